From an optimization exercise on the open Yosys and OpenROAD flow, aimed at small area; shortcuts taken in it are not production practice.
In this exercise RTL edits were held to simulation tests only and were not proved equivalent to the original.
Runs are listed by start time; runs that overlapped did not see each other's results, and the first one shown may already differ from the original design.
The series may have gaps, and a smaller design here may also do less where the tests do not look.

--- flow/run.sh ---
#!/bin/bash
# synth_recipe.tcl (not shown) runs the flow's synth.tcl, then flattens the netlist and writes it again
# the make line also repeats each setting of config.mk as NAME=value (left out here)
make -C /OpenROAD-flow-scripts/flow DESIGN_CONFIG=/design/flow/config.mk WORK_HOME=/design/flow/orfs CLKGATE_MAP_FILE= SYNTH_SCRIPT=/design/flow/synth_recipe.tcl finish
--- flow/config.mk ---
export PLATFORM = sky130hd
export DESIGN_NAME = synth_engine
export DESIGN_NICKNAME = synth_engine
export VERILOG_FILES = /design/flow/design.v
export SDC_FILE = /design/flow/constraint.sdc
export NUM_CORES = 4
export LEC_CHECK = 0
export CAP_MARGIN = 20
export CORE_MARGIN = 2
export CORE_UTILIZATION = 40
export SLEW_MARGIN = 20
--- flow/constraint.sdc ---
create_clock -name core_clock -period 10.0 [get_ports {clk}]
set_input_delay 2.0000 -clock core_clock [delete_from_list [all_inputs] [get_ports {clk}]]
set_output_delay 2.0000 -clock core_clock [all_outputs]
set_load 0.01 [all_outputs]
--- flow/design.v ---
`timescale 1ns / 1ps
module phase_gen_256(
    input nReset,
    input sysClk,
    input audioClkSync,
    output [10:0] reg_index,
    output reg_index_valid,
    input signed [23:0] s_axis_delta_tdata,
    input s_axis_delta_tvalid,
    output [10:0] m_bram_int_rdaddr,
    output [10:0] m_bram_int_wraddr,
    input signed [23:0] m_bram_int_rddata,
    output signed [23:0] m_bram_int_wrdata,
    output m_bram_int_we,
    output [15:0] m_axis_phase_tdata,
    output m_axis_phase_tvalid,
    output sync,
    output last
    );
parameter signed [23:0] M_TWO = 24'hC00000;
parameter signed [23:0] M_ONE = 24'hE00000;
parameter signed [23:0] ONE = 24'h200000;
reg [10:0] index;
reg index_valid;
reg [10:0] bram_int_rdIndex;
reg [10:0] bram_int_wrIndex;
reg signed [23:0] delta;
reg delta_valid;
reg signed [23:0] phase;
reg phase_valid;
reg signed [23:0] phasePlusDelta;
reg phasePlusDeltaValid;
always @(posedge sysClk)
begin
    if(~nReset)
    begin
        index_valid <= 1'b0;
        index <= 11'h7FF;
    end
    else
    begin
        if(audioClkSync)
        begin
            index_valid <= 1'b1;
            index <= 11'h000;
        end
        else if(index < 11'h7FF)
        begin
            index_valid <= 1'b1;
            index <= index + 11'h001;
        end
        else
        begin
            index_valid <= 1'b0;
        end
    end
end
always @(posedge sysClk)
begin
    if(~nReset)
    begin
        delta <= 24'h000000;
        delta_valid <= 1'b0;
        phasePlusDelta <= 24'b000000;
        phasePlusDeltaValid <= 1'b0;
        bram_int_rdIndex <= 11'h000;
    end
    else
    begin
        delta <= s_axis_delta_tdata;
        delta_valid <= s_axis_delta_tvalid;
        phasePlusDelta <= m_bram_int_rddata + delta;
        phasePlusDeltaValid <= delta_valid;
        if(s_axis_delta_tvalid)
        begin
            bram_int_rdIndex <= bram_int_rdIndex + 11'h001;
        end
        else
        begin
            bram_int_rdIndex <= 11'h000;
        end
    end
end
always @(posedge sysClk)
begin
    if(~nReset)
    begin
        phase <= 24'h000000;
        phase_valid <= 1'b0;
        bram_int_wrIndex <= 11'h7FF;
    end
    else
    begin
        if(phasePlusDeltaValid)
        begin
            if(phasePlusDelta < ONE)
            begin
                phase <= phasePlusDelta;
            end
            else
            begin
                phase <= M_TWO + phasePlusDelta;
            end
            phase_valid <= 1'b1;
            bram_int_wrIndex <= bram_int_wrIndex + 11'h001;
        end
        else
        begin
            phase_valid <= 1'b0;
            bram_int_wrIndex <= 11'h7FF;
        end
    end
end
assign reg_index = index;
assign reg_index_valid = index_valid;
assign m_bram_int_rdaddr = bram_int_rdIndex;
assign m_bram_int_wraddr = bram_int_wrIndex;
assign m_bram_int_wrdata = phase;
assign m_bram_int_we = phase_valid;
assign m_axis_phase_tdata = phase[23:8];
assign m_axis_phase_tvalid = phase_valid;
assign sync = index_valid & (index == 11'h000);
assign last = index_valid & (index == 11'h7FF);
endmodule
`timescale 1ns / 1ps
module DSP_reg_read
#(
    parameter EXT_MULT_DELAY = 4
)(
    input nReset,
    input aclk,
    output [10:0] m_bram_addr,
    input [31:0] m_bram_rddata,
    input [10:0] index,
    input index_valid,
    output [17:0] freq,
    output [17:0] freq_const,
    input [35:0] freqXconst,
    output [23:0] m_axis_delta_tdata,
    output m_axis_delta_tvalid,
    output [13:0] m_axis_gain_tdata,
    output m_axis_gain_tvalid
    );
reg bramDataValid;
reg [EXT_MULT_DELAY:0] freqXconstValid;
reg gainValid;
reg [13:0] gainBuffer;
reg [23:0] deltaBuffer;
always @(posedge aclk)
begin
    if(~nReset)
    begin
        bramDataValid <= 1'b0;
        freqXconstValid <= 0;
        gainValid <= 1'b0;
    end
    else
    begin
        bramDataValid <= index_valid;
        freqXconstValid <= {bramDataValid, freqXconstValid[EXT_MULT_DELAY:1]};
        gainValid <= bramDataValid;
    end 
end
always @(posedge aclk)
begin
    if(~nReset)
    begin
        gainBuffer <= 14'h0000;
        deltaBuffer <= 24'h000000;
    end
    else
    begin
        gainBuffer <= m_bram_rddata[31:18];
        deltaBuffer <= (freqXconst >> 14);
    end 
end
assign m_bram_addr = index;
assign freq = m_bram_rddata[17:0];
assign freq_const = 18'd143165;
assign m_axis_delta_tdata = deltaBuffer;
assign m_axis_delta_tvalid = freqXconstValid[0];
assign m_axis_gain_tdata = gainBuffer;
assign m_axis_gain_tvalid = gainValid;
endmodule
`timescale 1ns / 1ps
module mult_gen
#(
    parameter A_WIDTH = 18,
    parameter B_WIDTH = 18,
    parameter A_SIGNED = 0,
    parameter LATENCY = 4
)(
    input CLK,
    input [A_WIDTH-1:0] A,
    input [B_WIDTH-1:0] B,
    output [A_WIDTH+B_WIDTH-1:0] P
    );
reg [A_WIDTH-1:0] a_r;
reg [B_WIDTH-1:0] b_r;
reg [A_WIDTH+B_WIDTH-1:0] p_r [0:LATENCY-2];
wire [A_WIDTH+B_WIDTH-1:0] a_ext;
wire [A_WIDTH+B_WIDTH-1:0] prod;
integer i;
assign a_ext = A_SIGNED ? {{B_WIDTH{a_r[A_WIDTH-1]}}, a_r} : {{B_WIDTH{1'b0}}, a_r};
assign prod = a_ext * {{A_WIDTH{1'b0}}, b_r};
always @(posedge CLK)
begin
    a_r <= A;
    b_r <= B;
    p_r[0] <= prod;
    for(i=1; i<=LATENCY-2; i=i+1)
    begin
        p_r[i] <= p_r[i-1];
    end
end
assign P = p_r[LATENCY-2];
endmodule
`timescale 1ns / 1ps
module sin_cordic
#(
    parameter ITER = 16
)(
    input aclk,
    input nReset,
    input signed [15:0] s_axis_phase_tdata,
    input s_axis_phase_tvalid,
    output signed [15:0] m_axis_dout_tdata,
    output m_axis_dout_tvalid
    );
localparam signed [19:0] X_INIT = 20'd159188;  
localparam signed [15:0] HALF   = 16'sh1000;
localparam signed [15:0] M_HALF = 16'shF000;
localparam signed [15:0] ONE    = 16'sh2000;
function [19:0] atan_tab;
    input integer i;
    case(i)
     0: atan_tab = 20'd65536;
     1: atan_tab = 20'd38688;
     2: atan_tab = 20'd20442;
     3: atan_tab = 20'd10377;
     4: atan_tab = 20'd5208;
     5: atan_tab = 20'd2607;
     6: atan_tab = 20'd1304;
     7: atan_tab = 20'd652;
     8: atan_tab = 20'd326;
     9: atan_tab = 20'd163;
    10: atan_tab = 20'd81;
    11: atan_tab = 20'd41;
    12: atan_tab = 20'd20;
    13: atan_tab = 20'd10;
    14: atan_tab = 20'd5;
    15: atan_tab = 20'd3;
    default: atan_tab = 20'd0;
    endcase
endfunction
reg signed [19:0] x [0:ITER];
reg signed [19:0] y [0:ITER];
reg signed [19:0] z [0:ITER];
reg neg [0:ITER];
reg valid [0:ITER+1];
reg signed [15:0] dout;
integer i;
wire flip;
wire signed [15:0] coarse;
assign flip = (s_axis_phase_tdata > HALF) | (s_axis_phase_tdata < M_HALF);
assign coarse = (s_axis_phase_tdata > HALF) ? s_axis_phase_tdata - ONE :
                (s_axis_phase_tdata < M_HALF) ? s_axis_phase_tdata + ONE :
                s_axis_phase_tdata;
always @(posedge aclk)
begin
    x[0] <= X_INIT;
    y[0] <= 20'sd0;
    z[0] <= {{4{coarse[15]}}, coarse} << 5;
    neg[0] <= flip;
    for(i=0; i<ITER; i=i+1)
    begin
        if(z[i][19])
        begin
            x[i+1] <= x[i] + (y[i] >>> i);
            y[i+1] <= y[i] - (x[i] >>> i);
            z[i+1] <= z[i] + atan_tab(i);
        end
        else
        begin
            x[i+1] <= x[i] - (y[i] >>> i);
            y[i+1] <= y[i] + (x[i] >>> i);
            z[i+1] <= z[i] - atan_tab(i);
        end
        neg[i+1] <= neg[i];
    end
    dout <= neg[ITER] ? -y[ITER][19:4] : y[ITER][19:4];
end
always @(posedge aclk)
begin
    if(~nReset)
    begin
        for(i=0; i<=ITER+1; i=i+1)
        begin
            valid[i] <= 1'b0;
        end
    end
    else
    begin
        valid[0] <= s_axis_phase_tvalid;
        for(i=0; i<=ITER; i=i+1)
        begin
            valid[i+1] <= valid[i];
        end
    end
end
assign m_axis_dout_tdata = dout;
assign m_axis_dout_tvalid = valid[ITER+1];
endmodule
`timescale 1ns / 1ps
module delay
#(
    parameter WIDTH = 10,
    parameter DELAY = 16
)(
    input nReset,
    input aclk,
    input [WIDTH-1:0] s_axis_in_tdata,
    input s_axis_in_tvalid,
    output [WIDTH-1:0] m_axis_out_tdata,
    output m_axis_out_tvalid
    );
integer i;
reg [WIDTH-1:0] dataBuffer [0:DELAY-1];
reg validBuffer [0:DELAY-1];
always @(posedge aclk)
begin
    if(~nReset)
    begin
        for(i=0; i<=DELAY-1; i=i+1)
        begin
            dataBuffer[i] <= 64'd0;
            validBuffer[i] <= 1'b0;
        end
    end
    else
    begin
        for(i=0; i<=DELAY-2; i=i+1)
        begin
            dataBuffer[i] <= dataBuffer[i+1];
            validBuffer[i] <= validBuffer[i+1];
        end
        dataBuffer[DELAY-1] <= s_axis_in_tdata;
        validBuffer[DELAY-1] <= s_axis_in_tvalid;
    end
end
assign m_axis_out_tdata = dataBuffer[0];
assign m_axis_out_tvalid = validBuffer[0];
endmodule
`timescale 1ns / 1ps
module mult_sum
#(
    parameter CLEAR_DELAY = 30,
    parameter LAST_DELAY = 31
)(
    input nReset,
    input sysClk,
    input frameSync,
    input clear,
    input last,
    output sync,
    input signed [15:0] s_axis_sin_tdata,
    input s_axis_sin_tvalid,
    input [13:0] s_axis_gain_tdata,
    input s_axis_gain_tvalid,
    output signed [15:0] mult_A,
    output [13:0] mult_B,
    input signed [29:0] mult_P,
    output signed [15:0] outData,
    input [4:0] outGain
    );
wire signed [40:0] mult_P_ex;
assign mult_P_ex = mult_P[29] ? {11'h7FF, mult_P[29:0]} : {11'h000, mult_P[29:0]};
reg signed [40:0] sum;
reg signed [15:0] outDataBuffer;
reg outValid;
reg [CLEAR_DELAY-1:0] clear_delay;
reg [LAST_DELAY-1:0] last_delay;
reg [4:0] frameGain;
reg [4:0] outGainBuf;
wire signed [40:0] sum_gained;
assign sum_gained = sum >>> outGainBuf;
always @(posedge sysClk)
begin
    if(~nReset)
    begin
        frameGain <= 5'h00;
        outGainBuf <= 5'h00;
    end
    else
    begin
        if(frameSync)
        begin
            frameGain <= outGain;
        end
        if(last)
        begin
            outGainBuf <= frameGain;
        end
    end
end
always @(posedge sysClk)
begin
    if(~nReset)
    begin
        outDataBuffer <= 16'h0000;
        outValid <= 1'b0;
        sum <= 41'h00000000000;
        clear_delay <= 0;
        last_delay <= 0;
    end
    else
    begin
        if(last_delay[0])
        begin
            if(sum[40])
            begin
                outDataBuffer <= ~sum_gained > 41'h7FFF ? 16'h8000 : sum_gained[15:0];
            end
            else
            begin
                outDataBuffer <= sum_gained > 41'h7FFF ? 16'h7FFF : sum_gained[15:0];
            end
        end
        else
        begin
            outDataBuffer <= outDataBuffer;
        end
        outValid <= last_delay[0];
        if(clear_delay[0])
        begin
            sum <= mult_P_ex;
        end
        else
        begin
            sum <= sum + mult_P_ex;
        end
        clear_delay <= {clear,clear_delay[CLEAR_DELAY-1:1]};
        last_delay <= {last,last_delay[LAST_DELAY-1:1]};
    end
end
assign mult_A = s_axis_sin_tvalid ? s_axis_sin_tdata : 16'h0000;
assign mult_B = s_axis_sin_tvalid ? s_axis_gain_tdata : 14'h0000;
assign outData = outDataBuffer;
assign sync = outValid;
endmodule
`timescale 1ns / 1ps
module synth_engine(
    input clk,
    input rst_n,
    input audio_sync,
    input [4:0] out_gain,
    output [10:0] reg_addr,
    input [31:0] reg_rdata,
    output [10:0] ph_raddr,
    input [23:0] ph_rdata,
    output [10:0] ph_waddr,
    output [23:0] ph_wdata,
    output ph_we,
    output [15:0] out_data,
    output out_valid
    );
wire [10:0] reg_index;
wire reg_index_valid;
wire frame_first;
wire frame_last;
wire [17:0] freq;
wire [17:0] freq_const;
wire [35:0] freqXconst;
wire [23:0] delta_tdata;
wire delta_tvalid;
wire [13:0] gain_tdata;
wire gain_tvalid;
wire [15:0] phase_tdata;
wire phase_tvalid;
wire [15:0] sin_tdata;
wire sin_tvalid;
wire [13:0] gain_d_tdata;
wire gain_d_tvalid;
wire [15:0] mult_A;
wire [13:0] mult_B;
wire [29:0] mult_P;
phase_gen_256 phase_gen_256_0(
    .nReset(rst_n),
    .sysClk(clk),
    .audioClkSync(audio_sync),
    .reg_index(reg_index),
    .reg_index_valid(reg_index_valid),
    .s_axis_delta_tdata(delta_tdata),
    .s_axis_delta_tvalid(delta_tvalid),
    .m_bram_int_rdaddr(ph_raddr),
    .m_bram_int_wraddr(ph_waddr),
    .m_bram_int_rddata(ph_rdata),
    .m_bram_int_wrdata(ph_wdata),
    .m_bram_int_we(ph_we),
    .m_axis_phase_tdata(phase_tdata),
    .m_axis_phase_tvalid(phase_tvalid),
    .sync(frame_first),
    .last(frame_last)
    );
DSP_reg_read #(.EXT_MULT_DELAY(4)) DSP_reg_read_0(
    .nReset(rst_n),
    .aclk(clk),
    .m_bram_addr(reg_addr),
    .m_bram_rddata(reg_rdata),
    .index(reg_index),
    .index_valid(reg_index_valid),
    .freq(freq),
    .freq_const(freq_const),
    .freqXconst(freqXconst),
    .m_axis_delta_tdata(delta_tdata),
    .m_axis_delta_tvalid(delta_tvalid),
    .m_axis_gain_tdata(gain_tdata),
    .m_axis_gain_tvalid(gain_tvalid)
    );
mult_gen #(.A_WIDTH(18), .B_WIDTH(18), .A_SIGNED(0), .LATENCY(4)) mult_gen_1(
    .CLK(clk),
    .A(freq),
    .B(freq_const),
    .P(freqXconst)
    );
sin_cordic #(.ITER(16)) cordic_0(
    .aclk(clk),
    .nReset(rst_n),
    .s_axis_phase_tdata(phase_tdata),
    .s_axis_phase_tvalid(phase_tvalid),
    .m_axis_dout_tdata(sin_tdata),
    .m_axis_dout_tvalid(sin_tvalid)
    );
delay #(.WIDTH(14), .DELAY(25)) delay_0(
    .nReset(rst_n),
    .aclk(clk),
    .s_axis_in_tdata(gain_tdata),
    .s_axis_in_tvalid(gain_tvalid),
    .m_axis_out_tdata(gain_d_tdata),
    .m_axis_out_tvalid(gain_d_tvalid)
    );
mult_gen #(.A_WIDTH(16), .B_WIDTH(14), .A_SIGNED(1), .LATENCY(3)) mult_gen_0(
    .CLK(clk),
    .A(mult_A),
    .B(mult_B),
    .P(mult_P)
    );
mult_sum #(.CLEAR_DELAY(30), .LAST_DELAY(31)) mult_sum_0(
    .nReset(rst_n),
    .sysClk(clk),
    .frameSync(audio_sync),
    .clear(frame_first),
    .last(frame_last),
    .sync(out_valid),
    .s_axis_sin_tdata(sin_tdata),
    .s_axis_sin_tvalid(sin_tvalid),
    .s_axis_gain_tdata(gain_d_tdata),
    .s_axis_gain_tvalid(gain_d_tvalid),
    .mult_A(mult_A),
    .mult_B(mult_B),
    .mult_P(mult_P),
    .outData(out_data),
    .outGain(out_gain)
    );
endmodule
==> results of run 1 <==
[per-layer routing]
layer  GRT usage (%)  up-vias  share of wire, %
met1            22.1    32900                46
met5               0        -             0.021
met2            30.1     1051                48
met3            2.33      357               3.3
li1                -    35500                 -
met4            5.21        8               2.7
[metrics by stage]
step	cell area, um2	hold slack [ns]	worst slack, ns	std cells
3_3_place_gp	102000	0.310	2.98	13500
5_1_grt	108000	0.313	2.46	13800
2_1_floorplan	97400	0.310	3.73	10400
4_1_cts	108000	0.305	2.92	13800
3_5_place_dp	102000	0.312	2.97	13500
6_report	108000	0.305	3.01	13800
[path summary, 6_finish.rpt]
check                                to  slack, ns
setup / recovery  mult_gen_0.p_r[0][29]       3.01
hold / removal         cordic_0.z[5][1]       0.30
setup reg to reg  mult_gen_0.p_r[0][29]       3.01
hold reg to reg        cordic_0.z[5][1]       0.30
[area by class of cell]
class	count	share of cell area [%]
sequential	1678	31.0
clock buffer	244	4.68
antenna	2	0.00462
multi-input combinational	7661	55.3
tap	3202	3.70
timing repair buffer	166	1.49
inverter	775	2.69
clock inverter	92	1.17
[synthesized netlist by cell type (all sizes together) (60+ instances only)]
cell    count
dfxtp    1678
ha       1092
nor2      853
inv       773
and2      715
xnor2     661
a21oi     619
nand2     475
o21ai     435
fa        372
xor2      315
nor3      296
clkbuf    178
a21o      171
nor2b     153
mux2i     135
nand3     132
o21a      120
and3      108
nand2b    103
a31oi      99
or3        88
a211oi     75
buf        60
[sequential cells by signal, summed over array words and instances (netlist names), 17 cells and up]
signal and count:
mult_sum_0.last_delay 31, cordic_0.y 296, mult_sum_0.sum 41, cordic_0.x 257, phase_gen_256_0.delta 22, delay_0.dataBuffer 350, cordic_0.valid 18, cordic_0.z 272
DSP_reg_read_0.deltaBuffer 22, mult_gen_1.a_r 18, mult_gen_1.p_r 66, phase_gen_256_0.phasePlusDelta 24, mult_sum_0.clear_delay 30, cordic_0.neg 17, mult_gen_0.p_r 60, phase_gen_256_0.phase 24
[cells by family after synthesis]
| group | synth area share [%] |
|---|---|
| AOI/OAI and AO/OA | 12.4 |
| other | 0.00385 |
| DFF | 34.5 |
| buffers and inverters | 4.07 |
| muxes | 2.57 |
| adders and majority gates | 21.7 |
| and+or+nand+nor | 16.0 |
| xor gates and xnor gates | 8.78 |
==> run notes, run 1 <==
* Final WL at 216 mm
* Worst skew pair latency at 0.84 ns
* Die X at between 400 and 500 um
* Yosys cell types at 100
* Syn_area_per_cell at 9.41 um2
* Syn Nets at ~12,000
* Die Y at 497 um
* Initial antenna violation count at 9
* Final nets at 12,000
* Area of the core at 0.243 mm2
* Storage cell area at 0.0336 mm2
* Area leader, netlist: dfxtp_1
* Number of synthesized flops with an enable pin at 0
* Final HPWL DP at about 170 mm
* Die Area at 0.247 mm2
* CTS sink cnt at approximately 1,700
* WP data required at 10.74 ns
* Mapped cell area at 0.0974 mm2
* GP Congestion at 0.883
* Largest net degree at the start of global routing at 278
* First-pass GRT wire length at 357 mm
* Hold crit path type: reg -> reg
* Num ports at 139
* Synthesized instance count at 10,400
* Most frequent cells in the layout: dfxtp_1, ha_1, nor2_1
* H-tree depth at 4
* Fin. max-slew vios at 0
* Vias in the first global route at 70,300
* Cell mode on critical path: fa_1
* Clk buf depth at 3
* Top-area cell type share of the netlist area at between 30% and 40%
* GRT Util Overall at between 15 and 20%
* Post-synthesis sequential area ratio at 34.5%
* Area Overhead vs Synth at 11.2%
* Hold depth at 0
* Flops & latches, synth at around 1,700
* Reg2reg start: mult_gen_0.b_r[8]
* Worst-path fanout max at 16
* Starting DRT DRC Count at 3,523
* Min-delay src: cordic_0.z[4][1]
* CP arrival at 7.74 ns
* Status: finished clean
* Root Driver: clkbuf_16
* Worst slew margin at 32.1%
* Total grt overflow at 0
* Per-cell routed wire length at 15.6 um
* Top cells by area, synth: dfxtp_1, ha_1, fa_1
* ANT nets after route at 0
* Vias per cell at 5.05
* Skew final at roughly 0.047 ns
* Crit. End Element: flip-flop
* Reg2reg path depth at 21
* Critical path class: reg -> reg
* CP top delay family: adder cells
* Worst-path clk slew at around 0.070 ns
* Share of cells above drive strength 1 at 4.66%
* Port-buffer cells at 138
* Min cycle time layout at 6.99 ns
* CTS tree: built
* Post-CTS Setup Bufs at 0
* Ys async rst share at 0%
* Filler cell count at 23,200
* RSZ-0062 raised after global routing: no
* Stages on the worst setup path at 21
* Worst-margin pin slew at 1.01 ns
* Critical Path, Cell by Cell: nand2_1, fa_1, fa_1, inv_1, fa_1, fa_1, fa_1, inv_1, fa_1, inv_1, ha_1, a21o_1, a21oi_1, o21ai_0, o41ai_1, a31oi_1, a41o_1, o41ai_1, o21bai_1, a21oi_1, xnor2_1
* DRC Markers at 0
* Beginning of the critical path: mult_gen_0.b_r[8]
* Slowest CP cell: dfxtp_1
* Num CTS Buffers at 182
* F_max at 143 MHz
* Util after Layout at roughly 45%
* Post-CTS Hold Buffers at 0
* Area of the multi-input gates at 0.0598 mm2
* Setup tns final at 0 ns
* Tcrit/Tclk final at approximately 70%
* Synth warnings at 16
* WP buf/inv at 3
* Hold Vio Cnt, Final at 0
* Post-cts sizing count at 0
* Initial Util at between 40% and 50%
* Total vias in the final route at between 60,000 and 70,000
* Most common cell after layout, fill and taps aside: dfxtp_1
* Final Setup Violations at 0
* Maxcap violations at 0
* Crit start category: flip-flop
* Pre-antenna DRT Iters at 7
* Ys flop type: dfxtp_1
* Worst path max stage delay at 0.77 ns
* # rows at about 180
Power of run 1 is not shown: the default activity estimate is doubtful for this run.
==> run 2, diff against run 1 <==
==> flow/design.v (replaced) <==
`timescale 1ns / 1ps
module synth_engine(
    input clk,
    input rst_n,
    input audio_sync,
    input [4:0] out_gain,
    output [10:0] reg_addr,
    input [31:0] reg_rdata,
    output [10:0] ph_raddr,
    input [23:0] ph_rdata,
    output [10:0] ph_waddr,
    output [23:0] ph_wdata,
    output ph_we,
    output [15:0] out_data,
    output out_valid
    );
reg [10:0] cnt;
reg run;
reg v;                  
reg [4:0] gain_frame;   
reg [4:0] gain_out;     
wire cnt_last = &cnt;
always @(posedge clk) begin
    if (!rst_n) begin
        cnt <= 11'd0;
        run <= 1'b0;
        v <= 1'b0;
    end else begin
        v <= run;
        if (audio_sync) begin
            cnt <= 11'd0;
            run <= 1'b1;
        end else begin
            cnt <= cnt + {10'd0, run};
            if (cnt_last) run <= 1'b0;
        end
    end
end
always @(posedge clk) begin
    if (audio_sync) gain_frame <= out_gain;
    if (run & cnt_last) gain_out <= gain_frame;
end
assign reg_addr = cnt;
assign ph_raddr = cnt;
reg [21:0] pn1_q2;
reg v_q2;
reg signed [13:0] z_5_q3;
reg signed [9:0] z_9_q4;
reg pos_4_q3;
reg pos_4_q4;
reg pos_3_q3;
reg pos_3_q4;
reg pos_2_q3;
reg pos_2_q4;
reg pos_1_q3;
reg pos_1_q4;
reg pos_0_q3;
reg pos_0_q4;
reg pos_5_q4;
reg pos_6_q4;
reg pos_7_q4;
reg signed [19:0] x_8_q5;
reg signed [19:0] y_8_q5;
reg pos_8_q4;
reg pos_8_q5;
reg pos_9_q5;
reg pos_10_q5;
reg signed [19:0] x_11_q6;
reg signed [19:0] y_11_q6;
reg pos_11_q5;
reg pos_11_q6;
reg pos_12_q5;
reg pos_12_q6;
reg pos_13_q5;
reg pos_13_q6;
reg signed [19:0] x_14_q7;
reg signed [19:0] y_14_q7;
reg pos_14_q5;
reg pos_14_q6;
reg pos_14_q7;
reg pos_15_q5;
reg pos_15_q6;
reg pos_15_q7;
reg signed [15:0] sin_m_q8;
reg flip_q3;
reg flip_q4;
reg flip_q5;
reg flip_q6;
reg flip_q7;
reg flip_q8;
reg [13:0] g_q2;
reg [13:0] g_q3;
reg [13:0] g_q4;
reg [13:0] g_q5;
reg [13:0] g_q6;
reg [13:0] g_q7;
reg [13:0] g_q8;
reg v_q3;
reg v_q4;
reg v_q5;
reg v_q6;
reg v_q7;
reg v_q8;
reg first_q3;
reg first_q4;
reg first_q5;
reg first_q6;
reg first_q7;
reg first_q8;
reg last_q3;
reg last_q4;
reg last_q5;
reg last_q6;
reg last_q7;
reg last_q8;
always @(posedge clk) begin
    pn1_q2 <= pn1;
    z_5_q3 <= z_5;
    z_9_q4 <= z_9;
    pos_4_q3 <= pos_4;
    pos_4_q4 <= pos_4_q3;
    pos_3_q3 <= pos_3;
    pos_3_q4 <= pos_3_q3;
    pos_2_q3 <= pos_2;
    pos_2_q4 <= pos_2_q3;
    pos_1_q3 <= pos_1;
    pos_1_q4 <= pos_1_q3;
    pos_0_q3 <= pos_0;
    pos_0_q4 <= pos_0_q3;
    pos_5_q4 <= pos_5;
    pos_6_q4 <= pos_6;
    pos_7_q4 <= pos_7;
    x_8_q5 <= x_8;
    y_8_q5 <= y_8;
    pos_8_q4 <= pos_8;
    pos_8_q5 <= pos_8_q4;
    pos_9_q5 <= pos_9;
    pos_10_q5 <= pos_10;
    x_11_q6 <= x_11;
    y_11_q6 <= y_11;
    pos_11_q5 <= pos_11;
    pos_11_q6 <= pos_11_q5;
    pos_12_q5 <= pos_12;
    pos_12_q6 <= pos_12_q5;
    pos_13_q5 <= pos_13;
    pos_13_q6 <= pos_13_q5;
    x_14_q7 <= x_14;
    y_14_q7 <= y_14;
    pos_14_q5 <= pos_14;
    pos_14_q6 <= pos_14_q5;
    pos_14_q7 <= pos_14_q6;
    pos_15_q5 <= pos_15;
    pos_15_q6 <= pos_15_q5;
    pos_15_q7 <= pos_15_q6;
    sin_m_q8 <= sin_m;
    flip_q3 <= flip;
    flip_q4 <= flip_q3;
    flip_q5 <= flip_q4;
    flip_q6 <= flip_q5;
    flip_q7 <= flip_q6;
    flip_q8 <= flip_q7;
    g_q2 <= g;
    g_q3 <= g_q2;
    g_q4 <= g_q3;
    g_q5 <= g_q4;
    g_q6 <= g_q5;
    g_q7 <= g_q6;
    g_q8 <= g_q7;
    if (!rst_n) begin
        v_q2 <= 1'b0;
        v_q3 <= 1'b0;
        v_q4 <= 1'b0;
        v_q5 <= 1'b0;
        v_q6 <= 1'b0;
        v_q7 <= 1'b0;
        v_q8 <= 1'b0;
        first_q3 <= 1'b0;
        first_q4 <= 1'b0;
        first_q5 <= 1'b0;
        first_q6 <= 1'b0;
        first_q7 <= 1'b0;
        first_q8 <= 1'b0;
        last_q3 <= 1'b0;
        last_q4 <= 1'b0;
        last_q5 <= 1'b0;
        last_q6 <= 1'b0;
        last_q7 <= 1'b0;
        last_q8 <= 1'b0;
    end else begin
        v_q2 <= v;
        v_q3 <= v_q2;
        v_q4 <= v_q3;
        v_q5 <= v_q4;
        v_q6 <= v_q5;
        v_q7 <= v_q6;
        v_q8 <= v_q7;
        first_q3 <= first;
        first_q4 <= first_q3;
        first_q5 <= first_q4;
        first_q6 <= first_q5;
        first_q7 <= first_q6;
        first_q8 <= first_q7;
        last_q3 <= last;
        last_q4 <= last_q3;
        last_q5 <= last_q4;
        last_q6 <= last_q5;
        last_q7 <= last_q6;
        last_q8 <= last_q7;
    end
end
wire [13:0] g = reg_rdata[31:18];
wire [35:0] fx1 = {ph_rdata[21:0], 14'd0} + reg_rdata[17:0] * 18'd143165;
wire [21:0] pn1 = fx1[35:14];
reg [10:0] wcnt;
always @(posedge clk) begin
    if (!rst_n) wcnt <= 11'd0;
    else wcnt <= wcnt + {10'd0, v_q2};
end
assign ph_waddr = wcnt;
assign ph_wdata = {{2{pn1_q2[21]}}, pn1_q2};
assign ph_we = v_q2;
wire first = v_q2 & (wcnt == 11'd0);
wire last = v_q2 & (&wcnt);
wire [13:0] th = pn1_q2[21:8];
wire flip = (th[13] ^ th[12]) & (th[13] | (|th[11:0]));
wire signed [13:0] coarse = {th[13] ^ flip, th[12:0]};
wire signed [19:0] z_0 = {coarse[13], coarse, 5'd0};
wire pos_0 = ~z_0[19];
wire signed [17:0] z_1 = z_0[17:0] + (pos_0 ? -18'sd65536 : 18'sd65536);
wire pos_1 = ~z_1[17];
wire signed [16:0] z_2 = z_1[16:0] + (pos_1 ? -17'sd38688 : 17'sd38688);
wire pos_2 = ~z_2[16];
wire signed [15:0] z_3 = z_2[15:0] + (pos_2 ? -16'sd20442 : 16'sd20442);
wire pos_3 = ~z_3[15];
wire signed [14:0] z_4 = z_3[14:0] + (pos_3 ? -15'sd10377 : 15'sd10377);
wire pos_4 = ~z_4[14];
wire signed [13:0] z_5 = z_4[13:0] + (pos_4 ? -14'sd5208 : 14'sd5208);
wire pos_5 = ~z_5_q3[13];
wire signed [12:0] z_6 = z_5_q3[12:0] + (pos_5 ? -13'sd2607 : 13'sd2607);
wire pos_6 = ~z_6[12];
wire signed [11:0] z_7 = z_6[11:0] + (pos_6 ? -12'sd1304 : 12'sd1304);
wire pos_7 = ~z_7[11];
wire signed [10:0] z_8 = z_7[10:0] + (pos_7 ? -11'sd652 : 11'sd652);
wire pos_8 = ~z_8[10];
wire signed [9:0] z_9 = z_8[9:0] + (pos_8 ? -10'sd326 : 10'sd326);
wire pos_9 = ~z_9_q4[9];
wire signed [8:0] z_10 = z_9_q4[8:0] + (pos_9 ? -9'sd163 : 9'sd163);
wire pos_10 = ~z_10[8];
wire signed [7:0] z_11 = z_10[7:0] + (pos_10 ? -8'sd81 : 8'sd81);
wire pos_11 = ~z_11[7];
wire signed [6:0] z_12 = z_11[6:0] + (pos_11 ? -7'sd41 : 7'sd41);
wire pos_12 = ~z_12[6];
wire signed [5:0] z_13 = z_12[5:0] + (pos_12 ? -6'sd20 : 6'sd20);
wire pos_13 = ~z_13[5];
wire signed [4:0] z_14 = z_13[4:0] + (pos_13 ? -5'sd10 : 5'sd10);
wire pos_14 = ~z_14[4];
wire signed [3:0] z_15 = z_14[3:0] + (pos_14 ? -4'sd5 : 4'sd5);
wire pos_15 = ~z_15[3];
reg signed [19:0] x_5, y_5;
always @(*) begin
    case ({pos_4_q4, pos_3_q4, pos_2_q4, pos_1_q4, pos_0_q4})
    5'd0: begin x_5 = -20'sd28760; y_5 = -20'sd260389; end
    5'd1: begin x_5 = 20'sd260389; y_5 = -20'sd28758; end
    5'd2: begin x_5 = 20'sd191055; y_5 = -20'sd179240; end
    5'd3: begin x_5 = 20'sd179241; y_5 = 20'sd191058; end
    5'd4: begin x_5 = 20'sd97160; y_5 = -20'sd243290; end
    5'd5: begin x_5 = 20'sd243290; y_5 = 20'sd97161; end
    5'd6: begin x_5 = 20'sd252928; y_5 = -20'sd68246; end
    5'd7: begin x_5 = 20'sd68246; y_5 = 20'sd252929; end
    5'd8: begin x_5 = 20'sd36220; y_5 = -20'sd259457; end
    5'd9: begin x_5 = 20'sd259457; y_5 = 20'sd36222; end
    5'd10: begin x_5 = 20'sd229299; y_5 = -20'sd126697; end
    5'd11: begin x_5 = 20'sd126697; y_5 = 20'sd229300; end
    5'd12: begin x_5 = 20'sd154058; y_5 = -20'sd211888; end
    5'd13: begin x_5 = 20'sd211888; y_5 = 20'sd154057; end
    5'd14: begin x_5 = 20'sd261946; y_5 = -20'sd3887; end
    5'd15: begin x_5 = 20'sd3886; y_5 = 20'sd261945; end
    5'd16: begin x_5 = 20'sd3886; y_5 = -20'sd261945; end
    5'd17: begin x_5 = 20'sd261945; y_5 = 20'sd3886; end
    5'd18: begin x_5 = 20'sd211887; y_5 = -20'sd154058; end
    5'd19: begin x_5 = 20'sd154057; y_5 = 20'sd211888; end
    5'd20: begin x_5 = 20'sd126698; y_5 = -20'sd229300; end
    5'd21: begin x_5 = 20'sd229300; y_5 = 20'sd126697; end
    5'd22: begin x_5 = 20'sd259458; y_5 = -20'sd36222; end
    5'd23: begin x_5 = 20'sd36222; y_5 = 20'sd259457; end
    5'd24: begin x_5 = 20'sd68246; y_5 = -20'sd252929; end
    5'd25: begin x_5 = 20'sd252929; y_5 = 20'sd68246; end
    5'd26: begin x_5 = 20'sd243291; y_5 = -20'sd97161; end
    5'd27: begin x_5 = 20'sd97161; y_5 = 20'sd243290; end
    5'd28: begin x_5 = 20'sd179244; y_5 = -20'sd191058; end
    5'd29: begin x_5 = 20'sd191058; y_5 = 20'sd179241; end
    5'd30: begin x_5 = 20'sd260392; y_5 = 20'sd28759; end
    5'd31: begin x_5 = -20'sd28758; y_5 = 20'sd260389; end
    default: begin x_5 = 20'sd0; y_5 = 20'sd0; end
    endcase
end
wire signed [19:0] ys_5 = y_5 >>> 5;
wire signed [19:0] x_6 = x_5 + (ys_5 ^ {20{pos_5_q4}}) + {19'd0, pos_5_q4};
wire signed [19:0] xs_5 = x_5 >>> 5;
wire signed [19:0] y_6 = y_5 + (xs_5 ^ {20{~pos_5_q4}}) + {19'd0, ~pos_5_q4};
wire signed [19:0] ys_6 = y_6 >>> 6;
wire signed [19:0] x_7 = x_6 + (ys_6 ^ {20{pos_6_q4}}) + {19'd0, pos_6_q4};
wire signed [19:0] xs_6 = x_6 >>> 6;
wire signed [19:0] y_7 = y_6 + (xs_6 ^ {20{~pos_6_q4}}) + {19'd0, ~pos_6_q4};
wire signed [19:0] ys_7 = y_7 >>> 7;
wire signed [19:0] x_8 = x_7 + (ys_7 ^ {20{pos_7_q4}}) + {19'd0, pos_7_q4};
wire signed [19:0] xs_7 = x_7 >>> 7;
wire signed [19:0] y_8 = y_7 + (xs_7 ^ {20{~pos_7_q4}}) + {19'd0, ~pos_7_q4};
wire signed [19:0] ys_8 = y_8_q5 >>> 8;
wire signed [19:0] x_9 = x_8_q5 + (ys_8 ^ {20{pos_8_q5}}) + {19'd0, pos_8_q5};
wire signed [19:0] xs_8 = x_8_q5 >>> 8;
wire signed [19:0] y_9 = y_8_q5 + (xs_8 ^ {20{~pos_8_q5}}) + {19'd0, ~pos_8_q5};
wire signed [19:0] ys_9 = y_9 >>> 9;
wire signed [19:0] x_10 = x_9 + (ys_9 ^ {20{pos_9_q5}}) + {19'd0, pos_9_q5};
wire signed [19:0] xs_9 = x_9 >>> 9;
wire signed [19:0] y_10 = y_9 + (xs_9 ^ {20{~pos_9_q5}}) + {19'd0, ~pos_9_q5};
wire signed [19:0] ys_10 = y_10 >>> 10;
wire signed [19:0] x_11 = x_10 + (ys_10 ^ {20{pos_10_q5}}) + {19'd0, pos_10_q5};
wire signed [19:0] xs_10 = x_10 >>> 10;
wire signed [19:0] y_11 = y_10 + (xs_10 ^ {20{~pos_10_q5}}) + {19'd0, ~pos_10_q5};
wire signed [19:0] ys_11 = y_11_q6 >>> 11;
wire signed [19:0] x_12 = x_11_q6 + (ys_11 ^ {20{pos_11_q6}}) + {19'd0, pos_11_q6};
wire signed [19:0] xs_11 = x_11_q6 >>> 11;
wire signed [19:0] y_12 = y_11_q6 + (xs_11 ^ {20{~pos_11_q6}}) + {19'd0, ~pos_11_q6};
wire signed [19:0] ys_12 = y_12 >>> 12;
wire signed [19:0] x_13 = x_12 + (ys_12 ^ {20{pos_12_q6}}) + {19'd0, pos_12_q6};
wire signed [19:0] xs_12 = x_12 >>> 12;
wire signed [19:0] y_13 = y_12 + (xs_12 ^ {20{~pos_12_q6}}) + {19'd0, ~pos_12_q6};
wire signed [19:0] ys_13 = y_13 >>> 13;
wire signed [19:0] x_14 = x_13 + (ys_13 ^ {20{pos_13_q6}}) + {19'd0, pos_13_q6};
wire signed [19:0] xs_13 = x_13 >>> 13;
wire signed [19:0] y_14 = y_13 + (xs_13 ^ {20{~pos_13_q6}}) + {19'd0, ~pos_13_q6};
wire signed [19:0] x_15 = x_14_q7;
wire signed [19:0] xs_14 = x_14_q7 >>> 14;
wire signed [19:0] y_15 = y_14_q7 + (xs_14 ^ {20{~pos_14_q7}}) + {19'd0, ~pos_14_q7};
wire signed [19:0] xs_15 = x_15 >>> 15;
wire signed [19:0] y_16 = y_15 + (xs_15 ^ {20{~pos_15_q7}}) + {19'd0, ~pos_15_q7};
wire signed [15:0] sin_m = y_16[19:4];
wire signed [14:0] gs = {1'b0, g_q8};
wire signed [29:0] prod = sin_m_q8 * gs;
wire [40:0] prodx = {{11{prod[29]}}, prod} ^ {41{flip_q8}};
reg signed [40:0] sum;
reg out_v;
always @(posedge clk) begin
    if (v_q8) sum <= (first_q8 ? 41'sd0 : sum) + prodx + {40'd0, flip_q8};
    if (!rst_n) out_v <= 1'b0;
    else out_v <= last_q8;
end
wire signed [40:0] sh = sum >>> gain_out;
wire ovf = ~(&sh[40:15] | ~(|sh[40:15]));
assign out_data = ovf ? (sh[40] ? 16'h8000 : 16'h7FFF) : sh[15:0];
assign out_valid = out_v;
endmodule
==> run 2 against run 1 <==
  * First-iteration DRC count decreased by 36%
  * Register-to-register slack lost 2.3 ns
  * Maximum frequency decreased by 24%
  * Design area is 47% lower
  * Die area fell by 46%
  * Critical path depth increased by 10
  * Synthesized cell count fell by 42%
  * Global-route usage grew 0.47 points
  * Still clean on timing, DRC and antenna
  * Clock skew shrank 0.015 ns
  * Sequential share of layout area fell by 15 points
  * Count of clock-buffer cells in the layout decreased by 180
==> run notes, run 2 <==
* Final WL at 120 mm (-44%)
* Cell mode on critical path: fa_1
* Pre-antenna DRT Iters at 7 (unchanged)
* Port-buffer cells at 136 (-1.4%)
* Finished Layout Cells at 7,856 (-43%)
* Most common cell after layout, fill and taps aside: ha_1
* Filler cell count at 12,800 (-45%)
* Worst path max stage delay at 0.73 ns (-0.04 ns)
* Placed cells at 7,753 (-42%)
* CP top delay family: adder cells
* Crit start category: flip-flop
* WP buf/inv at 3 (unchanged)
* Hold depth at 0 (unchanged)
* CTS tree: built
* Post-synthesis sequential area ratio at 17.2% (-17 points)
* Vias in the first global route at 40,400 (-43%)
* Flops & latches, synth at 426 (-75%)
* Most frequent cells in the layout: ha_1, inv_1, xnor2_1
* Total vias in the final route at 40,600 (-42%)
* F_max at 108 MHz (-24%)
* Hold WS at 0.318 ns (+0.0130 ns)
* Starting DRT DRC Count at 2,260 (-36%)
* Cell with the most instances after synthesis: ha_1
* GP Congestion at 0.863 (-2.2%)
* Hold crit path type: reg -> reg
* Largest regs: sum: 41 flops, pn1_q2: 22 flops
* Critical path class: reg -> reg
* Final HPWL DP at 97.7 mm (-42%)
* Syn Nets at 7,173 (-40%)
* Share of cells above drive strength 1 at 4.25% (-0.41 points)
* DRC Markers at 0 (unchanged)
* Per-cell routed wire length at 15.3 um (-2.1%)
* Initial Util at 40.4% (+0.29 points)
* Stages on the worst setup path at 31 (+48%)
* Reg2reg path depth at 31 (+48%)
* Yosys cell types at 96 (-4.0%)
* Area leader, netlist: ha_1
* Largest net degree at the start of global routing at 86 (-69%)
* CTS sink cnt at 426 (-75%)
* First-pass GRT wire length at 201 mm (-44%)
* Maxcap violations at 0 (unchanged)
* Clk buf depth at 3 (unchanged)
* Setup tns final at 0 ns (unchanged)
* WP data required at 10.39 ns (-0.35 ns)
* Storage cell area at 0.00905 mm2 (-73%)
* Die X at 366 um (-26%)
* Ys flop type: dfxtp_1
* Top-area cell type share of the netlist area at 17.4% (-17 points)
* Root Driver: clkbuf_16
* Synth cell count leaders: ha_1, inv_1, xnor2_1
* GRT Util Overall at 17.8% (+0.47 points)
* Tcrit/Tclk final at 92.5% (+23 points)
* Vias per cell at 5.17 (+2.4%)
* Number of synthesized flops with an enable pin at 51 (+51)
* # rows at 132 (-27%)
* Largest register by flop count: sum
* ANT nets after route at 0 (unchanged)
* Slowest CP cell: dfxtp_1
* Initial antenna violation count at 0 (-9)
* Mapped cell area at 0.0525 mm2 (-46%)
* H-tree depth at 2 (-2)
* Top cells by area, synth: ha_1, fa_1, dfxtp_1
* Status: finished clean
* Hold Vio Cnt, Final at 0 (unchanged)
* Fin. max-slew vios at 0 (unchanged)
* Area of the core at 0.130 mm2 (-46%)
* Worst slew margin at 30.0% (-2.1 points)
* Num ports at 139 (unchanged)
* Worst skew pair latency at 0.66 ns (-0.18 ns)
* Synth warnings at 1 (-15)
* Total grt overflow at 0 (unchanged)
* Final nets at 7,247 (-40%)
* Min cycle time layout at 9.25 ns (+2.26 ns)
* Number of flip-flops in the largest register at 41 (-88%)
* Syn_area_per_cell at 8.75 um2 (-6.9%)
* Area Overhead vs Synth at 9.75%
* Synthesized instance count at 5,996 (-42%)
* Worst-path fanout max at 18 (+2)
* Worst-path clk slew at 0.06 ns (about the same)
* Worst-margin pin slew at 1.05 ns (+0.0408 ns)
* Die Area at 0.134 mm2 (-46%)
* Die Y at 366 um (-26%)
* Area of the multi-input gates at 0.0403 mm2 (-33%)
* Skew final at 0.0314 ns (-0.0152 ns)
* Crit. End Element: flip-flop
* RSZ-0062 raised after global routing: no
* Num CTS Buffers at 51 (-72%)
* Ys async rst share at 0% (unchanged)
* CP arrival at 9.64 ns (+1.90 ns)
* Final Setup Violations at 0 (unchanged)
run 2: cell types whose count changed in the layout (fill, tap and decap cells not counted), sizes merged, moves of 197 or more:
cell   delta
a21oi   -219
and2    -555
dfxtp  -1303
ha      -363
nor2    -482
nor3    -197
run 2: cells by family (layout without fill, tap and decap cells):
group | after synthesis | in the layout | share of synthesized area, %
AO/OA/AOI/OAI | 1304 | 1304 | 16.0
flip-flops | 426 | 426 | 17.2
other | 0 | 1 | 0
AND/OR/NAND/NOR | 1493 | 1493 | 13.8
multiplexers | 106 | 106 | 2.62
buffers and inverters | 839 | 956 | 6.13
adder cells (fa/ha/maj) | 1116 | 1116 | 32.1
XOR/XNOR | 712 | 712 | 12.2
run 2: layer usage:
layer	vias to the layer above	GRT usage, %	part of all wire, %
met2	575	30.6	48
met1	19300	24.0	48
met4	0	3.72	1.7
li1	20600	-	-
met3	120	1.78	2.9
met5	-	0	0
run 2: timing repair:
item                                    in CTS  in global routing
buffers inserted                             0                  6
endpoints found under the setup margin       0                  8
hold buffers                                 0                  0
gates resized for setup                      0                 10
run 2: area by class of cell:
cell class,count,share of cell area [%]
flip-flops and latches,426,15.7
repair buffers,188,3.04
diodes,1,0.00434
well taps,1742,3.78
clock inverters,32,0.712
clock buffers,64,2.46
inverters,672,4.38
multi-input cells,4731,69.9
run 2: final timing paths:
kind	from	end	slack, ns
worst max-delay path	g_q8[0]	sum[40]	0.75
worst min-delay path	g_q7[10]	g_q8[10]	0.32
worst max register to register	g_q8[0]	sum[40]	0.75
worst min register to register	g_q7[10]	g_q8[10]	0.32
run 2: worst reg2reg max path, delay by kind of cell (launching register included):
kind	cells	cell delay, ns
buffers and inverters	3	0.33
flip-flops	1	0.73
AO/OA/AOI/OAI	15	3.22
XOR/XNOR	2	0.48
AND/OR/NAND/NOR	3	0.63
adder cells (fa/ha/maj)	8	3.61
run 2: per-stage QoR:
stage / setup slack (ns) / util [%] / cell area (um2)
after floorplan: 1.06 / - / 52500
after global placement: 0.405 / 42.9 / 55700
after detailed placement: 0.320 / 42.9 / 55700
after CTS: 0.190 / 44.3 / 57500
after global routing: 0.0459 / 44.4 / 57600
final: 0.748 / 44.4 / 57600
Power of run 2 is not shown: default switching activity piles up to over one toggle a cycle in this logic, so the estimate is an artifact.
==> run 3, diff against run 2 <==
--- a/flow/design.v
+++ b/flow/design.v
@@ -46,6 +46,7 @@
 reg v_q2;
 reg signed [13:0] z_5_q3;
 reg signed [9:0] z_9_q4;
+reg pos_5_q4;
 reg pos_4_q3;
 reg pos_4_q4;
 reg pos_3_q3;
@@ -56,7 +57,6 @@
 reg pos_1_q4;
 reg pos_0_q3;
 reg pos_0_q4;
-reg pos_5_q4;
 reg pos_6_q4;
 reg pos_7_q4;
 reg signed [19:0] x_8_q5;
@@ -117,6 +117,7 @@
     pn1_q2 <= pn1;
     z_5_q3 <= z_5;
     z_9_q4 <= z_9;
+    pos_5_q4 <= pos_5;
     pos_4_q3 <= pos_4;
     pos_4_q4 <= pos_4_q3;
     pos_3_q3 <= pos_3;
@@ -127,7 +128,6 @@
     pos_1_q4 <= pos_1_q3;
     pos_0_q3 <= pos_0;
     pos_0_q4 <= pos_0_q3;
-    pos_5_q4 <= pos_5;
     pos_6_q4 <= pos_6;
     pos_7_q4 <= pos_7;
     x_8_q5 <= x_8;
@@ -209,7 +209,10 @@
     end
 end
 wire [13:0] g = reg_rdata[31:18];
-wire [35:0] fx1 = {ph_rdata[21:0], 14'd0} + reg_rdata[17:0] * 18'd143165;
+wire [17:0] f = reg_rdata[17:0];
+wire [19:0] u = {2'b00, f} + {1'b0, f, 1'b0};
+wire [25:0] u65 = {6'd0, u} + {u, 6'd0};
+wire [35:0] fx1 = {ph_rdata[21:0], 14'd0} + {1'b0, f, 17'd0} + {4'd0, u, 12'd0} - {10'd0, u65};
 wire [21:0] pn1 = fx1[35:14];
 reg [10:0] wcnt;
 always @(posedge clk) begin
@@ -256,48 +259,76 @@
 wire pos_14 = ~z_14[4];
 wire signed [3:0] z_15 = z_14[3:0] + (pos_14 ? -4'sd5 : 4'sd5);
 wire pos_15 = ~z_15[3];
-reg signed [19:0] x_5, y_5;
+reg signed [19:0] x_6, y_6;
 always @(*) begin
-    case ({pos_4_q4, pos_3_q4, pos_2_q4, pos_1_q4, pos_0_q4})
-    5'd0: begin x_5 = -20'sd28760; y_5 = -20'sd260389; end
-    5'd1: begin x_5 = 20'sd260389; y_5 = -20'sd28758; end
-    5'd2: begin x_5 = 20'sd191055; y_5 = -20'sd179240; end
-    5'd3: begin x_5 = 20'sd179241; y_5 = 20'sd191058; end
-    5'd4: begin x_5 = 20'sd97160; y_5 = -20'sd243290; end
-    5'd5: begin x_5 = 20'sd243290; y_5 = 20'sd97161; end
-    5'd6: begin x_5 = 20'sd252928; y_5 = -20'sd68246; end
-    5'd7: begin x_5 = 20'sd68246; y_5 = 20'sd252929; end
-    5'd8: begin x_5 = 20'sd36220; y_5 = -20'sd259457; end
-    5'd9: begin x_5 = 20'sd259457; y_5 = 20'sd36222; end
-    5'd10: begin x_5 = 20'sd229299; y_5 = -20'sd126697; end
-    5'd11: begin x_5 = 20'sd126697; y_5 = 20'sd229300; end
-    5'd12: begin x_5 = 20'sd154058; y_5 = -20'sd211888; end
-    5'd13: begin x_5 = 20'sd211888; y_5 = 20'sd154057; end
-    5'd14: begin x_5 = 20'sd261946; y_5 = -20'sd3887; end
-    5'd15: begin x_5 = 20'sd3886; y_5 = 20'sd261945; end
-    5'd16: begin x_5 = 20'sd3886; y_5 = -20'sd261945; end
-    5'd17: begin x_5 = 20'sd261945; y_5 = 20'sd3886; end
-    5'd18: begin x_5 = 20'sd211887; y_5 = -20'sd154058; end
-    5'd19: begin x_5 = 20'sd154057; y_5 = 20'sd211888; end
-    5'd20: begin x_5 = 20'sd126698; y_5 = -20'sd229300; end
-    5'd21: begin x_5 = 20'sd229300; y_5 = 20'sd126697; end
-    5'd22: begin x_5 = 20'sd259458; y_5 = -20'sd36222; end
-    5'd23: begin x_5 = 20'sd36222; y_5 = 20'sd259457; end
-    5'd24: begin x_5 = 20'sd68246; y_5 = -20'sd252929; end
-    5'd25: begin x_5 = 20'sd252929; y_5 = 20'sd68246; end
-    5'd26: begin x_5 = 20'sd243291; y_5 = -20'sd97161; end
-    5'd27: begin x_5 = 20'sd97161; y_5 = 20'sd243290; end
-    5'd28: begin x_5 = 20'sd179244; y_5 = -20'sd191058; end
-    5'd29: begin x_5 = 20'sd191058; y_5 = 20'sd179241; end
-    5'd30: begin x_5 = 20'sd260392; y_5 = 20'sd28759; end
-    5'd31: begin x_5 = -20'sd28758; y_5 = 20'sd260389; end
-    default: begin x_5 = 20'sd0; y_5 = 20'sd0; end
+    case ({pos_5_q4, pos_4_q4, pos_3_q4, pos_2_q4, pos_1_q4, pos_0_q4})
+    6'd0: begin x_6 = -20'sd36898; y_6 = -20'sd259490; end
+    6'd1: begin x_6 = 20'sd259490; y_6 = -20'sd36895; end
+    6'd2: begin x_6 = 20'sd185453; y_6 = -20'sd185210; end
+    6'd3: begin x_6 = 20'sd185211; y_6 = 20'sd185457; end
+    6'd4: begin x_6 = 20'sd89557; y_6 = -20'sd246326; end
+    6'd5: begin x_6 = 20'sd246326; y_6 = 20'sd89559; end
+    6'd6: begin x_6 = 20'sd250795; y_6 = -20'sd76150; end
+    6'd7: begin x_6 = 20'sd76150; y_6 = 20'sd250797; end
+    6'd8: begin x_6 = 20'sd28111; y_6 = -20'sd260588; end
+    6'd9: begin x_6 = 20'sd260588; y_6 = 20'sd28114; end
+    6'd10: begin x_6 = 20'sd225339; y_6 = -20'sd133862; end
+    6'd11: begin x_6 = 20'sd133862; y_6 = 20'sd225341; end
+    6'd12: begin x_6 = 20'sd147436; y_6 = -20'sd216702; end
+    6'd13: begin x_6 = 20'sd216702; y_6 = 20'sd147436; end
+    6'd14: begin x_6 = 20'sd261824; y_6 = -20'sd12072; end
+    6'd15: begin x_6 = 20'sd12071; y_6 = 20'sd261824; end
+    6'd16: begin x_6 = -20'sd4300; y_6 = -20'sd262066; end
+    6'd17: begin x_6 = 20'sd262066; y_6 = -20'sd4299; end
+    6'd18: begin x_6 = 20'sd207072; y_6 = -20'sd160679; end
+    6'd19: begin x_6 = 20'sd160678; y_6 = 20'sd207074; end
+    6'd20: begin x_6 = 20'sd119532; y_6 = -20'sd233259; end
+    6'd21: begin x_6 = 20'sd233259; y_6 = 20'sd119532; end
+    6'd22: begin x_6 = 20'sd258326; y_6 = -20'sd44330; end
+    6'd23: begin x_6 = 20'sd44330; y_6 = 20'sd258326; end
+    6'd24: begin x_6 = 20'sd60341; y_6 = -20'sd255061; end
+    6'd25: begin x_6 = 20'sd255061; y_6 = 20'sd60342; end
+    6'd26: begin x_6 = 20'sd240254; y_6 = -20'sd104763; end
+    6'd27: begin x_6 = 20'sd104763; y_6 = 20'sd240254; end
+    6'd28: begin x_6 = 20'sd173273; y_6 = -20'sd196659; end
+    6'd29: begin x_6 = 20'sd196659; y_6 = 20'sd173271; end
+    6'd30: begin x_6 = 20'sd261290; y_6 = 20'sd20622; end
+    6'd31: begin x_6 = -20'sd20621; y_6 = 20'sd261288; end
+    6'd32: begin x_6 = -20'sd20622; y_6 = -20'sd261288; end
+    6'd33: begin x_6 = 20'sd261288; y_6 = -20'sd20621; end
+    6'd34: begin x_6 = 20'sd196657; y_6 = -20'sd173270; end
+    6'd35: begin x_6 = 20'sd173271; y_6 = 20'sd196659; end
+    6'd36: begin x_6 = 20'sd104763; y_6 = -20'sd240254; end
+    6'd37: begin x_6 = 20'sd240254; y_6 = 20'sd104763; end
+    6'd38: begin x_6 = 20'sd255061; y_6 = -20'sd60342; end
+    6'd39: begin x_6 = 20'sd60342; y_6 = 20'sd255061; end
+    6'd40: begin x_6 = 20'sd44329; y_6 = -20'sd258326; end
+    6'd41: begin x_6 = 20'sd258326; y_6 = 20'sd44330; end
+    6'd42: begin x_6 = 20'sd233259; y_6 = -20'sd119532; end
+    6'd43: begin x_6 = 20'sd119532; y_6 = 20'sd233259; end
+    6'd44: begin x_6 = 20'sd160680; y_6 = -20'sd207074; end
+    6'd45: begin x_6 = 20'sd207074; y_6 = 20'sd160678; end
+    6'd46: begin x_6 = 20'sd262068; y_6 = 20'sd4298; end
+    6'd47: begin x_6 = -20'sd4299; y_6 = 20'sd262066; end
+    6'd48: begin x_6 = 20'sd12072; y_6 = -20'sd261824; end
+    6'd49: begin x_6 = 20'sd261824; y_6 = 20'sd12071; end
+    6'd50: begin x_6 = 20'sd216702; y_6 = -20'sd147437; end
+    6'd51: begin x_6 = 20'sd147436; y_6 = 20'sd216702; end
+    6'd52: begin x_6 = 20'sd133864; y_6 = -20'sd225341; end
+    6'd53: begin x_6 = 20'sd225341; y_6 = 20'sd133862; end
+    6'd54: begin x_6 = 20'sd260590; y_6 = -20'sd28114; end
+    6'd55: begin x_6 = 20'sd28114; y_6 = 20'sd260588; end
+    6'd56: begin x_6 = 20'sd76151; y_6 = -20'sd250797; end
+    6'd57: begin x_6 = 20'sd250797; y_6 = 20'sd76150; end
+    6'd58: begin x_6 = 20'sd246328; y_6 = -20'sd89559; end
+    6'd59: begin x_6 = 20'sd89559; y_6 = 20'sd246326; end
+    6'd60: begin x_6 = 20'sd185215; y_6 = -20'sd185457; end
+    6'd61: begin x_6 = 20'sd185457; y_6 = 20'sd185211; end
+    6'd62: begin x_6 = 20'sd259494; y_6 = 20'sd36896; end
+    6'd63: begin x_6 = -20'sd36895; y_6 = 20'sd259490; end
+    default: begin x_6 = 20'sd0; y_6 = 20'sd0; end
     endcase
 end
-wire signed [19:0] ys_5 = y_5 >>> 5;
-wire signed [19:0] x_6 = x_5 + (ys_5 ^ {20{pos_5_q4}}) + {19'd0, pos_5_q4};
-wire signed [19:0] xs_5 = x_5 >>> 5;
-wire signed [19:0] y_6 = y_5 + (xs_5 ^ {20{~pos_5_q4}}) + {19'd0, ~pos_5_q4};
 wire signed [19:0] ys_6 = y_6 >>> 6;
 wire signed [19:0] x_7 = x_6 + (ys_6 ^ {20{pos_6_q4}}) + {19'd0, pos_6_q4};
 wire signed [19:0] xs_6 = x_6 >>> 6;
@@ -342,7 +373,7 @@
 reg signed [40:0] sum;
 reg out_v;
 always @(posedge clk) begin
-    if (v_q8) sum <= (first_q8 ? 41'sd0 : sum) + prodx + {40'd0, flip_q8};
+    sum <= (first_q8 ? 41'sd0 : sum) + prodx + {40'd0, flip_q8};
     if (!rst_n) out_v <= 1'b0;
     else out_v <= last_q8;
 end
==> run 3 against run 2 <==
  * Critical path depth up 8
  * Final cell count down 6.2%
  * Wire length down 1.2%
  * Hold slack better by 0.0021 ns
  * Setup slack worse by 0.42 ns
  * Critical path type is now in -> reg
  * Global-route usage up 1.5 points
  * Highest routed layer unchanged
  * Non-clock buffer count up 101
  * Design area down 7.0%
  * Clock skew up 0.0086 ns
  * Synthesized area down 9.1%
  * Die area down 9.0%
  * Synthesized cell count down 6.2%
==> run notes, run 3 <==
* H-tree depth at 2 (unchanged)
* GRT Util Overall at 19.3% (+1.5 points)
* Placed cells at 7,258 (-6.4%)
* Mapped cell area at 0.0477 mm2 (-9.1%)
* DRC Markers at 0 (unchanged)
* Total vias in the final route at 39,000 (-3.9%)
* Cell with the most instances after synthesis: ha_1
* Largest net degree at the start of global routing at 100 (+16%)
* Top cells by area, synth: dfxtp_1, ha_1, fa_1
* Number of synthesized flops with an enable pin at 10 (-80%)
* Worst-path clk slew at 0.07 ns (about the same)
* Die Area at 0.122 mm2 (-9.0%)
* Final Setup Violations at 0 (unchanged)
* Area of the core at 0.118 mm2 (-8.9%)
* Synth cell count leaders: ha_1, inv_1, xnor2_1
* Pre-antenna DRT Iters at 6 (-1)
* Clk buf depth at 3 (unchanged)
* Ys flop type: dfxtp_1
* Worst-margin pin slew at 1.01 ns (-0.0325 ns)
* Initial Util at 40.3% (-0.091 points)
* Slowest CP cell: fa_1
* Worst skew pair latency at 0.68 ns (+0.02 ns)
* Final HPWL DP at 95.3 mm (-2.5%)
* Setup tns final at 0 ns (unchanged)
* Num ports at 139 (unchanged)
* Worst path max stage delay at 0.50 ns (-0.23 ns)
* Crit. End Element: flip-flop
* CP top delay family: compound AO/OA/AOI/OAI gates
* Worst slew margin at 31.9% (+1.9 points)
* Tcrit/Tclk final at 96.8% (+4.2 points)
* Syn_area_per_cell at 8.48 um2 (-3.1%)
* CP arrival at 10.29 ns (+0.65 ns)
* Skew final at 0.0400 ns (+0.00857 ns)
* Critical path class: in -> reg
* Final WL at 119 mm (-1.2%)
* Per-cell routed wire length at 16.1 um (+5.3%)
* WP data required at 10.62 ns (+0.23 ns)
* Place WS at -0.590 ns (-0.910 ns)
* Finished Layout Cells at 7,370 (-6.2%)
* Area leader, netlist: dfxtp_1
* Total grt overflow at 0 (unchanged)
* Die X at 349 um (-4.6%)
* Syn Nets at 6,570 (-8.4%)
* Starting DRT DRC Count at 2,474 (+9.5%)
* Initial antenna violation count at 2 (+2)
* Share of cells above drive strength 1 at 7.20% (+2.9 points)
* # rows at 126 (-4.5%)
* Top-area cell type share of the netlist area at 17.2% (-0.21 points)
* Final setup margin at 0.323 ns (-0.425 ns)
* Post-synthesis sequential area ratio at 17.8% (+0.57 points)
* WP buf/inv at 8 (+5)
* Fin. max-slew vios at 0 (unchanged)
* Number of flip-flops in the largest register at 41 (unchanged)
* Final nets at 6,733 (-7.1%)
* First-pass GRT wire length at 195 mm (-3.2%)
* Yosys cell types at 111 (+16%)
* Largest register by flop count: sum
* Final instance area at 0.0536 mm2 (-7.0%)
* Hold Vio Cnt, Final at 0 (unchanged)
* Vias in the first global route at 38,600 (-4.4%)
* Largest regs: sum: 41 flops, pn1_q2: 22 flops
* CTS tree: built
* Hold crit path type: reg -> reg
* Num CTS Buffers at 54 (+5.9%)
* Synth warnings at 1 (unchanged)
* Area Overhead vs Synth at 12.4%
* Port-buffer cells at 136 (unchanged)
* Instance area at placement at 0.0513 mm2 (-7.9%)
* Most frequent cells in the layout: ha_1, inv_1, xnor2_1
* F_max at 103 MHz (-4.4%)
* Ys async rst share at 0% (unchanged)
* Min cycle time layout at 9.68 ns (+0.425 ns)
* Flops & latches, synth at 419 (-1.6%)
* ANT nets after route at 0 (unchanged)
* CTS sink cnt at 419 (-1.6%)
* Crit start category: input port
* Vias per cell at 5.30 (+2.4%)
* Root Driver: clkbuf_16
* Synthesized instance count at 5,625 (-6.2%)
* GP Congestion at 0.883 (+2.3%)
* Most common cell after layout, fill and taps aside: ha_1
* Status: finished clean
* Post-CTS Hold Buffers at 0 (unchanged)
* Maxcap violations at 0 (unchanged)
* Die Y at 349 um (-4.6%)
* Worst-path fanout max at 4 (-14)
==> run 3: final cells by class <==
class	instances	area, um2
fillers	11600	64600
multi-input cells	4473	36600
flip-flops and latches	419	8510
repair buffers	289	2510
inverters	551	2070
well taps	1536	1920
clock buffers	70	1510
clock inverters	31	422
diodes	1	2.50
==> run 3: worst paths after layout <==
path | slack [ns] | cells after the start | end | from
setup / recovery | 0.32 | 39 | pn1_q2[21] | reg_rdata[2]
hold / removal | 0.32 | 0 | g_q6[2] | g_q5[2]
setup reg to reg | 0.62 | 33 | sum[40] | g_q8[1]
hold reg to reg | 0.32 | 0 | g_q6[2] | g_q5[2]
==> run 3: cells by family (layout without fill, tap and decap cells) <==
logic type | Yosys count | count (layout) | synth area share (%)
AND/OR/NAND/NOR | 1476 | 1476 | 14.9
AO/OA/AOI/OAI | 1296 | 1296 | 17.7
adder cells (fa/ha/maj) | 884 | 884 | 27.5
buffers and inverters | 733 | 941 | 5.93
XOR/XNOR | 703 | 703 | 13.1
flip-flops | 419 | 419 | 17.8
multiplexers | 114 | 114 | 3.19
other | 0 | 1 | 0
==> run 3: metrics by stage <==
stage	hold WS [ns]	utilization, %
floorplan	0.310	-
global placement	0.311	43.4
detailed placement	0.312	43.4
CTS	0.321	45.0
global route	0.329	45.3
finish	0.320	45.3
==> run 3: per-layer routing <==
layer	global-route usage [%]	up-vias	part of all wire, %
li1	-	19600	-
met1	25.1	18500	45
met2	33.5	776	48
met3	2.63	184	4.6
met4	5.03	0	2.5
met5	0	-	0
==> run 3: worst register-to-register path, delay by kind of cell (launching register included) <==
family	cells	cell delay, ns
flip-flops	1	0.53
adder cells (fa/ha/maj)	8	3.64
AND/OR/NAND/NOR	4	0.60
XOR/XNOR	3	0.61
buffers and inverters	2	0.10
AO/OA/AOI/OAI	16	3.83
==> run 3: repair_timing <==
| action | CTS | global route |
|---|---|---|
| resized for setup | 0 | 68 |
| setup endpoints to repair | 0 | 26 |
| buffers inserted | 0 | 10 |
Power of run 3 is left out for the same reason.
==> run 4, diff against run 3 <==
--- a/flow/design.v
+++ b/flow/design.v
@@ -334,31 +334,38 @@
 wire signed [19:0] xs_6 = x_6 >>> 6;
 wire signed [19:0] y_7 = y_6 + (xs_6 ^ {20{~pos_6_q4}}) + {19'd0, ~pos_6_q4};
 wire signed [19:0] ys_7 = y_7 >>> 7;
-wire signed [19:0] x_8 = x_7 + (ys_7 ^ {20{pos_7_q4}}) + {19'd0, pos_7_q4};
+wire [18:0] xh_8 = x_7[19:1] + (ys_7[19:1] ^ {19{pos_7_q4}}) + {18'd0, pos_7_q4};
+wire signed [19:0] x_8 = {xh_8, 1'd0};
 wire signed [19:0] xs_7 = x_7 >>> 7;
 wire signed [19:0] y_8 = y_7 + (xs_7 ^ {20{~pos_7_q4}}) + {19'd0, ~pos_7_q4};
 wire signed [19:0] ys_8 = y_8_q5 >>> 8;
-wire signed [19:0] x_9 = x_8_q5 + (ys_8 ^ {20{pos_8_q5}}) + {19'd0, pos_8_q5};
+wire [18:0] xh_9 = x_8_q5[19:1] + (ys_8[19:1] ^ {19{pos_8_q5}}) + {18'd0, pos_8_q5};
+wire signed [19:0] x_9 = {xh_9, 1'd0};
 wire signed [19:0] xs_8 = x_8_q5 >>> 8;
 wire signed [19:0] y_9 = y_8_q5 + (xs_8 ^ {20{~pos_8_q5}}) + {19'd0, ~pos_8_q5};
 wire signed [19:0] ys_9 = y_9 >>> 9;
-wire signed [19:0] x_10 = x_9 + (ys_9 ^ {20{pos_9_q5}}) + {19'd0, pos_9_q5};
+wire [16:0] xh_10 = x_9[19:3] + (ys_9[19:3] ^ {17{pos_9_q5}}) + {16'd0, pos_9_q5};
+wire signed [19:0] x_10 = {xh_10, 3'd0};
 wire signed [19:0] xs_9 = x_9 >>> 9;
 wire signed [19:0] y_10 = y_9 + (xs_9 ^ {20{~pos_9_q5}}) + {19'd0, ~pos_9_q5};
 wire signed [19:0] ys_10 = y_10 >>> 10;
-wire signed [19:0] x_11 = x_10 + (ys_10 ^ {20{pos_10_q5}}) + {19'd0, pos_10_q5};
+wire [15:0] xh_11 = x_10[19:4] + (ys_10[19:4] ^ {16{pos_10_q5}}) + {15'd0, pos_10_q5};
+wire signed [19:0] x_11 = {xh_11, 4'd0};
 wire signed [19:0] xs_10 = x_10 >>> 10;
 wire signed [19:0] y_11 = y_10 + (xs_10 ^ {20{~pos_10_q5}}) + {19'd0, ~pos_10_q5};
 wire signed [19:0] ys_11 = y_11_q6 >>> 11;
-wire signed [19:0] x_12 = x_11_q6 + (ys_11 ^ {20{pos_11_q6}}) + {19'd0, pos_11_q6};
+wire [15:0] xh_12 = x_11_q6[19:4] + (ys_11[19:4] ^ {16{pos_11_q6}}) + {15'd0, pos_11_q6};
+wire signed [19:0] x_12 = {xh_12, 4'd0};
 wire signed [19:0] xs_11 = x_11_q6 >>> 11;
 wire signed [19:0] y_12 = y_11_q6 + (xs_11 ^ {20{~pos_11_q6}}) + {19'd0, ~pos_11_q6};
 wire signed [19:0] ys_12 = y_12 >>> 12;
-wire signed [19:0] x_13 = x_12 + (ys_12 ^ {20{pos_12_q6}}) + {19'd0, pos_12_q6};
+wire [15:0] xh_13 = x_12[19:4] + (ys_12[19:4] ^ {16{pos_12_q6}}) + {15'd0, pos_12_q6};
+wire signed [19:0] x_13 = {xh_13, 4'd0};
 wire signed [19:0] xs_12 = x_12 >>> 12;
 wire signed [19:0] y_13 = y_12 + (xs_12 ^ {20{~pos_12_q6}}) + {19'd0, ~pos_12_q6};
 wire signed [19:0] ys_13 = y_13 >>> 13;
-wire signed [19:0] x_14 = x_13 + (ys_13 ^ {20{pos_13_q6}}) + {19'd0, pos_13_q6};
+wire [15:0] xh_14 = x_13[19:4] + (ys_13[19:4] ^ {16{pos_13_q6}}) + {15'd0, pos_13_q6};
+wire signed [19:0] x_14 = {xh_14, 4'd0};
 wire signed [19:0] xs_13 = x_13 >>> 13;
 wire signed [19:0] y_14 = y_13 + (xs_13 ^ {20{~pos_13_q6}}) + {19'd0, ~pos_13_q6};
 wire signed [19:0] x_15 = x_14_q7;
@@ -373,10 +380,11 @@
 reg signed [40:0] sum;
 reg out_v;
 always @(posedge clk) begin
-    sum <= (first_q8 ? 41'sd0 : sum) + prodx + {40'd0, flip_q8};
+    sum <= sum_next;
     if (!rst_n) out_v <= 1'b0;
     else out_v <= last_q8;
 end
+wire [40:0] sum_next = (first_q8 ? 41'sd0 : sum) + prodx + {40'd0, flip_q8};
 wire signed [40:0] sh = sum >>> gain_out;
 wire ovf = ~(&sh[40:15] | ~(|sh[40:15]));
 assign out_data = ovf ? (sh[40] ? 16'h8000 : 16'h7FFF) : sh[15:0];
==> run 4 against run 3 <==
  * Wire length is 3.1% lower
  * Non-clock buffer count shrank 58
  * Still clean
  * Clock skew down 0.015 ns
  * Critical path depth is the same
  * Maximum frequency up 4.1%
  * Largest cell class unchanged
  * Register-to-register slack improved by 0.08 ns
  * Via count fell by 2.0%
  * Die area fell by 1.8%
  * First-iteration DRC count decreased by 7.2%
  * Critical path type is now reg -> reg
==> run notes, run 4 <==
* Status: finished clean
* Util after Layout at 44.7% (-0.66 points)
* Slowest CP cell: or4_1
* Ys flop type: dfxtp_1
* Mapped cell area at 0.0468 mm2 (-1.9%)
* Top-area cell type share of the netlist area at 17.3% (+0.11 points)
* Tcrit/Tclk final at 93.0% (-3.8 points)
* Total grt overflow at 0 (unchanged)
* Area leader, netlist: dfxtp_1
* Crit start category: flip-flop
* Syn_area_per_cell at 8.48 um2 (about the same)
* Share of cells above drive strength 1 at 5.37% (-1.8 points)
* Crit. End Element: flip-flop
* Largest regs: sum: 41 flops, pn1_q2: 22 flops
* Vias in the first global route at 37,100 (-3.8%)
* Filler cell count at 11,400 (-1.8%)
* Critical path class: reg -> reg
* Largest register by flop count: sum
* Initial Util at 40.3% (-0.055 points)
* Storage cell area at 0.00840 mm2 (-1.3%)
* Per-cell routed wire length at 16.0 um (-0.63%)
* Root Driver: clkbuf_16
* Port-buffer cells at 136 (unchanged)
* Starting DRT DRC Count at 2,295 (-7.2%)
* Maxcap violations at 0 (unchanged)
* Pre-antenna DRT Iters at 6 (unchanged)
* Worst-path clk slew at 0.06 ns (about the same)
* Die Area at 0.120 mm2 (-1.8%)
* Initial antenna violation count at 2 (unchanged)
* Cell with the most instances after synthesis: ha_1
* Final WL at 115 mm (-3.1%)
* Skew final at 0.0249 ns (-0.0151 ns)
* Final HPWL DP at 92.5 mm (-2.9%)
* Hold WS at 0.313 ns (-0.00677 ns)
* Die Y at 346 um (-0.92%)
* Post-synthesis sequential area ratio at 17.9% (+0.12 points)
* Num CTS Buffers at 51 (-5.6%)
* Clk buf depth at 3 (unchanged)
* ANT nets after route at 0 (unchanged)
* # rows at 125 (-0.79%)
* Final Setup Violations at 0 (unchanged)
* Cell mode on critical path: ha_1
* Ys async rst share at 0% (unchanged)
* Die X at 346 um (-0.92%)
* Worst slew margin at 37.7% (+5.8 points)
* GP Congestion at 0.913 (+3.4%)
* Area of the core at 0.116 mm2 (-1.7%)
* Post-CTS Hold Buffers at 0 (unchanged)
* Num ports at 139 (unchanged)
* GRT Util Overall at 19.0% (-0.33 points)
* Worst-path fanout max at 14 (+10)
* Vias per cell at 5.32 (+0.50%)
* Flops & latches, synth at 414 (-1.2%)
* Largest net degree at the start of global routing at 79 (-21%)
* R2r setup slk at 0.70 ns (+0.08 ns)
* CP arrival at 9.79 ns (-0.50 ns)
* Hold crit path type: reg -> reg
* CTS sink cnt at 414 (-1.2%)
* Synthesized instance count at 5,518 (-1.9%)
* Synth cell count leaders: ha_1, inv_1, xnor2_1
* Most common cell after layout, fill and taps aside: ha_1
* Hold Vio Cnt, Final at 0 (unchanged)
* Number of flip-flops in the largest register at 41 (unchanged)
* DRC Markers at 0 (unchanged)
* Most frequent cells in the layout: ha_1, inv_1, xnor2_1
* F_max at 108 MHz (+4.1%)
* Top cells by area, synth: dfxtp_1, ha_1, fa_1
* Worst-margin pin slew at 0.922 ns (-0.0915 ns)
* Fin. max-slew vios at 0 (unchanged)
* Worst path max stage delay at 0.55 ns (+0.05 ns)
* Min cycle time layout at 9.30 ns (-0.378 ns)
* Worst skew pair latency at 0.62 ns (-0.06 ns)
* Final nets at 6,544 (-2.8%)
* Instance area at placement at 0.0500 mm2 (-2.6%)
* WP data required at 10.50 ns (-0.12 ns)
* First-pass GRT wire length at 190 mm (-2.3%)
* Final instance area at 0.0519 mm2 (-3.1%)
* Total vias in the final route at 38,300 (-2.0%)
* Syn Nets at 6,442 (-1.9%)
* Area of the multi-input gates at 0.0357 mm2 (-2.5%)
* H-tree depth at 2 (unchanged)
* Area Overhead vs Synth at 10.9%
* Number of synthesized flops with an enable pin at 10 (unchanged)
* CTS tree: built
* Synth warnings at 1 (unchanged)
* Yosys cell types at 92 (-17%)
-- run 4: cells by family after synthesis --
family / after synthesis / synth area share, %
mux: 105 / 3.31
flops: 414 / 17.9
compound gates: 1293 / 17.8
xor+xnor: 644 / 12.2
buf+inv: 713 / 5.86
fa+ha+maj: 860 / 27.3
simple gates: 1489 / 15.5
-- run 4: worst paths after layout --
path,start,to,cells after the start
worst max-delay path,pn1_q2[15],z_5_q3[13],39
worst min-delay path,g_q4[1],g_q5[1],0
worst max register to register,pn1_q2[15],z_5_q3[13],39
worst min register to register,g_q4[1],g_q5[1],0
-- run 4: stage by stage --
step	cells	setup TNS [ns]	worst slack (ns)
2_1_floorplan	5518	0	0.349
3_3_place_gp	7080	0	0.165
3_5_place_dp	7080	0	0.130
4_1_cts	7173	0	0.135
5_1_grt	7184	-0.0528	-0.0528
6_report	7185	0	0.701
-- run 4: what timing repair did --
item / CTS / global route
endpoints found under the setup margin: 0 / 11
setup buffers: 0 / 11
hold endpoints to repair: 0 / 0
gates resized for setup: 0 / 16
-- run 4: per-layer routing --
layer / share of wire, % / track usage (%)
met3: 4.5 / 2.11
met2: 46 / 31.6
met4: 1.9 / 4.26
met5: 0 / 0
met1: 47 / 26.3
-- run 4: worst max-delay path: cells and delay by family, from the launching register on --
| family | cells | cell delay [ns] |
|---|---|---|
| AO/OA/AOI/OAI | 14 | 3.40 |
| AND/OR/NAND/NOR | 11 | 2.27 |
| adder cells (fa/ha/maj) | 5 | 1.38 |
| XOR/XNOR | 4 | 0.86 |
| buffers and inverters | 4 | 0.70 |
| flip-flops | 1 | 0.38 |
| multiplexers | 1 | 0.18 |
-- run 4: final cells by class --
cell class                      instances  area share (%)
Antenna cell                            1         0.00482
Clock buffer                           64            2.73
Clock inverter                         29           0.682
Inverter                              531            3.85
Multi-Input combinational cell       4391            68.9
Sequential cell                       414            16.2
Tap cell                             1524            3.67
Timing Repair Buffer                  231            4.02
Power of run 4 is left out for the same reason.
==> run 5, diff against run 4 <==
--- a/flow/design.v
+++ b/flow/design.v
@@ -71,10 +71,11 @@
 reg pos_11_q6;
 reg pos_12_q5;
 reg pos_12_q6;
+reg signed [19:0] x_13_q7;
+reg signed [19:0] y_13_q7;
 reg pos_13_q5;
 reg pos_13_q6;
-reg signed [19:0] x_14_q7;
-reg signed [19:0] y_14_q7;
+reg pos_13_q7;
 reg pos_14_q5;
 reg pos_14_q6;
 reg pos_14_q7;
@@ -142,10 +143,11 @@
     pos_11_q6 <= pos_11_q5;
     pos_12_q5 <= pos_12;
     pos_12_q6 <= pos_12_q5;
+    x_13_q7 <= x_13;
+    y_13_q7 <= y_13;
     pos_13_q5 <= pos_13;
     pos_13_q6 <= pos_13_q5;
-    x_14_q7 <= x_14;
-    y_14_q7 <= y_14;
+    pos_13_q7 <= pos_13_q6;
     pos_14_q5 <= pos_14;
     pos_14_q6 <= pos_14_q5;
     pos_14_q7 <= pos_14_q6;
@@ -363,16 +365,14 @@
 wire signed [19:0] x_13 = {xh_13, 4'd0};
 wire signed [19:0] xs_12 = x_12 >>> 12;
 wire signed [19:0] y_13 = y_12 + (xs_12 ^ {20{~pos_12_q6}}) + {19'd0, ~pos_12_q6};
-wire signed [19:0] ys_13 = y_13 >>> 13;
-wire [15:0] xh_14 = x_13[19:4] + (ys_13[19:4] ^ {16{pos_13_q6}}) + {15'd0, pos_13_q6};
+wire signed [19:0] ys_13 = y_13_q7 >>> 13;
+wire [15:0] xh_14 = x_13_q7[19:4] + (ys_13[19:4] ^ {16{pos_13_q7}}) + {15'd0, pos_13_q7};
 wire signed [19:0] x_14 = {xh_14, 4'd0};
-wire signed [19:0] xs_13 = x_13 >>> 13;
-wire signed [19:0] y_14 = y_13 + (xs_13 ^ {20{~pos_13_q6}}) + {19'd0, ~pos_13_q6};
-wire signed [19:0] x_15 = x_14_q7;
-wire signed [19:0] xs_14 = x_14_q7 >>> 14;
-wire signed [19:0] y_15 = y_14_q7 + (xs_14 ^ {20{~pos_14_q7}}) + {19'd0, ~pos_14_q7};
+wire signed [19:0] xs_13 = x_13_q7 >>> 13;
+wire signed [19:0] x_15 = x_14;
+wire signed [19:0] xs_14 = x_14 >>> 14;
 wire signed [19:0] xs_15 = x_15 >>> 15;
-wire signed [19:0] y_16 = y_15 + (xs_15 ^ {20{~pos_15_q7}}) + {19'd0, ~pos_15_q7};
+wire signed [19:0] y_16 = y_13_q7 + (xs_13 ^ {20{~pos_13_q7}}) + (xs_14 ^ {20{~pos_14_q7}}) + (xs_15 ^ {20{~pos_15_q7}}) + {19'd0, ~pos_13_q7} + {19'd0, ~pos_14_q7} + {19'd0, ~pos_15_q7};
 wire signed [15:0] sin_m = y_16[19:4];
 wire signed [14:0] gs = {1'b0, g_q8};
 wire signed [29:0] prod = sin_m_q8 * gs;
@@ -385,8 +385,28 @@
     else out_v <= last_q8;
 end
 wire [40:0] sum_next = (first_q8 ? 41'sd0 : sum) + prodx + {40'd0, flip_q8};
-wire signed [40:0] sh = sum >>> gain_out;
-wire ovf = ~(&sh[40:15] | ~(|sh[40:15]));
-assign out_data = ovf ? (sh[40] ? 16'h8000 : 16'h7FFF) : sh[15:0];
+wire [30:0] osh1; wire [22:0] osh2; wire [18:0] osh3; wire [16:0] osh4; wire [15:0] osh5;
+genvar ok;
+generate
+for (ok = 0; ok < 31; ok = ok + 1) begin : osl1
+    assign osh1[ok] = gain_out[4] ? sum[(ok + 16 > 40) ? 40 : ok + 16] : sum[ok];
+end
+for (ok = 0; ok < 23; ok = ok + 1) begin : osl2
+    assign osh2[ok] = gain_out[3] ? osh1[ok + 8] : osh1[ok];
+end
+for (ok = 0; ok < 19; ok = ok + 1) begin : osl3
+    assign osh3[ok] = gain_out[2] ? osh2[ok + 4] : osh2[ok];
+end
+for (ok = 0; ok < 17; ok = ok + 1) begin : osl4
+    assign osh4[ok] = gain_out[1] ? osh3[ok + 2] : osh3[ok];
+end
+for (ok = 0; ok < 16; ok = ok + 1) begin : osl5
+    assign osh5[ok] = gain_out[0] ? osh4[ok + 1] : osh4[ok];
+end
+endgenerate
+wire [24:0] odiff = sum[39:15] ^ {25{sum[40]}};
+wire [24:0] omask = {25{1'b1}} << gain_out;
+wire ovf = |(odiff & omask);
+assign out_data = ovf ? {sum[40], {15{~sum[40]}}} : osh5;
 assign out_valid = out_v;
 endmodule
==> flow/config.mk (replaced) <==
export PLATFORM = sky130hd
export DESIGN_NAME = synth_engine
export DESIGN_NICKNAME = synth_engine
export VERILOG_FILES = /design/flow/design.v
export SDC_FILE = /design/flow/constraint.sdc
export NUM_CORES = 4
export LEC_CHECK = 0
export CAP_MARGIN = 0
export CORE_MARGIN = 2
export CORE_UTILIZATION = 65
export SLEW_MARGIN = 0
==> run 5 against run 4 <==
  * Largest cell class unchanged
  * Final cell count decreased by 12%
  * Die area decreased by 40%
  * Setup slack got worse by 0.074 ns
  * Still clean
  * Utilization increased by 27 points
==> run notes, run 5 <==
* Crit start category: flip-flop
* Initial Util at 65.8% (+25 points)
* Most common cell after layout, fill and taps aside: ha_1
* Min-delay src: g_q7[10]
* Cell mode on critical path: a21oi_1
* Synthesized instance count at 5,286 (-4.2%)
* CTS sink cnt at 425 (+2.7%)
* Most frequent cells in the layout: ha_1, inv_1, xnor2_1
* GRT Util Overall at 30.1% (+11 points)
* Mapped cell area at 0.0453 mm2 (-3.3%)
* Pre-antenna DRT Iters at 6 (unchanged)
* Skew final at 0.0314 ns (+0.00657 ns)
* Post-synthesis sequential area ratio at 19.0% (+1.1 points)
* Area Overhead vs Synth at 9.01%
* DRC Markers at 0 (unchanged)
* Ant. Diodes at 0 (-1)
* Total grt overflow at 0 (unchanged)
* H-tree depth at 2 (unchanged)
* Number of flip-flops in the largest register at 41 (unchanged)
* Reg2reg path depth at 46 (+18%)
* Final instance area at 0.0494 mm2 (-4.9%)
* Yosys cell types at 96 (+4.3%)
* F_max at 107 MHz (-0.80%)
* Util after Layout at 71.7% (+27 points)
* Final setup margin at 0.627 ns (-0.0745 ns)
* Critical path class: reg -> reg
* WP buf/inv at 6 (+2)
* Crit. End Element: flip-flop
* Synth cell count leaders: ha_1, inv_1, xnor2_1
* Top cells by area, synth: dfxtp_1, ha_1, fa_1
* Area of the core at 0.0688 mm2 (-41%)
* First-pass GRT wire length at 177 mm (-6.9%)
* Worst skew pair latency at 0.60 ns (-0.02 ns)
* Syn_area_per_cell at 8.57 um2 (+0.96%)
* Synth warnings at 1 (unchanged)
* Ys async rst share at 0% (unchanged)
* Die X at 268 um (-23%)
* Clk buf depth at 3 (unchanged)
* Largest net degree at the start of global routing at 98 (+24%)
* Hold EP: g_q8[10]
* Hold depth at 0 (unchanged)
* Flops & latches, synth at 425 (+2.7%)
* # rows at 96 (-23%)
* Total vias in the final route at 37,000 (-3.1%)
* Final nets at 6,293 (-3.8%)
* Root Driver: clkbuf_16
* CTS tree: built
* Vias in the first global route at 35,500 (-4.3%)
* Num ports at 139 (unchanged)
* Final WL at 108 mm (-5.9%)
* CP top delay family: compound AO/OA/AOI/OAI gates
* Syn Nets at 6,199 (-3.8%)
* Initial antenna violation count at 1 (-1)
* Cell with the most instances after synthesis: ha_1
* Die Area at 0.0718 mm2 (-40%)
* Min cycle time layout at 9.37 ns (+0.0745 ns)
* ANT nets after route at 0 (unchanged)
* Worst-path fanout max at 6 (-8)
* WP data required at 10.52 ns (+0.02 ns)
* Worst path max stage delay at 0.49 ns (-0.06 ns)
* Final Setup Violations at 0 (unchanged)
* R2r setup slk at 0.63 ns (-0.07 ns)
* GP Congestion at 1.01 (+10%)
* Instance area at placement at 0.0477 mm2 (-4.7%)
* Slowest CP cell: dfxtp_1
* Filler cell count at 5,672 (-50%)
* Worst-path clk slew at 0.06 ns (about the same)
* Top-area cell type share of the netlist area at 18.3% (+1.1 points)
* Hold Vio Cnt, Final at 0 (unchanged)
* Ys flop type: dfxtp_1
* Vias per cell at 5.84 (+9.6%)
* Die Y at 268 um (-23%)
* Fin. max-slew vios at 0 (unchanged)
* Largest register by flop count: sum
* Hold crit path type: reg -> reg
* Port-buffer cells at 136 (unchanged)
* Tcrit/Tclk final at 93.7% (+0.74 points)
* Worst slew margin at 17.5% (-20 points)
* CP arrival at 9.90 ns (+0.11 ns)
* Starting DRT DRC Count at 2,669 (+16%)
* Final HPWL DP at 85.9 mm (-7.1%)
* Reg2reg start: z_9_q4[9]
* Place WS at -0.113 ns (-0.243 ns)
* Per-cell routed wire length at 17.0 um (+6.5%)
* Share of cells above drive strength 1 at 4.95% (-0.42 points)
* Reg2Reg Capture Point: pos_15_q5
* Status: finished clean
* Maxcap violations at 0 (unchanged)
* RSZ-0062 raised after global routing: yes
* Number of synthesized flops with an enable pin at 10 (unchanged)
* Num CTS Buffers at 47 (-7.8%)
* Area leader, netlist: dfxtp_1
* Largest regs: sum: 41 flops, pn1_q2: 22 flops
* Worst-margin pin slew at 1.23 ns (+0.304 ns)
run 5: cell types whose count changed in the layout (fill, tap and decap cells not counted), moves of 21 or more:
cell	before	now
mux4_2	38	4
ha_1	588	558
inv_1	524	485
o21ai_0	257	232
xor2_1	185	155
a21o_1	161	113
xnor2_1	447	468
nand2_1	408	353
run 5: cell families (layout without fill, tap and decap cells):
group                    Yosys count  count (layout)  share of synthesized area [%]
AO/OA/AOI/OAI                   1213            1213                           17.1
XOR/XNOR                         631             631                           12.3
adder cells (fa/ha/maj)          850             850                           28.3
buffers and inverters            657             789                           5.58
flip-flops                       425             425                           19.0
multiplexers                     103             103                           2.48
AND/OR/NAND/NOR                 1407            1407                           15.2
run 5: how the worst max path moves through the flow:
stage                 start         end  slack [ns]  cells after the start
2_1_floorplan    z_5_q3[13]   z_9_q4[9]        0.53                     49
3_3_place_gp   reg_rdata[1]  pn1_q2[21]        0.08                     38
3_5_place_dp   reg_rdata[1]  pn1_q2[21]       -0.11                     38
4_1_cts           z_9_q4[9]   pos_15_q5        0.17                     46
5_1_grt           z_9_q4[9]   pos_15_q5       -0.12                     46
6_report          z_9_q4[9]   pos_15_q5        0.63                     46
run 5: repair_timing:
item,in CTS,in global routing
endpoints found under the setup margin,0,7
hold buffers,0,0
buffers inserted,0,5
resized for setup,0,13
run 5: through the flow:
stage / instances / setup TNS, ns / hold slack [ns]
2_1_floorplan: 5286 / 0 / 0.310
3_3_place_gp: 6257 / 0 / 0.310
3_5_place_dp: 6257 / -0.113 / 0.312
4_1_cts: 6344 / 0 / 0.322
5_1_grt: 6349 / -0.165 / 0.327
6_report: 6349 / 0 / 0.321
run 5: routing by layer:
layer / wire (um) / global-route usage, % / part of all wire (%)
met5: 0 / 0 / 0
met4: 2710 / 7.91 / 2.5
met3: 5900 / 3.73 / 5.5
met2: 50300 / 50.3 / 47
met1: 49100 / 41.2 / 45
run 5: layout make-up:
cell class	instances	area (um2)	area share [%]
clock inverter	32	358	0.725
inverter	492	1850	3.75
timing repair buffer	210	1920	3.88
clock buffer	55	1240	2.50
multi-input combinational	4204	34200	69.3
tap	931	1160	2.36
sequential	425	8610	17.5
run 5: worst register-to-register path: cells and delay by family, from the launching register on:
kind	cells	cell delay, ns
adders and majority gates	6	1.93
AOI/OAI and AO/OA	19	3.24
xor gates and xnor gates	13	2.56
and+or+nand+nor	2	0.23
buffers and inverters	6	0.86
DFF	1	0.49
Power of run 5 is left out for the same reason.
==> run 6, diff against run 5 <==
--- a/flow/design.v
+++ b/flow/design.v
@@ -374,9 +374,721 @@
 wire signed [19:0] xs_15 = x_15 >>> 15;
 wire signed [19:0] y_16 = y_13_q7 + (xs_13 ^ {20{~pos_13_q7}}) + (xs_14 ^ {20{~pos_14_q7}}) + (xs_15 ^ {20{~pos_15_q7}}) + {19'd0, ~pos_13_q7} + {19'd0, ~pos_14_q7} + {19'd0, ~pos_15_q7};
 wire signed [15:0] sin_m = y_16[19:4];
-wire signed [14:0] gs = {1'b0, g_q8};
-wire signed [29:0] prod = sin_m_q8 * gs;
-wire [40:0] prodx = {{11{prod[29]}}, prod} ^ {41{flip_q8}};
+wire [40:0] macc_acc = first_q8 ? 41'd0 : sum;
+wire [15:0] msx = sin_m_q8 ^ {16{flip_q8}};
+wire mpp_0_0 = g_q8[0] & msx[0];
+wire mpp_0_1 = g_q8[0] & msx[1];
+wire mpp_0_2 = g_q8[0] & msx[2];
+wire mpp_0_3 = g_q8[0] & msx[3];
+wire mpp_0_4 = g_q8[0] & msx[4];
+wire mpp_0_5 = g_q8[0] & msx[5];
+wire mpp_0_6 = g_q8[0] & msx[6];
+wire mpp_0_7 = g_q8[0] & msx[7];
+wire mpp_0_8 = g_q8[0] & msx[8];
+wire mpp_0_9 = g_q8[0] & msx[9];
+wire mpp_0_10 = g_q8[0] & msx[10];
+wire mpp_0_11 = g_q8[0] & msx[11];
+wire mpp_0_12 = g_q8[0] & msx[12];
+wire mpp_0_13 = g_q8[0] & msx[13];
+wire mpp_0_14 = g_q8[0] & msx[14];
+wire mpp_0_15 = ~(g_q8[0] & msx[15]);
+wire mpp_1_0 = g_q8[1] & msx[0];
+wire mpp_1_1 = g_q8[1] & msx[1];
+wire mpp_1_2 = g_q8[1] & msx[2];
+wire mpp_1_3 = g_q8[1] & msx[3];
+wire mpp_1_4 = g_q8[1] & msx[4];
+wire mpp_1_5 = g_q8[1] & msx[5];
+wire mpp_1_6 = g_q8[1] & msx[6];
+wire mpp_1_7 = g_q8[1] & msx[7];
+wire mpp_1_8 = g_q8[1] & msx[8];
+wire mpp_1_9 = g_q8[1] & msx[9];
+wire mpp_1_10 = g_q8[1] & msx[10];
+wire mpp_1_11 = g_q8[1] & msx[11];
+wire mpp_1_12 = g_q8[1] & msx[12];
+wire mpp_1_13 = g_q8[1] & msx[13];
+wire mpp_1_14 = g_q8[1] & msx[14];
+wire mpp_1_15 = ~(g_q8[1] & msx[15]);
+wire mpp_2_0 = g_q8[2] & msx[0];
+wire mpp_2_1 = g_q8[2] & msx[1];
+wire mpp_2_2 = g_q8[2] & msx[2];
+wire mpp_2_3 = g_q8[2] & msx[3];
+wire mpp_2_4 = g_q8[2] & msx[4];
+wire mpp_2_5 = g_q8[2] & msx[5];
+wire mpp_2_6 = g_q8[2] & msx[6];
+wire mpp_2_7 = g_q8[2] & msx[7];
+wire mpp_2_8 = g_q8[2] & msx[8];
+wire mpp_2_9 = g_q8[2] & msx[9];
+wire mpp_2_10 = g_q8[2] & msx[10];
+wire mpp_2_11 = g_q8[2] & msx[11];
+wire mpp_2_12 = g_q8[2] & msx[12];
+wire mpp_2_13 = g_q8[2] & msx[13];
+wire mpp_2_14 = g_q8[2] & msx[14];
+wire mpp_2_15 = ~(g_q8[2] & msx[15]);
+wire mpp_3_0 = g_q8[3] & msx[0];
+wire mpp_3_1 = g_q8[3] & msx[1];
+wire mpp_3_2 = g_q8[3] & msx[2];
+wire mpp_3_3 = g_q8[3] & msx[3];
+wire mpp_3_4 = g_q8[3] & msx[4];
+wire mpp_3_5 = g_q8[3] & msx[5];
+wire mpp_3_6 = g_q8[3] & msx[6];
+wire mpp_3_7 = g_q8[3] & msx[7];
+wire mpp_3_8 = g_q8[3] & msx[8];
+wire mpp_3_9 = g_q8[3] & msx[9];
+wire mpp_3_10 = g_q8[3] & msx[10];
+wire mpp_3_11 = g_q8[3] & msx[11];
+wire mpp_3_12 = g_q8[3] & msx[12];
+wire mpp_3_13 = g_q8[3] & msx[13];
+wire mpp_3_14 = g_q8[3] & msx[14];
+wire mpp_3_15 = ~(g_q8[3] & msx[15]);
+wire mpp_4_0 = g_q8[4] & msx[0];
+wire mpp_4_1 = g_q8[4] & msx[1];
+wire mpp_4_2 = g_q8[4] & msx[2];
+wire mpp_4_3 = g_q8[4] & msx[3];
+wire mpp_4_4 = g_q8[4] & msx[4];
+wire mpp_4_5 = g_q8[4] & msx[5];
+wire mpp_4_6 = g_q8[4] & msx[6];
+wire mpp_4_7 = g_q8[4] & msx[7];
+wire mpp_4_8 = g_q8[4] & msx[8];
+wire mpp_4_9 = g_q8[4] & msx[9];
+wire mpp_4_10 = g_q8[4] & msx[10];
+wire mpp_4_11 = g_q8[4] & msx[11];
+wire mpp_4_12 = g_q8[4] & msx[12];
+wire mpp_4_13 = g_q8[4] & msx[13];
+wire mpp_4_14 = g_q8[4] & msx[14];
+wire mpp_4_15 = ~(g_q8[4] & msx[15]);
+wire mpp_5_0 = g_q8[5] & msx[0];
+wire mpp_5_1 = g_q8[5] & msx[1];
+wire mpp_5_2 = g_q8[5] & msx[2];
+wire mpp_5_3 = g_q8[5] & msx[3];
+wire mpp_5_4 = g_q8[5] & msx[4];
+wire mpp_5_5 = g_q8[5] & msx[5];
+wire mpp_5_6 = g_q8[5] & msx[6];
+wire mpp_5_7 = g_q8[5] & msx[7];
+wire mpp_5_8 = g_q8[5] & msx[8];
+wire mpp_5_9 = g_q8[5] & msx[9];
+wire mpp_5_10 = g_q8[5] & msx[10];
+wire mpp_5_11 = g_q8[5] & msx[11];
+wire mpp_5_12 = g_q8[5] & msx[12];
+wire mpp_5_13 = g_q8[5] & msx[13];
+wire mpp_5_14 = g_q8[5] & msx[14];
+wire mpp_5_15 = ~(g_q8[5] & msx[15]);
+wire mpp_6_0 = g_q8[6] & msx[0];
+wire mpp_6_1 = g_q8[6] & msx[1];
+wire mpp_6_2 = g_q8[6] & msx[2];
+wire mpp_6_3 = g_q8[6] & msx[3];
+wire mpp_6_4 = g_q8[6] & msx[4];
+wire mpp_6_5 = g_q8[6] & msx[5];
+wire mpp_6_6 = g_q8[6] & msx[6];
+wire mpp_6_7 = g_q8[6] & msx[7];
+wire mpp_6_8 = g_q8[6] & msx[8];
+wire mpp_6_9 = g_q8[6] & msx[9];
+wire mpp_6_10 = g_q8[6] & msx[10];
+wire mpp_6_11 = g_q8[6] & msx[11];
+wire mpp_6_12 = g_q8[6] & msx[12];
+wire mpp_6_13 = g_q8[6] & msx[13];
+wire mpp_6_14 = g_q8[6] & msx[14];
+wire mpp_6_15 = ~(g_q8[6] & msx[15]);
+wire mpp_7_0 = g_q8[7] & msx[0];
+wire mpp_7_1 = g_q8[7] & msx[1];
+wire mpp_7_2 = g_q8[7] & msx[2];
+wire mpp_7_3 = g_q8[7] & msx[3];
+wire mpp_7_4 = g_q8[7] & msx[4];
+wire mpp_7_5 = g_q8[7] & msx[5];
+wire mpp_7_6 = g_q8[7] & msx[6];
+wire mpp_7_7 = g_q8[7] & msx[7];
+wire mpp_7_8 = g_q8[7] & msx[8];
+wire mpp_7_9 = g_q8[7] & msx[9];
+wire mpp_7_10 = g_q8[7] & msx[10];
+wire mpp_7_11 = g_q8[7] & msx[11];
+wire mpp_7_12 = g_q8[7] & msx[12];
+wire mpp_7_13 = g_q8[7] & msx[13];
+wire mpp_7_14 = g_q8[7] & msx[14];
+wire mpp_7_15 = ~(g_q8[7] & msx[15]);
+wire mpp_8_0 = g_q8[8] & msx[0];
+wire mpp_8_1 = g_q8[8] & msx[1];
+wire mpp_8_2 = g_q8[8] & msx[2];
+wire mpp_8_3 = g_q8[8] & msx[3];
+wire mpp_8_4 = g_q8[8] & msx[4];
+wire mpp_8_5 = g_q8[8] & msx[5];
+wire mpp_8_6 = g_q8[8] & msx[6];
+wire mpp_8_7 = g_q8[8] & msx[7];
+wire mpp_8_8 = g_q8[8] & msx[8];
+wire mpp_8_9 = g_q8[8] & msx[9];
+wire mpp_8_10 = g_q8[8] & msx[10];
+wire mpp_8_11 = g_q8[8] & msx[11];
+wire mpp_8_12 = g_q8[8] & msx[12];
+wire mpp_8_13 = g_q8[8] & msx[13];
+wire mpp_8_14 = g_q8[8] & msx[14];
+wire mpp_8_15 = ~(g_q8[8] & msx[15]);
+wire mpp_9_0 = g_q8[9] & msx[0];
+wire mpp_9_1 = g_q8[9] & msx[1];
+wire mpp_9_2 = g_q8[9] & msx[2];
+wire mpp_9_3 = g_q8[9] & msx[3];
+wire mpp_9_4 = g_q8[9] & msx[4];
+wire mpp_9_5 = g_q8[9] & msx[5];
+wire mpp_9_6 = g_q8[9] & msx[6];
+wire mpp_9_7 = g_q8[9] & msx[7];
+wire mpp_9_8 = g_q8[9] & msx[8];
+wire mpp_9_9 = g_q8[9] & msx[9];
+wire mpp_9_10 = g_q8[9] & msx[10];
+wire mpp_9_11 = g_q8[9] & msx[11];
+wire mpp_9_12 = g_q8[9] & msx[12];
+wire mpp_9_13 = g_q8[9] & msx[13];
+wire mpp_9_14 = g_q8[9] & msx[14];
+wire mpp_9_15 = ~(g_q8[9] & msx[15]);
+wire mpp_10_0 = g_q8[10] & msx[0];
+wire mpp_10_1 = g_q8[10] & msx[1];
+wire mpp_10_2 = g_q8[10] & msx[2];
+wire mpp_10_3 = g_q8[10] & msx[3];
+wire mpp_10_4 = g_q8[10] & msx[4];
+wire mpp_10_5 = g_q8[10] & msx[5];
+wire mpp_10_6 = g_q8[10] & msx[6];
+wire mpp_10_7 = g_q8[10] & msx[7];
+wire mpp_10_8 = g_q8[10] & msx[8];
+wire mpp_10_9 = g_q8[10] & msx[9];
+wire mpp_10_10 = g_q8[10] & msx[10];
+wire mpp_10_11 = g_q8[10] & msx[11];
+wire mpp_10_12 = g_q8[10] & msx[12];
+wire mpp_10_13 = g_q8[10] & msx[13];
+wire mpp_10_14 = g_q8[10] & msx[14];
+wire mpp_10_15 = ~(g_q8[10] & msx[15]);
+wire mpp_11_0 = g_q8[11] & msx[0];
+wire mpp_11_1 = g_q8[11] & msx[1];
+wire mpp_11_2 = g_q8[11] & msx[2];
+wire mpp_11_3 = g_q8[11] & msx[3];
+wire mpp_11_4 = g_q8[11] & msx[4];
+wire mpp_11_5 = g_q8[11] & msx[5];
+wire mpp_11_6 = g_q8[11] & msx[6];
+wire mpp_11_7 = g_q8[11] & msx[7];
+wire mpp_11_8 = g_q8[11] & msx[8];
+wire mpp_11_9 = g_q8[11] & msx[9];
+wire mpp_11_10 = g_q8[11] & msx[10];
+wire mpp_11_11 = g_q8[11] & msx[11];
+wire mpp_11_12 = g_q8[11] & msx[12];
+wire mpp_11_13 = g_q8[11] & msx[13];
+wire mpp_11_14 = g_q8[11] & msx[14];
+wire mpp_11_15 = ~(g_q8[11] & msx[15]);
+wire mpp_12_0 = g_q8[12] & msx[0];
+wire mpp_12_1 = g_q8[12] & msx[1];
+wire mpp_12_2 = g_q8[12] & msx[2];
+wire mpp_12_3 = g_q8[12] & msx[3];
+wire mpp_12_4 = g_q8[12] & msx[4];
+wire mpp_12_5 = g_q8[12] & msx[5];
+wire mpp_12_6 = g_q8[12] & msx[6];
+wire mpp_12_7 = g_q8[12] & msx[7];
+wire mpp_12_8 = g_q8[12] & msx[8];
+wire mpp_12_9 = g_q8[12] & msx[9];
+wire mpp_12_10 = g_q8[12] & msx[10];
+wire mpp_12_11 = g_q8[12] & msx[11];
+wire mpp_12_12 = g_q8[12] & msx[12];
+wire mpp_12_13 = g_q8[12] & msx[13];
+wire mpp_12_14 = g_q8[12] & msx[14];
+wire mpp_12_15 = ~(g_q8[12] & msx[15]);
+wire mpp_13_0 = g_q8[13] & msx[0];
+wire mpp_13_1 = g_q8[13] & msx[1];
+wire mpp_13_2 = g_q8[13] & msx[2];
+wire mpp_13_3 = g_q8[13] & msx[3];
+wire mpp_13_4 = g_q8[13] & msx[4];
+wire mpp_13_5 = g_q8[13] & msx[5];
+wire mpp_13_6 = g_q8[13] & msx[6];
+wire mpp_13_7 = g_q8[13] & msx[7];
+wire mpp_13_8 = g_q8[13] & msx[8];
+wire mpp_13_9 = g_q8[13] & msx[9];
+wire mpp_13_10 = g_q8[13] & msx[10];
+wire mpp_13_11 = g_q8[13] & msx[11];
+wire mpp_13_12 = g_q8[13] & msx[12];
+wire mpp_13_13 = g_q8[13] & msx[13];
+wire mpp_13_14 = g_q8[13] & msx[14];
+wire mpp_13_15 = ~(g_q8[13] & msx[15]);
+wire mgf_0 = g_q8[0] & flip_q8;
+wire mgf_1 = g_q8[1] & flip_q8;
+wire mgf_2 = g_q8[2] & flip_q8;
+wire mgf_3 = g_q8[3] & flip_q8;
+wire mgf_4 = g_q8[4] & flip_q8;
+wire mgf_5 = g_q8[5] & flip_q8;
+wire mgf_6 = g_q8[6] & flip_q8;
+wire mgf_7 = g_q8[7] & flip_q8;
+wire mgf_8 = g_q8[8] & flip_q8;
+wire mgf_9 = g_q8[9] & flip_q8;
+wire mgf_10 = g_q8[10] & flip_q8;
+wire mgf_11 = g_q8[11] & flip_q8;
+wire mgf_12 = g_q8[12] & flip_q8;
+wire mgf_13 = g_q8[13] & flip_q8;
+wire ma_1 = mpp_0_11 ^ mpp_1_10;
+wire ma_2 = mpp_0_11 & mpp_1_10;
+wire ma_3 = mpp_0_12 ^ mpp_1_11 ^ mpp_2_10;
+wire ma_4 = (mpp_0_12 & mpp_1_11) | (mpp_0_12 & mpp_2_10) | (mpp_1_11 & mpp_2_10);
+wire ma_5 = mpp_3_9 ^ mpp_4_8;
+wire ma_6 = mpp_3_9 & mpp_4_8;
+wire ma_7 = mpp_0_13 ^ mpp_1_12 ^ mpp_2_11;
+wire ma_8 = (mpp_0_13 & mpp_1_12) | (mpp_0_13 & mpp_2_11) | (mpp_1_12 & mpp_2_11);
+wire ma_9 = mpp_3_10 ^ mpp_4_9 ^ mpp_5_8;
+wire ma_10 = (mpp_3_10 & mpp_4_9) | (mpp_3_10 & mpp_5_8) | (mpp_4_9 & mpp_5_8);
+wire ma_11 = mpp_6_7 ^ mpp_7_6;
+wire ma_12 = mpp_6_7 & mpp_7_6;
+wire ma_13 = mpp_0_14 ^ mpp_1_13 ^ mpp_2_12;
+wire ma_14 = (mpp_0_14 & mpp_1_13) | (mpp_0_14 & mpp_2_12) | (mpp_1_13 & mpp_2_12);
+wire ma_15 = mpp_3_11 ^ mpp_4_10 ^ mpp_5_9;
+wire ma_16 = (mpp_3_11 & mpp_4_10) | (mpp_3_11 & mpp_5_9) | (mpp_4_10 & mpp_5_9);
+wire ma_17 = mpp_6_8 ^ mpp_7_7;
+wire ma_18 = mpp_6_8 & mpp_7_7;
+wire ma_19 = mpp_0_15 ^ mpp_1_14 ^ mpp_2_13;
+wire ma_20 = (mpp_0_15 & mpp_1_14) | (mpp_0_15 & mpp_2_13) | (mpp_1_14 & mpp_2_13);
+wire ma_21 = mpp_3_12 ^ mpp_4_11 ^ mpp_5_10;
+wire ma_22 = (mpp_3_12 & mpp_4_11) | (mpp_3_12 & mpp_5_10) | (mpp_4_11 & mpp_5_10);
+wire ma_23 = mpp_6_9 ^ mpp_7_8 ^ mpp_8_7;
+wire ma_24 = (mpp_6_9 & mpp_7_8) | (mpp_6_9 & mpp_8_7) | (mpp_7_8 & mpp_8_7);
+wire ma_25 = mpp_1_15 ^ mpp_2_14 ^ mpp_3_13;
+wire ma_26 = (mpp_1_15 & mpp_2_14) | (mpp_1_15 & mpp_3_13) | (mpp_2_14 & mpp_3_13);
+wire ma_27 = mpp_4_12 ^ mpp_5_11 ^ mpp_6_10;
+wire ma_28 = (mpp_4_12 & mpp_5_11) | (mpp_4_12 & mpp_6_10) | (mpp_5_11 & mpp_6_10);
+wire ma_29 = mpp_2_15 ^ mpp_3_14 ^ mpp_4_13;
+wire ma_30 = (mpp_2_15 & mpp_3_14) | (mpp_2_15 & mpp_4_13) | (mpp_3_14 & mpp_4_13);
+wire ma_31 = mpp_0_7 ^ mpp_1_6;
+wire ma_32 = mpp_0_7 & mpp_1_6;
+wire ma_33 = mpp_0_8 ^ mpp_1_7 ^ mpp_2_6;
+wire ma_34 = (mpp_0_8 & mpp_1_7) | (mpp_0_8 & mpp_2_6) | (mpp_1_7 & mpp_2_6);
+wire ma_35 = mpp_3_5 ^ mpp_4_4;
+wire ma_36 = mpp_3_5 & mpp_4_4;
+wire ma_37 = mpp_0_9 ^ mpp_1_8 ^ mpp_2_7;
+wire ma_38 = (mpp_0_9 & mpp_1_8) | (mpp_0_9 & mpp_2_7) | (mpp_1_8 & mpp_2_7);
+wire ma_39 = mpp_3_6 ^ mpp_4_5 ^ mpp_5_4;
+wire ma_40 = (mpp_3_6 & mpp_4_5) | (mpp_3_6 & mpp_5_4) | (mpp_4_5 & mpp_5_4);
+wire ma_41 = mpp_6_3 ^ mpp_7_2;
+wire ma_42 = mpp_6_3 & mpp_7_2;
+wire ma_43 = mpp_0_10 ^ mpp_1_9 ^ mpp_2_8;
+wire ma_44 = (mpp_0_10 & mpp_1_9) | (mpp_0_10 & mpp_2_8) | (mpp_1_9 & mpp_2_8);
+wire ma_45 = mpp_3_7 ^ mpp_4_6 ^ mpp_5_5;
+wire ma_46 = (mpp_3_7 & mpp_4_6) | (mpp_3_7 & mpp_5_5) | (mpp_4_6 & mpp_5_5);
+wire ma_47 = mpp_6_4 ^ mpp_7_3 ^ mpp_8_2;
+wire ma_48 = (mpp_6_4 & mpp_7_3) | (mpp_6_4 & mpp_8_2) | (mpp_7_3 & mpp_8_2);
+wire ma_49 = mpp_9_1 ^ mpp_10_0;
+wire ma_50 = mpp_9_1 & mpp_10_0;
+wire ma_51 = ma_1 ^ mpp_2_9 ^ mpp_3_8;
+wire ma_52 = (ma_1 & mpp_2_9) | (ma_1 & mpp_3_8) | (mpp_2_9 & mpp_3_8);
+wire ma_53 = mpp_4_7 ^ mpp_5_6 ^ mpp_6_5;
+wire ma_54 = (mpp_4_7 & mpp_5_6) | (mpp_4_7 & mpp_6_5) | (mpp_5_6 & mpp_6_5);
+wire ma_55 = mpp_7_4 ^ mpp_8_3 ^ mpp_9_2;
+wire ma_56 = (mpp_7_4 & mpp_8_3) | (mpp_7_4 & mpp_9_2) | (mpp_8_3 & mpp_9_2);
+wire ma_57 = mpp_10_1 ^ mpp_11_0 ^ mgf_11;
+wire ma_58 = (mpp_10_1 & mpp_11_0) | (mpp_10_1 & mgf_11) | (mpp_11_0 & mgf_11);
+wire ma_59 = ma_3 ^ ma_5 ^ mpp_5_7;
+wire ma_60 = (ma_3 & ma_5) | (ma_3 & mpp_5_7) | (ma_5 & mpp_5_7);
+wire ma_61 = mpp_6_6 ^ mpp_7_5 ^ mpp_8_4;
+wire ma_62 = (mpp_6_6 & mpp_7_5) | (mpp_6_6 & mpp_8_4) | (mpp_7_5 & mpp_8_4);
+wire ma_63 = mpp_9_3 ^ mpp_10_2 ^ mpp_11_1;
+wire ma_64 = (mpp_9_3 & mpp_10_2) | (mpp_9_3 & mpp_11_1) | (mpp_10_2 & mpp_11_1);
+wire ma_65 = mpp_12_0 ^ mgf_12 ^ macc_acc[12];
+wire ma_66 = (mpp_12_0 & mgf_12) | (mpp_12_0 & macc_acc[12]) | (mgf_12 & macc_acc[12]);
+wire ma_67 = ma_7 ^ ma_9 ^ ma_11;
+wire ma_68 = (ma_7 & ma_9) | (ma_7 & ma_11) | (ma_9 & ma_11);
+wire ma_69 = mpp_8_5 ^ mpp_9_4 ^ mpp_10_3;
+wire ma_70 = (mpp_8_5 & mpp_9_4) | (mpp_8_5 & mpp_10_3) | (mpp_9_4 & mpp_10_3);
+wire ma_71 = mpp_11_2 ^ mpp_12_1 ^ mpp_13_0;
+wire ma_72 = (mpp_11_2 & mpp_12_1) | (mpp_11_2 & mpp_13_0) | (mpp_12_1 & mpp_13_0);
+wire ma_73 = mgf_13 ^ macc_acc[13] ^ ma_4;
+wire ma_74 = (mgf_13 & macc_acc[13]) | (mgf_13 & ma_4) | (macc_acc[13] & ma_4);
+wire ma_75 = ma_13 ^ ma_15 ^ ma_17;
+wire ma_76 = (ma_13 & ma_15) | (ma_13 & ma_17) | (ma_15 & ma_17);
+wire ma_77 = mpp_8_6 ^ mpp_9_5 ^ mpp_10_4;
+wire ma_78 = (mpp_8_6 & mpp_9_5) | (mpp_8_6 & mpp_10_4) | (mpp_9_5 & mpp_10_4);
+wire ma_79 = mpp_11_3 ^ mpp_12_2 ^ mpp_13_1;
+wire ma_80 = (mpp_11_3 & mpp_12_2) | (mpp_11_3 & mpp_13_1) | (mpp_12_2 & mpp_13_1);
+wire ma_81 = macc_acc[14] ^ ma_8 ^ ma_10;
+wire ma_82 = (macc_acc[14] & ma_8) | (macc_acc[14] & ma_10) | (ma_8 & ma_10);
+wire ma_83 = ma_19 ^ ma_21 ^ ma_23;
+wire ma_84 = (ma_19 & ma_21) | (ma_19 & ma_23) | (ma_21 & ma_23);
+wire ma_85 = mpp_9_6 ^ mpp_10_5 ^ mpp_11_4;
+wire ma_86 = (mpp_9_6 & mpp_10_5) | (mpp_9_6 & mpp_11_4) | (mpp_10_5 & mpp_11_4);
+wire ma_87 = mpp_12_3 ^ mpp_13_2 ^ 1'b1;
+wire ma_88 = (mpp_12_3 & mpp_13_2) | (mpp_12_3 & 1'b1) | (mpp_13_2 & 1'b1);
+wire ma_89 = macc_acc[15] ^ ma_14 ^ ma_16;
+wire ma_90 = (macc_acc[15] & ma_14) | (macc_acc[15] & ma_16) | (ma_14 & ma_16);
+wire ma_91 = ma_25 ^ ma_27 ^ mpp_7_9;
+wire ma_92 = (ma_25 & ma_27) | (ma_25 & mpp_7_9) | (ma_27 & mpp_7_9);
+wire ma_93 = mpp_8_8 ^ mpp_9_7 ^ mpp_10_6;
+wire ma_94 = (mpp_8_8 & mpp_9_7) | (mpp_8_8 & mpp_10_6) | (mpp_9_7 & mpp_10_6);
+wire ma_95 = mpp_11_5 ^ mpp_12_4 ^ mpp_13_3;
+wire ma_96 = (mpp_11_5 & mpp_12_4) | (mpp_11_5 & mpp_13_3) | (mpp_12_4 & mpp_13_3);
+wire ma_97 = macc_acc[16] ^ ma_20 ^ ma_22;
+wire ma_98 = (macc_acc[16] & ma_20) | (macc_acc[16] & ma_22) | (ma_20 & ma_22);
+wire ma_99 = ma_29 ^ mpp_5_12 ^ mpp_6_11;
+wire ma_100 = (ma_29 & mpp_5_12) | (ma_29 & mpp_6_11) | (mpp_5_12 & mpp_6_11);
+wire ma_101 = mpp_7_10 ^ mpp_8_9 ^ mpp_9_8;
+wire ma_102 = (mpp_7_10 & mpp_8_9) | (mpp_7_10 & mpp_9_8) | (mpp_8_9 & mpp_9_8);
+wire ma_103 = mpp_10_7 ^ mpp_11_6 ^ mpp_12_5;
+wire ma_104 = (mpp_10_7 & mpp_11_6) | (mpp_10_7 & mpp_12_5) | (mpp_11_6 & mpp_12_5);
+wire ma_105 = mpp_13_4 ^ macc_acc[17] ^ ma_26;
+wire ma_106 = (mpp_13_4 & macc_acc[17]) | (mpp_13_4 & ma_26) | (macc_acc[17] & ma_26);
+wire ma_107 = mpp_3_15 ^ mpp_4_14 ^ mpp_5_13;
+wire ma_108 = (mpp_3_15 & mpp_4_14) | (mpp_3_15 & mpp_5_13) | (mpp_4_14 & mpp_5_13);
+wire ma_109 = mpp_6_12 ^ mpp_7_11 ^ mpp_8_10;
+wire ma_110 = (mpp_6_12 & mpp_7_11) | (mpp_6_12 & mpp_8_10) | (mpp_7_11 & mpp_8_10);
+wire ma_111 = mpp_9_9 ^ mpp_10_8 ^ mpp_11_7;
+wire ma_112 = (mpp_9_9 & mpp_10_8) | (mpp_9_9 & mpp_11_7) | (mpp_10_8 & mpp_11_7);
+wire ma_113 = mpp_12_6 ^ mpp_13_5 ^ macc_acc[18];
+wire ma_114 = (mpp_12_6 & mpp_13_5) | (mpp_12_6 & macc_acc[18]) | (mpp_13_5 & macc_acc[18]);
+wire ma_115 = mpp_4_15 ^ mpp_5_14 ^ mpp_6_13;
+wire ma_116 = (mpp_4_15 & mpp_5_14) | (mpp_4_15 & mpp_6_13) | (mpp_5_14 & mpp_6_13);
+wire ma_117 = mpp_7_12 ^ mpp_8_11 ^ mpp_9_10;
+wire ma_118 = (mpp_7_12 & mpp_8_11) | (mpp_7_12 & mpp_9_10) | (mpp_8_11 & mpp_9_10);
+wire ma_119 = mpp_10_9 ^ mpp_11_8 ^ mpp_12_7;
+wire ma_120 = (mpp_10_9 & mpp_11_8) | (mpp_10_9 & mpp_12_7) | (mpp_11_8 & mpp_12_7);
+wire ma_121 = mpp_5_15 ^ mpp_6_14 ^ mpp_7_13;
+wire ma_122 = (mpp_5_15 & mpp_6_14) | (mpp_5_15 & mpp_7_13) | (mpp_6_14 & mpp_7_13);
+wire ma_123 = mpp_8_12 ^ mpp_9_11 ^ mpp_10_10;
+wire ma_124 = (mpp_8_12 & mpp_9_11) | (mpp_8_12 & mpp_10_10) | (mpp_9_11 & mpp_10_10);
+wire ma_125 = mpp_6_15 ^ mpp_7_14 ^ mpp_8_13;
+wire ma_126 = (mpp_6_15 & mpp_7_14) | (mpp_6_15 & mpp_8_13) | (mpp_7_14 & mpp_8_13);
+wire ma_127 = mpp_0_4 ^ mpp_1_3;
+wire ma_128 = mpp_0_4 & mpp_1_3;
+wire ma_129 = mpp_0_5 ^ mpp_1_4 ^ mpp_2_3;
+wire ma_130 = (mpp_0_5 & mpp_1_4) | (mpp_0_5 & mpp_2_3) | (mpp_1_4 & mpp_2_3);
+wire ma_131 = mpp_3_2 ^ mpp_4_1;
+wire ma_132 = mpp_3_2 & mpp_4_1;
+wire ma_133 = mpp_0_6 ^ mpp_1_5 ^ mpp_2_4;
+wire ma_134 = (mpp_0_6 & mpp_1_5) | (mpp_0_6 & mpp_2_4) | (mpp_1_5 & mpp_2_4);
+wire ma_135 = mpp_3_3 ^ mpp_4_2 ^ mpp_5_1;
+wire ma_136 = (mpp_3_3 & mpp_4_2) | (mpp_3_3 & mpp_5_1) | (mpp_4_2 & mpp_5_1);
+wire ma_137 = mpp_6_0 ^ mgf_6;
+wire ma_138 = mpp_6_0 & mgf_6;
+wire ma_139 = ma_31 ^ mpp_2_5 ^ mpp_3_4;
+wire ma_140 = (ma_31 & mpp_2_5) | (ma_31 & mpp_3_4) | (mpp_2_5 & mpp_3_4);
+wire ma_141 = mpp_4_3 ^ mpp_5_2 ^ mpp_6_1;
+wire ma_142 = (mpp_4_3 & mpp_5_2) | (mpp_4_3 & mpp_6_1) | (mpp_5_2 & mpp_6_1);
+wire ma_143 = mpp_7_0 ^ mgf_7 ^ macc_acc[7];
+wire ma_144 = (mpp_7_0 & mgf_7) | (mpp_7_0 & macc_acc[7]) | (mgf_7 & macc_acc[7]);
+wire ma_145 = ma_33 ^ ma_35 ^ mpp_5_3;
+wire ma_146 = (ma_33 & ma_35) | (ma_33 & mpp_5_3) | (ma_35 & mpp_5_3);
+wire ma_147 = mpp_6_2 ^ mpp_7_1 ^ mpp_8_0;
+wire ma_148 = (mpp_6_2 & mpp_7_1) | (mpp_6_2 & mpp_8_0) | (mpp_7_1 & mpp_8_0);
+wire ma_149 = mgf_8 ^ macc_acc[8] ^ ma_32;
+wire ma_150 = (mgf_8 & macc_acc[8]) | (mgf_8 & ma_32) | (macc_acc[8] & ma_32);
+wire ma_151 = ma_37 ^ ma_39 ^ ma_41;
+wire ma_152 = (ma_37 & ma_39) | (ma_37 & ma_41) | (ma_39 & ma_41);
+wire ma_153 = mpp_8_1 ^ mpp_9_0 ^ mgf_9;
+wire ma_154 = (mpp_8_1 & mpp_9_0) | (mpp_8_1 & mgf_9) | (mpp_9_0 & mgf_9);
+wire ma_155 = macc_acc[9] ^ ma_34 ^ ma_36;
+wire ma_156 = (macc_acc[9] & ma_34) | (macc_acc[9] & ma_36) | (ma_34 & ma_36);
+wire ma_157 = ma_43 ^ ma_45 ^ ma_47;
+wire ma_158 = (ma_43 & ma_45) | (ma_43 & ma_47) | (ma_45 & ma_47);
+wire ma_159 = ma_49 ^ mgf_10 ^ macc_acc[10];
+wire ma_160 = (ma_49 & mgf_10) | (ma_49 & macc_acc[10]) | (mgf_10 & macc_acc[10]);
+wire ma_161 = ma_38 ^ ma_40 ^ ma_42;
+wire ma_162 = (ma_38 & ma_40) | (ma_38 & ma_42) | (ma_40 & ma_42);
+wire ma_163 = ma_51 ^ ma_53 ^ ma_55;
+wire ma_164 = (ma_51 & ma_53) | (ma_51 & ma_55) | (ma_53 & ma_55);
+wire ma_165 = ma_57 ^ macc_acc[11] ^ ma_44;
+wire ma_166 = (ma_57 & macc_acc[11]) | (ma_57 & ma_44) | (macc_acc[11] & ma_44);
+wire ma_167 = ma_46 ^ ma_48 ^ ma_50;
+wire ma_168 = (ma_46 & ma_48) | (ma_46 & ma_50) | (ma_48 & ma_50);
+wire ma_169 = ma_59 ^ ma_61 ^ ma_63;
+wire ma_170 = (ma_59 & ma_61) | (ma_59 & ma_63) | (ma_61 & ma_63);
+wire ma_171 = ma_65 ^ ma_2 ^ ma_52;
+wire ma_172 = (ma_65 & ma_2) | (ma_65 & ma_52) | (ma_2 & ma_52);
+wire ma_173 = ma_54 ^ ma_56 ^ ma_58;
+wire ma_174 = (ma_54 & ma_56) | (ma_54 & ma_58) | (ma_56 & ma_58);
+wire ma_175 = ma_67 ^ ma_69 ^ ma_71;
+wire ma_176 = (ma_67 & ma_69) | (ma_67 & ma_71) | (ma_69 & ma_71);
+wire ma_177 = ma_73 ^ ma_6 ^ ma_60;
+wire ma_178 = (ma_73 & ma_6) | (ma_73 & ma_60) | (ma_6 & ma_60);
+wire ma_179 = ma_62 ^ ma_64 ^ ma_66;
+wire ma_180 = (ma_62 & ma_64) | (ma_62 & ma_66) | (ma_64 & ma_66);
+wire ma_181 = ma_75 ^ ma_77 ^ ma_79;
+wire ma_182 = (ma_75 & ma_77) | (ma_75 & ma_79) | (ma_77 & ma_79);
+wire ma_183 = ma_81 ^ ma_12 ^ ma_68;
+wire ma_184 = (ma_81 & ma_12) | (ma_81 & ma_68) | (ma_12 & ma_68);
+wire ma_185 = ma_70 ^ ma_72 ^ ma_74;
+wire ma_186 = (ma_70 & ma_72) | (ma_70 & ma_74) | (ma_72 & ma_74);
+wire ma_187 = ma_83 ^ ma_85 ^ ma_87;
+wire ma_188 = (ma_83 & ma_85) | (ma_83 & ma_87) | (ma_85 & ma_87);
+wire ma_189 = ma_89 ^ ma_18 ^ ma_76;
+wire ma_190 = (ma_89 & ma_18) | (ma_89 & ma_76) | (ma_18 & ma_76);
+wire ma_191 = ma_78 ^ ma_80 ^ ma_82;
+wire ma_192 = (ma_78 & ma_80) | (ma_78 & ma_82) | (ma_80 & ma_82);
+wire ma_193 = ma_91 ^ ma_93 ^ ma_95;
+wire ma_194 = (ma_91 & ma_93) | (ma_91 & ma_95) | (ma_93 & ma_95);
+wire ma_195 = ma_97 ^ ma_24 ^ ma_84;
+wire ma_196 = (ma_97 & ma_24) | (ma_97 & ma_84) | (ma_24 & ma_84);
+wire ma_197 = ma_86 ^ ma_88 ^ ma_90;
+wire ma_198 = (ma_86 & ma_88) | (ma_86 & ma_90) | (ma_88 & ma_90);
+wire ma_199 = ma_99 ^ ma_101 ^ ma_103;
+wire ma_200 = (ma_99 & ma_101) | (ma_99 & ma_103) | (ma_101 & ma_103);
+wire ma_201 = ma_105 ^ ma_28 ^ ma_92;
+wire ma_202 = (ma_105 & ma_28) | (ma_105 & ma_92) | (ma_28 & ma_92);
+wire ma_203 = ma_94 ^ ma_96 ^ ma_98;
+wire ma_204 = (ma_94 & ma_96) | (ma_94 & ma_98) | (ma_96 & ma_98);
+wire ma_205 = ma_107 ^ ma_109 ^ ma_111;
+wire ma_206 = (ma_107 & ma_109) | (ma_107 & ma_111) | (ma_109 & ma_111);
+wire ma_207 = ma_113 ^ ma_30 ^ ma_100;
+wire ma_208 = (ma_113 & ma_30) | (ma_113 & ma_100) | (ma_30 & ma_100);
+wire ma_209 = ma_102 ^ ma_104 ^ ma_106;
+wire ma_210 = (ma_102 & ma_104) | (ma_102 & ma_106) | (ma_104 & ma_106);
+wire ma_211 = ma_115 ^ ma_117 ^ ma_119;
+wire ma_212 = (ma_115 & ma_117) | (ma_115 & ma_119) | (ma_117 & ma_119);
+wire ma_213 = mpp_13_6 ^ macc_acc[19] ^ ma_108;
+wire ma_214 = (mpp_13_6 & macc_acc[19]) | (mpp_13_6 & ma_108) | (macc_acc[19] & ma_108);
+wire ma_215 = ma_110 ^ ma_112 ^ ma_114;
+wire ma_216 = (ma_110 & ma_112) | (ma_110 & ma_114) | (ma_112 & ma_114);
+wire ma_217 = ma_121 ^ ma_123 ^ mpp_11_9;
+wire ma_218 = (ma_121 & ma_123) | (ma_121 & mpp_11_9) | (ma_123 & mpp_11_9);
+wire ma_219 = mpp_12_8 ^ mpp_13_7 ^ macc_acc[20];
+wire ma_220 = (mpp_12_8 & mpp_13_7) | (mpp_12_8 & macc_acc[20]) | (mpp_13_7 & macc_acc[20]);
+wire ma_221 = ma_116 ^ ma_118 ^ ma_120;
+wire ma_222 = (ma_116 & ma_118) | (ma_116 & ma_120) | (ma_118 & ma_120);
+wire ma_223 = ma_125 ^ mpp_9_12 ^ mpp_10_11;
+wire ma_224 = (ma_125 & mpp_9_12) | (ma_125 & mpp_10_11) | (mpp_9_12 & mpp_10_11);
+wire ma_225 = mpp_11_10 ^ mpp_12_9 ^ mpp_13_8;
+wire ma_226 = (mpp_11_10 & mpp_12_9) | (mpp_11_10 & mpp_13_8) | (mpp_12_9 & mpp_13_8);
+wire ma_227 = macc_acc[21] ^ ma_122 ^ ma_124;
+wire ma_228 = (macc_acc[21] & ma_122) | (macc_acc[21] & ma_124) | (ma_122 & ma_124);
+wire ma_229 = mpp_7_15 ^ mpp_8_14 ^ mpp_9_13;
+wire ma_230 = (mpp_7_15 & mpp_8_14) | (mpp_7_15 & mpp_9_13) | (mpp_8_14 & mpp_9_13);
+wire ma_231 = mpp_10_12 ^ mpp_11_11 ^ mpp_12_10;
+wire ma_232 = (mpp_10_12 & mpp_11_11) | (mpp_10_12 & mpp_12_10) | (mpp_11_11 & mpp_12_10);
+wire ma_233 = mpp_13_9 ^ macc_acc[22] ^ ma_126;
+wire ma_234 = (mpp_13_9 & macc_acc[22]) | (mpp_13_9 & ma_126) | (macc_acc[22] & ma_126);
+wire ma_235 = mpp_8_15 ^ mpp_9_14 ^ mpp_10_13;
+wire ma_236 = (mpp_8_15 & mpp_9_14) | (mpp_8_15 & mpp_10_13) | (mpp_9_14 & mpp_10_13);
+wire ma_237 = mpp_11_12 ^ mpp_12_11 ^ mpp_13_10;
+wire ma_238 = (mpp_11_12 & mpp_12_11) | (mpp_11_12 & mpp_13_10) | (mpp_12_11 & mpp_13_10);
+wire ma_239 = mpp_9_15 ^ mpp_10_14 ^ mpp_11_13;
+wire ma_240 = (mpp_9_15 & mpp_10_14) | (mpp_9_15 & mpp_11_13) | (mpp_10_14 & mpp_11_13);
+wire ma_241 = mpp_0_2 ^ mpp_1_1;
+wire ma_242 = mpp_0_2 & mpp_1_1;
+wire ma_243 = mpp_0_3 ^ mpp_1_2 ^ mpp_2_1;
+wire ma_244 = (mpp_0_3 & mpp_1_2) | (mpp_0_3 & mpp_2_1) | (mpp_1_2 & mpp_2_1);
+wire ma_245 = mpp_3_0 ^ mgf_3;
+wire ma_246 = mpp_3_0 & mgf_3;
+wire ma_247 = ma_127 ^ mpp_2_2 ^ mpp_3_1;
+wire ma_248 = (ma_127 & mpp_2_2) | (ma_127 & mpp_3_1) | (mpp_2_2 & mpp_3_1);
+wire ma_249 = mpp_4_0 ^ mgf_4 ^ macc_acc[4];
+wire ma_250 = (mpp_4_0 & mgf_4) | (mpp_4_0 & macc_acc[4]) | (mgf_4 & macc_acc[4]);
+wire ma_251 = ma_129 ^ ma_131 ^ mpp_5_0;
+wire ma_252 = (ma_129 & ma_131) | (ma_129 & mpp_5_0) | (ma_131 & mpp_5_0);
+wire ma_253 = mgf_5 ^ macc_acc[5] ^ ma_128;
+wire ma_254 = (mgf_5 & macc_acc[5]) | (mgf_5 & ma_128) | (macc_acc[5] & ma_128);
+wire ma_255 = ma_133 ^ ma_135 ^ ma_137;
+wire ma_256 = (ma_133 & ma_135) | (ma_133 & ma_137) | (ma_135 & ma_137);
+wire ma_257 = macc_acc[6] ^ ma_130 ^ ma_132;
+wire ma_258 = (macc_acc[6] & ma_130) | (macc_acc[6] & ma_132) | (ma_130 & ma_132);
+wire ma_259 = ma_139 ^ ma_141 ^ ma_143;
+wire ma_260 = (ma_139 & ma_141) | (ma_139 & ma_143) | (ma_141 & ma_143);
+wire ma_261 = ma_134 ^ ma_136 ^ ma_138;
+wire ma_262 = (ma_134 & ma_136) | (ma_134 & ma_138) | (ma_136 & ma_138);
+wire ma_263 = ma_145 ^ ma_147 ^ ma_149;
+wire ma_264 = (ma_145 & ma_147) | (ma_145 & ma_149) | (ma_147 & ma_149);
+wire ma_265 = ma_140 ^ ma_142 ^ ma_144;
+wire ma_266 = (ma_140 & ma_142) | (ma_140 & ma_144) | (ma_142 & ma_144);
+wire ma_267 = ma_151 ^ ma_153 ^ ma_155;
+wire ma_268 = (ma_151 & ma_153) | (ma_151 & ma_155) | (ma_153 & ma_155);
+wire ma_269 = ma_146 ^ ma_148 ^ ma_150;
+wire ma_270 = (ma_146 & ma_148) | (ma_146 & ma_150) | (ma_148 & ma_150);
+wire ma_271 = ma_157 ^ ma_159 ^ ma_161;
+wire ma_272 = (ma_157 & ma_159) | (ma_157 & ma_161) | (ma_159 & ma_161);
+wire ma_273 = ma_152 ^ ma_154 ^ ma_156;
+wire ma_274 = (ma_152 & ma_154) | (ma_152 & ma_156) | (ma_154 & ma_156);
+wire ma_275 = ma_163 ^ ma_165 ^ ma_167;
+wire ma_276 = (ma_163 & ma_165) | (ma_163 & ma_167) | (ma_165 & ma_167);
+wire ma_277 = ma_158 ^ ma_160 ^ ma_162;
+wire ma_278 = (ma_158 & ma_160) | (ma_158 & ma_162) | (ma_160 & ma_162);
+wire ma_279 = ma_169 ^ ma_171 ^ ma_173;
+wire ma_280 = (ma_169 & ma_171) | (ma_169 & ma_173) | (ma_171 & ma_173);
+wire ma_281 = ma_164 ^ ma_166 ^ ma_168;
+wire ma_282 = (ma_164 & ma_166) | (ma_164 & ma_168) | (ma_166 & ma_168);
+wire ma_283 = ma_175 ^ ma_177 ^ ma_179;
+wire ma_284 = (ma_175 & ma_177) | (ma_175 & ma_179) | (ma_177 & ma_179);
+wire ma_285 = ma_170 ^ ma_172 ^ ma_174;
+wire ma_286 = (ma_170 & ma_172) | (ma_170 & ma_174) | (ma_172 & ma_174);
+wire ma_287 = ma_181 ^ ma_183 ^ ma_185;
+wire ma_288 = (ma_181 & ma_183) | (ma_181 & ma_185) | (ma_183 & ma_185);
+wire ma_289 = ma_176 ^ ma_178 ^ ma_180;
+wire ma_290 = (ma_176 & ma_178) | (ma_176 & ma_180) | (ma_178 & ma_180);
+wire ma_291 = ma_187 ^ ma_189 ^ ma_191;
+wire ma_292 = (ma_187 & ma_189) | (ma_187 & ma_191) | (ma_189 & ma_191);
+wire ma_293 = ma_182 ^ ma_184 ^ ma_186;
+wire ma_294 = (ma_182 & ma_184) | (ma_182 & ma_186) | (ma_184 & ma_186);
+wire ma_295 = ma_193 ^ ma_195 ^ ma_197;
+wire ma_296 = (ma_193 & ma_195) | (ma_193 & ma_197) | (ma_195 & ma_197);
+wire ma_297 = ma_188 ^ ma_190 ^ ma_192;
+wire ma_298 = (ma_188 & ma_190) | (ma_188 & ma_192) | (ma_190 & ma_192);
+wire ma_299 = ma_199 ^ ma_201 ^ ma_203;
+wire ma_300 = (ma_199 & ma_201) | (ma_199 & ma_203) | (ma_201 & ma_203);
+wire ma_301 = ma_194 ^ ma_196 ^ ma_198;
+wire ma_302 = (ma_194 & ma_196) | (ma_194 & ma_198) | (ma_196 & ma_198);
+wire ma_303 = ma_205 ^ ma_207 ^ ma_209;
+wire ma_304 = (ma_205 & ma_207) | (ma_205 & ma_209) | (ma_207 & ma_209);
+wire ma_305 = ma_200 ^ ma_202 ^ ma_204;
+wire ma_306 = (ma_200 & ma_202) | (ma_200 & ma_204) | (ma_202 & ma_204);
+wire ma_307 = ma_211 ^ ma_213 ^ ma_215;
+wire ma_308 = (ma_211 & ma_213) | (ma_211 & ma_215) | (ma_213 & ma_215);
+wire ma_309 = ma_206 ^ ma_208 ^ ma_210;
+wire ma_310 = (ma_206 & ma_208) | (ma_206 & ma_210) | (ma_208 & ma_210);
+wire ma_311 = ma_217 ^ ma_219 ^ ma_221;
+wire ma_312 = (ma_217 & ma_219) | (ma_217 & ma_221) | (ma_219 & ma_221);
+wire ma_313 = ma_212 ^ ma_214 ^ ma_216;
+wire ma_314 = (ma_212 & ma_214) | (ma_212 & ma_216) | (ma_214 & ma_216);
+wire ma_315 = ma_223 ^ ma_225 ^ ma_227;
+wire ma_316 = (ma_223 & ma_225) | (ma_223 & ma_227) | (ma_225 & ma_227);
+wire ma_317 = ma_218 ^ ma_220 ^ ma_222;
+wire ma_318 = (ma_218 & ma_220) | (ma_218 & ma_222) | (ma_220 & ma_222);
+wire ma_319 = ma_229 ^ ma_231 ^ ma_233;
+wire ma_320 = (ma_229 & ma_231) | (ma_229 & ma_233) | (ma_231 & ma_233);
+wire ma_321 = ma_224 ^ ma_226 ^ ma_228;
+wire ma_322 = (ma_224 & ma_226) | (ma_224 & ma_228) | (ma_226 & ma_228);
+wire ma_323 = ma_235 ^ ma_237 ^ macc_acc[23];
+wire ma_324 = (ma_235 & ma_237) | (ma_235 & macc_acc[23]) | (ma_237 & macc_acc[23]);
+wire ma_325 = ma_230 ^ ma_232 ^ ma_234;
+wire ma_326 = (ma_230 & ma_232) | (ma_230 & ma_234) | (ma_232 & ma_234);
+wire ma_327 = ma_239 ^ mpp_12_12 ^ mpp_13_11;
+wire ma_328 = (ma_239 & mpp_12_12) | (ma_239 & mpp_13_11) | (mpp_12_12 & mpp_13_11);
+wire ma_329 = macc_acc[24] ^ ma_236 ^ ma_238;
+wire ma_330 = (macc_acc[24] & ma_236) | (macc_acc[24] & ma_238) | (ma_236 & ma_238);
+wire ma_331 = mpp_10_15 ^ mpp_11_14 ^ mpp_12_13;
+wire ma_332 = (mpp_10_15 & mpp_11_14) | (mpp_10_15 & mpp_12_13) | (mpp_11_14 & mpp_12_13);
+wire ma_333 = mpp_13_12 ^ macc_acc[25] ^ ma_240;
+wire ma_334 = (mpp_13_12 & macc_acc[25]) | (mpp_13_12 & ma_240) | (macc_acc[25] & ma_240);
+wire ma_335 = mpp_11_15 ^ mpp_12_14 ^ mpp_13_13;
+wire ma_336 = (mpp_11_15 & mpp_12_14) | (mpp_11_15 & mpp_13_13) | (mpp_12_14 & mpp_13_13);
+wire ma_337 = mpp_0_1 ^ mpp_1_0;
+wire ma_338 = mpp_0_1 & mpp_1_0;
+wire ma_339 = ma_241 ^ mpp_2_0 ^ mgf_2;
+wire ma_340 = (ma_241 & mpp_2_0) | (ma_241 & mgf_2) | (mpp_2_0 & mgf_2);
+wire ma_341 = ma_243 ^ ma_245 ^ macc_acc[3];
+wire ma_342 = (ma_243 & ma_245) | (ma_243 & macc_acc[3]) | (ma_245 & macc_acc[3]);
+wire ma_343 = ma_247 ^ ma_249 ^ ma_244;
+wire ma_344 = (ma_247 & ma_249) | (ma_247 & ma_244) | (ma_249 & ma_244);
+wire ma_345 = ma_251 ^ ma_253 ^ ma_248;
+wire ma_346 = (ma_251 & ma_253) | (ma_251 & ma_248) | (ma_253 & ma_248);
+wire ma_347 = ma_255 ^ ma_257 ^ ma_252;
+wire ma_348 = (ma_255 & ma_257) | (ma_255 & ma_252) | (ma_257 & ma_252);
+wire ma_349 = ma_259 ^ ma_261 ^ ma_256;
+wire ma_350 = (ma_259 & ma_261) | (ma_259 & ma_256) | (ma_261 & ma_256);
+wire ma_351 = ma_263 ^ ma_265 ^ ma_260;
+wire ma_352 = (ma_263 & ma_265) | (ma_263 & ma_260) | (ma_265 & ma_260);
+wire ma_353 = ma_267 ^ ma_269 ^ ma_264;
+wire ma_354 = (ma_267 & ma_269) | (ma_267 & ma_264) | (ma_269 & ma_264);
+wire ma_355 = ma_271 ^ ma_273 ^ ma_268;
+wire ma_356 = (ma_271 & ma_273) | (ma_271 & ma_268) | (ma_273 & ma_268);
+wire ma_357 = ma_275 ^ ma_277 ^ ma_272;
+wire ma_358 = (ma_275 & ma_277) | (ma_275 & ma_272) | (ma_277 & ma_272);
+wire ma_359 = ma_279 ^ ma_281 ^ ma_276;
+wire ma_360 = (ma_279 & ma_281) | (ma_279 & ma_276) | (ma_281 & ma_276);
+wire ma_361 = ma_283 ^ ma_285 ^ ma_280;
+wire ma_362 = (ma_283 & ma_285) | (ma_283 & ma_280) | (ma_285 & ma_280);
+wire ma_363 = ma_287 ^ ma_289 ^ ma_284;
+wire ma_364 = (ma_287 & ma_289) | (ma_287 & ma_284) | (ma_289 & ma_284);
+wire ma_365 = ma_291 ^ ma_293 ^ ma_288;
+wire ma_366 = (ma_291 & ma_293) | (ma_291 & ma_288) | (ma_293 & ma_288);
+wire ma_367 = ma_295 ^ ma_297 ^ ma_292;
+wire ma_368 = (ma_295 & ma_297) | (ma_295 & ma_292) | (ma_297 & ma_292);
+wire ma_369 = ma_299 ^ ma_301 ^ ma_296;
+wire ma_370 = (ma_299 & ma_301) | (ma_299 & ma_296) | (ma_301 & ma_296);
+wire ma_371 = ma_303 ^ ma_305 ^ ma_300;
+wire ma_372 = (ma_303 & ma_305) | (ma_303 & ma_300) | (ma_305 & ma_300);
+wire ma_373 = ma_307 ^ ma_309 ^ ma_304;
+wire ma_374 = (ma_307 & ma_309) | (ma_307 & ma_304) | (ma_309 & ma_304);
+wire ma_375 = ma_311 ^ ma_313 ^ ma_308;
+wire ma_376 = (ma_311 & ma_313) | (ma_311 & ma_308) | (ma_313 & ma_308);
+wire ma_377 = ma_315 ^ ma_317 ^ ma_312;
+wire ma_378 = (ma_315 & ma_317) | (ma_315 & ma_312) | (ma_317 & ma_312);
+wire ma_379 = ma_319 ^ ma_321 ^ ma_316;
+wire ma_380 = (ma_319 & ma_321) | (ma_319 & ma_316) | (ma_321 & ma_316);
+wire ma_381 = ma_323 ^ ma_325 ^ ma_320;
+wire ma_382 = (ma_323 & ma_325) | (ma_323 & ma_320) | (ma_325 & ma_320);
+wire ma_383 = ma_327 ^ ma_329 ^ ma_324;
+wire ma_384 = (ma_327 & ma_329) | (ma_327 & ma_324) | (ma_329 & ma_324);
+wire ma_385 = ma_331 ^ ma_333 ^ ma_328;
+wire ma_386 = (ma_331 & ma_333) | (ma_331 & ma_328) | (ma_333 & ma_328);
+wire ma_387 = ma_335 ^ macc_acc[26] ^ ma_332;
+wire ma_388 = (ma_335 & macc_acc[26]) | (ma_335 & ma_332) | (macc_acc[26] & ma_332);
+wire ma_389 = mpp_12_15 ^ mpp_13_14 ^ macc_acc[27];
+wire ma_390 = (mpp_12_15 & mpp_13_14) | (mpp_12_15 & macc_acc[27]) | (mpp_13_14 & macc_acc[27]);
+wire ma_391 = mpp_0_0 ^ mgf_0;
+wire ma_392 = mpp_0_0 & mgf_0;
+wire ma_393 = ma_337 ^ mgf_1 ^ macc_acc[1];
+wire ma_394 = (ma_337 & mgf_1) | (ma_337 & macc_acc[1]) | (mgf_1 & macc_acc[1]);
+wire ma_395 = ma_339 ^ macc_acc[2] ^ ma_338;
+wire ma_396 = (ma_339 & macc_acc[2]) | (ma_339 & ma_338) | (macc_acc[2] & ma_338);
+wire ma_397 = ma_341 ^ ma_242 ^ ma_340;
+wire ma_398 = (ma_341 & ma_242) | (ma_341 & ma_340) | (ma_242 & ma_340);
+wire ma_399 = ma_343 ^ ma_246 ^ ma_342;
+wire ma_400 = (ma_343 & ma_246) | (ma_343 & ma_342) | (ma_246 & ma_342);
+wire ma_401 = ma_345 ^ ma_250 ^ ma_344;
+wire ma_402 = (ma_345 & ma_250) | (ma_345 & ma_344) | (ma_250 & ma_344);
+wire ma_403 = ma_347 ^ ma_254 ^ ma_346;
+wire ma_404 = (ma_347 & ma_254) | (ma_347 & ma_346) | (ma_254 & ma_346);
+wire ma_405 = ma_349 ^ ma_258 ^ ma_348;
+wire ma_406 = (ma_349 & ma_258) | (ma_349 & ma_348) | (ma_258 & ma_348);
+wire ma_407 = ma_351 ^ ma_262 ^ ma_350;
+wire ma_408 = (ma_351 & ma_262) | (ma_351 & ma_350) | (ma_262 & ma_350);
+wire ma_409 = ma_353 ^ ma_266 ^ ma_352;
+wire ma_410 = (ma_353 & ma_266) | (ma_353 & ma_352) | (ma_266 & ma_352);
+wire ma_411 = ma_355 ^ ma_270 ^ ma_354;
+wire ma_412 = (ma_355 & ma_270) | (ma_355 & ma_354) | (ma_270 & ma_354);
+wire ma_413 = ma_357 ^ ma_274 ^ ma_356;
+wire ma_414 = (ma_357 & ma_274) | (ma_357 & ma_356) | (ma_274 & ma_356);
+wire ma_415 = ma_359 ^ ma_278 ^ ma_358;
+wire ma_416 = (ma_359 & ma_278) | (ma_359 & ma_358) | (ma_278 & ma_358);
+wire ma_417 = ma_361 ^ ma_282 ^ ma_360;
+wire ma_418 = (ma_361 & ma_282) | (ma_361 & ma_360) | (ma_282 & ma_360);
+wire ma_419 = ma_363 ^ ma_286 ^ ma_362;
+wire ma_420 = (ma_363 & ma_286) | (ma_363 & ma_362) | (ma_286 & ma_362);
+wire ma_421 = ma_365 ^ ma_290 ^ ma_364;
+wire ma_422 = (ma_365 & ma_290) | (ma_365 & ma_364) | (ma_290 & ma_364);
+wire ma_423 = ma_367 ^ ma_294 ^ ma_366;
+wire ma_424 = (ma_367 & ma_294) | (ma_367 & ma_366) | (ma_294 & ma_366);
+wire ma_425 = ma_369 ^ ma_298 ^ ma_368;
+wire ma_426 = (ma_369 & ma_298) | (ma_369 & ma_368) | (ma_298 & ma_368);
+wire ma_427 = ma_371 ^ ma_302 ^ ma_370;
+wire ma_428 = (ma_371 & ma_302) | (ma_371 & ma_370) | (ma_302 & ma_370);
+wire ma_429 = ma_373 ^ ma_306 ^ ma_372;
+wire ma_430 = (ma_373 & ma_306) | (ma_373 & ma_372) | (ma_306 & ma_372);
+wire ma_431 = ma_375 ^ ma_310 ^ ma_374;
+wire ma_432 = (ma_375 & ma_310) | (ma_375 & ma_374) | (ma_310 & ma_374);
+wire ma_433 = ma_377 ^ ma_314 ^ ma_376;
+wire ma_434 = (ma_377 & ma_314) | (ma_377 & ma_376) | (ma_314 & ma_376);
+wire ma_435 = ma_379 ^ ma_318 ^ ma_378;
+wire ma_436 = (ma_379 & ma_318) | (ma_379 & ma_378) | (ma_318 & ma_378);
+wire ma_437 = ma_381 ^ ma_322 ^ ma_380;
+wire ma_438 = (ma_381 & ma_322) | (ma_381 & ma_380) | (ma_322 & ma_380);
+wire ma_439 = ma_383 ^ ma_326 ^ ma_382;
+wire ma_440 = (ma_383 & ma_326) | (ma_383 & ma_382) | (ma_326 & ma_382);
+wire ma_441 = ma_385 ^ ma_330 ^ ma_384;
+wire ma_442 = (ma_385 & ma_330) | (ma_385 & ma_384) | (ma_330 & ma_384);
+wire ma_443 = ma_387 ^ ma_334 ^ ma_386;
+wire ma_444 = (ma_387 & ma_334) | (ma_387 & ma_386) | (ma_334 & ma_386);
+wire ma_445 = ma_389 ^ ma_336 ^ ma_388;
+wire ma_446 = (ma_389 & ma_336) | (ma_389 & ma_388) | (ma_336 & ma_388);
+wire ma_447 = mpp_13_15 ^ macc_acc[28] ^ ma_390;
+wire ma_448 = (mpp_13_15 & macc_acc[28]) | (mpp_13_15 & ma_390) | (macc_acc[28] & ma_390);
+wire ma_449 = 1'b1 ^ macc_acc[29];
+wire ma_450 = 1'b1 & macc_acc[29];
+wire ma_451 = 1'b1 ^ macc_acc[30];
+wire ma_452 = 1'b1 & macc_acc[30];
+wire ma_453 = 1'b1 ^ macc_acc[31];
+wire ma_454 = 1'b1 & macc_acc[31];
+wire ma_455 = 1'b1 ^ macc_acc[32];
+wire ma_456 = 1'b1 & macc_acc[32];
+wire ma_457 = 1'b1 ^ macc_acc[33];
+wire ma_458 = 1'b1 & macc_acc[33];
+wire ma_459 = 1'b1 ^ macc_acc[34];
+wire ma_460 = 1'b1 & macc_acc[34];
+wire ma_461 = 1'b1 ^ macc_acc[35];
+wire ma_462 = 1'b1 & macc_acc[35];
+wire ma_463 = 1'b1 ^ macc_acc[36];
+wire ma_464 = 1'b1 & macc_acc[36];
+wire ma_465 = 1'b1 ^ macc_acc[37];
+wire ma_466 = 1'b1 & macc_acc[37];
+wire ma_467 = 1'b1 ^ macc_acc[38];
+wire ma_468 = 1'b1 & macc_acc[38];
+wire ma_469 = 1'b1 ^ macc_acc[39];
+wire ma_470 = 1'b1 & macc_acc[39];
+wire ma_471 = 1'b1 ^ macc_acc[40];
+wire ma_472 = 1'b1 & macc_acc[40];
+wire [40:0] macc_r0 = {ma_471, ma_469, ma_467, ma_465, ma_463, ma_461, ma_459, ma_457, ma_455, ma_453, ma_451, ma_449, ma_447, ma_445, ma_443, ma_441, ma_439, ma_437, ma_435, ma_433, ma_431, ma_429, ma_427, ma_425, ma_423, ma_421, ma_419, ma_417, ma_415, ma_413, ma_411, ma_409, ma_407, ma_405, ma_403, ma_401, ma_399, ma_397, ma_395, ma_393, ma_391};
+wire [40:0] macc_r1 = {ma_470, ma_468, ma_466, ma_464, ma_462, ma_460, ma_458, ma_456, ma_454, ma_452, ma_450, ma_448, ma_446, ma_444, ma_442, ma_440, ma_438, ma_436, ma_434, ma_432, ma_430, ma_428, ma_426, ma_424, ma_422, ma_420, ma_418, ma_416, ma_414, ma_412, ma_410, ma_408, ma_406, ma_404, ma_402, ma_400, ma_398, ma_396, ma_394, ma_392, macc_acc[0]};
+wire [40:0] macc = macc_r0 + macc_r1;
 reg signed [40:0] sum;
 reg out_v;
 always @(posedge clk) begin
@@ -384,7 +1096,7 @@
     if (!rst_n) out_v <= 1'b0;
     else out_v <= last_q8;
 end
-wire [40:0] sum_next = (first_q8 ? 41'sd0 : sum) + prodx + {40'd0, flip_q8};
+wire [40:0] sum_next = macc;
 wire [30:0] osh1; wire [22:0] osh2; wire [18:0] osh3; wire [16:0] osh4; wire [15:0] osh5;
 genvar ok;
 generate
--- a/flow/config.mk
+++ b/flow/config.mk
@@ -8,4 +8,6 @@
 export CAP_MARGIN = 0
 export CORE_MARGIN = 2
 export CORE_UTILIZATION = 65
+export CTS_CLUSTER_DIAMETER = 80
+export CTS_CLUSTER_SIZE = 30
 export SLEW_MARGIN = 0
==> run 6 against run 5 <==
  * Sequential share of layout area increased by 0.59 points
  * Maximum frequency decreased by 0.25%
  * Global-route usage increased by 0.19 points
  * Still clean
  * Largest cell class unchanged
  * Hold slack got worse by 0.020 ns
  * Critical endpoint is now pn1_q2[21]
  * Design area decreased by 3.2%
  * Highest routed layer unchanged
  * Via count decreased by 2.5%
  * Critical path type is now in -> reg
  * First-iteration DRC count decreased by 7.4%
  * Critical path depth decreased by 7
==> run notes, run 6 <==
* RSZ-0062 raised after global routing: no
* Die Y at 265 um (-1.3%)
* CP arrival at 9.95 ns (+0.05 ns)
* Grt met2 use at 53.8% (+3.5 points)
* Tcrit/Tclk final at 94.0% (+0.23 points)
* Root Driver: clkbuf_16
* Port-buffer cells at 136 (unchanged)
* Min cycle time layout at 9.40 ns (+0.0234 ns)
* Number of flip-flops in the largest register at 41 (unchanged)
* Worst skew pair latency at 0.63 ns (+0.03 ns)
* Largest register by flop count: sum
* Initial Util at 65.7% (-0.093 points)
* Largest regs: sum: 41 flops, pn1_q2: 22 flops
* Cell mode on critical path: a21oi_1
* Gr busiest metal: met2
* Simple-gate share of the synthesized area at 15.1% (-0.12 points)
* CTS sink cnt at 425 (unchanged)
* Ys flop type: dfxtp_1
* Post-CTS Hold Buffers at 0 (unchanged)
* Worst slew margin at 26.4% (+8.9 points)
* Util after Layout at 71.2% (-0.57 points)
* Flops & latches, synth at 425 (unchanged)
* Starting DRT DRC Count at 2,471 (-7.4%)
* Area of the multi-input gates at 0.0330 mm2 (-3.5%)
* Num CTS Buffers at 30 (-36%)
* Ant. Diodes at 0 (unchanged)
* Synth warnings at 1 (unchanged)
* Num ports at 139 (unchanged)
* Die Area at 0.0700 mm2 (-2.5%)
* Critical path class: in -> reg
* Ys async rst share at 0% (unchanged)
* Most frequent cells in the layout: ha_1, inv_1, dfxtp_1
* Status: finished clean
* Total vias in the final route at 36,100 (-2.5%)
* Final HPWL DP at 83.1 mm (-3.3%)
* First-pass GRT wire length at 175 mm (-1.3%)
* Storage cell area at 0.00862 mm2 (about the same)
* Yosys cell types at 95 (-1.0%)
* Worst path max stage delay at 0.51 ns (+0.02 ns)
* Total grt overflow at 0 (unchanged)
* Synth cell count leaders: ha_1, inv_1, dfxtp_1
* Final WL at 107 mm (-0.79%)
* Clk buf depth at 3 (unchanged)
* Most common cell after layout, fill and taps aside: ha_1
* F_max at 106 MHz (-0.25%)
* Die X at 265 um (-1.3%)
* Maxcap violations at 0 (unchanged)
* Hold crit path type: reg -> reg
* Fin. max-slew vios at 0 (unchanged)
* Worst-margin pin slew at 1.10 ns (-0.126 ns)
* WP data required at 10.55 ns (+0.03 ns)
* Top cells by area, synth: dfxtp_1, ha_1, fa_1
* Crit. End Element: flip-flop
* Post-Synth Adder-Cell Area at 27.3% (-1.0 points)
* Area leader, netlist: dfxtp_1
* Mapped cell area at 0.0441 mm2 (-2.6%)
* CTS tree: built
* Initial antenna violation count at 2 (+1)
* GRT Util Overall at 30.3% (+0.19 points)
* Hold Vio Cnt, Final at 0 (unchanged)
* Met1 Track Usage GR at 38.6% (-2.6 points)
* H-tree depth at 1 (-1)
* Largest net degree at the start of global routing at 96 (-2.0%)
* Slowest CP cell: fa_1
* # rows at 95 (-1.0%)
* Top-area cell type share of the netlist area at 18.8% (+0.48 points)
* Syn Nets at 5,995 (-3.3%)
* Syn_area_per_cell at 8.58 um2 (+0.19%)
* Final Setup Violations at 0 (unchanged)
* Worst-path clk slew at 0.11 ns (+0.05 ns)
* Area of the core at 0.0672 mm2 (-2.4%)
* Pre-antenna DRT Iters at 7 (+1)
* Area Overhead vs Synth at 8.31%
* Vias per cell at 5.91 (+1.3%)
* Post-synthesis mux area share at 2.58% (+0.099 points)
* Share of cells above drive strength 1 at 4.73% (-0.21 points)
* Number of synthesized flops with an enable pin at 10 (unchanged)
* Crit start category: input port
* Skew final at 0.0267 ns (-0.00471 ns)
* Final nets at 6,069 (-3.6%)
* Cell with the most instances after synthesis: ha_1
* Synthesized instance count at 5,141 (-2.7%)
* Vias in the first global route at 35,200 (-0.95%)
* ANT nets after route at 0 (unchanged)
* Largest family of logic cells by synthesized area: adder cells
* Filler cell count at 5,462 (-3.7%)
* Worst-path fanout max at 4 (-2)
* GP Congestion at 0.983 (-2.3%)
* Compound-Gate Fraction of Synth Area at 17.8% (+0.71 points)
* Per-cell routed wire length at 17.5 um (+3.1%)
* Post-Synth XOR/XNOR Area at 11.9% (-0.46 points)
* DRC Markers at 0 (unchanged)
* Met3 Usage GRT at 3.29% (-0.44 points)
* Post-synthesis sequential area ratio at 19.5% (+0.50 points)
run 6: worst max-delay path: cells and delay by family:
| family | cells | cell delay, ns |
|---|---|---|
| xor+xnor | 3 | 0.52 |
| buf+inv | 6 | 1.01 |
| simple gates | 4 | 0.42 |
| fa+ha+maj | 6 | 2.12 |
| compound gates | 20 | 3.85 |
run 6: timing repair:
| action | 4_1_cts | 5_1_grt |
|---|---|---|
| endpoints found under the hold margin | 0 | 0 |
| buffers inserted | 0 | 5 |
| gates resized for setup | 0 | 26 |
| setup endpoints to repair | 0 | 9 |
run 6: cell type report:
type | count | share of cell area, %
Multi-Input combinational cell | 4049 | 69.1
Inverter | 491 | 3.88
Tap cell | 873 | 2.29
Sequential cell | 425 | 18.0
Timing Repair Buffer | 218 | 4.14
Clock inverter | 23 | 0.880
Clock buffer | 33 | 1.66
run 6: path summary, 6_finish.rpt:
path                startpoint          to  slack (ns)  cells after the start
setup / recovery  reg_rdata[1]  pn1_q2[21]        0.60                     39
hold / removal         g_q5[4]     g_q6[4]        0.30                      0
setup reg to reg     pn1_q2[8]  z_5_q3[13]        0.71                     36
hold reg to reg        g_q5[4]     g_q6[4]        0.30                      0
run 6: through the flow:
| step | area (um2) | instances | TNS [ns] | hold WS (ns) | setup WS [ns] |
|---|---|---|---|---|---|
| global placement | 46400 | 6051 | -0.00444 | 0.310 | -0.00444 |
| CTS | 47700 | 6107 | 0 | 0.302 | 0.288 |
| global route | 47800 | 6112 | 0 | 0.305 | 0.00608 |
| detailed placement | 46400 | 6051 | -0.372 | 0.312 | -0.160 |
| finish | 47800 | 6112 | 0 | 0.301 | 0.603 |
| floorplan | 44100 | 5141 | 0 | 0.310 | 0.427 |
run 6: logic make-up (layout without fill, tap and decap cells):
group / count (synthesis) / count (layout)
buffers and inverters: 667 / 765
DFF: 425 / 425
xor gates and xnor gates: 590 / 590
AOI/OAI and AO/OA: 1213 / 1213
adders and majority gates: 792 / 792
and+or+nand+nor: 1352 / 1352
muxes: 102 / 102
run 6: per-layer routing:
layer | share of wire, % | up-vias
met4 | 3.2 | 0
met2 | 49 | 1085
met1 | 42 | 17000
met3 | 5.8 | 260
li1 | - | 17800
met5 | 0 | -
Power of run 6 is left out for the same reason.
==> run 7, diff against run 6 <==
--- a/flow/config.mk
+++ b/flow/config.mk
@@ -7,7 +7,7 @@
 export LEC_CHECK = 0
 export CAP_MARGIN = 0
 export CORE_MARGIN = 2
-export CORE_UTILIZATION = 65
-export CTS_CLUSTER_DIAMETER = 80
-export CTS_CLUSTER_SIZE = 30
+export CORE_UTILIZATION = 72
+export CTS_CLUSTER_DIAMETER = 70
+export CTS_CLUSTER_SIZE = 35
 export SLEW_MARGIN = 0
==> run 7 against run 6 <==
  * First-iteration DRC count increased by 21%
  * Register-to-register slack worse by 0.03 ns
  * Die area decreased by 9.6%
  * Maximum frequency increased by 0.22%
  * Setup slack better by 0.020 ns
  * Wire length up 2.0%
  * Count of clock-buffer cells in the layout fell by 3
  * Hold slack improved by 0.00063 ns
  * Synthesized cell count unchanged
  * Synthesized area did not move
  * Critical path depth up 1
  * Global-route usage up 3.9 points
  * Highest routed layer unchanged
  * Critical path type unchanged
==> run notes, run 7 <==
* H-tree depth at 1 (unchanged)
* Root Driver: clkbuf_16
* Met3 Usage GRT at 3.45% (+0.16 points)
* Ys flop type: dfxtp_1
* Initial Util at 73.0% (+7.3 points)
* CP top delay family: compound AO/OA/AOI/OAI gates
* Crit. End Element: flip-flop
* Number of synthesized flops with an enable pin at 10 (unchanged)
* Hold crit path type: reg -> reg
* Flops & latches, synth at 425 (unchanged)
* Worst-path fanout max at 3 (-1)
* Most frequent cells in the layout: ha_1, inv_1, dfxtp_1
* Die Area at 0.0633 mm2 (-9.6%)
* Share of cells above drive strength 1 at 4.66% (-0.070 points)
* Status: finished clean
* Final WL at 109 mm (+2.0%)
* Die X at 252 um (-4.9%)
* Post-Synth Adder-Cell Area at 27.3% (unchanged)
* Gr busiest metal: met2
* Crit start category: input port
* Instance area at placement at 0.0463 mm2 (-0.31%)
* Compound-Gate Fraction of Synth Area at 17.8% (unchanged)
* Yosys cell types at 95 (unchanged)
* Num CTS Buffers at 29 (-3.3%)
* Cell mode on critical path: o21ai_0
* Pre-antenna DRT Iters at 6 (-1)
* Place WS at -0.0801 ns (+0.0799 ns)
* Final setup margin at 0.624 ns (+0.0203 ns)
* GP Congestion at 0.979 (-0.38%)
* Largest net degree at the start of global routing at 95 (-1.0%)
* Final nets at 6,064 (-0.082%)
* Util after Layout at 79.0% (+7.8 points)
* Synthesized instance count at 5,141 (unchanged)
* Maxcap violations at 0 (unchanged)
* Area of the core at 0.0605 mm2 (-10%)
* Vias in the first global route at 36,200 (+2.8%)
* Total grt overflow at 0 (unchanged)
* Top cells by area, synth: dfxtp_1, ha_1, fa_1
* Num ports at 139 (unchanged)
* Die Y at 252 um (-4.9%)
* Skew final at 0.0264 ns (-0.000301 ns)
* Fin. max-slew vios at 0 (unchanged)
* Worst path max stage delay at 0.50 ns (about the same)
* WP buf/inv at 3 (-3)
* Largest regs: sum: 41 flops, pn1_q2: 22 flops
* Worst slew margin at 24.5% (-1.8 points)
* Synth cell count leaders: ha_1, inv_1, dfxtp_1
* Top-area cell type share of the netlist area at 18.8% (unchanged)
* CTS tree: built
* Worst skew pair latency at 0.62 ns (about the same)
* Critical path class: in -> reg
* Starting DRT DRC Count at 2,996 (+21%)
* Port-buffer cells at 136 (unchanged)
* Final Setup Violations at 0 (unchanged)
* Filler cell count at 4,252 (-22%)
* F_max at 107 MHz (+0.22%)
* Most common cell after layout, fill and taps aside: ha_1
* Largest family of logic cells by synthesized area: adder cells
* Initial antenna violation count at 1 (-1)
* Worst-margin pin slew at 1.13 ns (+0.0298 ns)
* Tcrit/Tclk final at 93.8% (-0.20 points)
* Worst-path clk slew at 0.11 ns (about the same)
* Cell with the most instances after synthesis: ha_1
* CP arrival at 9.91 ns (-0.04 ns)
* Clk buf depth at 3 (unchanged)
* Per-cell routed wire length at 18.2 um (+3.6%)
* Total vias in the final route at 36,800 (+1.9%)
* Post-synthesis mux area share at 2.58% (unchanged)
* Post-synthesis sequential area ratio at 19.5% (unchanged)
* Number of flip-flops in the largest register at 41 (unchanged)
* Syn_area_per_cell at 8.58 um2 (unchanged)
* Ys async rst share at 0% (unchanged)
* Final HPWL DP at 82.9 mm (-0.22%)
* Vias per cell at 6.12 (+3.5%)
* Synth warnings at 1 (unchanged)
* GRT Util Overall at 34.2% (+3.9 points)
* Area Overhead vs Synth at 8.22% (about the same)
* ANT nets after route at 0 (unchanged)
* CTS sink cnt at 425 (unchanged)
* Min cycle time layout at 9.38 ns (-0.0203 ns)
* Area leader, netlist: dfxtp_1
* Hold Vio Cnt, Final at 0 (unchanged)
* Met1 Track Usage GR at 42.4% (+3.8 points)
* WP data required at 10.54 ns (about the same)
* Mapped cell area at 0.0441 mm2 (unchanged)
* Largest register by flop count: sum
* # rows at 90 (-5.3%)
* Grt met2 use at 61.2% (+7.4 points)
* Syn Nets at 5,995 (unchanged)
* DRC Markers at 0 (unchanged)
* Post-Synth XOR/XNOR Area at 11.9% (unchanged)
* Final instance area at 0.0477 mm2 (about the same)
* Post-CTS Hold Buffers at 0 (unchanged)
* Slowest CP cell: fa_1
* First-pass GRT wire length at 178 mm (+2.0%)
* Simple-gate share of the synthesized area at 15.1% (unchanged)
[run 7: cell count changes in the layout (fill, tap and decap cells not counted), sizes merged]
cell	change
buf	-4
bufinv	+1
clkbuf	-3
clkinv	+10
clkinvlp	-1
diode	+1
inv	-10
[run 7: logic make-up (layout without fill, tap and decap cells)]
group                    Yosys count  count (layout)
AO/OA/AOI/OAI                   1213            1213
AND/OR/NAND/NOR                 1352            1352
XOR/XNOR                         590             590
adder cells (fa/ha/maj)          792             792
other                              0               1
flip-flops                       425             425
multiplexers                     102             102
buffers and inverters            667             758
[run 7: layout make-up]
| cell class | instances | area [um2] | share of cell area (%) |
|---|---|---|---|
| inverter | 491 | 1860 | 3.89 |
| clock inverter | 23 | 578 | 1.21 |
| multi-input combinational | 4049 | 33000 | 69.2 |
| sequential | 425 | 8620 | 18.0 |
| tap | 782 | 978 | 2.05 |
| timing repair buffer | 214 | 1950 | 4.08 |
| clock buffer | 30 | 739 | 1.55 |
| antenna | 1 | 2.50 | 0.00524 |
[run 7: worst paths after layout]
path | to | slack (ns) | startpoint | depth (start not counted)
worst max register to register | z_5_q3[13] | 0.68 | pn1_q2[8] | 38
worst min-delay path | g_q6[2] | 0.30 | g_q5[2] | 0
worst min register to register | g_q6[2] | 0.30 | g_q5[2] | 0
worst max-delay path | pn1_q2[21] | 0.62 | reg_rdata[1] | 40
[run 7: timing repair]
action                     in CTS  in global routing
gates resized for setup         0                 30
setup endpoints to repair       0                 10
buffers inserted                0                  3
[run 7: metrics by stage]
stage               hold slack, ns  setup TNS [ns]  std cells
floorplan                    0.310               0       5141
global route                 0.302         -0.0264       6014
detailed placement           0.312          -0.125       5958
finish                       0.301               0       6015
CTS                          0.290               0       6011
global placement             0.310               0       5958
[run 7: metal layers]
layer	vias up	share of wire, %
li1	17800	-
met1	17300	41
met2	1345	49
met3	337	6.1
met4	0	4.2
met5	-	0
[run 7: worst reg2reg max path, delay by kind of cell (launching register included)]
kind	cells	cell delay (ns)
adder cells (fa/ha/maj)	5	1.44
AO/OA/AOI/OAI	15	3.44
multiplexers	1	0.37
buffers and inverters	4	0.51
XOR/XNOR	1	0.13
flip-flops	1	0.47
AND/OR/NAND/NOR	12	2.79
Power of run 7 is left out for the same reason.
==> run 8, diff against run 7 <==
--- a/flow/design.v
+++ b/flow/design.v
@@ -59,61 +59,49 @@
 reg pos_0_q4;
 reg pos_6_q4;
 reg pos_7_q4;
-reg signed [19:0] x_8_q5;
-reg signed [19:0] y_8_q5;
 reg pos_8_q4;
-reg pos_8_q5;
+reg signed [19:0] x_9_q5;
+reg signed [19:0] y_9_q5;
 reg pos_9_q5;
 reg pos_10_q5;
-reg signed [19:0] x_11_q6;
-reg signed [19:0] y_11_q6;
 reg pos_11_q5;
-reg pos_11_q6;
+reg signed [19:0] x_12_q6;
+reg signed [19:0] y_12_q6;
 reg pos_12_q5;
 reg pos_12_q6;
-reg signed [19:0] x_13_q7;
-reg signed [19:0] y_13_q7;
 reg pos_13_q5;
 reg pos_13_q6;
-reg pos_13_q7;
 reg pos_14_q5;
 reg pos_14_q6;
-reg pos_14_q7;
 reg pos_15_q5;
 reg pos_15_q6;
-reg pos_15_q7;
-reg signed [15:0] sin_m_q8;
+reg signed [15:0] sin_m_q7;
 reg flip_q3;
 reg flip_q4;
 reg flip_q5;
 reg flip_q6;
 reg flip_q7;
-reg flip_q8;
 reg [13:0] g_q2;
 reg [13:0] g_q3;
 reg [13:0] g_q4;
 reg [13:0] g_q5;
 reg [13:0] g_q6;
 reg [13:0] g_q7;
-reg [13:0] g_q8;
 reg v_q3;
 reg v_q4;
 reg v_q5;
 reg v_q6;
 reg v_q7;
-reg v_q8;
 reg first_q3;
 reg first_q4;
 reg first_q5;
 reg first_q6;
 reg first_q7;
-reg first_q8;
 reg last_q3;
 reg last_q4;
 reg last_q5;
 reg last_q6;
 reg last_q7;
-reg last_q8;
 always @(posedge clk) begin
     pn1_q2 <= pn1;
     z_5_q3 <= z_5;
@@ -131,43 +119,34 @@
     pos_0_q4 <= pos_0_q3;
     pos_6_q4 <= pos_6;
     pos_7_q4 <= pos_7;
-    x_8_q5 <= x_8;
-    y_8_q5 <= y_8;
     pos_8_q4 <= pos_8;
-    pos_8_q5 <= pos_8_q4;
+    x_9_q5 <= x_9;
+    y_9_q5 <= y_9;
     pos_9_q5 <= pos_9;
     pos_10_q5 <= pos_10;
-    x_11_q6 <= x_11;
-    y_11_q6 <= y_11;
     pos_11_q5 <= pos_11;
-    pos_11_q6 <= pos_11_q5;
+    x_12_q6 <= x_12;
+    y_12_q6 <= y_12;
     pos_12_q5 <= pos_12;
     pos_12_q6 <= pos_12_q5;
-    x_13_q7 <= x_13;
-    y_13_q7 <= y_13;
     pos_13_q5 <= pos_13;
     pos_13_q6 <= pos_13_q5;
-    pos_13_q7 <= pos_13_q6;
     pos_14_q5 <= pos_14;
     pos_14_q6 <= pos_14_q5;
-    pos_14_q7 <= pos_14_q6;
     pos_15_q5 <= pos_15;
     pos_15_q6 <= pos_15_q5;
-    pos_15_q7 <= pos_15_q6;
-    sin_m_q8 <= sin_m;
+    sin_m_q7 <= sin_m;
     flip_q3 <= flip;
     flip_q4 <= flip_q3;
     flip_q5 <= flip_q4;
     flip_q6 <= flip_q5;
     flip_q7 <= flip_q6;
-    flip_q8 <= flip_q7;
     g_q2 <= g;
     g_q3 <= g_q2;
     g_q4 <= g_q3;
     g_q5 <= g_q4;
     g_q6 <= g_q5;
     g_q7 <= g_q6;
-    g_q8 <= g_q7;
     if (!rst_n) begin
         v_q2 <= 1'b0;
         v_q3 <= 1'b0;
@@ -175,19 +154,16 @@
         v_q5 <= 1'b0;
         v_q6 <= 1'b0;
         v_q7 <= 1'b0;
-        v_q8 <= 1'b0;
         first_q3 <= 1'b0;
         first_q4 <= 1'b0;
         first_q5 <= 1'b0;
         first_q6 <= 1'b0;
         first_q7 <= 1'b0;
-        first_q8 <= 1'b0;
         last_q3 <= 1'b0;
         last_q4 <= 1'b0;
         last_q5 <= 1'b0;
         last_q6 <= 1'b0;
         last_q7 <= 1'b0;
-        last_q8 <= 1'b0;
     end else begin
         v_q2 <= v;
         v_q3 <= v_q2;
@@ -195,19 +171,16 @@
         v_q5 <= v_q4;
         v_q6 <= v_q5;
         v_q7 <= v_q6;
-        v_q8 <= v_q7;
         first_q3 <= first;
         first_q4 <= first_q3;
         first_q5 <= first_q4;
         first_q6 <= first_q5;
         first_q7 <= first_q6;
-        first_q8 <= first_q7;
         last_q3 <= last;
         last_q4 <= last_q3;
         last_q5 <= last_q4;
         last_q6 <= last_q5;
         last_q7 <= last_q6;
-        last_q8 <= last_q7;
     end
 end
 wire [13:0] g = reg_rdata[31:18];
@@ -340,280 +313,280 @@
 wire signed [19:0] x_8 = {xh_8, 1'd0};
 wire signed [19:0] xs_7 = x_7 >>> 7;
 wire signed [19:0] y_8 = y_7 + (xs_7 ^ {20{~pos_7_q4}}) + {19'd0, ~pos_7_q4};
-wire signed [19:0] ys_8 = y_8_q5 >>> 8;
-wire [18:0] xh_9 = x_8_q5[19:1] + (ys_8[19:1] ^ {19{pos_8_q5}}) + {18'd0, pos_8_q5};
+wire signed [19:0] ys_8 = y_8 >>> 8;
+wire [18:0] xh_9 = x_8[19:1] + (ys_8[19:1] ^ {19{pos_8_q4}}) + {18'd0, pos_8_q4};
 wire signed [19:0] x_9 = {xh_9, 1'd0};
-wire signed [19:0] xs_8 = x_8_q5 >>> 8;
-wire signed [19:0] y_9 = y_8_q5 + (xs_8 ^ {20{~pos_8_q5}}) + {19'd0, ~pos_8_q5};
-wire signed [19:0] ys_9 = y_9 >>> 9;
-wire [16:0] xh_10 = x_9[19:3] + (ys_9[19:3] ^ {17{pos_9_q5}}) + {16'd0, pos_9_q5};
+wire signed [19:0] xs_8 = x_8 >>> 8;
+wire signed [19:0] y_9 = y_8 + (xs_8 ^ {20{~pos_8_q4}}) + {19'd0, ~pos_8_q4};
+wire signed [19:0] ys_9 = y_9_q5 >>> 9;
+wire [16:0] xh_10 = x_9_q5[19:3] + (ys_9[19:3] ^ {17{pos_9_q5}}) + {16'd0, pos_9_q5};
 wire signed [19:0] x_10 = {xh_10, 3'd0};
-wire signed [19:0] xs_9 = x_9 >>> 9;
-wire signed [19:0] y_10 = y_9 + (xs_9 ^ {20{~pos_9_q5}}) + {19'd0, ~pos_9_q5};
+wire signed [19:0] xs_9 = x_9_q5 >>> 9;
+wire signed [19:0] y_10 = y_9_q5 + (xs_9 ^ {20{~pos_9_q5}}) + {19'd0, ~pos_9_q5};
 wire signed [19:0] ys_10 = y_10 >>> 10;
 wire [15:0] xh_11 = x_10[19:4] + (ys_10[19:4] ^ {16{pos_10_q5}}) + {15'd0, pos_10_q5};
 wire signed [19:0] x_11 = {xh_11, 4'd0};
 wire signed [19:0] xs_10 = x_10 >>> 10;
 wire signed [19:0] y_11 = y_10 + (xs_10 ^ {20{~pos_10_q5}}) + {19'd0, ~pos_10_q5};
-wire signed [19:0] ys_11 = y_11_q6 >>> 11;
-wire [15:0] xh_12 = x_11_q6[19:4] + (ys_11[19:4] ^ {16{pos_11_q6}}) + {15'd0, pos_11_q6};
+wire signed [19:0] ys_11 = y_11 >>> 11;
+wire [15:0] xh_12 = x_11[19:4] + (ys_11[19:4] ^ {16{pos_11_q5}}) + {15'd0, pos_11_q5};
 wire signed [19:0] x_12 = {xh_12, 4'd0};
-wire signed [19:0] xs_11 = x_11_q6 >>> 11;
-wire signed [19:0] y_12 = y_11_q6 + (xs_11 ^ {20{~pos_11_q6}}) + {19'd0, ~pos_11_q6};
-wire signed [19:0] ys_12 = y_12 >>> 12;
-wire [15:0] xh_13 = x_12[19:4] + (ys_12[19:4] ^ {16{pos_12_q6}}) + {15'd0, pos_12_q6};
+wire signed [19:0] xs_11 = x_11 >>> 11;
+wire signed [19:0] y_12 = y_11 + (xs_11 ^ {20{~pos_11_q5}}) + {19'd0, ~pos_11_q5};
+wire signed [19:0] ys_12 = y_12_q6 >>> 12;
+wire [15:0] xh_13 = x_12_q6[19:4] + (ys_12[19:4] ^ {16{pos_12_q6}}) + {15'd0, pos_12_q6};
 wire signed [19:0] x_13 = {xh_13, 4'd0};
-wire signed [19:0] xs_12 = x_12 >>> 12;
-wire signed [19:0] y_13 = y_12 + (xs_12 ^ {20{~pos_12_q6}}) + {19'd0, ~pos_12_q6};
-wire signed [19:0] ys_13 = y_13_q7 >>> 13;
-wire [15:0] xh_14 = x_13_q7[19:4] + (ys_13[19:4] ^ {16{pos_13_q7}}) + {15'd0, pos_13_q7};
+wire signed [19:0] xs_12 = x_12_q6 >>> 12;
+wire signed [19:0] y_13 = y_12_q6 + (xs_12 ^ {20{~pos_12_q6}}) + {19'd0, ~pos_12_q6};
+wire signed [19:0] ys_13 = y_13 >>> 13;
+wire [15:0] xh_14 = x_13[19:4] + (ys_13[19:4] ^ {16{pos_13_q6}}) + {15'd0, pos_13_q6};
 wire signed [19:0] x_14 = {xh_14, 4'd0};
-wire signed [19:0] xs_13 = x_13_q7 >>> 13;
+wire signed [19:0] xs_13 = x_13 >>> 13;
 wire signed [19:0] x_15 = x_14;
 wire signed [19:0] xs_14 = x_14 >>> 14;
 wire signed [19:0] xs_15 = x_15 >>> 15;
-wire signed [19:0] y_16 = y_13_q7 + (xs_13 ^ {20{~pos_13_q7}}) + (xs_14 ^ {20{~pos_14_q7}}) + (xs_15 ^ {20{~pos_15_q7}}) + {19'd0, ~pos_13_q7} + {19'd0, ~pos_14_q7} + {19'd0, ~pos_15_q7};
+wire signed [19:0] y_16 = y_13 + (xs_13 ^ {20{~pos_13_q6}}) + (xs_14 ^ {20{~pos_14_q6}}) + (xs_15 ^ {20{~pos_15_q6}}) + {19'd0, ~pos_13_q6} + {19'd0, ~pos_14_q6} + {19'd0, ~pos_15_q6};
 wire signed [15:0] sin_m = y_16[19:4];
-wire [40:0] macc_acc = first_q8 ? 41'd0 : sum;
-wire [15:0] msx = sin_m_q8 ^ {16{flip_q8}};
-wire mpp_0_0 = g_q8[0] & msx[0];
-wire mpp_0_1 = g_q8[0] & msx[1];
-wire mpp_0_2 = g_q8[0] & msx[2];
-wire mpp_0_3 = g_q8[0] & msx[3];
-wire mpp_0_4 = g_q8[0] & msx[4];
-wire mpp_0_5 = g_q8[0] & msx[5];
-wire mpp_0_6 = g_q8[0] & msx[6];
-wire mpp_0_7 = g_q8[0] & msx[7];
-wire mpp_0_8 = g_q8[0] & msx[8];
-wire mpp_0_9 = g_q8[0] & msx[9];
-wire mpp_0_10 = g_q8[0] & msx[10];
-wire mpp_0_11 = g_q8[0] & msx[11];
-wire mpp_0_12 = g_q8[0] & msx[12];
-wire mpp_0_13 = g_q8[0] & msx[13];
-wire mpp_0_14 = g_q8[0] & msx[14];
-wire mpp_0_15 = ~(g_q8[0] & msx[15]);
-wire mpp_1_0 = g_q8[1] & msx[0];
-wire mpp_1_1 = g_q8[1] & msx[1];
-wire mpp_1_2 = g_q8[1] & msx[2];
-wire mpp_1_3 = g_q8[1] & msx[3];
-wire mpp_1_4 = g_q8[1] & msx[4];
-wire mpp_1_5 = g_q8[1] & msx[5];
-wire mpp_1_6 = g_q8[1] & msx[6];
-wire mpp_1_7 = g_q8[1] & msx[7];
-wire mpp_1_8 = g_q8[1] & msx[8];
-wire mpp_1_9 = g_q8[1] & msx[9];
-wire mpp_1_10 = g_q8[1] & msx[10];
-wire mpp_1_11 = g_q8[1] & msx[11];
-wire mpp_1_12 = g_q8[1] & msx[12];
-wire mpp_1_13 = g_q8[1] & msx[13];
-wire mpp_1_14 = g_q8[1] & msx[14];
-wire mpp_1_15 = ~(g_q8[1] & msx[15]);
-wire mpp_2_0 = g_q8[2] & msx[0];
-wire mpp_2_1 = g_q8[2] & msx[1];
-wire mpp_2_2 = g_q8[2] & msx[2];
-wire mpp_2_3 = g_q8[2] & msx[3];
-wire mpp_2_4 = g_q8[2] & msx[4];
-wire mpp_2_5 = g_q8[2] & msx[5];
-wire mpp_2_6 = g_q8[2] & msx[6];
-wire mpp_2_7 = g_q8[2] & msx[7];
-wire mpp_2_8 = g_q8[2] & msx[8];
-wire mpp_2_9 = g_q8[2] & msx[9];
-wire mpp_2_10 = g_q8[2] & msx[10];
-wire mpp_2_11 = g_q8[2] & msx[11];
-wire mpp_2_12 = g_q8[2] & msx[12];
-wire mpp_2_13 = g_q8[2] & msx[13];
-wire mpp_2_14 = g_q8[2] & msx[14];
-wire mpp_2_15 = ~(g_q8[2] & msx[15]);
-wire mpp_3_0 = g_q8[3] & msx[0];
-wire mpp_3_1 = g_q8[3] & msx[1];
-wire mpp_3_2 = g_q8[3] & msx[2];
-wire mpp_3_3 = g_q8[3] & msx[3];
-wire mpp_3_4 = g_q8[3] & msx[4];
-wire mpp_3_5 = g_q8[3] & msx[5];
-wire mpp_3_6 = g_q8[3] & msx[6];
-wire mpp_3_7 = g_q8[3] & msx[7];
-wire mpp_3_8 = g_q8[3] & msx[8];
-wire mpp_3_9 = g_q8[3] & msx[9];
-wire mpp_3_10 = g_q8[3] & msx[10];
-wire mpp_3_11 = g_q8[3] & msx[11];
-wire mpp_3_12 = g_q8[3] & msx[12];
-wire mpp_3_13 = g_q8[3] & msx[13];
-wire mpp_3_14 = g_q8[3] & msx[14];
-wire mpp_3_15 = ~(g_q8[3] & msx[15]);
-wire mpp_4_0 = g_q8[4] & msx[0];
-wire mpp_4_1 = g_q8[4] & msx[1];
-wire mpp_4_2 = g_q8[4] & msx[2];
-wire mpp_4_3 = g_q8[4] & msx[3];
-wire mpp_4_4 = g_q8[4] & msx[4];
-wire mpp_4_5 = g_q8[4] & msx[5];
-wire mpp_4_6 = g_q8[4] & msx[6];
-wire mpp_4_7 = g_q8[4] & msx[7];
-wire mpp_4_8 = g_q8[4] & msx[8];
-wire mpp_4_9 = g_q8[4] & msx[9];
-wire mpp_4_10 = g_q8[4] & msx[10];
-wire mpp_4_11 = g_q8[4] & msx[11];
-wire mpp_4_12 = g_q8[4] & msx[12];
-wire mpp_4_13 = g_q8[4] & msx[13];
-wire mpp_4_14 = g_q8[4] & msx[14];
-wire mpp_4_15 = ~(g_q8[4] & msx[15]);
-wire mpp_5_0 = g_q8[5] & msx[0];
-wire mpp_5_1 = g_q8[5] & msx[1];
-wire mpp_5_2 = g_q8[5] & msx[2];
-wire mpp_5_3 = g_q8[5] & msx[3];
-wire mpp_5_4 = g_q8[5] & msx[4];
-wire mpp_5_5 = g_q8[5] & msx[5];
-wire mpp_5_6 = g_q8[5] & msx[6];
-wire mpp_5_7 = g_q8[5] & msx[7];
-wire mpp_5_8 = g_q8[5] & msx[8];
-wire mpp_5_9 = g_q8[5] & msx[9];
-wire mpp_5_10 = g_q8[5] & msx[10];
-wire mpp_5_11 = g_q8[5] & msx[11];
-wire mpp_5_12 = g_q8[5] & msx[12];
-wire mpp_5_13 = g_q8[5] & msx[13];
-wire mpp_5_14 = g_q8[5] & msx[14];
-wire mpp_5_15 = ~(g_q8[5] & msx[15]);
-wire mpp_6_0 = g_q8[6] & msx[0];
-wire mpp_6_1 = g_q8[6] & msx[1];
-wire mpp_6_2 = g_q8[6] & msx[2];
-wire mpp_6_3 = g_q8[6] & msx[3];
-wire mpp_6_4 = g_q8[6] & msx[4];
-wire mpp_6_5 = g_q8[6] & msx[5];
-wire mpp_6_6 = g_q8[6] & msx[6];
-wire mpp_6_7 = g_q8[6] & msx[7];
-wire mpp_6_8 = g_q8[6] & msx[8];
-wire mpp_6_9 = g_q8[6] & msx[9];
-wire mpp_6_10 = g_q8[6] & msx[10];
-wire mpp_6_11 = g_q8[6] & msx[11];
-wire mpp_6_12 = g_q8[6] & msx[12];
-wire mpp_6_13 = g_q8[6] & msx[13];
-wire mpp_6_14 = g_q8[6] & msx[14];
-wire mpp_6_15 = ~(g_q8[6] & msx[15]);
-wire mpp_7_0 = g_q8[7] & msx[0];
-wire mpp_7_1 = g_q8[7] & msx[1];
-wire mpp_7_2 = g_q8[7] & msx[2];
-wire mpp_7_3 = g_q8[7] & msx[3];
-wire mpp_7_4 = g_q8[7] & msx[4];
-wire mpp_7_5 = g_q8[7] & msx[5];
-wire mpp_7_6 = g_q8[7] & msx[6];
-wire mpp_7_7 = g_q8[7] & msx[7];
-wire mpp_7_8 = g_q8[7] & msx[8];
-wire mpp_7_9 = g_q8[7] & msx[9];
-wire mpp_7_10 = g_q8[7] & msx[10];
-wire mpp_7_11 = g_q8[7] & msx[11];
-wire mpp_7_12 = g_q8[7] & msx[12];
-wire mpp_7_13 = g_q8[7] & msx[13];
-wire mpp_7_14 = g_q8[7] & msx[14];
-wire mpp_7_15 = ~(g_q8[7] & msx[15]);
-wire mpp_8_0 = g_q8[8] & msx[0];
-wire mpp_8_1 = g_q8[8] & msx[1];
-wire mpp_8_2 = g_q8[8] & msx[2];
-wire mpp_8_3 = g_q8[8] & msx[3];
-wire mpp_8_4 = g_q8[8] & msx[4];
-wire mpp_8_5 = g_q8[8] & msx[5];
-wire mpp_8_6 = g_q8[8] & msx[6];
-wire mpp_8_7 = g_q8[8] & msx[7];
-wire mpp_8_8 = g_q8[8] & msx[8];
-wire mpp_8_9 = g_q8[8] & msx[9];
-wire mpp_8_10 = g_q8[8] & msx[10];
-wire mpp_8_11 = g_q8[8] & msx[11];
-wire mpp_8_12 = g_q8[8] & msx[12];
-wire mpp_8_13 = g_q8[8] & msx[13];
-wire mpp_8_14 = g_q8[8] & msx[14];
-wire mpp_8_15 = ~(g_q8[8] & msx[15]);
-wire mpp_9_0 = g_q8[9] & msx[0];
-wire mpp_9_1 = g_q8[9] & msx[1];
-wire mpp_9_2 = g_q8[9] & msx[2];
-wire mpp_9_3 = g_q8[9] & msx[3];
-wire mpp_9_4 = g_q8[9] & msx[4];
-wire mpp_9_5 = g_q8[9] & msx[5];
-wire mpp_9_6 = g_q8[9] & msx[6];
-wire mpp_9_7 = g_q8[9] & msx[7];
-wire mpp_9_8 = g_q8[9] & msx[8];
-wire mpp_9_9 = g_q8[9] & msx[9];
-wire mpp_9_10 = g_q8[9] & msx[10];
-wire mpp_9_11 = g_q8[9] & msx[11];
-wire mpp_9_12 = g_q8[9] & msx[12];
-wire mpp_9_13 = g_q8[9] & msx[13];
-wire mpp_9_14 = g_q8[9] & msx[14];
-wire mpp_9_15 = ~(g_q8[9] & msx[15]);
-wire mpp_10_0 = g_q8[10] & msx[0];
-wire mpp_10_1 = g_q8[10] & msx[1];
-wire mpp_10_2 = g_q8[10] & msx[2];
-wire mpp_10_3 = g_q8[10] & msx[3];
-wire mpp_10_4 = g_q8[10] & msx[4];
-wire mpp_10_5 = g_q8[10] & msx[5];
-wire mpp_10_6 = g_q8[10] & msx[6];
-wire mpp_10_7 = g_q8[10] & msx[7];
-wire mpp_10_8 = g_q8[10] & msx[8];
-wire mpp_10_9 = g_q8[10] & msx[9];
-wire mpp_10_10 = g_q8[10] & msx[10];
-wire mpp_10_11 = g_q8[10] & msx[11];
-wire mpp_10_12 = g_q8[10] & msx[12];
-wire mpp_10_13 = g_q8[10] & msx[13];
-wire mpp_10_14 = g_q8[10] & msx[14];
-wire mpp_10_15 = ~(g_q8[10] & msx[15]);
-wire mpp_11_0 = g_q8[11] & msx[0];
-wire mpp_11_1 = g_q8[11] & msx[1];
-wire mpp_11_2 = g_q8[11] & msx[2];
-wire mpp_11_3 = g_q8[11] & msx[3];
-wire mpp_11_4 = g_q8[11] & msx[4];
-wire mpp_11_5 = g_q8[11] & msx[5];
-wire mpp_11_6 = g_q8[11] & msx[6];
-wire mpp_11_7 = g_q8[11] & msx[7];
-wire mpp_11_8 = g_q8[11] & msx[8];
-wire mpp_11_9 = g_q8[11] & msx[9];
-wire mpp_11_10 = g_q8[11] & msx[10];
-wire mpp_11_11 = g_q8[11] & msx[11];
-wire mpp_11_12 = g_q8[11] & msx[12];
-wire mpp_11_13 = g_q8[11] & msx[13];
-wire mpp_11_14 = g_q8[11] & msx[14];
-wire mpp_11_15 = ~(g_q8[11] & msx[15]);
-wire mpp_12_0 = g_q8[12] & msx[0];
-wire mpp_12_1 = g_q8[12] & msx[1];
-wire mpp_12_2 = g_q8[12] & msx[2];
-wire mpp_12_3 = g_q8[12] & msx[3];
-wire mpp_12_4 = g_q8[12] & msx[4];
-wire mpp_12_5 = g_q8[12] & msx[5];
-wire mpp_12_6 = g_q8[12] & msx[6];
-wire mpp_12_7 = g_q8[12] & msx[7];
-wire mpp_12_8 = g_q8[12] & msx[8];
-wire mpp_12_9 = g_q8[12] & msx[9];
-wire mpp_12_10 = g_q8[12] & msx[10];
-wire mpp_12_11 = g_q8[12] & msx[11];
-wire mpp_12_12 = g_q8[12] & msx[12];
-wire mpp_12_13 = g_q8[12] & msx[13];
-wire mpp_12_14 = g_q8[12] & msx[14];
-wire mpp_12_15 = ~(g_q8[12] & msx[15]);
-wire mpp_13_0 = g_q8[13] & msx[0];
-wire mpp_13_1 = g_q8[13] & msx[1];
-wire mpp_13_2 = g_q8[13] & msx[2];
-wire mpp_13_3 = g_q8[13] & msx[3];
-wire mpp_13_4 = g_q8[13] & msx[4];
-wire mpp_13_5 = g_q8[13] & msx[5];
-wire mpp_13_6 = g_q8[13] & msx[6];
-wire mpp_13_7 = g_q8[13] & msx[7];
-wire mpp_13_8 = g_q8[13] & msx[8];
-wire mpp_13_9 = g_q8[13] & msx[9];
-wire mpp_13_10 = g_q8[13] & msx[10];
-wire mpp_13_11 = g_q8[13] & msx[11];
-wire mpp_13_12 = g_q8[13] & msx[12];
-wire mpp_13_13 = g_q8[13] & msx[13];
-wire mpp_13_14 = g_q8[13] & msx[14];
-wire mpp_13_15 = ~(g_q8[13] & msx[15]);
-wire mgf_0 = g_q8[0] & flip_q8;
-wire mgf_1 = g_q8[1] & flip_q8;
-wire mgf_2 = g_q8[2] & flip_q8;
-wire mgf_3 = g_q8[3] & flip_q8;
-wire mgf_4 = g_q8[4] & flip_q8;
-wire mgf_5 = g_q8[5] & flip_q8;
-wire mgf_6 = g_q8[6] & flip_q8;
-wire mgf_7 = g_q8[7] & flip_q8;
-wire mgf_8 = g_q8[8] & flip_q8;
-wire mgf_9 = g_q8[9] & flip_q8;
-wire mgf_10 = g_q8[10] & flip_q8;
-wire mgf_11 = g_q8[11] & flip_q8;
-wire mgf_12 = g_q8[12] & flip_q8;
-wire mgf_13 = g_q8[13] & flip_q8;
+wire [40:0] macc_acc = first_q7 ? 41'd0 : sum;
+wire [15:0] msx = sin_m_q7 ^ {16{flip_q7}};
+wire mpp_0_0 = g_q7[0] & msx[0];
+wire mpp_0_1 = g_q7[0] & msx[1];
+wire mpp_0_2 = g_q7[0] & msx[2];
+wire mpp_0_3 = g_q7[0] & msx[3];
+wire mpp_0_4 = g_q7[0] & msx[4];
+wire mpp_0_5 = g_q7[0] & msx[5];
+wire mpp_0_6 = g_q7[0] & msx[6];
+wire mpp_0_7 = g_q7[0] & msx[7];
+wire mpp_0_8 = g_q7[0] & msx[8];
+wire mpp_0_9 = g_q7[0] & msx[9];
+wire mpp_0_10 = g_q7[0] & msx[10];
+wire mpp_0_11 = g_q7[0] & msx[11];
+wire mpp_0_12 = g_q7[0] & msx[12];
+wire mpp_0_13 = g_q7[0] & msx[13];
+wire mpp_0_14 = g_q7[0] & msx[14];
+wire mpp_0_15 = ~(g_q7[0] & msx[15]);
+wire mpp_1_0 = g_q7[1] & msx[0];
+wire mpp_1_1 = g_q7[1] & msx[1];
+wire mpp_1_2 = g_q7[1] & msx[2];
+wire mpp_1_3 = g_q7[1] & msx[3];
+wire mpp_1_4 = g_q7[1] & msx[4];
+wire mpp_1_5 = g_q7[1] & msx[5];
+wire mpp_1_6 = g_q7[1] & msx[6];
+wire mpp_1_7 = g_q7[1] & msx[7];
+wire mpp_1_8 = g_q7[1] & msx[8];
+wire mpp_1_9 = g_q7[1] & msx[9];
+wire mpp_1_10 = g_q7[1] & msx[10];
+wire mpp_1_11 = g_q7[1] & msx[11];
+wire mpp_1_12 = g_q7[1] & msx[12];
+wire mpp_1_13 = g_q7[1] & msx[13];
+wire mpp_1_14 = g_q7[1] & msx[14];
+wire mpp_1_15 = ~(g_q7[1] & msx[15]);
+wire mpp_2_0 = g_q7[2] & msx[0];
+wire mpp_2_1 = g_q7[2] & msx[1];
+wire mpp_2_2 = g_q7[2] & msx[2];
+wire mpp_2_3 = g_q7[2] & msx[3];
+wire mpp_2_4 = g_q7[2] & msx[4];
+wire mpp_2_5 = g_q7[2] & msx[5];
+wire mpp_2_6 = g_q7[2] & msx[6];
+wire mpp_2_7 = g_q7[2] & msx[7];
+wire mpp_2_8 = g_q7[2] & msx[8];
+wire mpp_2_9 = g_q7[2] & msx[9];
+wire mpp_2_10 = g_q7[2] & msx[10];
+wire mpp_2_11 = g_q7[2] & msx[11];
+wire mpp_2_12 = g_q7[2] & msx[12];
+wire mpp_2_13 = g_q7[2] & msx[13];
+wire mpp_2_14 = g_q7[2] & msx[14];
+wire mpp_2_15 = ~(g_q7[2] & msx[15]);
+wire mpp_3_0 = g_q7[3] & msx[0];
+wire mpp_3_1 = g_q7[3] & msx[1];
+wire mpp_3_2 = g_q7[3] & msx[2];
+wire mpp_3_3 = g_q7[3] & msx[3];
+wire mpp_3_4 = g_q7[3] & msx[4];
+wire mpp_3_5 = g_q7[3] & msx[5];
+wire mpp_3_6 = g_q7[3] & msx[6];
+wire mpp_3_7 = g_q7[3] & msx[7];
+wire mpp_3_8 = g_q7[3] & msx[8];
+wire mpp_3_9 = g_q7[3] & msx[9];
+wire mpp_3_10 = g_q7[3] & msx[10];
+wire mpp_3_11 = g_q7[3] & msx[11];
+wire mpp_3_12 = g_q7[3] & msx[12];
+wire mpp_3_13 = g_q7[3] & msx[13];
+wire mpp_3_14 = g_q7[3] & msx[14];
+wire mpp_3_15 = ~(g_q7[3] & msx[15]);
+wire mpp_4_0 = g_q7[4] & msx[0];
+wire mpp_4_1 = g_q7[4] & msx[1];
+wire mpp_4_2 = g_q7[4] & msx[2];
+wire mpp_4_3 = g_q7[4] & msx[3];
+wire mpp_4_4 = g_q7[4] & msx[4];
+wire mpp_4_5 = g_q7[4] & msx[5];
+wire mpp_4_6 = g_q7[4] & msx[6];
+wire mpp_4_7 = g_q7[4] & msx[7];
+wire mpp_4_8 = g_q7[4] & msx[8];
+wire mpp_4_9 = g_q7[4] & msx[9];
+wire mpp_4_10 = g_q7[4] & msx[10];
+wire mpp_4_11 = g_q7[4] & msx[11];
+wire mpp_4_12 = g_q7[4] & msx[12];
+wire mpp_4_13 = g_q7[4] & msx[13];
+wire mpp_4_14 = g_q7[4] & msx[14];
+wire mpp_4_15 = ~(g_q7[4] & msx[15]);
+wire mpp_5_0 = g_q7[5] & msx[0];
+wire mpp_5_1 = g_q7[5] & msx[1];
+wire mpp_5_2 = g_q7[5] & msx[2];
+wire mpp_5_3 = g_q7[5] & msx[3];
+wire mpp_5_4 = g_q7[5] & msx[4];
+wire mpp_5_5 = g_q7[5] & msx[5];
+wire mpp_5_6 = g_q7[5] & msx[6];
+wire mpp_5_7 = g_q7[5] & msx[7];
+wire mpp_5_8 = g_q7[5] & msx[8];
+wire mpp_5_9 = g_q7[5] & msx[9];
+wire mpp_5_10 = g_q7[5] & msx[10];
+wire mpp_5_11 = g_q7[5] & msx[11];
+wire mpp_5_12 = g_q7[5] & msx[12];
+wire mpp_5_13 = g_q7[5] & msx[13];
+wire mpp_5_14 = g_q7[5] & msx[14];
+wire mpp_5_15 = ~(g_q7[5] & msx[15]);
+wire mpp_6_0 = g_q7[6] & msx[0];
+wire mpp_6_1 = g_q7[6] & msx[1];
+wire mpp_6_2 = g_q7[6] & msx[2];
+wire mpp_6_3 = g_q7[6] & msx[3];
+wire mpp_6_4 = g_q7[6] & msx[4];
+wire mpp_6_5 = g_q7[6] & msx[5];
+wire mpp_6_6 = g_q7[6] & msx[6];
+wire mpp_6_7 = g_q7[6] & msx[7];
+wire mpp_6_8 = g_q7[6] & msx[8];
+wire mpp_6_9 = g_q7[6] & msx[9];
+wire mpp_6_10 = g_q7[6] & msx[10];
+wire mpp_6_11 = g_q7[6] & msx[11];
+wire mpp_6_12 = g_q7[6] & msx[12];
+wire mpp_6_13 = g_q7[6] & msx[13];
+wire mpp_6_14 = g_q7[6] & msx[14];
+wire mpp_6_15 = ~(g_q7[6] & msx[15]);
+wire mpp_7_0 = g_q7[7] & msx[0];
+wire mpp_7_1 = g_q7[7] & msx[1];
+wire mpp_7_2 = g_q7[7] & msx[2];
+wire mpp_7_3 = g_q7[7] & msx[3];
+wire mpp_7_4 = g_q7[7] & msx[4];
+wire mpp_7_5 = g_q7[7] & msx[5];
+wire mpp_7_6 = g_q7[7] & msx[6];
+wire mpp_7_7 = g_q7[7] & msx[7];
+wire mpp_7_8 = g_q7[7] & msx[8];
+wire mpp_7_9 = g_q7[7] & msx[9];
+wire mpp_7_10 = g_q7[7] & msx[10];
+wire mpp_7_11 = g_q7[7] & msx[11];
+wire mpp_7_12 = g_q7[7] & msx[12];
+wire mpp_7_13 = g_q7[7] & msx[13];
+wire mpp_7_14 = g_q7[7] & msx[14];
+wire mpp_7_15 = ~(g_q7[7] & msx[15]);
+wire mpp_8_0 = g_q7[8] & msx[0];
+wire mpp_8_1 = g_q7[8] & msx[1];
+wire mpp_8_2 = g_q7[8] & msx[2];
+wire mpp_8_3 = g_q7[8] & msx[3];
+wire mpp_8_4 = g_q7[8] & msx[4];
+wire mpp_8_5 = g_q7[8] & msx[5];
+wire mpp_8_6 = g_q7[8] & msx[6];
+wire mpp_8_7 = g_q7[8] & msx[7];
+wire mpp_8_8 = g_q7[8] & msx[8];
+wire mpp_8_9 = g_q7[8] & msx[9];
+wire mpp_8_10 = g_q7[8] & msx[10];
+wire mpp_8_11 = g_q7[8] & msx[11];
+wire mpp_8_12 = g_q7[8] & msx[12];
+wire mpp_8_13 = g_q7[8] & msx[13];
+wire mpp_8_14 = g_q7[8] & msx[14];
+wire mpp_8_15 = ~(g_q7[8] & msx[15]);
+wire mpp_9_0 = g_q7[9] & msx[0];
+wire mpp_9_1 = g_q7[9] & msx[1];
+wire mpp_9_2 = g_q7[9] & msx[2];
+wire mpp_9_3 = g_q7[9] & msx[3];
+wire mpp_9_4 = g_q7[9] & msx[4];
+wire mpp_9_5 = g_q7[9] & msx[5];
+wire mpp_9_6 = g_q7[9] & msx[6];
+wire mpp_9_7 = g_q7[9] & msx[7];
+wire mpp_9_8 = g_q7[9] & msx[8];
+wire mpp_9_9 = g_q7[9] & msx[9];
+wire mpp_9_10 = g_q7[9] & msx[10];
+wire mpp_9_11 = g_q7[9] & msx[11];
+wire mpp_9_12 = g_q7[9] & msx[12];
+wire mpp_9_13 = g_q7[9] & msx[13];
+wire mpp_9_14 = g_q7[9] & msx[14];
+wire mpp_9_15 = ~(g_q7[9] & msx[15]);
+wire mpp_10_0 = g_q7[10] & msx[0];
+wire mpp_10_1 = g_q7[10] & msx[1];
+wire mpp_10_2 = g_q7[10] & msx[2];
+wire mpp_10_3 = g_q7[10] & msx[3];
+wire mpp_10_4 = g_q7[10] & msx[4];
+wire mpp_10_5 = g_q7[10] & msx[5];
+wire mpp_10_6 = g_q7[10] & msx[6];
+wire mpp_10_7 = g_q7[10] & msx[7];
+wire mpp_10_8 = g_q7[10] & msx[8];
+wire mpp_10_9 = g_q7[10] & msx[9];
+wire mpp_10_10 = g_q7[10] & msx[10];
+wire mpp_10_11 = g_q7[10] & msx[11];
+wire mpp_10_12 = g_q7[10] & msx[12];
+wire mpp_10_13 = g_q7[10] & msx[13];
+wire mpp_10_14 = g_q7[10] & msx[14];
+wire mpp_10_15 = ~(g_q7[10] & msx[15]);
+wire mpp_11_0 = g_q7[11] & msx[0];
+wire mpp_11_1 = g_q7[11] & msx[1];
+wire mpp_11_2 = g_q7[11] & msx[2];
+wire mpp_11_3 = g_q7[11] & msx[3];
+wire mpp_11_4 = g_q7[11] & msx[4];
+wire mpp_11_5 = g_q7[11] & msx[5];
+wire mpp_11_6 = g_q7[11] & msx[6];
+wire mpp_11_7 = g_q7[11] & msx[7];
+wire mpp_11_8 = g_q7[11] & msx[8];
+wire mpp_11_9 = g_q7[11] & msx[9];
+wire mpp_11_10 = g_q7[11] & msx[10];
+wire mpp_11_11 = g_q7[11] & msx[11];
+wire mpp_11_12 = g_q7[11] & msx[12];
+wire mpp_11_13 = g_q7[11] & msx[13];
+wire mpp_11_14 = g_q7[11] & msx[14];
+wire mpp_11_15 = ~(g_q7[11] & msx[15]);
+wire mpp_12_0 = g_q7[12] & msx[0];
+wire mpp_12_1 = g_q7[12] & msx[1];
+wire mpp_12_2 = g_q7[12] & msx[2];
+wire mpp_12_3 = g_q7[12] & msx[3];
+wire mpp_12_4 = g_q7[12] & msx[4];
+wire mpp_12_5 = g_q7[12] & msx[5];
+wire mpp_12_6 = g_q7[12] & msx[6];
+wire mpp_12_7 = g_q7[12] & msx[7];
+wire mpp_12_8 = g_q7[12] & msx[8];
+wire mpp_12_9 = g_q7[12] & msx[9];
+wire mpp_12_10 = g_q7[12] & msx[10];
+wire mpp_12_11 = g_q7[12] & msx[11];
+wire mpp_12_12 = g_q7[12] & msx[12];
+wire mpp_12_13 = g_q7[12] & msx[13];
+wire mpp_12_14 = g_q7[12] & msx[14];
+wire mpp_12_15 = ~(g_q7[12] & msx[15]);
+wire mpp_13_0 = g_q7[13] & msx[0];
+wire mpp_13_1 = g_q7[13] & msx[1];
+wire mpp_13_2 = g_q7[13] & msx[2];
+wire mpp_13_3 = g_q7[13] & msx[3];
+wire mpp_13_4 = g_q7[13] & msx[4];
+wire mpp_13_5 = g_q7[13] & msx[5];
+wire mpp_13_6 = g_q7[13] & msx[6];
+wire mpp_13_7 = g_q7[13] & msx[7];
+wire mpp_13_8 = g_q7[13] & msx[8];
+wire mpp_13_9 = g_q7[13] & msx[9];
+wire mpp_13_10 = g_q7[13] & msx[10];
+wire mpp_13_11 = g_q7[13] & msx[11];
+wire mpp_13_12 = g_q7[13] & msx[12];
+wire mpp_13_13 = g_q7[13] & msx[13];
+wire mpp_13_14 = g_q7[13] & msx[14];
+wire mpp_13_15 = ~(g_q7[13] & msx[15]);
+wire mgf_0 = g_q7[0] & flip_q7;
+wire mgf_1 = g_q7[1] & flip_q7;
+wire mgf_2 = g_q7[2] & flip_q7;
+wire mgf_3 = g_q7[3] & flip_q7;
+wire mgf_4 = g_q7[4] & flip_q7;
+wire mgf_5 = g_q7[5] & flip_q7;
+wire mgf_6 = g_q7[6] & flip_q7;
+wire mgf_7 = g_q7[7] & flip_q7;
+wire mgf_8 = g_q7[8] & flip_q7;
+wire mgf_9 = g_q7[9] & flip_q7;
+wire mgf_10 = g_q7[10] & flip_q7;
+wire mgf_11 = g_q7[11] & flip_q7;
+wire mgf_12 = g_q7[12] & flip_q7;
+wire mgf_13 = g_q7[13] & flip_q7;
 wire ma_1 = mpp_0_11 ^ mpp_1_10;
 wire ma_2 = mpp_0_11 & mpp_1_10;
 wire ma_3 = mpp_0_12 ^ mpp_1_11 ^ mpp_2_10;
@@ -1094,7 +1067,7 @@
 always @(posedge clk) begin
     sum <= sum_next;
     if (!rst_n) out_v <= 1'b0;
-    else out_v <= last_q8;
+    else out_v <= last_q7;
 end
 wire [40:0] sum_next = macc;
 wire [30:0] osh1; wire [22:0] osh2; wire [18:0] osh3; wire [16:0] osh4; wire [15:0] osh5;
--- a/flow/config.mk
+++ b/flow/config.mk
@@ -7,7 +7,7 @@
 export LEC_CHECK = 0
 export CAP_MARGIN = 0
 export CORE_MARGIN = 2
-export CORE_UTILIZATION = 72
-export CTS_CLUSTER_DIAMETER = 70
-export CTS_CLUSTER_SIZE = 35
+export CORE_UTILIZATION = 65
+export CTS_CLUSTER_DIAMETER = 80
+export CTS_CLUSTER_SIZE = 30
 export SLEW_MARGIN = 0
==> run 8 against run 7 <==
  * Hold slack improved by 0.031 ns
  * Critical path depth fell by 3
  * Largest cell class unchanged
  * Sequential share of layout area down 2.3 points
  * Non-clock buffer count increased by 67
  * Via count fell by 1.0%
  * Utilization decreased by 7.1 points
  * Flip-flop and latch count is 60 lower
  * Final cell count rose by 2.5%
==> run notes, run 8 <==
* Status: finished clean
* RSZ-0062 raised after global routing: yes
* Area leader, netlist: dfxtp_1
* CTS sink cnt at 365 (-14%)
* Cell with the most instances after synthesis: ha_1
* Top-area cell type share of the netlist area at 16.5% (-2.4 points)
* Most common cell after layout, fill and taps aside: ha_1
* Per-cell routed wire length at 17.4 um (-4.4%)
* Crit start category: input port
* Worst path max stage delay at 0.48 ns (-0.02 ns)
* Top cells by area, synth: dfxtp_1, ha_1, fa_1
* Number of synthesized flops with an enable pin at 10 (unchanged)
* Share of cells above drive strength 1 at 5.77% (+1.1 points)
* Final HPWL DP at 84.3 mm (+1.7%)
* Skew final at 0.0357 ns (+0.00923 ns)
* CP arrival at 9.96 ns (+0.05 ns)
* DRC Markers at 0 (unchanged)
* Total grt overflow at 0 (unchanged)
* Syn Nets at 6,007 (+0.20%)
* Post-CTS Hold Buffers at 0 (unchanged)
* CTS tree: built
* Initial Util at 65.7% (-7.3 points)
* Critical path class: in -> reg
* Slowest CP cell: clkdlybuf4s50_1
* Reg2Reg Capture Point: z_5_q3[13]
* WP data required at 10.51 ns (-0.03 ns)
* Port-buffer cells at 136 (unchanged)
* Die Area at 0.0685 mm2 (+8.2%)
* Worst-margin pin slew at 1.22 ns (+0.0944 ns)
* Ys flop type: dfxtp_1
* Flops & latches, synth at 365 (-14%)
* Synthesized instance count at 5,150 (+0.18%)
* Reg2reg path depth at 37 (-2.6%)
* Worst-path clk slew at 0.10 ns (about the same)
* GP Congestion at 0.955 (-2.5%)
* Largest regs: sum: 41 flops, pn1_q2: 22 flops
* Hold Vio Cnt, Final at 0 (unchanged)
* F_max at 106 MHz (-0.75%)
* Cell mode on critical path: a21oi_1
* Synth cell count leaders: ha_1, inv_1, xnor2_1
* Vias in the first global route at 35,100 (-2.9%)
* Num CTS Buffers at 27 (-6.9%)
* First-pass GRT wire length at 176 mm (-1.5%)
* Total vias in the final route at 36,400 (-1.0%)
* Worst skew pair latency at 0.63 ns (about the same)
* Area Overhead vs Synth at 9.39%
* Ant. Diodes at 0 (-1)
* Vias per cell at 5.90 (-3.5%)
* Fin. max-slew vios at 0 (unchanged)
* GRT Util Overall at 31.2% (-3.0 points)
* Final nets at 6,140 (+1.3%)
* Tcrit/Tclk final at 94.5% (+0.71 points)
* Min-delay src: g_q2[8]
* Mapped cell area at 0.0432 mm2 (-2.2%)
* Clk buf depth at 3 (unchanged)
* Worst slew margin at 17.6% (-6.9 points)
* Largest net degree at the start of global routing at 94 (-1.1%)
* Final WL at 107 mm (-2.0%)
* Root Driver: clkbuf_16
* Number of flip-flops in the largest register at 41 (unchanged)
* # rows at 94 (+4.4%)
* Maxcap violations at 0 (unchanged)
* Post-synthesis sequential area ratio at 17.2% (-2.4 points)
* H-tree depth at 1 (unchanged)
* Num ports at 139 (unchanged)
* Syn_area_per_cell at 8.38 um2 (-2.3%)
* Synth warnings at 1 (unchanged)
* Hold depth at 0 (unchanged)
* Most frequent cells in the layout: ha_1, inv_1, xnor2_1
* Hold crit path type: reg -> reg
* Area of the core at 0.0657 mm2 (+8.7%)
* Die X at 262 um (+4.0%)
* Initial antenna violation count at 1 (unchanged)
* Largest register by flop count: sum
* Instance area at placement at 0.0460 mm2 (-0.72%)
* Ys async rst share at 0% (unchanged)
* Crit. End Element: flip-flop
* R2r setup slk at 0.63 ns (-0.05 ns)
* Worst-path fanout max at 4 (+1)
* Hold WS at 0.332 ns (+0.0312 ns)
* Reg2reg start: pn1_q2[8]
* Final Setup Violations at 0 (unchanged)
* Filler cell count at 5,386 (+27%)
* Min cycle time layout at 9.45 ns (+0.0712 ns)
* ANT nets after route at 0 (unchanged)
* Starting DRT DRC Count at 2,875 (-4.0%)
* Pre-antenna DRT Iters at 8 (+2)
* Yosys cell types at 112 (+18%)
* Die Y at 262 um (+4.0%)
* Hold EP: g_q3[8]
* Final instance area at 0.0472 mm2 (-1.1%)
==> run 8: logic make-up after synthesis <==
logic type | after synthesis | share of synthesized area (%)
compound gates | 1238 | 18.5
buf+inv | 688 | 6.14
mux | 86 | 2.23
fa+ha+maj | 795 | 28.0
xor+xnor | 567 | 11.8
simple gates | 1411 | 16.2
flops | 365 | 17.2
==> run 8: layout make-up <==
type / instances / area (um2) / area share (%)
clock inverters: 22 / 443 / 0.938
multi-input cells: 4097 / 33200 / 70.4
repair buffers: 281 / 2450 / 5.19
inverters: 511 / 1930 / 4.08
well taps: 864 / 1080 / 2.29
clock buffers: 28 / 679 / 1.44
flip-flops and latches: 365 / 7420 / 15.7
==> run 8: routing by layer <==
metal | global-route usage [%] | up-vias | wire length, um
met1 | 40.7 | 17000 | 46100
met5 | 0 | - | 0
met2 | 53.7 | 1133 | 51000
met4 | 10.7 | 0 | 3710
li1 | - | 18000 | -
met3 | 3.59 | 269 | 6340
==> run 8: per-stage QoR <==
step | std cells | setup WS [ns] | utilization (%) | setup TNS, ns
2_1_floorplan | 5150 | 0.244 | - | 0
3_3_place_gp | 6115 | -0.203 | 69.9 | -0.579
3_5_place_dp | 6115 | -0.281 | 69.9 | -0.883
4_1_cts | 6165 | 0.253 | 71.6 | 0
5_1_grt | 6168 | -0.0665 | 71.8 | -0.0695
6_report | 6168 | 0.552 | 71.8 | 0
==> run 8: timing repair <==
action	CTS	global route
endpoints found under the setup margin	0	26
resized for setup	0	31
buffers inserted	0	3
==> run 8: worst max path at each step <==
| stage | from | end |
|---|---|---|
| 4_1_cts | pos_9_q5 | y_12_q6[16] |
| 6_report | reg_rdata[1] | pn1_q2[20] |
| 3_3_place_gp | reg_rdata[1] | pn1_q2[20] |
| 5_1_grt | z_9_q4[9] | pos_15_q5 |
| 3_5_place_dp | reg_rdata[1] | pn1_q2[20] |
| 2_1_floorplan | pos_12_q6 | sin_m_q7[15] |
==> run 8: worst max-delay path: cells and delay by family <==
kind	cells	cell delay, ns
buffers and inverters	4	0.88
adder cells (fa/ha/maj)	6	2.38
AND/OR/NAND/NOR	2	0.26
XOR/XNOR	3	0.46
AO/OA/AOI/OAI	22	3.97
Power of run 8 is left out for the same reason.
==> run 9, diff against run 8 <==
--- a/flow/design.v
+++ b/flow/design.v
@@ -46,6 +46,7 @@
 reg v_q2;
 reg signed [13:0] z_5_q3;
 reg signed [9:0] z_9_q4;
+reg pos_6_q4;
 reg pos_5_q4;
 reg pos_4_q3;
 reg pos_4_q4;
@@ -57,7 +58,6 @@
 reg pos_1_q4;
 reg pos_0_q3;
 reg pos_0_q4;
-reg pos_6_q4;
 reg pos_7_q4;
 reg pos_8_q4;
 reg signed [19:0] x_9_q5;
@@ -106,6 +106,7 @@
     pn1_q2 <= pn1;
     z_5_q3 <= z_5;
     z_9_q4 <= z_9;
+    pos_6_q4 <= pos_6;
     pos_5_q4 <= pos_5;
     pos_4_q3 <= pos_4;
     pos_4_q4 <= pos_4_q3;
@@ -117,7 +118,6 @@
     pos_1_q4 <= pos_1_q3;
     pos_0_q3 <= pos_0;
     pos_0_q4 <= pos_0_q3;
-    pos_6_q4 <= pos_6;
     pos_7_q4 <= pos_7;
     pos_8_q4 <= pos_8;
     x_9_q5 <= x_9;
@@ -234,80 +234,140 @@
 wire pos_14 = ~z_14[4];
 wire signed [3:0] z_15 = z_14[3:0] + (pos_14 ? -4'sd5 : 4'sd5);
 wire pos_15 = ~z_15[3];
-reg signed [19:0] x_6, y_6;
+reg signed [19:0] x_7, y_7;
 always @(*) begin
-    case ({pos_5_q4, pos_4_q4, pos_3_q4, pos_2_q4, pos_1_q4, pos_0_q4})
-    6'd0: begin x_6 = -20'sd36898; y_6 = -20'sd259490; end
-    6'd1: begin x_6 = 20'sd259490; y_6 = -20'sd36895; end
-    6'd2: begin x_6 = 20'sd185453; y_6 = -20'sd185210; end
-    6'd3: begin x_6 = 20'sd185211; y_6 = 20'sd185457; end
-    6'd4: begin x_6 = 20'sd89557; y_6 = -20'sd246326; end
-    6'd5: begin x_6 = 20'sd246326; y_6 = 20'sd89559; end
-    6'd6: begin x_6 = 20'sd250795; y_6 = -20'sd76150; end
-    6'd7: begin x_6 = 20'sd76150; y_6 = 20'sd250797; end
-    6'd8: begin x_6 = 20'sd28111; y_6 = -20'sd260588; end
-    6'd9: begin x_6 = 20'sd260588; y_6 = 20'sd28114; end
-    6'd10: begin x_6 = 20'sd225339; y_6 = -20'sd133862; end
-    6'd11: begin x_6 = 20'sd133862; y_6 = 20'sd225341; end
-    6'd12: begin x_6 = 20'sd147436; y_6 = -20'sd216702; end
-    6'd13: begin x_6 = 20'sd216702; y_6 = 20'sd147436; end
-    6'd14: begin x_6 = 20'sd261824; y_6 = -20'sd12072; end
-    6'd15: begin x_6 = 20'sd12071; y_6 = 20'sd261824; end
-    6'd16: begin x_6 = -20'sd4300; y_6 = -20'sd262066; end
-    6'd17: begin x_6 = 20'sd262066; y_6 = -20'sd4299; end
-    6'd18: begin x_6 = 20'sd207072; y_6 = -20'sd160679; end
-    6'd19: begin x_6 = 20'sd160678; y_6 = 20'sd207074; end
-    6'd20: begin x_6 = 20'sd119532; y_6 = -20'sd233259; end
-    6'd21: begin x_6 = 20'sd233259; y_6 = 20'sd119532; end
-    6'd22: begin x_6 = 20'sd258326; y_6 = -20'sd44330; end
-    6'd23: begin x_6 = 20'sd44330; y_6 = 20'sd258326; end
-    6'd24: begin x_6 = 20'sd60341; y_6 = -20'sd255061; end
-    6'd25: begin x_6 = 20'sd255061; y_6 = 20'sd60342; end
-    6'd26: begin x_6 = 20'sd240254; y_6 = -20'sd104763; end
-    6'd27: begin x_6 = 20'sd104763; y_6 = 20'sd240254; end
-    6'd28: begin x_6 = 20'sd173273; y_6 = -20'sd196659; end
-    6'd29: begin x_6 = 20'sd196659; y_6 = 20'sd173271; end
-    6'd30: begin x_6 = 20'sd261290; y_6 = 20'sd20622; end
-    6'd31: begin x_6 = -20'sd20621; y_6 = 20'sd261288; end
-    6'd32: begin x_6 = -20'sd20622; y_6 = -20'sd261288; end
-    6'd33: begin x_6 = 20'sd261288; y_6 = -20'sd20621; end
-    6'd34: begin x_6 = 20'sd196657; y_6 = -20'sd173270; end
-    6'd35: begin x_6 = 20'sd173271; y_6 = 20'sd196659; end
-    6'd36: begin x_6 = 20'sd104763; y_6 = -20'sd240254; end
-    6'd37: begin x_6 = 20'sd240254; y_6 = 20'sd104763; end
-    6'd38: begin x_6 = 20'sd255061; y_6 = -20'sd60342; end
-    6'd39: begin x_6 = 20'sd60342; y_6 = 20'sd255061; end
-    6'd40: begin x_6 = 20'sd44329; y_6 = -20'sd258326; end
-    6'd41: begin x_6 = 20'sd258326; y_6 = 20'sd44330; end
-    6'd42: begin x_6 = 20'sd233259; y_6 = -20'sd119532; end
-    6'd43: begin x_6 = 20'sd119532; y_6 = 20'sd233259; end
-    6'd44: begin x_6 = 20'sd160680; y_6 = -20'sd207074; end
-    6'd45: begin x_6 = 20'sd207074; y_6 = 20'sd160678; end
-    6'd46: begin x_6 = 20'sd262068; y_6 = 20'sd4298; end
-    6'd47: begin x_6 = -20'sd4299; y_6 = 20'sd262066; end
-    6'd48: begin x_6 = 20'sd12072; y_6 = -20'sd261824; end
-    6'd49: begin x_6 = 20'sd261824; y_6 = 20'sd12071; end
-    6'd50: begin x_6 = 20'sd216702; y_6 = -20'sd147437; end
-    6'd51: begin x_6 = 20'sd147436; y_6 = 20'sd216702; end
-    6'd52: begin x_6 = 20'sd133864; y_6 = -20'sd225341; end
-    6'd53: begin x_6 = 20'sd225341; y_6 = 20'sd133862; end
-    6'd54: begin x_6 = 20'sd260590; y_6 = -20'sd28114; end
-    6'd55: begin x_6 = 20'sd28114; y_6 = 20'sd260588; end
-    6'd56: begin x_6 = 20'sd76151; y_6 = -20'sd250797; end
-    6'd57: begin x_6 = 20'sd250797; y_6 = 20'sd76150; end
-    6'd58: begin x_6 = 20'sd246328; y_6 = -20'sd89559; end
-    6'd59: begin x_6 = 20'sd89559; y_6 = 20'sd246326; end
-    6'd60: begin x_6 = 20'sd185215; y_6 = -20'sd185457; end
-    6'd61: begin x_6 = 20'sd185457; y_6 = 20'sd185211; end
-    6'd62: begin x_6 = 20'sd259494; y_6 = 20'sd36896; end
-    6'd63: begin x_6 = -20'sd36895; y_6 = 20'sd259490; end
-    default: begin x_6 = 20'sd0; y_6 = 20'sd0; end
+    case ({pos_6_q4, pos_5_q4, pos_4_q4, pos_3_q4, pos_2_q4, pos_1_q4, pos_0_q4})
+    7'd0: begin x_7 = -20'sd40953; y_7 = -20'sd258913; end
+    7'd1: begin x_7 = 20'sd258913; y_7 = -20'sd40949; end
+    7'd2: begin x_7 = 20'sd182559; y_7 = -20'sd188107; end
+    7'd3: begin x_7 = 20'sd188108; y_7 = 20'sd182564; end
+    7'd4: begin x_7 = 20'sd85708; y_7 = -20'sd247725; end
+    7'd5: begin x_7 = 20'sd247725; y_7 = 20'sd85711; end
+    7'd6: begin x_7 = 20'sd249605; y_7 = -20'sd80068; end
+    7'd7: begin x_7 = 20'sd80068; y_7 = 20'sd249608; end
+    7'd8: begin x_7 = 20'sd24039; y_7 = -20'sd261027; end
+    7'd9: begin x_7 = 20'sd261027; y_7 = 20'sd24043; end
+    7'd10: begin x_7 = 20'sd223247; y_7 = -20'sd137382; end
+    7'd11: begin x_7 = 20'sd137382; y_7 = 20'sd223250; end
+    7'd12: begin x_7 = 20'sd144050; y_7 = -20'sd219005; end
+    7'd13: begin x_7 = 20'sd219005; y_7 = 20'sd144051; end
+    7'd14: begin x_7 = 20'sd261635; y_7 = -20'sd16163; end
+    7'd15: begin x_7 = 20'sd16162; y_7 = 20'sd261636; end
+    7'd16: begin x_7 = -20'sd8395; y_7 = -20'sd261998; end
+    7'd17: begin x_7 = 20'sd261998; y_7 = -20'sd8393; end
+    7'd18: begin x_7 = 20'sd204561; y_7 = -20'sd163914; end
+    7'd19: begin x_7 = 20'sd163913; y_7 = 20'sd204564; end
+    7'd20: begin x_7 = 20'sd115887; y_7 = -20'sd235126; end
+    7'd21: begin x_7 = 20'sd235126; y_7 = 20'sd115888; end
+    7'd22: begin x_7 = 20'sd257633; y_7 = -20'sd48366; end
+    7'd23: begin x_7 = 20'sd48366; y_7 = 20'sd257634; end
+    7'd24: begin x_7 = 20'sd56355; y_7 = -20'sd256003; end
+    7'd25: begin x_7 = 20'sd256003; y_7 = 20'sd56357; end
+    7'd26: begin x_7 = 20'sd238617; y_7 = -20'sd108516; end
+    7'd27: begin x_7 = 20'sd108516; y_7 = 20'sd238618; end
+    7'd28: begin x_7 = 20'sd170200; y_7 = -20'sd199366; end
+    7'd29: begin x_7 = 20'sd199366; y_7 = 20'sd170199; end
+    7'd30: begin x_7 = 20'sd261612; y_7 = 20'sd16540; end
+    7'd31: begin x_7 = -20'sd16539; y_7 = 20'sd261611; end
+    7'd32: begin x_7 = -20'sd24705; y_7 = -20'sd260965; end
+    7'd33: begin x_7 = 20'sd260965; y_7 = -20'sd24703; end
+    7'd34: begin x_7 = 20'sd193949; y_7 = -20'sd176342; end
+    7'd35: begin x_7 = 20'sd176343; y_7 = 20'sd193952; end
+    7'd36: begin x_7 = 20'sd101009; y_7 = -20'sd241890; end
+    7'd37: begin x_7 = 20'sd241890; y_7 = 20'sd101010; end
+    7'd38: begin x_7 = 20'sd254118; y_7 = -20'sd64327; end
+    7'd39: begin x_7 = 20'sd64327; y_7 = 20'sd254119; end
+    7'd40: begin x_7 = 20'sd40292; y_7 = -20'sd259018; end
+    7'd41: begin x_7 = 20'sd259018; y_7 = 20'sd40294; end
+    7'd42: begin x_7 = 20'sd231391; y_7 = -20'sd123176; end
+    7'd43: begin x_7 = 20'sd123176; y_7 = 20'sd231392; end
+    7'd44: begin x_7 = 20'sd157444; y_7 = -20'sd209584; end
+    7'd45: begin x_7 = 20'sd209584; y_7 = 20'sd157443; end
+    7'd46: begin x_7 = 20'sd262135; y_7 = 20'sd204; end
+    7'd47: begin x_7 = -20'sd205; y_7 = 20'sd262134; end
+    7'd48: begin x_7 = 20'sd7981; y_7 = -20'sd262012; end
+    7'd49: begin x_7 = 20'sd262012; y_7 = 20'sd7980; end
+    7'd50: begin x_7 = 20'sd214398; y_7 = -20'sd150822; end
+    7'd51: begin x_7 = 20'sd150821; y_7 = 20'sd214399; end
+    7'd52: begin x_7 = 20'sd130343; y_7 = -20'sd227432; end
+    7'd53: begin x_7 = 20'sd227432; y_7 = 20'sd130342; end
+    7'd54: begin x_7 = 20'sd260150; y_7 = -20'sd32185; end
+    7'd55: begin x_7 = 20'sd32185; y_7 = 20'sd260149; end
+    7'd56: begin x_7 = 20'sd72232; y_7 = -20'sd251986; end
+    7'd57: begin x_7 = 20'sd251986; y_7 = 20'sd72232; end
+    7'd58: begin x_7 = 20'sd244928; y_7 = -20'sd93407; end
+    7'd59: begin x_7 = 20'sd93407; y_7 = 20'sd244927; end
+    7'd60: begin x_7 = 20'sd182317; y_7 = -20'sd188350; end
+    7'd61: begin x_7 = 20'sd188350; y_7 = 20'sd182314; end
+    7'd62: begin x_7 = 20'sd260070; y_7 = 20'sd32842; end
+    7'd63: begin x_7 = -20'sd32841; y_7 = 20'sd260067; end
+    7'd64: begin x_7 = -20'sd32843; y_7 = -20'sd260067; end
+    7'd65: begin x_7 = 20'sd260067; y_7 = -20'sd32841; end
+    7'd66: begin x_7 = 20'sd188347; y_7 = -20'sd182313; end
+    7'd67: begin x_7 = 20'sd182314; y_7 = 20'sd188350; end
+    7'd68: begin x_7 = 20'sd93406; y_7 = -20'sd244927; end
+    7'd69: begin x_7 = 20'sd244927; y_7 = 20'sd93407; end
+    7'd70: begin x_7 = 20'sd251985; y_7 = -20'sd72232; end
+    7'd71: begin x_7 = 20'sd72232; y_7 = 20'sd251986; end
+    7'd72: begin x_7 = 20'sd32183; y_7 = -20'sd260149; end
+    7'd73: begin x_7 = 20'sd260149; y_7 = 20'sd32185; end
+    7'd74: begin x_7 = 20'sd227431; y_7 = -20'sd130342; end
+    7'd75: begin x_7 = 20'sd130342; y_7 = 20'sd227432; end
+    7'd76: begin x_7 = 20'sd150822; y_7 = -20'sd214399; end
+    7'd77: begin x_7 = 20'sd214399; y_7 = 20'sd150821; end
+    7'd78: begin x_7 = 20'sd262013; y_7 = -20'sd7981; end
+    7'd79: begin x_7 = 20'sd7980; y_7 = 20'sd262012; end
+    7'd80: begin x_7 = -20'sd205; y_7 = -20'sd262134; end
+    7'd81: begin x_7 = 20'sd262134; y_7 = -20'sd205; end
+    7'd82: begin x_7 = 20'sd209583; y_7 = -20'sd157444; end
+    7'd83: begin x_7 = 20'sd157443; y_7 = 20'sd209584; end
+    7'd84: begin x_7 = 20'sd123177; y_7 = -20'sd231392; end
+    7'd85: begin x_7 = 20'sd231392; y_7 = 20'sd123176; end
+    7'd86: begin x_7 = 20'sd259019; y_7 = -20'sd40294; end
+    7'd87: begin x_7 = 20'sd40294; y_7 = 20'sd259018; end
+    7'd88: begin x_7 = 20'sd64327; y_7 = -20'sd254119; end
+    7'd89: begin x_7 = 20'sd254119; y_7 = 20'sd64327; end
+    7'd90: begin x_7 = 20'sd241891; y_7 = -20'sd101010; end
+    7'd91: begin x_7 = 20'sd101010; y_7 = 20'sd241890; end
+    7'd92: begin x_7 = 20'sd176346; y_7 = -20'sd193952; end
+    7'd93: begin x_7 = 20'sd193952; y_7 = 20'sd176343; end
+    7'd94: begin x_7 = 20'sd260968; y_7 = 20'sd24704; end
+    7'd95: begin x_7 = -20'sd24703; y_7 = 20'sd260965; end
+    7'd96: begin x_7 = -20'sd16539; y_7 = -20'sd261611; end
+    7'd97: begin x_7 = 20'sd261611; y_7 = -20'sd16539; end
+    7'd98: begin x_7 = 20'sd199365; y_7 = -20'sd170198; end
+    7'd99: begin x_7 = 20'sd170199; y_7 = 20'sd199366; end
+    7'd100: begin x_7 = 20'sd108517; y_7 = -20'sd238618; end
+    7'd101: begin x_7 = 20'sd238618; y_7 = 20'sd108516; end
+    7'd102: begin x_7 = 20'sd256004; y_7 = -20'sd56357; end
+    7'd103: begin x_7 = 20'sd56357; y_7 = 20'sd256003; end
+    7'd104: begin x_7 = 20'sd48366; y_7 = -20'sd257634; end
+    7'd105: begin x_7 = 20'sd257634; y_7 = 20'sd48366; end
+    7'd106: begin x_7 = 20'sd235127; y_7 = -20'sd115888; end
+    7'd107: begin x_7 = 20'sd115888; y_7 = 20'sd235126; end
+    7'd108: begin x_7 = 20'sd163916; y_7 = -20'sd204564; end
+    7'd109: begin x_7 = 20'sd204564; y_7 = 20'sd163913; end
+    7'd110: begin x_7 = 20'sd262001; y_7 = 20'sd8392; end
+    7'd111: begin x_7 = -20'sd8393; y_7 = 20'sd261998; end
+    7'd112: begin x_7 = 20'sd16163; y_7 = -20'sd261636; end
+    7'd113: begin x_7 = 20'sd261636; y_7 = 20'sd16162; end
+    7'd114: begin x_7 = 20'sd219006; y_7 = -20'sd144052; end
+    7'd115: begin x_7 = 20'sd144051; y_7 = 20'sd219005; end
+    7'd116: begin x_7 = 20'sd137385; y_7 = -20'sd223250; end
+    7'd117: begin x_7 = 20'sd223250; y_7 = 20'sd137382; end
+    7'd118: begin x_7 = 20'sd261030; y_7 = -20'sd24043; end
+    7'd119: begin x_7 = 20'sd24043; y_7 = 20'sd261027; end
+    7'd120: begin x_7 = 20'sd80070; y_7 = -20'sd249608; end
+    7'd121: begin x_7 = 20'sd249608; y_7 = 20'sd80068; end
+    7'd122: begin x_7 = 20'sd247728; y_7 = -20'sd85711; end
+    7'd123: begin x_7 = 20'sd85711; y_7 = 20'sd247725; end
+    7'd124: begin x_7 = 20'sd188113; y_7 = -20'sd182564; end
+    7'd125: begin x_7 = 20'sd182564; y_7 = 20'sd188108; end
+    7'd126: begin x_7 = 20'sd258918; y_7 = 20'sd40950; end
+    7'd127: begin x_7 = -20'sd40949; y_7 = 20'sd258913; end
+    default: begin x_7 = 20'sd0; y_7 = 20'sd0; end
     endcase
 end
-wire signed [19:0] ys_6 = y_6 >>> 6;
-wire signed [19:0] x_7 = x_6 + (ys_6 ^ {20{pos_6_q4}}) + {19'd0, pos_6_q4};
-wire signed [19:0] xs_6 = x_6 >>> 6;
-wire signed [19:0] y_7 = y_6 + (xs_6 ^ {20{~pos_6_q4}}) + {19'd0, ~pos_6_q4};
 wire signed [19:0] ys_7 = y_7 >>> 7;
 wire [18:0] xh_8 = x_7[19:1] + (ys_7[19:1] ^ {19{pos_7_q4}}) + {18'd0, pos_7_q4};
 wire signed [19:0] x_8 = {xh_8, 1'd0};
--- a/flow/config.mk
+++ b/flow/config.mk
@@ -11,3 +11,4 @@
 export CTS_CLUSTER_DIAMETER = 80
 export CTS_CLUSTER_SIZE = 30
 export SLEW_MARGIN = 0
+export SYNTH_MEMORY_MAX_BITS = 65536
==> run 9 against run 8 <==
  * Critical endpoint unchanged
  * Wire length is 16% higher
  * Critical path depth is 2 lower
  * Synthesized cell count is 3.9% higher
  * Via count is 7.0% higher
  * Design area is 0.42% lower
  * Still clean on timing, DRC and antenna
  * Highest routed layer is now met5
  * Die area is 0.95% higher
  * Global-route usage is 4.3 points higher
  * Non-clock buffer count is 51 lower
  * Hold slack worse by 0.014 ns
  * Clock skew is 0.010 ns lower
==> run notes, run 9 <==
* Vias per cell at 6.22 (+5.4%)
* First-pass GRT wire length at 200 mm (+14%)
* Worst slew margin at 9.29% (-8.3 points)
* Crit start category: input port
* Largest net degree at the start of global routing at 70 (-26%)
* Beginning of the critical path: reg_rdata[2]
* GRT Util Overall at 35.5% (+4.3 points)
* Num CTS Buffers at 26 (-3.7%)
* Placed cells at 6,203 (+1.4%)
* Ys async rst share at 0% (unchanged)
* Worst path max stage delay at 0.61 ns (+0.13 ns)
* Syn Nets at 6,170 (+2.7%)
* Skew final at 0.0256 ns (-0.0101 ns)
* CP arrival at 10.01 ns (+0.05 ns)
* Synthesized instance count at 5,351 (+3.9%)
* Tcrit/Tclk final at 94.8% (+0.36 points)
* Most common cell after layout, fill and taps aside: inv_1
* Hold crit path type: reg -> reg
* Total grt overflow at 0 (unchanged)
* Crit. End Element: flip-flop
* Final instance area at 0.0470 mm2 (-0.42%)
* Status: finished clean
* Num ports at 139 (unchanged)
* Largest regs: sum: 41 flops, pn1_q2: 22 flops
* M1 WL at 50.0 mm (+8.4%)
* # rows at 94 (unchanged)
* Die Area at 0.0691 mm2 (+0.95%)
* GP Congestion at 1.09 (+14%)
* CTS sink cnt at 363 (-0.55%)
* Final nets at 6,196 (+0.91%)
* Hold Vio Cnt, Final at 0 (unchanged)
* Largest register by flop count: sum
* Maxcap violations at 0 (unchanged)
* Most frequent cells in the layout: inv_1, ha_1, a21oi_1
* Final HPWL DP at 93.1 mm (+10%)
* Min cycle time layout at 9.48 ns (+0.0365 ns)
* Die X at 263 um (+0.47%)
* Finished Layout Cells at 6,262 (+1.5%)
* Ys flop type: dfxtp_1
* Min-delay src: g_q4[13]
* Reg2reg start: pn1_q2[9]
* Initial antenna violation count at 6 (+5)
* Area leader, netlist: dfxtp_1
* Starting DRT DRC Count at 3,520 (+22%)
* Worst-path fanout max at 4 (unchanged)
* CTS tree: built
* Worst-path clk slew at 0.11 ns (about the same)
* Critical path class: in -> reg
* Share of cells above drive strength 1 at 4.41% (-1.4 points)
* Area of the core at 0.0661 mm2 (+0.54%)
* Top-area cell type share of the netlist area at 16.2% (-0.25 points)
* Hold depth at 0 (unchanged)
* Post-CTS Hold Buffers at 0 (unchanged)
* Syn_area_per_cell at 8.14 um2 (-2.8%)
* Worst-margin pin slew at 1.36 ns (+0.131 ns)
* Hold EP: g_q5[13]
* Per-cell routed wire length at 19.9 um (+14%)
* Instance area at placement at 0.0458 mm2 (-0.46%)
* Synth cell count leaders: inv_1, ha_1, a21oi_1
* Area Overhead vs Synth at 7.89%
* F_max at 105 MHz (-0.38%)
* Total vias in the final route at 39,000 (+7.0%)
* Pre-antenna DRT Iters at 7 (-1)
* Worst skew pair latency at 0.61 ns (-0.02 ns)
* Number of synthesized flops with an enable pin at 10 (unchanged)
* Mapped cell area at 0.0436 mm2 (+0.96%)
* Highest metal used: met5
* Top cells by area, synth: dfxtp_1, ha_1, fa_1
* ANT nets after route at 0 (unchanged)
* Synth warnings at 1 (unchanged)
* Final Setup Violations at 0 (unchanged)
* WP data required at 10.53 ns (+0.02 ns)
* Post-synthesis sequential area ratio at 16.9% (-0.25 points)
* R2r setup slk at 0.73 ns (+0.10 ns)
* Fin. max-slew vios at 0 (unchanged)
* Area of the multi-input gates at 0.0334 mm2 (+0.67%)
* Initial Util at 65.9% (+0.28 points)
* Clk buf depth at 3 (unchanged)
* Yosys cell types at 95 (-15%)
* Die Y at 263 um (+0.47%)
* Routed wl met3 at 10.4 mm (+63%)
* Port-buffer cells at 136 (unchanged)
* Cell with the most instances after synthesis: inv_1
* Slowest CP cell: clkdlybuf4s50_1
* Flops & latches, synth at 363 (-0.55%)
* H-tree depth at 1 (unchanged)
* Storage cell area at 0.00738 mm2 (-0.49%)
* Reg2reg path depth at 35 (-5.4%)
* Met2 routed WL at 57.5 mm (+13%)
* DRC Markers at 0 (unchanged)
* Reg2Reg Capture Point: z_5_q3[13]
* Final WL at 124 mm (+16%)
* Root Driver: clkbuf_16
* Number of flip-flops in the largest register at 41 (unchanged)
* Vias in the first global route at 38,100 (+8.5%)
* Filler cell count at 5,344 (-0.78%)
-- run 9: changes by cell type in the layout (fill, tap and decap cells not counted), sizes merged, moves of 23 or more --
cell   delta
xnor2    -57
ha       -36
a21oi    +23
o21ai    +45
nor2     +30
buf      -51
nand2    +53
-- run 9: logic make-up (layout without fill, tap and decap cells) --
family          count (synthesis)  in the layout  synth area share [%]
simple gates                 1489           1489                  16.5
compound gates               1371           1371                  20.2
fa+ha+maj                     759            759                  26.7
buf+inv                       753            798                  6.63
xor+xnor                      522            522                  10.7
flops                         363            363                  16.9
mux                            94             94                  2.37
other cells                     0              2                     0
-- run 9: worst max-delay path by stage --
stage            endpoint  slack (ns)  depth (start not counted)
2_1_floorplan   z_9_q4[9]        0.26                         50
3_5_place_dp   pn1_q2[20]        -0.1                         35
4_1_cts         pos_15_q5       0.006                         45
5_1_grt         pos_15_q5       -0.05                         46
6_report       pn1_q2[20]        0.52                         35
3_3_place_gp   pn1_q2[20]       -0.04                         36
-- run 9: per-layer routing --
metal,global-route usage (%),vias to the layer above
met1,44.5,18400
li1,-,18500
met3,6.57,467
met4,15.2,8
met5,0,-
met2,60.0,1641
-- run 9: final cells by class --
cell class / count / share of cell area, %
well taps: 864 / 2.30
flip-flops and latches: 363 / 15.7
multi-input cells: 4235 / 71.1
clock inverters: 18 / 0.833
clock buffers: 29 / 1.47
inverters: 521 / 4.16
diodes: 2 / 0.0106
repair buffers: 230 / 4.40
-- run 9: worst max-delay path: cells and delay by family --
family          cells  cell delay (ns)
buf+inv             3             0.70
xor+xnor            3             0.52
fa+ha+maj           5             1.95
simple gates        5             0.86
compound gates     19             3.96
-- run 9: repair_timing --
action	4_1_cts	5_1_grt
endpoints found under the hold margin	0	0
pin swaps	0	4
endpoints found under the setup margin	1	19
resized for setup	1	18
buffers inserted	0	10
-- run 9: per-stage QoR --
step / worst slack (ns) / hold slack [ns] / utilization, % / TNS [ns]
global placement: -0.0361 / 0.310 / 69.2 / -0.0361
CTS: 0.00586 / 0.313 / 70.9 / 0
finish: 0.516 / 0.318 / 71.1 / 0
global route: -0.0454 / 0.333 / 71.1 / -0.0754
floorplan: 0.259 / 0.310 / - / 0
detailed placement: -0.0986 / 0.312 / 69.2 / -0.133
Power of run 9 is left out for the same reason.
==> run 10: too many edits to list; what changed since run 9 <==
flow/design.v: 1157 -> 2475 lines; modules unchanged: 0
  synth_engine: edited, 1156 -> 2474 lines, shown in part
==> module synth_engine, changes in run 10, first 105 of 2361 lines <==
@@ -44,108 +44,476 @@
 reg [21:0] pn1_q2;
 reg v_q2;
 reg signed [13:0] z_5_q3;
-reg signed [9:0] z_9_q4;
-reg pos_6_q4;
-reg pos_5_q4;
+reg signed [10:0] z_8_q4;
+reg signed [6:0] z_12_q5;
 reg pos_4_q3;
-reg pos_4_q4;
 reg pos_3_q3;
-reg pos_3_q4;
 reg pos_2_q3;
-reg pos_2_q4;
 reg pos_1_q3;
-reg pos_1_q4;
 reg pos_0_q3;
-reg pos_0_q4;
+reg pos_6_q4;
+reg yb_6_19_q4;
+reg xb_6_16_q4;
+reg cx_6_16_q4;
+reg xb_6_17_q4;
+reg xb_6_18_q4;
+reg xb_6_19_q4;
+reg yb_6_16_q4;
+reg cy_6_16_q4;
+reg yb_6_17_q4;
+reg yb_6_18_q4;
 reg pos_7_q4;
-reg pos_8_q4;
-reg signed [19:0] x_9_q5;
-reg signed [19:0] y_9_q5;
+reg yb_7_14_q4;
+reg xb_7_7_q4;
+reg cx_7_7_q4;
+reg yb_7_15_q4;
+reg xb_7_8_q4;
+reg xb_7_9_q4;
+reg xb_7_10_q4;
+reg xb_7_11_q4;
+reg xb_7_12_q4;
+reg xb_7_13_q4;
+reg xb_7_14_q4;
+reg xb_7_15_q4;
+reg yb_7_7_q4;
+reg cy_7_7_q4;
+reg yb_7_8_q4;
+reg yb_7_9_q4;
+reg yb_7_10_q4;
+reg yb_7_11_q4;
+reg yb_7_12_q4;
+reg yb_7_13_q4;
+reg xb_8_1_q4;
+reg xb_8_2_q4;
+reg xb_8_3_q4;
+reg xb_8_4_q4;
+reg xb_8_5_q4;
+reg xb_8_6_q4;
+reg pos_8_q5;
+reg yb_8_19_q5;
+reg xb_8_19_q5;
+reg cx_8_19_q5;
+reg yb_8_0_q4;
+reg yb_8_1_q4;
+reg yb_8_2_q4;
+reg yb_8_3_q4;
+reg yb_8_4_q4;
+reg yb_8_5_q4;
+reg yb_8_6_q4;
+reg cy_8_19_q5;
 reg pos_9_q5;
+reg yb_9_17_q5;
+reg xb_9_8_q5;
+reg cx_9_8_q5;
+reg yb_9_18_q5;
+reg xb_9_9_q5;
+reg xb_9_10_q5;
+reg xb_9_11_q5;
+reg xb_9_12_q5;
+reg xb_9_13_q5;
+reg xb_9_14_q5;
+reg xb_9_15_q5;
+reg xb_9_16_q5;
+reg xb_9_17_q5;
+reg xb_9_18_q5;
+reg yb_9_8_q5;
+reg cy_9_8_q5;
+reg yb_9_9_q5;
+reg yb_9_10_q5;
+reg yb_9_11_q5;
+reg yb_9_12_q5;
+reg yb_9_13_q5;
+reg yb_9_14_q5;
+reg yb_9_15_q5;
+reg yb_9_16_q5;
 reg pos_10_q5;
+reg xb_10_4_q5;
+reg xb_10_5_q5;
+reg xb_10_6_q5;
+reg xb_10_7_q5;
+reg pos_10_q6;
+reg yb_10_19_q6;
+reg xb_10_18_q6;
--- a/flow/config.mk
+++ b/flow/config.mk
@@ -11,4 +11,3 @@
 export CTS_CLUSTER_DIAMETER = 80
 export CTS_CLUSTER_SIZE = 30
 export SLEW_MARGIN = 0
-export SYNTH_MEMORY_MAX_BITS = 65536
==> run 10 against run 9 <==
  * Setup slack improved by 0.065 ns
  * Critical endpoint is now yb_10_7_q5
  * Critical path depth fell by 8
  * Register-to-register slack got worse by 0.15 ns
  * Die area fell by 7.5%
  * First-iteration DRC count fell by 44%
  * Non-clock buffer count fell by 21
  * Utilization fell by 0.084 points
  * Synthesized cell count fell by 22%
==> run notes, run 10 <==
* Status: finished clean
* Worst slew margin at 26.4% (+17 points)
* Tcrit/Tclk final at 94.2% (-0.65 points)
* Ys async rst share at 0% (unchanged)
* Ant. Diodes at 0 (-2)
* # rows at 91 (-3.2%)
* Final nets at 5,112 (-17%)
* Num ports at 139 (unchanged)
* Syn Nets at 5,031 (-18%)
* Largest register by flop count: sum
* Per-cell routed wire length at 17.9 um (-10%)
* Most frequent cells in the layout: inv_1, fa_1, dfxtp_1
* Worst path max stage delay at 0.51 ns (-0.10 ns)
* GRT Util Overall at 29.0% (-6.6 points)
* Final instance area at 0.0437 mm2 (-7.1%)
* GP Congestion at 1.01 (-6.8%)
* RSZ-0062 raised after global routing: no
* Crit start category: flip-flop
* Largest regs: sum: 41 flops, pn1_q2: 22 flops, sin_m_q9: 16 flops
* Gr busiest metal: met2
* CTS tree: built
* Worst-path clk slew at 0.10 ns (about the same)
* Worst-path fanout max at 3 (-1)
* Cell mode on critical path: fa_1
* Die Y at 253 um (-3.8%)
* Mapped cell area at 0.0403 mm2 (-7.6%)
* Share of cells above drive strength 1 at 4.65% (+0.24 points)
* Met3 Usage GRT at 3.00% (-3.6 points)
* Synth cell count leaders: inv_1, fa_1, dfxtp_1
* Vias per cell at 5.67 (-8.9%)
* Post-CTS Setup Bufs at 0 (unchanged)
* Instance area at placement at 0.0425 mm2 (-7.0%)
* Slowest CP cell: fa_1
* Place WS at 0.247 ns (+0.345 ns)
* Min cycle time layout at 9.42 ns (-0.0650 ns)
* Hold crit path type: reg -> reg
* Area leader, netlist: fa_1
* Hold WS at 0.299 ns (-0.0190 ns)
* Pre-antenna DRT Iters at 7 (unchanged)
* CTS sink cnt at 479 (+32%)
* Final HPWL DP at 70.6 mm (-24%)
* Syn_area_per_cell at 9.59 um2 (+18%)
* Initial antenna violation count at 0 (-6)
* Critical path class: reg -> reg
* Area of the multi-input gates at 0.0278 mm2 (-17%)
* Crit. End Element: flip-flop
* Post-synthesis sequential area ratio at 24.1% (+7.2 points)
* Top-area cell type share of the netlist area at 25.4% (+9.1 points)
* Final Setup Violations at 0 (unchanged)
* WP buf/inv at 4 (+1)
* Area Overhead vs Synth at 8.50%
* Met1 Track Usage GR at 37.3% (-7.1 points)
* Most common cell after layout, fill and taps aside: inv_1
* Total vias in the final route at 28,800 (-26%)
* Flops & latches, synth at 479 (+32%)
* Number of flip-flops in the largest register at 41 (unchanged)
* Die Area at 0.0639 mm2 (-7.5%)
* ANT nets after route at 0 (unchanged)
* Vias in the first global route at 29,100 (-24%)
* Root Driver: clkbuf_16
* First-pass GRT wire length at 149 mm (-26%)
* Yosys cell types at 88 (-7.4%)
* Cell with the most instances after synthesis: inv_1
* Hold Vio Cnt, Final at 0 (unchanged)
* H-tree depth at 1 (unchanged)
* Setup tns final at 0 ns (unchanged)
* Clk buf depth at 3 (unchanged)
* Fin. max-slew vios at 0 (unchanged)
* Ys flop type: dfxtp_1
* Num CTS Buffers at 29 (+12%)
* Final setup margin at 0.581 ns (+0.0650 ns)
* Skew final at 0.0479 ns (+0.0223 ns)
* Filler cell count at 4,716 (-12%)
* Largest net degree at the start of global routing at 64 (-8.6%)
* F_max at 106 MHz (+0.69%)
* Final WL at 91.0 mm (-27%)
* Storage cell area at 0.00970 mm2 (+31%)
* Post-CTS Hold Buffers at 0 (unchanged)
* CP arrival at 9.95 ns (-0.06 ns)
* Port-buffer cells at 136 (unchanged)
* CP top delay family: adder cells
* Worst-margin pin slew at 1.09 ns (-0.261 ns)
* Grt met2 use at 51.7% (-8.3 points)
* Synth warnings at 1 (unchanged)
* WP data required at 10.53 ns (about the same)
* Die X at 253 um (-3.8%)
* Worst skew pair latency at 0.64 ns (+0.03 ns)
* Synthesized instance count at 4,199 (-22%)
* Number of synthesized flops with an enable pin at 10 (unchanged)
* Maxcap violations at 0 (unchanged)
* Total grt overflow at 0 (unchanged)
* Starting DRT DRC Count at 1,971 (-44%)
* Area of the core at 0.0615 mm2 (-7.0%)
* Initial Util at 65.5% (-0.45 points)
* DRC Markers at 0 (unchanged)
* Top cells by area, synth: fa_1, dfxtp_1, ha_1
run 10: repair_timing:
| action | in CTS | in global routing |
|---|---|---|
| hold endpoints to repair | 0 | 0 |
| resized for setup | 0 | 4 |
| endpoints found under the setup margin | 0 | 1 |
run 10: area by class of cell:
cell class              instances  area share [%]
multi-input cells            2997            63.7
clock buffers                  29            1.66
well taps                     790            2.26
flip-flops and latches        479            22.2
repair buffers                209            4.37
inverters                     564            4.85
clock inverters                21           0.917
run 10: worst register-to-register path, stage by stage, from the launching register on:
cell and delay, ns:
dfxtp_1 0.39, xor2_1 0.35, inv_1 0.10, fa_1 0.51, xor2_1 0.19, fa_1 0.41, fa_1 0.39, fa_1 0.41
fa_1 0.39, fa_1 0.40, fa_1 0.39, fa_1 0.37, inv_1 0.08, fa_1 0.46, xor2_1 0.20, fa_1 0.23
inv_1 0.06, fa_1 0.38, fa_1 0.50, inv_1 0.06, xnor2_1 0.14, fa_1 0.43, fa_1 0.40, fa_1 0.39
fa_1 0.41, fa_1 0.39, fa_1 0.42, fa_1 0.44
run 10: final timing paths:
kind                                 start    endpoint  slack (ns)  cells after the start
worst max-delay path            yb_6_19_q4  yb_10_7_q5        0.58                     27
worst min-delay path               g_q2[0]     g_q3[0]        0.30                      0
worst max register to register  yb_6_19_q4  yb_10_7_q5        0.58                     27
worst min register to register     g_q2[0]     g_q3[0]        0.30                      0
run 10: cell families after synthesis:
group | synth area share [%]
AND/OR/NAND/NOR | 11.9
adder cells (fa/ha/maj) | 33.5
AO/OA/AOI/OAI | 11.6
buffers and inverters | 6.91
flip-flops | 24.1
XOR/XNOR | 9.50
multiplexers | 2.61
run 10: stage by stage:
stage	util, %	instances
detailed placement	69.2	5039
CTS	71.0	5089
global route	71.1	5089
global placement	69.2	5039
finish	71.1	5089
floorplan	-	4199
run 10: routing by layer:
layer	part of all wire, %	vias up	wire length, um
li1	-	13800	-
met1	42	14000	38100
met2	50	817	45300
met3	5.4	189	4920
met4	2.9	0	2670
met5	0	-	0
Power of run 10 is left out for the same reason.
==> run 11: too many edits to list; what changed since run 10 <==
flow/design.v: 2475 -> 2512 lines; modules unchanged: 0
  synth_engine: edited, 2474 -> 2511 lines, shown in part
==> module synth_engine, changes in run 11, first 107 of 3187 lines <==
@@ -44,214 +44,226 @@
 reg [21:0] pn1_q2;
 reg v_q2;
 reg signed [13:0] z_5_q3;
-reg signed [10:0] z_8_q4;
-reg signed [6:0] z_12_q5;
+reg signed [9:0] z_9_q4;
+reg pos_5_q4;
 reg pos_4_q3;
+reg pos_4_q4;
 reg pos_3_q3;
+reg pos_3_q4;
 reg pos_2_q3;
+reg pos_2_q4;
 reg pos_1_q3;
+reg pos_1_q4;
 reg pos_0_q3;
+reg pos_0_q4;
 reg pos_6_q4;
-reg yb_6_19_q4;
-reg xb_6_16_q4;
-reg cx_6_16_q4;
-reg xb_6_17_q4;
-reg xb_6_18_q4;
-reg xb_6_19_q4;
-reg yb_6_16_q4;
-reg cy_6_16_q4;
-reg yb_6_17_q4;
-reg yb_6_18_q4;
+reg pos_6_q5;
+reg yb_6_19_q5;
+reg xb_6_18_q5;
+reg cx_6_18_q5;
+reg xb_6_19_q5;
+reg yb_6_18_q5;
+reg cy_6_18_q5;
 reg pos_7_q4;
-reg yb_7_14_q4;
-reg xb_7_7_q4;
-reg cx_7_7_q4;
-reg yb_7_15_q4;
-reg xb_7_8_q4;
-reg xb_7_9_q4;
-reg xb_7_10_q4;
-reg xb_7_11_q4;
-reg xb_7_12_q4;
-reg xb_7_13_q4;
-reg xb_7_14_q4;
-reg xb_7_15_q4;
-reg yb_7_7_q4;
-reg cy_7_7_q4;
-reg yb_7_8_q4;
-reg yb_7_9_q4;
-reg yb_7_10_q4;
-reg yb_7_11_q4;
-reg yb_7_12_q4;
-reg yb_7_13_q4;
-reg xb_8_1_q4;
-reg xb_8_2_q4;
-reg xb_8_3_q4;
-reg xb_8_4_q4;
-reg xb_8_5_q4;
-reg xb_8_6_q4;
+reg pos_7_q5;
+reg yb_7_16_q5;
+reg xb_7_9_q5;
+reg cx_7_9_q5;
+reg yb_7_17_q5;
+reg xb_7_10_q5;
+reg xb_7_11_q5;
+reg xb_7_12_q5;
+reg xb_7_13_q5;
+reg xb_7_14_q5;
+reg xb_7_15_q5;
+reg xb_7_16_q5;
+reg xb_7_17_q5;
+reg yb_7_9_q5;
+reg cy_7_9_q5;
+reg yb_7_10_q5;
+reg yb_7_11_q5;
+reg yb_7_12_q5;
+reg yb_7_13_q5;
+reg yb_7_14_q5;
+reg yb_7_15_q5;
+reg pos_8_q4;
 reg pos_8_q5;
-reg yb_8_19_q5;
-reg xb_8_19_q5;
-reg cx_8_19_q5;
-reg yb_8_0_q4;
-reg yb_8_1_q4;
-reg yb_8_2_q4;
-reg yb_8_3_q4;
-reg yb_8_4_q4;
-reg yb_8_5_q4;
-reg yb_8_6_q4;
-reg cy_8_19_q5;
+reg xb_8_1_q5;
+reg xb_8_2_q5;
+reg xb_8_3_q5;
+reg xb_8_4_q5;
+reg xb_8_5_q5;
+reg xb_8_6_q5;
+reg xb_8_7_q5;
+reg xb_8_8_q5;
+reg yb_8_0_q5;
+reg yb_8_1_q5;
==> run 11 against run 10 <==
  * Maximum frequency is 0.59% lower
  * Clock skew decreased by 0.015 ns
  * Final cell count grew 1.3%
  * Synthesized area is 2.2% higher
  * Design area up 2.5%
  * Wire length shrank 1.4%
  * Sequential share of layout area rose by 1.9 points
  * Setup slack got worse by 0.056 ns
  * Die area increased by 2.1%
  * Hold slack better by 0.011 ns
  * Largest cell class unchanged
==> run notes, run 11 <==
* Status: finished clean
* Flops & latches, synth at 534 (+11%)
* Tcrit/Tclk final at 94.8% (+0.56 points)
* RSZ-0062 raised after global routing: yes
* WP buf/inv at 2 (-2)
* Syn_area_per_cell at 9.73 um2 (+1.5%)
* H-tree depth at 2 (+1)
* Pre-antenna DRT Iters at 6 (-1)
* Worst path max stage delay at 0.56 ns (+0.05 ns)
* # rows at 92 (+1.1%)
* Hold crit path type: reg -> reg
* CP top delay family: adder cells
* Hold Vio Cnt, Final at 0 (unchanged)
* Ys flop type: dfxtp_1
* Worst-path fanout max at 8 (+5)
* GP Congestion at 0.960 (-5.1%)
* Per-cell routed wire length at 17.4 um (-2.7%)
* Area leader, netlist: dfxtp_1
* Setup tns final at 0 ns (unchanged)
* Final HPWL DP at 68.7 mm (-2.6%)
* Area Overhead vs Synth at 8.84%
* CTS sink cnt at 534 (+11%)
* Synth cell count leaders: inv_1, dfxtp_1, fa_1
* Skew final at 0.0333 ns (-0.0146 ns)
* Min cycle time layout at 9.48 ns (+0.0561 ns)
* Die Y at 256 um (+1.1%)
* CP arrival at 9.96 ns (about the same)
* Top cells by area, synth: dfxtp_1, fa_1, ha_1
* F_max at 106 MHz (-0.59%)
* Crit. End Element: flip-flop
* Initial antenna violation count at 4 (+4)
* Most common cell after layout, fill and taps aside: inv_1
* R2r setup slk at 0.52 ns (-0.06 ns)
* Yosys cell types at 83 (-5.7%)
* Syn Nets at 5,059 (+0.56%)
* Cell mode on critical path: fa_1
* Worst-path clk slew at 0.11 ns (about the same)
* Number of flip-flops in the largest register at 41 (unchanged)
* Share of cells above drive strength 1 at 4.44% (-0.22 points)
* Total grt overflow at 0 (unchanged)
* Synthesized instance count at 4,226 (+0.64%)
* Port-buffer cells at 136 (unchanged)
* Post-CTS Hold Buffers at 0 (unchanged)
* Slowest CP cell: dfxtp_1
* Starting DRT DRC Count at 2,048 (+3.9%)
* Most frequent cells in the layout: inv_1, fa_1, dfxtp_1
* Num ports at 139 (unchanged)
* Die X at 256 um (+1.1%)
* Maxcap violations at 0 (unchanged)
* ANT nets after route at 0 (unchanged)
* Top-area cell type share of the netlist area at 25.5% (+0.15 points)
* Crit start category: flip-flop
* Die Area at 0.0653 mm2 (+2.1%)
* Post-synthesis sequential area ratio at 26.2% (+2.2 points)
* DRC Markers at 0 (unchanged)
* Clk buf depth at 3 (unchanged)
* Initial Util at 65.4% (about the same)
* Vias in the first global route at 29,100 (+0.021%)
* Final Setup Violations at 0 (unchanged)
* Worst slew margin at 26.7% (+0.33 points)
* Synth warnings at 1 (unchanged)
* Critical path class: reg -> reg
* Number of synthesized flops with an enable pin at 10 (unchanged)
* Cell with the most instances after synthesis: inv_1
* Area of the core at 0.0629 mm2 (+2.2%)
* CTS tree: built
* Largest regs: sum: 41 flops, pn1_q2: 22 flops, sin_m_q10: 16 flops
* Vias per cell at 5.56 (-1.9%)
* Ys async rst share at 0% (unchanged)
* Total vias in the final route at 28,700 (-0.58%)
* Fin. max-slew vios at 0 (unchanged)
* First-pass GRT wire length at 149 mm (+0.16%)
* Final WL at 89.7 mm (-1.4%)
* Largest register by flop count: sum
* GRT Util Overall at 28.1% (-0.89 points)
* Final nets at 5,116 (+0.078%)
* Worst-margin pin slew at 1.10 ns (+0.00515 ns)
* Largest net degree at the start of global routing at 83 (+30%)
* WP data required at 10.48 ns (-0.05 ns)
* Mapped cell area at 0.0411 mm2 (+2.2%)
* Worst skew pair latency at 0.61 ns (-0.03 ns)
* Root Driver: clkbuf_16
* Num CTS Buffers at 35 (+21%)
## run 11: cell types whose count changed in the layout (fill, tap and decap cells not counted), moves of 10 or more
cell,delta
buf_4,-14
dfxtp_1,+55
nand2_1,-19
mux2i_1,-12
xor2_1,+19
fa_1,+14
xnor2_1,-25
nand2b_1,+10
nor2b_1,+13
nor2_1,-21
o21bai_1,+10
o21ai_1,+11
inv_1,-14
ha_1,-13
## run 11: kinds of logic after synthesis
kind of cell / share of synthesized area [%]
simple gates: 11.5
fa+ha+maj: 33.0
compound gates: 11.3
buf+inv: 6.76
flops: 26.2
xor+xnor: 8.86
mux: 2.29
## run 11: repair_timing
action | in CTS | in global routing
resized for setup | 0 | 10
setup buffers | 0 | 2
endpoints found under the setup margin | 0 | 2
## run 11: area by class of cell
cell class              instances  area [um2]
inverters                     552        2070
repair buffers                195        1800
diodes                          5        12.5
well taps                     846        1060
fillers                      4898       18100
clock inverters                23         470
flip-flops and latches        534       10800
clock buffers                  37         893
multi-input cells            2965       27700
## run 11: routing by layer
layer / global-route usage, % / share of wire (%) / up-vias
li1: - / - / 13800
met1: 35.8 / 41 / 13800
met3: 3.55 / 5.5 / 204
met4: 9.88 / 3.5 / 0
met5: 0 / 0 / -
met2: 49.4 / 50 / 826
## run 11: per-stage QoR
step	cells	area [um2]	hold WS [ns]	worst slack, ns	utilization [%]
6_report	5157	44800	0.310	0.525	71.2
5_1_grt	5156	44800	0.317	-0.0887	71.2
4_1_cts	5150	44700	0.319	0.324	71.1
3_5_place_dp	5090	43300	0.312	0.133	68.9
3_3_place_gp	5090	43300	0.310	0.241	68.9
2_1_floorplan	4226	41100	0.310	0.587	-
## run 11: worst register-to-register path: cells and delay by family (launching register included)
kind,cells,cell delay (ns)
adder cells (fa/ha/maj),20,8.01
XOR/XNOR,3,0.69
flip-flops,1,0.56
buffers and inverters,2,0.12
## run 11: path summary, 6_finish.rpt
| check | start | endpoint | depth (start not counted) |
|---|---|---|---|
| min reg2reg | g_q9[13] | g_q10[13] | 0 |
| max | pos_7_q5 | yb_10_9_q6 | 25 |
| max reg2reg | pos_7_q5 | yb_10_9_q6 | 25 |
| min | g_q9[13] | g_q10[13] | 0 |
Power of run 11 is left out for the same reason.
## Run 12: large edit since run 11, in outline
flow/design.v: 2512 -> 2461 lines; modules unchanged: 0
  synth_engine: edited, 2511 -> 2460 lines, shown in part
==> module synth_engine, changes in run 12, first 107 of 3146 lines <==
@@ -44,226 +44,207 @@
 reg [21:0] pn1_q2;
 reg v_q2;
 reg signed [13:0] z_5_q3;
-reg signed [9:0] z_9_q4;
-reg pos_5_q4;
+reg signed [10:0] z_8_q4;
+reg signed [6:0] z_12_q5;
 reg pos_4_q3;
-reg pos_4_q4;
 reg pos_3_q3;
-reg pos_3_q4;
 reg pos_2_q3;
-reg pos_2_q4;
 reg pos_1_q3;
-reg pos_1_q4;
 reg pos_0_q3;
-reg pos_0_q4;
 reg pos_6_q4;
-reg pos_6_q5;
-reg yb_6_19_q5;
-reg xb_6_18_q5;
-reg cx_6_18_q5;
-reg xb_6_19_q5;
-reg yb_6_18_q5;
-reg cy_6_18_q5;
+reg yb_6_19_q4;
+reg xb_6_17_q4;
+reg cx_6_17_q4;
+reg xb_6_18_q4;
+reg xb_6_19_q4;
+reg yb_6_17_q4;
+reg cy_6_17_q4;
+reg yb_6_18_q4;
 reg pos_7_q4;
-reg pos_7_q5;
-reg yb_7_16_q5;
-reg xb_7_9_q5;
-reg cx_7_9_q5;
-reg yb_7_17_q5;
-reg xb_7_10_q5;
-reg xb_7_11_q5;
-reg xb_7_12_q5;
-reg xb_7_13_q5;
-reg xb_7_14_q5;
-reg xb_7_15_q5;
-reg xb_7_16_q5;
-reg xb_7_17_q5;
-reg yb_7_9_q5;
-reg cy_7_9_q5;
-reg yb_7_10_q5;
-reg yb_7_11_q5;
-reg yb_7_12_q5;
-reg yb_7_13_q5;
-reg yb_7_14_q5;
-reg yb_7_15_q5;
-reg pos_8_q4;
-reg pos_8_q5;
-reg xb_8_1_q5;
-reg xb_8_2_q5;
-reg xb_8_3_q5;
-reg xb_8_4_q5;
-reg xb_8_5_q5;
-reg xb_8_6_q5;
-reg xb_8_7_q5;
-reg xb_8_8_q5;
-reg yb_8_0_q5;
-reg yb_8_1_q5;
-reg yb_8_2_q5;
-reg yb_8_3_q5;
-reg yb_8_4_q5;
-reg yb_8_5_q5;
-reg yb_8_6_q5;
-reg yb_8_7_q5;
-reg yb_8_8_q5;
+reg yb_7_15_q4;
+reg xb_7_8_q4;
+reg cx_7_8_q4;
+reg yb_7_16_q4;
+reg xb_7_9_q4;
+reg xb_7_10_q4;
+reg xb_7_11_q4;
+reg xb_7_12_q4;
+reg xb_7_13_q4;
+reg xb_7_14_q4;
+reg xb_7_15_q4;
+reg xb_7_16_q4;
+reg yb_7_8_q4;
+reg cy_7_8_q4;
+reg yb_7_9_q4;
+reg yb_7_10_q4;
+reg yb_7_11_q4;
+reg yb_7_12_q4;
+reg yb_7_13_q4;
+reg yb_7_14_q4;
+reg xb_8_1_q4;
+reg xb_8_2_q4;
+reg xb_8_3_q4;
+reg xb_8_4_q4;
+reg xb_8_5_q4;
+reg xb_8_6_q4;
+reg xb_8_7_q4;
+reg yb_8_0_q4;
+reg yb_8_1_q4;
+reg yb_8_2_q4;
+reg yb_8_3_q4;
+reg yb_8_4_q4;
==> run 12 against run 11 <==
  * Non-clock buffer count up 26
  * Largest cell class unchanged
  * Highest routed layer unchanged
  * Maximum frequency down 2.4%
  * Global-route usage up 0.83 points
  * Wire length down 1.2%
==> run notes, run 12 <==
* Status: finished clean
* Die Y at 252 um (-1.2%)
* Share of cells above drive strength 1 at 5.25% (+0.82 points)
* Port-buffer cells at 136 (unchanged)
* Number of flip-flops in the largest register at 41 (unchanged)
* Largest regs: sum: 41 flops, pn1_q2: 22 flops, sin_m_q9: 16 flops
* CTS sink cnt at 472 (-12%)
* Root Driver: clkbuf_16
* Post-synthesis sequential area ratio at 23.8% (-2.4 points)
* Area leader, netlist: fa_1
* Hold crit path type: reg -> reg
* Num ports at 139 (unchanged)
* Setup tns final at 0 ns (unchanged)
* Mapped cell area at 0.0401 mm2 (-2.4%)
* Tcrit/Tclk final at 97.1% (+2.3 points)
* Largest register by flop count: sum
* Skew final at 0.0422 ns (+0.00890 ns)
* Die X at 252 um (-1.2%)
* Fin. max-slew vios at 0 (unchanged)
* Reg2reg path depth at 26 (+4.0%)
* Maxcap violations at 0 (unchanged)
* Starting DRT DRC Count at 1,903 (-7.1%)
* CTS tree: built
* Worst slew margin at 17.5% (-9.2 points)
* Beginning of the critical path: yb_6_19_q4
* Hold WS at 0.327 ns (+0.0164 ns)
* CP arrival at 10.20 ns (+0.24 ns)
* Syn_area_per_cell at 9.67 um2 (-0.64%)
* Cell with the most instances after synthesis: inv_1
* Final WL at 88.6 mm (-1.2%)
* F_max at 103 MHz (-2.4%)
* Initial Util at 65.4% (about the same)
* Min cycle time layout at 9.71 ns (+0.230 ns)
* Syn Nets at 5,003 (-1.1%)
* Vias per cell at 5.53 (-0.60%)
* Initial antenna violation count at 0 (-4)
* Most common cell after layout, fill and taps aside: inv_1
* Largest net degree at the start of global routing at 75 (-9.6%)
* ANT nets after route at 0 (unchanged)
* Worst skew pair latency at 0.62 ns (about the same)
* Area Overhead vs Synth at 8.76% (about the same)
* Ys async rst share at 0% (unchanged)
* Worst-path fanout max at 2 (-6)
* Util after Layout at 71.1% (-0.11 points)
* # rows at 91 (-1.1%)
* Synthesized instance count at 4,150 (-1.8%)
* Most frequent cells in the layout: inv_1, fa_1, dfxtp_1
* Place WS at 0.139 ns (+0.00676 ns)
* GRT Util Overall at 28.9% (+0.83 points)
* WP data required at 10.50 ns (+0.02 ns)
* Synth cell count leaders: inv_1, fa_1, dfxtp_1
* Die Area at 0.0637 mm2 (-2.4%)
* GP Congestion at 1.01 (+5.7%)
* Worst-margin pin slew at 1.23 ns (+0.134 ns)
* Final Setup Violations at 0 (unchanged)
* Flops & latches, synth at 472 (-12%)
* Crit. End Element: flip-flop
* Pre-antenna DRT Iters at 6 (unchanged)
* Area of the core at 0.0614 mm2 (-2.4%)
* Total grt overflow at 0 (unchanged)
* Reg2reg start: yb_6_19_q4
* DRC Markers at 0 (unchanged)
* Top cells by area, synth: fa_1, dfxtp_1, ha_1
* R2r setup slk at 0.29 ns (-0.23 ns)
* Clk buf depth at 3 (unchanged)
* Final setup margin at 0.295 ns (-0.230 ns)
* Top-area cell type share of the netlist area at 26.9% (+1.4 points)
* Filler cell count at 4,741 (-3.2%)
* Vias in the first global route at 28,700 (-1.5%)
* Per-cell routed wire length at 17.5 um (+0.79%)
* Synth warnings at 1 (unchanged)
* Worst-path clk slew at 0.11 ns (about the same)
* Critical path class: reg -> reg
* Final HPWL DP at 69.7 mm (+1.5%)
* First-pass GRT wire length at 148 mm (-0.64%)
* CP endpoint: yb_10_9_q5
* Number of synthesized flops with an enable pin at 10 (unchanged)
* Ant. Diodes at 0 (-5)
* Yosys cell types at 91 (+9.6%)
* Crit start category: flip-flop
* Total vias in the final route at 27,900 (-2.5%)
* Num CTS Buffers at 29 (-17%)
* Hold Vio Cnt, Final at 0 (unchanged)
* Final nets at 5,098 (-0.35%)
* Post-CTS Hold Buffers at 0 (unchanged)
* H-tree depth at 1 (-1)
* Ys flop type: dfxtp_1
* Reg2Reg Capture Point: yb_10_9_q5
## run 12: logic make-up (layout without fill, tap and decap cells)
group / count (synthesis) / in the layout / synth area share, %
adders and majority gates: 790 / 790 / 34.7
AOI/OAI and AO/OA: 670 / 670 / 10.5
muxes: 102 / 102 / 2.99
buffers and inverters: 791 / 907 / 7.64
xor gates and xnor gates: 397 / 397 / 8.93
and+or+nand+nor: 928 / 928 / 11.4
DFF: 472 / 472 / 23.8
## run 12: worst min path at each step
stage	start	depth (start not counted)	end
final	g_q2[10]	0	g_q3[10]
after global routing	g_q2[6]	0	g_q3[6]
after CTS	g_q2[3]	0	g_q3[3]
after detailed placement	pos_14_q6	0	pos_14_q7
after global placement	g_q5[3]	0	g_q6[3]
after floorplan	flip_q3	0	flip_q4
## run 12: repair_timing
action | CTS | global route
buffers inserted | 0 | 1
resized for setup | 0 | 14
setup endpoints to repair | 0 | 3
## run 12: final cells by class
| class | count | area [um2] | area share [%] |
|---|---|---|---|
| Clock buffer | 29 | 726 | 1.66 |
| Clock inverter | 23 | 383 | 0.877 |
| Inverter | 634 | 2380 | 5.46 |
| Multi-Input combinational cell | 2887 | 27600 | 63.2 |
| Sequential cell | 472 | 9560 | 21.9 |
| Tap cell | 790 | 988 | 2.26 |
| Timing Repair Buffer | 221 | 2000 | 4.59 |
## run 12: through the flow
stage | instance area, um2 | instances
after global placement | 42500 | 5003
final | 43600 | 5056
after floorplan | 40100 | 4150
after CTS | 43600 | 5055
after detailed placement | 42500 | 5003
after global routing | 43600 | 5056
## run 12: critical path, stage by stage, from the launching register on
cell and delay (ns):
dfxtp_4 0.38, xor2_2 0.19, inv_1 0.08, fa_1 0.40
fa_1 0.53, xor2_1 0.20, fa_1 0.43, fa_1 0.40
fa_2 0.37, fa_1 0.40, fa_1 0.39, fa_1 0.37
inv_1 0.08, fa_2 0.47, xnor2_1 0.17, fa_1 0.43
fa_1 0.40, fa_1 0.39, fa_1 0.39, fa_1 0.40
fa_1 0.41, fa_2 0.56, xnor2_1 0.09, fa_1 0.42
fa_1 0.39, fa_1 0.40, fa_1 0.45
## run 12: layer usage
layer	GRT usage [%]	part of all wire (%)	up-vias
met5	0	0	-
met4	8.05	3.1	0
met3	4.12	6.0	170
met2	49.1	48	824
met1	38.8	43	13500
li1	-	-	13500
Power of run 12 is left out for the same reason.
==> run 13, diff against run 12 <==
--- a/flow/config.mk
+++ b/flow/config.mk
@@ -7,7 +7,8 @@
 export LEC_CHECK = 0
 export CAP_MARGIN = 0
 export CORE_MARGIN = 2
-export CORE_UTILIZATION = 65
+export CORE_UTILIZATION = 70
 export CTS_CLUSTER_DIAMETER = 80
 export CTS_CLUSTER_SIZE = 30
+export PLACE_DENSITY = 0.75
 export SLEW_MARGIN = 0
==> run 13 against run 12 <==
  * Critical path depth unchanged
  * Synthesized area did not move
  * Design area shrank 0.37%
  * Via count increased by 1.9%
  * Clock skew is 0.0030 ns higher
  * First-iteration DRC count up 4.6%
  * Largest cell class unchanged
==> run notes, run 13 <==
* Root Driver: clkbuf_16
* Area of the multi-input gates at 0.0276 mm2 (about the same)
* CTS tree: built
* Crit. End Element: flip-flop
* Total grt overflow at 0 (unchanged)
* Vias in the first global route at 29,500 (+2.9%)
* Cell with the most instances after synthesis: inv_1
* Post-synthesis sequential area ratio at 23.8% (unchanged)
* Hold Vio Cnt, Final at 0 (unchanged)
* Ant. Diodes at 0 (unchanged)
* Setup tns final at 0 ns (unchanged)
* Yosys cell types at 91 (unchanged)
* Pre-antenna DRT Iters at 7 (+1)
* Worst-margin pin slew at 1.09 ns (-0.141 ns)
* Crit start category: flip-flop
* Area leader, netlist: fa_1
* Worst-path clk slew at 0.11 ns (about the same)
* Storage cell area at 0.00956 mm2 (about the same)
* Maxcap violations at 0 (unchanged)
* ANT nets after route at 0 (unchanged)
* Worst slew margin at 26.8% (+9.3 points)
* Num ports at 139 (unchanged)
* Initial antenna violation count at 0 (unchanged)
* Finished Layout Cells at 5,011 (-0.89%)
* Final WL at 90.8 mm (+2.5%)
* Number of flip-flops in the largest register at 41 (unchanged)
* Share of cells above drive strength 1 at 5.03% (-0.22 points)
* F_max at 102 MHz (-1.3%)
* First-pass GRT wire length at 149 mm (+1.0%)
* H-tree depth at 1 (unchanged)
* Most common cell after layout, fill and taps aside: inv_1
* Starting DRT DRC Count at 1,991 (+4.6%)
* Area of the core at 0.0565 mm2 (-7.9%)
* WP data required at 10.47 ns (-0.03 ns)
* Top-area cell type share of the netlist area at 26.9% (unchanged)
* Critical path class: reg -> reg
* Final HPWL DP at 70.6 mm (+1.2%)
* Hold crit path type: reg -> reg
* R2r setup slk at 0.16 ns (-0.13 ns)
* Reg2Reg Capture Point: yb_10_9_q5
* Syn Nets at 5,003 (unchanged)
* Clk buf depth at 3 (unchanged)
* Die Area at 0.0593 mm2 (-7.0%)
* Total vias in the final route at 28,500 (+1.9%)
* Filler cell count at 3,918 (-17%)
* Die X at 243 um (-3.6%)
* Post-CTS Hold Buffers at 0 (unchanged)
* Largest regs: sum: 41 flops, pn1_q2: 22 flops, sin_m_q9: 16 flops
* DRC Markers at 0 (unchanged)
* Beginning of the critical path: pos_7_q4
* Reg2reg path depth at 26 (unchanged)
* Ys async rst share at 0% (unchanged)
* CP arrival at 10.31 ns (+0.11 ns)
* Synth warnings at 1 (unchanged)
* Synth cell count leaders: inv_1, fa_1, dfxtp_1
* Reg2reg start: pos_7_q4
* Port-buffer cells at 136 (unchanged)
* Min-delay src: g_q3[3]
* Per-cell routed wire length at 18.1 um (+3.4%)
* Largest register by flop count: sum
* Number of synthesized flops with an enable pin at 10 (unchanged)
* CP endpoint: yb_10_9_q5
* Die Y at 243 um (-3.6%)
* Worst-path fanout max at 2 (unchanged)
* Synthesized instance count at 4,150 (unchanged)
* CTS sink cnt at 472 (unchanged)
* Mapped cell area at 0.0401 mm2 (unchanged)
* Initial Util at 71.0% (+5.6 points)
* Area Overhead vs Synth at 8.36%
* Tcrit/Tclk final at 98.4% (+1.3 points)
* Flops & latches, synth at 472 (unchanged)
* # rows at 87 (-4.4%)
* Final Setup Violations at 0 (unchanged)
* Skew final at 0.0452 ns (+0.00296 ns)
* Min cycle time layout at 9.84 ns (+0.131 ns)
* Placed cells at 4,964 (-0.78%)
* Syn_area_per_cell at 9.67 um2 (unchanged)
* Worst skew pair latency at 0.62 ns (about the same)
* Num CTS Buffers at 26 (-10%)
* Fin. max-slew vios at 0 (unchanged)
* Top cells by area, synth: fa_1, dfxtp_1, ha_1
* Vias per cell at 5.68 (+2.8%)
* Most frequent cells in the layout: inv_1, fa_1, dfxtp_1
* Ys flop type: dfxtp_1
* Status: finished clean
* Largest net degree at the start of global routing at 71 (-5.3%)
* GP Congestion at 1.05 (+3.5%)
* GRT Util Overall at 31.3% (+2.4 points)
* Final nets at 5,091 (-0.14%)
[run 13: cell types whose count changed in the layout (fill, tap and decap cells not counted), moves of 2 or more]
cell	change
buf_4	-4
clkbuf_16	-3
bufinv_16	+2
clkinv_4	-2
inv_12	-2
inv_8	-2
xor2_1	-2
[run 13: how the worst min path moves through the flow]
stage          depth (start not counted)      end  slack, ns
6_report                               0  g_q4[3]       0.32
5_1_grt                                0  g_q4[3]       0.32
4_1_cts                                0  g_q4[3]       0.32
3_5_place_dp                           0  g_q7[9]       0.31
3_3_place_gp                           0  g_q8[3]       0.31
2_1_floorplan                          0  flip_q4       0.31
[run 13: worst max-delay path, stage by stage, from the launching register on]
cell and delay, ns:
dfxtp_1 0.47, xor2_2 0.26, fa_1 0.23, inv_1 0.08, fa_1 0.40, fa_1 0.42, fa_2 0.37, fa_1 0.39
fa_1 0.40, fa_1 0.41, fa_1 0.40, fa_1 0.37, inv_1 0.09, fa_1 0.45, xnor2_1 0.17, fa_1 0.42
fa_1 0.42, fa_1 0.40, fa_1 0.40, fa_1 0.40, fa_1 0.39, fa_1 0.39, fa_1 0.42, fa_1 0.43
fa_2 0.58, xnor2_2 0.13, fa_1 0.43
[run 13: final cells by class]
type	instances	share of cell area [%]
Clock inverter	17	0.754
Multi-Input combinational cell	2887	63.5
Sequential cell	472	22.0
Timing Repair Buffer	217	4.54
Clock buffer	28	1.54
Inverter	634	5.48
Tap cell	756	2.18
[run 13: routing by layer]
layer,vias to the layer above,share of wire (%),track usage [%]
met4,0,3.7,10.2
li1,13500,-,-
met1,13800,41,40.9
met2,995,49,54.2
met5,-,0,0
met3,230,6.6,4.22
[run 13: through the flow]
stage,setup slack (ns),cell area [um2],hold WS [ns],util [%]
floorplan,0.436,40100,0.310,-
global placement,0.294,42400,0.310,75.1
detailed placement,0.162,42400,0.312,75.1
CTS,0.0571,43400,0.315,76.8
global route,-0.0819,43500,0.319,77.0
finish,0.164,43500,0.316,77.0
[run 13: kinds of logic after synthesis]
| group | after synthesis | share of synthesized area (%) |
|---|---|---|
| fa+ha+maj | 790 | 34.7 |
| compound gates | 670 | 10.5 |
| xor+xnor | 397 | 8.93 |
| buf+inv | 791 | 7.64 |
| mux | 102 | 2.99 |
| simple gates | 928 | 11.4 |
| flops | 472 | 23.8 |
[run 13: what timing repair did]
item / in CTS / in global routing
resized for setup: 0 / 15
setup buffers: 0 / 2
setup endpoints to repair: 0 / 3
hold endpoints to repair: 0 / 0
Power of run 13 is left out for the same reason.
==> run 14: too many edits to list; what changed since run 13 <==
flow/design.v: 2461 -> 2612 lines; modules unchanged: 0
  synth_engine: edited, 2460 -> 2611 lines, shown in part
==> module synth_engine, changes in run 14, first 105 of 1877 lines <==
@@ -44,8 +44,30 @@
 reg [21:0] pn1_q2;
 reg v_q2;
 reg signed [13:0] z_5_q3;
-reg signed [10:0] z_8_q4;
-reg signed [6:0] z_12_q5;
+reg zb_8_0_q4;
+reg zb_8_1_q4;
+reg zb_8_2_q4;
+reg pos_8_q4;
+reg zb_8_3_q4;
+reg zb_8_4_q4;
+reg zb_8_5_q4;
+reg zb_8_6_q4;
+reg zb_8_7_q4;
+reg zb_8_8_q4;
+reg zb_8_9_q4;
+reg zb_10_7_q5;
+reg pos_10_q5;
+reg zc_10_7_q5;
+reg zb_11_1_q5;
+reg zc_11_1_q5;
+reg zb_11_2_q5;
+reg zb_11_3_q5;
+reg zb_11_4_q5;
+reg zb_11_5_q5;
+reg zb_11_6_q5;
+reg zc_12_1_q5;
+reg zc_13_1_q5;
+reg zc_14_1_q5;
 reg pos_4_q3;
 reg pos_3_q3;
 reg pos_2_q3;
@@ -97,9 +119,22 @@
 reg yb_8_6_q4;
 reg yb_8_7_q4;
 reg pos_9_q5;
+reg yb_9_12_q5;
+reg xb_9_3_q5;
+reg yb_9_13_q5;
+reg xb_9_4_q5;
+reg yb_9_14_q5;
+reg xb_9_5_q5;
+reg yb_9_15_q5;
+reg xb_9_6_q5;
+reg yb_9_16_q5;
+reg xb_9_7_q5;
+reg yb_9_17_q5;
+reg xb_9_8_q5;
+reg yb_9_18_q5;
+reg xb_9_9_q5;
 reg yb_9_19_q5;
 reg xb_9_10_q5;
-reg cx_9_10_q5;
 reg xb_9_11_q5;
 reg xb_9_12_q5;
 reg xb_9_13_q5;
@@ -109,100 +144,98 @@
 reg xb_9_17_q5;
 reg xb_9_18_q5;
 reg xb_9_19_q5;
+reg yb_9_0_q5;
+reg yb_9_1_q5;
+reg yb_9_2_q5;
+reg yb_9_3_q5;
+reg yb_9_4_q5;
+reg yb_9_5_q5;
+reg yb_9_6_q5;
+reg yb_9_7_q5;
+reg yb_9_8_q5;
+reg yb_9_9_q5;
 reg yb_9_10_q5;
-reg cy_9_10_q5;
 reg yb_9_11_q5;
-reg yb_9_12_q5;
-reg yb_9_13_q5;
-reg yb_9_14_q5;
-reg yb_9_15_q5;
-reg yb_9_16_q5;
-reg yb_9_17_q5;
-reg yb_9_18_q5;
-reg pos_10_q5;
-reg xb_10_4_q5;
-reg xb_10_5_q5;
-reg xb_10_6_q5;
-reg xb_10_7_q5;
-reg xb_10_8_q5;
-reg xb_10_9_q5;
-reg yb_10_0_q5;
-reg yb_10_1_q5;
-reg yb_10_2_q5;
-reg yb_10_3_q5;
-reg yb_10_4_q5;
-reg yb_10_5_q5;
-reg yb_10_6_q5;
-reg yb_10_7_q5;
-reg yb_10_8_q5;
-reg yb_10_9_q5;
-reg pos_11_q5;
+reg pos_10_q6;
+reg yb_10_19_q6;
+reg xb_10_11_q6;
+reg cx_10_11_q6;
+reg xb_10_12_q6;
+reg xb_10_13_q6;
==> run 14 against run 13 <==
  * Still clean
  * Setup slack improved by 0.19 ns
  * Global-route usage decreased by 0.42 points
  * Count of clock-buffer cells in the layout unchanged
  * Via count shrank 2.2%
  * Critical path depth fell by 2
  * Maximum frequency rose by 2.0%
  * Synthesized area is 0.94% lower
  * Clock skew increased by 0.0051 ns
  * Hold slack worse by 0.0089 ns
  * First-iteration DRC count fell by 1.2%
  * Non-clock buffer count is 3 higher
  * Die area fell by 0.92%
  * Critical path type unchanged
  * Critical endpoint is now yb_11_13_q6
==> run notes, run 14 <==
* Area leader, netlist: fa_1
* Hold WS at 0.307 ns (-0.00895 ns)
* Status: finished clean
* Syn Nets at 4,903 (-2.0%)
* Total vias in the final route at 27,800 (-2.2%)
* Starting DRT DRC Count at 1,967 (-1.2%)
* Root Driver: clkbuf_16
* Reg2reg start: pos_9_q5
* Initial Util at 70.6% (-0.39 points)
* Initial antenna violation count at 3 (+3)
* Port-buffer cells at 136 (unchanged)
* Final setup margin at 0.357 ns (+0.193 ns)
* GP Congestion at 1.00 (-4.5%)
* Vias in the first global route at 28,500 (-3.2%)
* GRT Util Overall at 30.9% (-0.42 points)
* Synth warnings at 1 (unchanged)
* ANT nets after route at 0 (unchanged)
* Stages on the worst setup path at 24 (-7.7%)
* DRC Markers at 0 (unchanged)
* Per-cell routed wire length at 18.2 um (+0.58%)
* Worst-path clk slew at 0.11 ns (about the same)
* Hold crit path type: reg -> reg
* Ys async rst share at 0% (unchanged)
* Vias per cell at 5.66 (-0.46%)
* H-tree depth at 1 (unchanged)
* Maxcap violations at 0 (unchanged)
* Tcrit/Tclk final at 96.4% (-1.9 points)
* Pre-antenna DRT Iters at 5 (-2)
* Ys flop type: dfxtp_1
* Hold Vio Cnt, Final at 0 (unchanged)
* CP top delay family: adder cells
* Util after Layout at 76.7% (-0.29 points)
* Largest register by flop count: sum
* Reg2Reg Capture Point: yb_11_13_q6
* R2r setup slk at 0.36 ns (+0.19 ns)
* Crit start category: flip-flop
* Worst slew margin at 17.9% (-8.9 points)
* Most common cell after layout, fill and taps aside: inv_1
* F_max at 104 MHz (+2.0%)
* Critical Path, Cell by Cell: xnor2_1, fa_1, inv_1, fa_1, fa_1, fa_1, fa_1, fa_1, fa_1, fa_1, fa_1, fa_1, fa_1, fa_1, fa_1, fa_1, fa_1, xnor2_1, xnor2_1, fa_1, fa_1, fa_1, fa_1, fa_1
* Slowest CP cell: dfxtp_1
* Fin. max-slew vios at 0 (unchanged)
* Syn_area_per_cell at 9.80 um2 (+1.4%)
* Critical path class: reg -> reg
* Largest regs: sum: 41 flops, pn1_q2: 22 flops, sin_m_q9: 16 flops
* Final nets at 4,993 (-1.9%)
* Die X at 242 um (-0.46%)
* Final WL at 89.7 mm (-1.2%)
* Synth cell count leaders: inv_1, fa_1, dfxtp_1
* Total grt overflow at 0 (unchanged)
* Cell mode on critical path: fa_1
* Die Y at 242 um (-0.46%)
* CTS tree: built
* Number of synthesized flops with an enable pin at 10 (unchanged)
* Die Area at 0.0587 mm2 (-0.92%)
* Post-synthesis sequential area ratio at 24.5% (+0.68 points)
* Top cells by area, synth: fa_1, dfxtp_1, ha_1
* Worst-margin pin slew at 1.22 ns (+0.130 ns)
* Flops & latches, synth at 481 (+1.9%)
* CP arrival at 10.16 ns (-0.15 ns)
* WP data required at 10.52 ns (+0.05 ns)
* Worst path max stage delay at 0.60 ns (+0.02 ns)
* Largest net degree at the start of global routing at 104 (+46%)
* Worst skew pair latency at 0.64 ns (+0.02 ns)
* Num ports at 139 (unchanged)
* Cell with the most instances after synthesis: inv_1
* Yosys cell types at 92 (+1.1%)
* Clk buf depth at 3 (unchanged)
* Area of the core at 0.0563 mm2 (-0.39%)
* Area Overhead vs Synth at 8.55%
* Place WS at 0.184 ns (+0.0228 ns)
* Min cycle time layout at 9.64 ns (-0.193 ns)
* Filler cell count at 3,890 (-0.71%)
* Synthesized instance count at 4,056 (-2.3%)
* Final Setup Violations at 0 (unchanged)
* Number of flip-flops in the largest register at 41 (unchanged)
* # rows at 87 (unchanged)
* WP buf/inv at 1 (-1)
* Worst-path fanout max at 8 (+6)
* First-pass GRT wire length at 146 mm (-2.2%)
* Beginning of the critical path: pos_9_q5
* CTS sink cnt at 481 (+1.9%)
* CP endpoint: yb_11_13_q6
* Skew final at 0.0503 ns (+0.00512 ns)
* Crit. End Element: flip-flop
* Share of cells above drive strength 1 at 4.83% (-0.20 points)
* Final HPWL DP at 68.4 mm (-3.1%)
* Mapped cell area at 0.0398 mm2 (-0.94%)
* Most frequent cells in the layout: inv_1, fa_1, dfxtp_1
* Post-CTS Hold Buffers at 0 (unchanged)
* Reg2reg path depth at 24 (-7.7%)
* Num CTS Buffers at 28 (+7.7%)
* Top-area cell type share of the netlist area at 28.1% (+1.2 points)
[run 14: worst min-delay path by stage]
stage | startpoint | end | cells after the start
after detailed placement | g_q4[0] | g_q5[0] | 0
after global routing | flip_q5 | flip_q6 | 0
after floorplan | flip_q3 | flip_q4 | 0
final | flip_q5 | flip_q6 | 0
after CTS | flip_q5 | flip_q6 | 0
after global placement | g_q6[13] | g_q7[13] | 0
[run 14: routing by layer]
metal  wire (um)  global-route usage [%]  up-vias
met1       35800                    39.9    13500
met2       44800                    54.2      955
li1            -                       -    13200
met4        3080                    9.91        2
met5          16                       0        -
met3        6010                    4.02      199
[run 14: metrics by stage]
stage,cell area [um2],TNS [ns],instances
3_3_place_gp,42000,0,4868
4_1_cts,43100,0,4916
3_5_place_dp,42000,0,4868
6_report,43200,0,4921
2_1_floorplan,39800,0,4056
5_1_grt,43200,-0.0707,4921
[run 14: logic make-up (layout without fill, tap and decap cells)]
family | after synthesis | in the layout | synth area share [%]
AO/OA/AOI/OAI | 651 | 651 | 10.5
XOR/XNOR | 375 | 375 | 8.49
buffers and inverters | 762 | 870 | 7.37
other | 0 | 1 | 0
adder cells (fa/ha/maj) | 786 | 786 | 35.3
AND/OR/NAND/NOR | 911 | 911 | 11.3
flip-flops | 481 | 481 | 24.5
multiplexers | 90 | 90 | 2.61
[run 14: area by class of cell]
| cell class | instances | area, um2 | area share (%) |
|---|---|---|---|
| Clock buffer | 28 | 701 | 1.62 |
| Sequential cell | 481 | 9740 | 22.6 |
| Timing Repair Buffer | 220 | 1990 | 4.62 |
| Clock inverter | 20 | 377 | 0.873 |
| Tap cell | 756 | 946 | 2.19 |
| Antenna cell | 1 | 2.50 | 0.00580 |
| Inverter | 602 | 2260 | 5.24 |
| Multi-Input combinational cell | 2813 | 27100 | 62.9 |
[run 14: worst register-to-register path, stage by stage (launching register included)]
cell and delay (ns):
dfxtp_1 0.60, xnor2_1 0.21, fa_1 0.21, inv_1 0.06, fa_1 0.37, fa_1 0.40
fa_1 0.41, fa_1 0.43, fa_1 0.40, fa_1 0.39, fa_1 0.40, fa_1 0.39
fa_1 0.40, fa_1 0.39, fa_1 0.39, fa_1 0.39, fa_1 0.40, fa_1 0.41
xnor2_1 0.36, xnor2_1 0.32, fa_1 0.54, fa_1 0.40, fa_1 0.40, fa_1 0.39
fa_1 0.45
[run 14: timing repair]
item,in CTS,in global routing
setup endpoints to repair,0,2
gates resized for setup,0,5
setup buffers,0,4
Power of run 14 is left out for the same reason.
==> run 15, diff against run 14 <==
--- a/flow/config.mk
+++ b/flow/config.mk
@@ -7,8 +7,8 @@
 export LEC_CHECK = 0
 export CAP_MARGIN = 0
 export CORE_MARGIN = 2
-export CORE_UTILIZATION = 70
+export CORE_UTILIZATION = 75
 export CTS_CLUSTER_DIAMETER = 80
 export CTS_CLUSTER_SIZE = 30
-export PLACE_DENSITY = 0.75
+export PLACE_DENSITY = 0.8
 export SLEW_MARGIN = 0
==> run 15 against run 14 <==
  * Still clean
  * Final cell count fell by 1.2%
  * Count of clock-buffer cells in the layout rose by 3
  * First-iteration DRC count rose by 25%
  * Via count rose by 3.3%
  * Register-to-register slack got worse by 0.16 ns
==> run notes, run 15 <==
* Status: finished clean
* Synthesized instance count at 4,056 (unchanged)
* Num CTS Buffers at 27 (-3.6%)
* CP arrival at 10.30 ns (+0.14 ns)
* Final HPWL DP at 72.5 mm (+6.1%)
* Pre-antenna DRT Iters at 9 (+4)
* Crit. End Element: flip-flop
* DRC Markers at 0 (unchanged)
* Area Overhead vs Synth at 8.67%
* F_max at 102 MHz (-1.6%)
* Clk buf depth at 3 (unchanged)
* Filler cell count at 3,081 (-21%)
* Hold EP: flip_q9
* Number of flip-flops in the largest register at 41 (unchanged)
* Largest register by flop count: sum
* Gr busiest metal: met2
* Top-area cell type share of the netlist area at 28.1% (unchanged)
* WP data required at 10.50 ns (-0.02 ns)
* Die Y at 234 um (-3.3%)
* R2r setup slk at 0.20 ns (-0.16 ns)
* Total vias in the final route at 28,700 (+3.3%)
* Final Setup Violations at 0 (unchanged)
* Die Area at 0.0549 mm2 (-6.6%)
* Tcrit/Tclk final at 98.0% (+1.6 points)
* GP Congestion at 1.02 (+1.9%)
* Grt met2 use at 63.1% (+8.9 points)
* Met1 Track Usage GR at 42.7% (+2.8 points)
* Min-delay src: flip_q8
* Initial Util at 75.8% (+5.2 points)
* Instance area at placement at 0.0420 mm2 (about the same)
* CTS sink cnt at 481 (unchanged)
* # rows at 84 (-3.4%)
* Hold Vio Cnt, Final at 0 (unchanged)
* Largest net degree at the start of global routing at 153 (+47%)
* Vias per cell at 5.91 (+4.5%)
* Number of synthesized flops with an enable pin at 10 (unchanged)
* Most frequent cells in the layout: inv_1, fa_1, dfxtp_1
* Cell mode on critical path: fa_1
* Post-CTS Hold Buffers at 0 (unchanged)
* Syn Nets at 4,903 (unchanged)
* Area of the core at 0.0524 mm2 (-6.8%)
* Worst-path fanout max at 7 (-1)
* WP buf/inv at 1 (unchanged)
* Met3 Usage GRT at 5.31% (+1.3 points)
* Worst slew margin at 17.5% (-0.46 points)
* Reg2reg start: pos_9_q5
* Root Driver: clkbuf_16
* Crit start category: flip-flop
* Ys async rst share at 0% (unchanged)
* Total grt overflow at 0 (unchanged)
* Top cells by area, synth: fa_1, dfxtp_1, ha_1
* Largest regs: sum: 41 flops, pn1_q2: 22 flops, sin_m_q9: 16 flops
* Final WL at 96.2 mm (+7.2%)
* Port-buffer cells at 136 (unchanged)
* Hold depth at 0 (unchanged)
* Synth cell count leaders: inv_1, fa_1, dfxtp_1
* Die X at 234 um (-3.3%)
* Critical Path, Cell by Cell: xnor2_2, fa_1, inv_1, fa_1, fa_1, fa_1, fa_1, fa_1, fa_1, fa_1, fa_1, fa_1, fa_1, fa_1, fa_1, fa_1, xnor2_1, fa_1, fa_1, fa_1, fa_1, fa_1, fa_1, fa_1
* Fin. max-slew vios at 0 (unchanged)
* Most common cell after layout, fill and taps aside: inv_1
* Worst-margin pin slew at 1.23 ns (+0.00679 ns)
* Cell with the most instances after synthesis: inv_1
* ANT nets after route at 0 (unchanged)
* Starting DRT DRC Count at 2,460 (+25%)
* Worst skew pair latency at 0.62 ns (-0.02 ns)
* Synth warnings at 1 (unchanged)
* Post-synthesis sequential area ratio at 24.5% (unchanged)
* Worst-path clk slew at 0.11 ns (about the same)
* Reg2Reg Capture Point: yb_11_13_q6
* Maxcap violations at 0 (unchanged)
* Final nets at 5,003 (+0.20%)
* Slowest CP cell: dfxtp_2
* Per-cell routed wire length at 19.8 um (+8.5%)
* Skew final at 0.0341 ns (-0.0162 ns)
* Final instance area at 0.0432 mm2 (+0.11%)
* CP top delay family: adder cells
* Hold crit path type: reg -> reg
* Vias in the first global route at 30,100 (+5.3%)
* Num ports at 139 (unchanged)
* Initial antenna violation count at 1 (-2)
* First-pass GRT wire length at 153 mm (+4.6%)
* Critical path class: reg -> reg
* Worst path max stage delay at 0.52 ns (-0.08 ns)
* H-tree depth at 1 (unchanged)
* Syn_area_per_cell at 9.80 um2 (unchanged)
* Share of cells above drive strength 1 at 5.32% (+0.49 points)
* Util after Layout at 82.4% (+5.7 points)
* CTS tree: built
* Ys flop type: dfxtp_1
* Area leader, netlist: fa_1
* GRT Util Overall at 35.6% (+4.7 points)
* Yosys cell types at 92 (unchanged)
* Flops & latches, synth at 481 (unchanged)
* Mapped cell area at 0.0398 mm2 (unchanged)
* RSZ-0062 raised after global routing: yes
* Min cycle time layout at 9.80 ns (+0.159 ns)
* Reg2reg path depth at 24 (unchanged)
-- run 15: cell type report --
class	count	area, um2	area share [%]
Multi-Input combinational cell	2813	27200	62.9
Sequential cell	481	9740	22.5
Clock inverter	15	323	0.747
Clock buffer	31	732	1.69
Antenna cell	1	2.50	0.00579
Tap cell	688	861	1.99
Inverter	602	2260	5.24
Timing Repair Buffer	231	2090	4.83
-- run 15: kinds of logic after synthesis --
logic type	count (synthesis)	synth area share (%)
and+or+nand+nor	911	11.3
buffers and inverters	762	7.37
DFF	481	24.5
xor gates and xnor gates	375	8.49
adders and majority gates	786	35.3
muxes	90	2.61
AOI/OAI and AO/OA	651	10.5
-- run 15: worst max path at each step --
| stage | cells past startpoint | start | slack (ns) | to |
|---|---|---|---|---|
| 2_1_floorplan | 26 | pos_9_q5 | 0.41 | yb_11_13_q6 |
| 3_3_place_gp | 35 | reg_rdata[1] | 0.26 | pn1_q2[20] |
| 3_5_place_dp | 38 | reg_rdata[1] | 0.08 | pn1_q2[21] |
| 4_1_cts | 24 | pos_9_q5 | 0.04 | yb_11_13_q6 |
| 5_1_grt | 42 | pn1_q2[21] | -0.08 | z_5_q3[13] |
| 6_report | 24 | pos_9_q5 | 0.20 | yb_11_13_q6 |
-- run 15: metal layers --
layer  up-vias  part of all wire, %
li1      13200                    -
met1     14000                   37
met2      1218                   50
met3       369                  7.2
met4         2                  5.3
met5         -                0.016
-- run 15: per-stage QoR --
step / hold slack (ns) / setup slack (ns) / cells / TNS, ns
finish: 0.310 / 0.198 / 4862 / 0
global route: 0.302 / -0.0792 / 4861 / -0.158
CTS: 0.308 / 0.0443 / 4853 / 0
detailed placement: 0.312 / 0.0760 / 4807 / 0
global placement: 0.310 / 0.263 / 4807 / 0
floorplan: 0.310 / 0.410 / 4056 / 0
-- run 15: what timing repair did --
action | CTS | global route
cloned | 0 | 0
pin swaps | 0 | 3
setup buffers | 0 | 8
endpoints found under the setup margin | 3 | 8
resized for setup | 2 | 16
Power of run 15 is left out for the same reason.
==> run 16, diff against run 15 <==
--- a/flow/config.mk
+++ b/flow/config.mk
@@ -7,8 +7,8 @@
 export LEC_CHECK = 0
 export CAP_MARGIN = 0
 export CORE_MARGIN = 2
-export CORE_UTILIZATION = 75
-export CTS_CLUSTER_DIAMETER = 80
-export CTS_CLUSTER_SIZE = 30
-export PLACE_DENSITY = 0.8
+export CORE_UTILIZATION = 70
+export CTS_CLUSTER_DIAMETER = 90
+export CTS_CLUSTER_SIZE = 25
+export PLACE_DENSITY = 0.75
 export SLEW_MARGIN = 0
==> run 16 against run 15 <==
  * Critical path type unchanged
  * Design area down 0.36%
  * Synthesized cell count unchanged
  * Critical path depth up 6
  * Maximum frequency up 2.2%
  * Die area up 7.0%
  * Global-route usage down 5.4 points
  * Largest cell class unchanged
  * Via count down 3.5%
  * Hold slack better by 0.0094 ns
  * Clock skew down 0.014 ns
  * Non-clock buffer count down 11
  * Sequential share of layout area up 0.070 points
==> run notes, run 16 <==
* Final Setup Violations at 0 (unchanged)
* Num CTS Buffers at 29 (+7.4%)
* Final HPWL DP at 68.4 mm (-5.7%)
* Critical path class: reg -> reg
* Worst-path clk slew at 0.09 ns (-0.02 ns)
* Top cells by area, synth: fa_1, dfxtp_1, ha_1
* Hold EP: g_q3[11]
* Hold crit path type: reg -> reg
* Port-buffer cells at 136 (unchanged)
* Number of flip-flops in the largest register at 41 (unchanged)
* Synthesized instance count at 4,056 (unchanged)
* Area of the core at 0.0563 mm2 (+7.3%)
* Most common cell after layout, fill and taps aside: inv_1
* Cell mode on critical path: fa_1
* Flops & latches, synth at 481 (unchanged)
* Die Area at 0.0587 mm2 (+7.0%)
* WP data required at 10.50 ns (about the same)
* Largest regs: sum: 41 flops, pn1_q2: 22 flops, sin_m_q9: 16 flops
* Vias in the first global route at 28,200 (-6.1%)
* H-tree depth at 1 (unchanged)
* Fin. max-slew vios at 0 (unchanged)
* Filler cell count at 3,905 (+27%)
* Root Driver: clkbuf_16
* Worst skew pair latency at 0.61 ns (about the same)
* Finished Layout Cells at 4,917 (+1.1%)
* Slowest CP cell: fa_1
* CP arrival at 10.09 ns (-0.21 ns)
* Worst-margin pin slew at 1.20 ns (-0.0300 ns)
* Largest net degree at the start of global routing at 104 (-32%)
* Post-CTS Hold Buffers at 0 (unchanged)
* Top-area cell type share of the netlist area at 28.1% (unchanged)
* Maxcap violations at 0 (unchanged)
* Share of cells above drive strength 1 at 4.71% (-0.61 points)
* Reg2Reg Capture Point: yb_13_9_q7
* Crit. End Element: flip-flop
* Worst path max stage delay at 0.49 ns (-0.03 ns)
* Placed cells at 4,868 (+1.3%)
* CTS sink cnt at 481 (unchanged)
* Min cycle time layout at 9.59 ns (-0.211 ns)
* Worst slew margin at 19.5% (+2.0 points)
* Starting DRT DRC Count at 1,964 (-20%)
* Status: finished clean
* Yosys cell types at 92 (unchanged)
* Ys async rst share at 0% (unchanged)
* Per-cell routed wire length at 17.9 um (-9.4%)
* Ys flop type: dfxtp_1
* First-pass GRT wire length at 144 mm (-6.0%)
* R2r setup slk at 0.41 ns (+0.21 ns)
* Number of synthesized flops with an enable pin at 10 (unchanged)
* Total vias in the final route at 27,700 (-3.5%)
* ANT nets after route at 0 (unchanged)
* Mapped cell area at 0.0398 mm2 (unchanged)
* Vias per cell at 5.64 (-4.6%)
* Most frequent cells in the layout: inv_1, fa_1, dfxtp_1
* # rows at 87 (+3.6%)
* Total grt overflow at 0 (unchanged)
* DRC Markers at 0 (unchanged)
* Area Overhead vs Synth at 8.28%
* Reg2reg start: xb_10_19_q6
* Initial antenna violation count at 4 (+3)
* Min-delay src: g_q2[11]
* Synth warnings at 1 (unchanged)
* CTS tree: built
* Tcrit/Tclk final at 95.9% (-2.1 points)
* F_max at 104 MHz (+2.2%)
* Post-synthesis sequential area ratio at 24.5% (unchanged)
* Pre-antenna DRT Iters at 6 (-3)
* Crit start category: flip-flop
* Final nets at 4,994 (-0.18%)
* Num ports at 139 (unchanged)
* Worst-path fanout max at 5 (-2)
* Die Y at 242 um (+3.4%)
* Die X at 242 um (+3.4%)
* Final WL at 88.1 mm (-8.4%)
* Cell with the most instances after synthesis: inv_1
* Area leader, netlist: fa_1
* Hold Vio Cnt, Final at 0 (unchanged)
* Hold depth at 0 (unchanged)
* Synth cell count leaders: inv_1, fa_1, dfxtp_1
* Syn_area_per_cell at 9.80 um2 (unchanged)
* Largest register by flop count: sum
* Reg2reg path depth at 30 (+25%)
* GP Congestion at 1.00 (-1.8%)
* Syn Nets at 4,903 (unchanged)
* GRT Util Overall at 30.2% (-5.4 points)
* Skew final at 0.0199 ns (-0.0142 ns)
* Initial Util at 70.6% (-5.2 points)
* Clk buf depth at 3 (unchanged)
## run 16: cell families (layout without fill, tap and decap cells)
family / after synthesis / after routing / synth area share [%]
buf+inv: 762 / 865 / 7.37
fa+ha+maj: 786 / 786 / 35.3
flops: 481 / 481 / 24.5
mux: 90 / 90 / 2.61
simple gates: 911 / 911 / 11.3
compound gates: 651 / 651 / 10.5
xor+xnor: 375 / 375 / 8.49
other cells: 0 / 2 / 0
## run 16: repair_timing
item / 4_1_cts / 5_1_grt
buffers inserted: 0 / 4
hold endpoints to repair: 0 / 0
gates resized for setup: 0 / 5
setup endpoints to repair: 0 / 2
## run 16: worst max path at each step
| stage | start | to | slack, ns | cells past startpoint |
|---|---|---|---|---|
| after global placement | reg_rdata[1] | pn1_q2[19] | 0.24 | 35 |
| after detailed placement | reg_rdata[1] | pn1_q2[19] | 0.18 | 35 |
| after global routing | pn1_q2[14] | z_5_q3[13] | -0.05 | 43 |
| after floorplan | pos_9_q5 | yb_11_13_q6 | 0.41 | 26 |
| after CTS | pos_10_q6 | xb_13_6_q7 | 0.24 | 29 |
| final | xb_10_19_q6 | yb_13_9_q7 | 0.41 | 30 |
## run 16: critical path: cells and delay by family, from the launching register on
family                     cells  cell delay, ns
adders and majority gates     20            7.69
buffers and inverters          6            0.54
DFF                            1            0.34
xor gates and xnor gates       4            0.86
## run 16: area by class of cell
| class | count | area (um2) | area share (%) |
|---|---|---|---|
| inverters | 602 | 2260 | 5.25 |
| well taps | 756 | 946 | 2.20 |
| repair buffers | 220 | 1990 | 4.63 |
| clock buffers | 30 | 751 | 1.74 |
| clock inverters | 13 | 220 | 0.512 |
| diodes | 2 | 5.00 | 0.0116 |
| flip-flops and latches | 481 | 9740 | 22.6 |
| multi-input cells | 2813 | 27100 | 63.0 |
## run 16: metal layers
layer	vias up	share of wire (%)	GRT usage, %
li1	13100	-	-
met1	13500	41	39.1
met2	879	50	53.5
met3	184	6.1	4.10
met4	4	2.9	8.17
met5	-	0.031	0
## run 16: metrics by stage
stage                     hold WS, ns  area [um2]  utilization, %  TNS, ns  setup WS (ns)
after floorplan                 0.310       39800               -        0          0.410
after global placement          0.310       42000            74.7        0          0.241
after detailed placement        0.312       42000            74.7        0          0.184
after CTS                       0.319       43000            76.4        0          0.236
after global routing            0.325       43000            76.5  -0.0465        -0.0465
final                           0.319       43000            76.5        0          0.409
Power of run 16 is left out for the same reason.

afterwards: timing with drivers on the ports:
The flow's constraints put no driver on any port. The routed layouts listed below were extracted and timed again, unchanged, in two steps.
Step 1: set_driving_cell puts a clkbuf_16 on clk and a buf_2 on each other input, an assumption about the parent block.
Step 2, shift: input delay + t, output delay - t, t = (earliest + latest rising clock arrival at the registers) / 2. This alone moves slack from input paths to output paths.
a / b / c = ideal / step 1 / step 2; a / b = the first two.
run | shift t [ns] | slack for setup (ns) | latest minus earliest clock arrival (ns) | worst data-port slew with drivers (ns) | cell pins on the clock port's net
run 1 | 0.903 | 3.007 / 3.007 / 3.007 | 0.050 / 0.050 | 0.11 | 1
run 2 | 0.707 | 0.748 / 0.748 / 0.748 | 0.031 / 0.032 | 0.08 | 1
run 3 | 0.732 | 0.323 / 0.374 / -0.358 | 0.050 / 0.051 | 0.05 | 1
run 4 | 0.680 | 0.701 / 0.701 / 0.155 | 0.026 / 0.026 | 0.07 | 1
run 5 | 0.655 | 0.627 / 0.627 / 0.056 | 0.032 / 0.032 | 0.05 | 1
run 6 | 0.684 | 0.603 / 0.647 / -0.038 | 0.027 / 0.027 | 0.07 | 1
run 7 | 0.681 | 0.624 / 0.662 / -0.019 | 0.030 / 0.030 | 0.07 | 1
run 8 | 0.679 | 0.552 / 0.601 / -0.078 | 0.036 / 0.036 | 0.05 | 1
run 9 | 0.671 | 0.516 / 0.562 / -0.108 | 0.034 / 0.033 | 0.07 | 1
run 10 | 0.684 | 0.581 / 0.581 / 0.176 | 0.056 / 0.056 | 0.04 | 1
run 11 | 0.648 | 0.525 / 0.525 / 0.121 | 0.044 / 0.044 | 0.09 | 1
run 12 | 0.671 | 0.295 / 0.295 / 0.271 | 0.047 / 0.047 | 0.07 | 1
run 13 | 0.661 | 0.164 / 0.164 / 0.164 | 0.050 / 0.050 | 0.06 | 1
run 14 | 0.675 | 0.357 / 0.357 / 0.132 | 0.055 / 0.056 | 0.07 | 1
run 15 | 0.653 | 0.198 / 0.198 / 0.021 | 0.043 / 0.043 | 0.08 | 1
run 16 | 0.666 | 0.409 / 0.409 / 0.096 | 0.026 / 0.026 | 0.07 | 1
Met with ideal ports but missed after step 2: setup timing in 5 of these runs. The setup slack of run 3, which loses most, moves by +0.051 ns with the drivers and by -0.681 ns with both steps.
